Source: an optimization exercise on an open RTL-to-GDS flow (aim: small area and a short achievable clock period). Production flows keep margins and buffers that such runs may drop. RTL that was checked went through simulation tests only; none was proved equivalent to the original. Runs are listed by start time; runs that overlapped did not see each other's results, and the first one shown may already differ from the original design. The series may have gaps, and a smaller design here may also do less where the tests do not look. Function not checked in runs 2 to 12, 15 and 17: the RTL went through the layout flow alone. No activity file was given, so power comes from the tool's default toggle rates.

==> design/flow/config.mk <==
export PLATFORM = sky130hd
export DESIGN_NAME = Unsigned_Array_Multiplier_32_Bit_Top
export DESIGN_NICKNAME = Unsigned_Array_Multiplier_32_Bit_Top
export VERILOG_FILES = /design/flow/design.v
export SDC_FILE = /design/flow/constraint.sdc
export NUM_CORES = 4
export LEC_CHECK = 0
export CAP_MARGIN = 20
export CORE_MARGIN = 2
export CORE_UTILIZATION = 60
export SLEW_MARGIN = 20
==> design/flow/constraint.sdc <==
create_clock -name core_clock -period 12.0 [get_ports {Clock_In}]
set_input_delay 2.4000 -clock core_clock [delete_from_list [all_inputs] [get_ports {Clock_In}]]
set_output_delay 2.4000 -clock core_clock [all_outputs]
set_load 0.01 [all_outputs]
==> design/flow/design.v <==
module Unsigned_Array_Multiplier_32_Bit (
    input         Enable_In,
    input  [31:0] Data_A_In,
    input  [31:0] Data_B_In,
    output [63:0] Multiplied_Result_Out
);
wire [63:0] Sub_Products [31:0];
wire [63:0] Addition_0 [15:0];
wire [63:0] Addition_1 [7:0];
wire [63:0] Addition_2 [3:0];
wire [63:0] Addition_3 [1:0];
wire [63:0] Addition_4;
assign Sub_Products[0]  = Data_B_In[0]  ? (Data_A_In)       : 64'b0;
assign Sub_Products[1]  = Data_B_In[1]  ? (Data_A_In << 1)  : 64'b0;
assign Sub_Products[2]  = Data_B_In[2]  ? (Data_A_In << 2)  : 64'b0;
assign Sub_Products[3]  = Data_B_In[3]  ? (Data_A_In << 3)  : 64'b0;
assign Sub_Products[4]  = Data_B_In[4]  ? (Data_A_In << 4)  : 64'b0;
assign Sub_Products[5]  = Data_B_In[5]  ? (Data_A_In << 5)  : 64'b0;
assign Sub_Products[6]  = Data_B_In[6]  ? (Data_A_In << 6)  : 64'b0;
assign Sub_Products[7]  = Data_B_In[7]  ? (Data_A_In << 7)  : 64'b0;
assign Sub_Products[8]  = Data_B_In[8]  ? (Data_A_In << 8)  : 64'b0;
assign Sub_Products[9]  = Data_B_In[9]  ? (Data_A_In << 9)  : 64'b0;
assign Sub_Products[10] = Data_B_In[10] ? (Data_A_In << 10) : 64'b0;
assign Sub_Products[11] = Data_B_In[11] ? (Data_A_In << 11) : 64'b0;
assign Sub_Products[12] = Data_B_In[12] ? (Data_A_In << 12) : 64'b0;
assign Sub_Products[13] = Data_B_In[13] ? (Data_A_In << 13) : 64'b0;
assign Sub_Products[14] = Data_B_In[14] ? (Data_A_In << 14) : 64'b0;
assign Sub_Products[15] = Data_B_In[15] ? (Data_A_In << 15) : 64'b0;
assign Sub_Products[16] = Data_B_In[16] ? (Data_A_In << 16) : 64'b0;
assign Sub_Products[17] = Data_B_In[17] ? (Data_A_In << 17) : 64'b0;
assign Sub_Products[18] = Data_B_In[18] ? (Data_A_In << 18) : 64'b0;
assign Sub_Products[19] = Data_B_In[19] ? (Data_A_In << 19) : 64'b0;
assign Sub_Products[20] = Data_B_In[20] ? (Data_A_In << 20) : 64'b0;
assign Sub_Products[21] = Data_B_In[21] ? (Data_A_In << 21) : 64'b0;
assign Sub_Products[22] = Data_B_In[22] ? (Data_A_In << 22) : 64'b0;
assign Sub_Products[23] = Data_B_In[23] ? (Data_A_In << 23) : 64'b0;
assign Sub_Products[24] = Data_B_In[24] ? (Data_A_In << 24) : 64'b0;
assign Sub_Products[25] = Data_B_In[25] ? (Data_A_In << 25) : 64'b0;
assign Sub_Products[26] = Data_B_In[26] ? (Data_A_In << 26) : 64'b0;
assign Sub_Products[27] = Data_B_In[27] ? (Data_A_In << 27) : 64'b0;
assign Sub_Products[28] = Data_B_In[28] ? (Data_A_In << 28) : 64'b0;
assign Sub_Products[29] = Data_B_In[29] ? (Data_A_In << 29) : 64'b0;
assign Sub_Products[30] = Data_B_In[30] ? (Data_A_In << 30) : 64'b0;
assign Sub_Products[31] = Data_B_In[31] ? (Data_A_In << 31) : 64'b0;
assign Addition_0[0]  = Sub_Products[0]  + Sub_Products[1];
assign Addition_0[1]  = Sub_Products[2]  + Sub_Products[3];
assign Addition_0[2]  = Sub_Products[4]  + Sub_Products[5];
assign Addition_0[3]  = Sub_Products[6]  + Sub_Products[7];
assign Addition_0[4]  = Sub_Products[8]  + Sub_Products[9];
assign Addition_0[5]  = Sub_Products[10] + Sub_Products[11];
assign Addition_0[6]  = Sub_Products[12] + Sub_Products[13];
assign Addition_0[7]  = Sub_Products[14] + Sub_Products[15];
assign Addition_0[8]  = Sub_Products[16] + Sub_Products[17];
assign Addition_0[9]  = Sub_Products[18] + Sub_Products[19];
assign Addition_0[10] = Sub_Products[20] + Sub_Products[21];
assign Addition_0[11] = Sub_Products[22] + Sub_Products[23];
assign Addition_0[12] = Sub_Products[24] + Sub_Products[25];
assign Addition_0[13] = Sub_Products[26] + Sub_Products[27];
assign Addition_0[14] = Sub_Products[28] + Sub_Products[29];
assign Addition_0[15] = Sub_Products[30] + Sub_Products[31];
assign Addition_1[0] = Addition_0[0]  + Addition_0[1];
assign Addition_1[1] = Addition_0[2]  + Addition_0[3];
assign Addition_1[2] = Addition_0[4]  + Addition_0[5];
assign Addition_1[3] = Addition_0[6]  + Addition_0[7];
assign Addition_1[4] = Addition_0[8]  + Addition_0[9];
assign Addition_1[5] = Addition_0[10] + Addition_0[11];
assign Addition_1[6] = Addition_0[12] + Addition_0[13];
assign Addition_1[7] = Addition_0[14] + Addition_0[15];
assign Addition_2[0] = Addition_1[0] + Addition_1[1];
assign Addition_2[1] = Addition_1[2] + Addition_1[3];
assign Addition_2[2] = Addition_1[4] + Addition_1[5];
assign Addition_2[3] = Addition_1[6] + Addition_1[7];
assign Addition_3[0] = Addition_2[0] + Addition_2[1];
assign Addition_3[1] = Addition_2[2] + Addition_2[3];
assign Addition_4 = Addition_3[0] + Addition_3[1];
assign Multiplied_Result_Out = Enable_In ? Addition_4 : 64'b0;
endmodule
module Unsigned_Array_Multiplier_32_Bit_Top (
    input         Clock_In,
    input         Enable_In,
    input  [31:0] Data_A_In,
    input  [31:0] Data_B_In,
    output [63:0] Multiplied_Result_Out
);
reg        Enable_Reg;
reg [31:0] Data_A_Reg;
reg [31:0] Data_B_Reg;
reg [63:0] Result_Reg;
wire [63:0] Product;
always @ (posedge Clock_In)
    begin
        Enable_Reg <= Enable_In;
        Data_A_Reg <= Data_A_In;
        Data_B_Reg <= Data_B_In;
        Result_Reg <= Product;
    end
Unsigned_Array_Multiplier_32_Bit Unsigned_Array_Multiplier_32_Bit_Inst (
    .Enable_In             (Enable_Reg),
    .Data_A_In             (Data_A_Reg),
    .Data_B_In             (Data_B_Reg),
    .Multiplied_Result_Out (Product)
);
assign Multiplied_Result_Out = Result_Reg;
endmodule
==> design/flow/run.sh <==
#!/bin/bash
# synth_recipe.tcl (not shown) runs the flow's synth.tcl, then flattens the netlist and writes it again
# the make line also repeats each setting of config.mk as NAME=value (left out here)
make -C /OpenROAD-flow-scripts/flow DESIGN_CONFIG=/design/flow/config.mk WORK_HOME=/design/flow/orfs CLKGATE_MAP_FILE= SYNTH_SCRIPT=/design/flow/synth_recipe.tcl finish
==> results of run 1 <==
-- logic make-up after synthesis --
| group | count (synthesis) | synth area share (%) |
|---|---|---|
| muxes | 5 | 0.142 |
| adders and majority gates | 1159 | 60.4 |
| and+or+nand+nor | 1240 | 16.0 |
| buffers and inverters | 1066 | 11.4 |
| xor gates and xnor gates | 47 | 1.17 |
| DFF | 129 | 7.34 |
| AOI/OAI and AO/OA | 187 | 3.54 |
-- sequential cells by signal, indices dropped and copies added, names as in the netlist --
signal / flops
Data_A_Reg: 32
Enable_Reg: 1
Data_B_Reg: 32
Result_Reg: 64
-- cells in the final DEF, fill, tap and decap left out, types with 14 or more instances in the layout --
cell type,n
buf_4,65
inv_1,854
clkbuf_16,17
ha_1,257
dfxtp_1,129
a21oi_1,63
o21ai_0,28
fa_1,902
a21o_1,23
nand2_1,767
nand3_1,17
xnor2_1,24
nand4_1,14
nor2_1,77
and2_1,326
clkdlybuf4s50_1,129
xor2_1,23
-- worst max path at each step --
stage | start | slack [ps] | end
finish | Data_A_Reg[20] | 3970 | Result_Reg[54]
global route | Data_A_Reg[19] | 3630 | Result_Reg[54]
CTS | Data_A_Reg[20] | 4060 | Result_Reg[54]
detailed placement | Data_A_Reg[20] | 4100 | Result_Reg[54]
global placement | Data_A_Reg[20] | 4250 | Result_Reg[54]
floorplan | Data_B_Reg[8] | 5020 | Result_Reg[61]
-- layout make-up --
class	count	area [um^2]	share of cell area, %
Inverter	855	3210	8.50
Tap cell	765	957	2.54
Clock buffer	18	439	1.16
Clock inverter	14	165	0.437
Multi-Input combinational cell	2638	28600	75.8
Sequential cell	129	2580	6.84
Timing Repair Buffer	194	1780	4.71
Antenna cell	2	5.00	0.0133
-- metal layers --
layer | global-route usage, % | vias up | routed length (um)
met5 | 0 | - | 13
met4 | 21.6 | 2 | 6800
met3 | 5.01 | 309 | 5530
met2 | 60.4 | 934 | 50300
met1 | 39.7 | 13500 | 35400
li1 | - | 11100 | -
-- through the flow --
| step | std cells | hold slack, ps | util (%) | setup slack [ps] |
|---|---|---|---|---|
| after floorplan | 3833 | 492 | - | 5020 |
| after global placement | 4581 | 661 | 64.3 | 4250 |
| final | 4615 | 680 | 65.3 | 3970 |
| after global routing | 4613 | 717 | 65.3 | 3630 |
| after CTS | 4613 | 676 | 65.3 | 4060 |
| after detailed placement | 4581 | 668 | 64.3 | 4100 |
-- worst reg2reg max path: stages, from the launching register on --
cell,delay (ps)
dfxtp_1,900
buf_4,390
nand2_1,130
fa_1,550
inv_1,50
fa_1,530
inv_1,50
fa_1,480
fa_1,610
fa_1,470
fa_1,510
inv_1,60
fa_1,500
ha_1,300
ha_1,370
a21o_1,210
o21bai_1,170
a211oi_1,320
o211ai_1,160
a31oi_2,410
o31ai_4,140
a311oi_1,340
xor2_1,180
nor2_1,50
==> flow_results.org, run 1 <==
** Critical path
- Total buffers and inverters traversed by the critical path :: 4
- In this run the number of cells on the critical path is 23.
- Length in cells of the worst reg-to-reg path :: 23
- The setup check on the worst reg-to-reg path leaves a slack of 3970 ps.
- Largest driver fanout on the critical path :: 18
- Among the stages of the critical path, the cell type that occurs most often is fa_1.
- The worst setup path is captured at a flip-flop.
- In this design, the largest share of critical-path delay is due to adder cells.
- Critical path's slowest cell :: dfxtp_1
- Critical Path RT :: 12350 ps
- Arrival time reported for the critical path endpoint :: 8380 ps
- Ordered list of cells on the worst path :: buf_4 -> nand2_1 -> fa_1 -> inv_1 -> fa_1 -> inv_1 -> fa_1 -> fa_1 -> fa_1 -> fa_1 -> inv_1 -> fa_1 -> ha_1 -> ha_1 -> a21o_1 -> o21bai_1 -> a211oi_1 -> o211ai_1 -> a31oi_2 -> o31ai_4 -> a311oi_1 -> xor2_1 -> nor2_1
- The largest single stage delay on the critical path is 900 ps.
- Endpoint of the worst register-to-register path :: Result_Reg[54]
- The worst register-to-register path begins at Data_A_Reg[20].
- Worst Setup Path Type :: flip-flop to flip-flop
- Startpoint class of the critical path :: flip-flop

** Global routing
- The number of global-route vias before repair was 29.1k.
- Entering global routing, the biggest net connects 47 pins.
- Wire length of the first global-routing pass :: 157000 um
- In the global route stage, overall resource usage came out at 34.5%.
- The number of antenna violations at the first check in global routing was 1.
- Global routing finished with a remaining overflow of 0.

** Routing
- The first TritonRoute pass finished after 6 iterations.
- Routed len/inst :: 21.2 um
- First-iteration detailed-routing DRC count :: 1389
- Final WL :: 98100 um
- In the routed layout, each cell is associated on average with a via count of 5.60.
- DRT antenna net count :: 0
- Post-route DRC violation count :: 0
- Summing over every cut layer, the via total after detailed routing is 25.8k.

** Floorplanning
- The core region is 57800 um^2.
- Effective utilization at floorplan :: 60.9%
- During I/O placement, the number of pins put on the boundary was 130.
- Overall die width :: 246 um
- Total die area :: 60600 um^2
- Vertical die dimension :: 246 um
- Site Rows :: 88

** Timing
- Final count of negative-setup-slack endpoints :: 0
- The final critical path takes up 66.9% of the cycle.
- Unrepaired setup endpoints after global routing :: no
- The total count of hold-check failures in the final report was 0.
- In the final timing run, aggregate negative setup slack is 0 ps.
- Max-slew headroom :: 42.3%
- Final Max Slew Viols :: 0
- Top achievable clock speed :: 0.124 GHz
- Worst clock skew :: 26.1 ps
- Worst Tran Pin Value :: 865 ps
- Counting I/O delays and the setup requirement, the final critical path takes 8030 ps.

** Finish
- Nets :: 5060
- After routing the design area is 37800 um^2.
- After filler insertion, the fill cell instance count of the layout stands at 4862.
- Proportion of layout cells with a drive suffix above 1 :: 2.96%
- Synthesis-to-finish area growth :: 7.25%

** Synthesis
- Synthesis instantiated 58 different standard cells from the library.
- Share of the yosys chip area belonging to registers :: 7.34%
- Number of synthesis warnings :: 2
- In the post-synthesis netlist, the cell with the most instances is fa_1.
- Ranked by instance count, the synthesized netlist is headed by fa_1 (902), inv_1 (854), nand2_1 (767).
- Ys async rst share :: 0%
- Yosys mapped a number of flops with a built-in enable equal to 0.
- Synth Area per Inst :: 9.18 um^2
- The synthesized design contains 129 register bits.
- By area the synthesized netlist is led by fa_1 (51%), ha_1 (9.1%), inv_1 (9.1%).
- Share of Yosys cell area claimed by the top area cell type :: 51.3%
- Largest area contributor in the netlist :: fa_1
- In the synthesized netlist the dominant register cell turns out to be dfxtp_1.
- Counting every instance in the synthesized netlist gives 3833.
- The cell area that synthesis handed to floorplanning was 35200 um^2.

** Clocking
- CTS placed an instance of clkbuf_16 at the clock tree root.
- TritonCTS created 17 clock buffers.
- After clock tree synthesis, the repair step resized 0 gates.
- Clock input transition at the sequential cells of the worst setup and hold paths :: 90 ps
- Later-pin clock latency in the skew report :: 510 ps
- In this run, post-CTS hold repair placed 0 buffers.
- Sink count of the clock tree :: 129
- Longest Clk Path Bufs :: 2
- Post-CTS timing repair inserted 0 buffers for setup.
- TritonCTS clock tree :: done
- CTS built an H-tree with a depth of 4.

** Placed design
- Hpwl dp :: 75700 um
- Dpl cell area :: 37100 um^2
- Count of input and output buffers :: 129
- Routability-driven placement finished with a final weighted congestion of 0.948.

** Hold path
- Hold worst-path end :: Result_Reg[63]
- Type of the most critical hold path :: flip-flop to flip-flop
- Count of cells along the worst hold path :: 2
- Startpoint of the lowest-slack hold path :: Enable_Reg

** Outcome
- The run finished with no timing, DRC or antenna violations.

** Flow run
- Max-cap check violation count :: 0
Power of run 1 is left out: the tool's default activity adds up to more than one toggle a clock period on the data nets, which glitch-free logic cannot reach.
--- run 2: outline of the changes from run 1 ---
design/flow/design.v: 104 -> 2867 lines; modules unchanged: 0
  Unsigned_Array_Multiplier_32_Bit: edited, 77 -> 2835 lines, shown in part
  mul_fa: new, 4 lines
  mul_ha: new, 4 lines
  Unsigned_Array_Multiplier_32_Bit_Top: edited, 27 -> 24 lines
==> module Unsigned_Array_Multiplier_32_Bit as of run 2, first 156 of 2835 lines <==
module Unsigned_Array_Multiplier_32_Bit (
    input  [31:0] a,
    input  [31:0] b,
    output [63:0] p
);
wire one0;
wire two0;
wire neg0;
wire pp1;
wire pp2;
wire pp3;
wire pp4;
wire pp5;
wire pp6;
wire pp7;
wire pp8;
wire pp9;
wire pp10;
wire pp11;
wire pp12;
wire pp13;
wire pp14;
wire pp15;
wire pp16;
wire pp17;
wire pp18;
wire pp19;
wire pp20;
wire pp21;
wire pp22;
wire pp23;
wire pp24;
wire pp25;
wire pp26;
wire pp27;
wire pp28;
wire pp29;
wire pp30;
wire pp31;
wire pp32;
wire pp33;
wire ns34;
wire one1;
wire two1;
wire neg1;
wire pp35;
wire pp36;
wire pp37;
wire pp38;
wire pp39;
wire pp40;
wire pp41;
wire pp42;
wire pp43;
wire pp44;
wire pp45;
wire pp46;
wire pp47;
wire pp48;
wire pp49;
wire pp50;
wire pp51;
wire pp52;
wire pp53;
wire pp54;
wire pp55;
wire pp56;
wire pp57;
wire pp58;
wire pp59;
wire pp60;
wire pp61;
wire pp62;
wire pp63;
wire pp64;
wire pp65;
wire pp66;
wire pp67;
wire ns68;
wire one2;
wire two2;
wire neg2;
wire pp69;
wire pp70;
wire pp71;
wire pp72;
wire pp73;
wire pp74;
wire pp75;
wire pp76;
wire pp77;
wire pp78;
wire pp79;
wire pp80;
wire pp81;
wire pp82;
wire pp83;
wire pp84;
wire pp85;
wire pp86;
wire pp87;
wire pp88;
wire pp89;
wire pp90;
wire pp91;
wire pp92;
wire pp93;
wire pp94;
wire pp95;
wire pp96;
wire pp97;
wire pp98;
wire pp99;
wire pp100;
wire pp101;
wire ns102;
wire one3;
wire two3;
wire neg3;
wire pp103;
wire pp104;
wire pp105;
wire pp106;
wire pp107;
wire pp108;
wire pp109;
wire pp110;
wire pp111;
wire pp112;
wire pp113;
wire pp114;
wire pp115;
wire pp116;
wire pp117;
wire pp118;
wire pp119;
wire pp120;
wire pp121;
wire pp122;
wire pp123;
wire pp124;
wire pp125;
wire pp126;
wire pp127;
wire pp128;
wire pp129;
wire pp130;
wire pp131;
wire pp132;
wire pp133;
wire pp134;
wire pp135;
wire ns136;
wire one4;
wire two4;
wire neg4;
==> module mul_fa as of run 2 <==
module mul_fa (input a, input b, input c, output s, output co);
assign s = a ^ b ^ c;
assign co = (a & b) | (a & c) | (b & c);
endmodule
==> module mul_ha as of run 2 <==
module mul_ha (input a, input b, output s, output co);
assign s = a ^ b;
assign co = a & b;
endmodule
==> module Unsigned_Array_Multiplier_32_Bit_Top as of run 2 <==
module Unsigned_Array_Multiplier_32_Bit_Top (
    input         Clock_In,
    input         Enable_In,
    input  [31:0] Data_A_In,
    input  [31:0] Data_B_In,
    output [63:0] Multiplied_Result_Out
);
reg [31:0] Data_A_Reg;
reg [31:0] Data_B_Reg;
reg [63:0] Result_Reg;
wire [63:0] Product;
always @ (posedge Clock_In)
    begin
        Data_A_Reg <= Enable_In ? Data_A_In : 32'b0;
        Data_B_Reg <= Data_B_In;
        Result_Reg <= Product;
    end
Unsigned_Array_Multiplier_32_Bit Unsigned_Array_Multiplier_32_Bit_Inst (
    .a (Data_A_Reg),
    .b (Data_B_Reg),
    .p (Product)
);
assign Multiplied_Result_Out = Result_Reg;
endmodule
--- a/design/flow/config.mk
+++ b/design/flow/config.mk
@@ -7,2 +7,3 @@
 export LEC_CHECK = 0
+export ABC_AREA = 1
 export CAP_MARGIN = 20
@@ -11 +12,3 @@
 export SLEW_MARGIN = 20
+export SYNTH_HIERARCHICAL = 1
+export SYNTH_MINIMUM_KEEP_SIZE = 0
==> run 2 against run 1 <==
  * Still clean on timing, DRC and antenna
  * Clock skew fell by 4.7 ps
  * Routed wire length rose by 10%
  * First-iteration DRC count rose by 150%
  * Worst hold slack improved by 110 ps
  * Cell count fell by 17%
  * Critical path depth rose by 1
  * Sequential share of layout area rose by 1.8 points
  * Clock-buffer cell count did not move
  * Global-route usage rose by 12 points
  * Worst setup slack improved by 8.1 ps
  * Die area fell by 21%
  * Critical endpoint is now Result_Reg[36]
  * Highest routed layer unchanged
==> flow_results.org, run 2 <==
** Outcome
- Outcome :: complete, no violations (unchanged)

** Timing
- The final worst-path cycle share was 66.9% (about the same).
- The measured slew at the worst slew-check pin is 1220 ps (was 865 ps).
- The clock skew after layout came to 21.4 ps (was 26.1 ps).
- The relative slew slack is 18.8% (was 42.3%).
- The time the worst path needs with I/O delays and setup was 8030 ps (about the same).
- The final setup violation count came to 0 (unchanged).
- The upper clock frequency limit was 0.125 GHz (was 0.124 GHz).
- The number of pins exceeding their max-slew limit in the final report is 0 (unchanged).
- Final TNS setup :: 0 ps (unchanged)
- The total count of hold-check failures in the final report was 0 (unchanged).
- Unrepaired setup endpoints after global routing: no (unchanged).

** Synthesis
- Post-synthesis cell type count :: 41 (was 58)
- Number of synthesized flops with an enable pin :: 0 (unchanged)
- Most common library cells after synthesis :: xor2_1 (542), o22ai_1 (495), fa_1 (480) (was fa_1 (902), inv_1 (854), nand2_1 (767))
- Number of synthesis warnings :: 7 (was 2)
- Share of the yosys chip area belonging to registers :: 9.26% (was 7.34%)
- Ys async rst share :: 0% (unchanged)
- The library cell occupying the most area in the post-synthesis netlist is fa_1 (unchanged).
- Gate count after technology mapping :: 3218 (was 3833)
- Most area-consuming cells after synthesis :: fa_1 (35%), xor2_1 (17%), o22ai_1 (11%) (was fa_1 (51%), ha_1 (9.1%), inv_1 (9.1%))
- Most instantiated library cell after synthesis :: xor2_1 (was fa_1)
- Share of Yosys cell area claimed by the top area cell type :: 34.7% (was 51.3%)
- The post-synthesis instance area came to 27700 um^2 (was 35200 um^2).
- Synth Area per Inst :: 8.60 um^2 (was 9.18 um^2)
- Synthesized flop and latch total :: 128 (was 129)
- The leading register cell type out of synthesis was dfxtp_1 (unchanged).

** Floorplanning
- The effective utilization at floorplan is 60.8% (was 60.9%).
- I/O pin count :: 130 (unchanged)
- Overall die width :: 219 um (was 246 um)
- The cell row count came to 78 (was 88).
- The die footprint is 47800 um^2 (was 60600 um^2).
- Floorplan Core Area :: 45500 um^2 (was 57800 um^2)
- The die boundary height was 219 um (was 246 um).

** Placed design
- Hpwl dp :: 76400 um (was 75700 um)
- Final weighted congestion in routability-driven placement :: 1.06 (was 0.948)
- The number of buffers inserted by port buffering is 129 (unchanged).

** Global routing
- The met2 usage in global routing is 68.0% (was 60.4%).
- Global routing usage on met3 :: 18.9% (was 5.01%)
- Wire length of the first global-routing pass :: 161000 um (was 157000 um)
- The number of global-route vias before repair is 26.3k (was 29.1k).
- The largest net degree at the start of global routing was 39 (was 47).
- Global router's overall resource usage :: 46.0% (was 34.5%)
- The remaining global-route overflow came to 0 (unchanged).
- Busiest grt layer :: met2 (unchanged)
- The number of antenna violations at the first check in global routing is 3 (was 1).
- The global routing usage on met1 was 55.0% (was 39.7%).

** Critical path
- The worst-path maximum fanout is 31 (was 18).
- The startpoint class of the critical path is a flip-flop (unchanged).
- The endpoint class of the critical path is a flip-flop (unchanged).
- The classification of the worst setup path is flip-flop to flip-flop (unchanged).
- Critical Path RT :: 12370 ps (was 12350 ps)
- The data arrival time at the worst-slack endpoint is 8400 ps (was 8380 ps).

** Clocking
- Root buffer cell :: clkbuf_16 (unchanged)
- Post-CTS Resized :: 0 (unchanged)
- The clock latency on the worst-skew pair was 500 ps (was 510 ps).
- TritonCTS clock tree :: done (unchanged)
- The number of hold buffers added after cts is 0 (unchanged).
- The count of clock tree sinks is 128 (was 129).
- The count of H-tree levels built during CTS was 4 (unchanged).
- The deepest clock path buffer count came to 2 (unchanged).
- The buffers inserted during post-CTS setup optimization was 0 (unchanged).
- The clock transition time at the flip-flop clock pins of the worst setup and hold paths was 70 ps (was 90 ps).
- TritonCTS Buffers :: 17 (unchanged)

** Hold path
- Type of the most critical hold path :: flip-flop to flip-flop (unchanged)

** Routing
- The total number of vias is 25.7k (was 25.8k).
- Post-route DRC violation count :: 0 (unchanged)
- The average wire per cell in the routed design is 28.4 um (was 21.2 um).
- Final WL :: 108000 um (was 98100 um)
- The average vias per placed instance came to 6.75 (was 5.60).
- DRT antenna net count :: 0 (unchanged)
- The number of DRC violations after detailed-routing iteration 0 came to 3415 (was 1389).
- The count of TritonRoute iterations in the first routing pass was 9 (was 6).

** Finish
- Top Registers :: Result_Reg: 64 flops, Data_A_Reg: 32 flops, Data_B_Reg: 32 flops (unchanged)
- The flip-flop count of the largest register, all copies and words added was 64 (unchanged).
- The register with the most flip-flops was Result_Reg (unchanged).
- The leading cell type in the layout, fill and taps excluded is xor2_1 (was fa_1).
- Filler cell count :: 3881 (was 4862)
- Commonest cells after routing, fill and taps aside: xor2_1 (542), o22ai_1 (495), fa_1 (480) (was fa_1 (902), inv_1 (854), nand2_1 (767)).
- The share of post-route cells with drive strength above 1 came to 5.80% (was 2.96%).
- Nets :: 3849 (was 5060)
- The area growth from synthesis to layout was 8.08% (was 7.25%).

** Flow run
- The count of max-cap constraint violations was 0 (unchanged).
## run 2: final timing paths
| kind | start | to | slack [ps] | cells past startpoint |
|---|---|---|---|---|
| setup / recovery | Data_B_Reg[11] | Result_Reg[36] | 3970 | 24 |
| hold / removal | Data_B_Reg[0] | Result_Reg[0] | 790 | 3 |
| setup reg to reg | Data_B_Reg[11] | Result_Reg[36] | 3970 | 24 |
| hold reg to reg | Data_B_Reg[0] | Result_Reg[0] | 790 | 3 |
## run 2: per-layer routing
layer / vias up / part of all wire, %
li1: 10500 / -
met1: 12200 / 34
met2: 2306 / 42
met3: 666 / 15
met4: 4 / 8.5
met5: - / 0.055
## run 2: layout make-up
type	instances	area, um^2	area share [%]
multi-input combinational	2549	23000	76.9
sequential	128	2580	8.65
timing repair buffer	206	1870	6.25
inverter	292	1100	3.67
tap	600	751	2.51
clock buffer	18	439	1.47
clock inverter	14	156	0.523
antenna	2	5.00	0.0167
## run 2: cells by family after synthesis
logic type               after synthesis  synth area share, %
adder cells (fa/ha/maj)              589                 39.7
AO/OA/AOI/OAI                        704                 15.4
flip-flops                           128                 9.26
buffers and inverters                556                 8.02
other                                  1               0.0136
XOR/XNOR                             549                 17.4
AND/OR/NAND/NOR                      691                 10.3
## run 2: critical path: stages (launching register included)
cell and delay (ps):
dfxtp_2 800, buf_4 390, nand2_1 100, inv_1 60, nor2_1 40, inv_1 880
o22ai_1 200, xor2_1 210, fa_1 470, fa_1 450, fa_1 450, fa_1 470
fa_1 490, fa_1 410, fa_1 450, ha_1 430, nand2_1 140, nor2_1 150
inv_1 80, nor2_2 190, inv_1 150, nor2_2 210, nand4_1 190, nand3_1 180
xor2_1 290
## run 2: Yosys stat by module (local to each module, per instance)
module	area, um^2	flip-flops and latches	cells inside
Unsigned_Array_Multiplier_32_Bit	14600	0	2497
mul_ha	12.5	0	1
Unsigned_Array_Multiplier_32_Bit_Top	2840	128	195
mul_fa	20.0	0	1
## run 2: metrics by stage
step	worst slack, ps	util, %	cell area [um^2]	hold WS, ps	cells
finish	3970	65.7	29900	792	3809
global route	3720	65.7	29900	810	3807
CTS	4150	65.7	29900	773	3807
detailed placement	4190	64.4	29300	756	3775
global placement	4180	64.4	29300	731	3775
floorplan	6250	-	27700	572	3233
Power of run 2 is left out for the same reason.
## Run 3: large edit since run 2, in outline
design/flow/design.v: 2867 -> 3243 lines; modules unchanged: 2
  Unsigned_Array_Multiplier_32_Bit: edited, 2835 -> 2743 lines, shown in part
  mul_add64: new, 453 lines, not shown
  mul_booth_enc: new, 9 lines
  Unsigned_Array_Multiplier_32_Bit_Top: edited, 24 -> 30 lines
==> module Unsigned_Array_Multiplier_32_Bit as of run 3, first 153 of 2743 lines <==
module Unsigned_Array_Multiplier_32_Bit (
    input  [31:0] a,
    input  [15:0] one,
    input  [15:0] two,
    input  [15:0] neg,
    output [63:0] p
);
wire pp1;
wire pp2;
wire pp3;
wire pp4;
wire pp5;
wire pp6;
wire pp7;
wire pp8;
wire pp9;
wire pp10;
wire pp11;
wire pp12;
wire pp13;
wire pp14;
wire pp15;
wire pp16;
wire pp17;
wire pp18;
wire pp19;
wire pp20;
wire pp21;
wire pp22;
wire pp23;
wire pp24;
wire pp25;
wire pp26;
wire pp27;
wire pp28;
wire pp29;
wire pp30;
wire pp31;
wire pp32;
wire pp33;
wire ns34;
wire pp35;
wire pp36;
wire pp37;
wire pp38;
wire pp39;
wire pp40;
wire pp41;
wire pp42;
wire pp43;
wire pp44;
wire pp45;
wire pp46;
wire pp47;
wire pp48;
wire pp49;
wire pp50;
wire pp51;
wire pp52;
wire pp53;
wire pp54;
wire pp55;
wire pp56;
wire pp57;
wire pp58;
wire pp59;
wire pp60;
wire pp61;
wire pp62;
wire pp63;
wire pp64;
wire pp65;
wire pp66;
wire pp67;
wire ns68;
wire pp69;
wire pp70;
wire pp71;
wire pp72;
wire pp73;
wire pp74;
wire pp75;
wire pp76;
wire pp77;
wire pp78;
wire pp79;
wire pp80;
wire pp81;
wire pp82;
wire pp83;
wire pp84;
wire pp85;
wire pp86;
wire pp87;
wire pp88;
wire pp89;
wire pp90;
wire pp91;
wire pp92;
wire pp93;
wire pp94;
wire pp95;
wire pp96;
wire pp97;
wire pp98;
wire pp99;
wire pp100;
wire pp101;
wire ns102;
wire pp103;
wire pp104;
wire pp105;
wire pp106;
wire pp107;
wire pp108;
wire pp109;
wire pp110;
wire pp111;
wire pp112;
wire pp113;
wire pp114;
wire pp115;
wire pp116;
wire pp117;
wire pp118;
wire pp119;
wire pp120;
wire pp121;
wire pp122;
wire pp123;
wire pp124;
wire pp125;
wire pp126;
wire pp127;
wire pp128;
wire pp129;
wire pp130;
wire pp131;
wire pp132;
wire pp133;
wire pp134;
wire pp135;
wire ns136;
wire pp137;
wire pp138;
wire pp139;
wire pp140;
wire pp141;
wire pp142;
wire pp143;
wire pp144;
wire pp145;
wire pp146;
==> module mul_booth_enc as of run 3 <==
module mul_booth_enc (input [31:0] b, input en, output [15:0] one, output [15:0] two, output [15:0] neg);
wire [32:0] bx = {b, 1'b0};
genvar i;
generate for (i = 0; i < 16; i = i + 1) begin : g
    assign one[i] = en & (bx[2*i+1] ^ bx[2*i]);
    assign two[i] = en & ((bx[2*i+2] & ~bx[2*i+1] & ~bx[2*i]) | (~bx[2*i+2] & bx[2*i+1] & bx[2*i]));
    assign neg[i] = en & bx[2*i+2];
end endgenerate
endmodule
==> module Unsigned_Array_Multiplier_32_Bit_Top as of run 3 <==
module Unsigned_Array_Multiplier_32_Bit_Top (
    input         Clock_In,
    input         Enable_In,
    input  [31:0] Data_A_In,
    input  [31:0] Data_B_In,
    output [63:0] Multiplied_Result_Out
);
reg  [31:0] Data_A_Reg;
wire [15:0] One_In, Two_In, Neg_In;
reg  [15:0] One_Reg, Two_Reg, Neg_Reg;
mul_booth_enc Booth_Enc_Inst (.b(Data_B_In), .en(Enable_In), .one(One_In), .two(Two_In), .neg(Neg_In));
reg  [63:0] Result_Reg;
wire [63:0] Product;
always @ (posedge Clock_In)
    begin
        Data_A_Reg <= Data_A_In;
        One_Reg    <= One_In;
        Two_Reg    <= Two_In;
        Neg_Reg    <= Neg_In;
        Result_Reg <= Product;
    end
Unsigned_Array_Multiplier_32_Bit Unsigned_Array_Multiplier_32_Bit_Inst (
    .a (Data_A_Reg),
    .one (One_Reg),
    .two (Two_Reg),
    .neg (Neg_Reg),
    .p (Product)
);
assign Multiplied_Result_Out = Result_Reg;
endmodule
--- a/design/flow/config.mk
+++ b/design/flow/config.mk
@@ -7,3 +7,2 @@
 export LEC_CHECK = 0
-export ABC_AREA = 1
 export CAP_MARGIN = 20
==> run 3 against run 2 <==
  * Still clean
  * Die area is 8.7% higher
  * Via count shrank 19%
  * Synthesized area grew 8.9%
  * Sequential cell count rose by 16
  * Design area grew 3.6%
  * First-iteration DRC count fell by 46%
==> flow_results.org, run 3 <==
** Outcome
- Outcome: complete, no violations (unchanged).

** Timing
- Final Cycle Share :: 64.9% (was 66.9%)
- Unrepaired setup endpoints after global routing: no (unchanged).
- The sum of negative setup slack is 0 ps (unchanged).
- Worst Tran Pin Value :: 1180 ps (was 1220 ps)
- Final count of negative-setup-slack endpoints :: 0 (unchanged)
- The number of pins exceeding their max-slew limit in the final report came to 0 (unchanged).
- Top achievable clock speed :: 0.128 GHz (was 0.125 GHz)
- The time the worst path needs with I/O delays and setup was 7790 ps (was 8030 ps).
- The post-route worst setup slack came to 4210 ps (was 3970 ps).
- Max-slew headroom :: 21.1% (was 18.8%)
- The total count of hold-check failures in the final report was 0 (unchanged).
- Worst clock skew :: 24.1 ps (was 21.4 ps)

** Critical path
- Setup crit end kind :: flip-flop (unchanged)
- Arrival time reported for the critical path endpoint :: 8170 ps (was 8400 ps)
- Crit-path most repeated cell :: fa_1 (unchanged)
- Worst Setup Path Type :: flip-flop to flip-flop (unchanged)
- Ordered list of cells on the worst path: a22oi_2 -> xnor2_1 -> fa_1 -> fa_1 -> fa_1 -> fa_1 -> fa_1 -> fa_1 -> ha_1 -> ha_1 -> nand4_1 -> inv_1 -> a221oi_4 -> o211ai_1 -> a31oi_1 -> a21oi_1 -> o41a_1 -> a221o_1 -> xor2_1 (was buf_4 -> nand2_1 -> inv_1 -> nor2_1 -> inv_1 -> o22ai_1 -> xor2_1 -> fa_1 -> fa_1 -> fa_1 -> fa_1 -> fa_1 -> fa_1 -> fa_1 -> ha_1 -> nand2_1 -> nor2_1 -> inv_1 -> nor2_2 -> inv_1 -> nor2_2 -> nand4_1 -> nand3_1 -> xor2_1).
- Startpoint of the most critical register-to-register path :: One_Reg[7] (was Data_B_Reg[11])
- Number of logic stages on the critical path including buffering :: 19 (was 24)
- The worst-path maximum fanout is 32 (was 31).
- The delay of the slowest critical-path stage came to 1020 ps (was 880 ps).
- The data required time of the worst path was 12390 ps (was 12370 ps).
- Register-to-Register Setup Slack :: 4210 ps (was 3970 ps)
- Length in cells of the worst reg-to-reg path :: 19 (was 24)
- The critical path's top delay family was adder cells (unchanged).
- Startpoint class of the critical path :: flip-flop (unchanged)
- Endpoint of the worst register-to-register path :: Result_Reg[63] (was Result_Reg[36])
- The buffer and inverter count on the worst path was 1 (was 5).
- Critical path's slowest cell :: dfxtp_2 (was inv_1)

** Finish
- The area growth from synthesis to layout was 2.82% (was 8.08%).
- The final non-filler cell total came to 3128 (was 3809).
- The register with the most flip-flops is Result_Reg (unchanged).
- The final antenna diode count is 0 (was 2).
- Most common cell after layout, fill and taps aside :: xnor2_1 (was xor2_1)
- The multi-input logic area was 24600 um^2 (was 23000 um^2).
- The share of post-route cells with drive strength above 1 was 27.8% (was 5.80%).
- Top Registers: Result_Reg: 64 flops, Data_A_Reg: 32 flops (was Result_Reg: 64 flops, Data_A_Reg: 32 flops, Data_B_Reg: 32 flops).
- The count of filler cells inserted in the layout came to 4157 (was 3881).
- The net count of the finished layout came to 3106 (was 3849).
- Max reg flops :: 64 (unchanged)
- Sequential Area :: 2980 um^2 (was 2580 um^2)
- Commonest cells after routing, fill and taps aside :: xnor2_1 (553), a22oi_2 (490), fa_1 (480) (was xor2_1 (542), o22ai_1 (495), fa_1 (480))
- The post-route core utilization is 62.1% (was 65.7%).

** Synthesis
- The post-synthesis instance area is 30100 um^2 (was 27700 um^2).
- Gate count after technology mapping :: 2503 (was 3218)
- The synthesized area divided by synthesized cell count was 12.0 um^2 (was 8.60 um^2).
- Number of synthesis warnings :: 7 (unchanged)

** Flow run
- The count of max-cap constraint violations came to 0 (unchanged).

** Routing
- DRT antenna net count :: 0 (unchanged)
- Final WL :: 93500 um (was 108000 um)
- First-iteration detailed-routing DRC count :: 1831 (was 3415)
- Total number of vias :: 20.8k (was 25.7k)
- Routed len/inst :: 29.9 um (was 28.4 um)
- Mean number of vias per cell :: 6.66 (was 6.75)
- Detailed-routing iteration count for the pre-antenna-repair pass :: 5 (was 9)
- The post-detailed-route DRC marker count is 0 (unchanged).

** Global routing
- Number of antenna violations at the first check in global routing :: 0 (was 3)
- The largest net degree at the start of global routing came to 62 (was 39).
- The global-route wire length before repair was 144000 um (was 161000 um).
- The remaining global-route overflow was 0 (unchanged).
- The number of global-route vias before repair came to 23.3k (was 26.3k).
- The total global-route track usage was 36.9% (was 46.0%).

** Clocking
- Later-pin clock latency in the skew report :: 510 ps (was 500 ps)
- TritonCTS Buffers :: 17 (unchanged)
- The clock tree root driver cell was clkbuf_16 (unchanged).
- The TritonCTS clock tree is done (unchanged).
- The count of clock tree sinks is 144 (was 128).
- Number of buffers inserted by hold repair at cts :: 0 (unchanged)
- The count of H-tree levels built during CTS was 4 (unchanged).
- The post-cts sizing count came to 0 (unchanged).
- Longest Clk Path Bufs :: 2 (unchanged)
- The buffers inserted during post-CTS setup optimization came to 0 (unchanged).
- The clock transition time at the flip-flop clock pins of the worst setup and hold paths was 80 ps (was 70 ps).

** Placed design
- Count of input and output buffers :: 129 (unchanged)
- Final weighted congestion in routability-driven placement :: 0.898 (was 1.06)
- Setup WS pre-CTS :: 4260 ps (was 4190 ps)
- The total half-perimeter wirelength after legalization and detailed placement is 58600 um (was 76400 um).
- Placed Cells :: 3097 (was 3775)

** Floorplanning
- The die boundary height was 228 um (was 219 um).
- The count of boundary I/O pins was 130 (unchanged).
- The die footprint is 52000 um^2 (was 47800 um^2).
- Overall die width :: 228 um (was 219 um)
- The cell row count is 82 (was 78).
- Effective utilization at floorplan :: 60.4% (was 60.8%)
- The total core area came to 49900 um^2 (was 45500 um^2).

** Hold path
- Hold worst-path end :: Result_Reg[0] (unchanged)
- Type of the most critical hold path :: flip-flop to flip-flop (unchanged)
- The critical hold path startpoint is Data_A_Reg[0] (was Data_B_Reg[0]).
- Count of cells along the worst hold path :: 4 (was 3)
==> run 3: worst max path at each step <==
| stage | from | to |
|---|---|---|
| after global placement | One_Reg[5] | Result_Reg[63] |
| after detailed placement | One_Reg[5] | Result_Reg[63] |
| final | One_Reg[7] | Result_Reg[63] |
| after global routing | One_Reg[7] | Result_Reg[63] |
| after CTS | One_Reg[5] | Result_Reg[63] |
| after floorplan | Neg_Reg[3] | Result_Reg[63] |
==> run 3: routing by layer <==
metal | up-vias | track usage (%) | routed length, um
li1 | 8447 | - | -
met1 | 10900 | 45.6 | 34900
met2 | 1159 | 60.5 | 45400
met3 | 298 | 8.41 | 8500
met4 | 0 | 19.2 | 4770
met5 | - | 0 | 0
==> run 3: cell type report <==
| class | instances | area share, % |
|---|---|---|
| flip-flops and latches | 144 | 9.63 |
| repair buffers | 205 | 6.03 |
| clock inverters | 13 | 0.485 |
| well taps | 672 | 2.71 |
| clock buffers | 18 | 1.39 |
| inverters | 27 | 0.327 |
| multi-input cells | 2049 | 79.4 |
==> run 3: worst reg2reg max path, stage by stage, from the launching register on <==
cell and delay [ps]:
dfxtp_2 1020, a22oi_2 230, xnor2_1 310, fa_1 520, fa_1 420, fa_1 480, fa_1 420, fa_1 510
fa_1 410, ha_1 290, ha_1 340, nand4_1 400, inv_1 140, a221oi_4 540, o211ai_1 280, a31oi_1 280
a21oi_1 150, o41a_1 450, a221o_1 350, xor2_1 140
==> run 3: per-stage QoR <==
stage	hold WS [ps]	area [um^2]
6_report	1060	31000
5_1_grt	1130	31000
4_1_cts	1060	31000
3_5_place_dp	1020	30400
3_3_place_gp	992	30400
2_1_floorplan	546	30200
Power of run 3 is left out for the same reason.
--- run 4: outline of the changes from run 3 ---
design/flow/design.v: 3243 -> 2510 lines; modules unchanged: 3
  Unsigned_Array_Multiplier_32_Bit: edited, 2743 -> 1792 lines, shown in part
  mul_booth_enc: edited, 9 -> 16 lines
  mul_add3a: new, 200 lines, not shown
  Unsigned_Array_Multiplier_32_Bit_Top: edited, 30 -> 41 lines
==> module Unsigned_Array_Multiplier_32_Bit, changes in run 4, first 120 of 2898 lines <==
@@ -2,5 +2,8 @@
     input  [31:0] a,
-    input  [15:0] one,
-    input  [15:0] two,
-    input  [15:0] neg,
+    input  [33:0] t,
+    input  [10:0] s1,
+    input  [10:0] s2,
+    input  [10:0] s3,
+    input  [10:0] s4,
+    input  [9:0]  neg,
     output [63:0] p
@@ -40,4 +43,4 @@
 wire pp33;
-wire ns34;
-wire pp35;
+wire pp34;
+wire ns35;
 wire pp36;
@@ -74,5 +77,5 @@
 wire pp67;
-wire ns68;
+wire pp68;
 wire pp69;
-wire pp70;
+wire ns70;
 wire pp71;
@@ -108,6 +111,6 @@
 wire pp101;
-wire ns102;
+wire pp102;
 wire pp103;
 wire pp104;
-wire pp105;
+wire ns105;
 wire pp106;
@@ -142,3 +145,3 @@
 wire pp135;
-wire ns136;
+wire pp136;
 wire pp137;
@@ -146,3 +149,3 @@
 wire pp139;
-wire pp140;
+wire ns140;
 wire pp141;
@@ -176,3 +179,3 @@
 wire pp169;
-wire ns170;
+wire pp170;
 wire pp171;
@@ -181,3 +184,3 @@
 wire pp174;
-wire pp175;
+wire ns175;
 wire pp176;
@@ -210,3 +213,3 @@
 wire pp203;
-wire ns204;
+wire pp204;
 wire pp205;
@@ -216,3 +219,3 @@
 wire pp209;
-wire pp210;
+wire ns210;
 wire pp211;
@@ -244,3 +247,3 @@
 wire pp237;
-wire ns238;
+wire pp238;
 wire pp239;
@@ -251,3 +254,3 @@
 wire pp244;
-wire pp245;
+wire ns245;
 wire pp246;
@@ -278,3 +281,3 @@
 wire pp271;
-wire ns272;
+wire pp272;
 wire pp273;
@@ -286,3 +289,3 @@
 wire pp279;
-wire pp280;
+wire ns280;
 wire pp281;
@@ -312,3 +315,3 @@
 wire pp305;
-wire ns306;
+wire pp306;
 wire pp307;
@@ -321,3 +324,3 @@
 wire pp314;
-wire pp315;
+wire ns315;
 wire pp316;
@@ -346,3 +349,3 @@
 wire pp339;
-wire ns340;
+wire pp340;
 wire pp341;
@@ -356,3 +359,3 @@
 wire pp349;
-wire pp350;
+wire ns350;
 wire pp351;
@@ -380,3 +383,3 @@
 wire pp373;
-wire ns374;
+wire pp374;
 wire pp375;
@@ -391,194 +394,194 @@
 wire pp384;
-wire pp385;
-wire pp386;
-wire pp387;
-wire pp388;
-wire pp389;
-wire pp390;
-wire pp391;
==> module mul_booth_enc as of run 4 <==
module mul_booth_enc (input [31:0] b, input en, output [10:0] s1, output [10:0] s2,
                      output [10:0] s3, output [10:0] s4, output [9:0] neg);
wire [34:0] bx = {2'b00, b, 1'b0};
genvar i;
generate for (i = 0; i < 11; i = i + 1) begin : g
    wire [2:0] m = bx[3*i+3] ? ~(bx[3*i+2:3*i+1] + bx[3*i]) : (bx[3*i+2:3*i+1] + bx[3*i]);
    wire [3:0] d = {bx[3*i+3], bx[3*i+2], bx[3*i+1], bx[3*i]};
    assign s1[i] = en & ((d == 4'b0001) | (d == 4'b0010) | (d == 4'b1101) | (d == 4'b1110));
    assign s2[i] = en & ((d == 4'b0011) | (d == 4'b0100) | (d == 4'b1011) | (d == 4'b1100));
    assign s3[i] = en & ((d == 4'b0101) | (d == 4'b0110) | (d == 4'b1001) | (d == 4'b1010));
    assign s4[i] = en & ((d == 4'b0111) | (d == 4'b1000));
    if (i < 10) begin : gn
        assign neg[i] = en & bx[3*i+3];
    end
end endgenerate
endmodule
==> module Unsigned_Array_Multiplier_32_Bit_Top as of run 4 <==
module Unsigned_Array_Multiplier_32_Bit_Top (
    input         Clock_In,
    input         Enable_In,
    input  [31:0] Data_A_In,
    input  [31:0] Data_B_In,
    output [63:0] Multiplied_Result_Out
);
reg  [31:0] Data_A_Reg;
wire [10:0] S1_In, S2_In, S3_In, S4_In;
wire [9:0]  Neg_In;
reg  [10:0] S1_Reg, S2_Reg, S3_Reg, S4_Reg;
reg  [9:0]  Neg_Reg;
wire [33:0] Triple_In;
reg  [33:1] Triple_Reg;
mul_booth_enc Booth_Enc_Inst (.b(Data_B_In), .en(Enable_In), .s1(S1_In), .s2(S2_In), .s3(S3_In), .s4(S4_In), .neg(Neg_In));
mul_add3a Triple_Inst (.x({1'b0, Data_A_In}), .y({Data_A_In, 1'b0}), .p(Triple_In));
reg  [63:0] Result_Reg;
wire [63:0] Product;
always @ (posedge Clock_In)
    begin
        Data_A_Reg <= Data_A_In;
        S1_Reg     <= S1_In;
        S2_Reg     <= S2_In;
        S3_Reg     <= S3_In;
        S4_Reg     <= S4_In;
        Neg_Reg    <= Neg_In;
        Triple_Reg <= Triple_In[33:1];
        Result_Reg <= Product;
    end
Unsigned_Array_Multiplier_32_Bit Unsigned_Array_Multiplier_32_Bit_Inst (
    .a (Data_A_Reg),
    .t ({Triple_Reg, Data_A_Reg[0]}),
    .s1 (S1_Reg),
    .s2 (S2_Reg),
    .s3 (S3_Reg),
    .s4 (S4_Reg),
    .neg (Neg_Reg),
    .p (Product)
);
assign Multiplied_Result_Out = Result_Reg;
endmodule
==> run 4 against run 3 <==
  * Clock skew rose by 2.2 ps
  * Synthesized area fell by 6.1%
  * Die area fell by 6.0%
  * Design area fell by 4.9%
  * Synthesized cell count rose by 3.3%
  * Sequential share of layout area rose by 2.9 points
  * Critical path depth did not move
  * Register-to-register slack improved by 550 ps
  * Sequential cell count rose by 39
  * Highest routed layer is now met5
  * Global-route usage rose by 4.3 points
  * Routed wire length rose by 9.5%
  * Still clean on timing, DRC and antenna
  * Worst setup slack improved by 550 ps
==> flow_results.org, run 4 <==
** Clocking
- The count of H-tree levels built during CTS came to 4 (unchanged).
- Number of buffers inserted by hold repair at cts :: 0 (unchanged)
- The clock tree root driver cell is clkbuf_16 (unchanged).
- TritonCTS Buffers :: 17 (unchanged)
- The clock transition time at the flip-flop clock pins of the worst setup and hold paths came to 80 ps (about the same).
- Post-CTS Resized :: 0 (unchanged)
- Sink count of the clock tree :: 183 (was 144)
- Later-pin clock latency in the skew report :: 520 ps (was 510 ps)
- TritonCTS clock tree :: done (unchanged)
- The buffers inserted during post-CTS setup optimization is 0 (unchanged).
- Longest Clk Path Bufs :: 2 (unchanged)

** Finish
- The register with the most flip-flops is Result_Reg (unchanged).
- Commonest cells after routing, fill and taps aside :: xnor2_1 (392), a22o_1 (303), a221oi_2 (301) (was xnor2_1 (553), a22oi_2 (490), fa_1 (480))
- Number of standard cells in the final layout excluding fillers :: 3115 (was 3128)
- Top Registers :: Result_Reg: 64 flops, Triple_Reg: 33 flops, Data_A_Reg: 32 flops (was Result_Reg: 64 flops, Data_A_Reg: 32 flops)
- Max reg flops :: 64 (unchanged)
- The multi-input logic area came to 22300 um^2 (was 24600 um^2).
- The net count of the finished layout came to 3002 (was 3106).
- Filler cell count :: 3786 (was 4157)
- Proportion of layout cells with a drive suffix above 1 :: 19.4% (was 27.8%)
- Synthesis-to-finish area growth :: 4.16% (was 2.82%)
- The leading cell type in the layout, fill and taps excluded is xnor2_1 (unchanged).
- The area used by sequential logic in the layout came to 3700 um^2 (was 2980 um^2).

** Outcome
- Outcome :: complete, no violations (unchanged)

** Critical path
- Register-to-Register Setup Slack :: 4770 ps (was 4210 ps)
- Startpoint of the most critical register-to-register path :: S4_Reg[2] (was One_Reg[7])
- Largest driver fanout on the critical path :: 32 (unchanged)
- The data required time of the worst path came to 12390 ps (about the same).
- The data arrival time at the worst-slack endpoint is 7630 ps (was 8170 ps).
- The endpoint class of the critical path is a flip-flop (unchanged).
- Startpoint class of the critical path :: flip-flop (unchanged)
- The path depth of the worst reg2reg path was 19 (unchanged).
- Worst Setup Path Type :: flip-flop to flip-flop (unchanged)
- Endpoint of the worst register-to-register path :: Result_Reg[63] (unchanged)

** Floorplanning
- The die footprint was 48900 um^2 (was 52000 um^2).
- The count of boundary I/O pins is 130 (unchanged).
- The die boundary height was 221 um (was 228 um).
- Floorplan Core Area :: 46600 um^2 (was 49900 um^2)
- Effective utilization at floorplan :: 60.8% (was 60.4%)
- The cell row count was 79 (was 82).
- Overall die width :: 221 um (was 228 um)

** Timing
- Worst Tran Pin Value :: 1180 ps (about the same)
- Unrepaired setup endpoints after global routing: no (unchanged).
- The number of pins exceeding their max-slew limit in the final report came to 0 (unchanged).
- Worst clock skew :: 26.3 ps (was 24.1 ps)
- Hold Fails Final Rpt :: 0 (unchanged)
- The upper clock frequency limit is 0.138 GHz (was 0.128 GHz).
- The time the worst path needs with I/O delays and setup was 7230 ps (was 7790 ps).
- The relative slew slack was 21.4% (was 21.1%).
- Final count of negative-setup-slack endpoints :: 0 (unchanged)
- The sum of negative setup slack came to 0 ps (unchanged).
- Final Cycle Share :: 60.3% (was 64.9%)
- The final hold slack came to 1110 ps (was 1060 ps).

** Hold path
- Hold worst-path end :: Result_Reg[0] (unchanged)
- Type of the most critical hold path :: flip-flop to flip-flop (unchanged)
- The instance count along the most critical hold path is 3 (was 4).
- The critical hold path startpoint is Neg_Reg[0] (was Data_A_Reg[0]).

** Routing
- The post-detailed-route DRC marker count was 0 (unchanged).
- Total number of vias :: 23.4k (was 20.8k)
- The average wire per cell in the routed design is 32.9 um (was 29.9 um).
- DRT antenna net count :: 0 (unchanged)
- The number of DRC violations after detailed-routing iteration 0 came to 3335 (was 1831).
- The average vias per placed instance is 7.52 (was 6.66).
- Detailed-routing iteration count for the pre-antenna-repair pass :: 8 (was 5)
- The wire length reported by the detailed router was 102000 um (was 93500 um).

** Placed design
- The final weighted congestion in routability-driven placement came to 0.980 (was 0.898).
- The number of buffers inserted by port buffering was 129 (unchanged).
- Placed Cells :: 3079 (was 3097)
- Hpwl dp :: 64900 um (was 58600 um)

** Synthesis
- The post-synthesis instance area is 28300 um^2 (was 30100 um^2).
- Number of synthesis warnings :: 7 (unchanged)
- The synthesized area divided by synthesized cell count was 10.9 um^2 (was 12.0 um^2).
- Gate count after technology mapping :: 2586 (was 2503)

** Global routing
- The global-route wire length before repair was 151000 um (was 144000 um).
- The total global-route track usage is 41.2% (was 36.9%).
- The largest net degree at the start of global routing is 52 (was 62).
- The number of global-route vias before repair is 23.3k (about the same).
- The number of antenna violations at the first check in global routing was 4 (was 0).
- The remaining global-route overflow was 0 (unchanged).

** Flow run
- Max-cap check violation count :: 0 (unchanged)
## run 4: metrics by stage
step,worst slack (ps),cell area (um^2),util [%]
after detailed placement,5020,28800,61.9
after CTS,4970,29500,63.3
final,4770,29500,63.3
after global placement,5070,28800,61.9
after floorplan,6020,28400,-
after global routing,4620,29500,63.3
## run 4: cell type report
type / instances / share of cell area [%]
repair buffers: 225 / 6.83
inverters: 29 / 0.369
diodes: 4 / 0.0340
multi-input cells: 2035 / 75.5
clock buffers: 17 / 1.44
flip-flops and latches: 183 / 12.6
clock inverters: 15 / 0.662
well taps: 607 / 2.58
## run 4: worst max path at each step
stage / start / to / slack, ps / cells past startpoint
2_1_floorplan: S3_Reg[6] / Result_Reg[63] / 6020 / 21
3_3_place_gp: S4_Reg[2] / Result_Reg[63] / 5070 / 19
3_5_place_dp: S4_Reg[2] / Result_Reg[63] / 5020 / 19
4_1_cts: S4_Reg[2] / Result_Reg[63] / 4970 / 19
5_1_grt: S4_Reg[2] / Result_Reg[63] / 4620 / 19
6_report: S4_Reg[2] / Result_Reg[63] / 4770 / 19
## run 4: critical path: stages (launching register included)
cell      delay, ps
dfxtp_2        1090
a22o_1          260
a221oi_2         50
xnor2_1         220
fa_1            440
fa_1            470
fa_1            410
fa_1            400
fa_1            430
fa_1            440
ha_1            350
nand4_1         290
inv_1           130
a221oi_4        470
o211ai_1        240
a31oi_1         260
a21oi_1         180
o41a_1          450
a221o_1         350
xor2_1          140
## run 4: per-layer routing
layer  share of wire, %  GRT usage, %  up-vias
met5              0.079          1.56        -
met4                5.3          21.2        2
met3                 16          18.4      433
met2                 40          56.2     1960
met1                 39          54.5    11500
li1                   -             -     9566
Power of run 4 is not shown: the default activity estimate is doubtful for this run.
==> inputs of run 5 (changes only) <==
--- a/design/flow/design.v
+++ b/design/flow/design.v
@@ -8,3 +8,4 @@
     input  [9:0]  neg,
-    output [63:0] p
+    output [63:0] x,
+    output [63:0] y
 );
@@ -1786,7 +1787,4 @@
 mul_ha us1055 (.a(1'b1), .b(pp384), .s(s1055), .co(c1056));
-wire [63:0] x = {c1054, s1053, c1050, c1046, s1045, c1038, c1032, s1031, c1020, c1012, s1011, c996, c986, s985, c966, c954, s953, c930, c916, s915, c888, c872, s871, c840, c822, s821, c786, c766, c746, c726, c708, c690, s689, c654, c636, s633, c600, c584, c568, c552, c538, c524, c510, c498, s495, c474, c464, c454, c444, c436, s433, c420, c414, s411, s405, c398, s395, s391, c388, c386, pp4, pp3, pp2, neg[0]};
-wire [63:0] y = {s1055, c1052, s1051, s1049, c1042, s1041, s1037, c1026, s1025, s1019, c1004, s1003, s995, c976, s975, s965, c942, s941, s929, c902, s901, s887, c856, s855, s839, c804, s803, s785, s765, s745, s725, s707, c672, s671, s653, s635, s617, s599, s583, s567, s551, s537, s523, s509, s497, s485, s473, s463, s453, s443, s435, s427, s419, s413, s407, s401, s397, s393, s389, s387, s385, 1'b0, 1'b0, pp1};
-wire [64:0] sum;
-mul_add64 fin (.x(x), .y(y), .p(sum));
-assign p = sum[63:0];
+assign x = {c1054, s1053, c1050, c1046, s1045, c1038, c1032, s1031, c1020, c1012, s1011, c996, c986, s985, c966, c954, s953, c930, c916, s915, c888, c872, s871, c840, c822, s821, c786, c766, c746, c726, c708, c690, s689, c654, c636, s633, c600, c584, c568, c552, c538, c524, c510, c498, s495, c474, c464, c454, c444, c436, s433, c420, c414, s411, s405, c398, s395, s391, c388, c386, pp4, pp3, pp2, neg[0]};
+assign y = {s1055, c1052, s1051, s1049, c1042, s1041, s1037, c1026, s1025, s1019, c1004, s1003, s995, c976, s975, s965, c942, s941, s929, c902, s901, s887, c856, s855, s839, c804, s803, s785, s765, s745, s725, s707, c672, s671, s653, s635, s617, s599, s583, s567, s551, s537, s523, s509, s497, s485, s473, s463, s453, s443, s435, s427, s419, s413, s407, s401, s397, s393, s389, s387, s385, 1'b0, 1'b0, pp1};
 endmodule
@@ -2485,4 +2483,4 @@
 mul_add3a Triple_Inst (.x({1'b0, Data_A_In}), .y({Data_A_In, 1'b0}), .p(Triple_In));
-reg  [63:0] Result_Reg;
-wire [63:0] Product;
+reg  [63:0] Sum_Reg, Carry_Reg;
+wire [63:0] Sum, Carry;
 always @ (posedge Clock_In)
@@ -2496,3 +2494,4 @@
         Triple_Reg <= Triple_In[33:1];
-        Result_Reg <= Product;
+        Sum_Reg    <= Sum;
+        Carry_Reg  <= Carry;
     end
@@ -2506,5 +2505,8 @@
     .neg (Neg_Reg),
-    .p (Product)
+    .x (Sum),
+    .y (Carry)
 );
-assign Multiplied_Result_Out = Result_Reg;
+wire [64:0] Result_Sum;
+mul_add64 Final_Add_Inst (.x(Sum_Reg), .y(Carry_Reg), .p(Result_Sum));
+assign Multiplied_Result_Out = Result_Sum[63:0];
 endmodule
--- a/design/flow/config.mk
+++ b/design/flow/config.mk
@@ -10,3 +10,3 @@
 export CORE_UTILIZATION = 60
-export SLEW_MARGIN = 20
+export SLEW_MARGIN = 70
 export SYNTH_HIERARCHICAL = 1
==> run 5 against run 4 <==
  * Sequential share of layout area up 3.2 points
  * Design area up 8.6%
  * Still clean on timing, DRC and antenna
  * Synthesized cell count up 7.4%
==> flow_results.org, run 5 <==
** Outcome
- Outcome: complete, no violations (unchanged).

** Timing
- Worst Hold Slack :: 595 ps (was 1110 ps)
- The final setup violation count came to 0 (unchanged).
- Hold Fails Final Rpt :: 0 (unchanged)
- Final TNS setup :: 0 ps (unchanged)
- Unrepaired setup endpoints after global routing :: no (unchanged)
- Final Max Slew Viols :: 0 (unchanged)
- Top achievable clock speed :: 0.131 GHz (was 0.138 GHz)
- The clock skew after layout is 18.5 ps (was 26.3 ps).
- Final setup margin :: 4340 ps (was 4770 ps)
- Final Cycle Share :: 63.8% (was 60.3%)
- Min cycle time layout :: 7660 ps (was 7230 ps)

** Critical path
- Largest driver fanout on the critical path :: 4 (was 32)
- Ordered list of cells on the worst path :: ha_1 -> ha_1 -> o211ai_1 -> a21oi_1 -> o211ai_1 -> buf_2 -> buf_1 -> a2111oi_4 -> clkdlybuf4s15_2 -> buf_2 -> clkdlybuf4s15_2 -> o2111ai_2 -> a21oi_1 -> o41a_1 -> a221o_1 -> xor2_1 -> clkdlybuf4s50_1 (was a22o_1 -> a221oi_2 -> xnor2_1 -> fa_1 -> fa_1 -> fa_1 -> fa_1 -> fa_1 -> fa_1 -> ha_1 -> nand4_1 -> inv_1 -> a221oi_4 -> o211ai_1 -> a31oi_1 -> a21oi_1 -> o41a_1 -> a221o_1 -> xor2_1)
- Total buffers and inverters traversed by the critical path :: 6 (was 1)
- Startpoint class of the critical path :: flip-flop (unchanged)
- Critical path's slowest cell :: clkdlybuf4s50_1 (was dfxtp_2)
- The classification of the worst setup path is flip-flop to output port (was flip-flop to flip-flop).
- The data required time of the worst path is 9600 ps (was 12390 ps).
- The endpoint class of the critical path is an output port (was flip-flop).
- Largest delay share family, worst path :: compound AO/OA/AOI/OAI gates (was adder cells)
- The delay of the slowest critical-path stage came to 560 ps (was 1090 ps).
- Arrival time reported for the critical path endpoint :: 5260 ps (was 7630 ps)

** Finish
- The area used by sequential logic in the layout was 5040 um^2 (was 3700 um^2).
- The area growth from synthesis to layout was 4.81% (was 4.16%).
- The share of post-route cells with drive strength above 1 was 21.0% (was 19.4%).
- Nets :: 3103 (was 3002)
- Commonest cells after routing, fill and taps aside :: xnor2_1 (390), a22o_1 (303), a221oi_2 (300) (was xnor2_1 (392), a22o_1 (303), a221oi_2 (301))
- Top Registers: Carry_Reg: 64 flops, Sum_Reg: 64 flops, Triple_Reg: 33 flops (was Result_Reg: 64 flops, Triple_Reg: 33 flops, Data_A_Reg: 32 flops).
- Most common cell after layout, fill and taps aside :: xnor2_1 (unchanged)
- The count of filler cells inserted in the layout is 4063 (was 3786).
- The multi-input logic area came to 22400 um^2 (was 22300 um^2).
- The final non-filler cell total came to 3284 (was 3115).

** Floorplanning
- The cell row count came to 82 (was 79).
- The total core area came to 50200 um^2 (was 46600 um^2).
- Total die area :: 52700 um^2 (was 48900 um^2)
- The die boundary height is 230 um (was 221 um).
- The width of the die came to 230 um (was 221 um).
- The count of boundary I/O pins came to 130 (unchanged).
- The effective utilization at floorplan is 60.9% (was 60.8%).

** Clocking
- H-tree levels :: 1 (was 4)
- The deepest clock path buffer count is 3 (was 2).
- The total CTS buffers came to 28 (was 17).
- The clock transition time at the flip-flop clock pins of the worst setup and hold paths is 60 ps (was 80 ps).
- The clock tree root driver cell is clkbuf_16 (unchanged).
- Number of buffers inserted by hold repair at cts :: 0 (unchanged)
- The TritonCTS clock tree is done (unchanged).
- The clock latency on the worst-skew pair came to 600 ps (was 520 ps).
- Post-CTS Resized :: 0 (unchanged)
- Sink count of the clock tree :: 247 (was 183)
- Post-CTS setup buffers :: 0 (unchanged)

** Global routing
- Vias in the first global route :: 24.1k (was 23.3k)
- The number of antenna violations at the first check in global routing is 2 (was 4).
- The remaining global-route overflow was 0 (unchanged).
- The total global-route track usage was 38.2% (was 41.2%).
- Largest net degree at the start of global routing :: 52 (unchanged)
- Wire length of the first global-routing pass :: 153000 um (was 151000 um)

** Power
- Power per cell area :: 223 nW/um^2
- Net switching power of the design :: 3.13 mW
- Clock group share of total power :: 11.4%
- Per report_power, the sequential group accounts for 18.3% of the total.
- Cell internal power was estimated by the tool at 4.00 mW.
- Highest ir drop seen on vdd :: 0.136 mV
- Net switching is 43.9% of the power.
- Leakage :: 12.1 nW
- Gate power share :: 70.3%

** Synthesis
- The synthesized instance count came to 2778 (was 2586).
- Mapped cell area :: 30500 um^2 (was 28300 um^2)
- Number of synthesis warnings :: 7 (unchanged)
- Synth Area per Inst :: 11.0 um^2 (was 10.9 um^2)

** Routing
- The average vias per placed instance came to 7.23 (was 7.52).
- The post-route antenna net violation count is 0 (unchanged).
- First-iteration detailed-routing DRC count :: 3165 (was 3335)
- The post-detailed-route DRC marker count is 0 (unchanged).
- The total number of vias was 23.8k (was 23.4k).
- Detailed-routing iteration count for the pre-antenna-repair pass :: 9 (was 8)
- Routed len/inst :: 31.2 um (was 32.9 um)
- The wire length reported by the detailed router came to 102000 um (about the same).

** Placed design
- Count of input and output buffers :: 129 (unchanged)
- The total half-perimeter wirelength after legalization and detailed placement was 65000 um (was 64900 um).
- The final weighted congestion in routability-driven placement is 0.911 (was 0.980).
- The number of instances in the placed design came to 3226 (was 3079).
- Setup WS pre-CTS :: 5000 ps (was 5020 ps)

** Flow run
- Max-cap check violation count :: 0 (unchanged)

** Hold path
- The type of the worst min-delay path is flip-flop to flip-flop (unchanged).
-- run 5: layout make-up --
| type | count | share of cell area [%] |
|---|---|---|
| Antenna cell | 1 | 0.00782 |
| Clock buffer | 46 | 2.59 |
| Clock inverter | 3 | 0.125 |
| Inverter | 29 | 0.340 |
| Multi-Input combinational cell | 2035 | 69.8 |
| Sequential cell | 247 | 15.7 |
| Tap cell | 672 | 2.63 |
| Timing Repair Buffer | 251 | 8.74 |
-- run 5: path summary, 6_finish.rpt --
kind	startpoint	endpoint	slack, ps	cells after the start
setup / recovery	Sum_Reg[1]	Multiplied_Result_Out[63]	4340	17
setup reg to reg	S3_Reg[8]	Carry_Reg[37]	7780	10
hold reg to reg	S1_Reg[0]	Carry_Reg[0]	590	2
hold / removal	S1_Reg[0]	Carry_Reg[0]	590	2
-- run 5: per-layer routing --
| layer | routed length (um) | GRT usage, % | part of all wire [%] |
|---|---|---|---|
| met1 | 40700 | 50.5 | 40 |
| met2 | 43300 | 56.7 | 42 |
| met4 | 5280 | 17.0 | 5.2 |
| met5 | 72 | 0.827 | 0.070 |
| met3 | 13000 | 12.6 | 13 |
-- run 5: through the flow --
stage / power (mW) / cell area (um^2) / util (%)
5_1_grt: 7.78 / 32000 / 63.8
4_1_cts: 7.15 / 31800 / 63.4
3_5_place_dp: 6.29 / 30900 / 61.6
2_1_floorplan: 5.86 / 30600 / -
3_3_place_gp: 6.22 / 30300 / 60.3
6_report: 7.13 / 32000 / 63.8
-- run 5: tightest hold or removal path, stage by stage (launching register included) --
cell and delay [ps]:
dfxtp_2 340, a22oi_1 90, xnor2_1 130
-- run 5: power groups by stage --
stage / registers [mW] / clock network, mW / logic (mW)
detailed placement: 1.31 / 0 / 4.98
global route: 1.31 / 0.862 / 5.60
global placement: 1.30 / 0 / 4.92
finish: 1.30 / 0.810 / 5.01
CTS: 1.29 / 0.832 / 5.02
floorplan: 1.21 / 0 / 4.65
--- run 6: outline of the changes from run 5 ---
design/flow/design.v: 2512 -> 3245 lines; modules unchanged: 3
  Unsigned_Array_Multiplier_32_Bit: edited, 1790 -> 2741 lines, shown in part
  mul_booth_enc: edited, 16 -> 9 lines
  Unsigned_Array_Multiplier_32_Bit_Top: edited, 45 -> 34 lines
  removed: mul_add3a
==> module Unsigned_Array_Multiplier_32_Bit, changes in run 6, first 121 of 2898 lines <==
@@ -2,8 +2,5 @@
     input  [31:0] a,
-    input  [33:0] t,
-    input  [10:0] s1,
-    input  [10:0] s2,
-    input  [10:0] s3,
-    input  [10:0] s4,
-    input  [9:0]  neg,
+    input  [15:0] one,
+    input  [15:0] two,
+    input  [15:0] neg,
     output [63:0] x,
@@ -44,4 +41,4 @@
 wire pp33;
-wire pp34;
-wire ns35;
+wire ns34;
+wire pp35;
 wire pp36;
@@ -78,5 +75,5 @@
 wire pp67;
-wire pp68;
+wire ns68;
 wire pp69;
-wire ns70;
+wire pp70;
 wire pp71;
@@ -112,6 +109,6 @@
 wire pp101;
-wire pp102;
+wire ns102;
 wire pp103;
 wire pp104;
-wire ns105;
+wire pp105;
 wire pp106;
@@ -146,3 +143,3 @@
 wire pp135;
-wire pp136;
+wire ns136;
 wire pp137;
@@ -150,3 +147,3 @@
 wire pp139;
-wire ns140;
+wire pp140;
 wire pp141;
@@ -180,3 +177,3 @@
 wire pp169;
-wire pp170;
+wire ns170;
 wire pp171;
@@ -185,3 +182,3 @@
 wire pp174;
-wire ns175;
+wire pp175;
 wire pp176;
@@ -214,3 +211,3 @@
 wire pp203;
-wire pp204;
+wire ns204;
 wire pp205;
@@ -220,3 +217,3 @@
 wire pp209;
-wire ns210;
+wire pp210;
 wire pp211;
@@ -248,3 +245,3 @@
 wire pp237;
-wire pp238;
+wire ns238;
 wire pp239;
@@ -255,3 +252,3 @@
 wire pp244;
-wire ns245;
+wire pp245;
 wire pp246;
@@ -282,3 +279,3 @@
 wire pp271;
-wire pp272;
+wire ns272;
 wire pp273;
@@ -290,3 +287,3 @@
 wire pp279;
-wire ns280;
+wire pp280;
 wire pp281;
@@ -316,3 +313,3 @@
 wire pp305;
-wire pp306;
+wire ns306;
 wire pp307;
@@ -325,3 +322,3 @@
 wire pp314;
-wire ns315;
+wire pp315;
 wire pp316;
@@ -350,3 +347,3 @@
 wire pp339;
-wire pp340;
+wire ns340;
 wire pp341;
@@ -360,3 +357,3 @@
 wire pp349;
-wire ns350;
+wire pp350;
 wire pp351;
@@ -384,3 +381,3 @@
 wire pp373;
-wire pp374;
+wire ns374;
 wire pp375;
@@ -395,194 +392,194 @@
 wire pp384;
-wire s385;
-wire c386;
-wire s387;
-wire c388;
-wire s389;
-wire c390;
-wire s391;
-wire c392;
==> module mul_booth_enc as of run 6 <==
module mul_booth_enc (input [31:0] b, input en, output [15:0] one, output [15:0] two, output [15:0] neg);
wire [32:0] bx = {b, 1'b0};
genvar i;
generate for (i = 0; i < 16; i = i + 1) begin : g
    assign one[i] = en & (bx[2*i+1] ^ bx[2*i]);
    assign two[i] = en & ((bx[2*i+2] & ~bx[2*i+1] & ~bx[2*i]) | (~bx[2*i+2] & bx[2*i+1] & bx[2*i]));
    assign neg[i] = en & bx[2*i+2];
end endgenerate
endmodule
==> module Unsigned_Array_Multiplier_32_Bit_Top as of run 6 <==
module Unsigned_Array_Multiplier_32_Bit_Top (
    input         Clock_In,
    input         Enable_In,
    input  [31:0] Data_A_In,
    input  [31:0] Data_B_In,
    output [63:0] Multiplied_Result_Out
);
reg  [31:0] Data_A_Reg;
wire [15:0] One_In, Two_In, Neg_In;
reg  [15:0] One_Reg, Two_Reg, Neg_Reg;
mul_booth_enc Booth_Enc_Inst (.b(Data_B_In), .en(Enable_In), .one(One_In), .two(Two_In), .neg(Neg_In));
reg  [63:0] Sum_Reg, Carry_Reg;
wire [63:0] Sum, Carry;
always @ (posedge Clock_In)
    begin
        Data_A_Reg <= Data_A_In;
        One_Reg    <= One_In;
        Two_Reg    <= Two_In;
        Neg_Reg    <= Neg_In;
        Sum_Reg    <= Sum;
        Carry_Reg  <= Carry;
    end
Unsigned_Array_Multiplier_32_Bit Unsigned_Array_Multiplier_32_Bit_Inst (
    .a (Data_A_Reg),
    .one (One_Reg),
    .two (Two_Reg),
    .neg (Neg_Reg),
    .x (Sum),
    .y (Carry)
);
wire [64:0] Result_Sum;
mul_add64 Final_Add_Inst (.x(Sum_Reg), .y(Carry_Reg), .p(Result_Sum));
assign Multiplied_Result_Out = Result_Sum[63:0];
endmodule
==> run 6 against run 5 <==
  * Clock power fell by 11%
  * Utilization fell by 1.0 points
  * Clock-buffer cell count fell by 12
  * Routed wire length fell by 4.7%
  * Largest power group unchanged
  * Highest routed layer unchanged
==> flow_results.org, run 6 <==
** Routing
- Mean number of vias per cell :: 6.55 (was 7.23)
- The average wire per cell in the routed design is 29.9 um (was 31.2 um).
- Detailed-routing iteration count for the pre-antenna-repair pass :: 5 (was 9)
- Post-route DRC violation count :: 0 (unchanged)
- The total number of vias was 21.4k (was 23.8k).
- First-iteration detailed-routing DRC count :: 1815 (was 3165)
- DRT antenna net count :: 0 (unchanged)
- Final WL :: 97500 um (was 102000 um)

** Critical path
- Worst Setup Path Type :: flip-flop to output port (unchanged)
- Critical Path RT :: 9600 ps (about the same)
- The endpoint class of the critical path was an output port (unchanged).
- Startpoint of the most critical register-to-register path :: Data_A_Reg[25] (was S3_Reg[8])
- The startpoint class of the critical path is a flip-flop (unchanged).
- Arrival time reported for the critical path endpoint :: 4630 ps (was 5260 ps)
- Launch point of the worst path :: Sum_Reg[1] (unchanged)
- Largest driver fanout on the critical path :: 4 (unchanged)

** Timing
- Final setup margin :: 4970 ps (was 4340 ps)
- Unrepaired setup endpoints after global routing: no (unchanged).
- The upper clock frequency limit was 0.142 GHz (was 0.131 GHz).
- Min cycle time layout :: 7030 ps (was 7660 ps)
- The sum of negative setup slack is 0 ps (unchanged).
- Hold Fails Final Rpt :: 0 (unchanged)
- Final Max Slew Viols :: 0 (unchanged)
- The clock skew after layout is 23.0 ps (was 18.5 ps).
- Final count of negative-setup-slack endpoints :: 0 (unchanged)
- Final Cycle Share :: 58.6% (was 63.8%)

** Finish
- Top Registers: Carry_Reg: 64 flops, Sum_Reg: 64 flops, Data_A_Reg: 32 flops (was Carry_Reg: 64 flops, Sum_Reg: 64 flops, Triple_Reg: 33 flops).
- Commonest cells after routing, fill and taps aside :: xnor2_1 (553), a22oi_2 (490), fa_1 (480) (was xnor2_1 (390), a22o_1 (303), a221oi_2 (300))
- Filler cell count :: 4259 (was 4063)
- The share of post-route cells with drive strength above 1 came to 28.4% (was 21.0%).
- The final antenna diode count was 0 (was 1).
- Synthesis-to-finish area growth :: 3.98% (was 4.81%)
- Cell area after layout :: 33700 um^2 (was 32000 um^2)
- Most common cell after layout, fill and taps aside :: xnor2_1 (unchanged)
- Nets :: 3215 (was 3103)

** Placed design
- The worst-case setup slack after placement came to 5540 ps (was 5000 ps).
- Dpl cell area :: 32600 um^2 (was 30900 um^2)
- The total half-perimeter wirelength after legalization and detailed placement came to 61300 um (was 65000 um).
- Final weighted congestion in routability-driven placement :: 0.911 (about the same)
- Count of input and output buffers :: 129 (unchanged)

** Global routing
- The total global-route track usage was 35.7% (was 38.2%).
- Vias in the first global route :: 24.0k (was 24.1k)
- The global-route wire length before repair is 149000 um (was 153000 um).
- The largest net degree at the start of global routing was 62 (was 52).
- The remaining global-route overflow came to 0 (unchanged).
- Number of antenna violations at the first check in global routing :: 1 (was 2)

** Clocking
- The number of hold buffers added after cts was 0 (unchanged).
- Clock input transition at the sequential cells of the worst setup and hold paths :: 60 ps (about the same)
- Post-CTS setup buffers :: 0 (unchanged)
- The TritonCTS clock tree is done (unchanged).
- Post-CTS Resized :: 0 (unchanged)
- TritonCTS Buffers :: 24 (was 28)
- Later-pin clock latency in the skew report :: 560 ps (was 600 ps)
- The count of clock tree sinks is 208 (was 247).
- The clock tree root driver cell was clkbuf_16 (unchanged).
- The count of H-tree levels built during CTS came to 1 (unchanged).
- The deepest clock path buffer count was 3 (unchanged).

** Floorplanning
- The die footprint came to 55800 um^2 (was 52700 um^2).
- I/O pin count :: 130 (unchanged)
- The total core area came to 53600 um^2 (was 50200 um^2).
- Site Rows :: 85 (was 82)
- Vertical die dimension :: 236 um (was 230 um)
- The width of the die is 236 um (was 230 um).
- The effective utilization at floorplan is 60.4% (was 60.9%).

** Synthesis
- Synth Area per Inst :: 12.0 um^2 (was 11.0 um^2)
- Gate count after technology mapping :: 2695 (was 2778)
- Number of synthesis warnings :: 7 (unchanged)
- The post-synthesis instance area came to 32400 um^2 (was 30500 um^2).

** Power
- The power per standard cell area is 265 nW/um^2 (was 223 nW/um^2).
- The leakage power total is 11.7 nW (was 12.1 nW).
- The worst vdd rail ir drop was 0.237 mV (was 0.136 mV).

** Hold path
- Type of the most critical hold path :: flip-flop to flip-flop (unchanged)
- Startpoint of the lowest-slack hold path :: Neg_Reg[0] (was S1_Reg[0])

** Outcome
- Outcome: complete, no violations (unchanged).

** Flow run
- The count of max-cap constraint violations was 0 (unchanged).
[run 6: report_power, final]
group	total (mW)	switching, mW	internal, mW
clock	0.720	0.301	0.420
combinational	7.07	3.74	3.33
sequential	1.13	0.0724	1.05
total	8.92	4.12	4.80
[run 6: worst paths after layout]
path                                    end  slack, ps  depth (start not counted)
setup reg to reg              Carry_Reg[37]       7440                         11
hold / removal                   Sum_Reg[0]        640                          1
setup / recovery  Multiplied_Result_Out[47]       4970                         17
hold reg to reg                  Sum_Reg[0]        640                          1
[run 6: area by class of cell]
cell class	count	area (um^2)	area share, %
Clock buffer	34	689	2.05
Tap cell	696	871	2.59
Clock inverter	9	76.3	0.227
Timing Repair Buffer	243	3020	8.96
Inverter	27	101	0.301
Sequential cell	208	4270	12.7
Multi-Input combinational cell	2049	24600	73.2
[run 6: per-layer routing]
metal / part of all wire [%] / GRT usage, %
met5: 0.048 / 0.519
met4: 4.8 / 17.6
met3: 8.1 / 6.37
met2: 48 / 59.3
met1: 39 / 45.0
[run 6: worst max-delay path, cell delays in order (launching register included)]
cell and delay [ps]:
dfxtp_1 300, ha_1 280, ha_1 190, o211ai_1 250, a21oi_1 160, o211ai_1 200
buf_1 200, buf_1 220, a2111oi_2 100, buf_4 180, nor2_1 310, o31ai_4 130
buf_4 190, buf_6 140, a21oi_1 360, o21bai_1 140, xor2_1 170, clkdlybuf4s50_1 560
[run 6: per-stage QoR]
step / hold slack (ps) / std cells / power [mW] / util [%]
2_1_floorplan: 425 / 2710 / 7.62 / -
3_3_place_gp: 779 / 3192 / 8.13 / 59.2
3_5_place_dp: 642 / 3209 / 8.25 / 60.8
4_1_cts: 652 / 3252 / 9.04 / 62.2
5_1_grt: 653 / 3266 / 9.79 / 62.8
6_report: 642 / 3266 / 8.92 / 62.8
## Run 7: large edit since run 6, in outline
design/flow/design.v: 3245 -> 2560 lines; modules unchanged: 2
  Unsigned_Array_Multiplier_32_Bit: edited, 2741 -> 1854 lines, shown in part
  mul_add64: edited, 453 -> 404 lines, not shown
  mul_booth_enc: edited, 9 -> 16 lines
  mul_add3a: new, 227 lines, not shown
  mul_aoi: new, 3 lines
  mul_oai: new, 3 lines
  Unsigned_Array_Multiplier_32_Bit_Top: edited, 34 -> 45 lines
==> module Unsigned_Array_Multiplier_32_Bit, changes in run 7, first 120 of 2962 lines <==
@@ -2,5 +2,8 @@
     input  [31:0] a,
-    input  [15:0] one,
-    input  [15:0] two,
-    input  [15:0] neg,
+    input  [33:0] t,
+    input  [10:0] s1,
+    input  [10:0] s2,
+    input  [10:0] s3,
+    input  [10:0] s4,
+    input  [9:0]  neg,
     output [63:0] x,
@@ -41,4 +44,4 @@
 wire pp33;
-wire ns34;
-wire pp35;
+wire pp34;
+wire ns35;
 wire pp36;
@@ -75,5 +78,5 @@
 wire pp67;
-wire ns68;
+wire pp68;
 wire pp69;
-wire pp70;
+wire ns70;
 wire pp71;
@@ -109,6 +112,6 @@
 wire pp101;
-wire ns102;
+wire pp102;
 wire pp103;
 wire pp104;
-wire pp105;
+wire ns105;
 wire pp106;
@@ -143,3 +146,3 @@
 wire pp135;
-wire ns136;
+wire pp136;
 wire pp137;
@@ -147,3 +150,3 @@
 wire pp139;
-wire pp140;
+wire ns140;
 wire pp141;
@@ -177,3 +180,3 @@
 wire pp169;
-wire ns170;
+wire pp170;
 wire pp171;
@@ -182,3 +185,3 @@
 wire pp174;
-wire pp175;
+wire ns175;
 wire pp176;
@@ -211,3 +214,3 @@
 wire pp203;
-wire ns204;
+wire pp204;
 wire pp205;
@@ -217,3 +220,3 @@
 wire pp209;
-wire pp210;
+wire ns210;
 wire pp211;
@@ -245,3 +248,3 @@
 wire pp237;
-wire ns238;
+wire pp238;
 wire pp239;
@@ -252,3 +255,3 @@
 wire pp244;
-wire pp245;
+wire ns245;
 wire pp246;
@@ -279,3 +282,3 @@
 wire pp271;
-wire ns272;
+wire pp272;
 wire pp273;
@@ -287,3 +290,3 @@
 wire pp279;
-wire pp280;
+wire ns280;
 wire pp281;
@@ -313,3 +316,3 @@
 wire pp305;
-wire ns306;
+wire pp306;
 wire pp307;
@@ -322,3 +325,3 @@
 wire pp314;
-wire pp315;
+wire ns315;
 wire pp316;
@@ -347,3 +350,3 @@
 wire pp339;
-wire ns340;
+wire pp340;
 wire pp341;
@@ -357,3 +360,3 @@
 wire pp349;
-wire pp350;
+wire ns350;
 wire pp351;
@@ -381,3 +384,3 @@
 wire pp373;
-wire ns374;
+wire pp374;
 wire pp375;
@@ -392,194 +395,194 @@
 wire pp384;
-wire pp385;
-wire pp386;
-wire pp387;
-wire pp388;
-wire pp389;
-wire pp390;
-wire pp391;
==> module mul_booth_enc as of run 7 <==
module mul_booth_enc (input [31:0] b, input en, output [10:0] s1, output [10:0] s2,
                      output [10:0] s3, output [10:0] s4, output [9:0] neg);
wire [34:0] bx = {2'b00, b, 1'b0};
genvar i;
generate for (i = 0; i < 11; i = i + 1) begin : g
    wire [2:0] m = bx[3*i+3] ? ~(bx[3*i+2:3*i+1] + bx[3*i]) : (bx[3*i+2:3*i+1] + bx[3*i]);
    wire [3:0] d = {bx[3*i+3], bx[3*i+2], bx[3*i+1], bx[3*i]};
    assign s1[i] = en & ((d == 4'b0001) | (d == 4'b0010) | (d == 4'b1101) | (d == 4'b1110));
    assign s2[i] = en & ((d == 4'b0011) | (d == 4'b0100) | (d == 4'b1011) | (d == 4'b1100));
    assign s3[i] = en & ((d == 4'b0101) | (d == 4'b0110) | (d == 4'b1001) | (d == 4'b1010));
    assign s4[i] = en & ((d == 4'b0111) | (d == 4'b1000));
    if (i < 10) begin : gn
        assign neg[i] = en & bx[3*i+3];
    end
end endgenerate
endmodule
==> module mul_aoi as of run 7 <==
module mul_aoi (input g1, input p1, input g0, output y);
assign y = ~(g1 | (p1 & g0));
endmodule
==> module mul_oai as of run 7 <==
module mul_oai (input g1, input p1, input g0, output y);
assign y = ~(g1 & (p1 | g0));
endmodule
==> module Unsigned_Array_Multiplier_32_Bit_Top as of run 7 <==
module Unsigned_Array_Multiplier_32_Bit_Top (
    input         Clock_In,
    input         Enable_In,
    input  [31:0] Data_A_In,
    input  [31:0] Data_B_In,
    output [63:0] Multiplied_Result_Out
);
reg  [31:0] Data_A_Reg;
wire [10:0] S1_In, S2_In, S3_In, S4_In;
wire [9:0]  Neg_In;
reg  [10:0] S1_Reg, S2_Reg, S3_Reg, S4_Reg;
reg  [9:0]  Neg_Reg;
wire [33:0] Triple_In;
reg  [33:1] Triple_Reg;
mul_booth_enc Booth_Enc_Inst (.b(Data_B_In), .en(Enable_In), .s1(S1_In), .s2(S2_In), .s3(S3_In), .s4(S4_In), .neg(Neg_In));
mul_add3a Triple_Inst (.x({1'b0, Data_A_In}), .y({Data_A_In, 1'b0}), .p(Triple_In));
reg  [63:0] Sum_Reg, Carry_Reg;
wire [63:0] Sum, Carry;
always @ (posedge Clock_In)
    begin
        Data_A_Reg <= Data_A_In;
        S1_Reg     <= S1_In;
        S2_Reg     <= S2_In;
        S3_Reg     <= S3_In;
        S4_Reg     <= S4_In;
        Neg_Reg    <= Neg_In;
        Triple_Reg <= Triple_In[33:1];
        Sum_Reg    <= Sum;
        Carry_Reg  <= Carry;
    end
Unsigned_Array_Multiplier_32_Bit Unsigned_Array_Multiplier_32_Bit_Inst (
    .a (Data_A_Reg),
    .t ({Triple_Reg, Data_A_Reg[0]}),
    .s1 (S1_Reg),
    .s2 (S2_Reg),
    .s3 (S3_Reg),
    .s4 (S4_Reg),
    .neg (Neg_Reg),
    .x (Sum),
    .y (Carry)
);
wire [64:0] Result_Sum;
mul_add64 Final_Add_Inst (.g0(Carry_Reg), .p0(Sum_Reg), .p(Result_Sum));
assign Multiplied_Result_Out = Result_Sum[63:0];
endmodule
==> run 7 against run 6 <==
  * Still clean
  * Worst setup slack better by 1200 ps
  * Via count up 17%
  * Global-route usage up 3.7 points
  * Combinational power down 14%
  * Design area up 0.55%
  * Cell count up 6.3%
  * Clock skew down 8.2 ps
  * Clock power up 22%
  * Synthesized area down 3.7%
  * Utilization up 3.2 points
  * Non-clock buffer count down 6
  * Critical endpoint is now Multiplied_Result_Out[61]
==> flow_results.org, run 7 <==
** Outcome
- Outcome :: complete, no violations (unchanged)

** Finish
- The area used by sequential logic in the layout was 5050 um^2 (was 4270 um^2).
- Synthesis-to-finish area growth :: 8.59% (was 3.98%)
- Area used by multi-input combinational logic :: 23800 um^2 (was 24600 um^2)
- Filler cell count :: 4077 (was 4259)
- The register with the most flip-flops in the layout has 64 of them.
- Most common cell after layout, fill and taps aside :: xnor2_1 (unchanged)
- The net count of the finished layout was 3271 (was 3215).
- Proportion of layout cells with a drive suffix above 1 :: 27.1% (was 28.4%)
- Top Registers :: Sum_Reg: 64 flops, Carry_Reg: 63 flops, Triple_Reg: 33 flops (was Carry_Reg: 64 flops, Sum_Reg: 64 flops, Data_A_Reg: 32 flops)
- Final design utilization :: 66.0% (was 62.8%)
- More flip-flops sit in one register than any other, and that register is Sum_Reg.
- Commonest cells after routing, fill and taps aside: xnor2_1 (407), a22o_1 (302), a221oi_2 (300) (was xnor2_1 (553), a22oi_2 (490), fa_1 (480)).
- Total inserted antenna cells :: 0 (unchanged)

** Power
- Gate power share :: 71.0% (was 79.3%)
- Cell internal power dissipation :: 4.44 mW (was 4.80 mW)
- The power consumption came to 8.56 mW (was 8.92 mW).
- Switching portion of total power :: 48.1% (was 46.2%)
- Clock group share of total power :: 10.3% (was 8.1%)
- The leakage power total was 12.6 nW (was 11.7 nW).
- The worst vdd rail ir drop came to 0.174 mV (was 0.237 mV).
- The sequential cell fraction of total power came to 18.7% (was 12.6%).
- Power per cell area :: 253 nW/um^2 (was 265 nW/um^2)
- The switching power came to 4.11 mW (was 4.12 mW).

** Timing
- Final TNS setup :: 0 ps (unchanged)
- Top achievable clock speed :: 0.172 GHz (was 0.142 GHz)
- The number of pins exceeding their max-slew limit in the final report is 0 (unchanged).
- Unrepaired setup endpoints after global routing :: no (unchanged)
- Min cycle time layout :: 5810 ps (was 7030 ps)
- Worst clock skew :: 14.7 ps (was 23.0 ps)
- The final worst-path cycle share was 48.4% (was 58.6%).
- Final count of negative-setup-slack endpoints :: 0 (unchanged)
- Hold Fails Final Rpt :: 0 (unchanged)

** Clocking
- The clock transition time at the flip-flop clock pins of the worst setup and hold paths is 60 ps (about the same).
- Later-pin clock latency in the skew report :: 560 ps (about the same)
- Root buffer cell :: clkbuf_16 (unchanged)
- The buffers inserted during post-CTS setup optimization is 0 (unchanged).
- The count of clock tree sinks came to 246 (was 208).
- TritonCTS Buffers :: 26 (was 24)
- Number of buffers inserted by hold repair at cts :: 0 (unchanged)
- The deepest clock path buffer count came to 3 (unchanged).
- The count of H-tree levels built during CTS was 1 (unchanged).
- The TritonCTS clock tree is done (unchanged).
- Post-CTS Resized :: 0 (unchanged)

** Floorplanning
- The cell row count was 83 (was 85).
- The die footprint was 53800 um^2 (was 55800 um^2).
- I/O pin count :: 130 (unchanged)
- The die boundary height is 232 um (was 236 um).
- The width of the die is 232 um (was 236 um).
- The total core area is 51300 um^2 (was 53600 um^2).
- Effective utilization at floorplan :: 60.7% (was 60.4%)

** Critical path
- The startpoint class of the critical path was a flip-flop (unchanged).
- The worst-path maximum fanout is 5 (was 4).
- The data arrival time at the worst-slack endpoint was 3410 ps (was 4630 ps).
- The endpoint class of the critical path is an output port (unchanged).
- Worst Setup Path Type :: flip-flop to output port (unchanged)
- Critical Path RT :: 9600 ps (about the same)

** Routing
- The total number of vias is 25.1k (was 21.4k).
- The count of TritonRoute iterations in the first routing pass came to 9 (was 5).
- Post-route DRC violation count :: 0 (unchanged)
- The post-route antenna net violation count came to 0 (unchanged).
- First-iteration detailed-routing DRC count :: 3407 (was 1815)
- Routed len/inst :: 30.6 um (was 29.9 um)
- The wire length reported by the detailed router is 106000 um (was 97500 um).
- The average vias per placed instance came to 7.21 (was 6.55).

** Synthesis
- The synthesized instance count was 2853 (was 2695).
- Number of synthesis warnings :: 7 (unchanged)
- The post-synthesis instance area was 31200 um^2 (was 32400 um^2).
- Synth Area per Inst :: 10.9 um^2 (was 12.0 um^2)

** Global routing
- The global-route wire length before repair came to 161000 um (was 149000 um).
- The total global-route track usage came to 39.4% (was 35.7%).
- The number of antenna violations at the first check in global routing is 2 (was 1).
- The remaining global-route overflow was 0 (unchanged).
- The largest net degree at the start of global routing is 52 (was 62).
- The number of global-route vias before repair came to 25.3k (was 24.0k).

** Placed design
- The number of buffers inserted by port buffering was 129 (unchanged).
- The total half-perimeter wirelength after legalization and detailed placement is 71400 um (was 61300 um).
- The final weighted congestion in routability-driven placement is 0.927 (was 0.911).

** Hold path
- Type of the most critical hold path :: flip-flop to flip-flop (unchanged)

** Flow run
- The count of max-cap constraint violations came to 0 (unchanged).
[run 7: routing by layer]
| metal | vias to the layer above | share of wire [%] | track usage [%] |
|---|---|---|---|
| li1 | 10500 | - | - |
| met1 | 12100 | 38 | 51.8 |
| met2 | 2024 | 42 | 58.3 |
| met3 | 487 | 14 | 14.0 |
| met4 | 2 | 5.2 | 17.4 |
| met5 | - | 0.012 | 0 |
[run 7: power groups by stage]
stage               clock [mW]  combinational [mW]  sequential, mW
floorplan                    0                3.58            1.40
detailed placement           0                5.86            1.60
global route             0.925                6.72            1.62
finish                   0.880                6.07            1.60
CTS                      0.895                5.96            1.58
global placement             0                5.73            1.59
[run 7: worst paths after layout]
check        cells after the start  slack, ps      startpoint                        end
max                              9       6190     Sum_Reg[17]  Multiplied_Result_Out[61]
min                              2        720      Neg_Reg[0]                 Sum_Reg[1]
max reg2reg                     12       7450  Data_A_Reg[22]                Sum_Reg[37]
min reg2reg                      2        720      Neg_Reg[0]                 Sum_Reg[1]
[run 7: area by class of cell]
type	instances	share of cell area, %
clock buffers	32	2.17
repair buffers	237	8.45
multi-input cells	2183	70.4
flip-flops and latches	246	14.9
well taps	680	2.51
clock inverters	15	0.647
inverters	80	0.887
[run 7: worst max-delay path, stage by stage, from the launching register on]
cell,delay (ps)
dfxtp_1,450
nand4_1,410
inv_1,250
a21oi_2,100
o21ai_1,290
a21oi_2,130
o21ai_1,360
a21oi_2,100
xnor2_1,180
clkdlybuf4s50_1,590
[run 7: metrics by stage]
step	instance area (um^2)	instances	hold slack, ps	worst slack, ps
after floorplan	31200	2875	450	7440
after global placement	31700	3402	940	6650
after detailed placement	32600	3420	807	6750
after CTS	33600	3467	818	6160
after global routing	33800	3473	725	6000
final	33800	3473	715	6190
==> inputs of run 8 (changes only) <==
==> design/flow/flow/run.sh (new file) <==
#!/bin/bash
# Own layout flow: the standard ORFS layout (standard.sh, standard synthesis
# unchanged), with area recovery on paths that have slack at global routing
# (RECOVER_POWER, cells may change footprint), and faster port buffers.
# Every tool's output goes to make.log in the work folder; ORFS's own per-step
# logs stay under orfs/logs/.
set -euo pipefail
export RECOVER_POWER=100
export BUFFER_PORTS_ARGS="-buffer_cell sky130_fd_sc_hd__buf_2"
bash standard.sh MATCH_CELL_FOOTPRINT=0 finish > make.log 2>&1
==> design/flow/standard.sh (new file) <==
#!/bin/bash
# synth_recipe.tcl (not shown) runs the flow's synth.tcl, then flattens the netlist and writes it again
# the make line also repeats each setting of config.mk as NAME=value (left out here)
make -C /OpenROAD-flow-scripts/flow DESIGN_CONFIG=/design/flow/config.mk WORK_HOME=/design/flow/orfs CLKGATE_MAP_FILE= SYNTH_SCRIPT=/design/flow/synth_recipe.tcl "${@:-finish}"
removed: design/flow/run.sh
==> run 8 against run 7 <==
  * Clock-buffer cell count is 4 higher
  * Non-clock buffer count is 5 higher
  * Die area unchanged
  * Synthesized area unchanged
  * Utilization is 2.1 points lower
  * Largest power group unchanged
  * Sequential power about the same
  * Total power shrank 2.9%
  * Via count is 1.7% higher
  * Clock power down 4.1%
  * Sequential share of layout area rose by 0.50 points
  * Clock skew grew 4.0 ps
  * Design area down 3.1%
  * The layout now fails its checks (max-capacitance violations, max-slew violations)
==> flow_results.org, run 8 <==
** Outcome
- Outcome :: finished with violations (was complete, no violations)
- The reasons given for failing layout checks are max-capacitance violations, max-slew violations.

** Critical path
- The classification of the worst setup path is flip-flop to output port (unchanged).
- The startpoint class of the critical path is a flip-flop (unchanged).
- Worst setup endpoint :: Multiplied_Result_Out[63] (was Multiplied_Result_Out[61])
- The reg-to-reg critical path startpoint is S2_Reg[3] (was Data_A_Reg[22]).
- Critical Path RT :: 9600 ps (about the same)
- Arrival time reported for the critical path endpoint :: 4080 ps (was 3410 ps)
- The endpoint class of the critical path is an output port (unchanged).
- Length in cells of the worst reg-to-reg path :: 10 (was 12)
- The worst-path maximum fanout came to 5 (unchanged).
- The destination of the worst register-to-register timing path was Sum_Reg[37] (unchanged).
- The flop-to-flop setup slack came to 5830 ps (was 7450 ps).
- Launch point of the worst path :: Sum_Reg[1] (was Sum_Reg[17])

** Hold path
- Type of the most critical hold path :: flip-flop to flip-flop (unchanged)
- Count of cells along the worst hold path :: 2 (unchanged)

** Placed design
- Count of input and output buffers :: 129 (unchanged)
- The final weighted congestion in routability-driven placement came to 0.908 (was 0.927).
- The total half-perimeter wirelength after legalization and detailed placement was 71500 um (was 71400 um).
- Setup WS pre-CTS :: 7100 ps (was 6750 ps)
- Placed Cells :: 3422 (was 3420)

** Finish
- Register containing the most flip-flops in the final layout :: Sum_Reg (unchanged)
- Commonest cells after routing, fill and taps aside: xnor2_1 (408), a22o_1 (302), fa_1 (288) (was xnor2_1 (407), a22o_1 (302), a221oi_2 (300)).
- The count of filler cells inserted in the layout was 4266 (was 4077).
- The net count of the finished layout is 3277 (was 3271).
- Max reg flops :: 64 (unchanged)
- Synthesis-to-finish area growth :: 5.19% (was 8.59%)
- The share of post-route cells with drive strength above 1 came to 27.0% (was 27.1%).
- Number of standard cells in the final layout excluding fillers :: 3482 (was 3473)
- Top Registers: Sum_Reg: 64 flops, Carry_Reg: 63 flops, Triple_Reg: 33 flops (unchanged).
- The leading cell type in the layout, fill and taps excluded is xnor2_1 (unchanged).

** Clocking
- TritonCTS clock tree :: done (unchanged)
- Number of buffers inserted by hold repair at cts :: 0 (unchanged)
- The buffers inserted during post-CTS setup optimization was 0 (unchanged).
- The clock latency on the worst-skew pair came to 570 ps (was 560 ps).
- H-tree levels :: 1 (unchanged)
- The clock tree root driver cell is clkbuf_16 (unchanged).
- Clock input transition at the sequential cells of the worst setup and hold paths :: 60 ps (about the same)
- Longest Clk Path Bufs :: 3 (unchanged)
- The count of clock tree sinks was 246 (unchanged).
- TritonCTS Buffers :: 27 (was 26)
- The post-cts sizing count came to 0 (unchanged).

** Routing
- DRT antenna net count :: 0 (unchanged)
- The count of TritonRoute iterations in the first routing pass was 7 (was 9).
- The post-detailed-route DRC marker count came to 0 (unchanged).
- Final WL :: 110000 um (was 106000 um)
- The total number of vias is 25.5k (was 25.1k).
- Routed len/inst :: 31.7 um (was 30.6 um)
- The number of DRC violations after detailed-routing iteration 0 came to 3577 (was 3407).
- The average vias per placed instance came to 7.32 (was 7.21).

** Synthesis
- The synthesized instance count came to 2853 (unchanged).
- The warning count from the yosys run is 7 (unchanged).
- Synth Area per Inst :: 10.9 um^2 (unchanged)
- The post-synthesis instance area is 31200 um^2 (unchanged).

** Global routing
- The number of global-route vias before repair was 25.7k (was 25.3k).
- Wire length of the first global-routing pass :: 165000 um (was 161000 um)
- Global router's overall resource usage :: 40.4% (was 39.4%)
- The number of antenna violations at the first check in global routing came to 1 (was 2).
- Sum of overflow across all layers after global routing :: 0 (unchanged)
- Largest net degree at the start of global routing :: 52 (unchanged)

** Timing
- Final Cycle Share :: 54.0% (was 48.4%)
- Unrepaired setup endpoints after global routing: no (unchanged).
- At the pin with the least slew margin, the transition time is 2660 ps.
- The post-route worst setup slack came to 5520 ps (was 6190 ps).
- The upper clock frequency limit came to 0.154 GHz (was 0.172 GHz).
- Final TNS setup :: 0 ps (unchanged)
- Max-slew headroom :: -77.7%
- Final Max Slew Viols :: 118 (was 0)
- The clock skew after layout came to 18.7 ps (was 14.7 ps).
- Final count of negative-setup-slack endpoints :: 0 (unchanged)
- Hold Fails Final Rpt :: 0 (unchanged)
- The time the worst path needs with I/O delays and setup is 6480 ps (was 5810 ps).

** Floorplanning
- The effective utilization at floorplan is 60.7% (unchanged).
- Overall die width :: 232 um (unchanged)
- Floorplan Core Area :: 51300 um^2 (unchanged)
- Vertical die dimension :: 232 um (unchanged)
- The count of boundary I/O pins came to 130 (unchanged).
- Site Rows :: 83 (unchanged)
- The die footprint was 53800 um^2 (unchanged).

** Power
- The worst vdd rail ir drop came to 0.169 mV (was 0.174 mV).
- The leakage power total was 12.4 nW (was 12.6 nW).
- The power consumption came to 8.31 mW (was 8.56 mW).
- The power per standard cell area was 254 nW/um^2 (was 253 nW/um^2).

** Flow run
- Max-cap check violation count :: 3 (was 0)
run 8: cell type report:
| type | instances | area [um^2] | share of cell area, % |
|---|---|---|---|
| Multi-Input combinational cell | 2183 | 23500 | 71.8 |
| Sequential cell | 246 | 5050 | 15.4 |
| Timing Repair Buffer | 242 | 2130 | 6.49 |
| Tap cell | 680 | 851 | 2.60 |
| Clock buffer | 36 | 761 | 2.32 |
| Inverter | 80 | 300 | 0.916 |
| Clock inverter | 14 | 151 | 0.462 |
| Antenna cell | 1 | 2.50 | 0.00763 |
run 8: per-stage QoR:
| step | hold slack (ps) | utilization [%] | cell area [um^2] |
|---|---|---|---|
| 2_1_floorplan | 450 | - | 31200 |
| 3_3_place_gp | 884 | 60.6 | 31100 |
| 3_5_place_dp | 872 | 62.3 | 32000 |
| 4_1_cts | 891 | 64.1 | 32900 |
| 5_1_grt | 834 | 63.9 | 32800 |
| 6_report | 819 | 63.9 | 32800 |
run 8: report_power, final:
group          total [mW]  internal, mW  switching (mW)
clock               0.844         0.493           0.350
sequential           1.59          1.16           0.429
combinational        5.88          2.50            3.37
total                8.31          4.16            4.15
run 8: how the worst min path moves through the flow:
stage / to / startpoint / slack, ps
2_1_floorplan: Sum_Reg[0] / Neg_Reg[0] / 450
3_3_place_gp: Sum_Reg[1] / Triple_Reg[1] / 880
3_5_place_dp: Sum_Reg[1] / Triple_Reg[1] / 870
4_1_cts: Sum_Reg[1] / Triple_Reg[1] / 890
5_1_grt: Sum_Reg[1] / Neg_Reg[0] / 830
6_report: Sum_Reg[1] / Neg_Reg[0] / 820
run 8: worst max-delay path: stages, from the launching register on:
cell and delay [ps]:
dfxtp_1 330, a21oi_1 460, inv_1 190, a21oi_1 580
o21ai_0 540, a21oi_1 550, o21ai_0 330, a21oi_2 220
xnor2_1 140, clkbuf_1 170
run 8: per-layer routing:
metal / wire length (um) / GRT usage (%)
met4: 6330 / 19.0
met2: 46600 / 60.0
met1: 42200 / 52.8
met5: 0 / 0
met3: 15100 / 13.7
--- run 9: outline of the changes from run 8 ---
design/flow/design.v: 2560 -> 2523 lines; modules unchanged: 5
  mul_add64: edited, 404 -> 388 lines, shown in part
  mul_add3a: edited, 227 -> 200 lines, not shown
  mul_pn_nnn: new, 3 lines
  mul_pn_nnp: new, 3 lines
  mul_pn_ppn: new, 3 lines
  mul_pn_ppp: new, 3 lines
  removed: mul_aoi, mul_oai
==> module mul_add64, changes in run 9, first 31 of 755 lines <==
@@ -1,339 +1,323 @@
 module mul_add64 (input [63:0] g0, input [63:0] p0, output [64:0] p);
-wire G1; mul_aoi n1 (.g1(g0[1]), .p1(p0[1]), .g0(g0[0]), .y(G1));
-wire G2; mul_aoi n2 (.g1(g0[3]), .p1(p0[3]), .g0(g0[2]), .y(G2));
+wire G1; mul_pn_ppp n1 (.g1(g0[1]), .p1(p0[1]), .g0(g0[0]), .y(G1));
+wire G2; mul_pn_ppp n2 (.g1(g0[3]), .p1(p0[3]), .g0(g0[2]), .y(G2));
 wire P2 = ~(p0[3] & p0[2]);
-wire G3; mul_aoi n3 (.g1(g0[5]), .p1(p0[5]), .g0(g0[4]), .y(G3));
+wire G3; mul_pn_ppp n3 (.g1(g0[5]), .p1(p0[5]), .g0(g0[4]), .y(G3));
 wire P3 = ~(p0[5] & p0[4]);
-wire G4; mul_aoi n4 (.g1(g0[7]), .p1(p0[7]), .g0(g0[6]), .y(G4));
+wire G4; mul_pn_ppp n4 (.g1(g0[7]), .p1(p0[7]), .g0(g0[6]), .y(G4));
 wire P4 = ~(p0[7] & p0[6]);
-wire G5; mul_aoi n5 (.g1(g0[9]), .p1(p0[9]), .g0(g0[8]), .y(G5));
+wire G5; mul_pn_ppp n5 (.g1(g0[9]), .p1(p0[9]), .g0(g0[8]), .y(G5));
 wire P5 = ~(p0[9] & p0[8]);
-wire G6; mul_aoi n6 (.g1(g0[11]), .p1(p0[11]), .g0(g0[10]), .y(G6));
+wire G6; mul_pn_ppp n6 (.g1(g0[11]), .p1(p0[11]), .g0(g0[10]), .y(G6));
 wire P6 = ~(p0[11] & p0[10]);
-wire G7; mul_aoi n7 (.g1(g0[13]), .p1(p0[13]), .g0(g0[12]), .y(G7));
+wire G7; mul_pn_ppp n7 (.g1(g0[13]), .p1(p0[13]), .g0(g0[12]), .y(G7));
 wire P7 = ~(p0[13] & p0[12]);
-wire G8; mul_aoi n8 (.g1(g0[15]), .p1(p0[15]), .g0(g0[14]), .y(G8));
+wire G8; mul_pn_ppp n8 (.g1(g0[15]), .p1(p0[15]), .g0(g0[14]), .y(G8));
 wire P8 = ~(p0[15] & p0[14]);
-wire G9; mul_aoi n9 (.g1(g0[17]), .p1(p0[17]), .g0(g0[16]), .y(G9));
+wire G9; mul_pn_ppp n9 (.g1(g0[17]), .p1(p0[17]), .g0(g0[16]), .y(G9));
 wire P9 = ~(p0[17] & p0[16]);
-wire G10; mul_aoi n10 (.g1(g0[19]), .p1(p0[19]), .g0(g0[18]), .y(G10));
+wire G10; mul_pn_ppp n10 (.g1(g0[19]), .p1(p0[19]), .g0(g0[18]), .y(G10));
 wire P10 = ~(p0[19] & p0[18]);
==> module mul_pn_nnn as of run 9 <==
module mul_pn_nnn (input g1, input p1, input g0, output y);
assign y = (~g1 | (~p1 & ~g0));
endmodule
==> module mul_pn_nnp as of run 9 <==
module mul_pn_nnp (input g1, input p1, input g0, output y);
assign y = (~g1 | (~p1 & g0));
endmodule
==> module mul_pn_ppn as of run 9 <==
module mul_pn_ppn (input g1, input p1, input g0, output y);
assign y = ~(g1 | (p1 & ~g0));
endmodule
==> module mul_pn_ppp as of run 9 <==
module mul_pn_ppp (input g1, input p1, input g0, output y);
assign y = ~(g1 | (p1 & g0));
endmodule
removed: design/flow/flow/run.sh
removed: design/flow/standard.sh
==> design/flow/run.sh (new file) <==
#!/bin/bash
# synth_recipe.tcl (not shown) runs the flow's synth.tcl, then flattens the netlist and writes it again
# the make line also repeats each setting of config.mk as NAME=value (left out here)
make -C /OpenROAD-flow-scripts/flow DESIGN_CONFIG=/design/flow/config.mk WORK_HOME=/design/flow/orfs CLKGATE_MAP_FILE= SYNTH_SCRIPT=/design/flow/synth_recipe.tcl finish
--- a/design/flow/config.mk
+++ b/design/flow/config.mk
@@ -9,3 +9,3 @@
 export CORE_MARGIN = 2
-export CORE_UTILIZATION = 60
+export CORE_UTILIZATION = 50
 export SLEW_MARGIN = 70
==> run 9 against run 8 <==
  * Now clean on timing, DRC and antenna
  * Non-clock buffer count grew 9
  * Critical endpoint is now Multiplied_Result_Out[59]
  * Fmax is 9.9% higher
  * Total power is 4.6% higher
  * Sequential share of layout area shrank 0.80 points
  * Worst setup slack better by 580 ps
  * Global-route usage is 6.2 points lower
  * Highest routed layer is now met5
  * Synthesized area up 0.73%
  * Register-to-register slack better by 1400 ps
  * Design area rose by 5.6%
  * Largest power group unchanged
  * Clock-buffer cell count is 2 lower
==> flow_results.org, run 9 <==
** Floorplanning
- Floorplan Core Area :: 61900 um^2 (was 51300 um^2)
- Effective utilization at floorplan :: 50.7% (was 60.7%)
- The die boundary height is 255 um (was 232 um).
- The die footprint came to 64800 um^2 (was 53800 um^2).
- Overall die width :: 255 um (was 232 um)
- The count of boundary I/O pins is 130 (unchanged).
- The cell row count is 91 (was 83).

** Timing
- The number of pins exceeding their max-slew limit in the final report came to 0 (was 118).
- The clock skew after layout came to 10.4 ps (was 18.7 ps).
- Top achievable clock speed :: 0.169 GHz (was 0.154 GHz)
- Final TNS setup :: 0 ps (unchanged)
- Min cycle time layout :: 5900 ps (was 6480 ps)
- Hold Fails Final Rpt :: 0 (unchanged)
- Final Cycle Share :: 49.2% (was 54.0%)
- Unrepaired setup endpoints after global routing :: no (unchanged)
- Final count of negative-setup-slack endpoints :: 0 (unchanged)

** Finish
- Register containing the most flip-flops in the final layout :: Sum_Reg (unchanged)
- The flip-flop count of the largest register, all copies and words added came to 64 (unchanged).
- Top Registers :: Sum_Reg: 64 flops, Carry_Reg: 63 flops, Triple_Reg: 33 flops (unchanged)
- The area growth from synthesis to layout is 10.3% (was 5.19%).
- Total inserted antenna cells :: 0 (was 1)
- Nets :: 3309 (was 3277)
- The cell area after layout was 34600 um^2 (was 32800 um^2).
- The share of post-route cells with drive strength above 1 came to 28.2% (was 27.0%).
- Commonest cells after routing, fill and taps aside: xnor2_1 (405), a22o_1 (302), a221oi_2 (300) (was xnor2_1 (408), a22o_1 (302), fa_1 (288)).
- The leading cell type in the layout, fill and taps excluded is xnor2_1 (unchanged).

** Outcome
- Outcome :: complete, no violations (was finished with violations)

** Clocking
- The total CTS buffers came to 28 (was 27).
- The TritonCTS clock tree is done (unchanged).
- The buffers inserted during post-CTS setup optimization is 0 (unchanged).
- Post-CTS Resized :: 0 (unchanged)
- Root buffer cell :: clkbuf_16 (unchanged)
- Clock input transition at the sequential cells of the worst setup and hold paths :: 60 ps (about the same)
- The deepest clock path buffer count came to 3 (unchanged).
- Number of buffers inserted by hold repair at cts :: 0 (unchanged)
- Sink count of the clock tree :: 246 (unchanged)
- Later-pin clock latency in the skew report :: 580 ps (was 570 ps)
- H-tree levels :: 1 (unchanged)

** Routing
- The average wire per cell in the routed design was 30.4 um (was 31.7 um).
- Final WL :: 112000 um (was 110000 um)
- The post-detailed-route DRC marker count came to 0 (unchanged).
- The average vias per placed instance was 6.77 (was 7.32).
- The number of DRC violations after detailed-routing iteration 0 came to 2938 (was 3577).
- DRT antenna net count :: 0 (unchanged)
- Total number of vias :: 24.8k (was 25.5k)
- Detailed-routing iteration count for the pre-antenna-repair pass :: 9 (was 7)

** Power
- Leakage :: 12.9 nW (was 12.4 nW)
- The worst vdd rail ir drop came to 0.160 mV (was 0.169 mV).
- The power per standard cell area was 251 nW/um^2 (was 254 nW/um^2).

** Flow run
- Max-cap check violation count :: 0 (was 3)

** Critical path
- Slowest Stage Delay on Critical Path :: 580 ps (about the same)
- Arrival time reported for the critical path endpoint :: 3500 ps (was 4080 ps)
- Critical path's slowest cell :: clkdlybuf4s50_1 (was a21oi_1)
- The path depth of the worst reg2reg path was 10 (unchanged).
- The critical path's top delay family was compound AO/OA/AOI/OAI gates (unchanged).
- The classification of the worst setup path is flip-flop to output port (unchanged).
- Ordered list of cells on the worst path :: nand4_1 -> inv_1 -> nand2_1 -> o21ai_1 -> a21oi_2 -> o21ai_1 -> a21oi_2 -> xnor2_1 -> clkdlybuf4s50_1 (was a21oi_1 -> inv_1 -> a21oi_1 -> o21ai_0 -> a21oi_1 -> o21ai_0 -> a21oi_2 -> xnor2_1 -> clkbuf_1)
- The endpoint class of the critical path is an output port (unchanged).
- Largest driver fanout on the critical path :: 5 (unchanged)
- The data required time of the worst path came to 9600 ps (about the same).
- Total buffers and inverters traversed by the critical path :: 2 (unchanged)
- Startpoint class of the critical path :: flip-flop (unchanged)
- Number of logic stages on the critical path including buffering :: 9 (unchanged)

** Synthesis
- The synthesized instance count is 2875 (was 2853).
- Mapped cell area :: 31400 um^2 (was 31200 um^2)
- The warning count from the yosys run came to 7 (unchanged).
- Synth Area per Inst :: 10.9 um^2 (about the same)

** Global routing
- Wire length of the first global-routing pass :: 167000 um (was 165000 um)
- Vias in the first global route :: 25.2k (was 25.7k)
- Sum of overflow across all layers after global routing :: 0 (unchanged)
- Largest net degree at the start of global routing :: 52 (unchanged)
- Global router's overall resource usage :: 34.2% (was 40.4%)
- The number of antenna violations at the first check in global routing is 2 (was 1).

** Placed design
- The final weighted congestion in routability-driven placement was 0.918 (was 0.908).
- Count of input and output buffers :: 129 (unchanged)
- Hpwl dp :: 76900 um (was 71500 um)
- The total cell area at the placement stage is 33300 um^2 (was 32000 um^2).

** Hold path
- The instance count along the most critical hold path is 2 (unchanged).
- The type of the worst min-delay path is flip-flop to flip-flop (unchanged).
-- run 9: worst paths after layout --
| check | start | endpoint | slack [ps] |
|---|---|---|---|
| worst max-delay path | Sum_Reg[18] | Multiplied_Result_Out[59] | 6100 |
| worst min-delay path | Neg_Reg[0] | Sum_Reg[1] | 690 |
| worst max register to register | S2_Reg[2] | Sum_Reg[40] | 7250 |
| worst min register to register | Neg_Reg[0] | Sum_Reg[1] | 690 |
-- run 9: area by class of cell --
cell class | instances | area [um^2]
clock inverter | 18 | 241
sequential | 246 | 5060
multi-input combinational | 2183 | 24000
inverter | 102 | 383
fill | 5369 | 27300
clock buffer | 34 | 785
timing repair buffer | 251 | 3100
tap | 837 | 1050
-- run 9: worst reg2reg max path, cell delays in order, from the launching register on --
cell and delay [ps]:
dfxtp_2 310, clkbuf_8 260, a222oi_1 450, clkdlybuf4s50_1 630
xnor2_1 110, fa_1 440, fa_1 460, fa_1 570
fa_1 440, fa_1 650, ha_1 300
-- run 9: report_power, final --
group	total, mW	switching [mW]	internal (mW)
Sequential	1.59	0.435	1.16
Combinational	6.17	3.40	2.77
Clock	0.937	0.363	0.574
-- run 9: metrics by stage --
| stage | setup WS (ps) | util (%) | hold slack (ps) | total power [mW] | cells |
|---|---|---|---|---|---|
| floorplan | 7340 | - | 450 | 5.01 | 2897 |
| global placement | 6410 | 51.8 | 889 | 7.53 | 3579 |
| detailed placement | 6730 | 53.7 | 822 | 7.59 | 3608 |
| CTS | 6110 | 55.4 | 835 | 8.63 | 3660 |
| global route | 5940 | 55.9 | 708 | 9.38 | 3671 |
| finish | 6100 | 55.9 | 694 | 8.70 | 3671 |
-- run 9: layer usage --
layer | up-vias | share of wire [%] | track usage (%)
li1 | 10500 | - | -
met1 | 12300 | 41 | 46.3
met2 | 1665 | 43 | 51.0
met3 | 308 | 13 | 12.0
met4 | 8 | 3.4 | 10.3
met5 | - | 0.13 | 1.35
==> inputs of run 10 (changes only) <==
==> design/flow/flow/run.sh (new file) <==
#!/bin/bash
# Own layout flow: the standard ORFS layout (standard.sh, with the standard
# synthesis unchanged); the only change is the cell used for the port buffers
# (buf_2 instead of the default pick, a slow delay buffer). make's full output
# goes to make.log in the work folder; ORFS's per-step logs stay in orfs/logs/.
set -euo pipefail
export BUFFER_PORTS_ARGS="-buffer_cell sky130_fd_sc_hd__buf_2"
bash standard.sh finish > make.log 2>&1
==> design/flow/standard.sh (new file) <==
#!/bin/bash
# synth_recipe.tcl (not shown) runs the flow's synth.tcl, then flattens the netlist and writes it again
# the make line also repeats each setting of config.mk as NAME=value (left out here)
make -C /OpenROAD-flow-scripts/flow DESIGN_CONFIG=/design/flow/config.mk WORK_HOME=/design/flow/orfs CLKGATE_MAP_FILE= SYNTH_SCRIPT=/design/flow/synth_recipe.tcl "${@:-finish}"
removed: design/flow/run.sh
==> run 10 against run 9 <==
  * Cell count down 0.30%
  * Highest routed layer is now met4
  * Largest cell class unchanged
  * Non-clock buffer count down 10
  * Sequential cell count unchanged
  * Combinational power down 6.8%
  * Critical path depth unchanged
  * Still clean
  * Critical path type unchanged
  * Die area unchanged
==> flow_results.org, run 10 <==
** Critical path
- The worst-path maximum fanout is 5 (unchanged).
- The path depth of the worst reg2reg path was 11 (was 10).
- The data required time of the worst path is 9600 ps (about the same).
- The endpoint class of the critical path is an output port (unchanged).
- Startpoint class of the critical path :: flip-flop (unchanged)
- The classification of the worst setup path is flip-flop to output port (unchanged).
- Arrival time reported for the critical path endpoint :: 3040 ps (was 3500 ps)

** Timing
- Final count of negative-setup-slack endpoints :: 0 (unchanged)
- The upper clock frequency limit is 0.184 GHz (was 0.169 GHz).
- The final hold slack came to 730 ps (was 694 ps).
- The sum of negative setup slack is 0 ps (unchanged).
- The time the worst path needs with I/O delays and setup is 5440 ps (was 5900 ps).
- Hold Fails Final Rpt :: 0 (unchanged)
- Final Max Slew Viols :: 0 (unchanged)
- Unrepaired setup endpoints after global routing :: no (unchanged)
- The clock skew after layout was 18.0 ps (was 10.4 ps).
- Final Cycle Share :: 45.4% (was 49.2%)

** Global routing
- The total global-route track usage is 34.3% (was 34.2%).
- The global-route wire length before repair came to 167000 um (about the same).
- Vias in the first global route :: 25.6k (was 25.2k)
- Largest net degree at the start of global routing :: 52 (unchanged)
- Number of antenna violations at the first check in global routing :: 0 (was 2)
- The remaining global-route overflow is 0 (unchanged).

** Routing
- Final WL :: 112000 um (about the same)
- Detailed-routing iteration count for the pre-antenna-repair pass :: 8 (was 9)
- Routed len/inst :: 30.5 um (was 30.4 um)
- The total number of vias came to 24.8k (about the same).
- The post-detailed-route DRC marker count came to 0 (unchanged).
- The post-route antenna net violation count came to 0 (unchanged).
- The number of DRC violations after detailed-routing iteration 0 is 3093 (was 2938).
- Mean number of vias per cell :: 6.79 (was 6.77)

** Power
- Power per cell area :: 246 nW/um^2 (was 251 nW/um^2)
- The leakage power total came to 12.8 nW (was 12.9 nW).
- Total design power :: 8.27 mW (was 8.70 mW)
- The worst vdd rail ir drop came to 0.163 mV (was 0.160 mV).

** Floorplanning
- Floorplan Core Area :: 61900 um^2 (unchanged)
- Effective utilization at floorplan :: 50.7% (unchanged)
- Site Rows :: 91 (unchanged)
- Total die area :: 64800 um^2 (unchanged)
- I/O pin count :: 130 (unchanged)
- The width of the die is 255 um (unchanged).
- Vertical die dimension :: 255 um (unchanged)

** Flow run
- The count of max-cap constraint violations is 0 (unchanged).

** Finish
- Final design utilization :: 54.3% (was 55.9%)
- Commonest cells after routing, fill and taps aside: xnor2_1 (407), a22o_1 (302), a221oi_2 (300) (was xnor2_1 (405), a22o_1 (302), a221oi_2 (300)).
- Top Registers :: Sum_Reg: 64 flops, Carry_Reg: 63 flops, Triple_Reg: 33 flops (unchanged)
- The cell area after layout came to 33600 um^2 (was 34600 um^2).
- The final antenna diode count was 0 (unchanged).
- Proportion of layout cells with a drive suffix above 1 :: 32.3% (was 28.2%)
- The leading cell type in the layout, fill and taps excluded is xnor2_1 (unchanged).
- The area growth from synthesis to layout came to 7.15% (was 10.3%).
- The net count of the finished layout was 3300 (was 3309).
- Register containing the most flip-flops in the final layout :: Sum_Reg (unchanged)
- Filler cell count :: 5501 (was 5369)
- The flip-flop count of the largest register, all copies and words added was 64 (unchanged).

** Clocking
- Later-pin clock latency in the skew report :: 570 ps (was 580 ps)
- TritonCTS Buffers :: 29 (was 28)
- The number of hold buffers added after cts came to 0 (unchanged).
- The TritonCTS clock tree is done (unchanged).
- Post-CTS setup buffers :: 0 (unchanged)
- The count of H-tree levels built during CTS came to 1 (unchanged).
- Post-CTS Resized :: 0 (unchanged)
- The clock transition time at the flip-flop clock pins of the worst setup and hold paths is 60 ps (about the same).
- Sink count of the clock tree :: 246 (unchanged)
- Root buffer cell :: clkbuf_16 (unchanged)
- Longest Clk Path Bufs :: 3 (unchanged)

** Placed design
- Hpwl dp :: 74400 um (was 76900 um)
- Final weighted congestion in routability-driven placement :: 0.988 (was 0.918)
- Count of input and output buffers :: 129 (unchanged)
- Dpl cell area :: 32300 um^2 (was 33300 um^2)

** Synthesis
- The synthesized instance count is 2875 (unchanged).
- The post-synthesis instance area was 31400 um^2 (unchanged).
- The synthesized area divided by synthesized cell count is 10.9 um^2 (unchanged).
- The warning count from the yosys run was 7 (unchanged).

** Hold path
- Type of the most critical hold path :: flip-flop to flip-flop (unchanged)
- Count of cells along the worst hold path :: 2 (unchanged)

** Outcome
- Outcome: complete, no violations (unchanged).
==> run 10: path summary, 6_finish.rpt <==
| kind | start | to | slack, ps |
|---|---|---|---|
| setup / recovery | Sum_Reg[17] | Multiplied_Result_Out[61] | 6560 |
| hold / removal | Neg_Reg[0] | Sum_Reg[1] | 730 |
| setup reg to reg | Data_A_Reg[20] | Sum_Reg[37] | 7300 |
| hold reg to reg | Neg_Reg[0] | Sum_Reg[1] | 730 |
==> run 10: metal layers <==
layer	part of all wire (%)	global-route usage, %	vias up
met1	41	46.1	12300
li1	-	-	10500
met3	13	11.6	329
met5	0	0	-
met4	4.3	14.5	0
met2	42	50.2	1713
==> run 10: report_power, final <==
group	internal, mW	total [mW]	switching, mW
Clock	0.555	0.914	0.359
Sequential	1.16	1.61	0.444
Combinational	2.49	5.75	3.26
Total	4.20	8.27	4.06
==> run 10: cell type report <==
type	count	area, um^2	share of cell area (%)
clock buffers	37	828	2.46
inverters	102	383	1.14
repair buffers	241	2200	6.53
clock inverters	14	179	0.532
multi-input cells	2183	24000	71.2
well taps	837	1050	3.11
flip-flops and latches	246	5040	15.0
==> run 10: critical path, cell delays in order (launching register included) <==
cell and delay, ps:
dfxtp_1 440, nand4_1 400, inv_1 280, a21oi_2 120, o21ai_1 360, a21oi_2 130
o21ai_1 340, a21oi_2 100, xnor2_1 150, buf_2 150
==> run 10: stage by stage <==
stage	cells	setup slack, ps
finish	3660	6560
global route	3660	6440
CTS	3649	6520
detailed placement	3598	7130
global placement	3583	6820
floorplan	2897	7340
## Run 11: large edit since run 10, in outline
design/flow/design.v: 2523 -> 2513 lines; modules unchanged: 8
  Unsigned_Array_Multiplier_32_Bit: edited, 1854 -> 1973 lines, shown in part
  mul_add64: edited, 388 -> 263 lines, not shown
  Unsigned_Array_Multiplier_32_Bit_Top: edited, 45 -> 41 lines
==> module Unsigned_Array_Multiplier_32_Bit, changes in run 11, first 38 of 261 lines <==
@@ -8,4 +8,3 @@
     input  [9:0]  neg,
-    output [63:0] x,
-    output [63:0] y
+    output [156:0] cut
 );
@@ -1787,68 +1786,188 @@
 mul_ha us1055 (.a(1'b1), .b(pp384), .s(s1055), .co(c1056));
-mul_ha hp0 (.a(neg[0]), .b(pp1), .s(x[0]), .co(y[0]));
-assign x[1] = pp2;
-assign y[1] = 1'b0;
-assign x[2] = pp3;
-assign y[2] = 1'b0;
-mul_ha hp3 (.a(pp4), .b(s385), .s(x[3]), .co(y[3]));
-mul_ha hp4 (.a(c386), .b(s387), .s(x[4]), .co(y[4]));
-mul_ha hp5 (.a(c388), .b(s389), .s(x[5]), .co(y[5]));
-mul_ha hp6 (.a(s391), .b(s393), .s(x[6]), .co(y[6]));
-mul_ha hp7 (.a(s395), .b(s397), .s(x[7]), .co(y[7]));
-mul_ha hp8 (.a(c398), .b(s401), .s(x[8]), .co(y[8]));
-mul_ha hp9 (.a(s405), .b(s407), .s(x[9]), .co(y[9]));
-mul_ha hp10 (.a(s411), .b(s413), .s(x[10]), .co(y[10]));
-mul_ha hp11 (.a(c414), .b(s419), .s(x[11]), .co(y[11]));
-mul_ha hp12 (.a(c420), .b(s427), .s(x[12]), .co(y[12]));
-mul_ha hp13 (.a(s433), .b(s435), .s(x[13]), .co(y[13]));
-mul_ha hp14 (.a(c436), .b(s443), .s(x[14]), .co(y[14]));
-mul_ha hp15 (.a(c444), .b(s453), .s(x[15]), .co(y[15]));
-mul_ha hp16 (.a(c454), .b(s463), .s(x[16]), .co(y[16]));
-mul_ha hp17 (.a(c464), .b(s473), .s(x[17]), .co(y[17]));
-mul_ha hp18 (.a(c474), .b(s485), .s(x[18]), .co(y[18]));
-mul_ha hp19 (.a(s495), .b(s497), .s(x[19]), .co(y[19]));
-mul_ha hp20 (.a(c498), .b(s509), .s(x[20]), .co(y[20]));
-mul_ha hp21 (.a(c510), .b(s523), .s(x[21]), .co(y[21]));
-mul_ha hp22 (.a(c524), .b(s537), .s(x[22]), .co(y[22]));
-mul_ha hp23 (.a(c538), .b(s551), .s(x[23]), .co(y[23]));
-mul_ha hp24 (.a(c552), .b(s567), .s(x[24]), .co(y[24]));
-mul_ha hp25 (.a(c568), .b(s583), .s(x[25]), .co(y[25]));
-mul_ha hp26 (.a(c584), .b(s599), .s(x[26]), .co(y[26]));
-mul_ha hp27 (.a(c600), .b(s617), .s(x[27]), .co(y[27]));
==> module Unsigned_Array_Multiplier_32_Bit_Top, changes in run 11 <==
@@ -16,4 +16,4 @@
 mul_add3a Triple_Inst (.x({1'b0, Data_A_In}), .y({Data_A_In, 1'b0}), .p(Triple_In));
-reg  [63:0] Sum_Reg, Carry_Reg;
-wire [63:0] Sum, Carry;
+reg  [156:0] Cut_Reg;
+wire [156:0] Cut;
 always @ (posedge Clock_In)
@@ -27,4 +27,3 @@
         Triple_Reg <= Triple_In[33:1];
-        Sum_Reg    <= Sum;
-        Carry_Reg  <= Carry;
+        Cut_Reg    <= Cut;
     end
@@ -38,8 +37,5 @@
     .neg (Neg_Reg),
-    .x (Sum),
-    .y (Carry)
+    .cut (Cut)
 );
-wire [64:0] Result_Sum;
-mul_add64 Final_Add_Inst (.g0(Carry_Reg), .p0(Sum_Reg), .p(Result_Sum));
-assign Multiplied_Result_Out = Result_Sum[63:0];
+mul_add64 Final_Add_Inst (.c(Cut_Reg), .p(Multiplied_Result_Out));
 endmodule
==> run 11 against run 10 <==
  * Still clean on timing, DRC and antenna
  * Worst setup slack gained 390 ps
  * Routed wire length grew 0.13%
  * Critical path depth decreased by 2
  * Clock-buffer cell count increased by 5
  * Worst hold slack better by 160 ps
  * Clock power is 5.4% higher
  * Non-clock buffer count increased by 5
  * Combinational power up 29%
  * Clock skew about the same
  * First-iteration DRC count fell by 3.5%
  * Die area is 2.7% higher
  * Largest cell class unchanged
  * Largest power group unchanged
==> flow_results.org, run 11 <==
** Outcome
- Outcome: complete, no violations (unchanged).

** Synthesis
- The synthesized area divided by synthesized cell count came to 10.7 um^2 (was 10.9 um^2).
- Number of synthesis warnings :: 7 (unchanged)
- The synthesized instance count came to 3028 (was 2875).
- The post-synthesis instance area is 32200 um^2 (was 31400 um^2).

** Global routing
- Vias in the first global route :: 25.3k (was 25.6k)
- The total global-route track usage was 33.0% (was 34.3%).
- The global-route wire length before repair came to 167000 um (about the same).
- The remaining global-route overflow is 0 (unchanged).
- Largest net degree at the start of global routing :: 52 (unchanged)
- Number of antenna violations at the first check in global routing :: 4 (was 0)

** Floorplanning
- Site Rows :: 93 (was 91)
- Effective utilization at floorplan :: 50.3% (was 50.7%)
- Total die area :: 66500 um^2 (was 64800 um^2)
- The die boundary height came to 258 um (was 255 um).
- Floorplan Core Area :: 64100 um^2 (was 61900 um^2)
- The width of the die is 258 um (was 255 um).
- The count of boundary I/O pins is 130 (unchanged).

** Finish
- The count of filler cells inserted in the layout was 5662 (was 5501).
- Top Registers: Cut_Reg: 155 flops, Triple_Reg: 33 flops, Data_A_Reg: 32 flops (was Sum_Reg: 64 flops, Carry_Reg: 63 flops, Triple_Reg: 33 flops).
- The register with the most flip-flops was Cut_Reg (was Sum_Reg).
- Commonest cells after routing, fill and taps aside: xnor2_1 (405), a22o_1 (301), a221oi_2 (297) (was xnor2_1 (407), a22o_1 (302), a221oi_2 (300)).
- Cell area after layout :: 33700 um^2 (was 33600 um^2)
- The leading cell type in the layout, fill and taps excluded was xnor2_1 (unchanged).
- Nets :: 3309 (was 3300)
- The flip-flop count of the largest register, all copies and words added came to 155 (was 64).
- The area growth from synthesis to layout is 4.47% (was 7.15%).
- The share of post-route cells with drive strength above 1 is 30.8% (was 32.3%).

** Routing
- The average wire per cell in the routed design was 30.2 um (was 30.5 um).
- Mean number of vias per cell :: 6.73 (was 6.79)
- The number of DRC violations after detailed-routing iteration 0 is 2986 (was 3093).
- The total number of vias was 24.9k (was 24.8k).
- The post-route antenna net violation count was 0 (unchanged).
- The wire length reported by the detailed router is 112000 um (about the same).
- The post-detailed-route DRC marker count is 0 (unchanged).
- Detailed-routing iteration count for the pre-antenna-repair pass :: 6 (was 8)

** Power
- The switching power came to 5.03 mW (was 4.06 mW).
- The clock power share was 9.7% (was 11.1%).
- Leakage :: 12.7 nW (was 12.8 nW)
- The power per standard cell area was 296 nW/um^2 (was 246 nW/um^2).
- The fraction of power spent switching nets was 50.5% (was 49.1%).
- The worst vdd rail ir drop is 0.309 mV (was 0.163 mV).
- The cell-internal power was 4.94 mW (was 4.20 mW).
- The power share of the combinational group was 74.4% (was 69.5%).
- Flop pwr share :: 16.0% (was 19.4%)

** Placed design
- The final weighted congestion in routability-driven placement came to 0.960 (was 0.988).
- The total half-perimeter wirelength after legalization and detailed placement came to 76200 um (was 74400 um).
- The total cell area at the placement stage is 32500 um^2 (was 32300 um^2).
- Count of input and output buffers :: 129 (unchanged)

** Clocking
- Post-CTS Resized :: 0 (unchanged)
- Sink count of the clock tree :: 274 (was 246)
- Number of buffers inserted by hold repair at cts :: 0 (unchanged)
- The count of H-tree levels built during CTS came to 1 (unchanged).
- The clock tree root driver cell is clkbuf_16 (unchanged).
- The total CTS buffers is 31 (was 29).
- The deepest clock path buffer count was 3 (unchanged).
- The TritonCTS clock tree was done (unchanged).
- Post-CTS setup buffers :: 0 (unchanged)
- Later-pin clock latency in the skew report :: 590 ps (was 570 ps)
- The clock transition time at the flip-flop clock pins of the worst setup and hold paths came to 60 ps (about the same).

** Timing
- The clock skew after layout came to 17.9 ps (was 18.0 ps).
- Final TNS setup :: 0 ps (unchanged)
- Unrepaired setup endpoints after global routing: no (unchanged).
- Final count of negative-setup-slack endpoints :: 0 (unchanged)
- Min cycle time layout :: 5050 ps (was 5440 ps)
- Final Cycle Share :: 42.1% (was 45.4%)
- Final Max Slew Viols :: 0 (unchanged)
- Hold Fails Final Rpt :: 0 (unchanged)
- The upper clock frequency limit was 0.198 GHz (was 0.184 GHz).

** Critical path
- Arrival time reported for the critical path endpoint :: 2650 ps (was 3040 ps)
- Register-to-Register Setup Slack :: 7170 ps (was 7300 ps)
- The data required time of the worst path is 9600 ps (about the same).
- Startpoint class of the critical path :: flip-flop (unchanged)
- Largest driver fanout on the critical path :: 5 (unchanged)
- Setup crit end kind :: output port (unchanged)
- Worst Setup Path Type :: flip-flop to output port (unchanged)

** Flow run
- Max-cap check violation count :: 0 (unchanged)

** Hold path
- The type of the worst min-delay path is flip-flop to flip-flop (unchanged).
-- run 11: routing by layer --
layer | GRT usage [%] | up-vias | wire length (um)
met5 | 0 | - | 8
met4 | 13.6 | 2 | 5790
met3 | 10.3 | 405 | 14500
met2 | 49.1 | 1713 | 46900
met1 | 44.4 | 12200 | 44500
li1 | - | 10500 | -
-- run 11: power groups by stage --
stage / clock network [mW] / logic [mW] / registers [mW]
floorplan: 0 / 7.47 / 1.48
global placement: 0 / 7.18 / 1.61
detailed placement: 0 / 7.29 / 1.60
CTS: 0.984 / 7.38 / 1.58
global route: 1.02 / 8.27 / 1.61
finish: 0.963 / 7.42 / 1.59
-- run 11: area by class of cell --
type	instances	area (um^2)	area share (%)
multi-input cells	2181	23400	69.4
flip-flops and latches	274	5590	16.6
repair buffers	246	2290	6.80
well taps	855	1070	3.18
clock buffers	42	898	2.67
inverters	77	289	0.858
clock inverters	15	149	0.442
diodes	4	10.0	0.0297
-- run 11: worst max-delay path: stages, from the launching register on --
cell and delay, ps:
dfxtp_1 400, a21oi_2 390, o21ai_2 210, a21oi_2 350, o21ai_1 230, a21oi_2 180, xnor2_1 130, buf_2 150
-- run 11: path summary, 6_finish.rpt --
path                            startpoint                        end  depth (start not counted)
worst max-delay path            Cut_Reg[2]  Multiplied_Result_Out[63]                          7
worst min-delay path            Neg_Reg[0]                 Cut_Reg[6]                          2
worst max register to register   S3_Reg[4]                Cut_Reg[89]                         13
worst min register to register  Neg_Reg[0]                 Cut_Reg[6]                          2
-- run 11: per-stage QoR --
step / std cells / hold WS (ps) / power, mW / utilization (%) / setup WS [ps]
2_1_floorplan: 3049 / 540 / 8.95 / - / 7340
3_3_place_gp: 3607 / 889 / 8.78 / 49.2 / 6930
3_5_place_dp: 3629 / 881 / 8.89 / 50.7 / 7240
4_1_cts: 3686 / 891 / 9.94 / 52.3 / 6850
5_1_grt: 3692 / 940 / 10.9 / 52.5 / 6780
6_report: 3694 / 890 / 9.98 / 52.5 / 6950
==> inputs of run 12 (changes only) <==
--- a/design/flow/design.v
+++ b/design/flow/design.v
@@ -8,3 +8,3 @@
     input  [9:0]  neg,
-    output [156:0] cut
+    output [157:0] cut
 );
@@ -1910,126 +1910,126 @@
 wire bp186 = ~(ap123 & ap121);
-wire bg187; mul_pn_ppp ubg187 (.g1(ag4), .p1(bp126), .g0(bg125), .y(bg187));
-wire bg188; mul_pn_nnp ubg188 (.g1(bg127), .p1(bp128), .g0(ag4), .y(bg188));
-wire bp189 = ~bp128 & bp126;
-wire bg190; mul_pn_nnn ubg190 (.g1(bg129), .p1(bp130), .g0(bg127), .y(bg190));
-wire bp191 = ~bp130 & ~bp128;
-wire bg192; mul_pn_nnn ubg192 (.g1(bg131), .p1(bp132), .g0(bg129), .y(bg192));
-wire bp193 = ~bp132 & ~bp130;
-wire bg194; mul_pn_nnn ubg194 (.g1(bg133), .p1(bp134), .g0(bg131), .y(bg194));
-wire bp195 = ~bp134 & ~bp132;
-wire bg196; mul_pn_nnn ubg196 (.g1(bg135), .p1(bp136), .g0(bg133), .y(bg196));
-wire bp197 = ~bp136 & ~bp134;
-wire bg198; mul_pn_nnn ubg198 (.g1(bg137), .p1(bp138), .g0(bg135), .y(bg198));
-wire bp199 = ~bp138 & ~bp136;
-wire bg200; mul_pn_nnn ubg200 (.g1(bg139), .p1(bp140), .g0(bg137), .y(bg200));
-wire bp201 = ~bp140 & ~bp138;
-wire bg202; mul_pn_nnn ubg202 (.g1(bg141), .p1(bp142), .g0(bg139), .y(bg202));
-wire bp203 = ~bp142 & ~bp140;
-wire bg204; mul_pn_nnn ubg204 (.g1(bg143), .p1(bp144), .g0(bg141), .y(bg204));
-wire bp205 = ~bp144 & ~bp142;
-wire bg206; mul_pn_nnn ubg206 (.g1(bg145), .p1(bp146), .g0(bg143), .y(bg206));
-wire bp207 = ~bp146 & ~bp144;
-wire bg208; mul_pn_nnn ubg208 (.g1(bg147), .p1(bp148), .g0(bg145), .y(bg208));
-wire bp209 = ~bp148 & ~bp146;
-wire bg210; mul_pn_nnn ubg210 (.g1(bg149), .p1(bp150), .g0(bg147), .y(bg210));
-wire bp211 = ~bp150 & ~bp148;
-wire bg212; mul_pn_nnn ubg212 (.g1(bg151), .p1(bp152), .g0(bg149), .y(bg212));
-wire bp213 = ~bp152 & ~bp150;
-wire bg214; mul_pn_nnn ubg214 (.g1(bg153), .p1(bp154), .g0(bg151), .y(bg214));
-wire bp215 = ~bp154 & ~bp152;
-wire bg216; mul_pn_nnn ubg216 (.g1(bg155), .p1(bp156), .g0(bg153), .y(bg216));
-wire bp217 = ~bp156 & ~bp154;
-wire bg218; mul_pn_nnn ubg218 (.g1(bg157), .p1(bp158), .g0(bg155), .y(bg218));
-wire bp219 = ~bp158 & ~bp156;
-wire bg220; mul_pn_nnn ubg220 (.g1(bg159), .p1(bp160), .g0(bg157), .y(bg220));
-wire bp221 = ~bp160 & ~bp158;
-wire bg222; mul_pn_nnn ubg222 (.g1(bg161), .p1(bp162), .g0(bg159), .y(bg222));
-wire bp223 = ~bp162 & ~bp160;
-wire bg224; mul_pn_nnn ubg224 (.g1(bg163), .p1(bp164), .g0(bg161), .y(bg224));
-wire bp225 = ~bp164 & ~bp162;
-wire bg226; mul_pn_nnn ubg226 (.g1(bg165), .p1(bp166), .g0(bg163), .y(bg226));
-wire bp227 = ~bp166 & ~bp164;
-wire bg228; mul_pn_nnn ubg228 (.g1(bg167), .p1(bp168), .g0(bg165), .y(bg228));
-wire bp229 = ~bp168 & ~bp166;
-wire bg230; mul_pn_nnn ubg230 (.g1(bg169), .p1(bp170), .g0(bg167), .y(bg230));
-wire bp231 = ~bp170 & ~bp168;
-wire bg232; mul_pn_nnn ubg232 (.g1(bg171), .p1(bp172), .g0(bg169), .y(bg232));
-wire bp233 = ~bp172 & ~bp170;
-wire bg234; mul_pn_nnn ubg234 (.g1(bg173), .p1(bp174), .g0(bg171), .y(bg234));
-wire bp235 = ~bp174 & ~bp172;
-wire bg236; mul_pn_nnn ubg236 (.g1(bg175), .p1(bp176), .g0(bg173), .y(bg236));
-wire bp237 = ~bp176 & ~bp174;
-wire bg238; mul_pn_nnn ubg238 (.g1(bg177), .p1(bp178), .g0(bg175), .y(bg238));
-wire bp239 = ~bp178 & ~bp176;
-wire bg240; mul_pn_nnn ubg240 (.g1(bg179), .p1(bp180), .g0(bg177), .y(bg240));
-wire bp241 = ~bp180 & ~bp178;
-wire bg242; mul_pn_nnn ubg242 (.g1(bg181), .p1(bp182), .g0(bg179), .y(bg242));
-wire bp243 = ~bp182 & ~bp180;
-wire bg244; mul_pn_nnn ubg244 (.g1(bg183), .p1(bp184), .g0(bg181), .y(bg244));
-wire bp245 = ~bp184 & ~bp182;
-wire bg246; mul_pn_nnn ubg246 (.g1(bg185), .p1(bp186), .g0(bg183), .y(bg246));
-wire bp247 = ~bp186 & ~bp184;
-assign cut = {ap123, bp247, bg246, ap121, ag122, ap119, bp245, bg244, ap117, ag118, ap115, bp243, bg242, ap113, ag114, ap111, bp241, bg240, ap109, ag110, ap107, bp239, bg238, ap105, ag106, ap103, bp237, bg236, ap101, ag102, ap99, bp235, bg234, ap97, ag98, ap95, bp233, bg232, ap93, ag94, ap91, bp231, bg230, ap89, ag90, ap87, bp229, bg228, ap85, ag86, ap83, bp227, bg226, ap81, ag82, ap79, bp225, bg224, ap77, ag78, ap75, bp223, bg222, ap73, ag74, ap71, bp221, bg220, ap69, ag70, ap67, bp219, bg218, ap65, ag66, ap63, bp217, bg216, ap61, ag62, ap59, bp215, bg214, ap57, ag58, ap55, bp213, bg212, ap53, ag54, ap51, bp211, bg210, ap49, ag50, ap47, bp209, bg208, ap45, ag46, ap43, bp207, bg206, ap41, ag42, ap39, bp205, bg204, ap37, ag38, ap35, bp203, bg202, ap33, ag34, ap31, bp201, bg200, ap29, ag30, ap27, bp199, bg198, ap25, ag26, ap23, bp197, bg196, ap21, ag22, ap19, bp195, bg194, ap17, ag18, ap15, bp193, bg192, ap13, ag14, ap11, bp191, bg190, ap9, ag10, ap7, bp189, bg188, ap5, ag6, ap3, bg187, pp3, pp2, bg125, ap1, ag2};
+assign cut = {ap123, bp186, bg185, ap121, ag122, ap119, bp184, bg183, ap117, ag118, ap115, bp182, bg181, ap113, ag114, ap111, bp180, bg179, ap109, ag110, ap107, bp178, bg177, ap105, ag106, ap103, bp176, bg175, ap101, ag102, ap99, bp174, bg173, ap97, ag98, ap95, bp172, bg171, ap93, ag94, ap91, bp170, bg169, ap89, ag90, ap87, bp168, bg167, ap85, ag86, ap83, bp166, bg165, ap81, ag82, ap79, bp164, bg163, ap77, ag78, ap75, bp162, bg161, ap73, ag74, ap71, bp160, bg159, ap69, ag70, ap67, bp158, bg157, ap65, ag66, ap63, bp156, bg155, ap61, ag62, ap59, bp154, bg153, ap57, ag58, ap55, bp152, bg151, ap53, ag54, ap51, bp150, bg149, ap49, ag50, ap47, bp148, bg147, ap45, ag46, ap43, bp146, bg145, ap41, ag42, ap39, bp144, bg143, ap37, ag38, ap35, bp142, bg141, ap33, ag34, ap31, bp140, bg139, ap29, ag30, ap27, bp138, bg137, ap25, ag26, ap23, bp136, bg135, ap21, ag22, ap19, bp134, bg133, ap17, ag18, ap15, bp132, bg131, ap13, ag14, ap11, bp130, bg129, ap9, ag10, ap7, bp128, bg127, ap5, ag6, ap3, bp126, ag4, pp3, pp2, bg125, ap1, ag2};
 endmodule
-module mul_add64 (input [156:0] c, output [63:0] p);
-wire bg248; mul_pn_ppp ubg248 (.g1(c[9]), .p1(c[10]), .g0(c[2]), .y(bg248));
-wire bg249; mul_pn_ppn ubg249 (.g1(c[14]), .p1(c[15]), .g0(c[5]), .y(bg249));
-wire bg250; mul_pn_ppp ubg250 (.g1(c[19]), .p1(c[20]), .g0(c[9]), .y(bg250));
-wire bp251 = ~(c[20] & c[10]);
-wire bg252; mul_pn_ppp ubg252 (.g1(c[24]), .p1(c[25]), .g0(c[14]), .y(bg252));
-wire bp253 = ~(c[25] & c[15]);
-wire bg254; mul_pn_ppp ubg254 (.g1(c[29]), .p1(c[30]), .g0(c[19]), .y(bg254));
-wire bp255 = ~(c[30] & c[20]);
-wire bg256; mul_pn_ppp ubg256 (.g1(c[34]), .p1(c[35]), .g0(c[24]), .y(bg256));
-wire bp257 = ~(c[35] & c[25]);
-wire bg258; mul_pn_ppp ubg258 (.g1(c[39]), .p1(c[40]), .g0(c[29]), .y(bg258));
-wire bp259 = ~(c[40] & c[30]);
-wire bg260; mul_pn_ppp ubg260 (.g1(c[44]), .p1(c[45]), .g0(c[34]), .y(bg260));
-wire bp261 = ~(c[45] & c[35]);
-wire bg262; mul_pn_ppp ubg262 (.g1(c[49]), .p1(c[50]), .g0(c[39]), .y(bg262));
-wire bp263 = ~(c[50] & c[40]);
-wire bg264; mul_pn_ppp ubg264 (.g1(c[54]), .p1(c[55]), .g0(c[44]), .y(bg264));
-wire bp265 = ~(c[55] & c[45]);
-wire bg266; mul_pn_ppp ubg266 (.g1(c[59]), .p1(c[60]), .g0(c[49]), .y(bg266));
-wire bp267 = ~(c[60] & c[50]);
-wire bg268; mul_pn_ppp ubg268 (.g1(c[64]), .p1(c[65]), .g0(c[54]), .y(bg268));
-wire bp269 = ~(c[65] & c[55]);
-wire bg270; mul_pn_ppp ubg270 (.g1(c[69]), .p1(c[70]), .g0(c[59]), .y(bg270));
-wire bp271 = ~(c[70] & c[60]);
-wire bg272; mul_pn_ppp ubg272 (.g1(c[74]), .p1(c[75]), .g0(c[64]), .y(bg272));
-wire bp273 = ~(c[75] & c[65]);
-wire bg274; mul_pn_ppp ubg274 (.g1(c[79]), .p1(c[80]), .g0(c[69]), .y(bg274));
-wire bp275 = ~(c[80] & c[70]);
-wire bg276; mul_pn_ppp ubg276 (.g1(c[84]), .p1(c[85]), .g0(c[74]), .y(bg276));
-wire bp277 = ~(c[85] & c[75]);
-wire bg278; mul_pn_ppp ubg278 (.g1(c[89]), .p1(c[90]), .g0(c[79]), .y(bg278));
-wire bp279 = ~(c[90] & c[80]);
-wire bg280; mul_pn_ppp ubg280 (.g1(c[94]), .p1(c[95]), .g0(c[84]), .y(bg280));
-wire bp281 = ~(c[95] & c[85]);
-wire bg282; mul_pn_ppp ubg282 (.g1(c[99]), .p1(c[100]), .g0(c[89]), .y(bg282));
-wire bp283 = ~(c[100] & c[90]);
-wire bg284; mul_pn_ppp ubg284 (.g1(c[104]), .p1(c[105]), .g0(c[94]), .y(bg284));
-wire bp285 = ~(c[105] & c[95]);
-wire bg286; mul_pn_ppp ubg286 (.g1(c[109]), .p1(c[110]), .g0(c[99]), .y(bg286));
-wire bp287 = ~(c[110] & c[100]);
-wire bg288; mul_pn_ppp ubg288 (.g1(c[114]), .p1(c[115]), .g0(c[104]), .y(bg288));
-wire bp289 = ~(c[115] & c[105]);
-wire bg290; mul_pn_ppp ubg290 (.g1(c[119]), .p1(c[120]), .g0(c[109]), .y(bg290));
-wire bp291 = ~(c[120] & c[110]);
-wire bg292; mul_pn_ppp ubg292 (.g1(c[124]), .p1(c[125]), .g0(c[114]), .y(bg292));
-wire bp293 = ~(c[125] & c[115]);
-wire bg294; mul_pn_ppp ubg294 (.g1(c[129]), .p1(c[130]), .g0(c[119]), .y(bg294));
-wire bp295 = ~(c[130] & c[120]);
-wire bg296; mul_pn_ppp ubg296 (.g1(c[134]), .p1(c[135]), .g0(c[124]), .y(bg296));
-wire bp297 = ~(c[135] & c[125]);
-wire bg298; mul_pn_ppp ubg298 (.g1(c[139]), .p1(c[140]), .g0(c[129]), .y(bg298));
-wire bp299 = ~(c[140] & c[130]);
-wire bg300; mul_pn_ppp ubg300 (.g1(c[144]), .p1(c[145]), .g0(c[134]), .y(bg300));
-wire bp301 = ~(c[145] & c[135]);
-wire bg302; mul_pn_ppp ubg302 (.g1(c[149]), .p1(c[150]), .g0(c[139]), .y(bg302));
-wire bp303 = ~(c[150] & c[140]);
-wire bg304; mul_pn_ppp ubg304 (.g1(c[154]), .p1(c[155]), .g0(c[144]), .y(bg304));
-wire bp305 = ~(c[155] & c[145]);
+module mul_add64 (input [157:0] c, output [63:0] p);
+wire bg187; mul_pn_ppp ubg187 (.g1(c[5]), .p1(c[6]), .g0(c[2]), .y(bg187));
+wire bg188; mul_pn_nnp ubg188 (.g1(c[10]), .p1(c[11]), .g0(c[5]), .y(bg188));
+wire bp189 = ~c[11] & c[6];
+wire bg190; mul_pn_nnn ubg190 (.g1(c[15]), .p1(c[16]), .g0(c[10]), .y(bg190));
+wire bp191 = ~c[16] & ~c[11];
+wire bg192; mul_pn_nnn ubg192 (.g1(c[20]), .p1(c[21]), .g0(c[15]), .y(bg192));
+wire bp193 = ~c[21] & ~c[16];
+wire bg194; mul_pn_nnn ubg194 (.g1(c[25]), .p1(c[26]), .g0(c[20]), .y(bg194));
+wire bp195 = ~c[26] & ~c[21];
+wire bg196; mul_pn_nnn ubg196 (.g1(c[30]), .p1(c[31]), .g0(c[25]), .y(bg196));
+wire bp197 = ~c[31] & ~c[26];
+wire bg198; mul_pn_nnn ubg198 (.g1(c[35]), .p1(c[36]), .g0(c[30]), .y(bg198));
+wire bp199 = ~c[36] & ~c[31];
+wire bg200; mul_pn_nnn ubg200 (.g1(c[40]), .p1(c[41]), .g0(c[35]), .y(bg200));
+wire bp201 = ~c[41] & ~c[36];
+wire bg202; mul_pn_nnn ubg202 (.g1(c[45]), .p1(c[46]), .g0(c[40]), .y(bg202));
+wire bp203 = ~c[46] & ~c[41];
+wire bg204; mul_pn_nnn ubg204 (.g1(c[50]), .p1(c[51]), .g0(c[45]), .y(bg204));
+wire bp205 = ~c[51] & ~c[46];
+wire bg206; mul_pn_nnn ubg206 (.g1(c[55]), .p1(c[56]), .g0(c[50]), .y(bg206));
+wire bp207 = ~c[56] & ~c[51];
+wire bg208; mul_pn_nnn ubg208 (.g1(c[60]), .p1(c[61]), .g0(c[55]), .y(bg208));
+wire bp209 = ~c[61] & ~c[56];
+wire bg210; mul_pn_nnn ubg210 (.g1(c[65]), .p1(c[66]), .g0(c[60]), .y(bg210));
+wire bp211 = ~c[66] & ~c[61];
+wire bg212; mul_pn_nnn ubg212 (.g1(c[70]), .p1(c[71]), .g0(c[65]), .y(bg212));
+wire bp213 = ~c[71] & ~c[66];
+wire bg214; mul_pn_nnn ubg214 (.g1(c[75]), .p1(c[76]), .g0(c[70]), .y(bg214));
+wire bp215 = ~c[76] & ~c[71];
+wire bg216; mul_pn_nnn ubg216 (.g1(c[80]), .p1(c[81]), .g0(c[75]), .y(bg216));
+wire bp217 = ~c[81] & ~c[76];
+wire bg218; mul_pn_nnn ubg218 (.g1(c[85]), .p1(c[86]), .g0(c[80]), .y(bg218));
+wire bp219 = ~c[86] & ~c[81];
+wire bg220; mul_pn_nnn ubg220 (.g1(c[90]), .p1(c[91]), .g0(c[85]), .y(bg220));
+wire bp221 = ~c[91] & ~c[86];
+wire bg222; mul_pn_nnn ubg222 (.g1(c[95]), .p1(c[96]), .g0(c[90]), .y(bg222));
+wire bp223 = ~c[96] & ~c[91];
+wire bg224; mul_pn_nnn ubg224 (.g1(c[100]), .p1(c[101]), .g0(c[95]), .y(bg224));
+wire bp225 = ~c[101] & ~c[96];
+wire bg226; mul_pn_nnn ubg226 (.g1(c[105]), .p1(c[106]), .g0(c[100]), .y(bg226));
+wire bp227 = ~c[106] & ~c[101];
+wire bg228; mul_pn_nnn ubg228 (.g1(c[110]), .p1(c[111]), .g0(c[105]), .y(bg228));
+wire bp229 = ~c[111] & ~c[106];
+wire bg230; mul_pn_nnn ubg230 (.g1(c[115]), .p1(c[116]), .g0(c[110]), .y(bg230));
+wire bp231 = ~c[116] & ~c[111];
+wire bg232; mul_pn_nnn ubg232 (.g1(c[120]), .p1(c[121]), .g0(c[115]), .y(bg232));
+wire bp233 = ~c[121] & ~c[116];
+wire bg234; mul_pn_nnn ubg234 (.g1(c[125]), .p1(c[126]), .g0(c[120]), .y(bg234));
+wire bp235 = ~c[126] & ~c[121];
+wire bg236; mul_pn_nnn ubg236 (.g1(c[130]), .p1(c[131]), .g0(c[125]), .y(bg236));
+wire bp237 = ~c[131] & ~c[126];
+wire bg238; mul_pn_nnn ubg238 (.g1(c[135]), .p1(c[136]), .g0(c[130]), .y(bg238));
+wire bp239 = ~c[136] & ~c[131];
+wire bg240; mul_pn_nnn ubg240 (.g1(c[140]), .p1(c[141]), .g0(c[135]), .y(bg240));
+wire bp241 = ~c[141] & ~c[136];
+wire bg242; mul_pn_nnn ubg242 (.g1(c[145]), .p1(c[146]), .g0(c[140]), .y(bg242));
+wire bp243 = ~c[146] & ~c[141];
+wire bg244; mul_pn_nnn ubg244 (.g1(c[150]), .p1(c[151]), .g0(c[145]), .y(bg244));
+wire bp245 = ~c[151] & ~c[146];
+wire bg246; mul_pn_nnn ubg246 (.g1(c[155]), .p1(c[156]), .g0(c[150]), .y(bg246));
+wire bp247 = ~c[156] & ~c[151];
+wire bg248; mul_pn_ppp ubg248 (.g1(bg188), .p1(bp189), .g0(c[2]), .y(bg248));
+wire bg249; mul_pn_ppn ubg249 (.g1(bg190), .p1(bp191), .g0(bg187), .y(bg249));
+wire bg250; mul_pn_ppp ubg250 (.g1(bg192), .p1(bp193), .g0(bg188), .y(bg250));
+wire bp251 = ~(bp193 & bp189);
+wire bg252; mul_pn_ppp ubg252 (.g1(bg194), .p1(bp195), .g0(bg190), .y(bg252));
+wire bp253 = ~(bp195 & bp191);
+wire bg254; mul_pn_ppp ubg254 (.g1(bg196), .p1(bp197), .g0(bg192), .y(bg254));
+wire bp255 = ~(bp197 & bp193);
+wire bg256; mul_pn_ppp ubg256 (.g1(bg198), .p1(bp199), .g0(bg194), .y(bg256));
+wire bp257 = ~(bp199 & bp195);
+wire bg258; mul_pn_ppp ubg258 (.g1(bg200), .p1(bp201), .g0(bg196), .y(bg258));
+wire bp259 = ~(bp201 & bp197);
+wire bg260; mul_pn_ppp ubg260 (.g1(bg202), .p1(bp203), .g0(bg198), .y(bg260));
+wire bp261 = ~(bp203 & bp199);
+wire bg262; mul_pn_ppp ubg262 (.g1(bg204), .p1(bp205), .g0(bg200), .y(bg262));
+wire bp263 = ~(bp205 & bp201);
+wire bg264; mul_pn_ppp ubg264 (.g1(bg206), .p1(bp207), .g0(bg202), .y(bg264));
+wire bp265 = ~(bp207 & bp203);
+wire bg266; mul_pn_ppp ubg266 (.g1(bg208), .p1(bp209), .g0(bg204), .y(bg266));
+wire bp267 = ~(bp209 & bp205);
+wire bg268; mul_pn_ppp ubg268 (.g1(bg210), .p1(bp211), .g0(bg206), .y(bg268));
+wire bp269 = ~(bp211 & bp207);
+wire bg270; mul_pn_ppp ubg270 (.g1(bg212), .p1(bp213), .g0(bg208), .y(bg270));
+wire bp271 = ~(bp213 & bp209);
+wire bg272; mul_pn_ppp ubg272 (.g1(bg214), .p1(bp215), .g0(bg210), .y(bg272));
+wire bp273 = ~(bp215 & bp211);
+wire bg274; mul_pn_ppp ubg274 (.g1(bg216), .p1(bp217), .g0(bg212), .y(bg274));
+wire bp275 = ~(bp217 & bp213);
+wire bg276; mul_pn_ppp ubg276 (.g1(bg218), .p1(bp219), .g0(bg214), .y(bg276));
+wire bp277 = ~(bp219 & bp215);
+wire bg278; mul_pn_ppp ubg278 (.g1(bg220), .p1(bp221), .g0(bg216), .y(bg278));
+wire bp279 = ~(bp221 & bp217);
+wire bg280; mul_pn_ppp ubg280 (.g1(bg222), .p1(bp223), .g0(bg218), .y(bg280));
+wire bp281 = ~(bp223 & bp219);
+wire bg282; mul_pn_ppp ubg282 (.g1(bg224), .p1(bp225), .g0(bg220), .y(bg282));
+wire bp283 = ~(bp225 & bp221);
+wire bg284; mul_pn_ppp ubg284 (.g1(bg226), .p1(bp227), .g0(bg222), .y(bg284));
+wire bp285 = ~(bp227 & bp223);
+wire bg286; mul_pn_ppp ubg286 (.g1(bg228), .p1(bp229), .g0(bg224), .y(bg286));
+wire bp287 = ~(bp229 & bp225);
+wire bg288; mul_pn_ppp ubg288 (.g1(bg230), .p1(bp231), .g0(bg226), .y(bg288));
+wire bp289 = ~(bp231 & bp227);
+wire bg290; mul_pn_ppp ubg290 (.g1(bg232), .p1(bp233), .g0(bg228), .y(bg290));
+wire bp291 = ~(bp233 & bp229);
+wire bg292; mul_pn_ppp ubg292 (.g1(bg234), .p1(bp235), .g0(bg230), .y(bg292));
+wire bp293 = ~(bp235 & bp231);
+wire bg294; mul_pn_ppp ubg294 (.g1(bg236), .p1(bp237), .g0(bg232), .y(bg294));
+wire bp295 = ~(bp237 & bp233);
+wire bg296; mul_pn_ppp ubg296 (.g1(bg238), .p1(bp239), .g0(bg234), .y(bg296));
+wire bp297 = ~(bp239 & bp235);
+wire bg298; mul_pn_ppp ubg298 (.g1(bg240), .p1(bp241), .g0(bg236), .y(bg298));
+wire bp299 = ~(bp241 & bp237);
+wire bg300; mul_pn_ppp ubg300 (.g1(bg242), .p1(bp243), .g0(bg238), .y(bg300));
+wire bp301 = ~(bp243 & bp239);
+wire bg302; mul_pn_ppp ubg302 (.g1(bg244), .p1(bp245), .g0(bg240), .y(bg302));
+wire bp303 = ~(bp245 & bp241);
+wire bg304; mul_pn_ppp ubg304 (.g1(bg246), .p1(bp247), .g0(bg242), .y(bg304));
+wire bp305 = ~(bp247 & bp243);
 wire bg306; mul_pn_nnp ubg306 (.g1(bg250), .p1(bp251), .g0(c[2]), .y(bg306));
-wire bg307; mul_pn_nnn ubg307 (.g1(bg252), .p1(bp253), .g0(c[5]), .y(bg307));
+wire bg307; mul_pn_nnn ubg307 (.g1(bg252), .p1(bp253), .g0(bg187), .y(bg307));
 wire bg308; mul_pn_nnn ubg308 (.g1(bg254), .p1(bp255), .g0(bg248), .y(bg308));
@@ -2085,3 +2085,3 @@
 wire bg358; mul_pn_ppp ubg358 (.g1(bg310), .p1(bp311), .g0(c[2]), .y(bg358));
-wire bg359; mul_pn_ppn ubg359 (.g1(bg312), .p1(bp313), .g0(c[5]), .y(bg359));
+wire bg359; mul_pn_ppn ubg359 (.g1(bg312), .p1(bp313), .g0(bg187), .y(bg359));
 wire bg360; mul_pn_ppn ubg360 (.g1(bg314), .p1(bp315), .g0(bg248), .y(bg360));
@@ -2125,3 +2125,3 @@
 wire bg398; mul_pn_nnp ubg398 (.g1(bg366), .p1(bp367), .g0(c[2]), .y(bg398));
-wire bg399; mul_pn_nnn ubg399 (.g1(bg368), .p1(bp369), .g0(c[5]), .y(bg399));
+wire bg399; mul_pn_nnn ubg399 (.g1(bg368), .p1(bp369), .g0(bg187), .y(bg399));
 wire bg400; mul_pn_nnn ubg400 (.g1(bg370), .p1(bp371), .g0(bg248), .y(bg400));
@@ -2141,32 +2141,32 @@
 wire bg414 = c[4] & c[2];
-wire bg415; mul_pn_ppn ubg415 (.g1(c[7]), .p1(c[8]), .g0(c[5]), .y(bg415));
-wire bg416; mul_pn_ppn ubg416 (.g1(c[12]), .p1(c[13]), .g0(bg248), .y(bg416));
-wire bg417; mul_pn_ppn ubg417 (.g1(c[17]), .p1(c[18]), .g0(bg249), .y(bg417));
-wire bg418; mul_pn_ppp ubg418 (.g1(c[22]), .p1(c[23]), .g0(bg306), .y(bg418));
-wire bg419; mul_pn_ppp ubg419 (.g1(c[27]), .p1(c[28]), .g0(bg307), .y(bg419));
-wire bg420; mul_pn_ppp ubg420 (.g1(c[32]), .p1(c[33]), .g0(bg308), .y(bg420));
-wire bg421; mul_pn_ppp ubg421 (.g1(c[37]), .p1(c[38]), .g0(bg309), .y(bg421));
-wire bg422; mul_pn_ppn ubg422 (.g1(c[42]), .p1(c[43]), .g0(bg358), .y(bg422));
-wire bg423; mul_pn_ppn ubg423 (.g1(c[47]), .p1(c[48]), .g0(bg359), .y(bg423));
-wire bg424; mul_pn_ppn ubg424 (.g1(c[52]), .p1(c[53]), .g0(bg360), .y(bg424));
-wire bg425; mul_pn_ppn ubg425 (.g1(c[57]), .p1(c[58]), .g0(bg361), .y(bg425));
-wire bg426; mul_pn_ppn ubg426 (.g1(c[62]), .p1(c[63]), .g0(bg362), .y(bg426));
-wire bg427; mul_pn_ppn ubg427 (.g1(c[67]), .p1(c[68]), .g0(bg363), .y(bg427));
-wire bg428; mul_pn_ppn ubg428 (.g1(c[72]), .p1(c[73]), .g0(bg364), .y(bg428));
-wire bg429; mul_pn_ppn ubg429 (.g1(c[77]), .p1(c[78]), .g0(bg365), .y(bg429));
-wire bg430; mul_pn_ppp ubg430 (.g1(c[82]), .p1(c[83]), .g0(bg398), .y(bg430));
-wire bg431; mul_pn_ppp ubg431 (.g1(c[87]), .p1(c[88]), .g0(bg399), .y(bg431));
-wire bg432; mul_pn_ppp ubg432 (.g1(c[92]), .p1(c[93]), .g0(bg400), .y(bg432));
-wire bg433; mul_pn_ppp ubg433 (.g1(c[97]), .p1(c[98]), .g0(bg401), .y(bg433));
-wire bg434; mul_pn_ppp ubg434 (.g1(c[102]), .p1(c[103]), .g0(bg402), .y(bg434));
-wire bg435; mul_pn_ppp ubg435 (.g1(c[107]), .p1(c[108]), .g0(bg403), .y(bg435));
-wire bg436; mul_pn_ppp ubg436 (.g1(c[112]), .p1(c[113]), .g0(bg404), .y(bg436));
-wire bg437; mul_pn_ppp ubg437 (.g1(c[117]), .p1(c[118]), .g0(bg405), .y(bg437));
-wire bg438; mul_pn_ppp ubg438 (.g1(c[122]), .p1(c[123]), .g0(bg406), .y(bg438));
-wire bg439; mul_pn_ppp ubg439 (.g1(c[127]), .p1(c[128]), .g0(bg407), .y(bg439));
-wire bg440; mul_pn_ppp ubg440 (.g1(c[132]), .p1(c[133]), .g0(bg408), .y(bg440));
-wire bg441; mul_pn_ppp ubg441 (.g1(c[137]), .p1(c[138]), .g0(bg409), .y(bg441));
-wire bg442; mul_pn_ppp ubg442 (.g1(c[142]), .p1(c[143]), .g0(bg410), .y(bg442));
-wire bg443; mul_pn_ppp ubg443 (.g1(c[147]), .p1(c[148]), .g0(bg411), .y(bg443));
-wire bg444; mul_pn_ppp ubg444 (.g1(c[152]), .p1(c[153]), .g0(bg412), .y(bg444));
+wire bg415; mul_pn_ppn ubg415 (.g1(c[8]), .p1(c[9]), .g0(bg187), .y(bg415));
+wire bg416; mul_pn_ppn ubg416 (.g1(c[13]), .p1(c[14]), .g0(bg248), .y(bg416));
+wire bg417; mul_pn_ppn ubg417 (.g1(c[18]), .p1(c[19]), .g0(bg249), .y(bg417));
+wire bg418; mul_pn_ppp ubg418 (.g1(c[23]), .p1(c[24]), .g0(bg306), .y(bg418));
+wire bg419; mul_pn_ppp ubg419 (.g1(c[28]), .p1(c[29]), .g0(bg307), .y(bg419));
+wire bg420; mul_pn_ppp ubg420 (.g1(c[33]), .p1(c[34]), .g0(bg308), .y(bg420));
+wire bg421; mul_pn_ppp ubg421 (.g1(c[38]), .p1(c[39]), .g0(bg309), .y(bg421));
+wire bg422; mul_pn_ppn ubg422 (.g1(c[43]), .p1(c[44]), .g0(bg358), .y(bg422));
+wire bg423; mul_pn_ppn ubg423 (.g1(c[48]), .p1(c[49]), .g0(bg359), .y(bg423));
+wire bg424; mul_pn_ppn ubg424 (.g1(c[53]), .p1(c[54]), .g0(bg360), .y(bg424));
+wire bg425; mul_pn_ppn ubg425 (.g1(c[58]), .p1(c[59]), .g0(bg361), .y(bg425));
+wire bg426; mul_pn_ppn ubg426 (.g1(c[63]), .p1(c[64]), .g0(bg362), .y(bg426));
+wire bg427; mul_pn_ppn ubg427 (.g1(c[68]), .p1(c[69]), .g0(bg363), .y(bg427));
+wire bg428; mul_pn_ppn ubg428 (.g1(c[73]), .p1(c[74]), .g0(bg364), .y(bg428));
+wire bg429; mul_pn_ppn ubg429 (.g1(c[78]), .p1(c[79]), .g0(bg365), .y(bg429));
+wire bg430; mul_pn_ppp ubg430 (.g1(c[83]), .p1(c[84]), .g0(bg398), .y(bg430));
+wire bg431; mul_pn_ppp ubg431 (.g1(c[88]), .p1(c[89]), .g0(bg399), .y(bg431));
+wire bg432; mul_pn_ppp ubg432 (.g1(c[93]), .p1(c[94]), .g0(bg400), .y(bg432));
+wire bg433; mul_pn_ppp ubg433 (.g1(c[98]), .p1(c[99]), .g0(bg401), .y(bg433));
+wire bg434; mul_pn_ppp ubg434 (.g1(c[103]), .p1(c[104]), .g0(bg402), .y(bg434));
+wire bg435; mul_pn_ppp ubg435 (.g1(c[108]), .p1(c[109]), .g0(bg403), .y(bg435));
+wire bg436; mul_pn_ppp ubg436 (.g1(c[113]), .p1(c[114]), .g0(bg404), .y(bg436));
+wire bg437; mul_pn_ppp ubg437 (.g1(c[118]), .p1(c[119]), .g0(bg405), .y(bg437));
+wire bg438; mul_pn_ppp ubg438 (.g1(c[123]), .p1(c[124]), .g0(bg406), .y(bg438));
+wire bg439; mul_pn_ppp ubg439 (.g1(c[128]), .p1(c[129]), .g0(bg407), .y(bg439));
+wire bg440; mul_pn_ppp ubg440 (.g1(c[133]), .p1(c[134]), .g0(bg408), .y(bg440));
+wire bg441; mul_pn_ppp ubg441 (.g1(c[138]), .p1(c[139]), .g0(bg409), .y(bg441));
+wire bg442; mul_pn_ppp ubg442 (.g1(c[143]), .p1(c[144]), .g0(bg410), .y(bg442));
+wire bg443; mul_pn_ppp ubg443 (.g1(c[148]), .p1(c[149]), .g0(bg411), .y(bg443));
+wire bg444; mul_pn_ppp ubg444 (.g1(c[153]), .p1(c[154]), .g0(bg412), .y(bg444));
 assign p[0] = c[1];
@@ -2174,63 +2174,63 @@
 assign p[2] = c[4] ^ c[2];
-assign p[3] = c[6] ^ bg414;
-assign p[4] = c[8] ^ ~c[5];
-assign p[5] = c[11] ^ ~bg415;
-assign p[6] = c[13] ^ ~bg248;
-assign p[7] = c[16] ^ ~bg416;
-assign p[8] = c[18] ^ ~bg249;
-assign p[9] = c[21] ^ ~bg417;
-assign p[10] = c[23] ^ bg306;
-assign p[11] = c[26] ^ ~bg418;
-assign p[12] = c[28] ^ bg307;
-assign p[13] = c[31] ^ ~bg419;
-assign p[14] = c[33] ^ bg308;
-assign p[15] = c[36] ^ ~bg420;
-assign p[16] = c[38] ^ bg309;
-assign p[17] = c[41] ^ ~bg421;
-assign p[18] = c[43] ^ ~bg358;
-assign p[19] = c[46] ^ ~bg422;
-assign p[20] = c[48] ^ ~bg359;
-assign p[21] = c[51] ^ ~bg423;
-assign p[22] = c[53] ^ ~bg360;
-assign p[23] = c[56] ^ ~bg424;
-assign p[24] = c[58] ^ ~bg361;
-assign p[25] = c[61] ^ ~bg425;
-assign p[26] = c[63] ^ ~bg362;
-assign p[27] = c[66] ^ ~bg426;
-assign p[28] = c[68] ^ ~bg363;
-assign p[29] = c[71] ^ ~bg427;
-assign p[30] = c[73] ^ ~bg364;
-assign p[31] = c[76] ^ ~bg428;
-assign p[32] = c[78] ^ ~bg365;
-assign p[33] = c[81] ^ ~bg429;
-assign p[34] = c[83] ^ bg398;
-assign p[35] = c[86] ^ ~bg430;
-assign p[36] = c[88] ^ bg399;
-assign p[37] = c[91] ^ ~bg431;
-assign p[38] = c[93] ^ bg400;
-assign p[39] = c[96] ^ ~bg432;
-assign p[40] = c[98] ^ bg401;
-assign p[41] = c[101] ^ ~bg433;
-assign p[42] = c[103] ^ bg402;
-assign p[43] = c[106] ^ ~bg434;
-assign p[44] = c[108] ^ bg403;
-assign p[45] = c[111] ^ ~bg435;
-assign p[46] = c[113] ^ bg404;
-assign p[47] = c[116] ^ ~bg436;
-assign p[48] = c[118] ^ bg405;
-assign p[49] = c[121] ^ ~bg437;
-assign p[50] = c[123] ^ bg406;
-assign p[51] = c[126] ^ ~bg438;
-assign p[52] = c[128] ^ bg407;
-assign p[53] = c[131] ^ ~bg439;
-assign p[54] = c[133] ^ bg408;
-assign p[55] = c[136] ^ ~bg440;
-assign p[56] = c[138] ^ bg409;
-assign p[57] = c[141] ^ ~bg441;
-assign p[58] = c[143] ^ bg410;
-assign p[59] = c[146] ^ ~bg442;
-assign p[60] = c[148] ^ bg411;
-assign p[61] = c[151] ^ ~bg443;
-assign p[62] = c[153] ^ bg412;
-assign p[63] = c[156] ^ ~bg444;
+assign p[3] = c[7] ^ bg414;
+assign p[4] = c[9] ^ ~bg187;
+assign p[5] = c[12] ^ ~bg415;
+assign p[6] = c[14] ^ ~bg248;
+assign p[7] = c[17] ^ ~bg416;
+assign p[8] = c[19] ^ ~bg249;
+assign p[9] = c[22] ^ ~bg417;
+assign p[10] = c[24] ^ bg306;
+assign p[11] = c[27] ^ ~bg418;
+assign p[12] = c[29] ^ bg307;
+assign p[13] = c[32] ^ ~bg419;
+assign p[14] = c[34] ^ bg308;
+assign p[15] = c[37] ^ ~bg420;
+assign p[16] = c[39] ^ bg309;
+assign p[17] = c[42] ^ ~bg421;
+assign p[18] = c[44] ^ ~bg358;
+assign p[19] = c[47] ^ ~bg422;
+assign p[20] = c[49] ^ ~bg359;
+assign p[21] = c[52] ^ ~bg423;
+assign p[22] = c[54] ^ ~bg360;
+assign p[23] = c[57] ^ ~bg424;
+assign p[24] = c[59] ^ ~bg361;
+assign p[25] = c[62] ^ ~bg425;
+assign p[26] = c[64] ^ ~bg362;
+assign p[27] = c[67] ^ ~bg426;
+assign p[28] = c[69] ^ ~bg363;
+assign p[29] = c[72] ^ ~bg427;
+assign p[30] = c[74] ^ ~bg364;
+assign p[31] = c[77] ^ ~bg428;
+assign p[32] = c[79] ^ ~bg365;
+assign p[33] = c[82] ^ ~bg429;
+assign p[34] = c[84] ^ bg398;
+assign p[35] = c[87] ^ ~bg430;
+assign p[36] = c[89] ^ bg399;
+assign p[37] = c[92] ^ ~bg431;
+assign p[38] = c[94] ^ bg400;
+assign p[39] = c[97] ^ ~bg432;
+assign p[40] = c[99] ^ bg401;
+assign p[41] = c[102] ^ ~bg433;
+assign p[42] = c[104] ^ bg402;
+assign p[43] = c[107] ^ ~bg434;
+assign p[44] = c[109] ^ bg403;
+assign p[45] = c[112] ^ ~bg435;
+assign p[46] = c[114] ^ bg404;
+assign p[47] = c[117] ^ ~bg436;
+assign p[48] = c[119] ^ bg405;
+assign p[49] = c[122] ^ ~bg437;
+assign p[50] = c[124] ^ bg406;
+assign p[51] = c[127] ^ ~bg438;
+assign p[52] = c[129] ^ bg407;
+assign p[53] = c[132] ^ ~bg439;
+assign p[54] = c[134] ^ bg408;
+assign p[55] = c[137] ^ ~bg440;
+assign p[56] = c[139] ^ bg409;
+assign p[57] = c[142] ^ ~bg441;
+assign p[58] = c[144] ^ bg410;
+assign p[59] = c[147] ^ ~bg442;
+assign p[60] = c[149] ^ bg411;
+assign p[61] = c[152] ^ ~bg443;
+assign p[62] = c[154] ^ bg412;
+assign p[63] = c[157] ^ ~bg444;
 endmodule
@@ -2488,4 +2488,4 @@
 mul_add3a Triple_Inst (.x({1'b0, Data_A_In}), .y({Data_A_In, 1'b0}), .p(Triple_In));
-reg  [156:0] Cut_Reg;
-wire [156:0] Cut;
+reg  [157:0] Cut_Reg;
+wire [157:0] Cut;
 always @ (posedge Clock_In)
==> run 12 against run 11 <==
  * First-iteration DRC count down 3.7%
  * Routed wire length is 3.4% higher
  * Synthesized cell count increased by 0.59%
  * Clock-buffer cell count down 2
  * Global-route usage rose by 0.89 points
  * Worst hold slack got worse by 230 ps
  * Still clean on timing, DRC and antenna
  * Design area up 0.34%
  * Combinational power is 5.3% lower
  * Sequential cell count increased by 1
  * Worst setup slack lost 350 ps
  * Non-clock buffer count grew 5
  * Total power is 3.4% lower
  * Critical endpoint is now Multiplied_Result_Out[59]
==> flow_results.org, run 12 <==
** Routing
- The average wire per cell in the routed design is 31.3 um (was 30.2 um).
- Total number of vias :: 25.4k (was 24.9k)
- First-iteration detailed-routing DRC count :: 2877 (was 2986)
- The post-route antenna net violation count was 0 (unchanged).
- The post-detailed-route DRC marker count came to 0 (unchanged).
- Mean number of vias per cell :: 6.88 (was 6.73)
- The count of TritonRoute iterations in the first routing pass was 9 (was 6).
- The wire length reported by the detailed router is 116000 um (was 112000 um).

** Global routing
- The global-route wire length before repair came to 171000 um (was 167000 um).
- The total global-route track usage came to 33.9% (was 33.0%).
- Sum of overflow across all layers after global routing :: 0 (unchanged)
- Largest net degree at the start of global routing :: 52 (unchanged)
- The number of antenna violations at the first check in global routing was 3 (was 4).
- Vias in the first global route :: 25.7k (was 25.3k)

** Clocking
- Number of buffers inserted by hold repair at cts :: 0 (unchanged)
- The post-cts sizing count is 0 (unchanged).
- TritonCTS clock tree :: done (unchanged)
- The clock transition time at the flip-flop clock pins of the worst setup and hold paths is 70 ps (was 60 ps).
- Sink count of the clock tree :: 275 (was 274)
- Root buffer cell :: clkbuf_16 (unchanged)
- The clock latency on the worst-skew pair came to 610 ps (was 590 ps).
- The deepest clock path buffer count came to 3 (unchanged).
- TritonCTS Buffers :: 30 (was 31)
- Post-CTS setup buffers :: 0 (unchanged)
- H-tree levels :: 1 (unchanged)

** Placed design
- The number of instances in the placed design was 3628 (was 3629).
- The final weighted congestion in routability-driven placement came to 0.937 (was 0.960).
- Count of input and output buffers :: 129 (unchanged)
- The total cell area at the placement stage is 32500 um^2 (about the same).
- The total half-perimeter wirelength after legalization and detailed placement is 76600 um (was 76200 um).

** Critical path
- Arrival time reported for the critical path endpoint :: 3000 ps (was 2650 ps)
- The classification of the worst setup path is flip-flop to output port (unchanged).
- Startpoint class of the critical path :: flip-flop (unchanged)
- Largest driver fanout on the critical path :: 7 (was 5)
- Critical Path RT :: 9600 ps (about the same)
- The endpoint class of the critical path is an output port (unchanged).

** Timing
- The final worst-path cycle share is 45.0% (was 42.1%).
- The sum of negative setup slack came to 0 ps (unchanged).
- The clock skew after layout was 25.1 ps (was 17.9 ps).
- Final count of negative-setup-slack endpoints :: 0 (unchanged)
- Final Max Slew Viols :: 0 (unchanged)
- Unrepaired setup endpoints after global routing: no (unchanged).
- The total count of hold-check failures in the final report was 0 (unchanged).
- The final hold slack came to 655 ps (was 890 ps).
- The upper clock frequency limit came to 0.185 GHz (was 0.198 GHz).
- Min cycle time layout :: 5400 ps (was 5050 ps)

** Outcome
- Outcome: complete, no violations (unchanged).

** Finish
- Top Registers: Cut_Reg: 156 flops, Triple_Reg: 33 flops, Data_A_Reg: 32 flops (was Cut_Reg: 155 flops, Triple_Reg: 33 flops, Data_A_Reg: 32 flops).
- The register with the most flip-flops is Cut_Reg (unchanged).
- The net count of the finished layout was 3311 (was 3309).
- Proportion of layout cells with a drive suffix above 1 :: 30.8% (about the same)
- Final design utilization :: 52.6% (was 52.5%)
- Commonest cells after routing, fill and taps aside: xnor2_1 (404), a22o_1 (302), a221oi_2 (297) (was xnor2_1 (405), a22o_1 (301), a221oi_2 (297)).
- Cell area after layout :: 33800 um^2 (was 33700 um^2)
- Sequential Area :: 5610 um^2 (was 5590 um^2)
- Synthesis-to-finish area growth :: 4.39% (was 4.47%)
- The leading cell type in the layout, fill and taps excluded was xnor2_1 (unchanged).
- The flip-flop count of the largest register, all copies and words added came to 156 (was 155).
- Area used by multi-input combinational logic :: 23500 um^2 (was 23400 um^2)
- Filler cell count :: 5664 (was 5662)
- The final non-filler cell total was 3691 (was 3694).
- The final antenna diode count was 0 (was 4).

** Power
- Leakage :: 12.7 nW (about the same)
- Power per cell area :: 285 nW/um^2 (was 296 nW/um^2)
- The cell-internal power was 4.89 mW (was 4.94 mW).
- The power share of the combinational group is 73.0% (was 74.4%).
- The switching power was 4.75 mW (was 5.03 mW).
- The sequential cell fraction of total power was 17.1% (was 16.0%).
- Switching portion of total power :: 49.3% (was 50.5%)
- The clock power share came to 9.9% (was 9.7%).
- Highest ir drop seen on vdd :: 0.239 mV (was 0.309 mV)

** Floorplanning
- The cell row count was 93 (unchanged).
- The width of the die came to 258 um (about the same).
- The count of boundary I/O pins is 130 (unchanged).
- Vertical die dimension :: 258 um (about the same)
- Effective utilization at floorplan :: 50.4% (was 50.3%)
- The die footprint is 66800 um^2 (was 66500 um^2).
- The total core area was 64200 um^2 (was 64100 um^2).

** Synthesis
- The post-synthesis instance area is 32400 um^2 (was 32200 um^2).
- Number of synthesis warnings :: 7 (unchanged)
- The synthesized instance count came to 3046 (was 3028).
- The synthesized area divided by synthesized cell count was 10.6 um^2 (was 10.7 um^2).

** Hold path
- The type of the worst min-delay path was flip-flop to flip-flop (unchanged).

** Flow run
- The count of max-cap constraint violations is 0 (unchanged).
run 12: changes by cell type in the layout (fill, tap and decap cells not counted), sizes merged, moves of 3 or more:
cell	change
and4	-10
nor2	+13
nand4	-7
diode	-4
inv	-5
or4	+38
nand2	-27
buf	+3
run 12: routing by layer:
layer	share of wire, %	track usage [%]	routed length [um]
met1	39	44.2	45200
met2	42	51.0	49000
met3	13	11.4	15300
met4	5.2	14.8	5970
met5	0.035	0	41
run 12: path summary, 6_finish.rpt:
kind / from / endpoint / slack, ps / depth (start not counted)
hold reg to reg: Neg_Reg[0] / Cut_Reg[3] / 650 / 2
setup / recovery: Cut_Reg[66] / Multiplied_Result_Out[59] / 6600 / 6
hold / removal: Neg_Reg[0] / Cut_Reg[3] / 650 / 2
setup reg to reg: Data_A_Reg[19] / Cut_Reg[90] / 7280 / 13
run 12: power by group through the flow:
stage	Sequential, mW	Combinational (mW)	Clock (mW)
3_3_place_gp	1.66	6.70	0
2_1_floorplan	1.53	7.19	0
4_1_cts	1.64	6.94	0.977
6_report	1.65	7.03	0.957
5_1_grt	1.67	7.72	1.01
3_5_place_dp	1.66	6.85	0
run 12: final cells by class:
| cell class | instances | area share [%] |
|---|---|---|
| clock buffers | 40 | 2.54 |
| repair buffers | 251 | 6.91 |
| clock inverters | 15 | 0.492 |
| flip-flops and latches | 275 | 16.6 |
| well taps | 855 | 3.16 |
| inverters | 74 | 0.822 |
| multi-input cells | 2181 | 69.5 |
run 12: worst max-delay path: stages (launching register included):
cell	delay, ps
dfxtp_1	380
or4_1	740
or4_1	590
o21ai_1	310
a21oi_2	100
xnor2_1	140
buf_2	150
run 12: stage by stage:
stage | total power, mW | setup slack, ps
after global routing | 10.4 | 6470
final | 9.64 | 6600
after floorplan | 8.71 | 7340
after CTS | 9.56 | 6510
after detailed placement | 8.52 | 7170
after global placement | 8.36 | 6970
==> inputs of run 13 (changes only) <==
--- a/design/flow/design.v
+++ b/design/flow/design.v
@@ -8,3 +8,3 @@
     input  [9:0]  neg,
-    output [157:0] cut
+    output [156:0] cut
 );
@@ -1851,185 +1851,185 @@
 wire bg127; mul_pn_ppp ubg127 (.g1(ag8), .p1(ap7), .g0(ag6), .y(bg127));
-wire bp128 = ~(ap7 & ap5);
+wire bp128; mul_pa_ppn ubp128 (.a(ap7), .b(ap5), .y(bp128));
 wire bg129; mul_pn_ppp ubg129 (.g1(ag12), .p1(ap11), .g0(ag10), .y(bg129));
-wire bp130 = ~(ap11 & ap9);
+wire bp130; mul_pa_ppn ubp130 (.a(ap11), .b(ap9), .y(bp130));
 wire bg131; mul_pn_ppp ubg131 (.g1(ag16), .p1(ap15), .g0(ag14), .y(bg131));
-wire bp132 = ~(ap15 & ap13);
+wire bp132; mul_pa_ppn ubp132 (.a(ap15), .b(ap13), .y(bp132));
 wire bg133; mul_pn_ppp ubg133 (.g1(ag20), .p1(ap19), .g0(ag18), .y(bg133));
-wire bp134 = ~(ap19 & ap17);
+wire bp134; mul_pa_ppn ubp134 (.a(ap19), .b(ap17), .y(bp134));
 wire bg135; mul_pn_ppp ubg135 (.g1(ag24), .p1(ap23), .g0(ag22), .y(bg135));
-wire bp136 = ~(ap23 & ap21);
+wire bp136; mul_pa_ppn ubp136 (.a(ap23), .b(ap21), .y(bp136));
 wire bg137; mul_pn_ppp ubg137 (.g1(ag28), .p1(ap27), .g0(ag26), .y(bg137));
-wire bp138 = ~(ap27 & ap25);
+wire bp138; mul_pa_ppn ubp138 (.a(ap27), .b(ap25), .y(bp138));
 wire bg139; mul_pn_ppp ubg139 (.g1(ag32), .p1(ap31), .g0(ag30), .y(bg139));
-wire bp140 = ~(ap31 & ap29);
+wire bp140; mul_pa_ppn ubp140 (.a(ap31), .b(ap29), .y(bp140));
 wire bg141; mul_pn_ppp ubg141 (.g1(ag36), .p1(ap35), .g0(ag34), .y(bg141));
-wire bp142 = ~(ap35 & ap33);
+wire bp142; mul_pa_ppn ubp142 (.a(ap35), .b(ap33), .y(bp142));
 wire bg143; mul_pn_ppp ubg143 (.g1(ag40), .p1(ap39), .g0(ag38), .y(bg143));
-wire bp144 = ~(ap39 & ap37);
+wire bp144; mul_pa_ppn ubp144 (.a(ap39), .b(ap37), .y(bp144));
 wire bg145; mul_pn_ppp ubg145 (.g1(ag44), .p1(ap43), .g0(ag42), .y(bg145));
-wire bp146 = ~(ap43 & ap41);
+wire bp146; mul_pa_ppn ubp146 (.a(ap43), .b(ap41), .y(bp146));
 wire bg147; mul_pn_ppp ubg147 (.g1(ag48), .p1(ap47), .g0(ag46), .y(bg147));
-wire bp148 = ~(ap47 & ap45);
+wire bp148; mul_pa_ppn ubp148 (.a(ap47), .b(ap45), .y(bp148));
 wire bg149; mul_pn_ppp ubg149 (.g1(ag52), .p1(ap51), .g0(ag50), .y(bg149));
-wire bp150 = ~(ap51 & ap49);
+wire bp150; mul_pa_ppn ubp150 (.a(ap51), .b(ap49), .y(bp150));
 wire bg151; mul_pn_ppp ubg151 (.g1(ag56), .p1(ap55), .g0(ag54), .y(bg151));
-wire bp152 = ~(ap55 & ap53);
+wire bp152; mul_pa_ppn ubp152 (.a(ap55), .b(ap53), .y(bp152));
 wire bg153; mul_pn_ppp ubg153 (.g1(ag60), .p1(ap59), .g0(ag58), .y(bg153));
-wire bp154 = ~(ap59 & ap57);
+wire bp154; mul_pa_ppn ubp154 (.a(ap59), .b(ap57), .y(bp154));
 wire bg155; mul_pn_ppp ubg155 (.g1(ag64), .p1(ap63), .g0(ag62), .y(bg155));
-wire bp156 = ~(ap63 & ap61);
+wire bp156; mul_pa_ppn ubp156 (.a(ap63), .b(ap61), .y(bp156));
 wire bg157; mul_pn_ppp ubg157 (.g1(ag68), .p1(ap67), .g0(ag66), .y(bg157));
-wire bp158 = ~(ap67 & ap65);
+wire bp158; mul_pa_ppn ubp158 (.a(ap67), .b(ap65), .y(bp158));
 wire bg159; mul_pn_ppp ubg159 (.g1(ag72), .p1(ap71), .g0(ag70), .y(bg159));
-wire bp160 = ~(ap71 & ap69);
+wire bp160; mul_pa_ppn ubp160 (.a(ap71), .b(ap69), .y(bp160));
 wire bg161; mul_pn_ppp ubg161 (.g1(ag76), .p1(ap75), .g0(ag74), .y(bg161));
-wire bp162 = ~(ap75 & ap73);
+wire bp162; mul_pa_ppn ubp162 (.a(ap75), .b(ap73), .y(bp162));
 wire bg163; mul_pn_ppp ubg163 (.g1(ag80), .p1(ap79), .g0(ag78), .y(bg163));
-wire bp164 = ~(ap79 & ap77);
+wire bp164; mul_pa_ppn ubp164 (.a(ap79), .b(ap77), .y(bp164));
 wire bg165; mul_pn_ppp ubg165 (.g1(ag84), .p1(ap83), .g0(ag82), .y(bg165));
-wire bp166 = ~(ap83 & ap81);
+wire bp166; mul_pa_ppn ubp166 (.a(ap83), .b(ap81), .y(bp166));
 wire bg167; mul_pn_ppp ubg167 (.g1(ag88), .p1(ap87), .g0(ag86), .y(bg167));
-wire bp168 = ~(ap87 & ap85);
+wire bp168; mul_pa_ppn ubp168 (.a(ap87), .b(ap85), .y(bp168));
 wire bg169; mul_pn_ppp ubg169 (.g1(ag92), .p1(ap91), .g0(ag90), .y(bg169));
-wire bp170 = ~(ap91 & ap89);
+wire bp170; mul_pa_ppn ubp170 (.a(ap91), .b(ap89), .y(bp170));
 wire bg171; mul_pn_ppp ubg171 (.g1(ag96), .p1(ap95), .g0(ag94), .y(bg171));
-wire bp172 = ~(ap95 & ap93);
+wire bp172; mul_pa_ppn ubp172 (.a(ap95), .b(ap93), .y(bp172));
 wire bg173; mul_pn_ppp ubg173 (.g1(ag100), .p1(ap99), .g0(ag98), .y(bg173));
-wire bp174 = ~(ap99 & ap97);
+wire bp174; mul_pa_ppn ubp174 (.a(ap99), .b(ap97), .y(bp174));
 wire bg175; mul_pn_ppp ubg175 (.g1(ag104), .p1(ap103), .g0(ag102), .y(bg175));
-wire bp176 = ~(ap103 & ap101);
+wire bp176; mul_pa_ppn ubp176 (.a(ap103), .b(ap101), .y(bp176));
 wire bg177; mul_pn_ppp ubg177 (.g1(ag108), .p1(ap107), .g0(ag106), .y(bg177));
-wire bp178 = ~(ap107 & ap105);
+wire bp178; mul_pa_ppn ubp178 (.a(ap107), .b(ap105), .y(bp178));
 wire bg179; mul_pn_ppp ubg179 (.g1(ag112), .p1(ap111), .g0(ag110), .y(bg179));
-wire bp180 = ~(ap111 & ap109);
+wire bp180; mul_pa_ppn ubp180 (.a(ap111), .b(ap109), .y(bp180));
 wire bg181; mul_pn_ppp ubg181 (.g1(ag116), .p1(ap115), .g0(ag114), .y(bg181));
-wire bp182 = ~(ap115 & ap113);
+wire bp182; mul_pa_ppn ubp182 (.a(ap115), .b(ap113), .y(bp182));
 wire bg183; mul_pn_ppp ubg183 (.g1(ag120), .p1(ap119), .g0(ag118), .y(bg183));
-wire bp184 = ~(ap119 & ap117);
+wire bp184; mul_pa_ppn ubp184 (.a(ap119), .b(ap117), .y(bp184));
 wire bg185; mul_pn_ppp ubg185 (.g1(ag124), .p1(ap123), .g0(ag122), .y(bg185));
-wire bp186 = ~(ap123 & ap121);
-assign cut = {ap123, bp186, bg185, ap121, ag122, ap119, bp184, bg183, ap117, ag118, ap115, bp182, bg181, ap113, ag114, ap111, bp180, bg179, ap109, ag110, ap107, bp178, bg177, ap105, ag106, ap103, bp176, bg175, ap101, ag102, ap99, bp174, bg173, ap97, ag98, ap95, bp172, bg171, ap93, ag94, ap91, bp170, bg169, ap89, ag90, ap87, bp168, bg167, ap85, ag86, ap83, bp166, bg165, ap81, ag82, ap79, bp164, bg163, ap77, ag78, ap75, bp162, bg161, ap73, ag74, ap71, bp160, bg159, ap69, ag70, ap67, bp158, bg157, ap65, ag66, ap63, bp156, bg155, ap61, ag62, ap59, bp154, bg153, ap57, ag58, ap55, bp152, bg151, ap53, ag54, ap51, bp150, bg149, ap49, ag50, ap47, bp148, bg147, ap45, ag46, ap43, bp146, bg145, ap41, ag42, ap39, bp144, bg143, ap37, ag38, ap35, bp142, bg141, ap33, ag34, ap31, bp140, bg139, ap29, ag30, ap27, bp138, bg137, ap25, ag26, ap23, bp136, bg135, ap21, ag22, ap19, bp134, bg133, ap17, ag18, ap15, bp132, bg131, ap13, ag14, ap11, bp130, bg129, ap9, ag10, ap7, bp128, bg127, ap5, ag6, ap3, bp126, ag4, pp3, pp2, bg125, ap1, ag2};
+wire bp186; mul_pa_ppn ubp186 (.a(ap123), .b(ap121), .y(bp186));
+wire bg187; mul_pn_ppp ubg187 (.g1(ag4), .p1(bp126), .g0(bg125), .y(bg187));
+wire bg188; mul_pn_nnp ubg188 (.g1(bg127), .p1(bp128), .g0(ag4), .y(bg188));
+wire bp189; mul_pa_npp ubp189 (.a(bp128), .b(bp126), .y(bp189));
+wire bg190; mul_pn_nnn ubg190 (.g1(bg129), .p1(bp130), .g0(bg127), .y(bg190));
+wire bp191; mul_pa_nnp ubp191 (.a(bp130), .b(bp128), .y(bp191));
+wire bg192; mul_pn_nnn ubg192 (.g1(bg131), .p1(bp132), .g0(bg129), .y(bg192));
+wire bp193; mul_pa_nnp ubp193 (.a(bp132), .b(bp130), .y(bp193));
+wire bg194; mul_pn_nnn ubg194 (.g1(bg133), .p1(bp134), .g0(bg131), .y(bg194));
+wire bp195; mul_pa_nnp ubp195 (.a(bp134), .b(bp132), .y(bp195));
+wire bg196; mul_pn_nnn ubg196 (.g1(bg135), .p1(bp136), .g0(bg133), .y(bg196));
+wire bp197; mul_pa_nnp ubp197 (.a(bp136), .b(bp134), .y(bp197));
+wire bg198; mul_pn_nnn ubg198 (.g1(bg137), .p1(bp138), .g0(bg135), .y(bg198));
+wire bp199; mul_pa_nnp ubp199 (.a(bp138), .b(bp136), .y(bp199));
+wire bg200; mul_pn_nnn ubg200 (.g1(bg139), .p1(bp140), .g0(bg137), .y(bg200));
+wire bp201; mul_pa_nnp ubp201 (.a(bp140), .b(bp138), .y(bp201));
+wire bg202; mul_pn_nnn ubg202 (.g1(bg141), .p1(bp142), .g0(bg139), .y(bg202));
+wire bp203; mul_pa_nnp ubp203 (.a(bp142), .b(bp140), .y(bp203));
+wire bg204; mul_pn_nnn ubg204 (.g1(bg143), .p1(bp144), .g0(bg141), .y(bg204));
+wire bp205; mul_pa_nnp ubp205 (.a(bp144), .b(bp142), .y(bp205));
+wire bg206; mul_pn_nnn ubg206 (.g1(bg145), .p1(bp146), .g0(bg143), .y(bg206));
+wire bp207; mul_pa_nnp ubp207 (.a(bp146), .b(bp144), .y(bp207));
+wire bg208; mul_pn_nnn ubg208 (.g1(bg147), .p1(bp148), .g0(bg145), .y(bg208));
+wire bp209; mul_pa_nnp ubp209 (.a(bp148), .b(bp146), .y(bp209));
+wire bg210; mul_pn_nnn ubg210 (.g1(bg149), .p1(bp150), .g0(bg147), .y(bg210));
+wire bp211; mul_pa_nnp ubp211 (.a(bp150), .b(bp148), .y(bp211));
+wire bg212; mul_pn_nnn ubg212 (.g1(bg151), .p1(bp152), .g0(bg149), .y(bg212));
+wire bp213; mul_pa_nnp ubp213 (.a(bp152), .b(bp150), .y(bp213));
+wire bg214; mul_pn_nnn ubg214 (.g1(bg153), .p1(bp154), .g0(bg151), .y(bg214));
+wire bp215; mul_pa_nnp ubp215 (.a(bp154), .b(bp152), .y(bp215));
+wire bg216; mul_pn_nnn ubg216 (.g1(bg155), .p1(bp156), .g0(bg153), .y(bg216));
+wire bp217; mul_pa_nnp ubp217 (.a(bp156), .b(bp154), .y(bp217));
+wire bg218; mul_pn_nnn ubg218 (.g1(bg157), .p1(bp158), .g0(bg155), .y(bg218));
+wire bp219; mul_pa_nnp ubp219 (.a(bp158), .b(bp156), .y(bp219));
+wire bg220; mul_pn_nnn ubg220 (.g1(bg159), .p1(bp160), .g0(bg157), .y(bg220));
+wire bp221; mul_pa_nnp ubp221 (.a(bp160), .b(bp158), .y(bp221));
+wire bg222; mul_pn_nnn ubg222 (.g1(bg161), .p1(bp162), .g0(bg159), .y(bg222));
+wire bp223; mul_pa_nnp ubp223 (.a(bp162), .b(bp160), .y(bp223));
+wire bg224; mul_pn_nnn ubg224 (.g1(bg163), .p1(bp164), .g0(bg161), .y(bg224));
+wire bp225; mul_pa_nnp ubp225 (.a(bp164), .b(bp162), .y(bp225));
+wire bg226; mul_pn_nnn ubg226 (.g1(bg165), .p1(bp166), .g0(bg163), .y(bg226));
+wire bp227; mul_pa_nnp ubp227 (.a(bp166), .b(bp164), .y(bp227));
+wire bg228; mul_pn_nnn ubg228 (.g1(bg167), .p1(bp168), .g0(bg165), .y(bg228));
+wire bp229; mul_pa_nnp ubp229 (.a(bp168), .b(bp166), .y(bp229));
+wire bg230; mul_pn_nnn ubg230 (.g1(bg169), .p1(bp170), .g0(bg167), .y(bg230));
+wire bp231; mul_pa_nnp ubp231 (.a(bp170), .b(bp168), .y(bp231));
+wire bg232; mul_pn_nnn ubg232 (.g1(bg171), .p1(bp172), .g0(bg169), .y(bg232));
+wire bp233; mul_pa_nnp ubp233 (.a(bp172), .b(bp170), .y(bp233));
+wire bg234; mul_pn_nnn ubg234 (.g1(bg173), .p1(bp174), .g0(bg171), .y(bg234));
+wire bp235; mul_pa_nnp ubp235 (.a(bp174), .b(bp172), .y(bp235));
+wire bg236; mul_pn_nnn ubg236 (.g1(bg175), .p1(bp176), .g0(bg173), .y(bg236));
+wire bp237; mul_pa_nnp ubp237 (.a(bp176), .b(bp174), .y(bp237));
+wire bg238; mul_pn_nnn ubg238 (.g1(bg177), .p1(bp178), .g0(bg175), .y(bg238));
+wire bp239; mul_pa_nnp ubp239 (.a(bp178), .b(bp176), .y(bp239));
+wire bg240; mul_pn_nnn ubg240 (.g1(bg179), .p1(bp180), .g0(bg177), .y(bg240));
+wire bp241; mul_pa_nnp ubp241 (.a(bp180), .b(bp178), .y(bp241));
+wire bg242; mul_pn_nnn ubg242 (.g1(bg181), .p1(bp182), .g0(bg179), .y(bg242));
+wire bp243; mul_pa_nnp ubp243 (.a(bp182), .b(bp180), .y(bp243));
+wire bg244; mul_pn_nnn ubg244 (.g1(bg183), .p1(bp184), .g0(bg181), .y(bg244));
+wire bp245; mul_pa_nnp ubp245 (.a(bp184), .b(bp182), .y(bp245));
+wire bg246; mul_pn_nnn ubg246 (.g1(bg185), .p1(bp186), .g0(bg183), .y(bg246));
+wire bp247; mul_pa_nnp ubp247 (.a(bp186), .b(bp184), .y(bp247));
+assign cut = {ap123, bp247, bg246, ap121, ag122, ap119, bp245, bg244, ap117, ag118, ap115, bp243, bg242, ap113, ag114, ap111, bp241, bg240, ap109, ag110, ap107, bp239, bg238, ap105, ag106, ap103, bp237, bg236, ap101, ag102, ap99, bp235, bg234, ap97, ag98, ap95, bp233, bg232, ap93, ag94, ap91, bp231, bg230, ap89, ag90, ap87, bp229, bg228, ap85, ag86, ap83, bp227, bg226, ap81, ag82, ap79, bp225, bg224, ap77, ag78, ap75, bp223, bg222, ap73, ag74, ap71, bp221, bg220, ap69, ag70, ap67, bp219, bg218, ap65, ag66, ap63, bp217, bg216, ap61, ag62, ap59, bp215, bg214, ap57, ag58, ap55, bp213, bg212, ap53, ag54, ap51, bp211, bg210, ap49, ag50, ap47, bp209, bg208, ap45, ag46, ap43, bp207, bg206, ap41, ag42, ap39, bp205, bg204, ap37, ag38, ap35, bp203, bg202, ap33, ag34, ap31, bp201, bg200, ap29, ag30, ap27, bp199, bg198, ap25, ag26, ap23, bp197, bg196, ap21, ag22, ap19, bp195, bg194, ap17, ag18, ap15, bp193, bg192, ap13, ag14, ap11, bp191, bg190, ap9, ag10, ap7, bp189, bg188, ap5, ag6, ap3, bg187, pp3, pp2, bg125, ap1, ag2};
 endmodule
-module mul_add64 (input [157:0] c, output [63:0] p);
-wire bg187; mul_pn_ppp ubg187 (.g1(c[5]), .p1(c[6]), .g0(c[2]), .y(bg187));
-wire bg188; mul_pn_nnp ubg188 (.g1(c[10]), .p1(c[11]), .g0(c[5]), .y(bg188));
-wire bp189 = ~c[11] & c[6];
-wire bg190; mul_pn_nnn ubg190 (.g1(c[15]), .p1(c[16]), .g0(c[10]), .y(bg190));
-wire bp191 = ~c[16] & ~c[11];
-wire bg192; mul_pn_nnn ubg192 (.g1(c[20]), .p1(c[21]), .g0(c[15]), .y(bg192));
-wire bp193 = ~c[21] & ~c[16];
-wire bg194; mul_pn_nnn ubg194 (.g1(c[25]), .p1(c[26]), .g0(c[20]), .y(bg194));
-wire bp195 = ~c[26] & ~c[21];
-wire bg196; mul_pn_nnn ubg196 (.g1(c[30]), .p1(c[31]), .g0(c[25]), .y(bg196));
-wire bp197 = ~c[31] & ~c[26];
-wire bg198; mul_pn_nnn ubg198 (.g1(c[35]), .p1(c[36]), .g0(c[30]), .y(bg198));
-wire bp199 = ~c[36] & ~c[31];
-wire bg200; mul_pn_nnn ubg200 (.g1(c[40]), .p1(c[41]), .g0(c[35]), .y(bg200));
-wire bp201 = ~c[41] & ~c[36];
-wire bg202; mul_pn_nnn ubg202 (.g1(c[45]), .p1(c[46]), .g0(c[40]), .y(bg202));
-wire bp203 = ~c[46] & ~c[41];
-wire bg204; mul_pn_nnn ubg204 (.g1(c[50]), .p1(c[51]), .g0(c[45]), .y(bg204));
-wire bp205 = ~c[51] & ~c[46];
-wire bg206; mul_pn_nnn ubg206 (.g1(c[55]), .p1(c[56]), .g0(c[50]), .y(bg206));
-wire bp207 = ~c[56] & ~c[51];
-wire bg208; mul_pn_nnn ubg208 (.g1(c[60]), .p1(c[61]), .g0(c[55]), .y(bg208));
-wire bp209 = ~c[61] & ~c[56];
-wire bg210; mul_pn_nnn ubg210 (.g1(c[65]), .p1(c[66]), .g0(c[60]), .y(bg210));
-wire bp211 = ~c[66] & ~c[61];
-wire bg212; mul_pn_nnn ubg212 (.g1(c[70]), .p1(c[71]), .g0(c[65]), .y(bg212));
-wire bp213 = ~c[71] & ~c[66];
-wire bg214; mul_pn_nnn ubg214 (.g1(c[75]), .p1(c[76]), .g0(c[70]), .y(bg214));
-wire bp215 = ~c[76] & ~c[71];
-wire bg216; mul_pn_nnn ubg216 (.g1(c[80]), .p1(c[81]), .g0(c[75]), .y(bg216));
-wire bp217 = ~c[81] & ~c[76];
-wire bg218; mul_pn_nnn ubg218 (.g1(c[85]), .p1(c[86]), .g0(c[80]), .y(bg218));
-wire bp219 = ~c[86] & ~c[81];
-wire bg220; mul_pn_nnn ubg220 (.g1(c[90]), .p1(c[91]), .g0(c[85]), .y(bg220));
-wire bp221 = ~c[91] & ~c[86];
-wire bg222; mul_pn_nnn ubg222 (.g1(c[95]), .p1(c[96]), .g0(c[90]), .y(bg222));
-wire bp223 = ~c[96] & ~c[91];
-wire bg224; mul_pn_nnn ubg224 (.g1(c[100]), .p1(c[101]), .g0(c[95]), .y(bg224));
-wire bp225 = ~c[101] & ~c[96];
-wire bg226; mul_pn_nnn ubg226 (.g1(c[105]), .p1(c[106]), .g0(c[100]), .y(bg226));
-wire bp227 = ~c[106] & ~c[101];
-wire bg228; mul_pn_nnn ubg228 (.g1(c[110]), .p1(c[111]), .g0(c[105]), .y(bg228));
-wire bp229 = ~c[111] & ~c[106];
-wire bg230; mul_pn_nnn ubg230 (.g1(c[115]), .p1(c[116]), .g0(c[110]), .y(bg230));
-wire bp231 = ~c[116] & ~c[111];
-wire bg232; mul_pn_nnn ubg232 (.g1(c[120]), .p1(c[121]), .g0(c[115]), .y(bg232));
-wire bp233 = ~c[121] & ~c[116];
-wire bg234; mul_pn_nnn ubg234 (.g1(c[125]), .p1(c[126]), .g0(c[120]), .y(bg234));
-wire bp235 = ~c[126] & ~c[121];
-wire bg236; mul_pn_nnn ubg236 (.g1(c[130]), .p1(c[131]), .g0(c[125]), .y(bg236));
-wire bp237 = ~c[131] & ~c[126];
-wire bg238; mul_pn_nnn ubg238 (.g1(c[135]), .p1(c[136]), .g0(c[130]), .y(bg238));
-wire bp239 = ~c[136] & ~c[131];
-wire bg240; mul_pn_nnn ubg240 (.g1(c[140]), .p1(c[141]), .g0(c[135]), .y(bg240));
-wire bp241 = ~c[141] & ~c[136];
-wire bg242; mul_pn_nnn ubg242 (.g1(c[145]), .p1(c[146]), .g0(c[140]), .y(bg242));
-wire bp243 = ~c[146] & ~c[141];
-wire bg244; mul_pn_nnn ubg244 (.g1(c[150]), .p1(c[151]), .g0(c[145]), .y(bg244));
-wire bp245 = ~c[151] & ~c[146];
-wire bg246; mul_pn_nnn ubg246 (.g1(c[155]), .p1(c[156]), .g0(c[150]), .y(bg246));
-wire bp247 = ~c[156] & ~c[151];
-wire bg248; mul_pn_ppp ubg248 (.g1(bg188), .p1(bp189), .g0(c[2]), .y(bg248));
-wire bg249; mul_pn_ppn ubg249 (.g1(bg190), .p1(bp191), .g0(bg187), .y(bg249));
-wire bg250; mul_pn_ppp ubg250 (.g1(bg192), .p1(bp193), .g0(bg188), .y(bg250));
-wire bp251 = ~(bp193 & bp189);
-wire bg252; mul_pn_ppp ubg252 (.g1(bg194), .p1(bp195), .g0(bg190), .y(bg252));
-wire bp253 = ~(bp195 & bp191);
-wire bg254; mul_pn_ppp ubg254 (.g1(bg196), .p1(bp197), .g0(bg192), .y(bg254));
-wire bp255 = ~(bp197 & bp193);
-wire bg256; mul_pn_ppp ubg256 (.g1(bg198), .p1(bp199), .g0(bg194), .y(bg256));
-wire bp257 = ~(bp199 & bp195);
-wire bg258; mul_pn_ppp ubg258 (.g1(bg200), .p1(bp201), .g0(bg196), .y(bg258));
-wire bp259 = ~(bp201 & bp197);
-wire bg260; mul_pn_ppp ubg260 (.g1(bg202), .p1(bp203), .g0(bg198), .y(bg260));
-wire bp261 = ~(bp203 & bp199);
-wire bg262; mul_pn_ppp ubg262 (.g1(bg204), .p1(bp205), .g0(bg200), .y(bg262));
-wire bp263 = ~(bp205 & bp201);
-wire bg264; mul_pn_ppp ubg264 (.g1(bg206), .p1(bp207), .g0(bg202), .y(bg264));
-wire bp265 = ~(bp207 & bp203);
-wire bg266; mul_pn_ppp ubg266 (.g1(bg208), .p1(bp209), .g0(bg204), .y(bg266));
-wire bp267 = ~(bp209 & bp205);
-wire bg268; mul_pn_ppp ubg268 (.g1(bg210), .p1(bp211), .g0(bg206), .y(bg268));
-wire bp269 = ~(bp211 & bp207);
-wire bg270; mul_pn_ppp ubg270 (.g1(bg212), .p1(bp213), .g0(bg208), .y(bg270));
-wire bp271 = ~(bp213 & bp209);
-wire bg272; mul_pn_ppp ubg272 (.g1(bg214), .p1(bp215), .g0(bg210), .y(bg272));
-wire bp273 = ~(bp215 & bp211);
-wire bg274; mul_pn_ppp ubg274 (.g1(bg216), .p1(bp217), .g0(bg212), .y(bg274));
-wire bp275 = ~(bp217 & bp213);
-wire bg276; mul_pn_ppp ubg276 (.g1(bg218), .p1(bp219), .g0(bg214), .y(bg276));
-wire bp277 = ~(bp219 & bp215);
-wire bg278; mul_pn_ppp ubg278 (.g1(bg220), .p1(bp221), .g0(bg216), .y(bg278));
-wire bp279 = ~(bp221 & bp217);
-wire bg280; mul_pn_ppp ubg280 (.g1(bg222), .p1(bp223), .g0(bg218), .y(bg280));
-wire bp281 = ~(bp223 & bp219);
-wire bg282; mul_pn_ppp ubg282 (.g1(bg224), .p1(bp225), .g0(bg220), .y(bg282));
-wire bp283 = ~(bp225 & bp221);
-wire bg284; mul_pn_ppp ubg284 (.g1(bg226), .p1(bp227), .g0(bg222), .y(bg284));
-wire bp285 = ~(bp227 & bp223);
-wire bg286; mul_pn_ppp ubg286 (.g1(bg228), .p1(bp229), .g0(bg224), .y(bg286));
-wire bp287 = ~(bp229 & bp225);
-wire bg288; mul_pn_ppp ubg288 (.g1(bg230), .p1(bp231), .g0(bg226), .y(bg288));
-wire bp289 = ~(bp231 & bp227);
-wire bg290; mul_pn_ppp ubg290 (.g1(bg232), .p1(bp233), .g0(bg228), .y(bg290));
-wire bp291 = ~(bp233 & bp229);
-wire bg292; mul_pn_ppp ubg292 (.g1(bg234), .p1(bp235), .g0(bg230), .y(bg292));
-wire bp293 = ~(bp235 & bp231);
-wire bg294; mul_pn_ppp ubg294 (.g1(bg236), .p1(bp237), .g0(bg232), .y(bg294));
-wire bp295 = ~(bp237 & bp233);
-wire bg296; mul_pn_ppp ubg296 (.g1(bg238), .p1(bp239), .g0(bg234), .y(bg296));
-wire bp297 = ~(bp239 & bp235);
-wire bg298; mul_pn_ppp ubg298 (.g1(bg240), .p1(bp241), .g0(bg236), .y(bg298));
-wire bp299 = ~(bp241 & bp237);
-wire bg300; mul_pn_ppp ubg300 (.g1(bg242), .p1(bp243), .g0(bg238), .y(bg300));
-wire bp301 = ~(bp243 & bp239);
-wire bg302; mul_pn_ppp ubg302 (.g1(bg244), .p1(bp245), .g0(bg240), .y(bg302));
-wire bp303 = ~(bp245 & bp241);
-wire bg304; mul_pn_ppp ubg304 (.g1(bg246), .p1(bp247), .g0(bg242), .y(bg304));
-wire bp305 = ~(bp247 & bp243);
+module mul_add64 (input [156:0] c, output [63:0] p);
+wire bg248; mul_pn_ppp ubg248 (.g1(c[9]), .p1(c[10]), .g0(c[2]), .y(bg248));
+wire bg249; mul_pn_ppn ubg249 (.g1(c[14]), .p1(c[15]), .g0(c[5]), .y(bg249));
+wire bg250; mul_pn_ppp ubg250 (.g1(c[19]), .p1(c[20]), .g0(c[9]), .y(bg250));
+wire bp251; mul_pa_ppn ubp251 (.a(c[20]), .b(c[10]), .y(bp251));
+wire bg252; mul_pn_ppp ubg252 (.g1(c[24]), .p1(c[25]), .g0(c[14]), .y(bg252));
+wire bp253; mul_pa_ppn ubp253 (.a(c[25]), .b(c[15]), .y(bp253));
+wire bg254; mul_pn_ppp ubg254 (.g1(c[29]), .p1(c[30]), .g0(c[19]), .y(bg254));
+wire bp255; mul_pa_ppn ubp255 (.a(c[30]), .b(c[20]), .y(bp255));
+wire bg256; mul_pn_ppp ubg256 (.g1(c[34]), .p1(c[35]), .g0(c[24]), .y(bg256));
+wire bp257; mul_pa_ppn ubp257 (.a(c[35]), .b(c[25]), .y(bp257));
+wire bg258; mul_pn_ppp ubg258 (.g1(c[39]), .p1(c[40]), .g0(c[29]), .y(bg258));
+wire bp259; mul_pa_ppn ubp259 (.a(c[40]), .b(c[30]), .y(bp259));
+wire bg260; mul_pn_ppp ubg260 (.g1(c[44]), .p1(c[45]), .g0(c[34]), .y(bg260));
+wire bp261; mul_pa_ppn ubp261 (.a(c[45]), .b(c[35]), .y(bp261));
+wire bg262; mul_pn_ppp ubg262 (.g1(c[49]), .p1(c[50]), .g0(c[39]), .y(bg262));
+wire bp263; mul_pa_ppn ubp263 (.a(c[50]), .b(c[40]), .y(bp263));
+wire bg264; mul_pn_ppp ubg264 (.g1(c[54]), .p1(c[55]), .g0(c[44]), .y(bg264));
+wire bp265; mul_pa_ppn ubp265 (.a(c[55]), .b(c[45]), .y(bp265));
+wire bg266; mul_pn_ppp ubg266 (.g1(c[59]), .p1(c[60]), .g0(c[49]), .y(bg266));
+wire bp267; mul_pa_ppn ubp267 (.a(c[60]), .b(c[50]), .y(bp267));
+wire bg268; mul_pn_ppp ubg268 (.g1(c[64]), .p1(c[65]), .g0(c[54]), .y(bg268));
+wire bp269; mul_pa_ppn ubp269 (.a(c[65]), .b(c[55]), .y(bp269));
+wire bg270; mul_pn_ppp ubg270 (.g1(c[69]), .p1(c[70]), .g0(c[59]), .y(bg270));
+wire bp271; mul_pa_ppn ubp271 (.a(c[70]), .b(c[60]), .y(bp271));
+wire bg272; mul_pn_ppp ubg272 (.g1(c[74]), .p1(c[75]), .g0(c[64]), .y(bg272));
+wire bp273; mul_pa_ppn ubp273 (.a(c[75]), .b(c[65]), .y(bp273));
+wire bg274; mul_pn_ppp ubg274 (.g1(c[79]), .p1(c[80]), .g0(c[69]), .y(bg274));
+wire bp275; mul_pa_ppn ubp275 (.a(c[80]), .b(c[70]), .y(bp275));
+wire bg276; mul_pn_ppp ubg276 (.g1(c[84]), .p1(c[85]), .g0(c[74]), .y(bg276));
+wire bp277; mul_pa_ppn ubp277 (.a(c[85]), .b(c[75]), .y(bp277));
+wire bg278; mul_pn_ppp ubg278 (.g1(c[89]), .p1(c[90]), .g0(c[79]), .y(bg278));
+wire bp279; mul_pa_ppn ubp279 (.a(c[90]), .b(c[80]), .y(bp279));
+wire bg280; mul_pn_ppp ubg280 (.g1(c[94]), .p1(c[95]), .g0(c[84]), .y(bg280));
+wire bp281; mul_pa_ppn ubp281 (.a(c[95]), .b(c[85]), .y(bp281));
+wire bg282; mul_pn_ppp ubg282 (.g1(c[99]), .p1(c[100]), .g0(c[89]), .y(bg282));
+wire bp283; mul_pa_ppn ubp283 (.a(c[100]), .b(c[90]), .y(bp283));
+wire bg284; mul_pn_ppp ubg284 (.g1(c[104]), .p1(c[105]), .g0(c[94]), .y(bg284));
+wire bp285; mul_pa_ppn ubp285 (.a(c[105]), .b(c[95]), .y(bp285));
+wire bg286; mul_pn_ppp ubg286 (.g1(c[109]), .p1(c[110]), .g0(c[99]), .y(bg286));
+wire bp287; mul_pa_ppn ubp287 (.a(c[110]), .b(c[100]), .y(bp287));
+wire bg288; mul_pn_ppp ubg288 (.g1(c[114]), .p1(c[115]), .g0(c[104]), .y(bg288));
+wire bp289; mul_pa_ppn ubp289 (.a(c[115]), .b(c[105]), .y(bp289));
+wire bg290; mul_pn_ppp ubg290 (.g1(c[119]), .p1(c[120]), .g0(c[109]), .y(bg290));
+wire bp291; mul_pa_ppn ubp291 (.a(c[120]), .b(c[110]), .y(bp291));
+wire bg292; mul_pn_ppp ubg292 (.g1(c[124]), .p1(c[125]), .g0(c[114]), .y(bg292));
+wire bp293; mul_pa_ppn ubp293 (.a(c[125]), .b(c[115]), .y(bp293));
+wire bg294; mul_pn_ppp ubg294 (.g1(c[129]), .p1(c[130]), .g0(c[119]), .y(bg294));
+wire bp295; mul_pa_ppn ubp295 (.a(c[130]), .b(c[120]), .y(bp295));
+wire bg296; mul_pn_ppp ubg296 (.g1(c[134]), .p1(c[135]), .g0(c[124]), .y(bg296));
+wire bp297; mul_pa_ppn ubp297 (.a(c[135]), .b(c[125]), .y(bp297));
+wire bg298; mul_pn_ppp ubg298 (.g1(c[139]), .p1(c[140]), .g0(c[129]), .y(bg298));
+wire bp299; mul_pa_ppn ubp299 (.a(c[140]), .b(c[130]), .y(bp299));
+wire bg300; mul_pn_ppp ubg300 (.g1(c[144]), .p1(c[145]), .g0(c[134]), .y(bg300));
+wire bp301; mul_pa_ppn ubp301 (.a(c[145]), .b(c[135]), .y(bp301));
+wire bg302; mul_pn_ppp ubg302 (.g1(c[149]), .p1(c[150]), .g0(c[139]), .y(bg302));
+wire bp303; mul_pa_ppn ubp303 (.a(c[150]), .b(c[140]), .y(bp303));
+wire bg304; mul_pn_ppp ubg304 (.g1(c[154]), .p1(c[155]), .g0(c[144]), .y(bg304));
+wire bp305; mul_pa_ppn ubp305 (.a(c[155]), .b(c[145]), .y(bp305));
 wire bg306; mul_pn_nnp ubg306 (.g1(bg250), .p1(bp251), .g0(c[2]), .y(bg306));
-wire bg307; mul_pn_nnn ubg307 (.g1(bg252), .p1(bp253), .g0(bg187), .y(bg307));
+wire bg307; mul_pn_nnn ubg307 (.g1(bg252), .p1(bp253), .g0(c[5]), .y(bg307));
 wire bg308; mul_pn_nnn ubg308 (.g1(bg254), .p1(bp255), .g0(bg248), .y(bg308));
@@ -2037,51 +2037,51 @@
 wire bg310; mul_pn_nnn ubg310 (.g1(bg258), .p1(bp259), .g0(bg250), .y(bg310));
-wire bp311 = ~bp259 & ~bp251;
+wire bp311; mul_pa_nnp ubp311 (.a(bp259), .b(bp251), .y(bp311));
 wire bg312; mul_pn_nnn ubg312 (.g1(bg260), .p1(bp261), .g0(bg252), .y(bg312));
-wire bp313 = ~bp261 & ~bp253;
+wire bp313; mul_pa_nnp ubp313 (.a(bp261), .b(bp253), .y(bp313));
 wire bg314; mul_pn_nnn ubg314 (.g1(bg262), .p1(bp263), .g0(bg254), .y(bg314));
-wire bp315 = ~bp263 & ~bp255;
+wire bp315; mul_pa_nnp ubp315 (.a(bp263), .b(bp255), .y(bp315));
 wire bg316; mul_pn_nnn ubg316 (.g1(bg264), .p1(bp265), .g0(bg256), .y(bg316));
-wire bp317 = ~bp265 & ~bp257;
+wire bp317; mul_pa_nnp ubp317 (.a(bp265), .b(bp257), .y(bp317));
 wire bg318; mul_pn_nnn ubg318 (.g1(bg266), .p1(bp267), .g0(bg258), .y(bg318));
-wire bp319 = ~bp267 & ~bp259;
+wire bp319; mul_pa_nnp ubp319 (.a(bp267), .b(bp259), .y(bp319));
 wire bg320; mul_pn_nnn ubg320 (.g1(bg268), .p1(bp269), .g0(bg260), .y(bg320));
-wire bp321 = ~bp269 & ~bp261;
+wire bp321; mul_pa_nnp ubp321 (.a(bp269), .b(bp261), .y(bp321));
 wire bg322; mul_pn_nnn ubg322 (.g1(bg270), .p1(bp271), .g0(bg262), .y(bg322));
-wire bp323 = ~bp271 & ~bp263;
+wire bp323; mul_pa_nnp ubp323 (.a(bp271), .b(bp263), .y(bp323));
 wire bg324; mul_pn_nnn ubg324 (.g1(bg272), .p1(bp273), .g0(bg264), .y(bg324));
-wire bp325 = ~bp273 & ~bp265;
+wire bp325; mul_pa_nnp ubp325 (.a(bp273), .b(bp265), .y(bp325));
 wire bg326; mul_pn_nnn ubg326 (.g1(bg274), .p1(bp275), .g0(bg266), .y(bg326));
-wire bp327 = ~bp275 & ~bp267;
+wire bp327; mul_pa_nnp ubp327 (.a(bp275), .b(bp267), .y(bp327));
 wire bg328; mul_pn_nnn ubg328 (.g1(bg276), .p1(bp277), .g0(bg268), .y(bg328));
-wire bp329 = ~bp277 & ~bp269;
+wire bp329; mul_pa_nnp ubp329 (.a(bp277), .b(bp269), .y(bp329));
 wire bg330; mul_pn_nnn ubg330 (.g1(bg278), .p1(bp279), .g0(bg270), .y(bg330));
-wire bp331 = ~bp279 & ~bp271;
+wire bp331; mul_pa_nnp ubp331 (.a(bp279), .b(bp271), .y(bp331));
 wire bg332; mul_pn_nnn ubg332 (.g1(bg280), .p1(bp281), .g0(bg272), .y(bg332));
-wire bp333 = ~bp281 & ~bp273;
+wire bp333; mul_pa_nnp ubp333 (.a(bp281), .b(bp273), .y(bp333));
 wire bg334; mul_pn_nnn ubg334 (.g1(bg282), .p1(bp283), .g0(bg274), .y(bg334));
-wire bp335 = ~bp283 & ~bp275;
+wire bp335; mul_pa_nnp ubp335 (.a(bp283), .b(bp275), .y(bp335));
 wire bg336; mul_pn_nnn ubg336 (.g1(bg284), .p1(bp285), .g0(bg276), .y(bg336));
-wire bp337 = ~bp285 & ~bp277;
+wire bp337; mul_pa_nnp ubp337 (.a(bp285), .b(bp277), .y(bp337));
 wire bg338; mul_pn_nnn ubg338 (.g1(bg286), .p1(bp287), .g0(bg278), .y(bg338));
-wire bp339 = ~bp287 & ~bp279;
+wire bp339; mul_pa_nnp ubp339 (.a(bp287), .b(bp279), .y(bp339));
 wire bg340; mul_pn_nnn ubg340 (.g1(bg288), .p1(bp289), .g0(bg280), .y(bg340));
-wire bp341 = ~bp289 & ~bp281;
+wire bp341; mul_pa_nnp ubp341 (.a(bp289), .b(bp281), .y(bp341));
 wire bg342; mul_pn_nnn ubg342 (.g1(bg290), .p1(bp291), .g0(bg282), .y(bg342));
-wire bp343 = ~bp291 & ~bp283;
+wire bp343; mul_pa_nnp ubp343 (.a(bp291), .b(bp283), .y(bp343));
 wire bg344; mul_pn_nnn ubg344 (.g1(bg292), .p1(bp293), .g0(bg284), .y(bg344));
-wire bp345 = ~bp293 & ~bp285;
+wire bp345; mul_pa_nnp ubp345 (.a(bp293), .b(bp285), .y(bp345));
 wire bg346; mul_pn_nnn ubg346 (.g1(bg294), .p1(bp295), .g0(bg286), .y(bg346));
-wire bp347 = ~bp295 & ~bp287;
+wire bp347; mul_pa_nnp ubp347 (.a(bp295), .b(bp287), .y(bp347));
 wire bg348; mul_pn_nnn ubg348 (.g1(bg296), .p1(bp297), .g0(bg288), .y(bg348));
-wire bp349 = ~bp297 & ~bp289;
+wire bp349; mul_pa_nnp ubp349 (.a(bp297), .b(bp289), .y(bp349));
 wire bg350; mul_pn_nnn ubg350 (.g1(bg298), .p1(bp299), .g0(bg290), .y(bg350));
-wire bp351 = ~bp299 & ~bp291;
+wire bp351; mul_pa_nnp ubp351 (.a(bp299), .b(bp291), .y(bp351));
 wire bg352; mul_pn_nnn ubg352 (.g1(bg300), .p1(bp301), .g0(bg292), .y(bg352));
-wire bp353 = ~bp301 & ~bp293;
+wire bp353; mul_pa_nnp ubp353 (.a(bp301), .b(bp293), .y(bp353));
 wire bg354; mul_pn_nnn ubg354 (.g1(bg302), .p1(bp303), .g0(bg294), .y(bg354));
-wire bp355 = ~bp303 & ~bp295;
+wire bp355; mul_pa_nnp ubp355 (.a(bp303), .b(bp295), .y(bp355));
 wire bg356; mul_pn_nnn ubg356 (.g1(bg304), .p1(bp305), .g0(bg296), .y(bg356));
-wire bp357 = ~bp305 & ~bp297;
+wire bp357; mul_pa_nnp ubp357 (.a(bp305), .b(bp297), .y(bp357));
 wire bg358; mul_pn_ppp ubg358 (.g1(bg310), .p1(bp311), .g0(c[2]), .y(bg358));
-wire bg359; mul_pn_ppn ubg359 (.g1(bg312), .p1(bp313), .g0(bg187), .y(bg359));
+wire bg359; mul_pn_ppn ubg359 (.g1(bg312), .p1(bp313), .g0(c[5]), .y(bg359));
 wire bg360; mul_pn_ppn ubg360 (.g1(bg314), .p1(bp315), .g0(bg248), .y(bg360));
@@ -2093,35 +2093,35 @@
 wire bg366; mul_pn_ppp ubg366 (.g1(bg326), .p1(bp327), .g0(bg310), .y(bg366));
-wire bp367 = ~(bp327 & bp311);
+wire bp367; mul_pa_ppn ubp367 (.a(bp327), .b(bp311), .y(bp367));
 wire bg368; mul_pn_ppp ubg368 (.g1(bg328), .p1(bp329), .g0(bg312), .y(bg368));
-wire bp369 = ~(bp329 & bp313);
+wire bp369; mul_pa_ppn ubp369 (.a(bp329), .b(bp313), .y(bp369));
 wire bg370; mul_pn_ppp ubg370 (.g1(bg330), .p1(bp331), .g0(bg314), .y(bg370));
-wire bp371 = ~(bp331 & bp315);
+wire bp371; mul_pa_ppn ubp371 (.a(bp331), .b(bp315), .y(bp371));
 wire bg372; mul_pn_ppp ubg372 (.g1(bg332), .p1(bp333), .g0(bg316), .y(bg372));
-wire bp373 = ~(bp333 & bp317);
+wire bp373; mul_pa_ppn ubp373 (.a(bp333), .b(bp317), .y(bp373));
 wire bg374; mul_pn_ppp ubg374 (.g1(bg334), .p1(bp335), .g0(bg318), .y(bg374));
-wire bp375 = ~(bp335 & bp319);
+wire bp375; mul_pa_ppn ubp375 (.a(bp335), .b(bp319), .y(bp375));
 wire bg376; mul_pn_ppp ubg376 (.g1(bg336), .p1(bp337), .g0(bg320), .y(bg376));
-wire bp377 = ~(bp337 & bp321);
+wire bp377; mul_pa_ppn ubp377 (.a(bp337), .b(bp321), .y(bp377));
 wire bg378; mul_pn_ppp ubg378 (.g1(bg338), .p1(bp339), .g0(bg322), .y(bg378));
-wire bp379 = ~(bp339 & bp323);
+wire bp379; mul_pa_ppn ubp379 (.a(bp339), .b(bp323), .y(bp379));
 wire bg380; mul_pn_ppp ubg380 (.g1(bg340), .p1(bp341), .g0(bg324), .y(bg380));
-wire bp381 = ~(bp341 & bp325);
+wire bp381; mul_pa_ppn ubp381 (.a(bp341), .b(bp325), .y(bp381));
 wire bg382; mul_pn_ppp ubg382 (.g1(bg342), .p1(bp343), .g0(bg326), .y(bg382));
-wire bp383 = ~(bp343 & bp327);
+wire bp383; mul_pa_ppn ubp383 (.a(bp343), .b(bp327), .y(bp383));
 wire bg384; mul_pn_ppp ubg384 (.g1(bg344), .p1(bp345), .g0(bg328), .y(bg384));
-wire bp385 = ~(bp345 & bp329);
+wire bp385; mul_pa_ppn ubp385 (.a(bp345), .b(bp329), .y(bp385));
 wire bg386; mul_pn_ppp ubg386 (.g1(bg346), .p1(bp347), .g0(bg330), .y(bg386));
-wire bp387 = ~(bp347 & bp331);
+wire bp387; mul_pa_ppn ubp387 (.a(bp347), .b(bp331), .y(bp387));
 wire bg388; mul_pn_ppp ubg388 (.g1(bg348), .p1(bp349), .g0(bg332), .y(bg388));
-wire bp389 = ~(bp349 & bp333);
+wire bp389; mul_pa_ppn ubp389 (.a(bp349), .b(bp333), .y(bp389));
 wire bg390; mul_pn_ppp ubg390 (.g1(bg350), .p1(bp351), .g0(bg334), .y(bg390));
-wire bp391 = ~(bp351 & bp335);
+wire bp391; mul_pa_ppn ubp391 (.a(bp351), .b(bp335), .y(bp391));
 wire bg392; mul_pn_ppp ubg392 (.g1(bg352), .p1(bp353), .g0(bg336), .y(bg392));
-wire bp393 = ~(bp353 & bp337);
+wire bp393; mul_pa_ppn ubp393 (.a(bp353), .b(bp337), .y(bp393));
 wire bg394; mul_pn_ppp ubg394 (.g1(bg354), .p1(bp355), .g0(bg338), .y(bg394));
-wire bp395 = ~(bp355 & bp339);
+wire bp395; mul_pa_ppn ubp395 (.a(bp355), .b(bp339), .y(bp395));
 wire bg396; mul_pn_ppp ubg396 (.g1(bg356), .p1(bp357), .g0(bg340), .y(bg396));
-wire bp397 = ~(bp357 & bp341);
+wire bp397; mul_pa_ppn ubp397 (.a(bp357), .b(bp341), .y(bp397));
 wire bg398; mul_pn_nnp ubg398 (.g1(bg366), .p1(bp367), .g0(c[2]), .y(bg398));
-wire bg399; mul_pn_nnn ubg399 (.g1(bg368), .p1(bp369), .g0(bg187), .y(bg399));
+wire bg399; mul_pn_nnn ubg399 (.g1(bg368), .p1(bp369), .g0(c[5]), .y(bg399));
 wire bg400; mul_pn_nnn ubg400 (.g1(bg370), .p1(bp371), .g0(bg248), .y(bg400));
@@ -2141,32 +2141,32 @@
 wire bg414 = c[4] & c[2];
-wire bg415; mul_pn_ppn ubg415 (.g1(c[8]), .p1(c[9]), .g0(bg187), .y(bg415));
-wire bg416; mul_pn_ppn ubg416 (.g1(c[13]), .p1(c[14]), .g0(bg248), .y(bg416));
-wire bg417; mul_pn_ppn ubg417 (.g1(c[18]), .p1(c[19]), .g0(bg249), .y(bg417));
-wire bg418; mul_pn_ppp ubg418 (.g1(c[23]), .p1(c[24]), .g0(bg306), .y(bg418));
-wire bg419; mul_pn_ppp ubg419 (.g1(c[28]), .p1(c[29]), .g0(bg307), .y(bg419));
-wire bg420; mul_pn_ppp ubg420 (.g1(c[33]), .p1(c[34]), .g0(bg308), .y(bg420));
-wire bg421; mul_pn_ppp ubg421 (.g1(c[38]), .p1(c[39]), .g0(bg309), .y(bg421));
-wire bg422; mul_pn_ppn ubg422 (.g1(c[43]), .p1(c[44]), .g0(bg358), .y(bg422));
-wire bg423; mul_pn_ppn ubg423 (.g1(c[48]), .p1(c[49]), .g0(bg359), .y(bg423));
-wire bg424; mul_pn_ppn ubg424 (.g1(c[53]), .p1(c[54]), .g0(bg360), .y(bg424));
-wire bg425; mul_pn_ppn ubg425 (.g1(c[58]), .p1(c[59]), .g0(bg361), .y(bg425));
-wire bg426; mul_pn_ppn ubg426 (.g1(c[63]), .p1(c[64]), .g0(bg362), .y(bg426));
-wire bg427; mul_pn_ppn ubg427 (.g1(c[68]), .p1(c[69]), .g0(bg363), .y(bg427));
-wire bg428; mul_pn_ppn ubg428 (.g1(c[73]), .p1(c[74]), .g0(bg364), .y(bg428));
-wire bg429; mul_pn_ppn ubg429 (.g1(c[78]), .p1(c[79]), .g0(bg365), .y(bg429));
-wire bg430; mul_pn_ppp ubg430 (.g1(c[83]), .p1(c[84]), .g0(bg398), .y(bg430));
-wire bg431; mul_pn_ppp ubg431 (.g1(c[88]), .p1(c[89]), .g0(bg399), .y(bg431));
-wire bg432; mul_pn_ppp ubg432 (.g1(c[93]), .p1(c[94]), .g0(bg400), .y(bg432));
-wire bg433; mul_pn_ppp ubg433 (.g1(c[98]), .p1(c[99]), .g0(bg401), .y(bg433));
-wire bg434; mul_pn_ppp ubg434 (.g1(c[103]), .p1(c[104]), .g0(bg402), .y(bg434));
-wire bg435; mul_pn_ppp ubg435 (.g1(c[108]), .p1(c[109]), .g0(bg403), .y(bg435));
-wire bg436; mul_pn_ppp ubg436 (.g1(c[113]), .p1(c[114]), .g0(bg404), .y(bg436));
-wire bg437; mul_pn_ppp ubg437 (.g1(c[118]), .p1(c[119]), .g0(bg405), .y(bg437));
-wire bg438; mul_pn_ppp ubg438 (.g1(c[123]), .p1(c[124]), .g0(bg406), .y(bg438));
-wire bg439; mul_pn_ppp ubg439 (.g1(c[128]), .p1(c[129]), .g0(bg407), .y(bg439));
-wire bg440; mul_pn_ppp ubg440 (.g1(c[133]), .p1(c[134]), .g0(bg408), .y(bg440));
-wire bg441; mul_pn_ppp ubg441 (.g1(c[138]), .p1(c[139]), .g0(bg409), .y(bg441));
-wire bg442; mul_pn_ppp ubg442 (.g1(c[143]), .p1(c[144]), .g0(bg410), .y(bg442));
-wire bg443; mul_pn_ppp ubg443 (.g1(c[148]), .p1(c[149]), .g0(bg411), .y(bg443));
-wire bg444; mul_pn_ppp ubg444 (.g1(c[153]), .p1(c[154]), .g0(bg412), .y(bg444));
+wire bg415; mul_pn_ppn ubg415 (.g1(c[7]), .p1(c[8]), .g0(c[5]), .y(bg415));
+wire bg416; mul_pn_ppn ubg416 (.g1(c[12]), .p1(c[13]), .g0(bg248), .y(bg416));
+wire bg417; mul_pn_ppn ubg417 (.g1(c[17]), .p1(c[18]), .g0(bg249), .y(bg417));
+wire bg418; mul_pn_ppp ubg418 (.g1(c[22]), .p1(c[23]), .g0(bg306), .y(bg418));
+wire bg419; mul_pn_ppp ubg419 (.g1(c[27]), .p1(c[28]), .g0(bg307), .y(bg419));
+wire bg420; mul_pn_ppp ubg420 (.g1(c[32]), .p1(c[33]), .g0(bg308), .y(bg420));
+wire bg421; mul_pn_ppp ubg421 (.g1(c[37]), .p1(c[38]), .g0(bg309), .y(bg421));
+wire bg422; mul_pn_ppn ubg422 (.g1(c[42]), .p1(c[43]), .g0(bg358), .y(bg422));
+wire bg423; mul_pn_ppn ubg423 (.g1(c[47]), .p1(c[48]), .g0(bg359), .y(bg423));
+wire bg424; mul_pn_ppn ubg424 (.g1(c[52]), .p1(c[53]), .g0(bg360), .y(bg424));
+wire bg425; mul_pn_ppn ubg425 (.g1(c[57]), .p1(c[58]), .g0(bg361), .y(bg425));
+wire bg426; mul_pn_ppn ubg426 (.g1(c[62]), .p1(c[63]), .g0(bg362), .y(bg426));
+wire bg427; mul_pn_ppn ubg427 (.g1(c[67]), .p1(c[68]), .g0(bg363), .y(bg427));
+wire bg428; mul_pn_ppn ubg428 (.g1(c[72]), .p1(c[73]), .g0(bg364), .y(bg428));
+wire bg429; mul_pn_ppn ubg429 (.g1(c[77]), .p1(c[78]), .g0(bg365), .y(bg429));
+wire bg430; mul_pn_ppp ubg430 (.g1(c[82]), .p1(c[83]), .g0(bg398), .y(bg430));
+wire bg431; mul_pn_ppp ubg431 (.g1(c[87]), .p1(c[88]), .g0(bg399), .y(bg431));
+wire bg432; mul_pn_ppp ubg432 (.g1(c[92]), .p1(c[93]), .g0(bg400), .y(bg432));
+wire bg433; mul_pn_ppp ubg433 (.g1(c[97]), .p1(c[98]), .g0(bg401), .y(bg433));
+wire bg434; mul_pn_ppp ubg434 (.g1(c[102]), .p1(c[103]), .g0(bg402), .y(bg434));
+wire bg435; mul_pn_ppp ubg435 (.g1(c[107]), .p1(c[108]), .g0(bg403), .y(bg435));
+wire bg436; mul_pn_ppp ubg436 (.g1(c[112]), .p1(c[113]), .g0(bg404), .y(bg436));
+wire bg437; mul_pn_ppp ubg437 (.g1(c[117]), .p1(c[118]), .g0(bg405), .y(bg437));
+wire bg438; mul_pn_ppp ubg438 (.g1(c[122]), .p1(c[123]), .g0(bg406), .y(bg438));
+wire bg439; mul_pn_ppp ubg439 (.g1(c[127]), .p1(c[128]), .g0(bg407), .y(bg439));
+wire bg440; mul_pn_ppp ubg440 (.g1(c[132]), .p1(c[133]), .g0(bg408), .y(bg440));
+wire bg441; mul_pn_ppp ubg441 (.g1(c[137]), .p1(c[138]), .g0(bg409), .y(bg441));
+wire bg442; mul_pn_ppp ubg442 (.g1(c[142]), .p1(c[143]), .g0(bg410), .y(bg442));
+wire bg443; mul_pn_ppp ubg443 (.g1(c[147]), .p1(c[148]), .g0(bg411), .y(bg443));
+wire bg444; mul_pn_ppp ubg444 (.g1(c[152]), .p1(c[153]), .g0(bg412), .y(bg444));
 assign p[0] = c[1];
@@ -2174,63 +2174,63 @@
 assign p[2] = c[4] ^ c[2];
-assign p[3] = c[7] ^ bg414;
-assign p[4] = c[9] ^ ~bg187;
-assign p[5] = c[12] ^ ~bg415;
-assign p[6] = c[14] ^ ~bg248;
-assign p[7] = c[17] ^ ~bg416;
-assign p[8] = c[19] ^ ~bg249;
-assign p[9] = c[22] ^ ~bg417;
-assign p[10] = c[24] ^ bg306;
-assign p[11] = c[27] ^ ~bg418;
-assign p[12] = c[29] ^ bg307;
-assign p[13] = c[32] ^ ~bg419;
-assign p[14] = c[34] ^ bg308;
-assign p[15] = c[37] ^ ~bg420;
-assign p[16] = c[39] ^ bg309;
-assign p[17] = c[42] ^ ~bg421;
-assign p[18] = c[44] ^ ~bg358;
-assign p[19] = c[47] ^ ~bg422;
-assign p[20] = c[49] ^ ~bg359;
-assign p[21] = c[52] ^ ~bg423;
-assign p[22] = c[54] ^ ~bg360;
-assign p[23] = c[57] ^ ~bg424;
-assign p[24] = c[59] ^ ~bg361;
-assign p[25] = c[62] ^ ~bg425;
-assign p[26] = c[64] ^ ~bg362;
-assign p[27] = c[67] ^ ~bg426;
-assign p[28] = c[69] ^ ~bg363;
-assign p[29] = c[72] ^ ~bg427;
-assign p[30] = c[74] ^ ~bg364;
-assign p[31] = c[77] ^ ~bg428;
-assign p[32] = c[79] ^ ~bg365;
-assign p[33] = c[82] ^ ~bg429;
-assign p[34] = c[84] ^ bg398;
-assign p[35] = c[87] ^ ~bg430;
-assign p[36] = c[89] ^ bg399;
-assign p[37] = c[92] ^ ~bg431;
-assign p[38] = c[94] ^ bg400;
-assign p[39] = c[97] ^ ~bg432;
-assign p[40] = c[99] ^ bg401;
-assign p[41] = c[102] ^ ~bg433;
-assign p[42] = c[104] ^ bg402;
-assign p[43] = c[107] ^ ~bg434;
-assign p[44] = c[109] ^ bg403;
-assign p[45] = c[112] ^ ~bg435;
-assign p[46] = c[114] ^ bg404;
-assign p[47] = c[117] ^ ~bg436;
-assign p[48] = c[119] ^ bg405;
-assign p[49] = c[122] ^ ~bg437;
-assign p[50] = c[124] ^ bg406;
-assign p[51] = c[127] ^ ~bg438;
-assign p[52] = c[129] ^ bg407;
-assign p[53] = c[132] ^ ~bg439;
-assign p[54] = c[134] ^ bg408;
-assign p[55] = c[137] ^ ~bg440;
-assign p[56] = c[139] ^ bg409;
-assign p[57] = c[142] ^ ~bg441;
-assign p[58] = c[144] ^ bg410;
-assign p[59] = c[147] ^ ~bg442;
-assign p[60] = c[149] ^ bg411;
-assign p[61] = c[152] ^ ~bg443;
-assign p[62] = c[154] ^ bg412;
-assign p[63] = c[157] ^ ~bg444;
+assign p[3] = c[6] ^ bg414;
+assign p[4] = c[8] ^ ~c[5];
+assign p[5] = c[11] ^ ~bg415;
+assign p[6] = c[13] ^ ~bg248;
+assign p[7] = c[16] ^ ~bg416;
+assign p[8] = c[18] ^ ~bg249;
+assign p[9] = c[21] ^ ~bg417;
+assign p[10] = c[23] ^ bg306;
+assign p[11] = c[26] ^ ~bg418;
+assign p[12] = c[28] ^ bg307;
+assign p[13] = c[31] ^ ~bg419;
+assign p[14] = c[33] ^ bg308;
+assign p[15] = c[36] ^ ~bg420;
+assign p[16] = c[38] ^ bg309;
+assign p[17] = c[41] ^ ~bg421;
+assign p[18] = c[43] ^ ~bg358;
+assign p[19] = c[46] ^ ~bg422;
+assign p[20] = c[48] ^ ~bg359;
+assign p[21] = c[51] ^ ~bg423;
+assign p[22] = c[53] ^ ~bg360;
+assign p[23] = c[56] ^ ~bg424;
+assign p[24] = c[58] ^ ~bg361;
+assign p[25] = c[61] ^ ~bg425;
+assign p[26] = c[63] ^ ~bg362;
+assign p[27] = c[66] ^ ~bg426;
+assign p[28] = c[68] ^ ~bg363;
+assign p[29] = c[71] ^ ~bg427;
+assign p[30] = c[73] ^ ~bg364;
+assign p[31] = c[76] ^ ~bg428;
+assign p[32] = c[78] ^ ~bg365;
+assign p[33] = c[81] ^ ~bg429;
+assign p[34] = c[83] ^ bg398;
+assign p[35] = c[86] ^ ~bg430;
+assign p[36] = c[88] ^ bg399;
+assign p[37] = c[91] ^ ~bg431;
+assign p[38] = c[93] ^ bg400;
+assign p[39] = c[96] ^ ~bg432;
+assign p[40] = c[98] ^ bg401;
+assign p[41] = c[101] ^ ~bg433;
+assign p[42] = c[103] ^ bg402;
+assign p[43] = c[106] ^ ~bg434;
+assign p[44] = c[108] ^ bg403;
+assign p[45] = c[111] ^ ~bg435;
+assign p[46] = c[113] ^ bg404;
+assign p[47] = c[116] ^ ~bg436;
+assign p[48] = c[118] ^ bg405;
+assign p[49] = c[121] ^ ~bg437;
+assign p[50] = c[123] ^ bg406;
+assign p[51] = c[126] ^ ~bg438;
+assign p[52] = c[128] ^ bg407;
+assign p[53] = c[131] ^ ~bg439;
+assign p[54] = c[133] ^ bg408;
+assign p[55] = c[136] ^ ~bg440;
+assign p[56] = c[138] ^ bg409;
+assign p[57] = c[141] ^ ~bg441;
+assign p[58] = c[143] ^ bg410;
+assign p[59] = c[146] ^ ~bg442;
+assign p[60] = c[148] ^ bg411;
+assign p[61] = c[151] ^ ~bg443;
+assign p[62] = c[153] ^ bg412;
+assign p[63] = c[156] ^ ~bg444;
 endmodule
@@ -2452,2 +2452,11 @@
 endmodule
+module mul_pa_nnp (input a, input b, output y);
+assign y = (~a & ~b);
+endmodule
+module mul_pa_npp (input a, input b, output y);
+assign y = (~a & b);
+endmodule
+module mul_pa_ppn (input a, input b, output y);
+assign y = ~(a & b);
+endmodule
 module mul_pn_nnn (input g1, input p1, input g0, output y);
@@ -2488,4 +2497,4 @@
 mul_add3a Triple_Inst (.x({1'b0, Data_A_In}), .y({Data_A_In, 1'b0}), .p(Triple_In));
-reg  [157:0] Cut_Reg;
-wire [157:0] Cut;
+reg  [156:0] Cut_Reg;
+wire [156:0] Cut;
 always @ (posedge Clock_In)
==> design/flow/flow/run.sh (replaced) <==
#!/bin/bash
# Own layout flow: the standard ORFS layout (standard.sh, with the standard
# synthesis unchanged) with two changes: the port buffers are buf_2 (instead of
# the default pick, a slow delay buffer), and after floorplanning the
# combinational cells that synthesis upsized are set back to drive 1
# (flow/downsize.tcl); placement's repair_design then fixes slew/capacitance.
# make's full output goes to make.log in the work folder; ORFS's per-step logs
# stay in orfs/logs/.
set -euo pipefail
export BUFFER_PORTS_ARGS="-buffer_cell sky130_fd_sc_hd__buf_2"
export POST_FLOORPLAN_TCL="$PWD/flow/downsize.tcl"
bash standard.sh finish > make.log 2>&1
==> design/flow/flow/downsize.tcl (new file) <==
set db [ord::get_db]
set block [ord::get_db_block]
set n 0
foreach inst [$block getInsts] {
  set m [[$inst getMaster] getName]
  if {![regexp {^(sky130_fd_sc_hd__([a-z0-9]+))_([0-9]+)$} $m -> base fn size]} { continue }
  if {$size eq "1" || $size eq "0"} { continue }
  if {[regexp {^(df|dl|sdf|edf|buf|clk|inv|dly|conb|tap|fill|decap|ha$|fa$|probe|lpflow)} $fn]} { continue }
  set new [$db findMaster "${base}_1"]
  if {$new eq "NULL"} { continue }
  $inst swapMaster $new
  incr n
}
puts "downsize.tcl: set $n cells to drive 1"
==> run 13 against run 12 <==
  * Synthesized area decreased by 0.82%
  * Sequential power decreased by 4%
  * Critical path depth increased by 2
  * First-iteration DRC count increased by 29%
  * Highest routed layer unchanged
==> flow_results.org, run 13 <==
** Clocking
- Longest Clk Path Bufs :: 3 (unchanged)
- The total CTS buffers was 30 (unchanged).
- The clock latency on the worst-skew pair is 600 ps (was 610 ps).
- Number of buffers inserted by hold repair at cts :: 0 (unchanged)
- The count of H-tree levels built during CTS came to 1 (unchanged).
- The count of clock tree sinks came to 274 (was 275).
- The clock transition time at the flip-flop clock pins of the worst setup and hold paths came to 60 ps (was 70 ps).
- The buffers inserted during post-CTS setup optimization is 0 (unchanged).
- Post-CTS Resized :: 0 (unchanged)
- The clock tree root driver cell was clkbuf_16 (unchanged).
- TritonCTS clock tree :: done (unchanged)

** Floorplanning
- The count of boundary I/O pins came to 130 (unchanged).
- Floorplan Core Area :: 63300 um^2 (was 64200 um^2)
- The die boundary height came to 257 um (was 258 um).
- The width of the die came to 257 um (was 258 um).
- Total die area :: 66300 um^2 (was 66800 um^2)
- Site Rows :: 92 (was 93)
- The effective utilization at floorplan is 50.7% (was 50.4%).

** Synthesis
- The synthesized area divided by synthesized cell count is 10.6 um^2 (about the same).
- Mapped cell area :: 32100 um^2 (was 32400 um^2)
- Number of synthesis warnings :: 7 (unchanged)
- Gate count after technology mapping :: 3025 (was 3046)

** Power
- The cell-internal power is 4.81 mW (was 4.89 mW).
- Leakage :: 11.8 nW (was 12.7 nW)
- The switching power came to 4.90 mW (was 4.75 mW).
- Highest ir drop seen on vdd :: 0.284 mV (was 0.239 mV)
- Flop pwr share :: 16.3% (was 17.1%)
- The power per standard cell area was 313 nW/um^2 (was 285 nW/um^2).
- Total design power :: 9.70 mW (was 9.64 mW)
- Clock group share of total power :: 10.1% (was 9.9%)
- The power share of the combinational group is 73.6% (was 73.0%).
- Switching portion of total power :: 50.5% (was 49.3%)

** Timing
- The final setup violation count was 0 (unchanged).
- The final hold slack came to 803 ps (was 655 ps).
- The sum of negative setup slack came to 0 ps (unchanged).
- The clock skew after layout came to 12.2 ps (was 25.1 ps).
- Top achievable clock speed :: 0.196 GHz (was 0.185 GHz)
- The final worst-path cycle share was 42.5% (was 45.0%).
- The total count of hold-check failures in the final report came to 0 (unchanged).
- Unrepaired setup endpoints after global routing: no (unchanged).
- The time the worst path needs with I/O delays and setup is 5100 ps (was 5400 ps).
- The post-route worst setup slack came to 6900 ps (was 6600 ps).
- Final Max Slew Viols :: 0 (unchanged)

** Routing
- Detailed-routing iteration count for the pre-antenna-repair pass :: 10 (was 9)
- Post-route DRC violation count :: 0 (unchanged)
- The post-route antenna net violation count came to 0 (unchanged).
- Final WL :: 112000 um (was 116000 um)
- Routed len/inst :: 30.3 um (was 31.3 um)
- The number of DRC violations after detailed-routing iteration 0 was 3725 (was 2877).
- The average vias per placed instance came to 6.86 (was 6.88).
- The total number of vias was 25.3k (was 25.4k).

** Flow run
- Max-cap check violation count :: 0 (unchanged)

** Critical path
- The data arrival time at the worst-slack endpoint was 2700 ps (was 3000 ps).
- Endpoint of the worst register-to-register path :: Cut_Reg[94] (was Cut_Reg[90])
- Length in cells of the worst reg-to-reg path :: 13 (unchanged)
- The flop-to-flop setup slack is 7160 ps (was 7280 ps).
- Startpoint of the most critical register-to-register path :: S3_Reg[4] (was Data_A_Reg[19])
- The worst-path maximum fanout was 6 (was 7).
- Setup crit end kind :: output port (unchanged)
- Critical Path RT :: 9600 ps (about the same)
- The startpoint class of the critical path is a flip-flop (unchanged).
- Worst Setup Path Type :: flip-flop to output port (unchanged)

** Placed design
- The total half-perimeter wirelength after legalization and detailed placement came to 73200 um (was 76600 um).
- The number of instances in the placed design was 3615 (was 3628).
- The final weighted congestion in routability-driven placement came to 1.05 (was 0.937).
- The number of buffers inserted by port buffering is 129 (unchanged).
- The worst-case setup slack after placement is 7160 ps (was 7170 ps).
- The total cell area at the placement stage was 29700 um^2 (was 32500 um^2).

** Hold path
- The critical hold path startpoint was Neg_Reg[0] (unchanged).
- The worst min-delay path endpoint is Cut_Reg[4] (was Cut_Reg[3]).
- Count of cells along the worst hold path :: 2 (unchanged)
- The type of the worst min-delay path is flip-flop to flip-flop (unchanged).

** Global routing
- Wire length of the first global-routing pass :: 166000 um (was 171000 um)
- Largest net degree at the start of global routing :: 52 (unchanged)
- Vias in the first global route :: 25.5k (was 25.7k)
- Number of antenna violations at the first check in global routing :: 3 (unchanged)
- Global router's overall resource usage :: 32.9% (was 33.9%)
- Sum of overflow across all layers after global routing :: 0 (unchanged)

** Finish
- Number of standard cells in the final layout excluding fillers :: 3682 (was 3691)
- Cell area after layout :: 31000 um^2 (was 33800 um^2)
- The final antenna diode count is 0 (unchanged).
- The flip-flop count of the largest register, all copies and words added is 155 (was 156).
- Filler cell count :: 5859 (was 5664)
- Final design utilization :: 49.0% (was 52.6%)
- Commonest cells after routing, fill and taps aside: xnor2_1 (406), a22o_1 (302), a221oi_1 (298) (was xnor2_1 (404), a22o_1 (302), a221oi_2 (297)).
- Register containing the most flip-flops in the final layout :: Cut_Reg (unchanged)
- The leading cell type in the layout, fill and taps excluded was xnor2_1 (unchanged).
- The share of post-route cells with drive strength above 1 came to 12.9% (was 30.8%).
- Top Registers :: Cut_Reg: 155 flops, Triple_Reg: 33 flops, Data_A_Reg: 32 flops (was Cut_Reg: 156 flops, Triple_Reg: 33 flops, Data_A_Reg: 32 flops)
- The net count of the finished layout was 3310 (was 3311).
- Synthesis-to-finish area growth :: -3.32% (was 4.39%)

** Outcome
- Outcome: complete, no violations (unchanged).
==> run 13: final cells by class <==
type / instances / area, um^2 / share of cell area [%]
clock buffers: 45 / 933 / 3.01
clock inverters: 11 / 124 / 0.399
inverters: 74 / 278 / 0.895
multi-input cells: 2181 / 20800 / 66.9
flip-flops and latches: 274 / 5600 / 18.1
well taps: 846 / 1060 / 3.41
repair buffers: 251 / 2280 / 7.33
==> run 13: critical path, stage by stage, from the launching register on <==
cell and delay, ps:
dfxtp_1 530, inv_1 100, a21oi_2 350, inv_1 100
a21oi_2 320, o21ai_1 210, a21oi_1 200, xnor2_1 140
buf_2 160
==> run 13: how the worst max path moves through the flow <==
stage                 startpoint                         to  slack [ps]  cells past startpoint
global placement       S2_Reg[3]                Cut_Reg[89]        6700                     11
finish                Cut_Reg[5]  Multiplied_Result_Out[57]        6900                      8
CTS                   Cut_Reg[5]  Multiplied_Result_Out[57]        6840                      8
floorplan           Data_A_In[3]             Triple_Reg[18]        7340                      8
detailed placement     S3_Reg[4]                Cut_Reg[89]        7160                     13
global route          Cut_Reg[5]  Multiplied_Result_Out[57]        6760                      8
==> run 13: metal layers <==
| layer | wire (um) | track usage (%) | up-vias | part of all wire, % |
|---|---|---|---|---|
| met5 | 26 | 0 | - | 0.023 |
| met2 | 46500 | 49.0 | 2144 | 42 |
| met1 | 41700 | 41.1 | 12100 | 37 |
| met4 | 6600 | 15.4 | 4 | 5.9 |
| met3 | 16800 | 13.8 | 567 | 15 |
| li1 | - | - | 10400 | - |
==> run 13: power groups by stage <==
stage                     combinational (mW)  sequential (mW)  clock (mW)
after CTS                               7.02             1.56       0.995
after detailed placement                6.94             1.58           0
after floorplan                         7.47             1.47           0
after global routing                    7.96             1.60        1.03
final                                   7.14             1.58       0.977
after global placement                  6.77             1.58           0
==> inputs of run 14 (changes only) <==
--- a/design/flow/flow/run.sh
+++ b/design/flow/flow/run.sh
@@ -6,2 +6,3 @@
 # (flow/downsize.tcl); placement's repair_design then fixes slew/capacitance.
+# Timing repair aims at a setup slack margin of 7.5 ns (a 4.5 ns period).
 # make's full output goes to make.log in the work folder; ORFS's per-step logs
@@ -10,2 +11,3 @@
 export BUFFER_PORTS_ARGS="-buffer_cell sky130_fd_sc_hd__buf_2"
+export SETUP_SLACK_MARGIN=7.5
 export POST_FLOORPLAN_TCL="$PWD/flow/downsize.tcl"
==> run 14 against run 13 <==
  * Sequential share of layout area decreased by 1.1 points
  * Synthesized cell count unchanged
  * Cell count increased by 1.1%
  * Highest routed layer unchanged
  * Worst hold slack got worse by 18 ps
  * Worst setup slack improved by 530 ps
  * Largest cell class unchanged
  * First-iteration DRC count decreased by 2.1%
  * Global-route usage decreased by 1.3 points
  * Clock-buffer cell count decreased by 8
  * Clock skew increased by 17 ps
  * Still clean on timing, DRC and antenna
==> flow_results.org, run 14 <==
** Critical path
- The cell that appears most often on the critical path is o21ai_4.
- Ordered list of cells on the worst path: nand2_4 -> o21ai_4 -> buf_6 -> inv_4 -> o21ai_4 -> a21oi_2 -> xnor2_2 -> buf_2 (was inv_1 -> a21oi_2 -> inv_1 -> a21oi_2 -> o21ai_1 -> a21oi_1 -> xnor2_1 -> buf_2).
- The endpoint class of the critical path is an output port (unchanged).
- The worst-path maximum fanout was 3 (was 6).
- Startpoint class of the critical path :: flip-flop (unchanged)
- The delay of the slowest critical-path stage came to 380 ps (was 530 ps).
- Total buffers and inverters traversed by the critical path :: 3 (unchanged)
- Critical path's slowest cell :: dfxtp_4 (was dfxtp_1)
- Largest delay share family, worst path :: compound AO/OA/AOI/OAI gates (unchanged)
- The data required time of the worst path is 9600 ps (about the same).
- Worst Setup Path Type :: flip-flop to output port (unchanged)
- Arrival time reported for the critical path endpoint :: 2170 ps (was 2700 ps)

** Timing
- The number of pins exceeding their max-slew limit in the final report was 0 (unchanged).
- Final setup margin :: 7430 ps (was 6900 ps)
- Top achievable clock speed :: 0.219 GHz (was 0.196 GHz)
- Unrepaired setup endpoints after global routing: yes (was no).
- Worst clock skew :: 29.7 ps (was 12.2 ps)
- The total count of hold-check failures in the final report is 0 (unchanged).
- The time the worst path needs with I/O delays and setup came to 4570 ps (was 5100 ps).
- Final Cycle Share :: 38.1% (was 42.5%)
- The final setup violation count came to 0 (unchanged).
- Final TNS setup :: 0 ps (unchanged)

** Clocking
- The clock latency on the worst-skew pair was 610 ps (was 600 ps).
- Clock input transition at the sequential cells of the worst setup and hold paths :: 60 ps (about the same)
- TritonCTS clock tree :: done (unchanged)
- Root buffer cell :: clkbuf_16 (unchanged)
- The total CTS buffers is 30 (unchanged).
- The count of H-tree levels built during CTS is 1 (unchanged).
- The count of clock tree sinks was 274 (unchanged).
- The deepest clock path buffer count is 3 (unchanged).
- The number of hold buffers added after cts came to 0 (unchanged).

** Floorplanning
- The die footprint came to 66300 um^2 (unchanged).
- Effective utilization at floorplan :: 50.7% (unchanged)
- Site Rows :: 92 (unchanged)
- The count of boundary I/O pins came to 130 (unchanged).
- Floorplan Core Area :: 63300 um^2 (unchanged)
- The die boundary height came to 257 um (unchanged).
- The width of the die came to 257 um (unchanged).

** Outcome
- Outcome: complete, no violations (unchanged).

** Synthesis
- The synthesized area divided by synthesized cell count was 10.6 um^2 (unchanged).
- The post-synthesis instance area was 32100 um^2 (unchanged).
- Gate count after technology mapping :: 3025 (unchanged)
- The warning count from the yosys run came to 7 (unchanged).

** Hold path
- Type of the most critical hold path :: flip-flop to flip-flop (unchanged)

** Finish
- The register with the most flip-flops is Cut_Reg (unchanged).
- The net count of the finished layout was 3351 (was 3310).
- The leading cell type in the layout, fill and taps excluded was xnor2_1 (unchanged).
- Commonest cells after routing, fill and taps aside :: xnor2_1 (394), a22o_1 (302), a221oi_1 (244) (was xnor2_1 (406), a22o_1 (302), a221oi_1 (298))
- Area used by multi-input combinational logic :: 22400 um^2 (was 20800 um^2)
- Filler cell count :: 5635 (was 5859)
- Final design utilization :: 52.4% (was 49.0%)
- Total inserted antenna cells :: 0 (unchanged)
- Proportion of layout cells with a drive suffix above 1 :: 24.6% (was 12.9%)
- Synthesis-to-finish area growth :: 3.21% (was -3.32%)
- The cell area after layout was 33100 um^2 (was 31000 um^2).
- Top Registers :: Cut_Reg: 155 flops, Triple_Reg: 33 flops, Data_A_Reg: 32 flops (unchanged)
- The area used by sequential logic in the layout came to 5630 um^2 (was 5600 um^2).
- The flip-flop count of the largest register, all copies and words added was 155 (unchanged).

** Routing
- The count of TritonRoute iterations in the first routing pass came to 9 (was 10).
- The average vias per placed instance is 6.76 (was 6.86).
- Post-route DRC violation count :: 0 (unchanged)
- Total number of vias :: 25.1k (was 25.3k)
- The post-route antenna net violation count was 0 (unchanged).
- The wire length reported by the detailed router is 109000 um (was 112000 um).
- Routed len/inst :: 29.3 um (was 30.3 um)
- The number of DRC violations after detailed-routing iteration 0 is 3645 (was 3725).

** Placed design
- Hpwl dp :: 71500 um (was 73200 um)
- Final weighted congestion in routability-driven placement :: 0.944 (was 1.05)
- The worst-case setup slack after placement came to 7160 ps (about the same).
- The number of buffers inserted by port buffering is 129 (unchanged).
- The total cell area at the placement stage is 29400 um^2 (was 29700 um^2).

** Global routing
- The total global-route track usage came to 31.5% (was 32.9%).
- Wire length of the first global-routing pass :: 160000 um (was 166000 um)
- The number of antenna violations at the first check in global routing is 1 (was 3).
- The number of global-route vias before repair was 25.1k (was 25.5k).
- Largest net degree at the start of global routing :: 52 (unchanged)
- Sum of overflow across all layers after global routing :: 0 (unchanged)

** Flow run
- The count of max-cap constraint violations is 0 (unchanged).
[run 14: path summary, 6_finish.rpt]
kind | startpoint | endpoint | slack [ps] | depth (start not counted)
hold / removal | Neg_Reg[0] | Cut_Reg[4] | 780 | 2
hold reg to reg | Neg_Reg[0] | Cut_Reg[4] | 780 | 2
setup / recovery | Cut_Reg[20] | Multiplied_Result_Out[43] | 7430 | 8
setup reg to reg | S4_Reg[5] | Cut_Reg[94] | 7510 | 14
[run 14: routing by layer]
layer / vias to the layer above / GRT usage [%] / routed length (um) / part of all wire, %
li1: 10500 / - / - / -
met1: 12200 / 40.7 / 41500 / 38
met2: 1964 / 48.0 / 46500 / 43
met3: 504 / 10.7 / 15100 / 14
met4: 4 / 13.6 / 5990 / 5.5
met5: - / 0 / 58 / 0.053
[run 14: metrics by stage]
step | instances | hold slack (ps)
after CTS | 3696 | 792
after detailed placement | 3610 | 783
final | 3722 | 785
after global routing | 3722 | 807
after floorplan | 3046 | 543
after global placement | 3594 | 927
[run 14: repair_timing]
item	in CTS	in global routing
buffers inserted	31	11
resized for setup	231	228
setup endpoints to repair	64	81
pin swaps	61	96
cloned	0	2
[run 14: layout make-up]
type	instances	area share, %
multi-input combinational	2181	67.6
sequential	274	17.0
timing repair buffer	292	8.01
tap	846	3.19
clock buffer	37	2.53
inverter	74	0.853
clock inverter	18	0.778
[run 14: tightest hold or removal path: stages, from the launching register on]
cell     delay [ps]
dfxtp_2         320
buf_8           220
xnor2_1         190
Power of run 14 is not shown: the default activity estimate is doubtful for this run.
==> inputs of run 15 (changes only) <==
--- a/design/flow/design.v
+++ b/design/flow/design.v
@@ -8,3 +8,3 @@
     input  [9:0]  neg,
-    output [156:0] cut
+    output [154:0] cut
 );
@@ -1971,119 +1971,119 @@
 wire bp247; mul_pa_nnp ubp247 (.a(bp186), .b(bp184), .y(bp247));
-assign cut = {ap123, bp247, bg246, ap121, ag122, ap119, bp245, bg244, ap117, ag118, ap115, bp243, bg242, ap113, ag114, ap111, bp241, bg240, ap109, ag110, ap107, bp239, bg238, ap105, ag106, ap103, bp237, bg236, ap101, ag102, ap99, bp235, bg234, ap97, ag98, ap95, bp233, bg232, ap93, ag94, ap91, bp231, bg230, ap89, ag90, ap87, bp229, bg228, ap85, ag86, ap83, bp227, bg226, ap81, ag82, ap79, bp225, bg224, ap77, ag78, ap75, bp223, bg222, ap73, ag74, ap71, bp221, bg220, ap69, ag70, ap67, bp219, bg218, ap65, ag66, ap63, bp217, bg216, ap61, ag62, ap59, bp215, bg214, ap57, ag58, ap55, bp213, bg212, ap53, ag54, ap51, bp211, bg210, ap49, ag50, ap47, bp209, bg208, ap45, ag46, ap43, bp207, bg206, ap41, ag42, ap39, bp205, bg204, ap37, ag38, ap35, bp203, bg202, ap33, ag34, ap31, bp201, bg200, ap29, ag30, ap27, bp199, bg198, ap25, ag26, ap23, bp197, bg196, ap21, ag22, ap19, bp195, bg194, ap17, ag18, ap15, bp193, bg192, ap13, ag14, ap11, bp191, bg190, ap9, ag10, ap7, bp189, bg188, ap5, ag6, ap3, bg187, pp3, pp2, bg125, ap1, ag2};
+wire bg248; mul_pn_ppp ubg248 (.g1(bg188), .p1(bp189), .g0(bg125), .y(bg248));
+wire bg249; mul_pn_ppn ubg249 (.g1(bg190), .p1(bp191), .g0(bg187), .y(bg249));
+wire bg250; mul_pn_ppp ubg250 (.g1(bg192), .p1(bp193), .g0(bg188), .y(bg250));
+wire bp251; mul_pa_ppn ubp251 (.a(bp193), .b(bp189), .y(bp251));
+wire bg252; mul_pn_ppp ubg252 (.g1(bg194), .p1(bp195), .g0(bg190), .y(bg252));
+wire bp253; mul_pa_ppn ubp253 (.a(bp195), .b(bp191), .y(bp253));
+wire bg254; mul_pn_ppp ubg254 (.g1(bg196), .p1(bp197), .g0(bg192), .y(bg254));
+wire bp255; mul_pa_ppn ubp255 (.a(bp197), .b(bp193), .y(bp255));
+wire bg256; mul_pn_ppp ubg256 (.g1(bg198), .p1(bp199), .g0(bg194), .y(bg256));
+wire bp257; mul_pa_ppn ubp257 (.a(bp199), .b(bp195), .y(bp257));
+wire bg258; mul_pn_ppp ubg258 (.g1(bg200), .p1(bp201), .g0(bg196), .y(bg258));
+wire bp259; mul_pa_ppn ubp259 (.a(bp201), .b(bp197), .y(bp259));
+wire bg260; mul_pn_ppp ubg260 (.g1(bg202), .p1(bp203), .g0(bg198), .y(bg260));
+wire bp261; mul_pa_ppn ubp261 (.a(bp203), .b(bp199), .y(bp261));
+wire bg262; mul_pn_ppp ubg262 (.g1(bg204), .p1(bp205), .g0(bg200), .y(bg262));
+wire bp263; mul_pa_ppn ubp263 (.a(bp205), .b(bp201), .y(bp263));
+wire bg264; mul_pn_ppp ubg264 (.g1(bg206), .p1(bp207), .g0(bg202), .y(bg264));
+wire bp265; mul_pa_ppn ubp265 (.a(bp207), .b(bp203), .y(bp265));
+wire bg266; mul_pn_ppp ubg266 (.g1(bg208), .p1(bp209), .g0(bg204), .y(bg266));
+wire bp267; mul_pa_ppn ubp267 (.a(bp209), .b(bp205), .y(bp267));
+wire bg268; mul_pn_ppp ubg268 (.g1(bg210), .p1(bp211), .g0(bg206), .y(bg268));
+wire bp269; mul_pa_ppn ubp269 (.a(bp211), .b(bp207), .y(bp269));
+wire bg270; mul_pn_ppp ubg270 (.g1(bg212), .p1(bp213), .g0(bg208), .y(bg270));
+wire bp271; mul_pa_ppn ubp271 (.a(bp213), .b(bp209), .y(bp271));
+wire bg272; mul_pn_ppp ubg272 (.g1(bg214), .p1(bp215), .g0(bg210), .y(bg272));
+wire bp273; mul_pa_ppn ubp273 (.a(bp215), .b(bp211), .y(bp273));
+wire bg274; mul_pn_ppp ubg274 (.g1(bg216), .p1(bp217), .g0(bg212), .y(bg274));
+wire bp275; mul_pa_ppn ubp275 (.a(bp217), .b(bp213), .y(bp275));
+wire bg276; mul_pn_ppp ubg276 (.g1(bg218), .p1(bp219), .g0(bg214), .y(bg276));
+wire bp277; mul_pa_ppn ubp277 (.a(bp219), .b(bp215), .y(bp277));
+wire bg278; mul_pn_ppp ubg278 (.g1(bg220), .p1(bp221), .g0(bg216), .y(bg278));
+wire bp279; mul_pa_ppn ubp279 (.a(bp221), .b(bp217), .y(bp279));
+wire bg280; mul_pn_ppp ubg280 (.g1(bg222), .p1(bp223), .g0(bg218), .y(bg280));
+wire bp281; mul_pa_ppn ubp281 (.a(bp223), .b(bp219), .y(bp281));
+wire bg282; mul_pn_ppp ubg282 (.g1(bg224), .p1(bp225), .g0(bg220), .y(bg282));
+wire bp283; mul_pa_ppn ubp283 (.a(bp225), .b(bp221), .y(bp283));
+wire bg284; mul_pn_ppp ubg284 (.g1(bg226), .p1(bp227), .g0(bg222), .y(bg284));
+wire bp285; mul_pa_ppn ubp285 (.a(bp227), .b(bp223), .y(bp285));
+wire bg286; mul_pn_ppp ubg286 (.g1(bg228), .p1(bp229), .g0(bg224), .y(bg286));
+wire bp287; mul_pa_ppn ubp287 (.a(bp229), .b(bp225), .y(bp287));
+wire bg288; mul_pn_ppp ubg288 (.g1(bg230), .p1(bp231), .g0(bg226), .y(bg288));
+wire bp289; mul_pa_ppn ubp289 (.a(bp231), .b(bp227), .y(bp289));
+wire bg290; mul_pn_ppp ubg290 (.g1(bg232), .p1(bp233), .g0(bg228), .y(bg290));
+wire bp291; mul_pa_ppn ubp291 (.a(bp233), .b(bp229), .y(bp291));
+wire bg292; mul_pn_ppp ubg292 (.g1(bg234), .p1(bp235), .g0(bg230), .y(bg292));
+wire bp293; mul_pa_ppn ubp293 (.a(bp235), .b(bp231), .y(bp293));
+wire bg294; mul_pn_ppp ubg294 (.g1(bg236), .p1(bp237), .g0(bg232), .y(bg294));
+wire bp295; mul_pa_ppn ubp295 (.a(bp237), .b(bp233), .y(bp295));
+wire bg296; mul_pn_ppp ubg296 (.g1(bg238), .p1(bp239), .g0(bg234), .y(bg296));
+wire bp297; mul_pa_ppn ubp297 (.a(bp239), .b(bp235), .y(bp297));
+wire bg298; mul_pn_ppp ubg298 (.g1(bg240), .p1(bp241), .g0(bg236), .y(bg298));
+wire bp299; mul_pa_ppn ubp299 (.a(bp241), .b(bp237), .y(bp299));
+wire bg300; mul_pn_ppp ubg300 (.g1(bg242), .p1(bp243), .g0(bg238), .y(bg300));
+wire bp301; mul_pa_ppn ubp301 (.a(bp243), .b(bp239), .y(bp301));
+wire bg302; mul_pn_ppp ubg302 (.g1(bg244), .p1(bp245), .g0(bg240), .y(bg302));
+wire bp303; mul_pa_ppn ubp303 (.a(bp245), .b(bp241), .y(bp303));
+wire bg304; mul_pn_ppp ubg304 (.g1(bg246), .p1(bp247), .g0(bg242), .y(bg304));
+wire bp305; mul_pa_ppn ubp305 (.a(bp247), .b(bp243), .y(bp305));
+assign cut = {ap123, bp305, bg304, ap121, ag122, ap119, bp303, bg302, ap117, ag118, ap115, bp301, bg300, ap113, ag114, ap111, bp299, bg298, ap109, ag110, ap107, bp297, bg296, ap105, ag106, ap103, bp295, bg294, ap101, ag102, ap99, bp293, bg292, ap97, ag98, ap95, bp291, bg290, ap93, ag94, ap91, bp289, bg288, ap89, ag90, ap87, bp287, bg286, ap85, ag86, ap83, bp285, bg284, ap81, ag82, ap79, bp283, bg282, ap77, ag78, ap75, bp281, bg280, ap73, ag74, ap71, bp279, bg278, ap69, ag70, ap67, bp277, bg276, ap65, ag66, ap63, bp275, bg274, ap61, ag62, ap59, bp273, bg272, ap57, ag58, ap55, bp271, bg270, ap53, ag54, ap51, bp269, bg268, ap49, ag50, ap47, bp267, bg266, ap45, ag46, ap43, bp265, bg264, ap41, ag42, ap39, bp263, bg262, ap37, ag38, ap35, bp261, bg260, ap33, ag34, ap31, bp259, bg258, ap29, ag30, ap27, bp257, bg256, ap25, ag26, ap23, bp255, bg254, ap21, ag22, ap19, bp253, bg252, ap17, ag18, ap15, bp251, bg250, ap13, ag14, ap11, bg249, ap9, ag10, ap7, bg248, ap5, ag6, ap3, bg187, pp3, pp2, bg125, ap1, ag2};
 endmodule
-module mul_add64 (input [156:0] c, output [63:0] p);
-wire bg248; mul_pn_ppp ubg248 (.g1(c[9]), .p1(c[10]), .g0(c[2]), .y(bg248));
-wire bg249; mul_pn_ppn ubg249 (.g1(c[14]), .p1(c[15]), .g0(c[5]), .y(bg249));
-wire bg250; mul_pn_ppp ubg250 (.g1(c[19]), .p1(c[20]), .g0(c[9]), .y(bg250));
-wire bp251; mul_pa_ppn ubp251 (.a(c[20]), .b(c[10]), .y(bp251));
-wire bg252; mul_pn_ppp ubg252 (.g1(c[24]), .p1(c[25]), .g0(c[14]), .y(bg252));
-wire bp253; mul_pa_ppn ubp253 (.a(c[25]), .b(c[15]), .y(bp253));
-wire bg254; mul_pn_ppp ubg254 (.g1(c[29]), .p1(c[30]), .g0(c[19]), .y(bg254));
-wire bp255; mul_pa_ppn ubp255 (.a(c[30]), .b(c[20]), .y(bp255));
-wire bg256; mul_pn_ppp ubg256 (.g1(c[34]), .p1(c[35]), .g0(c[24]), .y(bg256));
-wire bp257; mul_pa_ppn ubp257 (.a(c[35]), .b(c[25]), .y(bp257));
-wire bg258; mul_pn_ppp ubg258 (.g1(c[39]), .p1(c[40]), .g0(c[29]), .y(bg258));
-wire bp259; mul_pa_ppn ubp259 (.a(c[40]), .b(c[30]), .y(bp259));
-wire bg260; mul_pn_ppp ubg260 (.g1(c[44]), .p1(c[45]), .g0(c[34]), .y(bg260));
-wire bp261; mul_pa_ppn ubp261 (.a(c[45]), .b(c[35]), .y(bp261));
-wire bg262; mul_pn_ppp ubg262 (.g1(c[49]), .p1(c[50]), .g0(c[39]), .y(bg262));
-wire bp263; mul_pa_ppn ubp263 (.a(c[50]), .b(c[40]), .y(bp263));
-wire bg264; mul_pn_ppp ubg264 (.g1(c[54]), .p1(c[55]), .g0(c[44]), .y(bg264));
-wire bp265; mul_pa_ppn ubp265 (.a(c[55]), .b(c[45]), .y(bp265));
-wire bg266; mul_pn_ppp ubg266 (.g1(c[59]), .p1(c[60]), .g0(c[49]), .y(bg266));
-wire bp267; mul_pa_ppn ubp267 (.a(c[60]), .b(c[50]), .y(bp267));
-wire bg268; mul_pn_ppp ubg268 (.g1(c[64]), .p1(c[65]), .g0(c[54]), .y(bg268));
-wire bp269; mul_pa_ppn ubp269 (.a(c[65]), .b(c[55]), .y(bp269));
-wire bg270; mul_pn_ppp ubg270 (.g1(c[69]), .p1(c[70]), .g0(c[59]), .y(bg270));
-wire bp271; mul_pa_ppn ubp271 (.a(c[70]), .b(c[60]), .y(bp271));
-wire bg272; mul_pn_ppp ubg272 (.g1(c[74]), .p1(c[75]), .g0(c[64]), .y(bg272));
-wire bp273; mul_pa_ppn ubp273 (.a(c[75]), .b(c[65]), .y(bp273));
-wire bg274; mul_pn_ppp ubg274 (.g1(c[79]), .p1(c[80]), .g0(c[69]), .y(bg274));
-wire bp275; mul_pa_ppn ubp275 (.a(c[80]), .b(c[70]), .y(bp275));
-wire bg276; mul_pn_ppp ubg276 (.g1(c[84]), .p1(c[85]), .g0(c[74]), .y(bg276));
-wire bp277; mul_pa_ppn ubp277 (.a(c[85]), .b(c[75]), .y(bp277));
-wire bg278; mul_pn_ppp ubg278 (.g1(c[89]), .p1(c[90]), .g0(c[79]), .y(bg278));
-wire bp279; mul_pa_ppn ubp279 (.a(c[90]), .b(c[80]), .y(bp279));
-wire bg280; mul_pn_ppp ubg280 (.g1(c[94]), .p1(c[95]), .g0(c[84]), .y(bg280));
-wire bp281; mul_pa_ppn ubp281 (.a(c[95]), .b(c[85]), .y(bp281));
-wire bg282; mul_pn_ppp ubg282 (.g1(c[99]), .p1(c[100]), .g0(c[89]), .y(bg282));
-wire bp283; mul_pa_ppn ubp283 (.a(c[100]), .b(c[90]), .y(bp283));
-wire bg284; mul_pn_ppp ubg284 (.g1(c[104]), .p1(c[105]), .g0(c[94]), .y(bg284));
-wire bp285; mul_pa_ppn ubp285 (.a(c[105]), .b(c[95]), .y(bp285));
-wire bg286; mul_pn_ppp ubg286 (.g1(c[109]), .p1(c[110]), .g0(c[99]), .y(bg286));
-wire bp287; mul_pa_ppn ubp287 (.a(c[110]), .b(c[100]), .y(bp287));
-wire bg288; mul_pn_ppp ubg288 (.g1(c[114]), .p1(c[115]), .g0(c[104]), .y(bg288));
-wire bp289; mul_pa_ppn ubp289 (.a(c[115]), .b(c[105]), .y(bp289));
-wire bg290; mul_pn_ppp ubg290 (.g1(c[119]), .p1(c[120]), .g0(c[109]), .y(bg290));
-wire bp291; mul_pa_ppn ubp291 (.a(c[120]), .b(c[110]), .y(bp291));
-wire bg292; mul_pn_ppp ubg292 (.g1(c[124]), .p1(c[125]), .g0(c[114]), .y(bg292));
-wire bp293; mul_pa_ppn ubp293 (.a(c[125]), .b(c[115]), .y(bp293));
-wire bg294; mul_pn_ppp ubg294 (.g1(c[129]), .p1(c[130]), .g0(c[119]), .y(bg294));
-wire bp295; mul_pa_ppn ubp295 (.a(c[130]), .b(c[120]), .y(bp295));
-wire bg296; mul_pn_ppp ubg296 (.g1(c[134]), .p1(c[135]), .g0(c[124]), .y(bg296));
-wire bp297; mul_pa_ppn ubp297 (.a(c[135]), .b(c[125]), .y(bp297));
-wire bg298; mul_pn_ppp ubg298 (.g1(c[139]), .p1(c[140]), .g0(c[129]), .y(bg298));
-wire bp299; mul_pa_ppn ubp299 (.a(c[140]), .b(c[130]), .y(bp299));
-wire bg300; mul_pn_ppp ubg300 (.g1(c[144]), .p1(c[145]), .g0(c[134]), .y(bg300));
-wire bp301; mul_pa_ppn ubp301 (.a(c[145]), .b(c[135]), .y(bp301));
-wire bg302; mul_pn_ppp ubg302 (.g1(c[149]), .p1(c[150]), .g0(c[139]), .y(bg302));
-wire bp303; mul_pa_ppn ubp303 (.a(c[150]), .b(c[140]), .y(bp303));
-wire bg304; mul_pn_ppp ubg304 (.g1(c[154]), .p1(c[155]), .g0(c[144]), .y(bg304));
-wire bp305; mul_pa_ppn ubp305 (.a(c[155]), .b(c[145]), .y(bp305));
-wire bg306; mul_pn_nnp ubg306 (.g1(bg250), .p1(bp251), .g0(c[2]), .y(bg306));
-wire bg307; mul_pn_nnn ubg307 (.g1(bg252), .p1(bp253), .g0(c[5]), .y(bg307));
-wire bg308; mul_pn_nnn ubg308 (.g1(bg254), .p1(bp255), .g0(bg248), .y(bg308));
-wire bg309; mul_pn_nnn ubg309 (.g1(bg256), .p1(bp257), .g0(bg249), .y(bg309));
-wire bg310; mul_pn_nnn ubg310 (.g1(bg258), .p1(bp259), .g0(bg250), .y(bg310));
-wire bp311; mul_pa_nnp ubp311 (.a(bp259), .b(bp251), .y(bp311));
-wire bg312; mul_pn_nnn ubg312 (.g1(bg260), .p1(bp261), .g0(bg252), .y(bg312));
-wire bp313; mul_pa_nnp ubp313 (.a(bp261), .b(bp253), .y(bp313));
-wire bg314; mul_pn_nnn ubg314 (.g1(bg262), .p1(bp263), .g0(bg254), .y(bg314));
-wire bp315; mul_pa_nnp ubp315 (.a(bp263), .b(bp255), .y(bp315));
-wire bg316; mul_pn_nnn ubg316 (.g1(bg264), .p1(bp265), .g0(bg256), .y(bg316));
-wire bp317; mul_pa_nnp ubp317 (.a(bp265), .b(bp257), .y(bp317));
-wire bg318; mul_pn_nnn ubg318 (.g1(bg266), .p1(bp267), .g0(bg258), .y(bg318));
-wire bp319; mul_pa_nnp ubp319 (.a(bp267), .b(bp259), .y(bp319));
-wire bg320; mul_pn_nnn ubg320 (.g1(bg268), .p1(bp269), .g0(bg260), .y(bg320));
-wire bp321; mul_pa_nnp ubp321 (.a(bp269), .b(bp261), .y(bp321));
-wire bg322; mul_pn_nnn ubg322 (.g1(bg270), .p1(bp271), .g0(bg262), .y(bg322));
-wire bp323; mul_pa_nnp ubp323 (.a(bp271), .b(bp263), .y(bp323));
-wire bg324; mul_pn_nnn ubg324 (.g1(bg272), .p1(bp273), .g0(bg264), .y(bg324));
-wire bp325; mul_pa_nnp ubp325 (.a(bp273), .b(bp265), .y(bp325));
-wire bg326; mul_pn_nnn ubg326 (.g1(bg274), .p1(bp275), .g0(bg266), .y(bg326));
-wire bp327; mul_pa_nnp ubp327 (.a(bp275), .b(bp267), .y(bp327));
-wire bg328; mul_pn_nnn ubg328 (.g1(bg276), .p1(bp277), .g0(bg268), .y(bg328));
-wire bp329; mul_pa_nnp ubp329 (.a(bp277), .b(bp269), .y(bp329));
-wire bg330; mul_pn_nnn ubg330 (.g1(bg278), .p1(bp279), .g0(bg270), .y(bg330));
-wire bp331; mul_pa_nnp ubp331 (.a(bp279), .b(bp271), .y(bp331));
-wire bg332; mul_pn_nnn ubg332 (.g1(bg280), .p1(bp281), .g0(bg272), .y(bg332));
-wire bp333; mul_pa_nnp ubp333 (.a(bp281), .b(bp273), .y(bp333));
-wire bg334; mul_pn_nnn ubg334 (.g1(bg282), .p1(bp283), .g0(bg274), .y(bg334));
-wire bp335; mul_pa_nnp ubp335 (.a(bp283), .b(bp275), .y(bp335));
-wire bg336; mul_pn_nnn ubg336 (.g1(bg284), .p1(bp285), .g0(bg276), .y(bg336));
-wire bp337; mul_pa_nnp ubp337 (.a(bp285), .b(bp277), .y(bp337));
-wire bg338; mul_pn_nnn ubg338 (.g1(bg286), .p1(bp287), .g0(bg278), .y(bg338));
-wire bp339; mul_pa_nnp ubp339 (.a(bp287), .b(bp279), .y(bp339));
-wire bg340; mul_pn_nnn ubg340 (.g1(bg288), .p1(bp289), .g0(bg280), .y(bg340));
-wire bp341; mul_pa_nnp ubp341 (.a(bp289), .b(bp281), .y(bp341));
-wire bg342; mul_pn_nnn ubg342 (.g1(bg290), .p1(bp291), .g0(bg282), .y(bg342));
-wire bp343; mul_pa_nnp ubp343 (.a(bp291), .b(bp283), .y(bp343));
-wire bg344; mul_pn_nnn ubg344 (.g1(bg292), .p1(bp293), .g0(bg284), .y(bg344));
-wire bp345; mul_pa_nnp ubp345 (.a(bp293), .b(bp285), .y(bp345));
-wire bg346; mul_pn_nnn ubg346 (.g1(bg294), .p1(bp295), .g0(bg286), .y(bg346));
-wire bp347; mul_pa_nnp ubp347 (.a(bp295), .b(bp287), .y(bp347));
-wire bg348; mul_pn_nnn ubg348 (.g1(bg296), .p1(bp297), .g0(bg288), .y(bg348));
-wire bp349; mul_pa_nnp ubp349 (.a(bp297), .b(bp289), .y(bp349));
-wire bg350; mul_pn_nnn ubg350 (.g1(bg298), .p1(bp299), .g0(bg290), .y(bg350));
-wire bp351; mul_pa_nnp ubp351 (.a(bp299), .b(bp291), .y(bp351));
-wire bg352; mul_pn_nnn ubg352 (.g1(bg300), .p1(bp301), .g0(bg292), .y(bg352));
-wire bp353; mul_pa_nnp ubp353 (.a(bp301), .b(bp293), .y(bp353));
-wire bg354; mul_pn_nnn ubg354 (.g1(bg302), .p1(bp303), .g0(bg294), .y(bg354));
-wire bp355; mul_pa_nnp ubp355 (.a(bp303), .b(bp295), .y(bp355));
-wire bg356; mul_pn_nnn ubg356 (.g1(bg304), .p1(bp305), .g0(bg296), .y(bg356));
-wire bp357; mul_pa_nnp ubp357 (.a(bp305), .b(bp297), .y(bp357));
+module mul_add64 (input [154:0] c, output [63:0] p);
+wire bg306; mul_pn_nnp ubg306 (.g1(c[17]), .p1(c[18]), .g0(c[2]), .y(bg306));
+wire bg307; mul_pn_nnn ubg307 (.g1(c[22]), .p1(c[23]), .g0(c[5]), .y(bg307));
+wire bg308; mul_pn_nnn ubg308 (.g1(c[27]), .p1(c[28]), .g0(c[9]), .y(bg308));
+wire bg309; mul_pn_nnn ubg309 (.g1(c[32]), .p1(c[33]), .g0(c[13]), .y(bg309));
+wire bg310; mul_pn_nnn ubg310 (.g1(c[37]), .p1(c[38]), .g0(c[17]), .y(bg310));
+wire bp311; mul_pa_nnp ubp311 (.a(c[38]), .b(c[18]), .y(bp311));
+wire bg312; mul_pn_nnn ubg312 (.g1(c[42]), .p1(c[43]), .g0(c[22]), .y(bg312));
+wire bp313; mul_pa_nnp ubp313 (.a(c[43]), .b(c[23]), .y(bp313));
+wire bg314; mul_pn_nnn ubg314 (.g1(c[47]), .p1(c[48]), .g0(c[27]), .y(bg314));
+wire bp315; mul_pa_nnp ubp315 (.a(c[48]), .b(c[28]), .y(bp315));
+wire bg316; mul_pn_nnn ubg316 (.g1(c[52]), .p1(c[53]), .g0(c[32]), .y(bg316));
+wire bp317; mul_pa_nnp ubp317 (.a(c[53]), .b(c[33]), .y(bp317));
+wire bg318; mul_pn_nnn ubg318 (.g1(c[57]), .p1(c[58]), .g0(c[37]), .y(bg318));
+wire bp319; mul_pa_nnp ubp319 (.a(c[58]), .b(c[38]), .y(bp319));
+wire bg320; mul_pn_nnn ubg320 (.g1(c[62]), .p1(c[63]), .g0(c[42]), .y(bg320));
+wire bp321; mul_pa_nnp ubp321 (.a(c[63]), .b(c[43]), .y(bp321));
+wire bg322; mul_pn_nnn ubg322 (.g1(c[67]), .p1(c[68]), .g0(c[47]), .y(bg322));
+wire bp323; mul_pa_nnp ubp323 (.a(c[68]), .b(c[48]), .y(bp323));
+wire bg324; mul_pn_nnn ubg324 (.g1(c[72]), .p1(c[73]), .g0(c[52]), .y(bg324));
+wire bp325; mul_pa_nnp ubp325 (.a(c[73]), .b(c[53]), .y(bp325));
+wire bg326; mul_pn_nnn ubg326 (.g1(c[77]), .p1(c[78]), .g0(c[57]), .y(bg326));
+wire bp327; mul_pa_nnp ubp327 (.a(c[78]), .b(c[58]), .y(bp327));
+wire bg328; mul_pn_nnn ubg328 (.g1(c[82]), .p1(c[83]), .g0(c[62]), .y(bg328));
+wire bp329; mul_pa_nnp ubp329 (.a(c[83]), .b(c[63]), .y(bp329));
+wire bg330; mul_pn_nnn ubg330 (.g1(c[87]), .p1(c[88]), .g0(c[67]), .y(bg330));
+wire bp331; mul_pa_nnp ubp331 (.a(c[88]), .b(c[68]), .y(bp331));
+wire bg332; mul_pn_nnn ubg332 (.g1(c[92]), .p1(c[93]), .g0(c[72]), .y(bg332));
+wire bp333; mul_pa_nnp ubp333 (.a(c[93]), .b(c[73]), .y(bp333));
+wire bg334; mul_pn_nnn ubg334 (.g1(c[97]), .p1(c[98]), .g0(c[77]), .y(bg334));
+wire bp335; mul_pa_nnp ubp335 (.a(c[98]), .b(c[78]), .y(bp335));
+wire bg336; mul_pn_nnn ubg336 (.g1(c[102]), .p1(c[103]), .g0(c[82]), .y(bg336));
+wire bp337; mul_pa_nnp ubp337 (.a(c[103]), .b(c[83]), .y(bp337));
+wire bg338; mul_pn_nnn ubg338 (.g1(c[107]), .p1(c[108]), .g0(c[87]), .y(bg338));
+wire bp339; mul_pa_nnp ubp339 (.a(c[108]), .b(c[88]), .y(bp339));
+wire bg340; mul_pn_nnn ubg340 (.g1(c[112]), .p1(c[113]), .g0(c[92]), .y(bg340));
+wire bp341; mul_pa_nnp ubp341 (.a(c[113]), .b(c[93]), .y(bp341));
+wire bg342; mul_pn_nnn ubg342 (.g1(c[117]), .p1(c[118]), .g0(c[97]), .y(bg342));
+wire bp343; mul_pa_nnp ubp343 (.a(c[118]), .b(c[98]), .y(bp343));
+wire bg344; mul_pn_nnn ubg344 (.g1(c[122]), .p1(c[123]), .g0(c[102]), .y(bg344));
+wire bp345; mul_pa_nnp ubp345 (.a(c[123]), .b(c[103]), .y(bp345));
+wire bg346; mul_pn_nnn ubg346 (.g1(c[127]), .p1(c[128]), .g0(c[107]), .y(bg346));
+wire bp347; mul_pa_nnp ubp347 (.a(c[128]), .b(c[108]), .y(bp347));
+wire bg348; mul_pn_nnn ubg348 (.g1(c[132]), .p1(c[133]), .g0(c[112]), .y(bg348));
+wire bp349; mul_pa_nnp ubp349 (.a(c[133]), .b(c[113]), .y(bp349));
+wire bg350; mul_pn_nnn ubg350 (.g1(c[137]), .p1(c[138]), .g0(c[117]), .y(bg350));
+wire bp351; mul_pa_nnp ubp351 (.a(c[138]), .b(c[118]), .y(bp351));
+wire bg352; mul_pn_nnn ubg352 (.g1(c[142]), .p1(c[143]), .g0(c[122]), .y(bg352));
+wire bp353; mul_pa_nnp ubp353 (.a(c[143]), .b(c[123]), .y(bp353));
+wire bg354; mul_pn_nnn ubg354 (.g1(c[147]), .p1(c[148]), .g0(c[127]), .y(bg354));
+wire bp355; mul_pa_nnp ubp355 (.a(c[148]), .b(c[128]), .y(bp355));
+wire bg356; mul_pn_nnn ubg356 (.g1(c[152]), .p1(c[153]), .g0(c[132]), .y(bg356));
+wire bp357; mul_pa_nnp ubp357 (.a(c[153]), .b(c[133]), .y(bp357));
 wire bg358; mul_pn_ppp ubg358 (.g1(bg310), .p1(bp311), .g0(c[2]), .y(bg358));
 wire bg359; mul_pn_ppn ubg359 (.g1(bg312), .p1(bp313), .g0(c[5]), .y(bg359));
-wire bg360; mul_pn_ppn ubg360 (.g1(bg314), .p1(bp315), .g0(bg248), .y(bg360));
-wire bg361; mul_pn_ppn ubg361 (.g1(bg316), .p1(bp317), .g0(bg249), .y(bg361));
+wire bg360; mul_pn_ppn ubg360 (.g1(bg314), .p1(bp315), .g0(c[9]), .y(bg360));
+wire bg361; mul_pn_ppn ubg361 (.g1(bg316), .p1(bp317), .g0(c[13]), .y(bg361));
 wire bg362; mul_pn_ppp ubg362 (.g1(bg318), .p1(bp319), .g0(bg306), .y(bg362));
@@ -2126,4 +2126,4 @@
 wire bg399; mul_pn_nnn ubg399 (.g1(bg368), .p1(bp369), .g0(c[5]), .y(bg399));
-wire bg400; mul_pn_nnn ubg400 (.g1(bg370), .p1(bp371), .g0(bg248), .y(bg400));
-wire bg401; mul_pn_nnn ubg401 (.g1(bg372), .p1(bp373), .g0(bg249), .y(bg401));
+wire bg400; mul_pn_nnn ubg400 (.g1(bg370), .p1(bp371), .g0(c[9]), .y(bg400));
+wire bg401; mul_pn_nnn ubg401 (.g1(bg372), .p1(bp373), .g0(c[13]), .y(bg401));
 wire bg402; mul_pn_nnp ubg402 (.g1(bg374), .p1(bp375), .g0(bg306), .y(bg402));
@@ -2142,31 +2142,31 @@
 wire bg415; mul_pn_ppn ubg415 (.g1(c[7]), .p1(c[8]), .g0(c[5]), .y(bg415));
-wire bg416; mul_pn_ppn ubg416 (.g1(c[12]), .p1(c[13]), .g0(bg248), .y(bg416));
-wire bg417; mul_pn_ppn ubg417 (.g1(c[17]), .p1(c[18]), .g0(bg249), .y(bg417));
-wire bg418; mul_pn_ppp ubg418 (.g1(c[22]), .p1(c[23]), .g0(bg306), .y(bg418));
-wire bg419; mul_pn_ppp ubg419 (.g1(c[27]), .p1(c[28]), .g0(bg307), .y(bg419));
-wire bg420; mul_pn_ppp ubg420 (.g1(c[32]), .p1(c[33]), .g0(bg308), .y(bg420));
-wire bg421; mul_pn_ppp ubg421 (.g1(c[37]), .p1(c[38]), .g0(bg309), .y(bg421));
-wire bg422; mul_pn_ppn ubg422 (.g1(c[42]), .p1(c[43]), .g0(bg358), .y(bg422));
-wire bg423; mul_pn_ppn ubg423 (.g1(c[47]), .p1(c[48]), .g0(bg359), .y(bg423));
-wire bg424; mul_pn_ppn ubg424 (.g1(c[52]), .p1(c[53]), .g0(bg360), .y(bg424));
-wire bg425; mul_pn_ppn ubg425 (.g1(c[57]), .p1(c[58]), .g0(bg361), .y(bg425));
-wire bg426; mul_pn_ppn ubg426 (.g1(c[62]), .p1(c[63]), .g0(bg362), .y(bg426));
-wire bg427; mul_pn_ppn ubg427 (.g1(c[67]), .p1(c[68]), .g0(bg363), .y(bg427));
-wire bg428; mul_pn_ppn ubg428 (.g1(c[72]), .p1(c[73]), .g0(bg364), .y(bg428));
-wire bg429; mul_pn_ppn ubg429 (.g1(c[77]), .p1(c[78]), .g0(bg365), .y(bg429));
-wire bg430; mul_pn_ppp ubg430 (.g1(c[82]), .p1(c[83]), .g0(bg398), .y(bg430));
-wire bg431; mul_pn_ppp ubg431 (.g1(c[87]), .p1(c[88]), .g0(bg399), .y(bg431));
-wire bg432; mul_pn_ppp ubg432 (.g1(c[92]), .p1(c[93]), .g0(bg400), .y(bg432));
-wire bg433; mul_pn_ppp ubg433 (.g1(c[97]), .p1(c[98]), .g0(bg401), .y(bg433));
-wire bg434; mul_pn_ppp ubg434 (.g1(c[102]), .p1(c[103]), .g0(bg402), .y(bg434));
-wire bg435; mul_pn_ppp ubg435 (.g1(c[107]), .p1(c[108]), .g0(bg403), .y(bg435));
-wire bg436; mul_pn_ppp ubg436 (.g1(c[112]), .p1(c[113]), .g0(bg404), .y(bg436));
-wire bg437; mul_pn_ppp ubg437 (.g1(c[117]), .p1(c[118]), .g0(bg405), .y(bg437));
-wire bg438; mul_pn_ppp ubg438 (.g1(c[122]), .p1(c[123]), .g0(bg406), .y(bg438));
-wire bg439; mul_pn_ppp ubg439 (.g1(c[127]), .p1(c[128]), .g0(bg407), .y(bg439));
-wire bg440; mul_pn_ppp ubg440 (.g1(c[132]), .p1(c[133]), .g0(bg408), .y(bg440));
-wire bg441; mul_pn_ppp ubg441 (.g1(c[137]), .p1(c[138]), .g0(bg409), .y(bg441));
-wire bg442; mul_pn_ppp ubg442 (.g1(c[142]), .p1(c[143]), .g0(bg410), .y(bg442));
-wire bg443; mul_pn_ppp ubg443 (.g1(c[147]), .p1(c[148]), .g0(bg411), .y(bg443));
-wire bg444; mul_pn_ppp ubg444 (.g1(c[152]), .p1(c[153]), .g0(bg412), .y(bg444));
+wire bg416; mul_pn_ppn ubg416 (.g1(c[11]), .p1(c[12]), .g0(c[9]), .y(bg416));
+wire bg417; mul_pn_ppn ubg417 (.g1(c[15]), .p1(c[16]), .g0(c[13]), .y(bg417));
+wire bg418; mul_pn_ppp ubg418 (.g1(c[20]), .p1(c[21]), .g0(bg306), .y(bg418));
+wire bg419; mul_pn_ppp ubg419 (.g1(c[25]), .p1(c[26]), .g0(bg307), .y(bg419));
+wire bg420; mul_pn_ppp ubg420 (.g1(c[30]), .p1(c[31]), .g0(bg308), .y(bg420));
+wire bg421; mul_pn_ppp ubg421 (.g1(c[35]), .p1(c[36]), .g0(bg309), .y(bg421));
+wire bg422; mul_pn_ppn ubg422 (.g1(c[40]), .p1(c[41]), .g0(bg358), .y(bg422));
+wire bg423; mul_pn_ppn ubg423 (.g1(c[45]), .p1(c[46]), .g0(bg359), .y(bg423));
+wire bg424; mul_pn_ppn ubg424 (.g1(c[50]), .p1(c[51]), .g0(bg360), .y(bg424));
+wire bg425; mul_pn_ppn ubg425 (.g1(c[55]), .p1(c[56]), .g0(bg361), .y(bg425));
+wire bg426; mul_pn_ppn ubg426 (.g1(c[60]), .p1(c[61]), .g0(bg362), .y(bg426));
+wire bg427; mul_pn_ppn ubg427 (.g1(c[65]), .p1(c[66]), .g0(bg363), .y(bg427));
+wire bg428; mul_pn_ppn ubg428 (.g1(c[70]), .p1(c[71]), .g0(bg364), .y(bg428));
+wire bg429; mul_pn_ppn ubg429 (.g1(c[75]), .p1(c[76]), .g0(bg365), .y(bg429));
+wire bg430; mul_pn_ppp ubg430 (.g1(c[80]), .p1(c[81]), .g0(bg398), .y(bg430));
+wire bg431; mul_pn_ppp ubg431 (.g1(c[85]), .p1(c[86]), .g0(bg399), .y(bg431));
+wire bg432; mul_pn_ppp ubg432 (.g1(c[90]), .p1(c[91]), .g0(bg400), .y(bg432));
+wire bg433; mul_pn_ppp ubg433 (.g1(c[95]), .p1(c[96]), .g0(bg401), .y(bg433));
+wire bg434; mul_pn_ppp ubg434 (.g1(c[100]), .p1(c[101]), .g0(bg402), .y(bg434));
+wire bg435; mul_pn_ppp ubg435 (.g1(c[105]), .p1(c[106]), .g0(bg403), .y(bg435));
+wire bg436; mul_pn_ppp ubg436 (.g1(c[110]), .p1(c[111]), .g0(bg404), .y(bg436));
+wire bg437; mul_pn_ppp ubg437 (.g1(c[115]), .p1(c[116]), .g0(bg405), .y(bg437));
+wire bg438; mul_pn_ppp ubg438 (.g1(c[120]), .p1(c[121]), .g0(bg406), .y(bg438));
+wire bg439; mul_pn_ppp ubg439 (.g1(c[125]), .p1(c[126]), .g0(bg407), .y(bg439));
+wire bg440; mul_pn_ppp ubg440 (.g1(c[130]), .p1(c[131]), .g0(bg408), .y(bg440));
+wire bg441; mul_pn_ppp ubg441 (.g1(c[135]), .p1(c[136]), .g0(bg409), .y(bg441));
+wire bg442; mul_pn_ppp ubg442 (.g1(c[140]), .p1(c[141]), .g0(bg410), .y(bg442));
+wire bg443; mul_pn_ppp ubg443 (.g1(c[145]), .p1(c[146]), .g0(bg411), .y(bg443));
+wire bg444; mul_pn_ppp ubg444 (.g1(c[150]), .p1(c[151]), .g0(bg412), .y(bg444));
 assign p[0] = c[1];
@@ -2176,61 +2176,61 @@
 assign p[4] = c[8] ^ ~c[5];
-assign p[5] = c[11] ^ ~bg415;
-assign p[6] = c[13] ^ ~bg248;
-assign p[7] = c[16] ^ ~bg416;
-assign p[8] = c[18] ^ ~bg249;
-assign p[9] = c[21] ^ ~bg417;
-assign p[10] = c[23] ^ bg306;
-assign p[11] = c[26] ^ ~bg418;
-assign p[12] = c[28] ^ bg307;
-assign p[13] = c[31] ^ ~bg419;
-assign p[14] = c[33] ^ bg308;
-assign p[15] = c[36] ^ ~bg420;
-assign p[16] = c[38] ^ bg309;
-assign p[17] = c[41] ^ ~bg421;
-assign p[18] = c[43] ^ ~bg358;
-assign p[19] = c[46] ^ ~bg422;
-assign p[20] = c[48] ^ ~bg359;
-assign p[21] = c[51] ^ ~bg423;
-assign p[22] = c[53] ^ ~bg360;
-assign p[23] = c[56] ^ ~bg424;
-assign p[24] = c[58] ^ ~bg361;
-assign p[25] = c[61] ^ ~bg425;
-assign p[26] = c[63] ^ ~bg362;
-assign p[27] = c[66] ^ ~bg426;
-assign p[28] = c[68] ^ ~bg363;
-assign p[29] = c[71] ^ ~bg427;
-assign p[30] = c[73] ^ ~bg364;
-assign p[31] = c[76] ^ ~bg428;
-assign p[32] = c[78] ^ ~bg365;
-assign p[33] = c[81] ^ ~bg429;
-assign p[34] = c[83] ^ bg398;
-assign p[35] = c[86] ^ ~bg430;
-assign p[36] = c[88] ^ bg399;
-assign p[37] = c[91] ^ ~bg431;
-assign p[38] = c[93] ^ bg400;
-assign p[39] = c[96] ^ ~bg432;
-assign p[40] = c[98] ^ bg401;
-assign p[41] = c[101] ^ ~bg433;
-assign p[42] = c[103] ^ bg402;
-assign p[43] = c[106] ^ ~bg434;
-assign p[44] = c[108] ^ bg403;
-assign p[45] = c[111] ^ ~bg435;
-assign p[46] = c[113] ^ bg404;
-assign p[47] = c[116] ^ ~bg436;
-assign p[48] = c[118] ^ bg405;
-assign p[49] = c[121] ^ ~bg437;
-assign p[50] = c[123] ^ bg406;
-assign p[51] = c[126] ^ ~bg438;
-assign p[52] = c[128] ^ bg407;
-assign p[53] = c[131] ^ ~bg439;
-assign p[54] = c[133] ^ bg408;
-assign p[55] = c[136] ^ ~bg440;
-assign p[56] = c[138] ^ bg409;
-assign p[57] = c[141] ^ ~bg441;
-assign p[58] = c[143] ^ bg410;
-assign p[59] = c[146] ^ ~bg442;
-assign p[60] = c[148] ^ bg411;
-assign p[61] = c[151] ^ ~bg443;
-assign p[62] = c[153] ^ bg412;
-assign p[63] = c[156] ^ ~bg444;
+assign p[5] = c[10] ^ ~bg415;
+assign p[6] = c[12] ^ ~c[9];
+assign p[7] = c[14] ^ ~bg416;
+assign p[8] = c[16] ^ ~c[13];
+assign p[9] = c[19] ^ ~bg417;
+assign p[10] = c[21] ^ bg306;
+assign p[11] = c[24] ^ ~bg418;
+assign p[12] = c[26] ^ bg307;
+assign p[13] = c[29] ^ ~bg419;
+assign p[14] = c[31] ^ bg308;
+assign p[15] = c[34] ^ ~bg420;
+assign p[16] = c[36] ^ bg309;
+assign p[17] = c[39] ^ ~bg421;
+assign p[18] = c[41] ^ ~bg358;
+assign p[19] = c[44] ^ ~bg422;
+assign p[20] = c[46] ^ ~bg359;
+assign p[21] = c[49] ^ ~bg423;
+assign p[22] = c[51] ^ ~bg360;
+assign p[23] = c[54] ^ ~bg424;
+assign p[24] = c[56] ^ ~bg361;
+assign p[25] = c[59] ^ ~bg425;
+assign p[26] = c[61] ^ ~bg362;
+assign p[27] = c[64] ^ ~bg426;
+assign p[28] = c[66] ^ ~bg363;
+assign p[29] = c[69] ^ ~bg427;
+assign p[30] = c[71] ^ ~bg364;
+assign p[31] = c[74] ^ ~bg428;
+assign p[32] = c[76] ^ ~bg365;
+assign p[33] = c[79] ^ ~bg429;
+assign p[34] = c[81] ^ bg398;
+assign p[35] = c[84] ^ ~bg430;
+assign p[36] = c[86] ^ bg399;
+assign p[37] = c[89] ^ ~bg431;
+assign p[38] = c[91] ^ bg400;
+assign p[39] = c[94] ^ ~bg432;
+assign p[40] = c[96] ^ bg401;
+assign p[41] = c[99] ^ ~bg433;
+assign p[42] = c[101] ^ bg402;
+assign p[43] = c[104] ^ ~bg434;
+assign p[44] = c[106] ^ bg403;
+assign p[45] = c[109] ^ ~bg435;
+assign p[46] = c[111] ^ bg404;
+assign p[47] = c[114] ^ ~bg436;
+assign p[48] = c[116] ^ bg405;
+assign p[49] = c[119] ^ ~bg437;
+assign p[50] = c[121] ^ bg406;
+assign p[51] = c[124] ^ ~bg438;
+assign p[52] = c[126] ^ bg407;
+assign p[53] = c[129] ^ ~bg439;
+assign p[54] = c[131] ^ bg408;
+assign p[55] = c[134] ^ ~bg440;
+assign p[56] = c[136] ^ bg409;
+assign p[57] = c[139] ^ ~bg441;
+assign p[58] = c[141] ^ bg410;
+assign p[59] = c[144] ^ ~bg442;
+assign p[60] = c[146] ^ bg411;
+assign p[61] = c[149] ^ ~bg443;
+assign p[62] = c[151] ^ bg412;
+assign p[63] = c[154] ^ ~bg444;
 endmodule
@@ -2497,4 +2497,4 @@
 mul_add3a Triple_Inst (.x({1'b0, Data_A_In}), .y({Data_A_In, 1'b0}), .p(Triple_In));
-reg  [156:0] Cut_Reg;
-wire [156:0] Cut;
+reg  [154:0] Cut_Reg;
+wire [154:0] Cut;
 always @ (posedge Clock_In)
--- a/design/flow/config.mk
+++ b/design/flow/config.mk
@@ -10,2 +10,4 @@
 export CORE_UTILIZATION = 50
+export CTS_CLUSTER_DIAMETER = 100
+export CTS_CLUSTER_SIZE = 30
 export SLEW_MARGIN = 70
==> run 15 against run 14 <==
  * Routed wire length increased by 1.6%
  * Worst setup slack got worse by 56 ps
  * Clock-buffer cell count fell by 21
  * Design area is 2.5% lower
  * Global-route usage up 0.72 points
  * Critical path depth is 6 higher
  * Clock skew is 3.5 ps lower
  * Worst hold slack gained 46 ps
  * Sequential share of layout area is 0.17 points higher
  * Critical path type is now flip-flop to flip-flop
  * Critical endpoint is now Cut_Reg[82]
==> flow_results.org, run 15 <==
** Outcome
- Outcome :: complete, no violations (unchanged)

** Finish
- The net count of the finished layout is 3308 (was 3351).
- Synthesis-to-finish area growth :: 0.804% (was 3.21%)
- The final antenna diode count is 0 (unchanged).
- The share of post-route cells with drive strength above 1 was 23.2% (was 24.6%).
- The register with the most flip-flops is Cut_Reg (unchanged).
- The leading cell type in the layout, fill and taps excluded was xnor2_1 (unchanged).
- Commonest cells after routing, fill and taps aside: xnor2_1 (398), a22o_1 (301), dfxtp_1 (218), fa_1 (218), a221oi_1 (203) (was xnor2_1 (394), a22o_1 (302), a221oi_1 (244)).
- Top Registers: Cut_Reg: 153 flops, Triple_Reg: 33 flops, Data_A_Reg: 32 flops (was Cut_Reg: 155 flops, Triple_Reg: 33 flops, Data_A_Reg: 32 flops).
- Max reg flops :: 153 (was 155)
- The final non-filler cell total was 3661 (was 3722).

** Critical path
- The worst-path maximum fanout came to 33 (was 3).
- Arrival time reported for the critical path endpoint :: 5070 ps (was 2170 ps)
- Startpoint class of the critical path :: flip-flop (unchanged)
- Critical Path RT :: 12440 ps (was 9600 ps)
- Worst Setup Path Type :: flip-flop to flip-flop (was flip-flop to output port)
- The endpoint class of the critical path is a flip-flop (was output port).

** Floorplanning
- Vertical die dimension :: 257 um (about the same)
- Site Rows :: 92 (unchanged)
- The width of the die was 257 um (about the same).
- I/O pin count :: 130 (unchanged)
- The effective utilization at floorplan is 50.7% (about the same).
- The total core area was 63200 um^2 (was 63300 um^2).
- The die footprint was 66200 um^2 (was 66300 um^2).

** Timing
- The time the worst path needs with I/O delays and setup was 4620 ps (was 4570 ps).
- The upper clock frequency limit is 0.216 GHz (was 0.219 GHz).
- Final Cycle Share :: 38.5% (was 38.1%)
- Hold Fails Final Rpt :: 0 (unchanged)
- Worst clock skew :: 26.2 ps (was 29.7 ps)
- Unrepaired setup endpoints after global routing :: yes (unchanged)
- Final Max Slew Viols :: 0 (unchanged)
- Final count of negative-setup-slack endpoints :: 0 (unchanged)
- The sum of negative setup slack came to 0 ps (unchanged).

** Clocking
- The count of H-tree levels built during CTS is 1 (unchanged).
- The clock latency on the worst-skew pair came to 550 ps (was 610 ps).
- The count of clock tree sinks is 272 (was 274).
- Longest Clk Path Bufs :: 3 (unchanged)
- Number of buffers inserted by hold repair at cts :: 0 (unchanged)
- The total CTS buffers was 14 (was 30).
- TritonCTS clock tree :: done (unchanged)
- The clock tree root driver cell is clkbuf_16 (unchanged).
- The clock transition time at the flip-flop clock pins of the worst setup and hold paths is 110 ps (was 60 ps).

** Global routing
- Sum of overflow across all layers after global routing :: 0 (unchanged)
- Number of antenna violations at the first check in global routing :: 3 (was 1)
- The total global-route track usage came to 32.3% (was 31.5%).
- Wire length of the first global-routing pass :: 164000 um (was 160000 um)
- The largest net degree at the start of global routing was 52 (unchanged).
- Vias in the first global route :: 25.4k (was 25.1k)

** Routing
- The wire length reported by the detailed router is 111000 um (was 109000 um).
- The met3 wire length was 16400 um (was 15100 um).
- The routed length on met1 came to 42300 um (was 41500 um).
- The top routing layer in use is met5 (unchanged).
- Post-route DRC violation count :: 0 (unchanged)
- The number of DRC violations after detailed-routing iteration 0 came to 3379 (was 3645).
- The post-route antenna net violation count came to 0 (unchanged).
- The average vias per placed instance is 6.89 (was 6.76).
- Detailed-routing iteration count for the pre-antenna-repair pass :: 9 (unchanged)
- Routed len/inst :: 30.3 um (was 29.3 um)
- Total number of vias :: 25.2k (was 25.1k)
- The met2 layer wire length in the routed design was 45900 um (was 46500 um).

** Hold path
- Type of the most critical hold path :: flip-flop to flip-flop (unchanged)

** Synthesis
- Number of synthesis warnings :: 7 (unchanged)
- The synthesized area divided by synthesized cell count came to 10.6 um^2 (about the same).
- The synthesized instance count is 3021 (was 3025).
- The post-synthesis instance area came to 32100 um^2 (about the same).

** Placed design
- Count of input and output buffers :: 129 (unchanged)
- The total half-perimeter wirelength after legalization and detailed placement is 70600 um (was 71500 um).
- Placed Cells :: 3598 (was 3610)
- Final weighted congestion in routability-driven placement :: 0.959 (was 0.944)

** Flow run
- The count of max-cap constraint violations came to 0 (unchanged).
run 15: final cells by class:
cell class	instances	area, um^2
Fill cell	5677	30900
Multi-Input combinational cell	2181	22500
Sequential cell	272	5550
Timing Repair Buffer	267	2530
Tap cell	846	1060
Clock buffer	16	379
Inverter	74	278
Clock inverter	5	66.3
run 15: final timing paths:
kind	start	endpoint	slack (ps)	depth (start not counted)
worst max register to register	Data_A_Reg[16]	Cut_Reg[82]	7380	14
worst min-delay path	Neg_Reg[0]	Cut_Reg[3]	830	2
worst min register to register	Neg_Reg[0]	Cut_Reg[3]	830	2
worst max-delay path	Data_A_Reg[16]	Cut_Reg[82]	7380	14
run 15: metal layers:
layer	global-route usage (%)	vias to the layer above
met4	15.7	6
met3	13.4	528
met5	0.0731	-
li1	-	10400
met1	41.7	12200
met2	46.3	2086
run 15: critical path: stages, from the launching register on:
cell and delay, ps:
dfxtp_1 340, buf_8 200, a22o_1 240, a221oi_2 200, xnor2_1 180, fa_2 530
fa_2 390, fa_2 380, fa_1 500, fa_2 390, fa_2 470, ha_4 320
nand2_8 80, o21ai_4 190, a21oi_2 70
run 15: metrics by stage:
| stage | cell area [um^2] | util [%] | worst slack, ps | hold slack, ps |
|---|---|---|---|---|
| 6_report | 32300 | 51.1 | 7380 | 831 |
| 5_1_grt | 32300 | 51.1 | 7290 | 857 |
| 4_1_cts | 31000 | 49.0 | 7450 | 819 |
| 3_5_place_dp | 29300 | 46.4 | 7160 | 801 |
| 3_3_place_gp | 28700 | 45.5 | 6910 | 856 |
| 2_1_floorplan | 32200 | - | 7480 | 543 |
run 15: repair_timing:
action,CTS,global route
resized for setup,203,188
cloned,4,2
pin swaps,65,73
endpoints found under the setup margin,51,51
setup buffers,15,11
Power of run 15 is not shown: the default activity estimate is doubtful for this run.
==> run 16: too many edits to list; what changed since run 15 <==
design/flow/design.v: 2522 -> 2522 lines; modules unchanged: 10
  Unsigned_Array_Multiplier_32_Bit: edited, 2031 -> 1973 lines, not shown
  mul_add64: edited, 205 -> 263 lines, shown in part
  mul_add3a: edited, 200 -> 200 lines, not shown
  Unsigned_Array_Multiplier_32_Bit_Top: edited, 41 -> 41 lines
==> module mul_add64 as of run 16, first 25 of 263 lines <==
module mul_add64 (input [156:0] c, output [63:0] p);
wire bg248; mul_pn_ppp ubg248 (.g1(c[9]), .p1(c[10]), .g0(c[2]), .y(bg248));
wire bg249; mul_pn_ppn ubg249 (.g1(c[14]), .p1(c[15]), .g0(c[5]), .y(bg249));
wire bg250; mul_pn_ppp ubg250 (.g1(c[19]), .p1(c[20]), .g0(c[9]), .y(bg250));
wire bp251; mul_pa_ppn ubp251 (.a(c[20]), .b(c[10]), .y(bp251));
wire bg252; mul_pn_ppp ubg252 (.g1(c[24]), .p1(c[25]), .g0(c[14]), .y(bg252));
wire bp253; mul_pa_ppn ubp253 (.a(c[25]), .b(c[15]), .y(bp253));
wire bg254; mul_pn_ppp ubg254 (.g1(c[29]), .p1(c[30]), .g0(c[19]), .y(bg254));
wire bp255; mul_pa_ppn ubp255 (.a(c[30]), .b(c[20]), .y(bp255));
wire bg256; mul_pn_ppp ubg256 (.g1(c[34]), .p1(c[35]), .g0(c[24]), .y(bg256));
wire bp257; mul_pa_ppn ubp257 (.a(c[35]), .b(c[25]), .y(bp257));
wire bg258; mul_pn_ppp ubg258 (.g1(c[39]), .p1(c[40]), .g0(c[29]), .y(bg258));
wire bp259; mul_pa_ppn ubp259 (.a(c[40]), .b(c[30]), .y(bp259));
wire bg260; mul_pn_ppp ubg260 (.g1(c[44]), .p1(c[45]), .g0(c[34]), .y(bg260));
wire bp261; mul_pa_ppn ubp261 (.a(c[45]), .b(c[35]), .y(bp261));
wire bg262; mul_pn_ppp ubg262 (.g1(c[49]), .p1(c[50]), .g0(c[39]), .y(bg262));
wire bp263; mul_pa_ppn ubp263 (.a(c[50]), .b(c[40]), .y(bp263));
wire bg264; mul_pn_ppp ubg264 (.g1(c[54]), .p1(c[55]), .g0(c[44]), .y(bg264));
wire bp265; mul_pa_ppn ubp265 (.a(c[55]), .b(c[45]), .y(bp265));
wire bg266; mul_pn_ppp ubg266 (.g1(c[59]), .p1(c[60]), .g0(c[49]), .y(bg266));
wire bp267; mul_pa_ppn ubp267 (.a(c[60]), .b(c[50]), .y(bp267));
wire bg268; mul_pn_ppp ubg268 (.g1(c[64]), .p1(c[65]), .g0(c[54]), .y(bg268));
wire bp269; mul_pa_ppn ubp269 (.a(c[65]), .b(c[55]), .y(bp269));
wire bg270; mul_pn_ppp ubg270 (.g1(c[69]), .p1(c[70]), .g0(c[59]), .y(bg270));
wire bp271; mul_pa_ppn ubp271 (.a(c[70]), .b(c[60]), .y(bp271));
==> module Unsigned_Array_Multiplier_32_Bit_Top, changes in run 16 <==
@@ -16,4 +16,4 @@
 mul_add3a Triple_Inst (.x({1'b0, Data_A_In}), .y({Data_A_In, 1'b0}), .p(Triple_In));
-reg  [154:0] Cut_Reg;
-wire [154:0] Cut;
+reg  [156:0] Cut_Reg;
+wire [156:0] Cut;
 always @ (posedge Clock_In)
--- a/design/flow/config.mk
+++ b/design/flow/config.mk
@@ -9,5 +9,3 @@
 export CORE_MARGIN = 2
-export CORE_UTILIZATION = 50
-export CTS_CLUSTER_DIAMETER = 100
-export CTS_CLUSTER_SIZE = 30
+export CORE_UTILIZATION = 60
 export SLEW_MARGIN = 70
==> run 16 against run 15 <==
  * Non-clock buffer count up 27
  * Worst hold slack worse by 37 ps
  * Synthesized cell count down 0.79%
  * Design area up 0.84%
  * Critical endpoint is now Multiplied_Result_Out[57]
  * Largest cell class unchanged
==> flow_results.org, run 16 <==
** Finish
- Nets :: 3324 (was 3308)
- Top Registers: Cut_Reg: 155 flops, Triple_Reg: 33 flops, Data_A_Reg: 32 flops (was Cut_Reg: 153 flops, Triple_Reg: 33 flops, Data_A_Reg: 32 flops).
- The leading cell type in the layout, fill and taps excluded was xnor2_1 (unchanged).
- Commonest cells after routing, fill and taps aside: xnor2_1 (411), a22o_1 (302), fa_1 (248) (was xnor2_1 (398), a22o_1 (301), dfxtp_1 (218), fa_1 (218), a221oi_1 (203)).
- Synthesis-to-finish area growth :: 2.17% (was 0.804%)
- Area used by multi-input combinational logic :: 22200 um^2 (was 22500 um^2)
- The count of filler cells inserted in the layout came to 4352 (was 5677).
- The flip-flop count of the largest register, all copies and words added came to 155 (was 153).
- Total inserted antenna cells :: 0 (unchanged)
- The share of post-route cells with drive strength above 1 is 24.8% (was 23.2%).
- The register with the most flip-flops is Cut_Reg (unchanged).
- The area used by sequential logic in the layout was 5670 um^2 (was 5550 um^2).

** Critical path
- Ordered list of cells on the worst path: a21oi_2 -> o21ai_2 -> a21oi_4 -> o21ai_4 -> a21oi_2 -> xnor2_1 -> buf_2 (was buf_8 -> a22o_1 -> a221oi_2 -> xnor2_1 -> fa_2 -> fa_2 -> fa_2 -> fa_1 -> fa_2 -> fa_2 -> ha_4 -> nand2_8 -> o21ai_4 -> a21oi_2).
- Launch point of the worst path :: Cut_Reg[44] (was Data_A_Reg[16])
- The startpoint class of the critical path is a flip-flop (unchanged).
- Setup crit end kind :: output port (was flip-flop)
- Length in cells of the worst reg-to-reg path :: 14 (unchanged)
- The reg-to-reg critical path startpoint was S3_Reg[4] (was Data_A_Reg[16]).
- Total buffers and inverters traversed by the critical path :: 1 (unchanged)
- Slowest Stage Delay on Critical Path :: 350 ps (was 530 ps)
- Largest driver fanout on the critical path :: 3 (was 33)
- The flop-to-flop setup slack is 7440 ps (was 7380 ps).
- The instance count on the critical path is 7 (was 14).
- Endpoint of the worst register-to-register path :: Cut_Reg[94] (was Cut_Reg[82])
- The data required time of the worst path was 9600 ps (was 12440 ps).
- Arrival time reported for the critical path endpoint :: 2170 ps (was 5070 ps)
- The master of the slowest instance on the critical path is dfxtp_1 (was fa_2).
- Crit-path most repeated cell :: a21oi_2 (was fa_2)
- The capturing instance or port of the critical path is Multiplied_Result_Out[57] (was Cut_Reg[82]).
- The critical path's top delay family is compound AO/OA/AOI/OAI gates (was adder cells).
- The classification of the worst setup path is flip-flop to output port (was flip-flop to flip-flop).

** Timing
- Final count of negative-setup-slack endpoints :: 0 (unchanged)
- Worst Tran Pin Value :: 514 ps
- Max-slew headroom :: 65.7%
- Top achievable clock speed :: 0.219 GHz (was 0.216 GHz)
- The final worst-path cycle share was 38.1% (was 38.5%).
- Final TNS setup :: 0 ps (unchanged)
- Final Max Slew Viols :: 0 (unchanged)
- Unrepaired setup endpoints after global routing: yes (unchanged).
- Min cycle time layout :: 4570 ps (was 4620 ps)
- The clock skew after layout is 9.15 ps (was 26.2 ps).
- Hold Fails Final Rpt :: 0 (unchanged)

** Global routing
- Largest net degree at the start of global routing :: 52 (unchanged)
- The number of global-route vias before repair is 24.9k (was 25.4k).
- The remaining global-route overflow came to 0 (unchanged).
- The total global-route track usage was 39.7% (was 32.3%).
- The number of antenna violations at the first check in global routing is 0 (was 3).
- Global routing usage on met3 :: 13.9% (was 13.4%)
- The met2 usage in global routing is 59.8% (was 46.3%).
- Busiest grt layer :: met2 (unchanged)
- Met1 capacity usage during global routing :: 51.7% (was 41.7%)
- The global-route wire length before repair came to 162000 um (was 164000 um).

** Clocking
- The count of clock tree sinks is 274 (was 272).
- H-tree levels :: 1 (unchanged)
- The TritonCTS clock tree is done (unchanged).
- The number of hold buffers added after cts was 0 (unchanged).
- Longest Clk Path Bufs :: 3 (unchanged)
- The clock latency on the worst-skew pair is 590 ps (was 550 ps).
- The total CTS buffers is 27 (was 14).
- The clock tree root driver cell is clkbuf_16 (unchanged).
- The clock transition time at the flip-flop clock pins of the worst setup and hold paths came to 60 ps (was 110 ps).

** Floorplanning
- The cell row count was 84 (was 92).
- I/O pin count :: 130 (unchanged)
- Vertical die dimension :: 235 um (was 257 um)
- The die footprint is 55000 um^2 (was 66200 um^2).
- Effective utilization at floorplan :: 60.7% (was 50.7%)
- The total core area is 52600 um^2 (was 63200 um^2).
- The width of the die is 235 um (was 257 um).

** Placed design
- The total half-perimeter wirelength after legalization and detailed placement was 71800 um (was 70600 um).
- Final weighted congestion in routability-driven placement :: 0.978 (was 0.959)
- Count of input and output buffers :: 129 (unchanged)

** Routing
- The count of TritonRoute iterations in the first routing pass is 10 (was 9).
- Routed len/inst :: 32.0 um (was 30.3 um)
- The post-detailed-route DRC marker count is 0 (unchanged).
- The total number of vias was 25.4k (was 25.2k).
- First-iteration detailed-routing DRC count :: 3567 (was 3379)
- Final WL :: 113000 um (was 111000 um)
- DRT antenna net count :: 0 (unchanged)
- Mean number of vias per cell :: 7.17 (was 6.89)

** Synthesis
- The post-synthesis instance area is 31900 um^2 (was 32100 um^2).
- The synthesized instance count was 2997 (was 3021).
- The warning count from the yosys run came to 7 (unchanged).
- Synth Area per Inst :: 10.6 um^2 (about the same)

** Outcome
- Outcome: complete, no violations (unchanged).

** Hold path
- Type of the most critical hold path :: flip-flop to flip-flop (unchanged)

** Flow run
- The count of max-cap constraint violations is 0 (unchanged).
## run 16: worst min-delay path, delay by kind of cell (launching register included)
family / cells / cell delay, ps
flops: 1 / 320
xor+xnor: 1 / 190
buf+inv: 1 / 220
## run 16: cell type report
type / instances / area share, %
Multi-Input combinational cell: 2178 / 68.0
Sequential cell: 274 / 17.4
Timing Repair Buffer: 294 / 8.31
Tap cell: 688 / 2.64
Clock buffer: 39 / 2.56
Inverter: 51 / 0.587
Clock inverter: 11 / 0.457
## run 16: metal layers
layer,vias to the layer above,routed length [um]
met5,-,0
met4,0,6980
met3,545,16500
met2,2128,47400
met1,12300,42100
li1,10400,-
## run 16: worst min-delay path by stage
stage,startpoint,end,slack [ps],depth (start not counted)
floorplan,Neg_Reg[0],Cut_Reg[1],540,2
global placement,Neg_Reg[0],Cut_Reg[4],900,2
detailed placement,Neg_Reg[0],Cut_Reg[4],770,2
CTS,Neg_Reg[0],Cut_Reg[4],790,2
global route,Neg_Reg[0],Cut_Reg[3],830,2
finish,Neg_Reg[0],Cut_Reg[4],790,2
## run 16: repair_timing
action	4_1_cts	5_1_grt
resized for setup	181	271
setup buffers	20	30
setup endpoints to repair	61	64
pin swaps	27	105
cloned	0	6
## run 16: per-stage QoR
stage               instances  cell area, um^2  setup slack [ps]  util (%)  hold slack, ps
finish                   3535            32600              7430      62.0             794
global route             3535            32600              7330      62.0             830
CTS                      3489            30900              7370      58.8             790
detailed placement       3419            29000              7240      55.1             767
global placement         3405            28400              7100      54.1             903
floorplan                3018            32000              7540         -             543
Power of run 16 is not shown: the default activity estimate is doubtful for this run.
==> inputs of run 17 (changes only) <==
--- a/design/flow/design.v
+++ b/design/flow/design.v
@@ -8,3 +8,3 @@
     input  [9:0]  neg,
-    output [156:0] cut
+    output [154:0] cut
 );
@@ -1542,5 +1542,5 @@
 mul_ha us567 (.a(c550), .b(s565), .s(s567), .co(c568));
-mul_fa us569 (.a(pp122), .b(pp154), .c(pp186), .s(s569), .co(c570));
-mul_fa us571 (.a(pp218), .b(pp250), .c(pp26), .s(s571), .co(c572));
-mul_fa us573 (.a(pp282), .b(pp58), .c(pp90), .s(s573), .co(c574));
+mul_x3 us569 (.a(pp122), .b(pp154), .c(pp186), .y(s569)); mul_mj uc570 (.a(pp122), .b(pp154), .c(pp186), .y(c570));
+mul_x3 us571 (.a(pp218), .b(pp250), .c(pp26), .y(s571)); mul_mj uc572 (.a(pp218), .b(pp250), .c(pp26), .y(c572));
+mul_x3 us573 (.a(pp282), .b(pp58), .c(pp90), .y(s573)); mul_mj uc574 (.a(pp282), .b(pp58), .c(pp90), .y(c574));
 mul_fa us575 (.a(c554), .b(c556), .c(c558), .s(s575), .co(c576));
@@ -1550,7 +1550,7 @@
 mul_ha us583 (.a(c566), .b(s581), .s(s583), .co(c584));
-mul_fa us585 (.a(pp123), .b(pp155), .c(pp187), .s(s585), .co(c586));
-mul_fa us587 (.a(pp219), .b(pp251), .c(pp27), .s(s587), .co(c588));
-mul_fa us589 (.a(pp283), .b(pp59), .c(pp91), .s(s589), .co(c590));
-mul_fa us591 (.a(c570), .b(c572), .c(c574), .s(s591), .co(c592));
-mul_fa us593 (.a(s585), .b(s587), .c(s589), .s(s593), .co(c594));
+mul_x3 us585 (.a(pp123), .b(pp155), .c(pp187), .y(s585)); mul_mj uc586 (.a(pp123), .b(pp155), .c(pp187), .y(c586));
+mul_x3 us587 (.a(pp219), .b(pp251), .c(pp27), .y(s587)); mul_mj uc588 (.a(pp219), .b(pp251), .c(pp27), .y(c588));
+mul_x3 us589 (.a(pp283), .b(pp59), .c(pp91), .y(s589)); mul_mj uc590 (.a(pp283), .b(pp59), .c(pp91), .y(c590));
+mul_x3 us591 (.a(c570), .b(c572), .c(c574), .y(s591)); mul_mj uc592 (.a(c570), .b(c572), .c(c574), .y(c592));
+mul_x3 us593 (.a(s585), .b(s587), .c(s589), .y(s593)); mul_mj uc594 (.a(s585), .b(s587), .c(s589), .y(c594));
 mul_fa us595 (.a(c576), .b(c578), .c(s591), .s(s595), .co(c596));
@@ -1558,10 +1558,10 @@
 mul_ha us599 (.a(c582), .b(s597), .s(s599), .co(c600));
-mul_fa us601 (.a(neg[9]), .b(pp124), .c(pp156), .s(s601), .co(c602));
+mul_x3 us601 (.a(neg[9]), .b(pp124), .c(pp156), .y(s601)); mul_mj uc602 (.a(neg[9]), .b(pp124), .c(pp156), .y(c602));
 mul_fa us603 (.a(pp188), .b(pp220), .c(pp252), .s(s603), .co(c604));
 mul_fa us605 (.a(pp28), .b(pp284), .c(pp316), .s(s605), .co(c606));
-mul_fa us607 (.a(pp60), .b(pp92), .c(c586), .s(s607), .co(c608));
-mul_fa us609 (.a(c588), .b(c590), .c(s601), .s(s609), .co(c610));
-mul_fa us611 (.a(s603), .b(s605), .c(c592), .s(s611), .co(c612));
-mul_fa us613 (.a(s607), .b(c594), .c(s609), .s(s613), .co(c614));
-mul_fa us615 (.a(s611), .b(c596), .c(s613), .s(s615), .co(c616));
+mul_x3 us607 (.a(pp60), .b(pp92), .c(c586), .y(s607)); mul_mj uc608 (.a(pp60), .b(pp92), .c(c586), .y(c608));
+mul_x3 us609 (.a(c588), .b(c590), .c(s601), .y(s609)); mul_mj uc610 (.a(c588), .b(c590), .c(s601), .y(c610));
+mul_x3 us611 (.a(s603), .b(s605), .c(c592), .y(s611)); mul_mj uc612 (.a(s603), .b(s605), .c(c592), .y(c612));
+mul_x3 us613 (.a(s607), .b(c594), .c(s609), .y(s613)); mul_mj uc614 (.a(s607), .b(c594), .c(s609), .y(c614));
+mul_x3 us615 (.a(s611), .b(c596), .c(s613), .y(s615)); mul_mj uc616 (.a(s611), .b(c596), .c(s613), .y(c616));
 mul_ha us617 (.a(c598), .b(s615), .s(s617), .co(c618));
@@ -1572,25 +1572,25 @@
 mul_fa us627 (.a(c606), .b(s619), .c(s621), .s(s627), .co(c628));
-mul_fa us629 (.a(s623), .b(c608), .c(c610), .s(s629), .co(c630));
-mul_fa us631 (.a(s625), .b(s627), .c(c612), .s(s631), .co(c632));
+mul_x3 us629 (.a(s623), .b(c608), .c(c610), .y(s629)); mul_mj uc630 (.a(s623), .b(c608), .c(c610), .y(c630));
+mul_x3 us631 (.a(s625), .b(s627), .c(c612), .y(s631)); mul_mj uc632 (.a(s625), .b(s627), .c(c612), .y(c632));
 mul_fa us633 (.a(c614), .b(s629), .c(s631), .s(s633), .co(c634));
 mul_ha us635 (.a(c616), .b(c618), .s(s635), .co(c636));
-mul_fa us637 (.a(pp126), .b(pp158), .c(pp190), .s(s637), .co(c638));
-mul_fa us639 (.a(pp222), .b(pp254), .c(pp286), .s(s639), .co(c640));
-mul_fa us641 (.a(pp30), .b(pp318), .c(pp62), .s(s641), .co(c642));
+mul_x3 us637 (.a(pp126), .b(pp158), .c(pp190), .y(s637)); mul_mj uc638 (.a(pp126), .b(pp158), .c(pp190), .y(c638));
+mul_x3 us639 (.a(pp222), .b(pp254), .c(pp286), .y(s639)); mul_mj uc640 (.a(pp222), .b(pp254), .c(pp286), .y(c640));
+mul_x3 us641 (.a(pp30), .b(pp318), .c(pp62), .y(s641)); mul_mj uc642 (.a(pp30), .b(pp318), .c(pp62), .y(c642));
 mul_fa us643 (.a(pp94), .b(c620), .c(c622), .s(s643), .co(c644));
-mul_fa us645 (.a(c624), .b(s637), .c(s639), .s(s645), .co(c646));
+mul_x3 us645 (.a(c624), .b(s637), .c(s639), .y(s645)); mul_mj uc646 (.a(c624), .b(s637), .c(s639), .y(c646));
 mul_fa us647 (.a(s641), .b(c626), .c(s643), .s(s647), .co(c648));
-mul_fa us649 (.a(c628), .b(s645), .c(c630), .s(s649), .co(c650));
-mul_fa us651 (.a(s647), .b(c632), .c(s649), .s(s651), .co(c652));
+mul_x3 us649 (.a(c628), .b(s645), .c(c630), .y(s649)); mul_mj uc650 (.a(c628), .b(s645), .c(c630), .y(c650));
+mul_x3 us651 (.a(s647), .b(c632), .c(s649), .y(s651)); mul_mj uc652 (.a(s647), .b(c632), .c(s649), .y(c652));
 mul_ha us653 (.a(c634), .b(s651), .s(s653), .co(c654));
-mul_fa us655 (.a(pp127), .b(pp159), .c(pp191), .s(s655), .co(c656));
+mul_x3 us655 (.a(pp127), .b(pp159), .c(pp191), .y(s655)); mul_mj uc656 (.a(pp127), .b(pp159), .c(pp191), .y(c656));
 mul_fa us657 (.a(pp223), .b(pp255), .c(pp287), .s(s657), .co(c658));
 mul_fa us659 (.a(pp31), .b(pp319), .c(pp351), .s(s659), .co(c660));
-mul_fa us661 (.a(pp63), .b(pp95), .c(c638), .s(s661), .co(c662));
-mul_fa us663 (.a(c640), .b(c642), .c(s655), .s(s663), .co(c664));
+mul_x3 us661 (.a(pp63), .b(pp95), .c(c638), .y(s661)); mul_mj uc662 (.a(pp63), .b(pp95), .c(c638), .y(c662));
+mul_x3 us663 (.a(c640), .b(c642), .c(s655), .y(s663)); mul_mj uc664 (.a(c640), .b(c642), .c(s655), .y(c664));
 mul_fa us665 (.a(s657), .b(s659), .c(c644), .s(s665), .co(c666));
-mul_fa us667 (.a(s661), .b(c646), .c(s663), .s(s667), .co(c668));
-mul_fa us669 (.a(c648), .b(s665), .c(s667), .s(s669), .co(c670));
-mul_fa us671 (.a(c650), .b(s669), .c(c652), .s(s671), .co(c672));
-mul_fa us673 (.a(pp128), .b(pp160), .c(pp192), .s(s673), .co(c674));
+mul_x3 us667 (.a(s661), .b(c646), .c(s663), .y(s667)); mul_mj uc668 (.a(s661), .b(c646), .c(s663), .y(c668));
+mul_x3 us669 (.a(c648), .b(s665), .c(s667), .y(s669)); mul_mj uc670 (.a(c648), .b(s665), .c(s667), .y(c670));
+mul_x3 us671 (.a(c650), .b(s669), .c(c652), .y(s671)); mul_mj uc672 (.a(c650), .b(s669), .c(c652), .y(c672));
+mul_x3 us673 (.a(pp128), .b(pp160), .c(pp192), .y(s673)); mul_mj uc674 (.a(pp128), .b(pp160), .c(pp192), .y(c674));
 mul_fa us675 (.a(pp224), .b(pp256), .c(pp288), .s(s675), .co(c676));
@@ -1603,6 +1603,6 @@
 mul_fa us689 (.a(s685), .b(c670), .c(s687), .s(s689), .co(c690));
-mul_fa us691 (.a(pp129), .b(pp161), .c(pp193), .s(s691), .co(c692));
-mul_fa us693 (.a(pp225), .b(pp257), .c(pp289), .s(s693), .co(c694));
-mul_fa us695 (.a(pp321), .b(pp33), .c(pp353), .s(s695), .co(c696));
-mul_fa us697 (.a(pp65), .b(pp97), .c(c674), .s(s697), .co(c698));
+mul_x3 us691 (.a(pp129), .b(pp161), .c(pp193), .y(s691)); mul_mj uc692 (.a(pp129), .b(pp161), .c(pp193), .y(c692));
+mul_x3 us693 (.a(pp225), .b(pp257), .c(pp289), .y(s693)); mul_mj uc694 (.a(pp225), .b(pp257), .c(pp289), .y(c694));
+mul_x3 us695 (.a(pp321), .b(pp33), .c(pp353), .y(s695)); mul_mj uc696 (.a(pp321), .b(pp33), .c(pp353), .y(c696));
+mul_x3 us697 (.a(pp65), .b(pp97), .c(c674), .y(s697)); mul_mj uc698 (.a(pp65), .b(pp97), .c(c674), .y(c698));
 mul_fa us699 (.a(c676), .b(c678), .c(s691), .s(s699), .co(c700));
@@ -1612,8 +1612,8 @@
 mul_fa us707 (.a(s703), .b(c688), .c(s705), .s(s707), .co(c708));
-mul_fa us709 (.a(pp130), .b(pp162), .c(pp194), .s(s709), .co(c710));
-mul_fa us711 (.a(pp226), .b(pp258), .c(pp290), .s(s711), .co(c712));
-mul_fa us713 (.a(pp322), .b(pp34), .c(pp354), .s(s713), .co(c714));
-mul_fa us715 (.a(pp66), .b(pp98), .c(c692), .s(s715), .co(c716));
-mul_fa us717 (.a(c694), .b(c696), .c(s709), .s(s717), .co(c718));
-mul_fa us719 (.a(s711), .b(s713), .c(c698), .s(s719), .co(c720));
+mul_x3 us709 (.a(pp130), .b(pp162), .c(pp194), .y(s709)); mul_mj uc710 (.a(pp130), .b(pp162), .c(pp194), .y(c710));
+mul_x3 us711 (.a(pp226), .b(pp258), .c(pp290), .y(s711)); mul_mj uc712 (.a(pp226), .b(pp258), .c(pp290), .y(c712));
+mul_x3 us713 (.a(pp322), .b(pp34), .c(pp354), .y(s713)); mul_mj uc714 (.a(pp322), .b(pp34), .c(pp354), .y(c714));
+mul_x3 us715 (.a(pp66), .b(pp98), .c(c692), .y(s715)); mul_mj uc716 (.a(pp66), .b(pp98), .c(c692), .y(c716));
+mul_x3 us717 (.a(c694), .b(c696), .c(s709), .y(s717)); mul_mj uc718 (.a(c694), .b(c696), .c(s709), .y(c718));
+mul_x3 us719 (.a(s711), .b(s713), .c(c698), .y(s719)); mul_mj uc720 (.a(s711), .b(s713), .c(c698), .y(c720));
 mul_fa us721 (.a(c700), .b(s715), .c(s717), .s(s721), .co(c722));
@@ -1621,41 +1621,41 @@
 mul_fa us725 (.a(s721), .b(c706), .c(s723), .s(s725), .co(c726));
-mul_fa us727 (.a(1'b1), .b(ns35), .c(pp131), .s(s727), .co(c728));
-mul_fa us729 (.a(pp163), .b(pp195), .c(pp227), .s(s729), .co(c730));
-mul_fa us731 (.a(pp259), .b(pp291), .c(pp323), .s(s731), .co(c732));
+mul_x3 us727 (.a(1'b1), .b(ns35), .c(pp131), .y(s727)); mul_mj uc728 (.a(1'b1), .b(ns35), .c(pp131), .y(c728));
+mul_x3 us729 (.a(pp163), .b(pp195), .c(pp227), .y(s729)); mul_mj uc730 (.a(pp163), .b(pp195), .c(pp227), .y(c730));
+mul_x3 us731 (.a(pp259), .b(pp291), .c(pp323), .y(s731)); mul_mj uc732 (.a(pp259), .b(pp291), .c(pp323), .y(c732));
 mul_fa us733 (.a(pp355), .b(pp67), .c(pp99), .s(s733), .co(c734));
-mul_fa us735 (.a(c710), .b(c712), .c(c714), .s(s735), .co(c736));
-mul_fa us737 (.a(s727), .b(s729), .c(s731), .s(s737), .co(c738));
-mul_fa us739 (.a(s733), .b(c716), .c(c718), .s(s739), .co(c740));
-mul_fa us741 (.a(s735), .b(s737), .c(c720), .s(s741), .co(c742));
-mul_fa us743 (.a(c722), .b(s739), .c(s741), .s(s743), .co(c744));
+mul_x3 us735 (.a(c710), .b(c712), .c(c714), .y(s735)); mul_mj uc736 (.a(c710), .b(c712), .c(c714), .y(c736));
+mul_x3 us737 (.a(s727), .b(s729), .c(s731), .y(s737)); mul_mj uc738 (.a(s727), .b(s729), .c(s731), .y(c738));
+mul_x3 us739 (.a(s733), .b(c716), .c(c718), .y(s739)); mul_mj uc740 (.a(s733), .b(c716), .c(c718), .y(c740));
+mul_x3 us741 (.a(s735), .b(s737), .c(c720), .y(s741)); mul_mj uc742 (.a(s735), .b(s737), .c(c720), .y(c742));
+mul_x3 us743 (.a(c722), .b(s739), .c(s741), .y(s743)); mul_mj uc744 (.a(c722), .b(s739), .c(s741), .y(c744));
 mul_ha us745 (.a(c724), .b(s743), .s(s745), .co(c746));
-mul_fa us747 (.a(1'b1), .b(pp100), .c(pp132), .s(s747), .co(c748));
-mul_fa us749 (.a(pp164), .b(pp196), .c(pp228), .s(s749), .co(c750));
-mul_fa us751 (.a(pp260), .b(pp292), .c(pp324), .s(s751), .co(c752));
-mul_fa us753 (.a(pp356), .b(pp68), .c(c728), .s(s753), .co(c754));
+mul_x3 us747 (.a(1'b1), .b(pp100), .c(pp132), .y(s747)); mul_mj uc748 (.a(1'b1), .b(pp100), .c(pp132), .y(c748));
+mul_x3 us749 (.a(pp164), .b(pp196), .c(pp228), .y(s749)); mul_mj uc750 (.a(pp164), .b(pp196), .c(pp228), .y(c750));
+mul_x3 us751 (.a(pp260), .b(pp292), .c(pp324), .y(s751)); mul_mj uc752 (.a(pp260), .b(pp292), .c(pp324), .y(c752));
+mul_x3 us753 (.a(pp356), .b(pp68), .c(c728), .y(s753)); mul_mj uc754 (.a(pp356), .b(pp68), .c(c728), .y(c754));
 mul_fa us755 (.a(c730), .b(c732), .c(c734), .s(s755), .co(c756));
 mul_fa us757 (.a(s747), .b(s749), .c(s751), .s(s757), .co(c758));
-mul_fa us759 (.a(c736), .b(s753), .c(c738), .s(s759), .co(c760));
-mul_fa us761 (.a(s755), .b(s757), .c(c740), .s(s761), .co(c762));
-mul_fa us763 (.a(s759), .b(c742), .c(s761), .s(s763), .co(c764));
+mul_x3 us759 (.a(c736), .b(s753), .c(c738), .y(s759)); mul_mj uc760 (.a(c736), .b(s753), .c(c738), .y(c760));
+mul_x3 us761 (.a(s755), .b(s757), .c(c740), .y(s761)); mul_mj uc762 (.a(s755), .b(s757), .c(c740), .y(c762));
+mul_x3 us763 (.a(s759), .b(c742), .c(s761), .y(s763)); mul_mj uc764 (.a(s759), .b(c742), .c(s761), .y(c764));
 mul_ha us765 (.a(c744), .b(s763), .s(s765), .co(c766));
-mul_fa us767 (.a(1'b1), .b(pp101), .c(pp133), .s(s767), .co(c768));
-mul_fa us769 (.a(pp165), .b(pp197), .c(pp229), .s(s769), .co(c770));
-mul_fa us771 (.a(pp261), .b(pp293), .c(pp325), .s(s771), .co(c772));
-mul_fa us773 (.a(pp357), .b(pp69), .c(c748), .s(s773), .co(c774));
-mul_fa us775 (.a(c750), .b(c752), .c(s767), .s(s775), .co(c776));
-mul_fa us777 (.a(s769), .b(s771), .c(c754), .s(s777), .co(c778));
+mul_x3 us767 (.a(1'b1), .b(pp101), .c(pp133), .y(s767)); mul_mj uc768 (.a(1'b1), .b(pp101), .c(pp133), .y(c768));
+mul_x3 us769 (.a(pp165), .b(pp197), .c(pp229), .y(s769)); mul_mj uc770 (.a(pp165), .b(pp197), .c(pp229), .y(c770));
+mul_x3 us771 (.a(pp261), .b(pp293), .c(pp325), .y(s771)); mul_mj uc772 (.a(pp261), .b(pp293), .c(pp325), .y(c772));
+mul_x3 us773 (.a(pp357), .b(pp69), .c(c748), .y(s773)); mul_mj uc774 (.a(pp357), .b(pp69), .c(c748), .y(c774));
+mul_x3 us775 (.a(c750), .b(c752), .c(s767), .y(s775)); mul_mj uc776 (.a(c750), .b(c752), .c(s767), .y(c776));
+mul_x3 us777 (.a(s769), .b(s771), .c(c754), .y(s777)); mul_mj uc778 (.a(s769), .b(s771), .c(c754), .y(c778));
 mul_fa us779 (.a(c756), .b(s773), .c(c758), .s(s779), .co(c780));
-mul_fa us781 (.a(s775), .b(s777), .c(c760), .s(s781), .co(c782));
-mul_fa us783 (.a(s779), .b(c762), .c(s781), .s(s783), .co(c784));
+mul_x3 us781 (.a(s775), .b(s777), .c(c760), .y(s781)); mul_mj uc782 (.a(s775), .b(s777), .c(c760), .y(c782));
+mul_x3 us783 (.a(s779), .b(c762), .c(s781), .y(s783)); mul_mj uc784 (.a(s779), .b(c762), .c(s781), .y(c784));
 mul_ha us785 (.a(c764), .b(s783), .s(s785), .co(c786));
-mul_fa us787 (.a(ns70), .b(pp102), .c(pp134), .s(s787), .co(c788));
-mul_fa us789 (.a(pp166), .b(pp198), .c(pp230), .s(s789), .co(c790));
+mul_x3 us787 (.a(ns70), .b(pp102), .c(pp134), .y(s787)); mul_mj uc788 (.a(ns70), .b(pp102), .c(pp134), .y(c788));
+mul_x3 us789 (.a(pp166), .b(pp198), .c(pp230), .y(s789)); mul_mj uc790 (.a(pp166), .b(pp198), .c(pp230), .y(c790));
 mul_fa us791 (.a(pp262), .b(pp294), .c(pp326), .s(s791), .co(c792));
-mul_fa us793 (.a(pp358), .b(c768), .c(c770), .s(s793), .co(c794));
-mul_fa us795 (.a(c772), .b(s787), .c(s789), .s(s795), .co(c796));
-mul_fa us797 (.a(s791), .b(c774), .c(c776), .s(s797), .co(c798));
-mul_fa us799 (.a(s793), .b(s795), .c(c778), .s(s799), .co(c800));
-mul_fa us801 (.a(c780), .b(s797), .c(s799), .s(s801), .co(c802));
-mul_fa us803 (.a(c782), .b(s801), .c(c784), .s(s803), .co(c804));
+mul_x3 us793 (.a(pp358), .b(c768), .c(c770), .y(s793)); mul_mj uc794 (.a(pp358), .b(c768), .c(c770), .y(c794));
+mul_x3 us795 (.a(c772), .b(s787), .c(s789), .y(s795)); mul_mj uc796 (.a(c772), .b(s787), .c(s789), .y(c796));
+mul_x3 us797 (.a(s791), .b(c774), .c(c776), .y(s797)); mul_mj uc798 (.a(s791), .b(c774), .c(c776), .y(c798));
+mul_x3 us799 (.a(s793), .b(s795), .c(c778), .y(s799)); mul_mj uc800 (.a(s793), .b(s795), .c(c778), .y(c800));
+mul_x3 us801 (.a(c780), .b(s797), .c(s799), .y(s801)); mul_mj uc802 (.a(c780), .b(s797), .c(s799), .y(c802));
+mul_x3 us803 (.a(c782), .b(s801), .c(c784), .y(s803)); mul_mj uc804 (.a(c782), .b(s801), .c(c784), .y(c804));
 mul_fa us805 (.a(1'b1), .b(pp103), .c(pp135), .s(s805), .co(c806));
@@ -1665,14 +1665,14 @@
 mul_fa us813 (.a(c792), .b(s805), .c(s807), .s(s813), .co(c814));
-mul_fa us815 (.a(s809), .b(c794), .c(c796), .s(s815), .co(c816));
-mul_fa us817 (.a(s811), .b(s813), .c(c798), .s(s817), .co(c818));
-mul_fa us819 (.a(s815), .b(c800), .c(s817), .s(s819), .co(c820));
+mul_x3 us815 (.a(s809), .b(c794), .c(c796), .y(s815)); mul_mj uc816 (.a(s809), .b(c794), .c(c796), .y(c816));
+mul_x3 us817 (.a(s811), .b(s813), .c(c798), .y(s817)); mul_mj uc818 (.a(s811), .b(s813), .c(c798), .y(c818));
+mul_x3 us819 (.a(s815), .b(c800), .c(s817), .y(s819)); mul_mj uc820 (.a(s815), .b(c800), .c(s817), .y(c820));
 mul_ha us821 (.a(c802), .b(s819), .s(s821), .co(c822));
-mul_fa us823 (.a(1'b1), .b(pp104), .c(pp136), .s(s823), .co(c824));
-mul_fa us825 (.a(pp168), .b(pp200), .c(pp232), .s(s825), .co(c826));
-mul_fa us827 (.a(pp264), .b(pp296), .c(pp328), .s(s827), .co(c828));
+mul_x3 us823 (.a(1'b1), .b(pp104), .c(pp136), .y(s823)); mul_mj uc824 (.a(1'b1), .b(pp104), .c(pp136), .y(c824));
+mul_x3 us825 (.a(pp168), .b(pp200), .c(pp232), .y(s825)); mul_mj uc826 (.a(pp168), .b(pp200), .c(pp232), .y(c826));
+mul_x3 us827 (.a(pp264), .b(pp296), .c(pp328), .y(s827)); mul_mj uc828 (.a(pp264), .b(pp296), .c(pp328), .y(c828));
 mul_fa us829 (.a(pp360), .b(c806), .c(c808), .s(s829), .co(c830));
-mul_fa us831 (.a(c810), .b(s823), .c(s825), .s(s831), .co(c832));
+mul_x3 us831 (.a(c810), .b(s823), .c(s825), .y(s831)); mul_mj uc832 (.a(c810), .b(s823), .c(s825), .y(c832));
 mul_fa us833 (.a(s827), .b(c812), .c(c814), .s(s833), .co(c834));
-mul_fa us835 (.a(s829), .b(s831), .c(c816), .s(s835), .co(c836));
-mul_fa us837 (.a(s833), .b(c818), .c(s835), .s(s837), .co(c838));
+mul_x3 us835 (.a(s829), .b(s831), .c(c816), .y(s835)); mul_mj uc836 (.a(s829), .b(s831), .c(c816), .y(c836));
+mul_x3 us837 (.a(s833), .b(c818), .c(s835), .y(s837)); mul_mj uc838 (.a(s833), .b(c818), .c(s835), .y(c838));
 mul_ha us839 (.a(c820), .b(s837), .s(s839), .co(c840));
@@ -1681,7 +1681,7 @@
 mul_fa us845 (.a(pp297), .b(pp329), .c(pp361), .s(s845), .co(c846));
-mul_fa us847 (.a(c824), .b(c826), .c(c828), .s(s847), .co(c848));
+mul_x3 us847 (.a(c824), .b(c826), .c(c828), .y(s847)); mul_mj uc848 (.a(c824), .b(c826), .c(c828), .y(c848));
 mul_fa us849 (.a(s841), .b(s843), .c(s845), .s(s849), .co(c850));
-mul_fa us851 (.a(c830), .b(c832), .c(s847), .s(s851), .co(c852));
-mul_fa us853 (.a(s849), .b(c834), .c(s851), .s(s853), .co(c854));
-mul_fa us855 (.a(c836), .b(s853), .c(c838), .s(s855), .co(c856));
+mul_x3 us851 (.a(c830), .b(c832), .c(s847), .y(s851)); mul_mj uc852 (.a(c830), .b(c832), .c(s847), .y(c852));
+mul_x3 us853 (.a(s849), .b(c834), .c(s851), .y(s853)); mul_mj uc854 (.a(s849), .b(c834), .c(s851), .y(c854));
+mul_x3 us855 (.a(c836), .b(s853), .c(c838), .y(s855)); mul_mj uc856 (.a(c836), .b(s853), .c(c838), .y(c856));
 mul_fa us857 (.a(1'b1), .b(pp138), .c(pp170), .s(s857), .co(c858));
@@ -1971,119 +1971,119 @@
 wire bp247; mul_pa_nnp ubp247 (.a(bp186), .b(bp184), .y(bp247));
-assign cut = {ap123, bp247, bg246, ap121, ag122, ap119, bp245, bg244, ap117, ag118, ap115, bp243, bg242, ap113, ag114, ap111, bp241, bg240, ap109, ag110, ap107, bp239, bg238, ap105, ag106, ap103, bp237, bg236, ap101, ag102, ap99, bp235, bg234, ap97, ag98, ap95, bp233, bg232, ap93, ag94, ap91, bp231, bg230, ap89, ag90, ap87, bp229, bg228, ap85, ag86, ap83, bp227, bg226, ap81, ag82, ap79, bp225, bg224, ap77, ag78, ap75, bp223, bg222, ap73, ag74, ap71, bp221, bg220, ap69, ag70, ap67, bp219, bg218, ap65, ag66, ap63, bp217, bg216, ap61, ag62, ap59, bp215, bg214, ap57, ag58, ap55, bp213, bg212, ap53, ag54, ap51, bp211, bg210, ap49, ag50, ap47, bp209, bg208, ap45, ag46, ap43, bp207, bg206, ap41, ag42, ap39, bp205, bg204, ap37, ag38, ap35, bp203, bg202, ap33, ag34, ap31, bp201, bg200, ap29, ag30, ap27, bp199, bg198, ap25, ag26, ap23, bp197, bg196, ap21, ag22, ap19, bp195, bg194, ap17, ag18, ap15, bp193, bg192, ap13, ag14, ap11, bp191, bg190, ap9, ag10, ap7, bp189, bg188, ap5, ag6, ap3, bg187, pp3, pp2, bg125, ap1, ag2};
+wire bg248; mul_pn_ppp ubg248 (.g1(bg188), .p1(bp189), .g0(bg125), .y(bg248));
+wire bg249; mul_pn_ppn ubg249 (.g1(bg190), .p1(bp191), .g0(bg187), .y(bg249));
+wire bg250; mul_pn_ppp ubg250 (.g1(bg192), .p1(bp193), .g0(bg188), .y(bg250));
+wire bp251; mul_pa_ppn ubp251 (.a(bp193), .b(bp189), .y(bp251));
+wire bg252; mul_pn_ppp ubg252 (.g1(bg194), .p1(bp195), .g0(bg190), .y(bg252));
+wire bp253; mul_pa_ppn ubp253 (.a(bp195), .b(bp191), .y(bp253));
+wire bg254; mul_pn_ppp ubg254 (.g1(bg196), .p1(bp197), .g0(bg192), .y(bg254));
+wire bp255; mul_pa_ppn ubp255 (.a(bp197), .b(bp193), .y(bp255));
+wire bg256; mul_pn_ppp ubg256 (.g1(bg198), .p1(bp199), .g0(bg194), .y(bg256));
+wire bp257; mul_pa_ppn ubp257 (.a(bp199), .b(bp195), .y(bp257));
+wire bg258; mul_pn_ppp ubg258 (.g1(bg200), .p1(bp201), .g0(bg196), .y(bg258));
+wire bp259; mul_pa_ppn ubp259 (.a(bp201), .b(bp197), .y(bp259));
+wire bg260; mul_pn_ppp ubg260 (.g1(bg202), .p1(bp203), .g0(bg198), .y(bg260));
+wire bp261; mul_pa_ppn ubp261 (.a(bp203), .b(bp199), .y(bp261));
+wire bg262; mul_pn_ppp ubg262 (.g1(bg204), .p1(bp205), .g0(bg200), .y(bg262));
+wire bp263; mul_pa_ppn ubp263 (.a(bp205), .b(bp201), .y(bp263));
+wire bg264; mul_pn_ppp ubg264 (.g1(bg206), .p1(bp207), .g0(bg202), .y(bg264));
+wire bp265; mul_pa_ppn ubp265 (.a(bp207), .b(bp203), .y(bp265));
+wire bg266; mul_pn_ppp ubg266 (.g1(bg208), .p1(bp209), .g0(bg204), .y(bg266));
+wire bp267; mul_pa_ppn ubp267 (.a(bp209), .b(bp205), .y(bp267));
+wire bg268; mul_pn_ppp ubg268 (.g1(bg210), .p1(bp211), .g0(bg206), .y(bg268));
+wire bp269; mul_pa_ppn ubp269 (.a(bp211), .b(bp207), .y(bp269));
+wire bg270; mul_pn_ppp ubg270 (.g1(bg212), .p1(bp213), .g0(bg208), .y(bg270));
+wire bp271; mul_pa_ppn ubp271 (.a(bp213), .b(bp209), .y(bp271));
+wire bg272; mul_pn_ppp ubg272 (.g1(bg214), .p1(bp215), .g0(bg210), .y(bg272));
+wire bp273; mul_pa_ppn ubp273 (.a(bp215), .b(bp211), .y(bp273));
+wire bg274; mul_pn_ppp ubg274 (.g1(bg216), .p1(bp217), .g0(bg212), .y(bg274));
+wire bp275; mul_pa_ppn ubp275 (.a(bp217), .b(bp213), .y(bp275));
+wire bg276; mul_pn_ppp ubg276 (.g1(bg218), .p1(bp219), .g0(bg214), .y(bg276));
+wire bp277; mul_pa_ppn ubp277 (.a(bp219), .b(bp215), .y(bp277));
+wire bg278; mul_pn_ppp ubg278 (.g1(bg220), .p1(bp221), .g0(bg216), .y(bg278));
+wire bp279; mul_pa_ppn ubp279 (.a(bp221), .b(bp217), .y(bp279));
+wire bg280; mul_pn_ppp ubg280 (.g1(bg222), .p1(bp223), .g0(bg218), .y(bg280));
+wire bp281; mul_pa_ppn ubp281 (.a(bp223), .b(bp219), .y(bp281));
+wire bg282; mul_pn_ppp ubg282 (.g1(bg224), .p1(bp225), .g0(bg220), .y(bg282));
+wire bp283; mul_pa_ppn ubp283 (.a(bp225), .b(bp221), .y(bp283));
+wire bg284; mul_pn_ppp ubg284 (.g1(bg226), .p1(bp227), .g0(bg222), .y(bg284));
+wire bp285; mul_pa_ppn ubp285 (.a(bp227), .b(bp223), .y(bp285));
+wire bg286; mul_pn_ppp ubg286 (.g1(bg228), .p1(bp229), .g0(bg224), .y(bg286));
+wire bp287; mul_pa_ppn ubp287 (.a(bp229), .b(bp225), .y(bp287));
+wire bg288; mul_pn_ppp ubg288 (.g1(bg230), .p1(bp231), .g0(bg226), .y(bg288));
+wire bp289; mul_pa_ppn ubp289 (.a(bp231), .b(bp227), .y(bp289));
+wire bg290; mul_pn_ppp ubg290 (.g1(bg232), .p1(bp233), .g0(bg228), .y(bg290));
+wire bp291; mul_pa_ppn ubp291 (.a(bp233), .b(bp229), .y(bp291));
+wire bg292; mul_pn_ppp ubg292 (.g1(bg234), .p1(bp235), .g0(bg230), .y(bg292));
+wire bp293; mul_pa_ppn ubp293 (.a(bp235), .b(bp231), .y(bp293));
+wire bg294; mul_pn_ppp ubg294 (.g1(bg236), .p1(bp237), .g0(bg232), .y(bg294));
+wire bp295; mul_pa_ppn ubp295 (.a(bp237), .b(bp233), .y(bp295));
+wire bg296; mul_pn_ppp ubg296 (.g1(bg238), .p1(bp239), .g0(bg234), .y(bg296));
+wire bp297; mul_pa_ppn ubp297 (.a(bp239), .b(bp235), .y(bp297));
+wire bg298; mul_pn_ppp ubg298 (.g1(bg240), .p1(bp241), .g0(bg236), .y(bg298));
+wire bp299; mul_pa_ppn ubp299 (.a(bp241), .b(bp237), .y(bp299));
+wire bg300; mul_pn_ppp ubg300 (.g1(bg242), .p1(bp243), .g0(bg238), .y(bg300));
+wire bp301; mul_pa_ppn ubp301 (.a(bp243), .b(bp239), .y(bp301));
+wire bg302; mul_pn_ppp ubg302 (.g1(bg244), .p1(bp245), .g0(bg240), .y(bg302));
+wire bp303; mul_pa_ppn ubp303 (.a(bp245), .b(bp241), .y(bp303));
+wire bg304; mul_pn_ppp ubg304 (.g1(bg246), .p1(bp247), .g0(bg242), .y(bg304));
+wire bp305; mul_pa_ppn ubp305 (.a(bp247), .b(bp243), .y(bp305));
+assign cut = {ap123, bp305, bg304, ap121, ag122, ap119, bp303, bg302, ap117, ag118, ap115, bp301, bg300, ap113, ag114, ap111, bp299, bg298, ap109, ag110, ap107, bp297, bg296, ap105, ag106, ap103, bp295, bg294, ap101, ag102, ap99, bp293, bg292, ap97, ag98, ap95, bp291, bg290, ap93, ag94, ap91, bp289, bg288, ap89, ag90, ap87, bp287, bg286, ap85, ag86, ap83, bp285, bg284, ap81, ag82, ap79, bp283, bg282, ap77, ag78, ap75, bp281, bg280, ap73, ag74, ap71, bp279, bg278, ap69, ag70, ap67, bp277, bg276, ap65, ag66, ap63, bp275, bg274, ap61, ag62, ap59, bp273, bg272, ap57, ag58, ap55, bp271, bg270, ap53, ag54, ap51, bp269, bg268, ap49, ag50, ap47, bp267, bg266, ap45, ag46, ap43, bp265, bg264, ap41, ag42, ap39, bp263, bg262, ap37, ag38, ap35, bp261, bg260, ap33, ag34, ap31, bp259, bg258, ap29, ag30, ap27, bp257, bg256, ap25, ag26, ap23, bp255, bg254, ap21, ag22, ap19, bp253, bg252, ap17, ag18, ap15, bp251, bg250, ap13, ag14, ap11, bg249, ap9, ag10, ap7, bg248, ap5, ag6, ap3, bg187, pp3, pp2, bg125, ap1, ag2};
 endmodule
-module mul_add64 (input [156:0] c, output [63:0] p);
-wire bg248; mul_pn_ppp ubg248 (.g1(c[9]), .p1(c[10]), .g0(c[2]), .y(bg248));
-wire bg249; mul_pn_ppn ubg249 (.g1(c[14]), .p1(c[15]), .g0(c[5]), .y(bg249));
-wire bg250; mul_pn_ppp ubg250 (.g1(c[19]), .p1(c[20]), .g0(c[9]), .y(bg250));
-wire bp251; mul_pa_ppn ubp251 (.a(c[20]), .b(c[10]), .y(bp251));
-wire bg252; mul_pn_ppp ubg252 (.g1(c[24]), .p1(c[25]), .g0(c[14]), .y(bg252));
-wire bp253; mul_pa_ppn ubp253 (.a(c[25]), .b(c[15]), .y(bp253));
-wire bg254; mul_pn_ppp ubg254 (.g1(c[29]), .p1(c[30]), .g0(c[19]), .y(bg254));
-wire bp255; mul_pa_ppn ubp255 (.a(c[30]), .b(c[20]), .y(bp255));
-wire bg256; mul_pn_ppp ubg256 (.g1(c[34]), .p1(c[35]), .g0(c[24]), .y(bg256));
-wire bp257; mul_pa_ppn ubp257 (.a(c[35]), .b(c[25]), .y(bp257));
-wire bg258; mul_pn_ppp ubg258 (.g1(c[39]), .p1(c[40]), .g0(c[29]), .y(bg258));
-wire bp259; mul_pa_ppn ubp259 (.a(c[40]), .b(c[30]), .y(bp259));
-wire bg260; mul_pn_ppp ubg260 (.g1(c[44]), .p1(c[45]), .g0(c[34]), .y(bg260));
-wire bp261; mul_pa_ppn ubp261 (.a(c[45]), .b(c[35]), .y(bp261));
-wire bg262; mul_pn_ppp ubg262 (.g1(c[49]), .p1(c[50]), .g0(c[39]), .y(bg262));
-wire bp263; mul_pa_ppn ubp263 (.a(c[50]), .b(c[40]), .y(bp263));
-wire bg264; mul_pn_ppp ubg264 (.g1(c[54]), .p1(c[55]), .g0(c[44]), .y(bg264));
-wire bp265; mul_pa_ppn ubp265 (.a(c[55]), .b(c[45]), .y(bp265));
-wire bg266; mul_pn_ppp ubg266 (.g1(c[59]), .p1(c[60]), .g0(c[49]), .y(bg266));
-wire bp267; mul_pa_ppn ubp267 (.a(c[60]), .b(c[50]), .y(bp267));
-wire bg268; mul_pn_ppp ubg268 (.g1(c[64]), .p1(c[65]), .g0(c[54]), .y(bg268));
-wire bp269; mul_pa_ppn ubp269 (.a(c[65]), .b(c[55]), .y(bp269));
-wire bg270; mul_pn_ppp ubg270 (.g1(c[69]), .p1(c[70]), .g0(c[59]), .y(bg270));
-wire bp271; mul_pa_ppn ubp271 (.a(c[70]), .b(c[60]), .y(bp271));
-wire bg272; mul_pn_ppp ubg272 (.g1(c[74]), .p1(c[75]), .g0(c[64]), .y(bg272));
-wire bp273; mul_pa_ppn ubp273 (.a(c[75]), .b(c[65]), .y(bp273));
-wire bg274; mul_pn_ppp ubg274 (.g1(c[79]), .p1(c[80]), .g0(c[69]), .y(bg274));
-wire bp275; mul_pa_ppn ubp275 (.a(c[80]), .b(c[70]), .y(bp275));
-wire bg276; mul_pn_ppp ubg276 (.g1(c[84]), .p1(c[85]), .g0(c[74]), .y(bg276));
-wire bp277; mul_pa_ppn ubp277 (.a(c[85]), .b(c[75]), .y(bp277));
-wire bg278; mul_pn_ppp ubg278 (.g1(c[89]), .p1(c[90]), .g0(c[79]), .y(bg278));
-wire bp279; mul_pa_ppn ubp279 (.a(c[90]), .b(c[80]), .y(bp279));
-wire bg280; mul_pn_ppp ubg280 (.g1(c[94]), .p1(c[95]), .g0(c[84]), .y(bg280));
-wire bp281; mul_pa_ppn ubp281 (.a(c[95]), .b(c[85]), .y(bp281));
-wire bg282; mul_pn_ppp ubg282 (.g1(c[99]), .p1(c[100]), .g0(c[89]), .y(bg282));
-wire bp283; mul_pa_ppn ubp283 (.a(c[100]), .b(c[90]), .y(bp283));
-wire bg284; mul_pn_ppp ubg284 (.g1(c[104]), .p1(c[105]), .g0(c[94]), .y(bg284));
-wire bp285; mul_pa_ppn ubp285 (.a(c[105]), .b(c[95]), .y(bp285));
-wire bg286; mul_pn_ppp ubg286 (.g1(c[109]), .p1(c[110]), .g0(c[99]), .y(bg286));
-wire bp287; mul_pa_ppn ubp287 (.a(c[110]), .b(c[100]), .y(bp287));
-wire bg288; mul_pn_ppp ubg288 (.g1(c[114]), .p1(c[115]), .g0(c[104]), .y(bg288));
-wire bp289; mul_pa_ppn ubp289 (.a(c[115]), .b(c[105]), .y(bp289));
-wire bg290; mul_pn_ppp ubg290 (.g1(c[119]), .p1(c[120]), .g0(c[109]), .y(bg290));
-wire bp291; mul_pa_ppn ubp291 (.a(c[120]), .b(c[110]), .y(bp291));
-wire bg292; mul_pn_ppp ubg292 (.g1(c[124]), .p1(c[125]), .g0(c[114]), .y(bg292));
-wire bp293; mul_pa_ppn ubp293 (.a(c[125]), .b(c[115]), .y(bp293));
-wire bg294; mul_pn_ppp ubg294 (.g1(c[129]), .p1(c[130]), .g0(c[119]), .y(bg294));
-wire bp295; mul_pa_ppn ubp295 (.a(c[130]), .b(c[120]), .y(bp295));
-wire bg296; mul_pn_ppp ubg296 (.g1(c[134]), .p1(c[135]), .g0(c[124]), .y(bg296));
-wire bp297; mul_pa_ppn ubp297 (.a(c[135]), .b(c[125]), .y(bp297));
-wire bg298; mul_pn_ppp ubg298 (.g1(c[139]), .p1(c[140]), .g0(c[129]), .y(bg298));
-wire bp299; mul_pa_ppn ubp299 (.a(c[140]), .b(c[130]), .y(bp299));
-wire bg300; mul_pn_ppp ubg300 (.g1(c[144]), .p1(c[145]), .g0(c[134]), .y(bg300));
-wire bp301; mul_pa_ppn ubp301 (.a(c[145]), .b(c[135]), .y(bp301));
-wire bg302; mul_pn_ppp ubg302 (.g1(c[149]), .p1(c[150]), .g0(c[139]), .y(bg302));
-wire bp303; mul_pa_ppn ubp303 (.a(c[150]), .b(c[140]), .y(bp303));
-wire bg304; mul_pn_ppp ubg304 (.g1(c[154]), .p1(c[155]), .g0(c[144]), .y(bg304));
-wire bp305; mul_pa_ppn ubp305 (.a(c[155]), .b(c[145]), .y(bp305));
-wire bg306; mul_pn_nnp ubg306 (.g1(bg250), .p1(bp251), .g0(c[2]), .y(bg306));
-wire bg307; mul_pn_nnn ubg307 (.g1(bg252), .p1(bp253), .g0(c[5]), .y(bg307));
-wire bg308; mul_pn_nnn ubg308 (.g1(bg254), .p1(bp255), .g0(bg248), .y(bg308));
-wire bg309; mul_pn_nnn ubg309 (.g1(bg256), .p1(bp257), .g0(bg249), .y(bg309));
-wire bg310; mul_pn_nnn ubg310 (.g1(bg258), .p1(bp259), .g0(bg250), .y(bg310));
-wire bp311; mul_pa_nnp ubp311 (.a(bp259), .b(bp251), .y(bp311));
-wire bg312; mul_pn_nnn ubg312 (.g1(bg260), .p1(bp261), .g0(bg252), .y(bg312));
-wire bp313; mul_pa_nnp ubp313 (.a(bp261), .b(bp253), .y(bp313));
-wire bg314; mul_pn_nnn ubg314 (.g1(bg262), .p1(bp263), .g0(bg254), .y(bg314));
-wire bp315; mul_pa_nnp ubp315 (.a(bp263), .b(bp255), .y(bp315));
-wire bg316; mul_pn_nnn ubg316 (.g1(bg264), .p1(bp265), .g0(bg256), .y(bg316));
-wire bp317; mul_pa_nnp ubp317 (.a(bp265), .b(bp257), .y(bp317));
-wire bg318; mul_pn_nnn ubg318 (.g1(bg266), .p1(bp267), .g0(bg258), .y(bg318));
-wire bp319; mul_pa_nnp ubp319 (.a(bp267), .b(bp259), .y(bp319));
-wire bg320; mul_pn_nnn ubg320 (.g1(bg268), .p1(bp269), .g0(bg260), .y(bg320));
-wire bp321; mul_pa_nnp ubp321 (.a(bp269), .b(bp261), .y(bp321));
-wire bg322; mul_pn_nnn ubg322 (.g1(bg270), .p1(bp271), .g0(bg262), .y(bg322));
-wire bp323; mul_pa_nnp ubp323 (.a(bp271), .b(bp263), .y(bp323));
-wire bg324; mul_pn_nnn ubg324 (.g1(bg272), .p1(bp273), .g0(bg264), .y(bg324));
-wire bp325; mul_pa_nnp ubp325 (.a(bp273), .b(bp265), .y(bp325));
-wire bg326; mul_pn_nnn ubg326 (.g1(bg274), .p1(bp275), .g0(bg266), .y(bg326));
-wire bp327; mul_pa_nnp ubp327 (.a(bp275), .b(bp267), .y(bp327));
-wire bg328; mul_pn_nnn ubg328 (.g1(bg276), .p1(bp277), .g0(bg268), .y(bg328));
-wire bp329; mul_pa_nnp ubp329 (.a(bp277), .b(bp269), .y(bp329));
-wire bg330; mul_pn_nnn ubg330 (.g1(bg278), .p1(bp279), .g0(bg270), .y(bg330));
-wire bp331; mul_pa_nnp ubp331 (.a(bp279), .b(bp271), .y(bp331));
-wire bg332; mul_pn_nnn ubg332 (.g1(bg280), .p1(bp281), .g0(bg272), .y(bg332));
-wire bp333; mul_pa_nnp ubp333 (.a(bp281), .b(bp273), .y(bp333));
-wire bg334; mul_pn_nnn ubg334 (.g1(bg282), .p1(bp283), .g0(bg274), .y(bg334));
-wire bp335; mul_pa_nnp ubp335 (.a(bp283), .b(bp275), .y(bp335));
-wire bg336; mul_pn_nnn ubg336 (.g1(bg284), .p1(bp285), .g0(bg276), .y(bg336));
-wire bp337; mul_pa_nnp ubp337 (.a(bp285), .b(bp277), .y(bp337));
-wire bg338; mul_pn_nnn ubg338 (.g1(bg286), .p1(bp287), .g0(bg278), .y(bg338));
-wire bp339; mul_pa_nnp ubp339 (.a(bp287), .b(bp279), .y(bp339));
-wire bg340; mul_pn_nnn ubg340 (.g1(bg288), .p1(bp289), .g0(bg280), .y(bg340));
-wire bp341; mul_pa_nnp ubp341 (.a(bp289), .b(bp281), .y(bp341));
-wire bg342; mul_pn_nnn ubg342 (.g1(bg290), .p1(bp291), .g0(bg282), .y(bg342));
-wire bp343; mul_pa_nnp ubp343 (.a(bp291), .b(bp283), .y(bp343));
-wire bg344; mul_pn_nnn ubg344 (.g1(bg292), .p1(bp293), .g0(bg284), .y(bg344));
-wire bp345; mul_pa_nnp ubp345 (.a(bp293), .b(bp285), .y(bp345));
-wire bg346; mul_pn_nnn ubg346 (.g1(bg294), .p1(bp295), .g0(bg286), .y(bg346));
-wire bp347; mul_pa_nnp ubp347 (.a(bp295), .b(bp287), .y(bp347));
-wire bg348; mul_pn_nnn ubg348 (.g1(bg296), .p1(bp297), .g0(bg288), .y(bg348));
-wire bp349; mul_pa_nnp ubp349 (.a(bp297), .b(bp289), .y(bp349));
-wire bg350; mul_pn_nnn ubg350 (.g1(bg298), .p1(bp299), .g0(bg290), .y(bg350));
-wire bp351; mul_pa_nnp ubp351 (.a(bp299), .b(bp291), .y(bp351));
-wire bg352; mul_pn_nnn ubg352 (.g1(bg300), .p1(bp301), .g0(bg292), .y(bg352));
-wire bp353; mul_pa_nnp ubp353 (.a(bp301), .b(bp293), .y(bp353));
-wire bg354; mul_pn_nnn ubg354 (.g1(bg302), .p1(bp303), .g0(bg294), .y(bg354));
-wire bp355; mul_pa_nnp ubp355 (.a(bp303), .b(bp295), .y(bp355));
-wire bg356; mul_pn_nnn ubg356 (.g1(bg304), .p1(bp305), .g0(bg296), .y(bg356));
-wire bp357; mul_pa_nnp ubp357 (.a(bp305), .b(bp297), .y(bp357));
+module mul_add64 (input [154:0] c, output [63:0] p);
+wire bg306; mul_pn_nnp ubg306 (.g1(c[17]), .p1(c[18]), .g0(c[2]), .y(bg306));
+wire bg307; mul_pn_nnn ubg307 (.g1(c[22]), .p1(c[23]), .g0(c[5]), .y(bg307));
+wire bg308; mul_pn_nnn ubg308 (.g1(c[27]), .p1(c[28]), .g0(c[9]), .y(bg308));
+wire bg309; mul_pn_nnn ubg309 (.g1(c[32]), .p1(c[33]), .g0(c[13]), .y(bg309));
+wire bg310; mul_pn_nnn ubg310 (.g1(c[37]), .p1(c[38]), .g0(c[17]), .y(bg310));
+wire bp311; mul_pa_nnp ubp311 (.a(c[38]), .b(c[18]), .y(bp311));
+wire bg312; mul_pn_nnn ubg312 (.g1(c[42]), .p1(c[43]), .g0(c[22]), .y(bg312));
+wire bp313; mul_pa_nnp ubp313 (.a(c[43]), .b(c[23]), .y(bp313));
+wire bg314; mul_pn_nnn ubg314 (.g1(c[47]), .p1(c[48]), .g0(c[27]), .y(bg314));
+wire bp315; mul_pa_nnp ubp315 (.a(c[48]), .b(c[28]), .y(bp315));
+wire bg316; mul_pn_nnn ubg316 (.g1(c[52]), .p1(c[53]), .g0(c[32]), .y(bg316));
+wire bp317; mul_pa_nnp ubp317 (.a(c[53]), .b(c[33]), .y(bp317));
+wire bg318; mul_pn_nnn ubg318 (.g1(c[57]), .p1(c[58]), .g0(c[37]), .y(bg318));
+wire bp319; mul_pa_nnp ubp319 (.a(c[58]), .b(c[38]), .y(bp319));
+wire bg320; mul_pn_nnn ubg320 (.g1(c[62]), .p1(c[63]), .g0(c[42]), .y(bg320));
+wire bp321; mul_pa_nnp ubp321 (.a(c[63]), .b(c[43]), .y(bp321));
+wire bg322; mul_pn_nnn ubg322 (.g1(c[67]), .p1(c[68]), .g0(c[47]), .y(bg322));
+wire bp323; mul_pa_nnp ubp323 (.a(c[68]), .b(c[48]), .y(bp323));
+wire bg324; mul_pn_nnn ubg324 (.g1(c[72]), .p1(c[73]), .g0(c[52]), .y(bg324));
+wire bp325; mul_pa_nnp ubp325 (.a(c[73]), .b(c[53]), .y(bp325));
+wire bg326; mul_pn_nnn ubg326 (.g1(c[77]), .p1(c[78]), .g0(c[57]), .y(bg326));
+wire bp327; mul_pa_nnp ubp327 (.a(c[78]), .b(c[58]), .y(bp327));
+wire bg328; mul_pn_nnn ubg328 (.g1(c[82]), .p1(c[83]), .g0(c[62]), .y(bg328));
+wire bp329; mul_pa_nnp ubp329 (.a(c[83]), .b(c[63]), .y(bp329));
+wire bg330; mul_pn_nnn ubg330 (.g1(c[87]), .p1(c[88]), .g0(c[67]), .y(bg330));
+wire bp331; mul_pa_nnp ubp331 (.a(c[88]), .b(c[68]), .y(bp331));
+wire bg332; mul_pn_nnn ubg332 (.g1(c[92]), .p1(c[93]), .g0(c[72]), .y(bg332));
+wire bp333; mul_pa_nnp ubp333 (.a(c[93]), .b(c[73]), .y(bp333));
+wire bg334; mul_pn_nnn ubg334 (.g1(c[97]), .p1(c[98]), .g0(c[77]), .y(bg334));
+wire bp335; mul_pa_nnp ubp335 (.a(c[98]), .b(c[78]), .y(bp335));
+wire bg336; mul_pn_nnn ubg336 (.g1(c[102]), .p1(c[103]), .g0(c[82]), .y(bg336));
+wire bp337; mul_pa_nnp ubp337 (.a(c[103]), .b(c[83]), .y(bp337));
+wire bg338; mul_pn_nnn ubg338 (.g1(c[107]), .p1(c[108]), .g0(c[87]), .y(bg338));
+wire bp339; mul_pa_nnp ubp339 (.a(c[108]), .b(c[88]), .y(bp339));
+wire bg340; mul_pn_nnn ubg340 (.g1(c[112]), .p1(c[113]), .g0(c[92]), .y(bg340));
+wire bp341; mul_pa_nnp ubp341 (.a(c[113]), .b(c[93]), .y(bp341));
+wire bg342; mul_pn_nnn ubg342 (.g1(c[117]), .p1(c[118]), .g0(c[97]), .y(bg342));
+wire bp343; mul_pa_nnp ubp343 (.a(c[118]), .b(c[98]), .y(bp343));
+wire bg344; mul_pn_nnn ubg344 (.g1(c[122]), .p1(c[123]), .g0(c[102]), .y(bg344));
+wire bp345; mul_pa_nnp ubp345 (.a(c[123]), .b(c[103]), .y(bp345));
+wire bg346; mul_pn_nnn ubg346 (.g1(c[127]), .p1(c[128]), .g0(c[107]), .y(bg346));
+wire bp347; mul_pa_nnp ubp347 (.a(c[128]), .b(c[108]), .y(bp347));
+wire bg348; mul_pn_nnn ubg348 (.g1(c[132]), .p1(c[133]), .g0(c[112]), .y(bg348));
+wire bp349; mul_pa_nnp ubp349 (.a(c[133]), .b(c[113]), .y(bp349));
+wire bg350; mul_pn_nnn ubg350 (.g1(c[137]), .p1(c[138]), .g0(c[117]), .y(bg350));
+wire bp351; mul_pa_nnp ubp351 (.a(c[138]), .b(c[118]), .y(bp351));
+wire bg352; mul_pn_nnn ubg352 (.g1(c[142]), .p1(c[143]), .g0(c[122]), .y(bg352));
+wire bp353; mul_pa_nnp ubp353 (.a(c[143]), .b(c[123]), .y(bp353));
+wire bg354; mul_pn_nnn ubg354 (.g1(c[147]), .p1(c[148]), .g0(c[127]), .y(bg354));
+wire bp355; mul_pa_nnp ubp355 (.a(c[148]), .b(c[128]), .y(bp355));
+wire bg356; mul_pn_nnn ubg356 (.g1(c[152]), .p1(c[153]), .g0(c[132]), .y(bg356));
+wire bp357; mul_pa_nnp ubp357 (.a(c[153]), .b(c[133]), .y(bp357));
 wire bg358; mul_pn_ppp ubg358 (.g1(bg310), .p1(bp311), .g0(c[2]), .y(bg358));
 wire bg359; mul_pn_ppn ubg359 (.g1(bg312), .p1(bp313), .g0(c[5]), .y(bg359));
-wire bg360; mul_pn_ppn ubg360 (.g1(bg314), .p1(bp315), .g0(bg248), .y(bg360));
-wire bg361; mul_pn_ppn ubg361 (.g1(bg316), .p1(bp317), .g0(bg249), .y(bg361));
+wire bg360; mul_pn_ppn ubg360 (.g1(bg314), .p1(bp315), .g0(c[9]), .y(bg360));
+wire bg361; mul_pn_ppn ubg361 (.g1(bg316), .p1(bp317), .g0(c[13]), .y(bg361));
 wire bg362; mul_pn_ppp ubg362 (.g1(bg318), .p1(bp319), .g0(bg306), .y(bg362));
@@ -2126,4 +2126,4 @@
 wire bg399; mul_pn_nnn ubg399 (.g1(bg368), .p1(bp369), .g0(c[5]), .y(bg399));
-wire bg400; mul_pn_nnn ubg400 (.g1(bg370), .p1(bp371), .g0(bg248), .y(bg400));
-wire bg401; mul_pn_nnn ubg401 (.g1(bg372), .p1(bp373), .g0(bg249), .y(bg401));
+wire bg400; mul_pn_nnn ubg400 (.g1(bg370), .p1(bp371), .g0(c[9]), .y(bg400));
+wire bg401; mul_pn_nnn ubg401 (.g1(bg372), .p1(bp373), .g0(c[13]), .y(bg401));
 wire bg402; mul_pn_nnp ubg402 (.g1(bg374), .p1(bp375), .g0(bg306), .y(bg402));
@@ -2142,31 +2142,31 @@
 wire bg415; mul_pn_ppn ubg415 (.g1(c[7]), .p1(c[8]), .g0(c[5]), .y(bg415));
-wire bg416; mul_pn_ppn ubg416 (.g1(c[12]), .p1(c[13]), .g0(bg248), .y(bg416));
-wire bg417; mul_pn_ppn ubg417 (.g1(c[17]), .p1(c[18]), .g0(bg249), .y(bg417));
-wire bg418; mul_pn_ppp ubg418 (.g1(c[22]), .p1(c[23]), .g0(bg306), .y(bg418));
-wire bg419; mul_pn_ppp ubg419 (.g1(c[27]), .p1(c[28]), .g0(bg307), .y(bg419));
-wire bg420; mul_pn_ppp ubg420 (.g1(c[32]), .p1(c[33]), .g0(bg308), .y(bg420));
-wire bg421; mul_pn_ppp ubg421 (.g1(c[37]), .p1(c[38]), .g0(bg309), .y(bg421));
-wire bg422; mul_pn_ppn ubg422 (.g1(c[42]), .p1(c[43]), .g0(bg358), .y(bg422));
-wire bg423; mul_pn_ppn ubg423 (.g1(c[47]), .p1(c[48]), .g0(bg359), .y(bg423));
-wire bg424; mul_pn_ppn ubg424 (.g1(c[52]), .p1(c[53]), .g0(bg360), .y(bg424));
-wire bg425; mul_pn_ppn ubg425 (.g1(c[57]), .p1(c[58]), .g0(bg361), .y(bg425));
-wire bg426; mul_pn_ppn ubg426 (.g1(c[62]), .p1(c[63]), .g0(bg362), .y(bg426));
-wire bg427; mul_pn_ppn ubg427 (.g1(c[67]), .p1(c[68]), .g0(bg363), .y(bg427));
-wire bg428; mul_pn_ppn ubg428 (.g1(c[72]), .p1(c[73]), .g0(bg364), .y(bg428));
-wire bg429; mul_pn_ppn ubg429 (.g1(c[77]), .p1(c[78]), .g0(bg365), .y(bg429));
-wire bg430; mul_pn_ppp ubg430 (.g1(c[82]), .p1(c[83]), .g0(bg398), .y(bg430));
-wire bg431; mul_pn_ppp ubg431 (.g1(c[87]), .p1(c[88]), .g0(bg399), .y(bg431));
-wire bg432; mul_pn_ppp ubg432 (.g1(c[92]), .p1(c[93]), .g0(bg400), .y(bg432));
-wire bg433; mul_pn_ppp ubg433 (.g1(c[97]), .p1(c[98]), .g0(bg401), .y(bg433));
-wire bg434; mul_pn_ppp ubg434 (.g1(c[102]), .p1(c[103]), .g0(bg402), .y(bg434));
-wire bg435; mul_pn_ppp ubg435 (.g1(c[107]), .p1(c[108]), .g0(bg403), .y(bg435));
-wire bg436; mul_pn_ppp ubg436 (.g1(c[112]), .p1(c[113]), .g0(bg404), .y(bg436));
-wire bg437; mul_pn_ppp ubg437 (.g1(c[117]), .p1(c[118]), .g0(bg405), .y(bg437));
-wire bg438; mul_pn_ppp ubg438 (.g1(c[122]), .p1(c[123]), .g0(bg406), .y(bg438));
-wire bg439; mul_pn_ppp ubg439 (.g1(c[127]), .p1(c[128]), .g0(bg407), .y(bg439));
-wire bg440; mul_pn_ppp ubg440 (.g1(c[132]), .p1(c[133]), .g0(bg408), .y(bg440));
-wire bg441; mul_pn_ppp ubg441 (.g1(c[137]), .p1(c[138]), .g0(bg409), .y(bg441));
-wire bg442; mul_pn_ppp ubg442 (.g1(c[142]), .p1(c[143]), .g0(bg410), .y(bg442));
-wire bg443; mul_pn_ppp ubg443 (.g1(c[147]), .p1(c[148]), .g0(bg411), .y(bg443));
-wire bg444; mul_pn_ppp ubg444 (.g1(c[152]), .p1(c[153]), .g0(bg412), .y(bg444));
+wire bg416; mul_pn_ppn ubg416 (.g1(c[11]), .p1(c[12]), .g0(c[9]), .y(bg416));
+wire bg417; mul_pn_ppn ubg417 (.g1(c[15]), .p1(c[16]), .g0(c[13]), .y(bg417));
+wire bg418; mul_pn_ppp ubg418 (.g1(c[20]), .p1(c[21]), .g0(bg306), .y(bg418));
+wire bg419; mul_pn_ppp ubg419 (.g1(c[25]), .p1(c[26]), .g0(bg307), .y(bg419));
+wire bg420; mul_pn_ppp ubg420 (.g1(c[30]), .p1(c[31]), .g0(bg308), .y(bg420));
+wire bg421; mul_pn_ppp ubg421 (.g1(c[35]), .p1(c[36]), .g0(bg309), .y(bg421));
+wire bg422; mul_pn_ppn ubg422 (.g1(c[40]), .p1(c[41]), .g0(bg358), .y(bg422));
+wire bg423; mul_pn_ppn ubg423 (.g1(c[45]), .p1(c[46]), .g0(bg359), .y(bg423));
+wire bg424; mul_pn_ppn ubg424 (.g1(c[50]), .p1(c[51]), .g0(bg360), .y(bg424));
+wire bg425; mul_pn_ppn ubg425 (.g1(c[55]), .p1(c[56]), .g0(bg361), .y(bg425));
+wire bg426; mul_pn_ppn ubg426 (.g1(c[60]), .p1(c[61]), .g0(bg362), .y(bg426));
+wire bg427; mul_pn_ppn ubg427 (.g1(c[65]), .p1(c[66]), .g0(bg363), .y(bg427));
+wire bg428; mul_pn_ppn ubg428 (.g1(c[70]), .p1(c[71]), .g0(bg364), .y(bg428));
+wire bg429; mul_pn_ppn ubg429 (.g1(c[75]), .p1(c[76]), .g0(bg365), .y(bg429));
+wire bg430; mul_pn_ppp ubg430 (.g1(c[80]), .p1(c[81]), .g0(bg398), .y(bg430));
+wire bg431; mul_pn_ppp ubg431 (.g1(c[85]), .p1(c[86]), .g0(bg399), .y(bg431));
+wire bg432; mul_pn_ppp ubg432 (.g1(c[90]), .p1(c[91]), .g0(bg400), .y(bg432));
+wire bg433; mul_pn_ppp ubg433 (.g1(c[95]), .p1(c[96]), .g0(bg401), .y(bg433));
+wire bg434; mul_pn_ppp ubg434 (.g1(c[100]), .p1(c[101]), .g0(bg402), .y(bg434));
+wire bg435; mul_pn_ppp ubg435 (.g1(c[105]), .p1(c[106]), .g0(bg403), .y(bg435));
+wire bg436; mul_pn_ppp ubg436 (.g1(c[110]), .p1(c[111]), .g0(bg404), .y(bg436));
+wire bg437; mul_pn_ppp ubg437 (.g1(c[115]), .p1(c[116]), .g0(bg405), .y(bg437));
+wire bg438; mul_pn_ppp ubg438 (.g1(c[120]), .p1(c[121]), .g0(bg406), .y(bg438));
+wire bg439; mul_pn_ppp ubg439 (.g1(c[125]), .p1(c[126]), .g0(bg407), .y(bg439));
+wire bg440; mul_pn_ppp ubg440 (.g1(c[130]), .p1(c[131]), .g0(bg408), .y(bg440));
+wire bg441; mul_pn_ppp ubg441 (.g1(c[135]), .p1(c[136]), .g0(bg409), .y(bg441));
+wire bg442; mul_pn_ppp ubg442 (.g1(c[140]), .p1(c[141]), .g0(bg410), .y(bg442));
+wire bg443; mul_pn_ppp ubg443 (.g1(c[145]), .p1(c[146]), .g0(bg411), .y(bg443));
+wire bg444; mul_pn_ppp ubg444 (.g1(c[150]), .p1(c[151]), .g0(bg412), .y(bg444));
 assign p[0] = c[1];
@@ -2176,61 +2176,61 @@
 assign p[4] = c[8] ^ ~c[5];
-assign p[5] = c[11] ^ ~bg415;
-assign p[6] = c[13] ^ ~bg248;
-assign p[7] = c[16] ^ ~bg416;
-assign p[8] = c[18] ^ ~bg249;
-assign p[9] = c[21] ^ ~bg417;
-assign p[10] = c[23] ^ bg306;
-assign p[11] = c[26] ^ ~bg418;
-assign p[12] = c[28] ^ bg307;
-assign p[13] = c[31] ^ ~bg419;
-assign p[14] = c[33] ^ bg308;
-assign p[15] = c[36] ^ ~bg420;
-assign p[16] = c[38] ^ bg309;
-assign p[17] = c[41] ^ ~bg421;
-assign p[18] = c[43] ^ ~bg358;
-assign p[19] = c[46] ^ ~bg422;
-assign p[20] = c[48] ^ ~bg359;
-assign p[21] = c[51] ^ ~bg423;
-assign p[22] = c[53] ^ ~bg360;
-assign p[23] = c[56] ^ ~bg424;
-assign p[24] = c[58] ^ ~bg361;
-assign p[25] = c[61] ^ ~bg425;
-assign p[26] = c[63] ^ ~bg362;
-assign p[27] = c[66] ^ ~bg426;
-assign p[28] = c[68] ^ ~bg363;
-assign p[29] = c[71] ^ ~bg427;
-assign p[30] = c[73] ^ ~bg364;
-assign p[31] = c[76] ^ ~bg428;
-assign p[32] = c[78] ^ ~bg365;
-assign p[33] = c[81] ^ ~bg429;
-assign p[34] = c[83] ^ bg398;
-assign p[35] = c[86] ^ ~bg430;
-assign p[36] = c[88] ^ bg399;
-assign p[37] = c[91] ^ ~bg431;
-assign p[38] = c[93] ^ bg400;
-assign p[39] = c[96] ^ ~bg432;
-assign p[40] = c[98] ^ bg401;
-assign p[41] = c[101] ^ ~bg433;
-assign p[42] = c[103] ^ bg402;
-assign p[43] = c[106] ^ ~bg434;
-assign p[44] = c[108] ^ bg403;
-assign p[45] = c[111] ^ ~bg435;
-assign p[46] = c[113] ^ bg404;
-assign p[47] = c[116] ^ ~bg436;
-assign p[48] = c[118] ^ bg405;
-assign p[49] = c[121] ^ ~bg437;
-assign p[50] = c[123] ^ bg406;
-assign p[51] = c[126] ^ ~bg438;
-assign p[52] = c[128] ^ bg407;
-assign p[53] = c[131] ^ ~bg439;
-assign p[54] = c[133] ^ bg408;
-assign p[55] = c[136] ^ ~bg440;
-assign p[56] = c[138] ^ bg409;
-assign p[57] = c[141] ^ ~bg441;
-assign p[58] = c[143] ^ bg410;
-assign p[59] = c[146] ^ ~bg442;
-assign p[60] = c[148] ^ bg411;
-assign p[61] = c[151] ^ ~bg443;
-assign p[62] = c[153] ^ bg412;
-assign p[63] = c[156] ^ ~bg444;
+assign p[5] = c[10] ^ ~bg415;
+assign p[6] = c[12] ^ ~c[9];
+assign p[7] = c[14] ^ ~bg416;
+assign p[8] = c[16] ^ ~c[13];
+assign p[9] = c[19] ^ ~bg417;
+assign p[10] = c[21] ^ bg306;
+assign p[11] = c[24] ^ ~bg418;
+assign p[12] = c[26] ^ bg307;
+assign p[13] = c[29] ^ ~bg419;
+assign p[14] = c[31] ^ bg308;
+assign p[15] = c[34] ^ ~bg420;
+assign p[16] = c[36] ^ bg309;
+assign p[17] = c[39] ^ ~bg421;
+assign p[18] = c[41] ^ ~bg358;
+assign p[19] = c[44] ^ ~bg422;
+assign p[20] = c[46] ^ ~bg359;
+assign p[21] = c[49] ^ ~bg423;
+assign p[22] = c[51] ^ ~bg360;
+assign p[23] = c[54] ^ ~bg424;
+assign p[24] = c[56] ^ ~bg361;
+assign p[25] = c[59] ^ ~bg425;
+assign p[26] = c[61] ^ ~bg362;
+assign p[27] = c[64] ^ ~bg426;
+assign p[28] = c[66] ^ ~bg363;
+assign p[29] = c[69] ^ ~bg427;
+assign p[30] = c[71] ^ ~bg364;
+assign p[31] = c[74] ^ ~bg428;
+assign p[32] = c[76] ^ ~bg365;
+assign p[33] = c[79] ^ ~bg429;
+assign p[34] = c[81] ^ bg398;
+assign p[35] = c[84] ^ ~bg430;
+assign p[36] = c[86] ^ bg399;
+assign p[37] = c[89] ^ ~bg431;
+assign p[38] = c[91] ^ bg400;
+assign p[39] = c[94] ^ ~bg432;
+assign p[40] = c[96] ^ bg401;
+assign p[41] = c[99] ^ ~bg433;
+assign p[42] = c[101] ^ bg402;
+assign p[43] = c[104] ^ ~bg434;
+assign p[44] = c[106] ^ bg403;
+assign p[45] = c[109] ^ ~bg435;
+assign p[46] = c[111] ^ bg404;
+assign p[47] = c[114] ^ ~bg436;
+assign p[48] = c[116] ^ bg405;
+assign p[49] = c[119] ^ ~bg437;
+assign p[50] = c[121] ^ bg406;
+assign p[51] = c[124] ^ ~bg438;
+assign p[52] = c[126] ^ bg407;
+assign p[53] = c[129] ^ ~bg439;
+assign p[54] = c[131] ^ bg408;
+assign p[55] = c[134] ^ ~bg440;
+assign p[56] = c[136] ^ bg409;
+assign p[57] = c[139] ^ ~bg441;
+assign p[58] = c[141] ^ bg410;
+assign p[59] = c[144] ^ ~bg442;
+assign p[60] = c[146] ^ bg411;
+assign p[61] = c[149] ^ ~bg443;
+assign p[62] = c[151] ^ bg412;
+assign p[63] = c[154] ^ ~bg444;
 endmodule
@@ -2473,2 +2473,8 @@
 endmodule
+module mul_x3 (input a, input b, input c, output y);
+assign y = (a ^ b) ^ c;
+endmodule
+module mul_mj (input a, input b, input c, output y);
+assign y = (a & b) | (c & (a | b));
+endmodule
 module mul_fa (input a, input b, input c, output s, output co);
@@ -2497,4 +2503,4 @@
 mul_add3a Triple_Inst (.x({1'b0, Data_A_In}), .y({Data_A_In, 1'b0}), .p(Triple_In));
-reg  [156:0] Cut_Reg;
-wire [156:0] Cut;
+reg  [154:0] Cut_Reg;
+wire [154:0] Cut;
 always @ (posedge Clock_In)
--- a/design/flow/config.mk
+++ b/design/flow/config.mk
@@ -9,3 +9,3 @@
 export CORE_MARGIN = 2
-export CORE_UTILIZATION = 60
+export CORE_UTILIZATION = 55
 export SLEW_MARGIN = 70
==> run 17 against run 16 <==
  * Global-route usage is 4.5 points lower
  * Routed wire length grew 1.5%
  * Utilization shrank 4.6 points
  * First-iteration DRC count grew 5.8%
  * Highest routed layer is now met5
==> flow_results.org, run 17 <==
** Critical path
- Critical path's slowest cell :: dfxtp_2 (was dfxtp_1)
- The data required time of the worst path is 9600 ps (about the same).
- Startpoint class of the critical path :: flip-flop (unchanged)
- Total buffers and inverters traversed by the critical path :: 1 (unchanged)
- The reg-to-reg critical path startpoint was S3_Reg[4] (unchanged).
- The worst-path maximum fanout came to 3 (unchanged).
- Slowest Stage Delay on Critical Path :: 350 ps (about the same)
- The critical path's top delay family was simple AND/OR/NAND/NOR gates (was compound AO/OA/AOI/OAI gates).
- The path depth of the worst reg2reg path was 14 (unchanged).
- The endpoint class of the critical path is an output port (unchanged).
- Worst Setup Path Type :: flip-flop to output port (unchanged)
- The flop-to-flop setup slack came to 7540 ps (was 7440 ps).
- The destination of the worst register-to-register timing path is Cut_Reg[97] (was Cut_Reg[94]).
- The data arrival time at the worst-slack endpoint is 2090 ps (was 2170 ps).
- Ordered list of cells on the worst path: nor2_2 -> nand2_1 -> o21ai_4 -> a21oi_2 -> xnor2_2 -> buf_2 (was a21oi_2 -> o21ai_2 -> a21oi_4 -> o21ai_4 -> a21oi_2 -> xnor2_1 -> buf_2).

** Hold path
- The instance count along the most critical hold path is 2 (unchanged).
- Startpoint of the lowest-slack hold path :: Neg_Reg[0] (unchanged)
- The type of the worst min-delay path is flip-flop to flip-flop (unchanged).
- Hold worst-path end :: Cut_Reg[3] (was Cut_Reg[4])

** Timing
- Hold Fails Final Rpt :: 0 (unchanged)
- The upper clock frequency limit was 0.223 GHz (was 0.219 GHz).
- The clock skew after layout was 36.4 ps (was 9.15 ps).
- The number of pins exceeding their max-slew limit in the final report is 0 (unchanged).
- The final worst-path cycle share came to 37.4% (was 38.1%).
- Unrepaired setup endpoints after global routing :: yes (unchanged)
- The final setup violation count was 0 (unchanged).
- The sum of negative setup slack was 0 ps (unchanged).
- The time the worst path needs with I/O delays and setup came to 4490 ps (was 4570 ps).

** Clocking
- Later-pin clock latency in the skew report :: 610 ps (was 590 ps)
- Root buffer cell :: clkbuf_16 (unchanged)
- The total CTS buffers came to 30 (was 27).
- Number of buffers inserted by hold repair at cts :: 0 (unchanged)
- Clock input transition at the sequential cells of the worst setup and hold paths :: 70 ps (was 60 ps)
- Longest Clk Path Bufs :: 3 (unchanged)
- Sink count of the clock tree :: 272 (was 274)
- The count of H-tree levels built during CTS is 1 (unchanged).
- TritonCTS clock tree :: done (unchanged)

** Synthesis
- Number of synthesis warnings :: 7 (unchanged)
- The post-synthesis instance area is 33100 um^2 (was 31900 um^2).
- The synthesized instance count is 3076 (was 2997).
- Synth Area per Inst :: 10.8 um^2 (was 10.6 um^2)

** Finish
- Commonest cells after routing, fill and taps aside :: xnor2_1 (410), a22o_1 (302), a221oi_1 (215) (was xnor2_1 (411), a22o_1 (302), fa_1 (248))
- The area growth from synthesis to layout was 2.80% (was 2.17%).
- The flip-flop count of the largest register, all copies and words added came to 153 (was 155).
- Proportion of layout cells with a drive suffix above 1 :: 23.9% (was 24.8%)
- Most common cell after layout, fill and taps aside :: xnor2_1 (unchanged)
- Final design utilization :: 57.4% (was 62.0%)
- The cell area after layout was 34000 um^2 (was 32600 um^2).
- The register with the most flip-flops was Cut_Reg (unchanged).
- The net count of the finished layout came to 3311 (was 3324).
- Top Registers :: Cut_Reg: 153 flops, Triple_Reg: 33 flops, Data_A_Reg: 32 flops (was Cut_Reg: 155 flops, Triple_Reg: 33 flops, Data_A_Reg: 32 flops)

** Placed design
- Count of input and output buffers :: 129 (unchanged)
- The total half-perimeter wirelength after legalization and detailed placement was 77700 um (was 71800 um).
- The final weighted congestion in routability-driven placement is 0.962 (was 0.978).
- Dpl cell area :: 30800 um^2 (was 29000 um^2)

** Routing
- The number of DRC violations after detailed-routing iteration 0 was 3774 (was 3567).
- Total number of vias :: 26.3k (was 25.4k)
- The post-detailed-route DRC marker count is 0 (unchanged).
- The average wire per cell in the routed design is 31.0 um (was 32.0 um).
- DRT antenna net count :: 0 (unchanged)
- Detailed-routing iteration count for the pre-antenna-repair pass :: 9 (was 10)
- The average vias per placed instance came to 7.12 (was 7.17).
- Final WL :: 115000 um (was 113000 um)

** Global routing
- The largest net degree at the start of global routing was 52 (unchanged).
- Vias in the first global route :: 25.6k (was 24.9k)
- The total global-route track usage came to 35.3% (was 39.7%).
- The number of antenna violations at the first check in global routing came to 2 (was 0).
- Wire length of the first global-routing pass :: 168000 um (was 162000 um)
- Sum of overflow across all layers after global routing :: 0 (unchanged)

** Flow run
- Max-cap check violation count :: 0 (unchanged)

** Floorplanning
- The width of the die was 249 um (was 235 um).
- The effective utilization at floorplan was 55.9% (was 60.7%).
- The cell row count came to 89 (was 84).
- Total die area :: 62100 um^2 (was 55000 um^2)
- I/O pin count :: 130 (unchanged)
- Floorplan Core Area :: 59200 um^2 (was 52600 um^2)
- The die boundary height is 249 um (was 235 um).

** Outcome
- Outcome :: complete, no violations (unchanged)
==> run 17: area by class of cell <==
class	instances	area (um^2)
tap	773	967
sequential	272	5690
clock inverter	22	251
multi-input combinational	2265	23300
fill	4996	25200
clock buffer	34	787
inverter	51	191
timing repair buffer	276	2830
antenna	1	2.50
==> run 17: metrics by stage <==
stage                     instances  hold WS [ps]  setup slack (ps)
after CTS                      3653           776              7460
after global placement         3545           902              7020
after floorplan                3101           543              7750
after global routing           3693           809              7430
after detailed placement       3585           759              7230
final                          3694           771              7510
==> run 17: worst min-delay path: stages (launching register included) <==
cell     delay [ps]
dfxtp_2         320
buf_8           210
xnor2_1         190
==> run 17: how the worst max path moves through the flow <==
stage,startpoint,endpoint,slack [ps],cells past startpoint
global route,Cut_Reg[82],Multiplied_Result_Out[45],7430,6
finish,Cut_Reg[78],Multiplied_Result_Out[43],7510,6
detailed placement,S3_Reg[4],Cut_Reg[102],7230,14
floorplan,Data_A_Reg[31],Cut_Reg[112],7750,14
global placement,Data_A_Reg[30],Cut_Reg[97],7020,12
CTS,Cut_Reg[43],Multiplied_Result_Out[45],7460,6
==> run 17: per-layer routing <==
metal	global-route usage (%)	routed length, um	up-vias
met2	53.0	48300	2214
met5	0	12	-
li1	-	-	10800
met4	15.1	6140	2
met3	12.9	16200	541
met1	45.5	44000	12700
==> run 17: what timing repair did <==
action,in CTS,in global routing
buffers inserted,12,30
resized for setup,108,226
setup endpoints to repair,60,60
pin swaps,26,78
Power of run 17 is not shown: the default activity estimate is doubtful for this run.
==> inputs of run 18 (changes only) <==
==> design/flow/design.v: back to that of run 16 <==
--- a/design/flow/config.mk
+++ b/design/flow/config.mk
@@ -9,5 +9,6 @@
 export CORE_MARGIN = 2
-export CORE_UTILIZATION = 55
-export SLEW_MARGIN = 70
+export CORE_UTILIZATION = 60
+export SLEW_MARGIN = 40
 export SYNTH_HIERARCHICAL = 1
 export SYNTH_MINIMUM_KEEP_SIZE = 0
+export TNS_END_PERCENT = 10
==> run 18 against run 17 <==
  * Cell count decreased by 5.7%
  * Worst setup slack worse by 110 ps
  * Critical path type unchanged
  * Highest routed layer is now met4
  * Register-to-register slack got worse by 120 ps
  * First-iteration DRC count increased by 2.9%
  * Critical path depth grew 1
  * Fmax fell by 2.4%
==> flow_results.org, run 18 <==
** Hold path
- Hold worst-path end :: Cut_Reg[4] (was Cut_Reg[3])
- The type of the worst min-delay path is flip-flop to flip-flop (unchanged).
- Count of cells along the worst hold path :: 2 (unchanged)
- Startpoint of the lowest-slack hold path :: Neg_Reg[0] (unchanged)

** Global routing
- The number of global-route vias before repair was 24.4k (was 25.6k).
- The global-route wire length before repair came to 161000 um (was 168000 um).
- Global router's overall resource usage :: 39.4% (was 35.3%)
- Largest net degree at the start of global routing :: 52 (unchanged)
- The remaining global-route overflow was 0 (unchanged).
- Number of antenna violations at the first check in global routing :: 0 (was 2)

** Power
- In this run the power density over the cells is 327 nW/um^2.
- Across the VDD grid, the largest voltage drop is 0.252 mV.
- In this run the static leakage power is 11.7 nW.

** Routing
- The average wire per cell in the routed design came to 31.7 um (was 31.0 um).
- Detailed-routing iteration count for the pre-antenna-repair pass :: 9 (unchanged)
- The wire length reported by the detailed router was 110000 um (was 115000 um).
- The post-route antenna net violation count was 0 (unchanged).
- The total number of vias was 24.8k (was 26.3k).
- First-iteration detailed-routing DRC count :: 3883 (was 3774)
- The average vias per placed instance was 7.13 (was 7.12).
- Post-route DRC violation count :: 0 (unchanged)

** Timing
- The time the worst path needs with I/O delays and setup came to 4600 ps (was 4490 ps).
- Final count of negative-setup-slack endpoints :: 0 (unchanged)
- The clock skew after layout was 19.6 ps (was 36.4 ps).
- Final TNS setup :: 0 ps (unchanged)
- The number of pins exceeding their max-slew limit in the final report came to 0 (unchanged).
- Unrepaired setup endpoints after global routing: yes (unchanged).
- At the pin with the least slew margin, the transition time is 818 ps.
- Top achievable clock speed :: 0.217 GHz (was 0.223 GHz)
- Final Cycle Share :: 38.3% (was 37.4%)
- The total count of hold-check failures in the final report came to 0 (unchanged).
- Max-slew headroom :: 45.5%

** Floorplanning
- Overall die width :: 235 um (was 249 um)
- I/O pin count :: 130 (unchanged)
- The die boundary height came to 235 um (was 249 um).
- Total die area :: 55000 um^2 (was 62100 um^2)
- The cell row count is 84 (was 89).
- Floorplan Core Area :: 52600 um^2 (was 59200 um^2)
- The effective utilization at floorplan was 60.7% (was 55.9%).

** Finish
- The area used by sequential logic in the layout was 5590 um^2 (was 5690 um^2).
- The post-route core utilization is 59.3% (was 57.4%).
- Cell area after layout :: 31200 um^2 (was 34000 um^2)
- Top Registers :: Cut_Reg: 155 flops, Triple_Reg: 33 flops, Data_A_Reg: 32 flops (was Cut_Reg: 153 flops, Triple_Reg: 33 flops, Data_A_Reg: 32 flops)
- The register with the most flip-flops was Cut_Reg (unchanged).
- The net count of the finished layout is 3272 (was 3311).
- Proportion of layout cells with a drive suffix above 1 :: 19.8% (was 23.9%)
- Commonest cells after routing, fill and taps aside: xnor2_1 (416), a22o_1 (302), fa_1 (259) (was xnor2_1 (410), a22o_1 (302), a221oi_1 (215)).
- The final antenna diode count came to 0 (was 1).
- Area used by multi-input combinational logic :: 21600 um^2 (was 23300 um^2)
- Filler cell count :: 4538 (was 4996)
- The final non-filler cell total came to 3483 (was 3694).
- Max reg flops :: 155 (was 153)
- The leading cell type in the layout, fill and taps excluded is xnor2_1 (unchanged).
- Synthesis-to-finish area growth :: -2.34% (was 2.80%)

** Clocking
- TritonCTS Buffers :: 28 (was 30)
- Later-pin clock latency in the skew report :: 600 ps (was 610 ps)
- TritonCTS clock tree :: done (unchanged)
- Root buffer cell :: clkbuf_16 (unchanged)
- Clock input transition at the sequential cells of the worst setup and hold paths :: 70 ps (about the same)
- The count of H-tree levels built during CTS came to 1 (unchanged).
- The count of clock tree sinks was 274 (was 272).
- Longest Clk Path Bufs :: 3 (unchanged)

** Placed design
- Final weighted congestion in routability-driven placement :: 0.978 (was 0.962)
- The number of instances in the placed design was 3405 (was 3585).
- The total half-perimeter wirelength after legalization and detailed placement was 71000 um (was 77700 um).
- The number of buffers inserted by port buffering came to 129 (unchanged).
- The total cell area at the placement stage came to 28400 um^2 (was 30800 um^2).

** Outcome
- Outcome :: complete, no violations (unchanged)

** Critical path
- Startpoint class of the critical path :: flip-flop (unchanged)
- The flop-to-flop setup slack was 7420 ps (was 7540 ps).
- The launching element of the worst setup path was Cut_Reg[55] (was Cut_Reg[78]).
- The worst-path maximum fanout came to 3 (unchanged).
- Endpoint of the worst register-to-register path :: Cut_Reg[124] (was Cut_Reg[97])
- The path depth of the worst reg2reg path came to 12 (was 14).
- Setup crit end kind :: output port (unchanged)
- The classification of the worst setup path is flip-flop to output port (unchanged).
- The data arrival time at the worst-slack endpoint was 2200 ps (was 2090 ps).
- The data required time of the worst path was 9600 ps (about the same).
- The reg-to-reg critical path startpoint is S3_Reg[5] (was S3_Reg[4]).

** Flow run
- Max-cap check violation count :: 0 (unchanged)

** Synthesis
- The synthesized instance count was 2997 (was 3076).
- The warning count from the yosys run came to 7 (unchanged).
- The post-synthesis instance area was 31900 um^2 (was 33100 um^2).
- The synthesized area divided by synthesized cell count came to 10.6 um^2 (was 10.8 um^2).
-- run 18: timing repair --
item | 4_1_cts | 5_1_grt
pin swaps | 20 | 40
endpoints found under the setup margin | 86 | 70
endpoints found under the hold margin | 0 | 0
hold buffers | 0 | 0
setup buffers | 14 | 12
gates cloned | 0 | 1
resized for setup | 163 | 201
-- run 18: worst max path at each step --
stage,slack (ps),cells past startpoint,end
floorplan,7540,13,Cut_Reg[94]
CTS,7370,13,Cut_Reg[94]
finish,7400,7,Multiplied_Result_Out[41]
global route,7330,8,Multiplied_Result_Out[63]
global placement,7100,13,Cut_Reg[94]
detailed placement,7020,13,Cut_Reg[94]
-- run 18: final cells by class --
class	count	share of cell area, %
clock inverters	16	0.811
flip-flops and latches	274	17.9
inverters	51	0.615
repair buffers	241	5.83
well taps	688	2.76
multi-input cells	2178	69.5
clock buffers	35	2.56
-- run 18: stage by stage --
step                      setup WS (ps)  power [mW]  hold slack, ps
after detailed placement           7020        8.35             913
after CTS                          7370        9.57             817
after global placement             7100        8.29             903
final                              7400        10.2             825
after global routing               7330        11.1             836
after floorplan                    7540        8.96             543
-- run 18: power breakdown --
group	switching (mW)	internal [mW]	total, mW
Sequential	0.295	1.33	1.63
Clock	0.394	0.601	0.995
Combinational	4.38	3.19	7.56
Total	5.07	5.12	10.2
-- run 18: critical path, stage by stage (launching register included) --
cell,delay (ps)
dfxtp_1,380
nand2_1,150
nor2_1,250
nand2_1,140
o21ai_4,260
a21oi_1,120
xnor2_1,150
buf_2,150
-- run 18: layer usage --
layer	track usage, %	share of wire (%)	routed length (um)	vias to the layer above
met5	0.357	0	0	-
met3	14.8	14	15900	447
met2	59.8	43	47100	2012
met4	15.4	5.2	5740	0
met1	50.9	38	41800	12100
li1	-	-	-	10300
==> inputs of run 19 (changes only) <==
--- a/design/flow/config.mk
+++ b/design/flow/config.mk
@@ -9,3 +9,3 @@
 export CORE_MARGIN = 2
-export CORE_UTILIZATION = 60
+export CORE_UTILIZATION = 55
 export SLEW_MARGIN = 40
==> run 19 against run 18 <==
  * Clock-buffer cell count rose by 7
  * Global-route usage is 4.3 points lower
  * Design area up 0.51%
  * Die area rose by 8.9%
  * Non-clock buffer count is 6 lower
  * Via count decreased by 0.38%
  * Register-to-register slack improved by 50 ps
  * Utilization down 4.8 points
  * Sequential cell count did not move
  * Critical path depth stayed put
  * Synthesized cell count unchanged
  * Fmax fell by 0.82%
==> flow_results.org, run 19 <==
** Outcome
- Outcome: complete, no violations (unchanged).

** Timing
- The upper clock frequency limit is 0.216 GHz (was 0.217 GHz).
- The relative slew slack was 44.6% (was 45.5%).
- Worst clock skew :: 14.7 ps (was 19.6 ps)
- The sum of negative setup slack is 0 ps (unchanged).
- Worst Tran Pin Value :: 830 ps (was 818 ps)
- Unrepaired setup endpoints after global routing: yes (unchanged).
- Final count of negative-setup-slack endpoints :: 0 (unchanged)
- Final Cycle Share :: 38.7% (was 38.3%)
- Min cycle time layout :: 4640 ps (was 4600 ps)
- Final Max Slew Viols :: 0 (unchanged)
- Hold Fails Final Rpt :: 0 (unchanged)

** Clocking
- Clock input transition at the sequential cells of the worst setup and hold paths :: 60 ps (was 70 ps)
- The TritonCTS clock tree is done (unchanged).
- Later-pin clock latency in the skew report :: 610 ps (was 600 ps)
- Longest Clk Path Bufs :: 3 (unchanged)
- The total CTS buffers came to 29 (was 28).
- Sink count of the clock tree :: 274 (unchanged)
- The clock tree root driver cell is clkbuf_16 (unchanged).
- The number of hold buffers added after cts was 0 (unchanged).
- The count of H-tree levels built during CTS was 1 (unchanged).

** Finish
- The register with the most flip-flops is Cut_Reg (unchanged).
- Synthesis-to-finish area growth :: -1.85% (was -2.34%)
- Top Registers :: Cut_Reg: 155 flops, Triple_Reg: 33 flops, Data_A_Reg: 32 flops (unchanged)
- Proportion of layout cells with a drive suffix above 1 :: 20.6% (was 19.8%)
- Max reg flops :: 155 (unchanged)
- The net count of the finished layout was 3267 (was 3272).
- Commonest cells after routing, fill and taps aside: xnor2_1 (412), a22o_1 (302), fa_1 (249) (was xnor2_1 (416), a22o_1 (302), fa_1 (259)).
- The leading cell type in the layout, fill and taps excluded is xnor2_1 (unchanged).
- Filler cell count :: 5172 (was 4538)

** Routing
- Total number of vias :: 24.7k (was 24.8k)
- Post-route DRC violation count :: 0 (unchanged)
- The number of DRC violations after detailed-routing iteration 0 came to 3350 (was 3883).
- Routed len/inst :: 30.2 um (was 31.7 um)
- Final WL :: 108000 um (was 110000 um)
- DRT antenna net count :: 0 (unchanged)
- The average vias per placed instance was 6.95 (was 7.13).
- The count of TritonRoute iterations in the first routing pass came to 6 (was 9).

** Floorplanning
- Overall die width :: 245 um (was 235 um)
- The effective utilization at floorplan came to 55.5% (was 60.7%).
- Floorplan Core Area :: 57500 um^2 (was 52600 um^2)
- The count of boundary I/O pins came to 130 (unchanged).
- The die footprint was 59900 um^2 (was 55000 um^2).
- Site Rows :: 88 (was 84)
- The die boundary height was 245 um (was 235 um).

** Global routing
- Number of antenna violations at the first check in global routing :: 1 (was 0)
- The total global-route track usage was 35.1% (was 39.4%).
- The remaining global-route overflow is 0 (unchanged).
- The number of global-route vias before repair was 24.8k (was 24.4k).
- Largest net degree at the start of global routing :: 52 (unchanged)
- The global-route wire length before repair was 159000 um (was 161000 um).

** Synthesis
- Mapped cell area :: 31900 um^2 (unchanged)
- Gate count after technology mapping :: 2997 (unchanged)
- The synthesized area divided by synthesized cell count came to 10.6 um^2 (unchanged).
- The warning count from the yosys run is 7 (unchanged).

** Flow run
- Max-cap check violation count :: 0 (unchanged)

** Critical path
- Worst Setup Path Type :: flip-flop to output port (unchanged)
- Startpoint class of the critical path :: flip-flop (unchanged)
- Critical Path RT :: 9600 ps (about the same)
- Arrival time reported for the critical path endpoint :: 2240 ps (was 2200 ps)
- Largest driver fanout on the critical path :: 3 (unchanged)
- The endpoint class of the critical path is an output port (unchanged).

** Hold path
- The type of the worst min-delay path is flip-flop to flip-flop (unchanged).

** Placed design
- Hpwl dp :: 72000 um (was 71000 um)
- The final weighted congestion in routability-driven placement came to 0.983 (was 0.978).
- Count of input and output buffers :: 129 (unchanged)
==> run 19: path summary, 6_finish.rpt <==
path                from                   endpoint  slack [ps]  cells past startpoint
max          Cut_Reg[55]  Multiplied_Result_Out[41]        7360                      7
max reg2reg    S3_Reg[9]               Cut_Reg[124]        7470                     12
min           Neg_Reg[0]                 Cut_Reg[3]         830                      2
min reg2reg   Neg_Reg[0]                 Cut_Reg[3]         830                      2
==> run 19: final cells by class <==
type	instances	area, um^2	share of cell area [%]
multi-input combinational	2178	21900	69.8
clock buffer	42	865	2.76
antenna	1	2.50	0.00799
timing repair buffer	235	1690	5.41
sequential	274	5570	17.8
clock inverter	12	170	0.543
tap	765	957	3.06
inverter	51	191	0.611
==> run 19: metal layers <==
layer	part of all wire (%)	wire length [um]	vias to the layer above	track usage [%]
met5	0.012	13	-	0
met1	38	41300	12200	45.2
met3	13	14200	381	11.5
met4	4.6	4900	2	13.5
met2	44	47200	1873	54.7
li1	-	-	10300	-
==> run 19: worst max-delay path: stages, from the launching register on <==
cell	delay [ps]
dfxtp_1	400
nand2_1	140
nor2_1	260
nand2_1	130
o21ai_2	280
a21oi_1	130
xnor2_1	140
buf_2	140
==> run 19: timing repair <==
action / 4_1_cts / 5_1_grt
hold endpoints to repair: 0 / 0
endpoints found under the setup margin: 74 / 77
resized for setup: 148 / 237
buffers inserted: 15 / 3
pin swaps: 20 / 40
==> run 19: stage by stage <==
step	utilization (%)	hold slack [ps]	instance area (um^2)	std cells	setup WS, ps
final	54.5	834	31300	3558	7360
after global routing	54.5	862	31300	3557	7310
after CTS	52.6	850	30200	3554	7350
after floorplan	-	543	32000	3018	7540
after detailed placement	49.6	906	28500	3485	7160
after global placement	49.6	891	28500	3485	7200
Power of run 19 is not shown: the default activity estimate is doubtful for this run.
==> inputs of run 20 (changes only) <==
--- a/design/flow/flow/run.sh
+++ b/design/flow/flow/run.sh
@@ -6,2 +6,3 @@
 # (flow/downsize.tcl); placement's repair_design then fixes slew/capacitance.
+# Clock tree synthesis runs without dummy loads (CTS_ARGS).
 # Timing repair aims at a setup slack margin of 7.5 ns (a 4.5 ns period).
@@ -12,2 +13,3 @@
 export SETUP_SLACK_MARGIN=7.5
+export CTS_ARGS="-sink_clustering_enable -repair_clock_nets -dont_use_dummy_load"
 export POST_FLOORPLAN_TCL="$PWD/flow/downsize.tcl"
==> run 20 against run 19 <==
  * Sequential share of layout area increased by 0.099 points
  * Still clean on timing, DRC and antenna
  * First-iteration DRC count increased by 5.2%
  * Clock skew increased by 41 ps
  * Highest routed layer is now met4
  * Design area decreased by 0.33%
  * Clock-buffer cell count decreased by 13
==> flow_results.org, run 20 <==
** Critical path
- The launching element of the worst setup path is Cut_Reg[40] (was Cut_Reg[55]).
- Length in cells of the worst reg-to-reg path :: 12 (unchanged)
- Startpoint class of the critical path :: flip-flop (unchanged)
- The data required time of the worst path came to 9600 ps (about the same).
- Setup crit end kind :: output port (unchanged)
- Register-to-Register Setup Slack :: 7500 ps (was 7470 ps)
- Worst Setup Path Type :: flip-flop to output port (unchanged)
- Largest driver fanout on the critical path :: 3 (unchanged)
- The data arrival time at the worst-slack endpoint is 2200 ps (was 2240 ps).
- The reg-to-reg critical path startpoint is S3_Reg[0] (was S3_Reg[9]).
- The destination of the worst register-to-register timing path is Cut_Reg[64] (was Cut_Reg[124]).

** Clocking
- The clock transition time at the flip-flop clock pins of the worst setup and hold paths came to 60 ps (about the same).
- Later-pin clock latency in the skew report :: 600 ps (was 610 ps)
- Longest Clk Path Bufs :: 3 (unchanged)
- TritonCTS Buffers :: 29 (unchanged)
- Root buffer cell :: clkbuf_16 (unchanged)
- The count of H-tree levels built during CTS came to 1 (unchanged).
- The TritonCTS clock tree was done (unchanged).
- Sink count of the clock tree :: 274 (unchanged)
- Number of buffers inserted by hold repair at cts :: 0 (unchanged)

** Synthesis
- Number of synthesis warnings :: 7 (unchanged)
- Mapped cell area :: 31900 um^2 (unchanged)
- The synthesized instance count is 2997 (unchanged).
- Synth Area per Inst :: 10.6 um^2 (unchanged)

** Hold path
- The type of the worst min-delay path is flip-flop to flip-flop (unchanged).
- The instance count along the most critical hold path came to 2 (unchanged).
- The critical hold path startpoint is Neg_Reg[0] (unchanged).
- Hold worst-path end :: Cut_Reg[3] (unchanged)

** Routing
- The average wire per cell in the routed design is 30.7 um (was 30.2 um).
- The wire length reported by the detailed router came to 108000 um (about the same).
- The count of TritonRoute iterations in the first routing pass came to 10 (was 6).
- Post-route DRC violation count :: 0 (unchanged)
- The number of DRC violations after detailed-routing iteration 0 is 3523 (was 3350).
- The total number of vias came to 24.7k (about the same).
- DRT antenna net count :: 0 (unchanged)
- Mean number of vias per cell :: 7.00 (was 6.95)

** Floorplanning
- Site Rows :: 88 (unchanged)
- Effective utilization at floorplan :: 55.5% (unchanged)
- The die boundary height was 245 um (unchanged).
- The width of the die is 245 um (unchanged).
- The die footprint came to 59900 um^2 (unchanged).
- I/O pin count :: 130 (unchanged)
- Floorplan Core Area :: 57500 um^2 (unchanged)

** Placed design
- Count of input and output buffers :: 129 (unchanged)
- Hpwl dp :: 72000 um (unchanged)
- Final weighted congestion in routability-driven placement :: 0.983 (unchanged)
- Setup WS pre-CTS :: 7160 ps (unchanged)

** Finish
- Max reg flops :: 155 (unchanged)
- Filler cell count :: 5203 (was 5172)
- Most common cell after layout, fill and taps aside :: xnor2_1 (unchanged)
- Nets :: 3270 (was 3267)
- The register with the most flip-flops was Cut_Reg (unchanged).
- Proportion of layout cells with a drive suffix above 1 :: 20.7% (was 20.6%)
- Synthesis-to-finish area growth :: -2.17% (was -1.85%)
- Top Registers: Cut_Reg: 155 flops, Triple_Reg: 33 flops, Data_A_Reg: 32 flops (unchanged).
- Commonest cells after routing, fill and taps aside: xnor2_1 (412), a22o_1 (302), fa_1 (243) (was xnor2_1 (412), a22o_1 (302), fa_1 (249)).

** Outcome
- Outcome :: complete, no violations (unchanged)

** Timing
- Min cycle time layout :: 4600 ps (was 4640 ps)
- The upper clock frequency limit came to 0.218 GHz (was 0.216 GHz).
- Max-slew headroom :: 44.7% (was 44.6%)
- Final TNS setup :: 0 ps (unchanged)
- The final setup violation count came to 0 (unchanged).
- Final Max Slew Viols :: 0 (unchanged)
- The measured slew at the worst slew-check pin was 830 ps (about the same).
- Final setup margin :: 7400 ps (was 7360 ps)
- The final worst-path cycle share was 38.3% (was 38.7%).
- Worst clock skew :: 55.3 ps (was 14.7 ps)
- Worst Hold Slack :: 841 ps (was 834 ps)
- Unrepaired setup endpoints after global routing :: yes (unchanged)
- Hold Fails Final Rpt :: 0 (unchanged)

** Global routing
- The most heavily used metal layer in global routing was met2 (unchanged).
- The total global-route track usage came to 35.1% (about the same).
- The number of antenna violations at the first check in global routing is 0 (was 1).
- The largest net degree at the start of global routing was 52 (unchanged).
- The met2 usage in global routing was 54.7% (about the same).
- Met1 capacity usage during global routing :: 45.1% (was 45.2%)
- Global routing usage on met3 :: 11.6% (was 11.5%)
- Vias in the first global route :: 24.8k (about the same)
- The global-route wire length before repair was 159000 um (about the same).
- The remaining global-route overflow is 0 (unchanged).

** Flow run
- Max-cap check violation count :: 0 (unchanged)
[run 20: timing repair]
action / CTS / global route
buffers inserted: 15 / 3
endpoints found under the setup margin: 79 / 76
resized for setup: 151 / 260
cloned: 0 / 3
pin swaps: 17 / 46
[run 20: final cells by class]
| type | count | area, um^2 | area share, % |
|---|---|---|---|
| multi-input cells | 2178 | 22000 | 70.4 |
| well taps | 765 | 957 | 3.07 |
| inverters | 51 | 191 | 0.613 |
| diodes | 1 | 2.50 | 0.00802 |
| repair buffers | 238 | 1780 | 5.69 |
| clock buffers | 29 | 726 | 2.33 |
| flip-flops and latches | 274 | 5580 | 17.9 |
[run 20: layer usage]
layer	vias up	wire, um
li1	10300	-
met1	12200	41500
met2	1863	47300
met3	402	14600
met4	0	5060
met5	-	0
[run 20: worst max path at each step]
stage | endpoint | slack [ps] | cells after the start
2_1_floorplan | Cut_Reg[94] | 7540 | 13
3_3_place_gp | Cut_Reg[104] | 7200 | 13
3_5_place_dp | Cut_Reg[104] | 7160 | 13
4_1_cts | Cut_Reg[79] | 7360 | 13
5_1_grt | Multiplied_Result_Out[55] | 7330 | 8
6_report | Multiplied_Result_Out[51] | 7400 | 9
[run 20: metrics by stage]
stage | std cells | instance area [um^2] | utilization (%)
final | 3536 | 31200 | 54.3
after detailed placement | 3485 | 28500 | 49.6
after CTS | 3529 | 30000 | 52.2
after floorplan | 3018 | 32000 | -
after global routing | 3535 | 31200 | 54.3
after global placement | 3485 | 28500 | 49.6
[run 20: critical path, stage by stage (launching register included)]
cell,delay (ps)
dfxtp_4,370
a21oi_4,190
o21ai_2,100
a21oi_2,150
buf_4,160
o21ai_4,60
buf_12,140
a21oi_4,140
xnor2_1,120
buf_2,150
Power of run 20 is not shown: the default activity estimate is doubtful for this run.
--- run 21: outline of the changes from run 20 ---
design/flow/design.v: 2522 -> 2498 lines; modules unchanged: 11
  Unsigned_Array_Multiplier_32_Bit: edited, 1973 -> 2022 lines, shown in part
  mul_add64: edited, 263 -> 187 lines, not shown
  mul_pn_npp: new, 3 lines
  Unsigned_Array_Multiplier_32_Bit_Top: edited, 41 -> 41 lines
==> module Unsigned_Array_Multiplier_32_Bit, changes in run 21, first 29 of 429 lines <==
@@ -8,3 +8,3 @@
     input  [9:0]  neg,
-    output [156:0] cut
+    output [134:0] cut
 );
@@ -1786,188 +1786,237 @@
 mul_ha us1055 (.a(1'b1), .b(pp384), .s(s1055), .co(c1056));
-wire ap1, ag2; mul_ha ah0 (.a(neg[0]), .b(pp1), .s(ap1), .co(ag2));
-wire ap3, ag4; mul_ha ah3 (.a(pp4), .b(s385), .s(ap3), .co(ag4));
-wire ap5, ag6; mul_ha ah4 (.a(c386), .b(s387), .s(ap5), .co(ag6));
-wire ap7, ag8; mul_ha ah5 (.a(c388), .b(s389), .s(ap7), .co(ag8));
-wire ap9, ag10; mul_ha ah6 (.a(s393), .b(s391), .s(ap9), .co(ag10));
-wire ap11, ag12; mul_ha ah7 (.a(s395), .b(s397), .s(ap11), .co(ag12));
-wire ap13, ag14; mul_ha ah8 (.a(c398), .b(s401), .s(ap13), .co(ag14));
-wire ap15, ag16; mul_ha ah9 (.a(s405), .b(s407), .s(ap15), .co(ag16));
-wire ap17, ag18; mul_ha ah10 (.a(s411), .b(s413), .s(ap17), .co(ag18));
-wire ap19, ag20; mul_ha ah11 (.a(c414), .b(s419), .s(ap19), .co(ag20));
-wire ap21, ag22; mul_ha ah12 (.a(c420), .b(s427), .s(ap21), .co(ag22));
-wire ap23, ag24; mul_ha ah13 (.a(s433), .b(s435), .s(ap23), .co(ag24));
-wire ap25, ag26; mul_ha ah14 (.a(c436), .b(s443), .s(ap25), .co(ag26));
-wire ap27, ag28; mul_ha ah15 (.a(c444), .b(s453), .s(ap27), .co(ag28));
-wire ap29, ag30; mul_ha ah16 (.a(c454), .b(s463), .s(ap29), .co(ag30));
-wire ap31, ag32; mul_ha ah17 (.a(c464), .b(s473), .s(ap31), .co(ag32));
-wire ap33, ag34; mul_ha ah18 (.a(c474), .b(s485), .s(ap33), .co(ag34));
-wire ap35, ag36; mul_ha ah19 (.a(s495), .b(s497), .s(ap35), .co(ag36));
-wire ap37, ag38; mul_ha ah20 (.a(c498), .b(s509), .s(ap37), .co(ag38));
-wire ap39, ag40; mul_ha ah21 (.a(c510), .b(s523), .s(ap39), .co(ag40));
-wire ap41, ag42; mul_ha ah22 (.a(c524), .b(s537), .s(ap41), .co(ag42));
-wire ap43, ag44; mul_ha ah23 (.a(c538), .b(s551), .s(ap43), .co(ag44));
==> module mul_pn_npp as of run 21 <==
module mul_pn_npp (input g1, input p1, input g0, output y);
assign y = (~g1 | (p1 & g0));
endmodule
==> module Unsigned_Array_Multiplier_32_Bit_Top, changes in run 21 <==
@@ -16,4 +16,4 @@
 mul_add3a Triple_Inst (.x({1'b0, Data_A_In}), .y({Data_A_In, 1'b0}), .p(Triple_In));
-reg  [156:0] Cut_Reg;
-wire [156:0] Cut;
+reg  [134:0] Cut_Reg;
+wire [134:0] Cut;
 always @ (posedge Clock_In)
==> run 21 against run 20 <==
  * Still clean on timing, DRC and antenna
  * Critical path depth rose by 2
  * Non-clock buffer count decreased by 4
  * Sequential cell count decreased by 21
  * Routed wire length increased by 0.53%
  * Global-route usage rose by 4.4 points
  * Worst hold slack improved by 150 ps
  * Synthesized cell count decreased by 1.3%
  * Fmax is 1.6% higher
  * Largest cell class unchanged
==> flow_results.org, run 21 <==
** Critical path
- The data arrival time at the worst-slack endpoint is 4990 ps (was 2200 ps).
- Crit-path most repeated cell :: fa_1 (was a21oi_4)
- Startpoint of the most critical register-to-register path :: Neg_Reg[7] (was S3_Reg[0])
- The endpoint class of the critical path was a flip-flop (was output port).
- The path depth of the worst reg2reg path came to 11 (was 12).
- The startpoint class of the critical path was a flip-flop (unchanged).
- The flop-to-flop setup slack is 7480 ps (was 7500 ps).
- The classification of the worst setup path was flip-flop to flip-flop (was flip-flop to output port).
- The data required time of the worst path was 12460 ps (was 9600 ps).
- Endpoint of the worst register-to-register path :: Cut_Reg[75] (was Cut_Reg[64])
- The delay of the slowest critical-path stage was 610 ps (was 370 ps).
- The worst-path maximum fanout is 36 (was 3).
- Ordered list of cells on the worst path :: buf_4 -> xnor2_1 -> fa_1 -> fa_2 -> fa_2 -> fa_1 -> fa_1 -> fa_1 -> ha_1 -> a21oi_2 -> o21ai_1 (was a21oi_4 -> o21ai_2 -> a21oi_2 -> buf_4 -> o21ai_4 -> buf_12 -> a21oi_4 -> xnor2_1 -> buf_2)
- The master of the slowest instance on the critical path is buf_4 (was dfxtp_4).

** Floorplanning
- The cell row count came to 84 (was 88).
- The width of the die was 233 um (was 245 um).
- Effective utilization at floorplan :: 55.3% (was 55.5%)
- The die boundary height came to 233 um (was 245 um).
- The total core area was 52200 um^2 (was 57500 um^2).
- I/O pin count :: 130 (unchanged)
- Total die area :: 54400 um^2 (was 59900 um^2)

** Synthesis
- The warning count from the yosys run was 7 (unchanged).
- Mapped cell area :: 28900 um^2 (was 31900 um^2)
- Gate count after technology mapping :: 2959 (was 2997)
- The synthesized area divided by synthesized cell count was 9.77 um^2 (was 10.6 um^2).

** Flow run
- The count of max-cap constraint violations is 0 (unchanged).

** Timing
- Final setup margin :: 7480 ps (was 7400 ps)
- The number of pins exceeding their max-slew limit in the final report was 0 (unchanged).
- The final setup violation count came to 0 (unchanged).
- Unrepaired setup endpoints after global routing :: yes (unchanged)
- The time the worst path needs with I/O delays and setup came to 4520 ps (was 4600 ps).
- Max-slew headroom :: 44.7% (about the same)
- Final TNS setup :: 0 ps (unchanged)
- Final Cycle Share :: 37.7% (was 38.3%)
- The total count of hold-check failures in the final report was 0 (unchanged).
- The upper clock frequency limit was 0.221 GHz (was 0.218 GHz).
- The measured slew at the worst slew-check pin is 830 ps (about the same).
- Worst clock skew :: 32.1 ps (was 55.3 ps)

** Finish
- The area used by sequential logic in the layout was 5150 um^2 (was 5580 um^2).
- Proportion of layout cells with a drive suffix above 1 :: 17.3% (was 20.7%)
- The net count of the finished layout came to 3248 (was 3270).
- Top Registers: Cut_Reg: 134 flops, Triple_Reg: 33 flops, Data_A_Reg: 32 flops (was Cut_Reg: 155 flops, Triple_Reg: 33 flops, Data_A_Reg: 32 flops).
- Register containing the most flip-flops in the final layout :: Cut_Reg (unchanged)
- Commonest cells after routing, fill and taps aside :: xnor2_1 (410), a22o_1 (301), fa_1 (260) (was xnor2_1 (412), a22o_1 (302), fa_1 (243))
- The multi-input logic area was 21500 um^2 (was 22000 um^2).
- Most common cell after layout, fill and taps aside :: xnor2_1 (unchanged)
- The area growth from synthesis to layout was 4.26% (was -2.17%).
- The cell area after layout is 30100 um^2 (was 31200 um^2).
- The post-route core utilization is 57.7% (was 54.3%).
- Filler cell count :: 4570 (was 5203)
- Total inserted antenna cells :: 0 (was 1)
- Max reg flops :: 134 (was 155)

** Global routing
- The global routing usage on met1 is 52.4% (was 45.1%).
- The most heavily used metal layer in global routing is met2 (unchanged).
- The largest net degree at the start of global routing came to 52 (unchanged).
- Global router's overall resource usage :: 39.5% (was 35.1%)
- The number of global-route vias before repair is 24.1k (was 24.8k).
- Number of antenna violations at the first check in global routing :: 0 (unchanged)
- The met3 demand-to-capacity share in global routing was 15.0% (was 11.6%).
- The global-route wire length before repair came to 160000 um (was 159000 um).
- The met2 usage in global routing was 58.0% (was 54.7%).
- Sum of overflow across all layers after global routing :: 0 (unchanged)

** Placed design
- The worst-case setup slack after placement is 7170 ps (was 7160 ps).
- The total half-perimeter wirelength after legalization and detailed placement came to 70200 um (was 72000 um).
- Dpl cell area :: 28000 um^2 (was 28500 um^2)
- The final weighted congestion in routability-driven placement came to 0.939 (was 0.983).
- The number of buffers inserted by port buffering was 129 (unchanged).

** Clocking
- Sink count of the clock tree :: 253 (was 274)
- H-tree levels :: 1 (unchanged)
- The total CTS buffers came to 28 (was 29).
- Later-pin clock latency in the skew report :: 590 ps (was 600 ps)
- The clock tree root driver cell is clkbuf_16 (unchanged).
- TritonCTS clock tree :: done (unchanged)
- The deepest clock path buffer count came to 3 (unchanged).
- Clock input transition at the sequential cells of the worst setup and hold paths :: 60 ps (about the same)

** Routing
- The number of DRC violations after detailed-routing iteration 0 was 3572 (was 3523).
- The wire length reported by the detailed router came to 109000 um (was 108000 um).
- Post-route DRC violation count :: 0 (unchanged)
- DRT antenna net count :: 0 (unchanged)
- Detailed-routing iteration count for the pre-antenna-repair pass :: 8 (was 10)
- Mean number of vias per cell :: 7.20 (was 7.00)
- Total number of vias :: 24.7k (about the same)
- The average wire per cell in the routed design came to 31.7 um (was 30.7 um).

** Hold path
- Type of the most critical hold path :: flip-flop to flip-flop (unchanged)
- Hold worst-path end :: Cut_Reg[0] (was Cut_Reg[3])
- The critical hold path startpoint is Neg_Reg[0] (unchanged).
- The instance count along the most critical hold path is 3 (was 2).

** Power
- Dividing total power by cell area gives a power density of 322 nW/um^2.
- In this run the static leakage power is 11.3 nW.
- IR analysis of the VDD net gives a maximum drop of 0.337 mV.

** Outcome
- Outcome: complete, no violations (unchanged).
==> run 21: layout make-up <==
type / count / area share (%)
sequential: 253 / 17.1
multi-input combinational: 2175 / 71.2
tap: 688 / 2.86
timing repair buffer: 234 / 5.79
inverter: 58 / 0.723
clock buffer: 28 / 2.33
==> run 21: worst max-delay path, delay by kind of cell (launching register included) <==
kind	cells	cell delay, ps
xor gates and xnor gates	1	220
adders and majority gates	7	2930
DFF	1	310
buffers and inverters	1	610
AOI/OAI and AO/OA	2	260
==> run 21: what timing repair did <==
| item | in CTS | in global routing |
|---|---|---|
| buffers inserted | 11 | 3 |
| resized for setup | 148 | 150 |
| pin swaps | 25 | 33 |
| endpoints found under the setup margin | 62 | 50 |
| hold buffers | 0 | 0 |
| gates cloned | 0 | 1 |
==> run 21: how the worst max path moves through the flow <==
stage,startpoint,slack (ps),depth (start not counted),endpoint
2_1_floorplan,S3_Reg[4],7500,15,Cut_Reg[55]
3_3_place_gp,Triple_Reg[26],7190,12,Cut_Reg[55]
6_report,Neg_Reg[7],7480,11,Cut_Reg[75]
4_1_cts,Cut_Reg[35],7450,8,Multiplied_Result_Out[46]
3_5_place_dp,Data_A_Reg[0],7170,13,Cut_Reg[55]
5_1_grt,S3_Reg[3],7380,13,Cut_Reg[75]
==> run 21: power breakdown <==
part	total, mW	leakage, nW	switching, mW	internal [mW]
Clock	0.732	0.345	0.328	0.404
Sequential	1.52	2.12	0.270	1.25
Combinational	7.45	8.88	4.34	3.11
==> run 21: per-stage QoR <==
stage | total power, mW | hold WS, ps | cells
5_1_grt | 10.6 | 1010 | 3436
6_report | 9.70 | 988 | 3436
4_1_cts | 9.23 | 978 | 3432
2_1_floorplan | 8.73 | 540 | 2980
3_3_place_gp | 8.15 | 1060 | 3393
3_5_place_dp | 8.23 | 1070 | 3393
==> run 21: per-layer routing <==
metal | routed length (um) | vias up | share of wire, %
met5 | 50 | - | 0.046
met4 | 5700 | 2 | 5.2
met3 | 15800 | 484 | 15
met2 | 45700 | 2017 | 42
met1 | 41800 | 12000 | 38
li1 | - | 10200 | -

[re-timing with driven ports]
The results above use ideal ports. As a check the final layouts listed here were re-extracted and re-timed, cells and wires unchanged.
Step 1, drivers: a clkbuf_16 drives Clock_In and a buf_2 each remaining input, both assumed.
Step 2 times the ports against the registers' clock, not the clock port: input delays grow and output delays shrink by t, the midpoint of the rising clock arrivals with the driver on.
Three values: no drivers, after step 1, after step 2; two values: the first two.
run	shift t [ns]	slack for setup (ns)	hold WS [ns]
run 1	0.560	3.967 / 3.967 / 3.967	0.680 / 0.680 / 0.680
run 2	0.545	3.975 / 3.975 / 3.975	0.792 / 0.792 / 0.792
run 3	0.553	4.213 / 4.213 / 4.213	1.064 / 1.064 / 1.064
run 4	0.566	4.765 / 4.765 / 4.765	1.115 / 1.115 / 1.115
run 5	0.649	4.340 / 4.278 / 4.927	0.595 / 0.595 / 0.595
run 6	0.617	4.966 / 4.902 / 5.519	0.642 / 0.642 / 0.642
run 7	0.615	6.187 / 6.124 / 6.739	0.715 / 0.715 / 0.715
run 8	0.615	5.516 / 5.458 / 5.832	0.819 / 0.819 / 0.819
run 9	0.631	6.100 / 6.042 / 6.673	0.694 / 0.694 / 0.694
run 10	0.626	6.558 / 6.497 / 7.123	0.730 / 0.730 / 0.730
run 11	0.647	6.945 / 6.885 / 7.168	0.890 / 0.890 / 0.890
run 12	0.663	6.596 / 6.527 / 7.190	0.655 / 0.655 / 0.655
run 13	0.662	6.899 / 6.835 / 7.160	0.803 / 0.803 / 0.803
run 14	0.656	7.433 / 7.366 / 7.267	0.785 / 0.785 / 0.785
run 15	0.599	7.377 / 7.377 / 7.225	0.831 / 0.831 / 0.831
run 16	0.651	7.428 / 7.365 / 7.226	0.794 / 0.794 / 0.794
run 17	0.655	7.508 / 7.449 / 7.364	0.771 / 0.771 / 0.771
run 18	0.649	7.399 / 7.336 / 7.223	0.825 / 0.825 / 0.825
run 19	0.663	7.361 / 7.304 / 7.298	0.834 / 0.834 / 0.834
run 20	0.635	7.403 / 7.346 / 7.285	0.841 / 0.841 / 0.841
run 21	0.638	7.475 / 7.414 / 7.267	0.988 / 0.988 / 0.988
The setup slack of run 21, which loses most, moves by -0.061 ns with the drivers and by -0.208 ns with both steps.
